Source: an optimization exercise on an open RTL-to-GDS flow (aim: small area and a short achievable clock period). Production flows keep margins and buffers that such runs may drop. RTL that was checked went through simulation tests only; none was proved equivalent to the original. Order is by start time. A run may have started before the one above it ended, and the first run may already hold edits. The series may have gaps, and a smaller design here may also do less where the tests do not look. The RTL of runs 2, 3, 7 to 10, 18, 20 to 22, 24, 25, 27, 29, 31, 32 and 36 was laid out without a check of its function.

===== flow/config.mk =====
export PLATFORM = sky130hd
export DESIGN_NAME = cordic
export DESIGN_NICKNAME = cordic
export VERILOG_FILES = /design/flow/design.v
export SDC_FILE = /design/flow/constraint.sdc
export NUM_CORES = 4
export LEC_CHECK = 0
export CAP_MARGIN = 20
export CORE_MARGIN = 2
export CORE_UTILIZATION = 40
export SLEW_MARGIN = 20

===== flow/constraint.sdc =====
create_clock -name core_clock -period 5.0 [get_ports {clk}]
set_input_delay 1.0000 -clock core_clock [delete_from_list [all_inputs] [get_ports {clk}]]
set_output_delay 1.0000 -clock core_clock [all_outputs]
set_load 0.01 [all_outputs]

===== flow/design.v =====
module cordic (
    input wire signed [31:0] angle,
    input wire clk, reset,
    output reg signed [31:0] x, y
);
parameter STAGES = 6;
reg signed [31:0] x_reg [0:STAGES];
reg signed [31:0] y_reg [0:STAGES];
reg signed [31:0] z_reg [0:STAGES];
reg [1:0] quadrant_flag [0:STAGES];
reg signed [31:0] mapped_angle;
reg [1:0] quadrant;
wire signed [31:0] atan_table [0:STAGES];
assign atan_table[0] = 32'sd8192; 
assign atan_table[1] = 32'sd4830; 
assign atan_table[2] = 32'sd2556; 
assign atan_table[3] = 32'sd1298; 
assign atan_table[4] = 32'sd651; 
assign atan_table[5] = 32'sd326; 
assign atan_table[6] = 32'sd163; 
always @(*) begin
    if (angle >= 0 && angle <= 32'sd16386) begin  
        mapped_angle = angle;
        quadrant = 2'b00;
    end else if (angle > 32'sd16386 && angle <= 32'sd32768) begin  
        mapped_angle = 32'sd32768 - angle;  
        quadrant = 2'b01;
    end else if (angle > 32'sd32768 && angle <= 32'sd49151) begin  
        mapped_angle = angle - 32'sd32768;  
        quadrant = 2'b10;
    end else begin  
        mapped_angle = 32'sd65535 - angle;  
        quadrant = 2'b11;
    end
end
always @(posedge clk) begin
    if (reset) begin
        x_reg[0] <= 32'sd0;
        y_reg[0] <= 32'sd0;
        z_reg[0] <= 32'sd0;
        quadrant_flag[0] <= 2'b00;
    end else begin
        quadrant_flag[0] <= quadrant;
        x_reg[0] <= 32'sd256;
        y_reg[0] <= 32'sd0;
        z_reg[0] <= mapped_angle;
    end
end
genvar i;
generate for (i = 0; i < STAGES; i = i + 1) begin : cordic_stages
    always @(posedge clk) begin
        if (reset) begin
            x_reg[i+1] <= 32'sd0;
            y_reg[i+1] <= 32'sd0;
            z_reg[i+1] <= 32'sd0;
            quadrant_flag[i+1] <= 2'b00;
        end else begin
            quadrant_flag[i+1] <= quadrant_flag[i];
            if (z_reg[i][31]) begin  
                x_reg[i+1] <= x_reg[i] + (y_reg[i] >>> i);
                y_reg[i+1] <= y_reg[i] - (x_reg[i] >>> i);
                z_reg[i+1] <= z_reg[i] + atan_table[i];
            end else begin  
                x_reg[i+1] <= x_reg[i] - (y_reg[i] >>> i);
                y_reg[i+1] <= y_reg[i] + (x_reg[i] >>> i);
                z_reg[i+1] <= z_reg[i] - atan_table[i];
            end
        end
    end
end
endgenerate
always @(posedge clk) begin
    if (reset) begin
        x <= 32'sd0;
        y <= 32'sd0;
    end else begin
        case (quadrant_flag[STAGES])
            2'b00: begin  
                x <= x_reg[STAGES];
                y <= y_reg[STAGES];
            end
            2'b01: begin  
                x <= -x_reg[STAGES];
                y <= y_reg[STAGES];
            end
            2'b10: begin  
                x <= -x_reg[STAGES];
                y <= -y_reg[STAGES];
            end
            2'b11: begin  
                x <= x_reg[STAGES];
                y <= -y_reg[STAGES];
            end
        endcase
    end
end
endmodule

===== flow/run.sh =====
#!/bin/bash
# synth_recipe.tcl (not shown) runs the flow's synth.tcl, then flattens the netlist and writes it again
# the make line also repeats each setting of config.mk as NAME=value (left out here)
make -C /OpenROAD-flow-scripts/flow DESIGN_CONFIG=/design/flow/config.mk WORK_HOME=/design/flow/orfs CLKGATE_MAP_FILE= SYNTH_SCRIPT=/design/flow/synth_recipe.tcl finish

==> results of run 1 <==
[logic make-up after synthesis]
family                   after synthesis  synth area share, %
AND/OR/NAND/NOR                     1509                20.50
XOR/XNOR                             452                11.02
buffers and inverters                305                3.202
AO/OA/AOI/OAI                       1212                21.42
flip-flops                           497                27.64
multiplexers                          36                1.078
adder cells (fa/ha/maj)              429                15.14
[Yosys cell counts (all sizes together) (10+ instances only)]
master	count	area share, %
or4	26	0.57
a41oi	10	0.29
and2	35	0.61
nor3b	18	0.39
ha	418	15
nand3	71	1.0
nand2	198	2.1
o21ai	234	3.3
nand2b	46	0.80
nand4	35	0.61
fa	11	0.61
buf	25	0.28
or3	46	0.80
clkbuf	101	1.1
dfxtp	497	28
nor2b	103	1.8
and3	46	0.80
a2111oi	11	0.27
mux2	22	0.69
xnor2	252	6.1
o31ai	25	0.52
or2	20	0.35
a21oi	404	5.7
mux2i	14	0.39
a31oi	62	1.1
o21bai	50	1.0
nor3	156	2.2
a21boi	12	0.25
a211o	10	0.24
nand3b	13	0.28
nor2	623	6.5
o31a	10	0.24
a21o	156	3.3
o21a	59	1.2
a211oi	48	1.0
inv	177	1.8
nor4	47	0.94
xor2	200	4.9
o41ai	16	0.41
o211ai	20	0.42
[repair_timing]
action	in CTS	in global routing
endpoints found under the setup margin	0	1
gates resized for setup	0	1
hold endpoints to repair	0	0
[area by class of cell]
type,instances,area (µm²)
clock buffer,76,1639
clock inverter,31,442.9
fill,8912,49260
inverter,179,671.9
multi-input combinational,3638,24900
sequential,497,9955
tap,1176,1471
timing repair buffer,134,1266
[worst min-delay path by stage]
stage	start	cells after the start	end	slack [ns]
after floorplan	z_reg[2][2]$_SDFF_PP0_	1	z_reg[3][2]$_SDFF_PP0_	0.41
after global placement	z_reg[2][1]$_SDFF_PP0_	1	z_reg[3][1]$_SDFF_PP0_	0.42
after detailed placement	z_reg[2][1]$_SDFF_PP0_	1	z_reg[3][1]$_SDFF_PP0_	0.42
after CTS	z_reg[2][1]$_SDFF_PP0_	1	z_reg[3][1]$_SDFF_PP0_	0.44
after global routing	z_reg[0][10]$_SDFF_PP0_	1	z_reg[1][10]$_SDFF_PP0_	0.45
final	quadrant_flag[3][1]$_SDFF_PP0_	1	quadrant_flag[4][1]$_SDFF_PP0_	0.44
[stage by stage]
stage	utilization (%)	hold slack (ns)	setup slack, ns
after floorplan	-	0.4137	0.6298
after global placement	42.70	0.4193	0.5322
after detailed placement	42.70	0.4231	0.3974
after CTS	45.02	0.4357	0.3323
after global routing	45.02	0.4497	0.1010
final	45.02	0.4357	0.4245
[per-layer routing]
metal / global-route usage, % / share of wire, %
met2: 31.28 / 45
met1: 26.46 / 50
met4: 4.755 / 2.2
met3: 1.922 / 3.6
met5: 0 / 0
[critical path: cells and delay by family, from the launching register on]
kind | cells | cell delay [ns]
AO/OA/AOI/OAI | 9 | 1.72
XOR/XNOR | 1 | 0.14
adder cells (fa/ha/maj) | 2 | 0.55
buffers and inverters | 1 | 0.14
flip-flops | 1 | 0.35
AND/OR/NAND/NOR | 6 | 1.51
==> reports/metrics.yaml, run 1 <==
outcome:
  status: "no timing/DRC/antenna violations"
cells_and_area:
  final_cell_mix: "622 x nor2_1, 493 x dfxtp_1, 418 x ha_1"
  fin_nets: 4970
  n_antenna_cell: 0
  final-instance-count-excl-fill: 5731
  layout_commonest_cell: "nor2_1"
  fin_area_um2: 40340
  area_delta_synth_final_pct: 12.08
  drive_above_1_share_pct: 5.027
floorplanning:
  rows: 110
  dieArea_um2: 92390
  io_pins: 98
  die-width_um: 304.0
  start_util_pct: 40.17
  coreArea_um2: 89600
  chipHeight_um: 304.0
grt:
  grt_pass1_vias: 29067
  grt_use_total_pct: 18.97
  grt_pass1_wl_um: 148500
  antenna_found_initial: 0
  grt_max_degree: 215
  overflow: 0
timing:
  drv_slew: 0
  hold_viol_final: 0
  period_share_pct: 91.51
  finalCriticalPeriod_ns: 4.575
  tns_ns: 0
  rsz0062_at_grt: "false"
  tightestPinTransition_ns: 1.032
  fmax_mhz: 218.6
  slew_headroom_pct: 31.19
  clock_skew_ns: 0.03151
  setup_viol: 0
drt:
  drt_iter0_drc: 1621
  drc: 0
  num_vias: 30484
  drtAntennaViolNets: 0
  vias_per_cell: 5.319
  drtPass1Iterations: 8
  routedWlPerCell_um: 15.68
  wirelength_um: 89840
yosys:
  yosysSeqAreaShare_pct: 27.64
  synth-async-reset-ratio_pct: 0
  synthCells: 4440
  synth_edf_count: 0
  ys_ff_latch: 497
  yosys_most_used_dff: "dfxtp_1"
  yosysWarnings: 5
  mappedNetlistArea_um2: 35990
  syn_avg_cell_area_um2: 8.106
  synth_cell_type_count: 93
setup_path:
  startpoint: "x_reg[4][4]$_SDFF_PP0_"
  slowest_delay_ns: 0.42
  arrival_ns: 5.05
  cp_slowest_cell: "or4_1"
  path_max_fanout: 6
  r2r.worst_path.cells: 19
  crit_chain: "inv_1 -> ha_1 -> nand2b_1 -> or4_1 -> or2_2 -> nor3_1 -> and3_1 -> a21oi_1 -> xnor2_1 -> ha_1 -> a21o_1 -> a21o_1 -> a21o_1 -> a21o_1 -> a221o_1 -> a21oi_1 -> nor4b_1 -> a211oi_1 -> o211ai_1"
  worst_ep_required_time_ns: 5.48
  r2r_end: "y_reg[5][31]$_SDFF_PP0_"
  critPathCapture: "y_reg[5][31]$_SDFF_PP0_"
  start_kind: "register"
  crit_top_cell: "a21o_1"
  r2r_slack_ns: 0.42
  regToRegStartpoint: "x_reg[4][4]$_SDFF_PP0_"
  crit_type: "reg -> reg"
  end_kind: "register"
clock_network:
  cts_tree: "done"
  htreeDepth: 2
  cts-root-buf: "clkbuf_16"
  clockBufferDepth: 3
  cts.reportedPaths.clkPinSlew_ns: 0.06
  post_cts_buffers: 0
  cts_buffers: 57
  cts_hold_buf: 0
  cts_sinks: 497
  clk_latency_ns: 0.64
placement:
  portBuffers: 97
  dp.cells: 5624
  hpwlAfterDp_um: 70670
  place_congestion: 0.9012
  dpl-instance-area_um2: 38250
hold_path:
  hold_class: "reg -> reg"
flow_run:
  drv_cap: 0
Power of run 1 is not shown: the default activity estimate is doubtful for this run.
==> inputs of run 2 (changes only) <==
==> flow/design.v (replaced) <==
module cordic (
    input wire signed [31:0] angle,
    input wire clk, reset,
    output wire signed [31:0] x, y
);
reg [2:0] vcnt;
always @(posedge clk)
    if (reset) vcnt <= 3'd0;
    else if (vcnt != 3'd7) vcnt <= vcnt + 3'd1;
reg [15:0] lo1;
reg s1, h01, zr1;
always @(posedge clk) begin
    lo1 <= angle[15:0];
    s1  <= angle[31];
    h01 <= angle[16];
    zr1 <= (angle[30:17] == 14'd0);
end
wire in_r  = ~s1 & zr1 & ~h01;
wire h1    = ~s1 & zr1 & h01;
wire sneg  = (~s1 & ~zr1) | (s1 & zr1 & ~h01);
wire h1big = h1 & (lo1 > 16'd17526);
wire q0 = in_r & (lo1 <= 16'd16386);
wire q1 = in_r & (lo1 > 16'd16386) & (lo1 <= 16'd32768);
wire q2 = in_r & (lo1 > 16'd32768) & (lo1 <= 16'd49151);
wire force_ = ~in_r & ~(h1 & ~h1big);
wire neg = q1 | (in_r & ~q0 & ~q1 & ~q2);
wire [14:0] lop = neg ? ~lo1[14:0] : lo1[14:0];
wire [14:0] z1c = lop + 15'h6000 + {14'd0, q1};
reg [14:0] z1_2;
reg [1:0] q_2;
reg f_2;
always @(posedge clk) begin
    z1_2 <= force_ ? 15'd9335 : z1c;
    q_2  <= q0 ? 2'd0 : q1 ? 2'd1 : q2 ? 2'd2 : 2'd3;
    f_2  <= h1 | sneg;
end
wire d1 = z1_2[14];
wire [14:0] z2f = d1 ? z1_2 + 15'd4830 : z1_2 - 15'd4830;
wire [13:0] z2 = z2f[13:0];
wire d2 = z2[13];
wire [13:0] z3f = d2 ? z2 + 14'd2556 : z2 - 14'd2556;
reg [12:0] z3_3;
reg [1:0] d_3;
reg [1:0] q_3;
reg f_3;
always @(posedge clk) begin
    z3_3 <= z3f[12:0];
    d_3  <= {d2, d1};
    q_3  <= q_2;
    f_3  <= f_2;
end
wire d3 = z3_3[12];
wire [12:0] z4f = d3 ? z3_3 + 13'd1298 : z3_3 - 13'd1298;
wire signed [11:0] z4 = z4f[11:0];
wire d4 = z4[11];
wire d5 = d4 ? (z4 < -12'sd651) : (z4 < 12'sd651);
reg [7:0] code_4, code_5, code_6, code_7;
always @(posedge clk) begin
    code_4 <= {q_3, {d5, d4, d3, d_3} ^ {5{f_3}}, f_3};
    code_5 <= code_4;
    code_6 <= code_5;
    code_7 <= code_6;
end
reg [9:0] tx, ty;
always @(*) begin
    case (code_7)
            8'd0: begin tx = 10'd965; ty = 10'd416; end
            8'd1: begin tx = 10'd418; ty = 10'd59; end
            8'd2: begin tx = 10'd299; ty = 10'd297; end
            8'd3: begin tx = 10'd299; ty = 10'd725; end
            8'd4: begin tx = 10'd145; ty = 10'd395; end
            8'd5: begin tx = 10'd397; ty = 10'd879; end
            8'd6: begin tx = 10'd404; ty = 10'd121; end
            8'd7: begin tx = 10'd123; ty = 10'd620; end
            8'd8: begin tx = 10'd46; ty = 10'd418; end
            8'd9: begin tx = 10'd420; ty = 10'd978; end
            8'd10: begin tx = 10'd363; ty = 10'd214; end
            8'd11: begin tx = 10'd216; ty = 10'd661; end
            8'd12: begin tx = 10'd238; ty = 10'd347; end
            8'd13: begin tx = 10'd349; ty = 10'd786; end
            8'd14: begin tx = 10'd422; ty = 10'd19; end
            8'd15: begin tx = 10'd21; ty = 10'd602; end
            8'd16: begin tx = 10'd1017; ty = 10'd422; end
            8'd17: begin tx = 10'd422; ty = 10'd7; end
            8'd18: begin tx = 10'd333; ty = 10'd258; end
            8'd19: begin tx = 10'd258; ty = 10'd691; end
            8'd20: begin tx = 10'd192; ty = 10'd375; end
            8'd21: begin tx = 10'd375; ty = 10'd832; end
            8'd22: begin tx = 10'd416; ty = 10'd72; end
            8'd23: begin tx = 10'd72; ty = 10'd608; end
            8'd24: begin tx = 10'd97; ty = 10'd410; end
            8'd25: begin tx = 10'd410; ty = 10'd927; end
            8'd26: begin tx = 10'd387; ty = 10'd169; end
            8'd27: begin tx = 10'd169; ty = 10'd637; end
            8'd28: begin tx = 10'd279; ty = 10'd317; end
            8'd29: begin tx = 10'd316; ty = 10'd745; end
            8'd30: begin tx = 10'd420; ty = 10'd991; end
            8'd31: begin tx = 10'd991; ty = 10'd604; end
            8'd32: begin tx = 10'd991; ty = 10'd420; end
            8'd33: begin tx = 10'd420; ty = 10'd33; end
            8'd34: begin tx = 10'd317; ty = 10'd279; end
            8'd35: begin tx = 10'd279; ty = 10'd707; end
            8'd36: begin tx = 10'd169; ty = 10'd387; end
            8'd37: begin tx = 10'd387; ty = 10'd855; end
            8'd38: begin tx = 10'd410; ty = 10'd97; end
            8'd39: begin tx = 10'd97; ty = 10'd614; end
            8'd40: begin tx = 10'd72; ty = 10'd416; end
            8'd41: begin tx = 10'd416; ty = 10'd952; end
            8'd42: begin tx = 10'd375; ty = 10'd192; end
            8'd43: begin tx = 10'd192; ty = 10'd649; end
            8'd44: begin tx = 10'd258; ty = 10'd333; end
            8'd45: begin tx = 10'd333; ty = 10'd766; end
            8'd46: begin tx = 10'd422; ty = 10'd1017; end
            8'd47: begin tx = 10'd1017; ty = 10'd602; end
            8'd48: begin tx = 10'd19; ty = 10'd422; end
            8'd49: begin tx = 10'd420; ty = 10'd1005; end
            8'd50: begin tx = 10'd347; ty = 10'd238; end
            8'd51: begin tx = 10'd236; ty = 10'd677; end
            8'd52: begin tx = 10'd214; ty = 10'd363; end
            8'd53: begin tx = 10'd361; ty = 10'd810; end
            8'd54: begin tx = 10'd418; ty = 10'd46; end
            8'd55: begin tx = 10'd44; ty = 10'd606; end
            8'd56: begin tx = 10'd121; ty = 10'd404; end
            8'd57: begin tx = 10'd402; ty = 10'd903; end
            8'd58: begin tx = 10'd395; ty = 10'd145; end
            8'd59: begin tx = 10'd143; ty = 10'd629; end
            8'd60: begin tx = 10'd297; ty = 10'd299; end
            8'd61: begin tx = 10'd298; ty = 10'd727; end
            8'd62: begin tx = 10'd416; ty = 10'd965; end
            8'd63: begin tx = 10'd963; ty = 10'd608; end
            8'd64: begin tx = 10'd59; ty = 10'd416; end
            8'd65: begin tx = 10'd606; ty = 10'd59; end
            8'd66: begin tx = 10'd725; ty = 10'd297; end
            8'd67: begin tx = 10'd725; ty = 10'd725; end
            8'd68: begin tx = 10'd879; ty = 10'd395; end
            8'd69: begin tx = 10'd627; ty = 10'd879; end
            8'd70: begin tx = 10'd620; ty = 10'd121; end
            8'd71: begin tx = 10'd901; ty = 10'd620; end
            8'd72: begin tx = 10'd978; ty = 10'd418; end
            8'd73: begin tx = 10'd604; ty = 10'd978; end
            8'd74: begin tx = 10'd661; ty = 10'd214; end
            8'd75: begin tx = 10'd808; ty = 10'd661; end
            8'd76: begin tx = 10'd786; ty = 10'd347; end
            8'd77: begin tx = 10'd675; ty = 10'd786; end
            8'd78: begin tx = 10'd602; ty = 10'd19; end
            8'd79: begin tx = 10'd1003; ty = 10'd602; end
            8'd80: begin tx = 10'd7; ty = 10'd422; end
            8'd81: begin tx = 10'd602; ty = 10'd7; end
            8'd82: begin tx = 10'd691; ty = 10'd258; end
            8'd83: begin tx = 10'd766; ty = 10'd691; end
            8'd84: begin tx = 10'd832; ty = 10'd375; end
            8'd85: begin tx = 10'd649; ty = 10'd832; end
            8'd86: begin tx = 10'd608; ty = 10'd72; end
            8'd87: begin tx = 10'd952; ty = 10'd608; end
            8'd88: begin tx = 10'd927; ty = 10'd410; end
            8'd89: begin tx = 10'd614; ty = 10'd927; end
            8'd90: begin tx = 10'd637; ty = 10'd169; end
            8'd91: begin tx = 10'd855; ty = 10'd637; end
            8'd92: begin tx = 10'd745; ty = 10'd317; end
            8'd93: begin tx = 10'd708; ty = 10'd745; end
            8'd94: begin tx = 10'd604; ty = 10'd991; end
            8'd95: begin tx = 10'd33; ty = 10'd604; end
            8'd96: begin tx = 10'd33; ty = 10'd420; end
            8'd97: begin tx = 10'd604; ty = 10'd33; end
            8'd98: begin tx = 10'd707; ty = 10'd279; end
            8'd99: begin tx = 10'd745; ty = 10'd707; end
            8'd100: begin tx = 10'd855; ty = 10'd387; end
            8'd101: begin tx = 10'd637; ty = 10'd855; end
            8'd102: begin tx = 10'd614; ty = 10'd97; end
            8'd103: begin tx = 10'd927; ty = 10'd614; end
            8'd104: begin tx = 10'd952; ty = 10'd416; end
            8'd105: begin tx = 10'd608; ty = 10'd952; end
            8'd106: begin tx = 10'd649; ty = 10'd192; end
            8'd107: begin tx = 10'd832; ty = 10'd649; end
            8'd108: begin tx = 10'd766; ty = 10'd333; end
            8'd109: begin tx = 10'd691; ty = 10'd766; end
            8'd110: begin tx = 10'd602; ty = 10'd1017; end
            8'd111: begin tx = 10'd7; ty = 10'd602; end
            8'd112: begin tx = 10'd1005; ty = 10'd422; end
            8'd113: begin tx = 10'd604; ty = 10'd1005; end
            8'd114: begin tx = 10'd677; ty = 10'd238; end
            8'd115: begin tx = 10'd788; ty = 10'd677; end
            8'd116: begin tx = 10'd810; ty = 10'd363; end
            8'd117: begin tx = 10'd663; ty = 10'd810; end
            8'd118: begin tx = 10'd606; ty = 10'd46; end
            8'd119: begin tx = 10'd980; ty = 10'd606; end
            8'd120: begin tx = 10'd903; ty = 10'd404; end
            8'd121: begin tx = 10'd622; ty = 10'd903; end
            8'd122: begin tx = 10'd629; ty = 10'd145; end
            8'd123: begin tx = 10'd881; ty = 10'd629; end
            8'd124: begin tx = 10'd727; ty = 10'd299; end
            8'd125: begin tx = 10'd726; ty = 10'd727; end
            8'd126: begin tx = 10'd608; ty = 10'd965; end
            8'd127: begin tx = 10'd61; ty = 10'd608; end
            8'd128: begin tx = 10'd59; ty = 10'd608; end
            8'd129: begin tx = 10'd606; ty = 10'd965; end
            8'd130: begin tx = 10'd725; ty = 10'd727; end
            8'd131: begin tx = 10'd725; ty = 10'd299; end
            8'd132: begin tx = 10'd879; ty = 10'd629; end
            8'd133: begin tx = 10'd627; ty = 10'd145; end
            8'd134: begin tx = 10'd620; ty = 10'd903; end
            8'd135: begin tx = 10'd901; ty = 10'd404; end
            8'd136: begin tx = 10'd978; ty = 10'd606; end
            8'd137: begin tx = 10'd604; ty = 10'd46; end
            8'd138: begin tx = 10'd661; ty = 10'd810; end
            8'd139: begin tx = 10'd808; ty = 10'd363; end
            8'd140: begin tx = 10'd786; ty = 10'd677; end
            8'd141: begin tx = 10'd675; ty = 10'd238; end
            8'd142: begin tx = 10'd602; ty = 10'd1005; end
            8'd143: begin tx = 10'd1003; ty = 10'd422; end
            8'd144: begin tx = 10'd7; ty = 10'd602; end
            8'd145: begin tx = 10'd602; ty = 10'd1017; end
            8'd146: begin tx = 10'd691; ty = 10'd766; end
            8'd147: begin tx = 10'd766; ty = 10'd333; end
            8'd148: begin tx = 10'd832; ty = 10'd649; end
            8'd149: begin tx = 10'd649; ty = 10'd192; end
            8'd150: begin tx = 10'd608; ty = 10'd952; end
            8'd151: begin tx = 10'd952; ty = 10'd416; end
            8'd152: begin tx = 10'd927; ty = 10'd614; end
            8'd153: begin tx = 10'd614; ty = 10'd97; end
            8'd154: begin tx = 10'd637; ty = 10'd855; end
            8'd155: begin tx = 10'd855; ty = 10'd387; end
            8'd156: begin tx = 10'd745; ty = 10'd707; end
            8'd157: begin tx = 10'd708; ty = 10'd279; end
            8'd158: begin tx = 10'd604; ty = 10'd33; end
            8'd159: begin tx = 10'd33; ty = 10'd420; end
            8'd160: begin tx = 10'd33; ty = 10'd604; end
            8'd161: begin tx = 10'd604; ty = 10'd991; end
            8'd162: begin tx = 10'd707; ty = 10'd745; end
            8'd163: begin tx = 10'd745; ty = 10'd317; end
            8'd164: begin tx = 10'd855; ty = 10'd637; end
            8'd165: begin tx = 10'd637; ty = 10'd169; end
            8'd166: begin tx = 10'd614; ty = 10'd927; end
            8'd167: begin tx = 10'd927; ty = 10'd410; end
            8'd168: begin tx = 10'd952; ty = 10'd608; end
            8'd169: begin tx = 10'd608; ty = 10'd72; end
            8'd170: begin tx = 10'd649; ty = 10'd832; end
            8'd171: begin tx = 10'd832; ty = 10'd375; end
            8'd172: begin tx = 10'd766; ty = 10'd691; end
            8'd173: begin tx = 10'd691; ty = 10'd258; end
            8'd174: begin tx = 10'd602; ty = 10'd7; end
            8'd175: begin tx = 10'd7; ty = 10'd422; end
            8'd176: begin tx = 10'd1005; ty = 10'd602; end
            8'd177: begin tx = 10'd604; ty = 10'd19; end
            8'd178: begin tx = 10'd677; ty = 10'd786; end
            8'd179: begin tx = 10'd788; ty = 10'd347; end
            8'd180: begin tx = 10'd810; ty = 10'd661; end
            8'd181: begin tx = 10'd663; ty = 10'd214; end
            8'd182: begin tx = 10'd606; ty = 10'd978; end
            8'd183: begin tx = 10'd980; ty = 10'd418; end
            8'd184: begin tx = 10'd903; ty = 10'd620; end
            8'd185: begin tx = 10'd622; ty = 10'd121; end
            8'd186: begin tx = 10'd629; ty = 10'd879; end
            8'd187: begin tx = 10'd881; ty = 10'd395; end
            8'd188: begin tx = 10'd727; ty = 10'd725; end
            8'd189: begin tx = 10'd726; ty = 10'd297; end
            8'd190: begin tx = 10'd608; ty = 10'd59; end
            8'd191: begin tx = 10'd61; ty = 10'd416; end
            8'd192: begin tx = 10'd965; ty = 10'd608; end
            8'd193: begin tx = 10'd418; ty = 10'd965; end
            8'd194: begin tx = 10'd299; ty = 10'd727; end
            8'd195: begin tx = 10'd299; ty = 10'd299; end
            8'd196: begin tx = 10'd145; ty = 10'd629; end
            8'd197: begin tx = 10'd397; ty = 10'd145; end
            8'd198: begin tx = 10'd404; ty = 10'd903; end
            8'd199: begin tx = 10'd123; ty = 10'd404; end
            8'd200: begin tx = 10'd46; ty = 10'd606; end
            8'd201: begin tx = 10'd420; ty = 10'd46; end
            8'd202: begin tx = 10'd363; ty = 10'd810; end
            8'd203: begin tx = 10'd216; ty = 10'd363; end
            8'd204: begin tx = 10'd238; ty = 10'd677; end
            8'd205: begin tx = 10'd349; ty = 10'd238; end
            8'd206: begin tx = 10'd422; ty = 10'd1005; end
            8'd207: begin tx = 10'd21; ty = 10'd422; end
            8'd208: begin tx = 10'd1017; ty = 10'd602; end
            8'd209: begin tx = 10'd422; ty = 10'd1017; end
            8'd210: begin tx = 10'd333; ty = 10'd766; end
            8'd211: begin tx = 10'd258; ty = 10'd333; end
            8'd212: begin tx = 10'd192; ty = 10'd649; end
            8'd213: begin tx = 10'd375; ty = 10'd192; end
            8'd214: begin tx = 10'd416; ty = 10'd952; end
            8'd215: begin tx = 10'd72; ty = 10'd416; end
            8'd216: begin tx = 10'd97; ty = 10'd614; end
            8'd217: begin tx = 10'd410; ty = 10'd97; end
            8'd218: begin tx = 10'd387; ty = 10'd855; end
            8'd219: begin tx = 10'd169; ty = 10'd387; end
            8'd220: begin tx = 10'd279; ty = 10'd707; end
            8'd221: begin tx = 10'd316; ty = 10'd279; end
            8'd222: begin tx = 10'd420; ty = 10'd33; end
            8'd223: begin tx = 10'd991; ty = 10'd420; end
            8'd224: begin tx = 10'd991; ty = 10'd604; end
            8'd225: begin tx = 10'd420; ty = 10'd991; end
            8'd226: begin tx = 10'd317; ty = 10'd745; end
            8'd227: begin tx = 10'd279; ty = 10'd317; end
            8'd228: begin tx = 10'd169; ty = 10'd637; end
            8'd229: begin tx = 10'd387; ty = 10'd169; end
            8'd230: begin tx = 10'd410; ty = 10'd927; end
            8'd231: begin tx = 10'd97; ty = 10'd410; end
            8'd232: begin tx = 10'd72; ty = 10'd608; end
            8'd233: begin tx = 10'd416; ty = 10'd72; end
            8'd234: begin tx = 10'd375; ty = 10'd832; end
            8'd235: begin tx = 10'd192; ty = 10'd375; end
            8'd236: begin tx = 10'd258; ty = 10'd691; end
            8'd237: begin tx = 10'd333; ty = 10'd258; end
            8'd238: begin tx = 10'd422; ty = 10'd7; end
            8'd239: begin tx = 10'd1017; ty = 10'd422; end
            8'd240: begin tx = 10'd19; ty = 10'd602; end
            8'd241: begin tx = 10'd420; ty = 10'd19; end
            8'd242: begin tx = 10'd347; ty = 10'd786; end
            8'd243: begin tx = 10'd236; ty = 10'd347; end
            8'd244: begin tx = 10'd214; ty = 10'd661; end
            8'd245: begin tx = 10'd361; ty = 10'd214; end
            8'd246: begin tx = 10'd418; ty = 10'd978; end
            8'd247: begin tx = 10'd44; ty = 10'd418; end
            8'd248: begin tx = 10'd121; ty = 10'd620; end
            8'd249: begin tx = 10'd402; ty = 10'd121; end
            8'd250: begin tx = 10'd395; ty = 10'd879; end
            8'd251: begin tx = 10'd143; ty = 10'd395; end
            8'd252: begin tx = 10'd297; ty = 10'd725; end
            8'd253: begin tx = 10'd298; ty = 10'd297; end
            8'd254: begin tx = 10'd416; ty = 10'd59; end
            8'd255: begin tx = 10'd963; ty = 10'd416; end
        default: begin tx = 10'd0; ty = 10'd0; end
    endcase
end
reg [9:0] xr, yr;
always @(posedge clk) begin
    if (reset || vcnt != 3'd7) begin
        xr <= 10'd0;
        yr <= 10'd0;
    end else begin
        xr <= tx;
        yr <= ty;
    end
end
assign x = {{22{xr[9]}}, xr};
assign y = {{22{yr[9]}}, yr};
endmodule
==> run 2 against run 1 <==
The run now fails in 1_2_yosys.
==> reports/metrics.yaml, run 2 <==
yosys:
  yosysWarnings: 1  # was 5
outcome:
  haltStage: "1_2_yosys"
  status: "aborted with a tool error"  # was no timing/DRC/antenna violations
  tool.error: "ERROR: TCL interpreter returned an error: Source files actually used in the design:"
==> inputs of run 3 (changes only) <==
==> flow/design.v (replaced) <==
module cordic (
    input wire signed [31:0] angle,
    input wire clk, reset,
    output wire signed [31:0] x, y
);
reg [2:0] vcnt;
always @(posedge clk)
    if (reset) vcnt <= 3'd0;
    else if (vcnt != 3'd7) vcnt <= vcnt + 3'd1;
reg [15:0] lo1;
reg s1, h01, zr1;
always @(posedge clk) begin
    lo1 <= angle[15:0];
    s1  <= angle[31];
    h01 <= angle[16];
    zr1 <= (angle[30:17] == 14'd0);
end
wire in_r  = ~s1 & zr1 & ~h01;
wire h1    = ~s1 & zr1 & h01;
wire sneg  = (~s1 & ~zr1) | (s1 & zr1 & ~h01);
wire h1big = h1 & (lo1 > 16'd17526);
wire q0 = in_r & (lo1 <= 16'd16386);
wire q1 = in_r & (lo1 > 16'd16386) & (lo1 <= 16'd32768);
wire q2 = in_r & (lo1 > 16'd32768) & (lo1 <= 16'd49151);
wire force_ = ~in_r & ~(h1 & ~h1big);
wire neg = q1 | (in_r & ~q0 & ~q1 & ~q2);
wire [14:0] lop = neg ? ~lo1[14:0] : lo1[14:0];
wire [14:0] z1c = lop + 15'h6000 + {14'd0, q1};
reg [14:0] z1_2;
reg [1:0] q_2;
reg f_2;
always @(posedge clk) begin
    z1_2 <= force_ ? 15'd9335 : z1c;
    q_2  <= q0 ? 2'd0 : q1 ? 2'd1 : q2 ? 2'd2 : 2'd3;
    f_2  <= h1 | sneg;
end
wire d1 = z1_2[14];
wire [14:0] z2f = d1 ? z1_2 + 15'd4830 : z1_2 - 15'd4830;
wire [13:0] z2 = z2f[13:0];
wire d2 = z2[13];
wire [13:0] z3f = d2 ? z2 + 14'd2556 : z2 - 14'd2556;
reg [12:0] z3_3;
reg [1:0] d_3;
reg [1:0] q_3;
reg f_3;
always @(posedge clk) begin
    z3_3 <= z3f[12:0];
    d_3  <= {d2, d1};
    q_3  <= q_2;
    f_3  <= f_2;
end
wire d3 = z3_3[12];
wire [12:0] z4f = d3 ? z3_3 + 13'd1298 : z3_3 - 13'd1298;
wire signed [11:0] z4 = z4f[11:0];
wire d4 = z4[11];
wire d5 = d4 ? (z4 < -12'sd651) : (z4 < 12'sd651);
reg [7:0] code_4, code_5, code_6, code_7;
always @(posedge clk) begin
    code_4 <= {q_3, {d5, d4, d3, d_3} ^ {5{f_3}}, f_3};
    code_5 <= code_4;
    code_6 <= code_5;
    code_7 <= code_6;
end
wire [9:0] x6, y6;
cordic_tab tab (.d(code_7[5:0]), .xo(x6), .yo(y6));
wire nx = code_7[6] ^ code_7[7];
wire ny = code_7[7];
wire [9:0] tx = nx ? -x6 : x6;
wire [9:0] ty = ny ? -y6 : y6;
reg [9:0] xr, yr;
always @(posedge clk) begin
    if (reset || vcnt != 3'd7) begin
        xr <= 10'd0;
        yr <= 10'd0;
    end else begin
        xr <= tx;
        yr <= ty;
    end
end
assign x = {{22{xr[9]}}, xr};
assign y = {{22{yr[9]}}, yr};
endmodule
module cordic_tab(d, xo, yo);
  input [5:0] d;
  wire [5:0] d;
  output [9:0] xo;
  wire [9:0] xo;
  output [9:0] yo;
  wire [9:0] yo;
  wire _000_;
  wire _001_;
  wire _002_;
  wire _003_;
  wire _004_;
  wire _005_;
  wire _006_;
  wire _007_;
  wire _008_;
  wire _009_;
  wire _010_;
  wire _011_;
  wire _012_;
  wire _013_;
  wire _014_;
  wire _015_;
  wire _016_;
  wire _017_;
  wire _018_;
  wire _019_;
  wire _020_;
  wire _021_;
  wire _022_;
  wire _023_;
  wire _024_;
  wire _025_;
  wire _026_;
  wire _027_;
  wire _028_;
  wire _029_;
  wire _030_;
  wire _031_;
  wire _032_;
  wire _033_;
  wire _034_;
  wire _035_;
  wire _036_;
  wire _037_;
  wire _038_;
  wire _039_;
  wire _040_;
  wire _041_;
  wire _042_;
  wire _043_;
  wire _044_;
  wire _045_;
  wire _046_;
  wire _047_;
  wire _048_;
  wire _049_;
  wire _050_;
  wire _051_;
  wire _052_;
  wire _053_;
  wire _054_;
  wire _055_;
  wire _056_;
  wire _057_;
  wire _058_;
  wire _059_;
  wire _060_;
  wire _061_;
  wire _062_;
  wire _063_;
  wire _064_;
  wire _065_;
  wire _066_;
  wire _067_;
  wire _068_;
  wire _069_;
  wire _070_;
  wire _071_;
  wire _072_;
  wire _073_;
  wire _074_;
  wire _075_;
  wire _076_;
  wire _077_;
  wire _078_;
  wire _079_;
  wire _080_;
  wire _081_;
  wire _082_;
  wire _083_;
  wire _084_;
  wire _085_;
  wire _086_;
  wire _087_;
  wire _088_;
  wire _089_;
  wire _090_;
  wire _091_;
  wire _092_;
  wire _093_;
  wire _094_;
  wire _095_;
  wire _096_;
  wire _097_;
  wire _098_;
  wire _099_;
  wire _100_;
  wire _101_;
  wire _102_;
  wire _103_;
  wire _104_;
  wire _105_;
  wire _106_;
  wire _107_;
  wire _108_;
  wire _109_;
  wire _110_;
  wire _111_;
  wire _112_;
  wire _113_;
  wire _114_;
  wire _115_;
  wire _116_;
  wire _117_;
  wire _118_;
  wire _119_;
  wire _120_;
  wire _121_;
  wire _122_;
  wire _123_;
  wire _124_;
  wire _125_;
  wire _126_;
  wire _127_;
  wire _128_;
  wire _129_;
  wire _130_;
  wire _131_;
  wire _132_;
  wire _133_;
  wire _134_;
  wire _135_;
  wire _136_;
  wire _137_;
  wire _138_;
  wire _139_;
  wire _140_;
  wire _141_;
  wire _142_;
  wire _143_;
  wire _144_;
  wire _145_;
  wire _146_;
  wire _147_;
  wire _148_;
  wire _149_;
  wire _150_;
  wire _151_;
  wire _152_;
  wire _153_;
  wire _154_;
  wire _155_;
  wire _156_;
  wire _157_;
  wire _158_;
  wire _159_;
  wire _160_;
  wire _161_;
  wire _162_;
  wire _163_;
  wire _164_;
  wire _165_;
  wire _166_;
  wire _167_;
  wire _168_;
  wire _169_;
  wire _170_;
  wire _171_;
  wire _172_;
  wire _173_;
  wire _174_;
  wire _175_;
  wire _176_;
  wire _177_;
  wire _178_;
  wire _179_;
  wire _180_;
  wire _181_;
  wire _182_;
  wire _183_;
  wire _184_;
  wire _185_;
  wire _186_;
  wire _187_;
  wire _188_;
  wire _189_;
  wire _190_;
  wire _191_;
  wire _192_;
  wire _193_;
  wire _194_;
  wire _195_;
  wire _196_;
  wire _197_;
  wire _198_;
  wire _199_;
  wire _200_;
  wire _201_;
  wire _202_;
  wire _203_;
  wire _204_;
  wire _205_;
  wire _206_;
  wire _207_;
  wire _208_;
  wire _209_;
  wire _210_;
  wire _211_;
  wire _212_;
  wire _213_;
  wire _214_;
  wire _215_;
  wire _216_;
  wire _217_;
  wire _218_;
  wire _219_;
  wire _220_;
  wire _221_;
  wire _222_;
  wire _223_;
  wire _224_;
  wire _225_;
  wire _226_;
  wire _227_;
  wire _228_;
  wire _229_;
  wire _230_;
  wire _231_;
  wire _232_;
  wire _233_;
  wire _234_;
  wire _235_;
  wire _236_;
  wire _237_;
  wire _238_;
  wire _239_;
  wire _240_;
  wire _241_;
  wire _242_;
  wire _243_;
  wire _244_;
  wire _245_;
  wire _246_;
  wire _247_;
  wire _248_;
  wire _249_;
  wire _250_;
  wire _251_;
  wire _252_;
  wire _253_;
  wire _254_;
  wire _255_;
  wire _256_;
  wire _257_;
  wire _258_;
  wire _259_;
  wire _260_;
  wire _261_;
  wire _262_;
  wire _263_;
  wire _264_;
  wire _265_;
  wire _266_;
  wire _267_;
  wire _268_;
  wire _269_;
  wire _270_;
  wire _271_;
  wire _272_;
  wire _273_;
  wire _274_;
  wire _275_;
  wire _276_;
  wire _277_;
  wire _278_;
  wire _279_;
  wire _280_;
  wire _281_;
  wire _282_;
  wire _283_;
  wire _284_;
  wire _285_;
  wire _286_;
  wire _287_;
  assign _247_ = d[2] & _179_;
  assign _248_ = _246_ & ~(_247_);
  assign _249_ = _248_ | ~(d[3]);
  assign _250_ = d[5] | _249_;
  assign _251_ = ~(d[2] & d[0]);
  assign _252_ = ~(d[2] & _158_);
  assign _253_ = _169_ & _252_;
  assign _254_ = d[3] | _253_;
  assign _255_ = d[2] | ~(d[0]);
  assign _256_ = d[3] & d[5];
  assign _257_ = ~(d[2] & d[3]);
  assign _258_ = d[0] | ~(d[3]);
  assign _259_ = ~(_255_ & _256_);
  assign _260_ = _234_ | _259_;
  assign _261_ = _254_ & _260_;
  assign _262_ = ~(_250_ & _261_);
  assign _263_ = d[4] | _262_;
  assign _264_ = _253_ | ~(d[3]);
  assign _265_ = d[4] & _264_;
  assign _266_ = _224_ ? _239_ : _228_;
  assign _267_ = ~(_265_ & _266_);
  assign yo[6] = _263_ & _267_;
  assign _268_ = d[3] | ~(_251_);
  assign _269_ = ~(d[2] ^ d[0]);
  assign _270_ = ~(d[3] | _269_);
  assign _271_ = ~(_231_ | _234_);
  assign _272_ = ~(_270_ & _271_);
  assign _273_ = d[0] & d[3];
  assign _274_ = ~(d[0] & d[3]);
  assign _275_ = ~(d[4] | _273_);
  assign _276_ = _275_ & ~(_236_);
  assign _277_ = ~(_272_ & _276_);
  assign _278_ = d[1] & ~(d[2]);
  assign _279_ = d[1] | ~(d[2]);
  assign _280_ = d[3] & _279_;
  assign _281_ = d[1] | ~(d[3]);
  assign _282_ = d[3] & ~(_278_);
  assign _283_ = ~(_279_ & _282_);
  assign _284_ = d[4] & ~(_199_);
  assign _285_ = ~(_283_ & _284_);
  assign _286_ = _277_ & _285_;
  assign _287_ = d[5] | _286_;
  assign _000_ = d[0] | ~(d[2]);
  assign _001_ = ~(d[2] & _169_);
  assign _002_ = _252_ | ~(_169_);
  assign _003_ = ~(_236_ & _002_);
  assign _004_ = d[1] & ~(d[3]);
  assign _005_ = d[3] | ~(d[1]);
  assign _006_ = _232_ & _235_;
  assign _007_ = d[4] & d[5];
  assign _008_ = ~(d[4] | d[5]);
  assign _009_ = _007_ | _008_;
  assign _010_ = d[5] & ~(d[4]);
  assign _011_ = _010_ & ~(_006_);
  assign _012_ = ~(_003_ & _011_);
  assign _013_ = _230_ & _268_;
  assign _014_ = ~(_238_ & _013_);
  assign _015_ = ~(_007_ & _014_);
  assign _016_ = _287_ & _015_;
  assign yo[5] = ~(_012_ & _016_);
  assign _017_ = d[1] | _251_;
  assign _018_ = d[1] ? _245_ : _251_;
  assign _019_ = ~(d[3] & _018_);
  assign _020_ = d[4] & _272_;
  assign _021_ = ~(_019_ & _020_);
  assign _022_ = _269_ | ~(_158_);
  assign _023_ = ~(_158_ & _270_);
  assign _024_ = ~(_276_ & _023_);
  assign _025_ = _021_ & _024_;
  assign _026_ = d[0] ? _279_ : d[2];
  assign _027_ = d[3] & _245_;
  assign _028_ = ~(_282_ & _026_);
  assign _029_ = d[4] & _028_;
  assign _030_ = ~(_013_ & _029_);
  assign _031_ = d[3] | _018_;
  assign _032_ = ~(_158_ & _282_);
  assign _033_ = _031_ & _032_;
  assign _034_ = d[4] | _033_;
  assign _035_ = ~(_030_ & _034_);
  assign yo[4] = d[5] ? _035_ : _025_;
  assign _036_ = ~(_199_ & _009_);
  assign _037_ = ~(_247_ & _008_);
  assign _038_ = _036_ & _037_;
  assign _039_ = d[0] | _279_;
  assign _040_ = ~(_239_ & _039_);
  assign _041_ = ~(_007_ & _040_);
  assign _042_ = ~(_010_ & _027_);
  assign _043_ = d[0] & ~(d[3]);
  assign _044_ = _043_ | ~(_209_);
  assign _045_ = _232_ | _044_;
  assign _046_ = _042_ & _045_;
  assign _047_ = _041_ & _046_;
  assign yo[3] = ~(_038_ & _047_);
  assign _048_ = _003_ | ~(_255_);
  assign _049_ = d[3] | _279_;
  assign _050_ = _007_ & _049_;
  assign _051_ = ~(_048_ & _050_);
  assign _052_ = _229_ | _027_;
  assign _053_ = _209_ & _017_;
  assign _054_ = ~(_052_ & _053_);
  assign _055_ = ~(_270_ | _280_);
  assign _056_ = ~(_010_ & _055_);
  assign _057_ = ~(_235_ & _043_);
  assign _058_ = ~(d[3] & _278_);
  assign _059_ = ~(_057_ & _058_);
  assign _060_ = ~(_008_ & _059_);
  assign _061_ = _056_ & _060_;
  assign _062_ = _054_ & _061_;
  assign yo[2] = ~(_051_ & _062_);
  assign _063_ = d[3] | ~(_255_);
  assign _064_ = _281_ | ~(_245_);
  assign _065_ = d[4] & _064_;
  assign _066_ = ~(_063_ & _065_);
  assign _067_ = d[4] | ~(_251_);
  assign _068_ = _006_ | _067_;
  assign _069_ = d[5] & _066_;
  assign _070_ = ~(_068_ & _069_);
  assign _071_ = _232_ | ~(_283_);
  assign _072_ = _209_ & _251_;
  assign _073_ = ~(_251_ & _282_);
  assign _074_ = ~(_071_ & _072_);
  assign _075_ = d[3] | _245_;
  assign _076_ = _005_ & _075_;
  assign _077_ = ~(_273_ & _278_);
  assign _078_ = _008_ & _077_;
  assign _079_ = ~(_076_ & _078_);
  assign _080_ = _074_ & _079_;
  assign yo[1] = ~(_070_ & _080_);
  assign _081_ = _063_ | ~(_039_);
  assign _082_ = d[0] | _235_;
  assign _083_ = d[0] ? _231_ : _234_;
  assign _084_ = ~(d[3] & _083_);
  assign _085_ = d[4] & _084_;
  assign _086_ = ~(_081_ & _085_);
  assign _087_ = _083_ & ~(d[3]);
  assign _088_ = ~(d[4] | _087_);
  assign _089_ = ~(d[3] & _269_);
  assign _090_ = ~(d[3] & _234_);
  assign _091_ = _089_ & _090_;
  assign _092_ = ~(_088_ & _091_);
  assign yo[0] = ~(_086_ & _092_);
  assign _093_ = _007_ | ~(_227_);
  assign _094_ = _158_ | _093_;
  assign _095_ = _257_ | _008_;
  assign _096_ = _169_ | _095_;
  assign xo[9] = ~(_094_ & _096_);
  assign _097_ = _093_ & _095_;
  assign xo[8] = ~(_179_ & _097_);
  assign _098_ = ~(_000_ & _004_);
  assign _099_ = ~(d[5] & _231_);
  assign _100_ = ~(_259_ & _089_);
  assign _101_ = ~(_099_ & _100_);
  assign _102_ = _098_ & _101_;
  assign _103_ = d[4] | _102_;
  assign _104_ = _268_ | _278_;
  assign _105_ = d[5] | _104_;
  assign _106_ = ~(_280_ & _082_);
  assign _107_ = _105_ & _106_;
  assign _108_ = d[4] & ~(_270_);
  assign _109_ = _209_ | _108_;
  assign _110_ = ~(_107_ & _109_);
  assign xo[7] = _103_ & _110_;
  assign _111_ = ~(_058_ & _089_);
  assign _112_ = ~(d[5] & _111_);
  assign _113_ = _088_ & _112_;
  assign _114_ = _085_ | _113_;
  assign _115_ = _209_ & ~(d[3]);
  assign _116_ = ~(_022_ & _115_);
  assign _117_ = _008_ & ~(_231_);
  assign _118_ = ~(_236_ & _117_);
  assign _119_ = ~(_006_ & _007_);
  assign _120_ = _116_ & _118_;
  assign _121_ = _119_ & _120_;
  assign xo[6] = ~(_114_ & _121_);
  assign _122_ = ~(d[2] & _281_);
  assign _123_ = _199_ | _122_;
  assign _124_ = ~(_246_ & _123_);
  assign _125_ = ~(_010_ & _124_);
  assign _126_ = _158_ & _001_;
  assign _127_ = ~(d[3] & _126_);
  assign _128_ = d[0] | ~(_232_);
  assign _129_ = _007_ & _128_;
  assign _130_ = ~(_127_ & _129_);
  assign _131_ = _125_ & _130_;
  assign _132_ = ~(_235_ & _002_);
  assign _133_ = d[3] ? _248_ : _132_;
  assign _134_ = ~(_209_ & _133_);
  assign _135_ = _258_ & _090_;
  assign _136_ = d[3] | ~(_126_);
  assign _137_ = ~(_135_ & _136_);
  assign _138_ = ~(_008_ & _137_);
  assign _139_ = _134_ & _138_;
  assign xo[5] = ~(_131_ & _139_);
  assign _140_ = _065_ & _076_;
  assign _141_ = ~(_251_ & _140_);
  assign _142_ = ~(_232_ & _000_);
  assign _143_ = _135_ & _142_;
  assign _144_ = d[4] | _143_;
  assign _145_ = d[4] & _004_;
  assign _146_ = ~(d[5] | _145_);
  assign _147_ = _144_ & _146_;
  assign _148_ = ~(_141_ & _147_);
  assign _149_ = _251_ & ~(_076_);
  assign _150_ = d[1] & ~(_089_);
  assign _151_ = d[4] | _150_;
  assign _152_ = _149_ | _151_;
  assign _153_ = d[4] & _090_;
  assign _154_ = ~(_128_ & _153_);
  assign _155_ = d[5] & _154_;
  assign _156_ = ~(_152_ & _155_);
  assign xo[4] = ~(_148_ & _156_);
  assign _157_ = _283_ | ~(_245_);
  assign _159_ = ~(_104_ & _157_);
  assign _160_ = ~(_009_ & _159_);
  assign _161_ = d[0] & ~(_232_);
  assign _162_ = ~(_209_ & _075_);
  assign _163_ = _231_ | ~(_043_);
  assign _164_ = _161_ | _162_;
  assign _165_ = _234_ | _258_;
  assign _166_ = d[0] ? _257_ : _236_;
  assign _167_ = ~(_010_ & _166_);
  assign _168_ = _164_ & _167_;
  assign xo[3] = _160_ & _168_;
  assign _170_ = ~(_199_ & _000_);
  assign _171_ = ~(_257_ & _170_);
  assign _172_ = ~(_209_ & _171_);
  assign _173_ = d[3] | ~(_082_);
  assign _174_ = _173_ | ~(_002_);
  assign _175_ = _008_ & _058_;
  assign _176_ = ~(_174_ & _175_);
  assign _177_ = _239_ & _010_;
  assign _178_ = _090_ & _177_;
  assign _180_ = ~(_237_ & _178_);
  assign _181_ = d[2] ? _179_ : d[0];
  assign _182_ = _282_ | ~(_007_);
  assign _183_ = _182_ | ~(_181_);
  assign _184_ = _176_ & _180_;
  assign _185_ = _172_ & _183_;
  assign xo[2] = ~(_184_ & _185_);
  assign _186_ = ~(_232_ & _255_);
  assign _187_ = _007_ | _186_;
  assign _188_ = _008_ | _073_;
  assign _190_ = _281_ | ~(_008_);
  assign _191_ = ~(_229_ & _007_);
  assign _192_ = _190_ & _191_;
  assign _193_ = _188_ & _192_;
  assign yo[8] = ~(_187_ & _193_);
  assign _194_ = d[3] | ~(_248_);
  assign _195_ = ~(_165_ & _194_);
  assign _196_ = ~(_010_ & _195_);
  assign _197_ = d[4] & _163_;
  assign _198_ = ~(_249_ & _197_);
  assign _200_ = d[4] | ~(_258_);
  assign _201_ = _200_ | ~(_136_);
  assign _202_ = ~(_198_ & _201_);
  assign _203_ = d[5] | _202_;
  assign _204_ = _258_ | _278_;
  assign _205_ = _007_ & ~(_043_);
  assign _206_ = ~(_204_ & _205_);
  assign _207_ = _196_ & _206_;
  assign xo[1] = ~(_203_ & _207_);
  assign _208_ = ~(d[2] & _145_);
  assign _210_ = ~(_189_ & _282_);
  assign _211_ = ~(_108_ & _210_);
  assign _212_ = ~(_236_ & _269_);
  assign _213_ = ~(_229_ & _255_);
  assign _214_ = _098_ & _213_;
  assign _215_ = _212_ & _214_;
  assign _216_ = d[4] | _215_;
  assign _217_ = ~(_211_ & _216_);
  assign xo[0] = _208_ & _217_;
  assign _218_ = d[4] | _235_;
  assign _220_ = ~(_043_ & _218_);
  assign _221_ = d[5] ? _220_ : _057_;
  assign _222_ = ~(_158_ & _027_);
  assign _223_ = _008_ ? _274_ : _222_;
  assign yo[9] = ~(_221_ & _223_);
  assign _158_ = d[1] | d[0];
  assign _169_ = ~(d[1] & d[0]);
  assign _179_ = ~(d[1] ^ d[0]);
  assign _189_ = ~_179_;
  assign _199_ = ~(d[3] | _179_);
  assign _209_ = d[4] & ~(d[5]);
  assign _219_ = ~(_199_ & _209_);
  assign _224_ = ~(d[5] & _189_);
  assign _225_ = ~(d[2] & _224_);
  assign _226_ = ~(d[3] & _225_);
  assign _227_ = ~(d[2] | d[3]);
  assign _228_ = d[2] | d[3];
  assign _229_ = ~(d[1] | d[3]);
  assign _230_ = d[1] | d[3];
  assign _231_ = d[2] & d[1];
  assign _232_ = ~(d[3] | _231_);
  assign _233_ = _179_ & _232_;
  assign _234_ = ~(d[2] | d[1]);
  assign _235_ = d[2] | d[1];
  assign _236_ = d[3] & _235_;
  assign _237_ = ~(d[3] & _179_);
  assign _238_ = ~(_179_ & _236_);
  assign _239_ = d[3] | ~(d[2]);
  assign _240_ = ~(d[4] | _233_);
  assign _241_ = ~(_226_ & _240_);
  assign _242_ = ~(_238_ & _239_);
  assign _243_ = ~(d[4] & _242_);
  assign _244_ = _219_ & _243_;
  assign yo[7] = _241_ & _244_;
  assign _245_ = d[2] | d[0];
  assign _246_ = d[2] | _179_;
endmodule
==> run 3 against run 2 <==
The run now finishes clean.
==> reports/metrics.yaml, run 3 <==
drt:
  drtAntennaViolNets: 0
  num_vias: 5533
  drtPass1Iterations: 5
  vias_per_cell: 5.388
  wirelength_um: 15580
  drc: 0
  drt_iter0_drc: 348
  routedWlPerCell_um: 15.17
cells_and_area:
  fill_cells: 1584
  largest_register: "lo1"
  largest_reg_flops: 16
  drive_above_1_share_pct: 5.081
  fin_nets: 891
  layout_commonest_cell: "dfxtp_1"
  final_cell_mix: "110 x dfxtp_1, 97 x clkdlybuf4s50_1, 63 x nor2_1"
  area_delta_synth_final_pct: 16.32
  n_antenna_cell: 0
yosys:
  syn_avg_cell_area_um2: 8.745
  yosysMostFrequentCell: "dfxtp_1"
  synth_edf_count: 0
  synthAdderAreaFrac_pct: 10.83
  yosys_most_used_dff: "dfxtp_1"
  yosysWarnings: 1  # unchanged
  synthCells: 766
  synth_top_area_share_pct: 32.87
  synthXorXnorAreaFrac_pct: 9.227
  yosysTopAreaCell: "dfxtp_1"
  synth_compound_area_share_pct: 18.23
  synth_top_family_by_area: "compound AO/OA/AOI/OAI gates"
  mappedNetlistArea_um2: 6699
  ys_top_cells_by_count: "110 x dfxtp_1, 63 x nor2_1, 50 x ha_1, 49 x a21oi_1, 44 x buf_4"
  yosysSeqAreaShare_pct: 32.87
  synth_mux_area_share_pct: 2.858
  synth-async-reset-ratio_pct: 0
  synth_area_leaders: "dfxtp_1 33%, ha_1 9.3%, buf_4 4.9%"
  synth_simple_gate_area_share_pct: 17.03
  ys_ff_latch: 110
  synth_cell_type_count: 71
grt:
  grt_max_degree: 57
  grt_pass1_vias: 5242
  antenna_found_initial: 0
  grt_pass1_wl_um: 25530
  grt_use_total_pct: 17.68
  overflow: 0
setup_path:
  worst_ep_required_time_ns: 5.24
  start_kind: "register"
  r2r_end: "z3_3[12]$_DFF_P_"
  r2r.worst_path.cells: 16
  cp_top_family: "compound AO/OA/AOI/OAI gates"
  slowest_delay_ns: 0.57
  startpoint: "z1_2[14]$_SDFF_PP0_"
  arrival_ns: 4.54
  r2r_slack_ns: 0.70
  end_kind: "register"
  crit_type: "reg -> reg"
  path_max_fanout: 11
  worst-path-buf-inv: 0
  crit_top_cell: "a21oi_1"
  regToRegStartpoint: "z1_2[14]$_SDFF_PP0_"
  cp_slowest_cell: "dfxtp_1"
  crit_chain: "ha_1 -> a21o_1 -> a21oi_1 -> o21ai_0 -> o21ai_0 -> a21oi_1 -> xnor2_1 -> ha_1 -> a21oi_1 -> o21ai_0 -> a21oi_1 -> a21oi_1 -> a21o_1 -> a21oi_1 -> xnor3_1 -> xor2_1"
clock_network:
  htreeDepth: 3
  clockBufferDepth: 2
  cts_hold_buf: 0
  cts_resized: 0
  post_cts_buffers: 0
  clk_latency_ns: 0.35
  cts_tree: "done"
  cts-root-buf: "clkbuf_16"
  cts_buffers: 9
  cts_sinks: 110
  cts.reportedPaths.clkPinSlew_ns: 0.08
timing:
  clock_skew_ns: 0.01022
  slew_headroom_pct: 35.62
  period_share_pct: 86.02
  fmax_mhz: 232.5
  setup_viol: 0
  finalCriticalPeriod_ns: 4.301
  tns_ns: 0
  tightestPinTransition_ns: 0.9644
  drv_slew: 0
  hold_viol_final: 0
  rsz0062_at_grt: "false"
hold_path:
  whs_endpoint: "code_6[6]$_DFF_P_"
  holdPathStages: 0
  min_from: "code_5[6]$_DFF_P_"
  hold_class: "reg -> reg"
floorplanning:
  chipHeight_um: 133.4
  start_util_pct: 40.68
  rows: 47
  io_pins: 98
  dieArea_um2: 17800
  coreArea_um2: 16470
  die-width_um: 133.4
placement:
  portBuffers: 97
  hpwlAfterDp_um: 11560
  place_congestion: 0.9415
flow_run:
  drv_cap: 0
outcome:
  status: "no timing/DRC/antenna violations"  # was aborted with a tool error
==> run 3: how the worst max path moves through the flow <==
stage                            end  slack, ns  depth (start not counted)
finish              z3_3[12]$_DFF_P_       0.70                         16
global route        z3_3[12]$_DFF_P_       0.30                         17
CTS                 z3_3[12]$_DFF_P_       0.71                         16
detailed placement  z3_3[12]$_DFF_P_       0.73                         16
global placement    z3_3[12]$_DFF_P_       0.89                         16
floorplan           z3_3[12]$_DFF_P_       0.96                         16
==> run 3: stage by stage <==
step / util (%) / instance area, µm² / setup WS [ns] / cells / hold slack (ns)
6_report: 47.33 / 7792 / 0.6992 / 1027 / 0.3199
5_1_grt: 47.33 / 7792 / 0.3009 / 1027 / 0.3309
4_1_cts: 47.33 / 7792 / 0.7053 / 1027 / 0.3231
3_5_place_dp: 45.59 / 7507 / 0.7333 / 1011 / 0.3121
3_3_place_gp: 45.59 / 7507 / 0.8932 / 1011 / 0.3109
2_1_floorplan: - / 6699 / 0.9584 / 766 / 0.3096
==> run 3: cells by family (layout without fill, tap and decap cells) <==
group / after synthesis / count (layout)
mux: 16 / 16
compound gates: 183 / 183
simple gates: 223 / 223
xor+xnor: 69 / 69
buf+inv: 110 / 151
flops: 110 / 110
fa+ha+maj: 55 / 55
==> run 3: routing by layer <==
layer / vias to the layer above / GRT usage [%] / routed length, µm
li1: 2736 / - / -
met1: 2616 / 21.45 / 6682
met2: 159 / 31.19 / 7879
met3: 22 / 3.539 / 714
met4: 0 / 6.147 / 307
met5: - / 0 / 0
==> run 3: area by class of cell <==
cell class	count	area, µm²	share of cell area [%]
clock buffer	11	242.7	3.115
clock inverter	5	42.54	0.5459
sequential	110	2202	28.26
timing repair buffer	102	1008	12.94
tap	220	275.3	3.532
multi-input combinational	546	3897	50.02
inverter	33	123.9	1.590
Power of run 3 is not shown: the default activity estimate is doubtful for this run.
==> inputs of run 4 (changes only) <==
--- a/flow/design.v
+++ b/flow/design.v
@@ -7,56 +7,66 @@
 always @(posedge clk)
     if (reset) vcnt <= 3'd0;
     else if (vcnt != 3'd7) vcnt <= vcnt + 3'd1;
-reg [15:0] lo1;
-reg s1, h01, zr1;
+wire [15:0] lo = angle[15:0];
+wire s   = angle[31];
+wire h0  = angle[16];
+wire zr  = (angle[30:17] == 14'd0);
+wire in_r = ~s & zr & ~h0;
+wire h1   = ~s & zr & h0;
+wire sneg = (~s & ~zr) | (s & zr & ~h0);
+wire spos = s & ~(zr & ~h0);
+wire a_q0 = (lo <= 16'd16386);
+wire a_q1 = ~a_q0 & (lo <= 16'd32768);
+wire a_q2 = (lo > 16'd32768) & (lo <= 16'd49151);
+wire a_q3 = lo[15] & lo[14];
+wire a_q1s = ~a_q0 & ~lo[15];    
+wire neg = in_r & (a_q1s | a_q3);
+reg [14:0] lop_1;
+reg [1:0] q_1;
+reg f_1, sat_1, cin_1;
 always @(posedge clk) begin
-    lo1 <= angle[15:0];
-    s1  <= angle[31];
-    h01 <= angle[16];
-    zr1 <= (angle[30:17] == 14'd0);
+    lop_1 <= lo[14:0] ^ {15{neg}};
+    q_1   <= ~in_r ? 2'd3 : a_q0 ? 2'd0 : a_q1 ? 2'd1 : a_q2 ? 2'd2 : 2'd3;
+    f_1   <= h1 | sneg;
+    cin_1 <= in_r & a_q1s;
+    sat_1 <= sneg | spos | (h1 & (lo > 16'd17526));
 end
-wire in_r  = ~s1 & zr1 & ~h01;
-wire h1    = ~s1 & zr1 & h01;
-wire sneg  = (~s1 & ~zr1) | (s1 & zr1 & ~h01);
-wire h1big = h1 & (lo1 > 16'd17526);
-wire q0 = in_r & (lo1 <= 16'd16386);
-wire q1 = in_r & (lo1 > 16'd16386) & (lo1 <= 16'd32768);
-wire q2 = in_r & (lo1 > 16'd32768) & (lo1 <= 16'd49151);
-wire force_ = ~in_r & ~(h1 & ~h1big);
-wire neg = q1 | (in_r & ~q0 & ~q1 & ~q2);
-wire [14:0] lop = neg ? ~lo1[14:0] : lo1[14:0];
-wire [14:0] z1c = lop + 15'h6000 + {14'd0, q1};
-reg [14:0] z1_2;
-reg [1:0] q_2;
-reg f_2;
+wire cin = cin_1;
+function lt;
+    input [14:0] a;
+    input c;
+    input [15:0] t;
+    reg [15:0] sum;
+    begin
+        sum = {1'b0, a} + {1'b0, c} + (16'h8000 - t);
+        lt = ~sum[15];
+    end
+endfunction
+wire d1  = lt(lop_1, cin, 16'd8192);
+wire d2a = lt(lop_1, cin, 16'd3362);
+wire d2b = lt(lop_1, cin, 16'd13022);
+wire d2  = d1 ? d2a : d2b;
+wire [12:0] k3 = d1 ? (d2 ? 13'd7386 : 13'd2274) : (d2 ? 13'd5918 : 13'd806);    
+wire [12:0] z3 = lop_1[12:0] + {12'd0, cin} + k3;
+reg [12:0] z3_2;
+reg [1:0] d_2, q_2;
+reg f_2, sat_2;
 always @(posedge clk) begin
-    z1_2 <= force_ ? 15'd9335 : z1c;
-    q_2  <= q0 ? 2'd0 : q1 ? 2'd1 : q2 ? 2'd2 : 2'd3;
-    f_2  <= h1 | sneg;
+    z3_2  <= z3;
+    d_2   <= {d2, d1};
+    q_2   <= q_1;
+    f_2   <= f_1;
+    sat_2 <= sat_1;
 end
-wire d1 = z1_2[14];
-wire [14:0] z2f = d1 ? z1_2 + 15'd4830 : z1_2 - 15'd4830;
-wire [13:0] z2 = z2f[13:0];
-wire d2 = z2[13];
-wire [13:0] z3f = d2 ? z2 + 14'd2556 : z2 - 14'd2556;
-reg [12:0] z3_3;
-reg [1:0] d_3;
-reg [1:0] q_3;
-reg f_3;
+wire signed [12:0] z3s = z3_2;
+wire d3 = z3s[12];
+wire d4 = d3 ? (z3s < -13'sd1298) : (z3s < 13'sd1298);
+wire d5 = d3 ? (d4 ? (z3s < -13'sd1949) : (z3s < -13'sd647))
+             : (d4 ? (z3s < 13'sd647)   : (z3s < 13'sd1949));
+reg [7:0] code_3, code_4, code_5, code_6, code_7;
 always @(posedge clk) begin
-    z3_3 <= z3f[12:0];
-    d_3  <= {d2, d1};
-    q_3  <= q_2;
-    f_3  <= f_2;
-end
-wire d3 = z3_3[12];
-wire [12:0] z4f = d3 ? z3_3 + 13'd1298 : z3_3 - 13'd1298;
-wire signed [11:0] z4 = z4f[11:0];
-wire d4 = z4[11];
-wire d5 = d4 ? (z4 < -12'sd651) : (z4 < 12'sd651);
-reg [7:0] code_4, code_5, code_6, code_7;
-always @(posedge clk) begin
-    code_4 <= {q_3, {d5, d4, d3, d_3} ^ {5{f_3}}, f_3};
+    code_3 <= {q_2, ({d5, d4, d3, d_2} & {5{~sat_2}}) ^ {5{f_2}}, f_2};
+    code_4 <= code_3;
     code_5 <= code_4;
     code_6 <= code_5;
     code_7 <= code_6;
--- a/flow/config.mk
+++ b/flow/config.mk
@@ -8,4 +8,5 @@
 export CAP_MARGIN = 20
 export CORE_MARGIN = 2
 export CORE_UTILIZATION = 40
+export SETUP_SLACK_MARGIN = 2.5
 export SLEW_MARGIN = 20
==> run 4 against run 3 <==
Still clean. Hold slack worse by 0.0011 ns. Non-clock buffer count is 100 higher. Synthesized area is 9.8% lower. Highest routed layer unchanged.
==> reports/metrics.yaml, run 4 <==
setup_path:
  arrival_ns: 4.01  # was 4.54 ns
  worst-path-buf-inv: 2  # was 0
  worst_ep_required_time_ns: 5.23  # was 5.24 ns
  slowest_delay_ns: 0.36  # was 0.57 ns
  cp_slowest_cell: "or3_4"  # was dfxtp_1
  end_kind: "register"  # unchanged
  start_kind: "register"  # unchanged
  crit_chain: "ha_4 -> buf_6 -> or3_4 -> a21oi_2 -> a221o_1 -> a311oi_2 -> a211oi_2 -> nor2_1 -> a21oi_2 -> buf_4 -> ha_4 -> o21a_1 -> o21ai_2 -> a2111oi_4 -> o21a_1 -> o21a_1 -> o41a_1 -> xnor2_2"  # was ha_1 -> a21o_1 -> a21oi_1 -> o21ai_0 -> o21ai_0 -> a21oi_1 -> xnor2_1 -> ha_1 -> a21oi_1 -> o21ai_0 -> a21oi_1 -> a21oi_1 -> a21o_1 -> a21oi_1 -> xnor3_1 -> xor2_1
  path_max_fanout: 6  # was 11
  crit_top_cell: "o21a_1"  # was a21oi_1
  crit_type: "reg -> reg"  # unchanged
  cp_top_family: "compound AO/OA/AOI/OAI gates"  # unchanged
yosys:
  yosysWarnings: 1  # unchanged
  synth_top_area_share_pct: 33.80  # was 32.87%
  synth-async-reset-ratio_pct: 0  # unchanged
  synth_area_leaders: "dfxtp_1 34%, ha_1 6.8%, buf_4 5.8%"  # was dfxtp_1 33%, ha_1 9.3%, buf_4 4.9%
  yosysMostFrequentCell: "dfxtp_1"  # unchanged
  yosysSeqAreaShare_pct: 33.80  # was 32.87%
  ys_ff_latch: 102  # was 110
  mappedNetlistArea_um2: 6041  # was 6699 µm²
  ys_top_cells_by_count: "102 x dfxtp_1, 66 x nor2_1, 47 x buf_4, 38 x nand2_1, 37 x a21oi_1"  # was 110 x dfxtp_1, 63 x nor2_1, 50 x ha_1, 49 x a21oi_1, 44 x buf_4
  synthCells: 714  # was 766
  synth_cell_type_count: 73  # was 71
  syn_avg_cell_area_um2: 8.460  # was 8.745 µm²
  yosysTopAreaCell: "dfxtp_1"  # unchanged
  yosys_most_used_dff: "dfxtp_1"  # unchanged
  synth_edf_count: 0  # unchanged
grt:
  grt_max_degree: 40  # was 57
  grt_use_total_pct: 20.86  # was 17.68%
  antenna_found_initial: 0  # unchanged
  grt_pass1_wl_um: 27300  # was 25530 µm
  overflow: 0  # unchanged
  grt_pass1_vias: 5504  # was 5242
timing:
  clock_skew_ns: 0.007149  # was 0.01022 ns
  hold_viol_final: 0  # unchanged
  setup_viol: 0  # unchanged
  period_share_pct: 75.48  # was 86.02%
  tightestPinTransition_ns: 0.9788  # was 0.9644 ns
  fmax_mhz: 265.0  # was 232.5 MHz
  drv_slew: 0  # unchanged
  rsz0062_at_grt: "true"  # was false
  finalCriticalPeriod_ns: 3.774  # was 4.301 ns
  slew_headroom_pct: 34.28  # was 35.62%
  tns_ns: 0  # unchanged
floorplanning:
  die-width_um: 126.9  # was 133.4 µm
  coreArea_um2: 14640  # was 16470 µm²
  rows: 44  # was 47
  chipHeight_um: 126.9  # was 133.4 µm
  start_util_pct: 41.25  # was 40.68%
  io_pins: 98  # unchanged
  dieArea_um2: 16100  # was 17800 µm²
cells_and_area:
  n_antenna_cell: 0  # unchanged
  largest_register: "lop_1"  # was lo1
  area_delta_synth_final_pct: 47.33  # was 16.32%
  layout_commonest_cell: "clkdlybuf4s50_1"  # was dfxtp_1
  largest_reg_flops: 15  # was 16
  drive_above_1_share_pct: 31.13  # was 5.081%
  fin_nets: 912  # was 891
  final_cell_mix: "88 x clkdlybuf4s50_1, 87 x buf_4, 85 x dfxtp_1"  # was 110 x dfxtp_1, 97 x clkdlybuf4s50_1, 63 x nor2_1
clock_network:
  cts.reportedPaths.clkPinSlew_ns: 0.07  # was 0.08 ns
  cts_hold_buf: 0  # unchanged
  cts_buffers: 9  # unchanged
  htreeDepth: 3  # unchanged
  cts_tree: "done"  # unchanged
  clockBufferDepth: 2  # unchanged
  clk_latency_ns: 0.35  # about the same
  cts_sinks: 102  # was 110
  cts-root-buf: "clkbuf_16"  # unchanged
drt:
  drtPass1Iterations: 6  # was 5
  wirelength_um: 17600  # was 15580 µm
  drc: 0  # unchanged
  num_vias: 5808  # was 5533
  routedWlPerCell_um: 17.05  # was 15.17 µm
  vias_per_cell: 5.628  # was 5.388
  drtAntennaViolNets: 0  # unchanged
  drt_iter0_drc: 422  # was 348
placement:
  portBuffers: 97  # unchanged
  hpwlAfterDp_um: 10790  # was 11560 µm
  place_congestion: 0.9226  # was 0.9415
hold_path:
  hold_class: "reg -> reg"  # unchanged
outcome:
  status: "no timing/DRC/antenna violations"  # unchanged
flow_run:
  drv_cap: 0  # unchanged
==> run 4: cell type report <==
type	count	area [µm²]
clock buffer	10	250.2
clock inverter	6	67.56
fill	1191	5744
inverter	33	150.1
multi-input combinational	495	4189
sequential	102	2098
tap	184	230.2
timing repair buffer	202	1914
==> run 4: final timing paths <==
path | slack [ns] | end | cells after the start | start
worst max register to register | 1.23 | z3_2[12]$_DFF_P_ | 18 | lop_1[0]$_DFF_P_
worst max-delay path | 1.23 | z3_2[12]$_DFF_P_ | 18 | lop_1[0]$_DFF_P_
worst min register to register | 0.32 | code_7[2]$_DFF_P_ | 0 | code_6[2]$_DFF_P_
worst min-delay path | 0.32 | code_7[2]$_DFF_P_ | 0 | code_6[2]$_DFF_P_
==> run 4: what timing repair did <==
item	CTS	global route
endpoints found under the setup margin	91	39
buffers inserted	75	26
gates resized for setup	101	63
cloned	1	1
pin swaps	50	35
==> run 4: metal layers <==
layer / up-vias / wire [µm] / global-route usage [%]
met5: - / 0 / 0
met4: 0 / 596 / 8.662
met3: 60 / 1323 / 4.639
met2: 283 / 8318 / 34.03
met1: 2702 / 7359 / 26.76
li1: 2763 / - / -
==> run 4: stage by stage <==
step | instance area [µm²] | setup slack, ns | hold WS [ns] | instances | util (%)
after floorplan | 6361 | 1.558 | 0.3089 | 714 | -
after global placement | 6988 | 0.9179 | 0.3101 | 913 | 47.72
after detailed placement | 6988 | 0.7870 | 0.3118 | 913 | 47.72
after CTS | 8388 | 1.301 | 0.3220 | 1005 | 57.28
after global routing | 8900 | 1.068 | 0.3198 | 1032 | 60.77
final | 8900 | 1.226 | 0.3188 | 1032 | 60.77
==> run 4: logic make-up (layout without fill, tap and decap cells) <==
kind of cell / after synthesis / after routing / share of synthesized area (%)
AOI/OAI and AO/OA: 178 / 178 / 20.07
muxes: 9 / 9 / 1.698
DFF: 102 / 102 / 33.80
xor gates and xnor gates: 52 / 52 / 7.539
and+or+nand+nor: 221 / 221 / 18.91
buffers and inverters: 117 / 251 / 10.48
adders and majority gates: 35 / 35 / 7.498
Power of run 4 is not shown: the default activity estimate is doubtful for this run.
==> inputs of run 5 (changes only) <==
--- a/flow/config.mk
+++ b/flow/config.mk
@@ -8,5 +8,4 @@
 export CAP_MARGIN = 20
 export CORE_MARGIN = 2
 export CORE_UTILIZATION = 40
-export SETUP_SLACK_MARGIN = 2.5
 export SLEW_MARGIN = 20
==> run 5 against run 4 <==
Flip-flop and latch count unchanged. Register-to-register slack worse by 0.64 ns. Die area stayed put. Routed wire length shrank 16%. Clock skew shrank 0.0031 ns. Clock-buffer cell count unchanged. Fmax fell by 14%. Synthesized cell count stayed put. First-iteration DRC count fell by 12%. Hold slack better by 0.0069 ns. Worst setup slack lost 0.64 ns. Non-clock buffer count down 96. Critical path type unchanged.
==> reports/metrics.yaml, run 5 <==
clock_network:
  cts_sinks: 102  # unchanged
  cts_resized: 0  # was 101
  post_cts_buffers: 0  # was 75
  cts_buffers: 9  # unchanged
  clk_latency_ns: 0.35  # about the same
  cts.reportedPaths.clkPinSlew_ns: 0.06  # was 0.07 ns
  htreeDepth: 3  # unchanged
  clockBufferDepth: 2  # unchanged
  cts_tree: "done"  # unchanged
  cts-root-buf: "clkbuf_16"  # unchanged
  cts_hold_buf: 0  # unchanged
timing:
  setup_viol: 0  # unchanged
  hold_viol_final: 0  # unchanged
  slew_headroom_pct: 38.98  # was 34.28%
  drv_slew: 0  # unchanged
  rsz0062_at_grt: "false"  # was true
  clock_skew_ns: 0.004048  # was 0.007149 ns
  tns_ns: 0  # unchanged
  period_share_pct: 88.19  # was 75.48%
  fmax_mhz: 226.8  # was 265.0 MHz
  tightestPinTransition_ns: 0.9141  # was 0.9788 ns
  finalCriticalPeriod_ns: 4.409  # was 3.774 ns
cells_and_area:
  final-instance-count-excl-fill: 935  # was 1032
  area_delta_synth_final_pct: 17.73  # was 47.33%
  drive_above_1_share_pct: 4.394  # was 31.13%
  fin_nets: 816  # was 912
  largest_register: "lop_1"  # unchanged
  layout_commonest_cell: "dfxtp_1"  # was clkdlybuf4s50_1
  largest_reg_flops: 15  # unchanged
  n_antenna_cell: 0  # unchanged
  final_cell_mix: "102 x dfxtp_1, 97 x clkdlybuf4s50_1, 66 x nor2_1"  # was 88 x clkdlybuf4s50_1, 87 x buf_4, 85 x dfxtp_1
setup_path:
  r2r_end: "z3_2[12]$_DFF_P_"  # unchanged
  arrival_ns: 4.64  # was 4.01 ns
  crit_type: "reg -> reg"  # unchanged
  r2r.worst_path.cells: 17  # was 18
  end_kind: "register"  # unchanged
  path_max_fanout: 10  # was 6
  start_kind: "register"  # unchanged
  r2r_slack_ns: 0.59  # was 1.23 ns
  worst_ep_required_time_ns: 5.23  # about the same
  regToRegStartpoint: "lop_1[1]$_DFF_P_"  # was lop_1[0]$_DFF_P_
outcome:
  status: "no timing/DRC/antenna violations"  # unchanged
yosys:
  yosys_most_used_dff: "dfxtp_1"  # unchanged
  yosysSeqAreaShare_pct: 33.80  # unchanged
  ys_ff_latch: 102  # unchanged
  ys_top_cells_by_count: "102 x dfxtp_1, 66 x nor2_1, 47 x buf_4, 38 x nand2_1, 37 x a21oi_1"  # unchanged
  mappedNetlistArea_um2: 6041  # unchanged
  yosysTopAreaCell: "dfxtp_1"  # unchanged
  yosysWarnings: 1  # unchanged
  synth-async-reset-ratio_pct: 0  # unchanged
  yosysMostFrequentCell: "dfxtp_1"  # unchanged
  synth_area_leaders: "dfxtp_1 34%, ha_1 6.8%, buf_4 5.8%"  # unchanged
  synth_top_area_share_pct: 33.80  # unchanged
  synth_cell_type_count: 73  # unchanged
  synth_edf_count: 0  # unchanged
  syn_avg_cell_area_um2: 8.460  # unchanged
  synthCells: 714  # unchanged
placement:
  place_congestion: 0.9388  # was 0.9226
  portBuffers: 97  # unchanged
  hpwlAfterDp_um: 10860  # was 10790 µm
  dp.cells: 920  # was 913
drt:
  met3WireLength_um: 866  # was 1323 µm
  wl_met1_um: 7156  # was 7359 µm
  drtPass1Iterations: 5  # was 6
  dr_wl_met2_um: 6567  # was 8318 µm
  drtAntennaViolNets: 0  # unchanged
  vias_per_cell: 5.521  # was 5.628
  routedWlPerCell_um: 15.86  # was 17.05 µm
  num_vias: 5162  # was 5808
  drc: 0  # unchanged
  highest_layer: "met4"  # unchanged
  wirelength_um: 14830  # was 17600 µm
  drt_iter0_drc: 371  # was 422
floorplanning:
  coreArea_um2: 14640  # unchanged
  die-width_um: 126.9  # unchanged
  chipHeight_um: 126.9  # unchanged
  start_util_pct: 41.25  # unchanged
  io_pins: 98  # unchanged
  dieArea_um2: 16100  # unchanged
  rows: 44  # unchanged
grt:
  grt_pass1_wl_um: 24180  # was 27300 µm
  antenna_found_initial: 0  # unchanged
  grt_pass1_vias: 4891  # was 5504
  grt_max_degree: 39  # was 40
  grt_use_total_pct: 18.42  # was 20.86%
  overflow: 0  # unchanged
hold_path:
  hold_class: "reg -> reg"  # unchanged
  holdPathStages: 0  # unchanged
  min_from: "code_6[7]$_DFF_P_"  # was code_6[2]$_DFF_P_
  whs_endpoint: "code_7[7]$_DFF_P_"  # was code_7[2]$_DFF_P_
flow_run:
  drv_cap: 0  # unchanged
[run 5: cell counts after synthesis]
Identical to the previous run, type by type.
[run 5: critical path: stages, from the launching register on]
cell and delay (ns):
dfxtp_1 0.54, inv_1 0.14, ha_1 0.35, nand4b_1 0.18, a21oi_1 0.15, a221o_1 0.15
a311oi_1 0.10, a211oi_1 0.38, nor2_1 0.09, a21oi_1 0.40, ha_1 0.37, o21a_1 0.14
o21ai_0 0.22, a2111oi_0 0.19, o21a_1 0.23, o21a_1 0.19, o41a_1 0.32, xnor2_1 0.13
[run 5: stage by stage]
step | cell area [µm²] | hold WS [ns] | utilization (%) | setup slack, ns
2_1_floorplan | 6041 | 0.3096 | - | 1.260
3_3_place_gp | 6800 | 0.3102 | 46.44 | 0.8030
3_5_place_dp | 6800 | 0.3121 | 46.44 | 0.6518
4_1_cts | 7112 | 0.3274 | 48.56 | 0.6255
5_1_grt | 7112 | 0.3308 | 48.56 | 0.1868
6_report | 7112 | 0.3257 | 48.56 | 0.5906
[run 5: kinds of logic after synthesis]
family	Yosys count	share of synthesized area [%]
compound gates	178	20.07
xor+xnor	52	7.539
fa+ha+maj	35	7.498
buf+inv	117	10.48
flops	102	33.80
mux	9	1.698
simple gates	221	18.91
[run 5: area by class of cell]
cell class / count / area (µm²)
fill: 1426 / 7532
multi-input combinational: 495 / 3366
sequential: 102 / 2042
timing repair buffer: 106 / 1039
tap: 184 / 230.2
clock buffer: 10 / 229.0
inverter: 33 / 123.9
clock inverter: 5 / 82.58
[run 5: how the worst max path moves through the flow]
stage | slack, ns | end | start
after floorplan | 1.26 | z3_2[12]$_DFF_P_ | lop_1[0]$_DFF_P_
after global placement | 0.80 | z3_2[12]$_DFF_P_ | lop_1[0]$_DFF_P_
after detailed placement | 0.65 | z3_2[12]$_DFF_P_ | lop_1[0]$_DFF_P_
after CTS | 0.63 | z3_2[12]$_DFF_P_ | lop_1[1]$_DFF_P_
after global routing | 0.19 | z3_2[11]$_DFF_P_ | lop_1[1]$_DFF_P_
final | 0.59 | z3_2[12]$_DFF_P_ | lop_1[1]$_DFF_P_
[run 5: per-layer routing]
layer  up-vias  track usage (%)
li1       2580                -
met1      2375            25.16
met2       186            28.78
met3        21            4.260
met4         0            6.141
met5         -                0
Power of run 5 is not shown: the default activity estimate is doubtful for this run.
==> inputs of run 6 (changes only) <==
==> flow/flow/run.sh (new file) <==
#!/bin/bash
# Standard ORFS layout, except that the port buffers are plain buffers
# (buf_2) instead of the delay cells buffer_ports picks by default.
set -euo pipefail
export BUFFER_PORTS_ARGS="-buffer_cell sky130_fd_sc_hd__buf_2"
bash standard.sh finish > flow_standard.log 2>&1
==> flow/standard.sh (new file) <==
#!/bin/bash
# synth_recipe.tcl (not shown) runs the flow's synth.tcl, then flattens the netlist and writes it again
# the make line also repeats each setting of config.mk as NAME=value (left out here)
make -C /OpenROAD-flow-scripts/flow DESIGN_CONFIG=/design/flow/config.mk WORK_HOME=/design/flow/orfs CLKGATE_MAP_FILE= SYNTH_SCRIPT=/design/flow/synth_recipe.tcl "${@:-finish}"
removed: flow/run.sh
==> run 6 against run 5 <==
Critical path type unchanged. Critical path depth up 1. Still clean. Register-to-register slack worse by 0.11 ns. Largest cell class unchanged. Flip-flop and latch count unchanged. First-iteration DRC count grew 12%. Die area is the same. Clock skew increased by 0.0017 ns. Fmax is 2.4% lower. Hold slack got worse by 0.0024 ns.
==> reports/metrics.yaml, run 6 <==
outcome:
  status: "no timing/DRC/antenna violations"  # unchanged
cells_and_area:
  ff_latch_area_um2: 2042  # unchanged
  largest_register: "lop_1"  # unchanged
  fill_cells: 1433  # was 1426
  n_antenna_cell: 0  # unchanged
  fin_area_um2: 6601  # was 7112 µm²
  multi_input_area_um2: 3368  # was 3366 µm²
  drive_above_1_share_pct: 17.58  # was 4.394%
  area_delta_synth_final_pct: 9.279  # was 17.73%
  largest_reg_flops: 15  # unchanged
  fin_nets: 815  # was 816
  final_cell_mix: "102 x dfxtp_1, 97 x buf_2, 66 x nor2_1"  # was 102 x dfxtp_1, 97 x clkdlybuf4s50_1, 66 x nor2_1
  layout_commonest_cell: "dfxtp_1"  # unchanged
  post-route-util_pct: 45.08  # was 48.56%
timing:
  fmax_mhz: 221.4  # was 226.8 MHz
  drv_slew: 0  # unchanged
  slew_headroom_pct: 44.55  # was 38.98%
  period_share_pct: 90.34  # was 88.19%
  setup_viol: 0  # unchanged
  fin_ws_ns: 0.4831  # was 0.5906 ns
  rsz0062_at_grt: "false"  # unchanged
  tightestPinTransition_ns: 0.8306  # was 0.9141 ns
  tns_ns: 0  # unchanged
  finalCriticalPeriod_ns: 4.517  # was 4.409 ns
  hold_viol_final: 0  # unchanged
  clock_skew_ns: 0.005718  # was 0.004048 ns
setup_path:
  critPathCapture: "z3_2[11]$_DFF_P_"  # was z3_2[12]$_DFF_P_
  start_kind: "register"  # unchanged
  slowest_delay_ns: 0.38  # was 0.54 ns
  path_max_fanout: 14  # was 10
  worst_ep_required_time_ns: 5.28  # was 5.23 ns
  r2r.worst_path.cells: 18  # was 17
  arrival_ns: 4.79  # was 4.64 ns
  crit_top_cell: "a21oi_1"  # was o21a_1
  cp_slowest_cell: "a21oi_1"  # was dfxtp_1
  startpoint: "lop_1[0]$_DFF_P_"  # was lop_1[1]$_DFF_P_
  worst-path-buf-inv: 1  # unchanged
  regToRegStartpoint: "lop_1[0]$_DFF_P_"  # was lop_1[1]$_DFF_P_
  cp_top_family: "compound AO/OA/AOI/OAI gates"  # unchanged
  cp.depth: 18  # was 17
  crit_type: "reg -> reg"  # unchanged
  r2r_end: "z3_2[11]$_DFF_P_"  # was z3_2[12]$_DFF_P_
  r2r_slack_ns: 0.48  # was 0.59 ns
  crit_chain: "ha_2 -> inv_1 -> ha_1 -> nand4b_1 -> a21oi_1 -> a221o_1 -> a311oi_1 -> a211oi_1 -> nor2_1 -> a21oi_1 -> ha_1 -> and4_1 -> a221oi_1 -> o21ai_0 -> a211oi_1 -> o21bai_1 -> a21oi_1 -> xnor2_1"  # was inv_1 -> ha_1 -> nand4b_1 -> a21oi_1 -> a221o_1 -> a311oi_1 -> a211oi_1 -> nor2_1 -> a21oi_1 -> ha_1 -> o21a_1 -> o21ai_0 -> a2111oi_0 -> o21a_1 -> o21a_1 -> o41a_1 -> xnor2_1
  end_kind: "register"  # unchanged
clock_network:
  cts-root-buf: "clkbuf_16"  # unchanged
  cts.reportedPaths.clkPinSlew_ns: 0.07  # was 0.06 ns
  cts_buffers: 9  # unchanged
  clk_latency_ns: 0.35  # about the same
  htreeDepth: 3  # unchanged
  clockBufferDepth: 2  # unchanged
  cts_hold_buf: 0  # unchanged
  cts_tree: "done"  # unchanged
  cts_sinks: 102  # unchanged
yosys:
  yosys_most_used_dff: "dfxtp_1"  # unchanged
  ys_ff_latch: 102  # unchanged
  yosysMostFrequentCell: "dfxtp_1"  # unchanged
  yosysSeqAreaShare_pct: 33.80  # unchanged
  yosysWarnings: 1  # unchanged
  synth_cell_type_count: 73  # unchanged
  yosysTopAreaCell: "dfxtp_1"  # unchanged
  synth-async-reset-ratio_pct: 0  # unchanged
  ys_top_cells_by_count: "102 x dfxtp_1, 66 x nor2_1, 47 x buf_4, 38 x nand2_1, 37 x a21oi_1"  # unchanged
  mappedNetlistArea_um2: 6041  # unchanged
  syn_avg_cell_area_um2: 8.460  # unchanged
  synth_area_leaders: "dfxtp_1 34%, ha_1 6.8%, buf_4 5.8%"  # unchanged
  synth_edf_count: 0  # unchanged
  synthCells: 714  # unchanged
  synth_top_area_share_pct: 33.80  # unchanged
drt:
  drtPass1Iterations: 4  # was 5
  drtAntennaViolNets: 0  # unchanged
  vias_per_cell: 5.553  # was 5.521
  drc: 0  # unchanged
  num_vias: 5192  # was 5162
  wirelength_um: 14230  # was 14830 µm
  routedWlPerCell_um: 15.22  # was 15.86 µm
  drt_iter0_drc: 414  # was 371
floorplanning:
  rows: 44  # unchanged
  io_pins: 98  # unchanged
  dieArea_um2: 16100  # unchanged
  die-width_um: 126.9  # unchanged
  coreArea_um2: 14640  # unchanged
  chipHeight_um: 126.9  # unchanged
  start_util_pct: 41.25  # unchanged
grt:
  overflow: 0  # unchanged
  grt_pass1_vias: 4593  # was 4891
  grt_pass1_wl_um: 22890  # was 24180 µm
  antenna_found_initial: 0  # unchanged
  grt_use_total_pct: 17.43  # was 18.42%
  grt_max_degree: 26  # was 39
flow_run:
  drv_cap: 0  # unchanged
placement:
  place_ws_ns: 0.3272  # was 0.6518 ns
  dpl-instance-area_um2: 6307  # was 6800 µm²
  portBuffers: 97  # unchanged
  place_congestion: 0.9815  # was 0.9388
  hpwlAfterDp_um: 10410  # was 10860 µm
hold_path:
  holdPathStages: 0  # unchanged
  min_from: "code_3[3]$_DFF_P_"  # was code_6[7]$_DFF_P_
  hold_class: "reg -> reg"  # unchanged
-- run 6: cell types whose count changed in the layout (fill, tap and decap cells not counted), sizes merged --
cell	before	now
bufinv	2	0
buf	9	105
clkdlybuf4s50	97	0
clkinvlp	0	1
inv	34	36
-- run 6: worst min-delay path by stage --
stage	endpoint
global placement	code_5[4]$_DFF_P_
finish	code_4[3]$_DFF_P_
CTS	code_4[3]$_DFF_P_
global route	code_4[1]$_DFF_P_
floorplan	code_3[6]$_DFF_P_
detailed placement	code_5[4]$_DFF_P_
-- run 6: repair_timing --
item / in CTS / in global routing
hold endpoints to repair: 0 / 0
buffers inserted: 0 / 0
endpoints found under the setup margin: 0 / 2
resized for setup: 0 / 1
-- run 6: per-layer routing --
metal,track usage [%],wire (µm),up-vias
li1,-,-,2569
met3,4.386,989,11
met1,24.52,6777,2411
met2,26.57,6302,201
met4,4.913,160,0
met5,0,0,-
-- run 6: logic make-up (layout without fill, tap and decap cells) --
family                   Yosys count  in the layout  share of synthesized area (%)
AO/OA/AOI/OAI                    178            178                          20.07
XOR/XNOR                          52             52                          7.539
adder cells (fa/ha/maj)           35             35                          7.498
buffers and inverters            117            154                          10.48
flip-flops                       102            102                          33.80
multiplexers                       9              9                          1.698
AND/OR/NAND/NOR                  221            221                          18.91
-- run 6: cell type report --
class,instances,area share [%]
multi-input cells,495,51.02
inverters,33,1.876
well taps,184,3.487
flip-flops and latches,102,30.93
clock inverters,6,0.7961
clock buffers,10,3.620
repair buffers,105,8.264
-- run 6: worst reg2reg max path, delay by kind of cell (launching register included) --
| kind | cells | cell delay [ns] |
|---|---|---|
| buffers and inverters | 1 | 0.17 |
| xor gates and xnor gates | 1 | 0.14 |
| and+or+nand+nor | 3 | 0.50 |
| DFF | 1 | 0.35 |
| adders and majority gates | 3 | 1.07 |
| AOI/OAI and AO/OA | 10 | 2.22 |
-- run 6: through the flow --
stage	hold slack [ns]	instances
2_1_floorplan	0.3096	714
3_3_place_gp	0.3101	919
3_5_place_dp	0.3121	919
4_1_cts	0.3209	935
5_1_grt	0.3331	935
6_report	0.3233	935
Power of run 6 is not shown: the default activity estimate is doubtful for this run.
==> run 7: too many edits to list; what changed since run 6 <==
flow/design.v: 696 -> 815 lines; modules unchanged: 0
  cordic: edited, 92 -> 107 lines, not shown
  cordic_tab: edited, 604 -> 708 lines, shown in part
==> module cordic_tab, changes in run 7, first 61 of 736 lines <==
@@ -1,10 +1,14 @@
-module cordic_tab(d, xo, yo);
+module cordic_tab(d, xo, yo, nx, ny);
   input [5:0] d;
   wire [5:0] d;
   output [9:0] xo;
   wire [9:0] xo;
   output [9:0] yo;
   wire [9:0] yo;
+  output [9:0] nx;
+  wire [9:0] nx;
+  output [9:0] ny;
+  wire [9:0] ny;
   wire _000_;
   wire _001_;
   wire _002_;
@@ -293,312 +297,412 @@
   wire _285_;
   wire _286_;
   wire _287_;
-  assign _247_ = d[2] & _179_;
-  assign _248_ = _246_ & ~(_247_);
-  assign _249_ = _248_ | ~(d[3]);
-  assign _250_ = d[5] | _249_;
-  assign _251_ = ~(d[2] & d[0]);
-  assign _252_ = ~(d[2] & _158_);
-  assign _253_ = _169_ & _252_;
-  assign _254_ = d[3] | _253_;
-  assign _255_ = d[2] | ~(d[0]);
-  assign _256_ = d[3] & d[5];
-  assign _257_ = ~(d[2] & d[3]);
-  assign _258_ = d[0] | ~(d[3]);
-  assign _259_ = ~(_255_ & _256_);
-  assign _260_ = _234_ | _259_;
-  assign _261_ = _254_ & _260_;
-  assign _262_ = ~(_250_ & _261_);
-  assign _263_ = d[4] | _262_;
-  assign _264_ = _253_ | ~(d[3]);
-  assign _265_ = d[4] & _264_;
-  assign _266_ = _224_ ? _239_ : _228_;
-  assign _267_ = ~(_265_ & _266_);
-  assign yo[6] = _263_ & _267_;
-  assign _268_ = d[3] | ~(_251_);
-  assign _269_ = ~(d[2] ^ d[0]);
-  assign _270_ = ~(d[3] | _269_);
-  assign _271_ = ~(_231_ | _234_);
-  assign _272_ = ~(_270_ & _271_);
-  assign _273_ = d[0] & d[3];
-  assign _274_ = ~(d[0] & d[3]);
-  assign _275_ = ~(d[4] | _273_);
-  assign _276_ = _275_ & ~(_236_);
-  assign _277_ = ~(_272_ & _276_);
-  assign _278_ = d[1] & ~(d[2]);
-  assign _279_ = d[1] | ~(d[2]);
-  assign _280_ = d[3] & _279_;
-  assign _281_ = d[1] | ~(d[3]);
-  assign _282_ = d[3] & ~(_278_);
-  assign _283_ = ~(_279_ & _282_);
-  assign _284_ = d[4] & ~(_199_);
-  assign _285_ = ~(_283_ & _284_);
-  assign _286_ = _277_ & _285_;
==> run 7 against run 6 <==
Clock-buffer cell count grew 11. Cell count fell by 4.2%. Highest routed layer unchanged. Routed wire length shrank 0.70%. Final area rose by 1.8%. Flip-flop and latch count increased by 12. Global-route usage is 0.75 points higher. Fmax increased by 59%. Non-clock buffer count shrank 4. Synthesized area shrank 2.8%.
==> reports/metrics.yaml, run 7 <==
outcome:
  status: "no timing/DRC/antenna violations"  # unchanged
cells_and_area:
  area_delta_synth_final_pct: 14.43  # was 9.279%
  largest_reg_flops: 15  # unchanged
  final_cell_mix: "113 x dfxtp_1, 97 x buf_2, 56 x nor2_1"  # was 102 x dfxtp_1, 97 x buf_2, 66 x nor2_1
  n_antenna_cell: 0  # unchanged
  fill_cells: 1361  # was 1433
  largest_register: "lop_1"  # unchanged
  fin_nets: 767  # was 815
  layout_commonest_cell: "dfxtp_1"  # unchanged
  drive_above_1_share_pct: 20.79  # was 17.58%
  final-instance-count-excl-fill: 896  # was 935
  post-route-util_pct: 46.58  # was 45.08%
yosys:
  yosysMostFrequentCell: "dfxtp_1"  # unchanged
  ys_top_cells_by_count: "114 x dfxtp_1, 56 x nor2_1, 45 x buf_4, 40 x xnor2_1, 39 x nand2_1"  # was 102 x dfxtp_1, 66 x nor2_1, 47 x buf_4, 38 x nand2_1, 37 x a21oi_1
  mappedNetlistArea_um2: 5872  # was 6041 µm²
  synthAdderAreaFrac_pct: 7.628  # was 7.498%
  synth_edf_count: 0  # unchanged
  syn_avg_cell_area_um2: 8.897  # was 8.460 µm²
  synth_top_area_share_pct: 38.87  # was 33.80%
  synth_area_leaders: "dfxtp_1 39%, ha_1 6.6%, xnor2_1 6.0%"  # was dfxtp_1 34%, ha_1 6.8%, buf_4 5.8%
  synthCells: 660  # was 714
  yosysTopAreaCell: "dfxtp_1"  # unchanged
  synth_compound_area_share_pct: 19.97  # was 20.07%
  synth_simple_gate_area_share_pct: 14.94  # was 18.91%
  synth_cell_type_count: 67  # was 73
  yosysWarnings: 1  # unchanged
  yosys_most_used_dff: "dfxtp_1"  # unchanged
  synth_mux_area_share_pct: 1.662  # was 1.698%
  synth_top_family_by_area: "compound AO/OA/AOI/OAI gates"  # unchanged
  ys_ff_latch: 114  # was 102
  synthXorXnorAreaFrac_pct: 7.309  # was 7.539%
  yosysSeqAreaShare_pct: 38.87  # was 33.80%
  synth-async-reset-ratio_pct: 0  # unchanged
setup_path:
  startpoint: "code_7[2]$_DFF_P_"  # was lop_1[0]$_DFF_P_
  r2r_slack_ns: 2.16  # was 0.48 ns
  arrival_ns: 3.11  # was 4.79 ns
  end_kind: "register"  # unchanged
  crit_type: "reg -> reg"  # unchanged
  worst_ep_required_time_ns: 5.27  # was 5.28 ns
  r2r.worst_path.cells: 9  # was 18
  r2r_end: "yr[4]$_SDFF_PP0_"  # was z3_2[11]$_DFF_P_
  regToRegStartpoint: "code_7[2]$_DFF_P_"  # was lop_1[0]$_DFF_P_
  start_kind: "register"  # unchanged
  critPathCapture: "yr[4]$_SDFF_PP0_"  # was z3_2[11]$_DFF_P_
  path_max_fanout: 25  # was 14
timing:
  hold_viol_final: 0  # unchanged
  fmax_mhz: 351.9  # was 221.4 MHz
  finalCriticalPeriod_ns: 2.842  # was 4.517 ns
  slew_headroom_pct: 40.68  # was 44.55%
  clock_skew_ns: 0.009619  # was 0.005718 ns
  drv_slew: 0  # unchanged
  tns_ns: 0  # unchanged
  tightestPinTransition_ns: 0.8877  # was 0.8306 ns
  setup_viol: 0  # unchanged
  period_share_pct: 56.84  # was 90.34%
  rsz0062_at_grt: "false"  # unchanged
floorplanning:
  rows: 44  # unchanged
  dieArea_um2: 15670  # was 16100 µm²
  start_util_pct: 40.71  # was 41.25%
  die-width_um: 125.2  # was 126.9 µm
  chipHeight_um: 125.2  # was 126.9 µm
  io_pins: 98  # unchanged
  coreArea_um2: 14420  # was 14640 µm²
drt:
  num_vias: 4980  # was 5192
  drt_iter0_drc: 627  # was 414
  wirelength_um: 14130  # was 14230 µm
  routedWlPerCell_um: 15.77  # was 15.22 µm
  vias_per_cell: 5.558  # was 5.553
  drtAntennaViolNets: 0  # unchanged
  drc: 0  # unchanged
  drtPass1Iterations: 5  # was 4
clock_network:
  cts.reportedPaths.clkPinSlew_ns: 0.06  # was 0.07 ns
  clockBufferDepth: 2  # unchanged
  htreeDepth: 4  # was 3
  cts_resized: 0  # unchanged
  clk_latency_ns: 0.41  # was 0.35 ns
  cts_tree: "done"  # unchanged
  post_cts_buffers: 0  # unchanged
  cts_buffers: 17  # was 9
  cts_hold_buf: 0  # unchanged
  cts-root-buf: "clkbuf_16"  # unchanged
  cts_sinks: 114  # was 102
placement:
  dp.cells: 864  # was 919
  hpwlAfterDp_um: 9731  # was 10410 µm
  place_congestion: 0.9141  # was 0.9815
  portBuffers: 97  # unchanged
grt:
  grt_pass1_wl_um: 23120  # was 22890 µm
  grt_max_degree: 48  # was 26
  grt_pass1_vias: 4639  # was 4593
  overflow: 0  # unchanged
  antenna_found_initial: 0  # unchanged
  grt_use_total_pct: 18.18  # was 17.43%
flow_run:
  drv_cap: 0  # unchanged
hold_path:
  hold_class: "reg -> reg"  # unchanged
## run 7: cell types whose count changed in the layout (fill, tap and decap cells not counted), sizes merged, moves of 7 or more
cell,previous run,this run
o221ai,7,0
a211oi,13,6
xnor2,28,40
xor2,24,9
inv,36,23
o21ai,36,47
dfxtp,102,114
nor2,66,56
clkbuf,10,21
## run 7: cell type report
cell class	instances	area (µm²)	share of cell area (%)
multi-input combinational	443	3032	45.12
tap	184	230.2	3.426
inverter	22	82.58	1.229
timing repair buffer	101	515.5	7.672
sequential	114	2283	33.99
clock buffer	21	470.5	7.002
clock inverter	11	105.1	1.564
## run 7: metal layers
layer | vias up | global-route usage, % | wire [µm]
met5 | - | 0 | 0
met4 | 0 | 7.124 | 299
met3 | 26 | 4.536 | 1210
met2 | 258 | 29.99 | 6674
met1 | 2302 | 22.92 | 5945
li1 | 2394 | - | -
## run 7: worst min-delay path by stage
stage | to | cells past startpoint | start | slack, ns
floorplan | code_4[6]$_DFF_P_ | 0 | q_3[0]$_DFF_P_ | 0.31
global placement | code_7[7]$_DFF_P_ | 0 | code_6[7]$_DFF_P_ | 0.31
detailed placement | code_7[4]$_DFF_P_ | 0 | code_6[4]$_DFF_P_ | 0.31
CTS | code_7[7]$_DFF_P_ | 0 | code_6[7]$_DFF_P_ | 0.32
global route | code_7[0]$_DFF_P_ | 0 | code_6[0]$_DFF_P_ | 0.33
finish | code_6[6]$_DFF_P_ | 0 | code_5[6]$_DFF_P_ | 0.31
## run 7: cells by family after synthesis
kind of cell / count (synthesis)
AO/OA/AOI/OAI: 173
XOR/XNOR: 49
adder cells (fa/ha/maj): 34
buffers and inverters: 103
flip-flops: 114
multiplexers: 7
AND/OR/NAND/NOR: 180
## run 7: worst max-delay path, cell delays in order, from the launching register on
cell and delay (ns):
dfxtp_1 0.29, buf_4 0.23, inv_1 0.27, ha_1 0.52, nand2b_1 0.23, o21ai_0 0.10, mux4_2 0.48, a221oi_1 0.37
xnor2_1 0.16, nor2_1 0.05
## run 7: per-stage QoR
step                      setup slack, ns  instance area [µm²]  hold WS [ns]
after global routing                1.904                 6719        0.3274
final                               2.158                 6719        0.3138
after detailed placement            2.197                 6143        0.3121
after CTS                           2.190                 6719        0.3209
after floorplan                     2.620                 5872        0.3096
after global placement              2.234                 6136        0.3105
Power of run 7 is not shown: the default activity estimate is doubtful for this run.
==> inputs of run 8 (changes only) <==
==> flow/flow/run.sh (replaced) <==
#!/bin/bash
# Standard ORFS layout, except that the port buffers are plain buffers
# (buf_1) instead of the delay cells buffer_ports picks by default.
set -euo pipefail
export BUFFER_PORTS_ARGS="-buffer_cell sky130_fd_sc_hd__buf_1"
bash standard.sh finish > flow_standard.log 2>&1
==> run 8 against run 7 <==
Largest cell class unchanged. Critical path depth is 1 lower. Critical endpoint unchanged. Cell count is 0.11% lower. Global-route usage is 0.43 points lower. Still clean on timing, DRC and antenna.
==> reports/metrics.yaml, run 8 <==
setup_path:
  arrival_ns: 3.52  # was 3.11 ns
  startpoint: "code_7[2]$_DFF_P_"  # unchanged
  r2r_end: "yr[4]$_SDFF_PP0_"  # unchanged
  r2r.worst_path.cells: 8  # was 9
  path_max_fanout: 25  # unchanged
  critPathCapture: "yr[4]$_SDFF_PP0_"  # unchanged
  end_kind: "register"  # unchanged
  r2r_slack_ns: 1.75  # was 2.16 ns
  crit_type: "reg -> reg"  # unchanged
  start_kind: "register"  # unchanged
  worst_ep_required_time_ns: 5.27  # about the same
  regToRegStartpoint: "code_7[2]$_DFF_P_"  # unchanged
floorplanning:
  start_util_pct: 40.71  # unchanged
  chipHeight_um: 125.2  # unchanged
  dieArea_um2: 15670  # unchanged
  rows: 44  # unchanged
  coreArea_um2: 14420  # unchanged
  die-width_um: 125.2  # unchanged
  io_pins: 98  # unchanged
clock_network:
  cts_hold_buf: 0  # unchanged
  clockBufferDepth: 2  # unchanged
  cts_tree: "done"  # unchanged
  cts-root-buf: "clkbuf_16"  # unchanged
  clk_latency_ns: 0.41  # about the same
  cts_resized: 0  # unchanged
  cts_sinks: 114  # unchanged
  cts.reportedPaths.clkPinSlew_ns: 0.06  # about the same
  htreeDepth: 4  # unchanged
  cts_buffers: 17  # unchanged
  post_cts_buffers: 0  # unchanged
yosys:
  synthCells: 660  # unchanged
  ys_ff_latch: 114  # unchanged
  syn_avg_cell_area_um2: 8.897  # unchanged
  synth_cell_type_count: 67  # unchanged
  yosys_most_used_dff: "dfxtp_1"  # unchanged
  yosysTopAreaCell: "dfxtp_1"  # unchanged
  synth_area_leaders: "dfxtp_1 39%, ha_1 6.6%, xnor2_1 6.0%"  # unchanged
  yosysMostFrequentCell: "dfxtp_1"  # unchanged
  yosysWarnings: 1  # unchanged
  synth_top_area_share_pct: 38.87  # unchanged
  synth-async-reset-ratio_pct: 0  # unchanged
  synth_edf_count: 0  # unchanged
  ys_top_cells_by_count: "114 x dfxtp_1, 56 x nor2_1, 45 x buf_4, 40 x xnor2_1, 39 x nand2_1"  # unchanged
  mappedNetlistArea_um2: 5872  # unchanged
  yosysSeqAreaShare_pct: 38.87  # unchanged
placement:
  hpwlAfterDp_um: 9711  # was 9731 µm
  place_congestion: 0.9048  # was 0.9141
  place_ws_ns: 1.840  # was 2.197 ns
  dp.cells: 863  # was 864
  portBuffers: 97  # unchanged
grt:
  grt_use_met2_pct: 28.26  # was 29.99%
  grt_use_met1_pct: 21.84  # was 22.92%
  grt_use_met3_pct: 5.477  # was 4.536%
  grt_pass1_vias: 4543  # was 4639
  overflow: 0  # unchanged
  grt_pass1_wl_um: 22310  # was 23120 µm
  antenna_found_initial: 0  # unchanged
  busiest_layer: "met2"  # unchanged
  grt_use_total_pct: 17.75  # was 18.18%
  grt_max_degree: 45  # was 48
cells_and_area:
  fin_nets: 766  # was 767
  layout_commonest_cell: "dfxtp_1"  # unchanged
  largest_reg_flops: 15  # unchanged
  area_delta_synth_final_pct: 12.64  # was 14.43%
  final-instance-count-excl-fill: 895  # was 896
  final_cell_mix: "113 x dfxtp_1, 97 x buf_1, 56 x nor2_1"  # was 113 x dfxtp_1, 97 x buf_2, 56 x nor2_1
  largest_register: "lop_1"  # unchanged
  n_antenna_cell: 0  # unchanged
  drive_above_1_share_pct: 7.173  # was 20.79%
outcome:
  status: "no timing/DRC/antenna violations"  # unchanged
hold_path:
  hold_class: "reg -> reg"  # unchanged
drt:
  routedWlPerCell_um: 15.52  # was 15.77 µm
  drt_iter0_drc: 405  # was 627
  vias_per_cell: 5.429  # was 5.558
  drtPass1Iterations: 5  # unchanged
  wirelength_um: 13890  # was 14130 µm
  num_vias: 4859  # was 4980
  drc: 0  # unchanged
  drtAntennaViolNets: 0  # unchanged
timing:
  setup_viol: 0  # unchanged
  hold_viol_final: 0  # unchanged
  tightestPinTransition_ns: 0.9837  # was 0.8877 ns
  tns_ns: 0  # unchanged
  holdWs_ns: 0.3189  # was 0.3138 ns
  rsz0062_at_grt: "false"  # unchanged
  slew_headroom_pct: 34.33  # was 40.68%
  finalCriticalPeriod_ns: 3.251  # was 2.842 ns
  period_share_pct: 65.02  # was 56.84%
  fmax_mhz: 307.6  # was 351.9 MHz
  fin_ws_ns: 1.749  # was 2.158 ns
  clock_skew_ns: 0.006569  # was 0.009619 ns
  drv_slew: 0  # unchanged
flow_run:
  drv_cap: 0  # unchanged
## run 8: cells by family after synthesis
kind of cell	share of synthesized area (%)
simple gates	14.94
fa+ha+maj	7.628
mux	1.662
xor+xnor	7.309
buf+inv	9.631
flops	38.87
compound gates	19.97
## run 8: worst max-delay path: stages, from the launching register on
cell and delay, ns:
dfxtp_1 0.96, inv_1 0.34, ha_1 0.39, nor2_1 0.31, nor2_1 0.09, mux4_2 0.47
a221oi_1 0.31, xnor2_1 0.16, nor2_1 0.05
## run 8: area by class of cell
class,instances,area (µm²)
clock inverter,15,173.9
sequential,114,2283
inverter,22,82.58
clock buffer,17,425.4
timing repair buffer,100,386.6
fill,1409,7810
tap,184,230.2
multi-input combinational,443,3032
## run 8: stage by stage
step,utilization [%],cell area [µm²]
2_1_floorplan,-,5872
3_3_place_gp,41.65,6007
3_5_place_dp,41.65,6007
4_1_cts,45.80,6606
5_1_grt,45.85,6614
6_report,45.85,6614
## run 8: routing by layer
layer	up-vias	part of all wire [%]	wire, µm
met5	-	0	0
met4	0	2.6	367
met3	28	7.7	1073
met2	209	47	6505
met1	2229	43	5939
li1	2393	-	-
## run 8: worst min-delay path by stage
stage,slack [ns],startpoint,cells past startpoint,end
3_3_place_gp,0.31,code_5[5]$_DFF_P_,0,code_6[5]$_DFF_P_
5_1_grt,0.32,code_5[5]$_DFF_P_,0,code_6[5]$_DFF_P_
3_5_place_dp,0.31,code_4[1]$_DFF_P_,0,code_5[1]$_DFF_P_
4_1_cts,0.32,code_5[5]$_DFF_P_,0,code_6[5]$_DFF_P_
6_report,0.32,code_6[1]$_DFF_P_,0,code_7[1]$_DFF_P_
2_1_floorplan,0.31,q_3[0]$_DFF_P_,0,code_4[6]$_DFF_P_
Power of run 8 is not shown: the default activity estimate is doubtful for this run.
==> inputs of run 9 (changes only) <==
==> flow/flow/run.sh (replaced) <==
#!/bin/bash
# Standard ORFS layout, except that the port buffers are plain buffers
# (buf_2) instead of the delay cells buffer_ports picks by default.
set -euo pipefail
export BUFFER_PORTS_ARGS="-buffer_cell sky130_fd_sc_hd__buf_2"
bash standard.sh finish > flow_standard.log 2>&1
--- a/flow/config.mk
+++ b/flow/config.mk
@@ -8,4 +8,5 @@
 export CAP_MARGIN = 20
 export CORE_MARGIN = 2
 export CORE_UTILIZATION = 40
+export SETUP_SLACK_MARGIN = 2.7
 export SLEW_MARGIN = 20
==> run 9 against run 8 <==
Still clean. Via count is 3.6% higher. Synthesized area unchanged. Routed wire length up 3.7%. Worst setup slack improved by 0.97 ns. First-iteration DRC count grew 13%. Largest cell class unchanged.
==> reports/metrics.yaml, run 9 <==
yosys:
  yosys_most_used_dff: "dfxtp_1"  # unchanged
  yosysSeqAreaShare_pct: 38.87  # unchanged
  mappedNetlistArea_um2: 5872  # unchanged
  ys_ff_latch: 114  # unchanged
  yosysWarnings: 1  # unchanged
  synthCells: 660  # unchanged
  synth_area_leaders: "dfxtp_1 39%, ha_1 6.6%, xnor2_1 6.0%"  # unchanged
  synth_cell_type_count: 67  # unchanged
  yosysMostFrequentCell: "dfxtp_1"  # unchanged
  synth_top_area_share_pct: 38.87  # unchanged
  syn_avg_cell_area_um2: 8.897  # unchanged
  synth-async-reset-ratio_pct: 0  # unchanged
  yosysTopAreaCell: "dfxtp_1"  # unchanged
  synth_edf_count: 0  # unchanged
  ys_top_cells_by_count: "114 x dfxtp_1, 56 x nor2_1, 45 x buf_4, 40 x xnor2_1, 39 x nand2_1"  # unchanged
cells_and_area:
  final_cell_mix: "105 x dfxtp_1, 97 x buf_2, 55 x nor2_1"  # was 113 x dfxtp_1, 97 x buf_1, 56 x nor2_1
  layout_commonest_cell: "dfxtp_1"  # unchanged
  fin_nets: 790  # was 766
  n_antenna_cell: 0  # unchanged
  largest_reg_flops: 15  # unchanged
  largest_register: "lop_1"  # unchanged
  drive_above_1_share_pct: 28.30  # was 7.173%
  area_delta_synth_final_pct: 21.67  # was 12.64%
  fill_cells: 1349  # was 1409
hold_path:
  hold_class: "reg -> reg"  # unchanged
floorplanning:
  io_pins: 98  # unchanged
  chipHeight_um: 125.2  # unchanged
  coreArea_um2: 14420  # unchanged
  rows: 44  # unchanged
  dieArea_um2: 15670  # unchanged
  die-width_um: 125.2  # unchanged
  start_util_pct: 40.71  # unchanged
grt:
  overflow: 0  # unchanged
  grt_max_degree: 50  # was 45
  grt_use_total_pct: 18.06  # was 17.75%
  grt_pass1_vias: 4719  # was 4543
  grt_pass1_wl_um: 23000  # was 22310 µm
  antenna_found_initial: 0  # unchanged
setup_path:
  crit_type: "reg -> reg"  # unchanged
  worst_ep_required_time_ns: 5.27  # about the same
  arrival_ns: 2.54  # was 3.52 ns
  end_kind: "register"  # unchanged
  start_kind: "register"  # unchanged
  path_max_fanout: 15  # was 25
clock_network:
  clk_latency_ns: 0.41  # about the same
  htreeDepth: 4  # unchanged
  clockBufferDepth: 2  # unchanged
  cts-root-buf: "clkbuf_16"  # unchanged
  cts_hold_buf: 0  # unchanged
  cts.reportedPaths.clkPinSlew_ns: 0.06  # about the same
  cts_tree: "done"  # unchanged
  cts_sinks: 114  # unchanged
  cts_buffers: 17  # unchanged
flow_run:
  drv_cap: 0  # unchanged
placement:
  hpwlAfterDp_um: 9698  # was 9711 µm
  portBuffers: 97  # unchanged
  place_congestion: 0.9280  # was 0.9048
timing:
  tns_ns: 0  # unchanged
  rsz0062_at_grt: "true"  # was false
  finalCriticalPeriod_ns: 2.279  # was 3.251 ns
  setup_viol: 0  # unchanged
  drv_slew: 0  # unchanged
  hold_viol_final: 0  # unchanged
  tightestPinTransition_ns: 0.7881  # was 0.9837 ns
  period_share_pct: 45.58  # was 65.02%
  fmax_mhz: 438.8  # was 307.6 MHz
  slew_headroom_pct: 47.46  # was 34.33%
  clock_skew_ns: 0.007756  # was 0.006569 ns
drt:
  routedWlPerCell_um: 15.67  # was 15.52 µm
  drt_iter0_drc: 457  # was 405
  drtAntennaViolNets: 0  # unchanged
  num_vias: 5036  # was 4859
  vias_per_cell: 5.480  # was 5.429
  drtPass1Iterations: 5  # unchanged
  wirelength_um: 14400  # was 13890 µm
  drc: 0  # unchanged
outcome:
  status: "no timing/DRC/antenna violations"  # unchanged
==> run 9: cell counts after synthesis <==
No cell type changed its count.
==> run 9: path summary, 6_finish.rpt <==
path         slack (ns)                 to  cells past startpoint         startpoint
min reg2reg        0.32  code_7[1]$_DFF_P_                      0  code_6[1]$_DFF_P_
max                2.72   xr[3]$_SDFF_PP0_                      9  code_7[0]$_DFF_P_
max reg2reg        2.72   xr[3]$_SDFF_PP0_                      9  code_7[0]$_DFF_P_
min                0.32  code_7[1]$_DFF_P_                      0  code_6[1]$_DFF_P_
==> run 9: layout make-up <==
| class | instances | area [µm²] | share of cell area (%) |
|---|---|---|---|
| clock buffer | 17 | 425.4 | 5.954 |
| clock inverter | 15 | 175.2 | 2.452 |
| inverter | 22 | 100.1 | 1.401 |
| multi-input combinational | 443 | 3167 | 44.33 |
| sequential | 114 | 2308 | 32.31 |
| tap | 184 | 230.2 | 3.222 |
| timing repair buffer | 124 | 738.2 | 10.33 |
==> run 9: worst max-delay path, stage by stage, from the launching register on <==
cell and delay [ns]:
dfxtp_4 0.39, buf_12 0.16, clkinvlp_4 0.15, buf_4 0.19, ha_1 0.24, or4_1 0.42
a31o_1 0.24, a21oi_1 0.16, xnor2_1 0.13, nor2_1 0.06
==> run 9: repair_timing <==
action,4_1_cts,5_1_grt
gates resized for setup,30,25
setup buffers,8,14
endpoints found under the setup margin,38,59
pin swaps,1,4
hold endpoints to repair,0,0
cloned,0,1
==> run 9: layer usage <==
layer | part of all wire, % | wire length, µm | track usage (%) | vias up
li1 | - | - | - | 2431
met1 | 42 | 6009 | 22.01 | 2320
met2 | 47 | 6772 | 29.44 | 253
met3 | 8.8 | 1269 | 5.734 | 32
met4 | 2.4 | 346 | 7.778 | 0
met5 | 0 | 0 | 0 | -
==> run 9: cell families (layout without fill, tap and decap cells) <==
group                    Yosys count  after routing  share of synthesized area, %
adder cells (fa/ha/maj)           34             34                         7.628
flip-flops                       114            114                         38.87
XOR/XNOR                          49             49                         7.309
AND/OR/NAND/NOR                  180            180                         14.94
multiplexers                       7              7                         1.662
AO/OA/AOI/OAI                    173            173                         19.97
buffers and inverters            103            178                         9.631
==> run 9: stage by stage <==
step           hold slack, ns  util [%]  cell area [µm²]  worst slack (ns)  std cells
2_1_floorplan          0.3095         -             5883             2.666        660
4_1_cts                0.3170     47.99             6922             2.686        904
3_3_place_gp           0.3106     42.59             6143             2.225        864
5_1_grt                0.3228     49.53             7144             2.618        919
6_report               0.3169     49.53             7144             2.721        919
3_5_place_dp           0.3120     42.59             6143             2.179        864
Power of run 9 is not shown: the default activity estimate is doubtful for this run.
==> inputs of run 10 (changes only) <==
--- a/flow/config.mk
+++ b/flow/config.mk
@@ -8,5 +8,5 @@
 export CAP_MARGIN = 20
 export CORE_MARGIN = 2
 export CORE_UTILIZATION = 40
-export SETUP_SLACK_MARGIN = 2.7
+export SETUP_SLACK_MARGIN = 2.4
 export SLEW_MARGIN = 20
==> run 10 against run 9 <==
Still clean on timing, DRC and antenna. Synthesized cell count did not move. Routed wire length is 1.8% lower. Final area fell by 4.7%. Die area is the same. Non-clock buffer count fell by 19. Via count shrank 1.6%. Global-route usage up 0.26 points. Fmax shrank 12%. Clock-buffer cell count increased by 4. Clock skew up 0.0031 ns. Register-to-register slack worse by 0.30 ns. Flip-flop and latch count is the same. Largest cell class unchanged.
==> reports/metrics.yaml, run 10 <==
grt:
  grt_pass1_wl_um: 23300  # was 23000 µm
  grt_use_met2_pct: 29.99  # was 29.44%
  grt_use_met3_pct: 4.536  # was 5.734%
  antenna_found_initial: 0  # unchanged
  busiest_layer: "met2"  # unchanged
  grt_pass1_vias: 4666  # was 4719
  grt_use_met1_pct: 23.29  # was 22.01%
  grt_max_degree: 48  # was 50
  grt_use_total_pct: 18.33  # was 18.06%
  overflow: 0  # unchanged
floorplanning:
  rows: 44  # unchanged
  start_util_pct: 40.71  # unchanged
  coreArea_um2: 14420  # unchanged
  die-width_um: 125.2  # unchanged
  io_pins: 98  # unchanged
  dieArea_um2: 15670  # unchanged
  chipHeight_um: 125.2  # unchanged
clock_network:
  cts_sinks: 114  # unchanged
  cts-root-buf: "clkbuf_16"  # unchanged
  clk_latency_ns: 0.41  # about the same
  htreeDepth: 4  # unchanged
  cts_tree: "done"  # unchanged
  cts.reportedPaths.clkPinSlew_ns: 0.06  # about the same
  cts_hold_buf: 0  # unchanged
  clockBufferDepth: 2  # unchanged
  cts_buffers: 17  # unchanged
cells_and_area:
  n_antenna_cell: 0  # unchanged
  final_cell_mix: "111 x dfxtp_1, 97 x buf_2, 55 x nor2_1"  # was 105 x dfxtp_1, 97 x buf_2, 55 x nor2_1
  largest_reg_flops: 15  # unchanged
  area_delta_synth_final_pct: 15.96  # was 21.67%
  largest_register: "lop_1"  # unchanged
  drive_above_1_share_pct: 23.18  # was 28.30%
  layout_commonest_cell: "dfxtp_1"  # unchanged
  fin_nets: 771  # was 790
setup_path:
  end_kind: "register"  # unchanged
  slowest_delay_ns: 0.49  # was 0.42 ns
  start_kind: "register"  # unchanged
  cp_top_family: "adder cells"  # was buffers and inverters
  crit_chain: "buf_6 -> clkinvlp_4 -> ha_2 -> ha_1 -> o21ai_0 -> a32oi_1 -> nand3_1 -> or3_1 -> a21oi_1"  # was buf_12 -> clkinvlp_4 -> buf_4 -> ha_1 -> or4_1 -> a31o_1 -> a21oi_1 -> xnor2_1 -> nor2_1
  path_max_fanout: 30  # was 15
  worst_ep_required_time_ns: 5.33  # was 5.27 ns
  arrival_ns: 2.91  # was 2.54 ns
  worst-path-buf-inv: 2  # was 3
  cp_slowest_cell: "ha_2"  # was or4_1
  crit_type: "reg -> reg"  # unchanged
timing:
  fmax_mhz: 388.2  # was 438.8 MHz
  tns_ns: 0  # unchanged
  clock_skew_ns: 0.01081  # was 0.007756 ns
  hold_viol_final: 0  # unchanged
  drv_slew: 0  # unchanged
  finalCriticalPeriod_ns: 2.576  # was 2.279 ns
  rsz0062_at_grt: "true"  # unchanged
  period_share_pct: 51.52  # was 45.58%
  tightestPinTransition_ns: 0.8877  # was 0.7881 ns
  setup_viol: 0  # unchanged
  slew_headroom_pct: 40.68  # was 47.46%
yosys:
  yosysMostFrequentCell: "dfxtp_1"  # unchanged
  yosysTopAreaCell: "dfxtp_1"  # unchanged
  synth_top_area_share_pct: 38.87  # unchanged
  synth-async-reset-ratio_pct: 0  # unchanged
  synth_cell_type_count: 67  # unchanged
  mappedNetlistArea_um2: 5872  # unchanged
  ys_ff_latch: 114  # unchanged
  synth_edf_count: 0  # unchanged
  syn_avg_cell_area_um2: 8.897  # unchanged
  ys_top_cells_by_count: "114 x dfxtp_1, 56 x nor2_1, 45 x buf_4, 40 x xnor2_1, 39 x nand2_1"  # unchanged
  yosysWarnings: 1  # unchanged
  synthCells: 660  # unchanged
  yosys_most_used_dff: "dfxtp_1"  # unchanged
  synth_area_leaders: "dfxtp_1 39%, ha_1 6.6%, xnor2_1 6.0%"  # unchanged
  yosysSeqAreaShare_pct: 38.87  # unchanged
placement:
  portBuffers: 97  # unchanged
  hpwlAfterDp_um: 9731  # was 9698 µm
  place_congestion: 0.9141  # was 0.9280
drt:
  drc: 0  # unchanged
  wirelength_um: 14140  # was 14400 µm
  num_vias: 4954  # was 5036
  drt_iter0_drc: 534  # was 457
  drtAntennaViolNets: 0  # unchanged
  routedWlPerCell_um: 15.71  # was 15.67 µm
  drtPass1Iterations: 6  # was 5
  vias_per_cell: 5.504  # was 5.480
hold_path:
  hold_class: "reg -> reg"  # unchanged
flow_run:
  drv_cap: 0  # unchanged
outcome:
  status: "no timing/DRC/antenna violations"  # unchanged
==> run 10: timing repair <==
action | in CTS | in global routing
endpoints found under the setup margin | 10 | 10
setup buffers | 4 | 0
resized for setup | 10 | 7
==> run 10: metrics by stage <==
step	hold slack, ns	instances	util [%]	area, µm²	setup WS, ns
finish	0.3126	900	47.21	6809	2.424
global route	0.3274	900	47.21	6809	2.283
CTS	0.3209	900	47.02	6783	2.382
detailed placement	0.3121	864	42.59	6143	2.197
global placement	0.3105	864	42.54	6136	2.234
floorplan	0.3096	660	-	5872	2.620
==> run 10: path summary, 6_finish.rpt <==
check	startpoint	endpoint	slack [ns]	cells past startpoint
min reg2reg	code_5[6]$_DFF_P_	code_6[6]$_DFF_P_	0.31	0
max reg2reg	code_7[0]$_DFF_P_	xr[2]$_SDFF_PP0_	2.42	9
max	code_7[0]$_DFF_P_	xr[2]$_SDFF_PP0_	2.42	9
min	code_5[6]$_DFF_P_	code_6[6]$_DFF_P_	0.31	0
==> run 10: cell families after synthesis <==
logic type	count (synthesis)	synth area share (%)
adder cells (fa/ha/maj)	34	7.628
multiplexers	7	1.662
XOR/XNOR	49	7.309
flip-flops	114	38.87
AND/OR/NAND/NOR	180	14.94
buffers and inverters	103	9.631
AO/OA/AOI/OAI	173	19.97
==> run 10: per-layer routing <==
metal | routed length, µm | part of all wire [%]
met2 | 6650 | 47
met1 | 6040 | 43
met4 | 242 | 1.7
met5 | 0 | 0
met3 | 1206 | 8.5
==> run 10: layout make-up <==
type	instances	area (µm²)
Sequential cell	114	2286
Tap cell	184	230.2
Clock buffer	21	470.5
Fill cell	1350	7615
Multi-Input combinational cell	443	3078
Clock inverter	11	105.1
Inverter	22	90.09
Timing Repair Buffer	105	549.3
Power of run 10 is not shown: the default activity estimate is doubtful for this run.
## Run 11: large edit since run 10, in outline
flow/design.v: 815 -> 814 lines; modules unchanged: 1
  cordic: edited, 107 -> 106 lines, shown in part
==> module cordic as of run 11, first 16 of 106 lines <==
module cordic (
    input wire signed [31:0] angle,
    input wire clk, reset,
    output wire signed [31:0] x, y
);
reg [2:0] vcnt;
always @(posedge clk)
    if (reset) vcnt <= 3'd0;
    else if (vcnt != 3'd7) vcnt <= vcnt + 3'd1;
wire [15:0] lo = angle[15:0];
wire [12:0] zo;
wire lo_lt16387 = (~lo[15] & ~lo[14]) | (~lo[15] & lo[14] & ~lo[13] & ~lo[12] & ~lo[11] & ~lo[10] & ~lo[9] & ~lo[8] & ~lo[7] & ~lo[6] & ~lo[5] & ~lo[4] & ~lo[3] & ~lo[2] & ~lo[1]) | (~lo[15] & lo[14] & ~lo[13] & ~lo[12] & ~lo[11] & ~lo[10] & ~lo[9] & ~lo[8] & ~lo[7] & ~lo[6] & ~lo[5] & ~lo[4] & ~lo[3] & ~lo[2] & lo[1] & ~lo[0]);
wire lo_lt32769 = (~lo[15]) | (lo[15] & ~lo[14] & ~lo[13] & ~lo[12] & ~lo[11] & ~lo[10] & ~lo[9] & ~lo[8] & ~lo[7] & ~lo[6] & ~lo[5] & ~lo[4] & ~lo[3] & ~lo[2] & ~lo[1] & ~lo[0]);
wire lo_lt49152 = (~lo[15]) | (lo[15] & ~lo[14]);
wire lo_lt17527 = (~lo[15] & ~lo[14]) | (~lo[15] & lo[14] & ~lo[13] & ~lo[12] & ~lo[11] & ~lo[10]) | (~lo[15] & lo[14] & ~lo[13] & ~lo[12] & ~lo[11] & lo[10] & ~lo[9] & ~lo[8] & ~lo[7] & ~lo[6]) | (~lo[15] & lo[14] & ~lo[13] & ~lo[12] & ~lo[11] & lo[10] & ~lo[9] & ~lo[8] & ~lo[7] & lo[6] & ~lo[5]) | (~lo[15] & lo[14] & ~lo[13] & ~lo[12] & ~lo[11] & lo[10] & ~lo[9] & ~lo[8] & ~lo[7] & lo[6] & lo[5] & ~lo[4]) | (~lo[15] & lo[14] & ~lo[13] & ~lo[12] & ~lo[11] & lo[10] & ~lo[9] & ~lo[8] & ~lo[7] & lo[6] & lo[5] & lo[4] & ~lo[3] & ~lo[2]) | (~lo[15] & lo[14] & ~lo[13] & ~lo[12] & ~lo[11] & lo[10] & ~lo[9] & ~lo[8] & ~lo[7] & lo[6] & lo[5] & lo[4] & ~lo[3] & lo[2] & ~lo[1]) | (~lo[15] & lo[14] & ~lo[13] & ~lo[12] & ~lo[11] & lo[10] & ~lo[9] & ~lo[8] & ~lo[7] & lo[6] & lo[5] & lo[4] & ~lo[3] & lo[2] & lo[1] & ~lo[0]);
wire lo_lt8192 = (~lo[15] & ~lo[14] & ~lo[13]);
--- a/flow/config.mk
+++ b/flow/config.mk
@@ -8,5 +8,5 @@
 export CAP_MARGIN = 20
 export CORE_MARGIN = 2
 export CORE_UTILIZATION = 40
-export SETUP_SLACK_MARGIN = 2.4
+export SETUP_SLACK_MARGIN = 3.0
 export SLEW_MARGIN = 20
==> run 11 against run 10 <==
Still clean on timing, DRC and antenna. Non-clock buffer count up 67. Final area up 14%. Sequential share of layout area down 7.6 points. Hold slack better by 0.010 ns. Flip-flop and latch count down 15. Clock skew down 0.0014 ns. Critical path type is now in -> reg.
==> reports/metrics.yaml, run 11 <==
outcome:
  status: "no timing/DRC/antenna violations"  # unchanged
drt:
  drtAntennaViolNets: 0  # unchanged
  wirelength_um: 17140  # was 14140 µm
  highest_layer: "met4"  # unchanged
  drtPass1Iterations: 7  # was 6
  vias_per_cell: 5.765  # was 5.504
  met3WireLength_um: 1480  # was 1206 µm
  routedWlPerCell_um: 17.67  # was 15.71 µm
  drt_iter0_drc: 466  # was 534
  dr_wl_met2_um: 8156  # was 6650 µm
  num_vias: 5592  # was 4954
  drc: 0  # unchanged
  wl_met1_um: 6860  # was 6040 µm
setup_path:
  r2r_end: "z3_2[11]$_DFF_P_"  # was xr[2]$_SDFF_PP0_
  regToRegStartpoint: "cls_1[0]$_SDFF_PP0_"  # was code_7[0]$_DFF_P_
  slowest_delay_ns: 0.39  # was 0.49 ns
  crit_type: "in -> reg"  # was reg -> reg
  end_kind: "register"  # unchanged
  cp_top_family: "compound AO/OA/AOI/OAI gates"  # was adder cells
  arrival_ns: 2.60  # was 2.91 ns
  r2r.worst_path.cells: 9  # unchanged
  worst-path-buf-inv: 1  # was 2
  worst_ep_required_time_ns: 5.24  # was 5.33 ns
  r2r_slack_ns: 2.79  # was 2.42 ns
  crit_chain: "buf_2 -> o41ai_2 -> a21oi_2 -> or3_1 -> o311ai_0 -> a21oi_1 -> o22ai_1 -> nor2_1"  # was buf_6 -> clkinvlp_4 -> ha_2 -> ha_1 -> o21ai_0 -> a32oi_1 -> nand3_1 -> or3_1 -> a21oi_1
  path_max_fanout: 5  # was 30
  start_kind: "input pin"  # was register
  cp_slowest_cell: "o41ai_2"  # was ha_2
yosys:
  synthCells: 684  # was 660
  synth_edf_count: 0  # unchanged
  synth_cell_type_count: 67  # unchanged
  synth-async-reset-ratio_pct: 0  # unchanged
  yosysSeqAreaShare_pct: 34.91  # was 38.87%
  synth_area_leaders: "dfxtp_1 35%, ha_1 7.1%, buf_4 5.8%"  # was dfxtp_1 39%, ha_1 6.6%, xnor2_1 6.0%
  yosysTopAreaCell: "dfxtp_1"  # unchanged
  ys_ff_latch: 99  # was 114
  syn_avg_cell_area_um2: 8.299  # was 8.897 µm²
  mappedNetlistArea_um2: 5677  # was 5872 µm²
  synth_top_area_share_pct: 34.91  # was 38.87%
  yosys_most_used_dff: "dfxtp_1"  # unchanged
  ys_top_cells_by_count: "99 x dfxtp_1, 62 x nor2_1, 54 x nand2_1, 46 x a21oi_1, 45 x o21ai_0"  # was 114 x dfxtp_1, 56 x nor2_1, 45 x buf_4, 40 x xnor2_1, 39 x nand2_1
  yosysMostFrequentCell: "dfxtp_1"  # unchanged
  yosysWarnings: 1  # unchanged
floorplanning:
  chipHeight_um: 123.1  # was 125.2 µm
  rows: 43  # was 44
  coreArea_um2: 13880  # was 14420 µm²
  die-width_um: 123.1  # was 125.2 µm
  io_pins: 98  # unchanged
  dieArea_um2: 15160  # was 15670 µm²
  start_util_pct: 40.90  # was 40.71%
cells_and_area:
  drive_above_1_share_pct: 40.13  # was 23.18%
  n_antenna_cell: 0  # unchanged
  fin_nets: 854  # was 771
  layout_commonest_cell: "dfxtp_1"  # unchanged
  area_delta_synth_final_pct: 36.50  # was 15.96%
  final_cell_mix: "88 x dfxtp_1, 85 x buf_2, 58 x nor2_1"  # was 111 x dfxtp_1, 97 x buf_2, 55 x nor2_1
hold_path:
  holdPathStages: 0  # unchanged
  min_from: "code_3[5]$_DFF_P_"  # was code_5[6]$_DFF_P_
  whs_endpoint: "code_4[5]$_DFF_P_"  # was code_6[6]$_DFF_P_
  hold_class: "reg -> reg"  # unchanged
clock_network:
  htreeDepth: 3  # was 4
  cts_tree: "done"  # unchanged
  cts_buffers: 9  # was 17
  clockBufferDepth: 2  # unchanged
  cts.reportedPaths.clkPinSlew_ns: 0.07  # was 0.06 ns
  cts-root-buf: "clkbuf_16"  # unchanged
  clk_latency_ns: 0.35  # was 0.41 ns
  cts_sinks: 99  # was 114
  cts_hold_buf: 0  # unchanged
timing:
  tns_ns: 0  # unchanged
  slew_headroom_pct: 48.86  # was 40.68%
  setup_viol: 0  # unchanged
  drv_slew: 0  # unchanged
  fmax_mhz: 424.9  # was 388.2 MHz
  period_share_pct: 47.07  # was 51.52%
  clock_skew_ns: 0.009391  # was 0.01081 ns
  rsz0062_at_grt: "true"  # unchanged
  fin_ws_ns: 2.647  # was 2.424 ns
  tightestPinTransition_ns: 0.7670  # was 0.8877 ns
  hold_viol_final: 0  # unchanged
  finalCriticalPeriod_ns: 2.353  # was 2.576 ns
placement:
  place_congestion: 0.9546  # was 0.9141
  portBuffers: 97  # unchanged
  place_ws_ns: 1.988  # was 2.197 ns
  hpwlAfterDp_um: 10110  # was 9731 µm
grt:
  grt_max_degree: 77  # was 48
  grt_pass1_vias: 4942  # was 4666
  antenna_found_initial: 0  # unchanged
  overflow: 0  # unchanged
  grt_pass1_wl_um: 24410  # was 23300 µm
  grt_use_total_pct: 20.60  # was 18.33%
flow_run:
  drv_cap: 0  # unchanged
==> run 11: changes by cell type in the layout (fill, tap and decap cells not counted), moves of 10 or more <==
cell | before | now
dfxtp_1 | 111 | 88
buf_4 | 7 | 55
xnor2_1 | 39 | 26
buf_6 | 1 | 19
ha_4 | 1 | 13
buf_2 | 97 | 85
xnor2_2 | 1 | 11
==> run 11: metrics by stage <==
step	hold WS, ns	std cells	utilization (%)	instance area [µm²]
floorplan	0.3089	684	-	5784
detailed placement	0.3121	882	43.26	6005
CTS	0.3219	936	50.14	6959
global route	0.3285	970	55.82	7749
global placement	0.3104	882	43.26	6005
finish	0.3231	970	55.82	7749
==> run 11: kinds of logic after synthesis <==
group / count (synthesis) / share of synthesized area, %
flops: 99 / 34.91
buf+inv: 109 / 10.65
fa+ha+maj: 35 / 8.111
xor+xnor: 42 / 6.480
mux: 9 / 1.609
simple gates: 196 / 15.85
compound gates: 194 / 22.39
==> run 11: how the worst max path moves through the flow <==
stage | slack, ns | start | to | depth (start not counted)
CTS | 2.79 | angle[5] | lop_1[1]$_DFF_P_ | 7
global placement | 2.04 | angle[10] | lop_1[12]$_DFF_P_ | 7
detailed placement | 1.99 | angle[10] | lop_1[7]$_DFF_P_ | 7
global route | 2.53 | angle[2] | d_1[1]$_DFF_P_ | 8
finish | 2.65 | angle[2] | d_1[1]$_DFF_P_ | 8
floorplan | 2.51 | angle[18] | lop_1[10]$_DFF_P_ | 7
==> run 11: layout make-up <==
cell class,count,area (µm²)
sequential,99,2016
multi-input combinational,477,3795
clock buffer,10,229.0
clock inverter,6,58.81
inverter,26,125.1
fill,1218,6132
tap,180,225.2
timing repair buffer,172,1300
==> run 11: per-layer routing <==
| layer | global-route usage (%) | up-vias |
|---|---|---|
| met5 | 0 | - |
| met4 | 10.30 | 0 |
| met3 | 4.935 | 61 |
| met2 | 31.94 | 309 |
| met1 | 26.72 | 2632 |
| li1 | - | 2590 |
==> run 11: what timing repair did <==
| item | in CTS | in global routing |
|---|---|---|
| buffers inserted | 37 | 32 |
| cloned | 1 | 2 |
| hold endpoints to repair | 0 | 0 |
| pin swaps | 40 | 65 |
| endpoints found under the setup margin | 88 | 57 |
| resized for setup | 94 | 112 |
Power of run 11 is not shown: the default activity estimate is doubtful for this run.
==> inputs of run 12 (changes only) <==
--- a/flow/config.mk
+++ b/flow/config.mk
@@ -8,5 +8,5 @@
 export CAP_MARGIN = 20
 export CORE_MARGIN = 2
 export CORE_UTILIZATION = 40
-export SETUP_SLACK_MARGIN = 3.0
+export SETUP_SLACK_MARGIN = 2.7
 export SLEW_MARGIN = 20
==> run 12 against run 11 <==
Hold slack improved by 0.0015 ns. Core utilization decreased by 6.0 points. Critical path depth unchanged. Die area unchanged. Non-clock buffer count decreased by 44. Critical path type unchanged. Critical endpoint unchanged.
==> reports/metrics.yaml, run 12 <==
drt:
  drc: 0  # unchanged
  routedWlPerCell_um: 17.21  # was 17.67 µm
  drt_iter0_drc: 687  # was 466
  vias_per_cell: 5.703  # was 5.765
  wirelength_um: 15920  # was 17140 µm
  drtPass1Iterations: 6  # was 7
  drtAntennaViolNets: 0  # unchanged
  num_vias: 5275  # was 5592
timing:
  tns_ns: 0  # unchanged
  rsz0062_at_grt: "true"  # unchanged
  finalCriticalPeriod_ns: 2.321  # was 2.353 ns
  fmax_mhz: 430.9  # was 424.9 MHz
  drv_slew: 0  # unchanged
  hold_viol_final: 0  # unchanged
  clock_skew_ns: 0.008178  # was 0.009391 ns
  setup_viol: 0  # unchanged
  period_share_pct: 46.42  # was 47.07%
  slew_headroom_pct: 48.44  # was 48.86%
  tightestPinTransition_ns: 0.7734  # was 0.7670 ns
clock_network:
  cts_sinks: 99  # unchanged
  cts-root-buf: "clkbuf_16"  # unchanged
  cts.reportedPaths.clkPinSlew_ns: 0.07  # about the same
  clk_latency_ns: 0.35  # about the same
  clockBufferDepth: 2  # unchanged
  cts_buffers: 9  # unchanged
  htreeDepth: 3  # unchanged
  cts_tree: "done"  # unchanged
grt:
  grt_max_degree: 49  # was 77
  overflow: 0  # unchanged
  grt_use_total_pct: 20.47  # was 20.60%
  grt_pass1_wl_um: 24280  # was 24410 µm
  antenna_found_initial: 0  # unchanged
  grt_pass1_vias: 4880  # was 4942
setup_path:
  regToRegStartpoint: "cls_1[0]$_SDFF_PP0_"  # unchanged
  path_max_fanout: 4  # was 5
  arrival_ns: 2.57  # was 2.60 ns
  r2r.worst_path.cells: 9  # unchanged
  startpoint: "angle[30]"  # was angle[2]
  start_kind: "input pin"  # unchanged
  crit_type: "in -> reg"  # unchanged
  crit_chain: "buf_6 -> nor4_4 -> nand4_1 -> or3_4 -> a211oi_4 -> o22ai_2 -> a21oi_1 -> nor2_1"  # was buf_2 -> o41ai_2 -> a21oi_2 -> or3_1 -> o311ai_0 -> a21oi_1 -> o22ai_1 -> nor2_1
  slowest_delay_ns: 0.46  # was 0.39 ns
  end_kind: "register"  # unchanged
  cp_slowest_cell: "or3_4"  # was o41ai_2
  worst_ep_required_time_ns: 5.25  # was 5.24 ns
yosys:
  synth_cell_type_count: 67  # unchanged
  synth_top_area_share_pct: 34.91  # unchanged
  synthCells: 684  # unchanged
  synth_area_leaders: "dfxtp_1 35%, ha_1 7.1%, buf_4 5.8%"  # unchanged
  yosys_most_used_dff: "dfxtp_1"  # unchanged
  syn_avg_cell_area_um2: 8.299  # unchanged
  yosysSeqAreaShare_pct: 34.91  # unchanged
  yosysWarnings: 1  # unchanged
  yosysTopAreaCell: "dfxtp_1"  # unchanged
  ys_top_cells_by_count: "99 x dfxtp_1, 62 x nor2_1, 54 x nand2_1, 46 x a21oi_1, 45 x o21ai_0"  # unchanged
  mappedNetlistArea_um2: 5677  # unchanged
  yosysMostFrequentCell: "dfxtp_1"  # unchanged
  synth_edf_count: 0  # unchanged
  synth-async-reset-ratio_pct: 0  # unchanged
  ys_ff_latch: 99  # unchanged
floorplanning:
  chipHeight_um: 123.1  # unchanged
  io_pins: 98  # unchanged
  dieArea_um2: 15160  # unchanged
  die-width_um: 123.1  # unchanged
  rows: 43  # unchanged
  coreArea_um2: 13880  # unchanged
  start_util_pct: 40.90  # unchanged
cells_and_area:
  final_cell_mix: "92 x dfxtp_1, 92 x buf_2, 60 x nor2_1"  # was 88 x dfxtp_1, 85 x buf_2, 58 x nor2_1
  fill_cells: 1321  # was 1218
  area_delta_synth_final_pct: 21.78  # was 36.50%
  n_antenna_cell: 0  # unchanged
  drive_above_1_share_pct: 28.32  # was 40.13%
  fin_nets: 810  # was 854
  multi_input_area_um2: 3435  # was 3795 µm²
  ff_latch_area_um2: 2003  # was 2016 µm²
hold_path:
  holdPathStages: 0  # unchanged
  min_from: "code_5[3]$_DFF_P_"  # was code_3[5]$_DFF_P_
  hold_class: "reg -> reg"  # unchanged
placement:
  place_congestion: 1.023  # was 0.9546
  portBuffers: 97  # unchanged
  hpwlAfterDp_um: 10360  # was 10110 µm
flow_run:
  drv_cap: 0  # unchanged
outcome:
  status: "no timing/DRC/antenna violations"  # unchanged
-- run 12: timing repair --
| item | 4_1_cts | 5_1_grt |
|---|---|---|
| gates resized for setup | 34 | 54 |
| endpoints found under the hold margin | 0 | 0 |
| pin swaps | 8 | 22 |
| hold buffers | 0 | 0 |
| cloned | 1 | 1 |
| setup buffers | 13 | 11 |
| setup endpoints to repair | 36 | 81 |
-- run 12: final timing paths --
path                             to  slack, ns
setup / recovery     d_1[1]$_DFF_P_       2.68
hold / removal    code_6[3]$_DFF_P_       0.32
setup reg to reg   z3_2[11]$_DFF_P_       2.72
hold reg to reg   code_6[3]$_DFF_P_       0.32
-- run 12: metal layers --
metal	GRT usage (%)	part of all wire, %	wire (µm)
met5	0	0	0
met3	4.428	8.6	1369
met2	31.28	44	7061
met1	26.96	43	6793
met4	10.94	4.4	699
-- run 12: cell type report --
type / instances / area share (%)
tap: 180 / 3.258
multi-input combinational: 477 / 49.68
clock buffer: 9 / 3.258
inverter: 26 / 1.575
clock inverter: 6 / 1.520
timing repair buffer: 128 / 11.73
sequential: 99 / 28.98
-- run 12: through the flow --
stage | setup WS, ns | instances | util [%] | area (µm²) | hold WS [ns]
global placement | 1.971 | 884 | 43.19 | 5995 | 0.3104
CTS | 2.681 | 913 | 47.22 | 6555 | 0.3257
global route | 2.604 | 925 | 49.80 | 6913 | 0.3300
detailed placement | 1.939 | 884 | 43.19 | 5995 | 0.3120
finish | 2.679 | 925 | 49.80 | 6913 | 0.3245
floorplan | 2.509 | 684 | - | 5746 | 0.3096
-- run 12: cell families after synthesis --
group / share of synthesized area, %
buf+inv: 10.65
fa+ha+maj: 8.111
simple gates: 15.85
mux: 1.609
xor+xnor: 6.480
compound gates: 22.39
flops: 34.91
-- run 12: critical path, delay by kind of cell --
family                 cells  cell delay [ns]
AO/OA/AOI/OAI              3             0.54
AND/OR/NAND/NOR            4             0.93
buffers and inverters      1             0.10
Power of run 12 is not shown: the default activity estimate is doubtful for this run.
==> run 13: too many edits to list; what changed since run 12 <==
flow/design.v: 814 -> 466 lines; modules unchanged: 0
  cordic: edited, 106 -> 106 lines
  cordic_tab: edited, 708 -> 360 lines, shown in part
==> module cordic, changes in run 13 <==
@@ -79,7 +79,7 @@
 wire [1:0] q = cls_2[2] ? {cls_2[1] | cls_2[0], 1'b1} : cls_2[1:0];
 reg [7:0] code_3, code_4, code_5, code_6, code_7;
 always @(posedge clk) begin
-    code_3 <= {q, ({d5, d4, d3, d_2} & {5{~sat}}) ^ {5{f}}, f};
+    code_3 <= {q, {d5 ^ d4, d4 ^ d3, d3 ^ d_2[1], d_2[1] ^ d_2[0], d_2[0]} & {5{~sat}}, f};
     code_4 <= code_3;
     code_5 <= code_4;
     code_6 <= code_5;
==> module cordic_tab as of run 13, first 124 of 360 lines <==
module cordic_tab(d, xo, yo, nx, ny);
  input [5:0] d;
  wire [5:0] d;
  output [9:0] xo;
  wire [9:0] xo;
  output [9:0] yo;
  wire [9:0] yo;
  output [9:0] nx;
  wire [9:0] nx;
  output [9:0] ny;
  wire [9:0] ny;
  wire _000_;
  wire _001_;
  wire _002_;
  wire _003_;
  wire _004_;
  wire _005_;
  wire _006_;
  wire _007_;
  wire _008_;
  wire _009_;
  wire _010_;
  wire _011_;
  wire _012_;
  wire _013_;
  wire _014_;
  wire _015_;
  wire _016_;
  wire _017_;
  wire _018_;
  wire _019_;
  wire _020_;
  wire _021_;
  wire _022_;
  wire _023_;
  wire _024_;
  wire _025_;
  wire _026_;
  wire _027_;
  wire _028_;
  wire _029_;
  wire _030_;
  wire _031_;
  wire _032_;
  wire _033_;
  wire _034_;
  wire _035_;
  wire _036_;
  wire _037_;
  wire _038_;
  wire _039_;
  wire _040_;
  wire _041_;
  wire _042_;
  wire _043_;
  wire _044_;
  wire _045_;
  wire _046_;
  wire _047_;
  wire _048_;
  wire _049_;
  wire _050_;
  wire _051_;
  wire _052_;
  wire _053_;
  wire _054_;
  wire _055_;
  wire _056_;
  wire _057_;
  wire _058_;
  wire _059_;
  wire _060_;
  wire _061_;
  wire _062_;
  wire _063_;
  wire _064_;
  wire _065_;
  wire _066_;
  wire _067_;
  wire _068_;
  wire _069_;
  wire _070_;
  wire _071_;
  wire _072_;
  wire _073_;
  wire _074_;
  wire _075_;
  wire _076_;
  wire _077_;
  wire _078_;
  wire _079_;
  wire _080_;
  wire _081_;
  wire _082_;
  wire _083_;
  wire _084_;
  wire _085_;
  wire _086_;
  wire _087_;
  wire _088_;
  wire _089_;
  wire _090_;
  wire _091_;
  wire _092_;
  wire _093_;
  wire _094_;
  wire _095_;
  wire _096_;
  wire _097_;
  wire _098_;
  wire _099_;
  wire _100_;
  wire _101_;
  wire _102_;
  wire _103_;
  wire _104_;
  wire _105_;
  wire _106_;
  wire _107_;
  wire _108_;
  wire _109_;
  wire _110_;
  wire _111_;
  wire _112_;
==> run 13 against run 12 <==
Still clean on timing, DRC and antenna. Via count down 16%. Sequential share of layout area up 3.2 points. Worst setup slack worse by 0.066 ns.
==> reports/metrics.yaml, run 13 <==
grt:
  grt_max_degree: 39  # was 49
  antenna_found_initial: 0  # unchanged
  overflow: 0  # unchanged
  grt_pass1_vias: 4059  # was 4880
  grt_use_total_pct: 15.86  # was 20.47%
  grt_pass1_wl_um: 18630  # was 24280 µm
clock_network:
  htreeDepth: 3  # unchanged
  clk_latency_ns: 0.34  # was 0.35 ns
  cts_sinks: 99  # unchanged
  cts_tree: "done"  # unchanged
  cts-root-buf: "clkbuf_16"  # unchanged
  cts_buffers: 9  # unchanged
  clockBufferDepth: 2  # unchanged
  cts.reportedPaths.clkPinSlew_ns: 0.07  # about the same
cells_and_area:
  n_antenna_cell: 0  # unchanged
  layout_commonest_cell: "buf_2"
  area_delta_synth_final_pct: 17.18  # was 21.78%
  final_cell_mix: "97 x buf_2, 94 x dfxtp_1, 50 x nor2_1"  # was 92 x dfxtp_1, 92 x buf_2, 60 x nor2_1
  drive_above_1_share_pct: 25.79  # was 28.32%
  fin_nets: 718  # was 810
placement:
  portBuffers: 97  # unchanged
  place_congestion: 0.9001  # was 1.023
  hpwlAfterDp_um: 7847  # was 10360 µm
outcome:
  status: "no timing/DRC/antenna violations"  # unchanged
timing:
  period_share_pct: 47.74  # was 46.42%
  finalCriticalPeriod_ns: 2.387  # was 2.321 ns
  tightestPinTransition_ns: 0.8691  # was 0.7734 ns
  setup_viol: 0  # unchanged
  clock_skew_ns: 0.008287  # was 0.008178 ns
  drv_slew: 0  # unchanged
  rsz0062_at_grt: "true"  # unchanged
  tns_ns: 0  # unchanged
  slew_headroom_pct: 41.64  # was 48.44%
  fmax_mhz: 419.0  # was 430.9 MHz
  hold_viol_final: 0  # unchanged
setup_path:
  arrival_ns: 2.67  # was 2.57 ns
  worst_ep_required_time_ns: 5.29  # was 5.25 ns
  crit_type: "in -> reg"  # unchanged
  r2r.worst_path.cells: 9  # unchanged
  end_kind: "register"  # unchanged
  path_max_fanout: 5  # was 4
  start_kind: "input pin"  # unchanged
floorplanning:
  dieArea_um2: 14170  # was 15160 µm²
  io_pins: 98  # unchanged
  coreArea_um2: 13090  # was 13880 µm²
  rows: 42  # was 43
  start_util_pct: 40.46  # was 40.90%
  die-width_um: 119.0  # was 123.1 µm
  chipHeight_um: 119.0  # was 123.1 µm
yosys:
  synthCells: 606  # was 684
  synth_edf_count: 0  # unchanged
  yosysWarnings: 1  # unchanged
  yosysMostFrequentCell: "dfxtp_1"  # unchanged
  yosys_most_used_dff: "dfxtp_1"  # unchanged
  yosysSeqAreaShare_pct: 37.44  # was 34.91%
  synth-async-reset-ratio_pct: 0  # unchanged
  mappedNetlistArea_um2: 5294  # was 5677 µm²
  synth_area_leaders: "dfxtp_1 37%, xnor2_1 6.3%, buf_4 6.2%"  # was dfxtp_1 35%, ha_1 7.1%, buf_4 5.8%
  syn_avg_cell_area_um2: 8.736  # was 8.299 µm²
  ys_top_cells_by_count: "99 x dfxtp_1, 50 x nor2_1, 48 x a21oi_1, 44 x buf_4, 40 x nand2_1"  # was 99 x dfxtp_1, 62 x nor2_1, 54 x nand2_1, 46 x a21oi_1, 45 x o21ai_0
  ys_ff_latch: 99  # unchanged
  yosysTopAreaCell: "dfxtp_1"  # unchanged
  synth_cell_type_count: 64  # was 67
  synth_top_area_share_pct: 37.44  # was 34.91%
drt:
  wirelength_um: 11340  # was 15920 µm
  drc: 0  # unchanged
  num_vias: 4440  # was 5275
  drtAntennaViolNets: 0  # unchanged
  vias_per_cell: 5.292  # was 5.703
  routedWlPerCell_um: 13.51  # was 17.21 µm
  drtPass1Iterations: 5  # was 6
  drt_iter0_drc: 232  # was 687
flow_run:
  drv_cap: 0  # unchanged
hold_path:
  hold_class: "reg -> reg"  # unchanged
  holdPathStages: 0  # unchanged
[run 13: changes by cell type in the layout (fill, tap and decap cells not counted), moves of 7 or more]
cell,delta
o21ai_0,-17
nand2_1,-14
buf_4,-12
nor2_1,-10
nor3_1,-7
o211ai_1,-7
xor2_1,+7
[run 13: logic make-up (layout without fill, tap and decap cells)]
| group | count (synthesis) | count (layout) | share of synthesized area [%] |
|---|---|---|---|
| compound gates | 159 | 159 | 19.55 |
| xor+xnor | 50 | 50 | 8.272 |
| buf+inv | 95 | 151 | 10.14 |
| fa+ha+maj | 26 | 26 | 6.145 |
| simple gates | 167 | 168 | 16.33 |
| mux | 10 | 10 | 2.127 |
| flops | 99 | 99 | 37.44 |
[run 13: through the flow]
| stage | setup slack [ns] | cells | instance area, µm² | util [%] | hold slack, ns |
|---|---|---|---|---|---|
| CTS | 2.603 | 828 | 6012 | 45.95 | 0.3286 |
| floorplan | 2.475 | 606 | 5325 | - | 0.3096 |
| global placement | 2.214 | 810 | 5599 | 42.79 | 0.3102 |
| global route | 2.502 | 839 | 6203 | 47.41 | 0.3308 |
| detailed placement | 2.198 | 810 | 5599 | 42.79 | 0.3121 |
| finish | 2.613 | 839 | 6203 | 47.41 | 0.3215 |
[run 13: worst max-delay path, cell delays in order]
cell	delay, ns
buf_2	0.14
a2111oi_2	0.43
nand4_1	0.24
nor4b_4	0.20
a32oi_1	0.19
o22ai_2	0.13
a211oi_1	0.21
or3_1	0.12
[run 13: path summary, 6_finish.rpt]
path,start,endpoint,slack [ns]
max,angle[0],d_1[1]$_DFF_P_,2.61
min,code_4[2]$_DFF_P_,code_5[2]$_DFF_P_,0.32
max reg2reg,code_7[2]$_DFF_P_,xr[2]$_SDFF_PP0_,2.80
min reg2reg,code_4[2]$_DFF_P_,code_5[2]$_DFF_P_,0.32
[run 13: what timing repair did]
action / in CTS / in global routing
hold buffers: 0 / 0
pin swaps: 3 / 4
resized for setup: 22 / 21
hold endpoints to repair: 0 / 0
cloned: 0 / 1
buffers inserted: 2 / 10
endpoints found under the setup margin: 22 / 27
[run 13: layout make-up]
class	instances	area [µm²]
fill	1236	6882
multi-input combinational	413	2944
sequential	99	1998
timing repair buffer	113	625.6
clock buffer	10	239.0
tap	176	220.2
inverter	22	97.59
clock inverter	6	78.83
[run 13: metal layers]
layer	track usage [%]	vias up	routed length, µm	part of all wire, %
li1	-	2225	-	-
met1	19.92	2020	4873	43
met2	26.90	176	5590	49
met3	1.868	19	665	5.9
met4	7.813	0	206	1.8
met5	0	-	0	0
Power of run 13 is not shown: the default activity estimate is doubtful for this run.
==> inputs of run 14 (changes only) <==
--- a/flow/config.mk
+++ b/flow/config.mk
@@ -7,6 +7,7 @@
 export LEC_CHECK = 0
 export CAP_MARGIN = 20
 export CORE_MARGIN = 2
-export CORE_UTILIZATION = 40
+export CORE_UTILIZATION = 60
+export CTS_BUF_LIST = sky130_fd_sc_hd__clkbuf_4 sky130_fd_sc_hd__clkbuf_8
 export SETUP_SLACK_MARGIN = 2.7
 export SLEW_MARGIN = 20
==> run 14 against run 13 <==
Register-to-register slack got worse by 0.12 ns. Highest routed layer unchanged. Hold slack got worse by 0.0025 ns. Sequential share of layout area increased by 1.4 points. Fmax increased by 1.8%. Final area decreased by 4.2%. Core utilization increased by 21 points. Die area decreased by 32%. Non-clock buffer count decreased by 4. Worst setup slack improved by 0.043 ns. Synthesized area unchanged.
==> reports/metrics.yaml, run 14 <==
clock_network:
  clockBufferDepth: 2  # unchanged
  cts_hold_buf: 0  # unchanged
  cts_tree: "done"  # unchanged
  cts-root-buf: "clkbuf_8"  # was clkbuf_16
  clk_latency_ns: 0.37  # was 0.34 ns
  cts_buffers: 9  # unchanged
  cts.reportedPaths.clkPinSlew_ns: 0.11  # was 0.07 ns
  htreeDepth: 3  # unchanged
  cts_sinks: 99  # unchanged
setup_path:
  r2r.worst_path.cells: 9  # unchanged
  end_kind: "register"  # unchanged
  crit_type: "in -> reg"  # unchanged
  worst_ep_required_time_ns: 5.25  # was 5.29 ns
  r2r_slack_ns: 2.68  # was 2.80 ns
  cp_slowest_cell: "nor4_4"  # was a2111oi_2
  crit_chain: "buf_2 -> nor4_4 -> nand4_4 -> nor3_4 -> a31oi_2 -> o22ai_2 -> a211oi_1 -> or3_1"  # was buf_2 -> a2111oi_2 -> nand4_1 -> nor4b_4 -> a32oi_1 -> o22ai_2 -> a211oi_1 -> or3_1
  r2r_end: "yr[4]$_SDFF_PP0_"  # was xr[2]$_SDFF_PP0_
  slowest_delay_ns: 0.31  # was 0.43 ns
  arrival_ns: 2.59  # was 2.67 ns
  start_kind: "input pin"  # unchanged
  path_max_fanout: 4  # was 5
  regToRegStartpoint: "code_7[1]$_DFF_P_"  # was code_7[2]$_DFF_P_
yosys:
  mappedNetlistArea_um2: 5294  # unchanged
  synthCells: 606  # unchanged
  synth_area_leaders: "dfxtp_1 37%, xnor2_1 6.3%, buf_4 6.2%"  # unchanged
  synth_top_area_share_pct: 37.44  # unchanged
  synthAdderAreaFrac_pct: 6.145  # unchanged
  synth-async-reset-ratio_pct: 0  # unchanged
  synth_top_family_by_area: "compound AO/OA/AOI/OAI gates"  # unchanged
  synth_edf_count: 0  # unchanged
  synth_cell_type_count: 64  # unchanged
  ys_top_cells_by_count: "99 x dfxtp_1, 50 x nor2_1, 48 x a21oi_1, 44 x buf_4, 40 x nand2_1"  # unchanged
  yosysSeqAreaShare_pct: 37.44  # unchanged
  yosys_most_used_dff: "dfxtp_1"  # unchanged
  synth_simple_gate_area_share_pct: 16.33  # unchanged
  synth_mux_area_share_pct: 2.127  # unchanged
  yosysMostFrequentCell: "dfxtp_1"  # unchanged
  synth_compound_area_share_pct: 19.55  # unchanged
  yosysWarnings: 1  # unchanged
  synthXorXnorAreaFrac_pct: 8.272  # unchanged
  yosysTopAreaCell: "dfxtp_1"  # unchanged
  syn_avg_cell_area_um2: 8.736  # unchanged
  ys_ff_latch: 99  # unchanged
floorplanning:
  chipHeight_um: 97.93  # was 119.0 µm
  io_pins: 98  # unchanged
  dieArea_um2: 9590  # was 14170 µm²
  rows: 34  # was 42
  coreArea_um2: 8636  # was 13090 µm²
  die-width_um: 97.93  # was 119.0 µm
  start_util_pct: 61.30  # was 40.46%
cells_and_area:
  post-route-util_pct: 68.81  # was 47.41%
  area_delta_synth_final_pct: 12.24  # was 17.18%
  n_antenna_cell: 0  # unchanged
  layout_commonest_cell: "buf_2"  # unchanged
  fin_nets: 713  # was 718
  drive_above_1_share_pct: 25.38  # was 25.79%
  final_cell_mix: "97 x buf_2, 91 x dfxtp_1, 50 x nor2_1"  # was 97 x buf_2, 94 x dfxtp_1, 50 x nor2_1
timing:
  drv_slew: 0  # unchanged
  period_share_pct: 46.88  # was 47.74%
  fmax_mhz: 426.6  # was 419.0 MHz
  rsz0062_at_grt: "true"  # unchanged
  clock_skew_ns: 0.01516  # was 0.008287 ns
  hold_viol_final: 0  # unchanged
  slew_headroom_pct: 43.94  # was 41.64%
  fin_ws_ns: 2.656  # was 2.613 ns
  tightestPinTransition_ns: 0.8349  # was 0.8691 ns
  finalCriticalPeriod_ns: 2.344  # was 2.387 ns
  setup_viol: 0  # unchanged
  tns_ns: 0  # unchanged
grt:
  overflow: 0  # unchanged
  grt_pass1_wl_um: 18290  # was 18630 µm
  antenna_found_initial: 0  # unchanged
  grt_max_degree: 36  # was 39
  grt_pass1_vias: 3989  # was 4059
  grt_use_total_pct: 23.05  # was 15.86%
hold_path:
  whs_endpoint: "code_7[3]$_DFF_P_"  # was code_5[2]$_DFF_P_
  min_from: "code_6[3]$_DFF_P_"  # was code_4[2]$_DFF_P_
  holdPathStages: 0  # unchanged
  hold_class: "reg -> reg"  # unchanged
placement:
  place_congestion: 0.9392  # was 0.9001
  portBuffers: 97  # unchanged
  hpwlAfterDp_um: 8096  # was 7847 µm
  place_ws_ns: 2.173  # was 2.198 ns
drt:
  num_vias: 4446  # was 4440
  wirelength_um: 11490  # was 11340 µm
  drtAntennaViolNets: 0  # unchanged
  drtPass1Iterations: 5  # unchanged
  vias_per_cell: 5.804  # was 5.292
  drc: 0  # unchanged
  drt_iter0_drc: 176  # was 232
  routedWlPerCell_um: 15.00  # was 13.51 µm
flow_run:
  drv_cap: 0  # unchanged
outcome:
  status: "no timing/DRC/antenna violations"  # unchanged
-- run 14: cell counts after synthesis --
No cell type changed its count.
-- run 14: metrics by stage --
stage	std cells	cell area, µm²	hold slack (ns)
finish	766	5942	0.3190
global route	766	5942	0.3370
CTS	762	5803	0.3217
detailed placement	742	5514	0.3121
global placement	742	5514	0.3096
floorplan	606	5325	0.3096
-- run 14: critical path, delay by kind of cell --
kind                   cells  cell delay, ns
AOI/OAI and AO/OA          3            0.44
buffers and inverters      1            0.11
and+or+nand+nor            4            1.03
-- run 14: worst max-delay path by stage --
stage	cells past startpoint	start	endpoint
6_report	8	angle[25]	d_1[1]$_DFF_P_
5_1_grt	9	code_7[0]$_DFF_P_	xr[2]$_SDFF_PP0_
4_1_cts	9	code_7[2]$_DFF_P_	yr[2]$_SDFF_PP0_
3_5_place_dp	9	code_7[2]$_DFF_P_	yr[2]$_SDFF_PP0_
3_3_place_gp	9	code_7[2]$_DFF_P_	yr[2]$_SDFF_PP0_
2_1_floorplan	7	angle[18]	d_1[1]$_DFF_P_
-- run 14: layer usage --
metal	wire length (µm)	part of all wire (%)	vias up	global-route usage, %
met5	0	0	-	0
met4	304	2.6	0	9.081
met3	575	5.0	34	4.653
met2	5980	52	163	42.10
met1	4628	40	2047	26.28
li1	-	-	2202	-
-- run 14: layout make-up --
type                       instances  area, µm²
clock inverter                     7      78.83
inverter                          22      88.84
multi-input combinational        412       2913
fill                             720       2694
timing repair buffer             109      605.6
tap                              108      135.1
sequential                        99       1997
clock buffer                       9      123.9
-- run 14: logic make-up after synthesis --
logic type / Yosys count
xor gates and xnor gates: 50
adders and majority gates: 26
DFF: 99
AOI/OAI and AO/OA: 159
buffers and inverters: 95
muxes: 10
and+or+nand+nor: 167
-- run 14: timing repair --
action                                  in CTS  in global routing
resized for setup                           17                 21
endpoints found under the setup margin      18                 49
pin swaps                                    3                  7
setup buffers                                4                  3
gates cloned                                 0                  1
Power of run 14 is not shown: the default activity estimate is doubtful for this run.
==> inputs of run 15 (changes only) <==
--- a/flow/config.mk
+++ b/flow/config.mk
@@ -5,6 +5,7 @@
 export SDC_FILE = /design/flow/constraint.sdc
 export NUM_CORES = 4
 export LEC_CHECK = 0
+export ABC_AREA = 1
 export CAP_MARGIN = 20
 export CORE_MARGIN = 2
 export CORE_UTILIZATION = 60
==> run 15 against run 14 <==
Register-to-register slack better by 0.14 ns. Worst setup slack better by 0.16 ns. Fmax up 7.3%. Die area up 4.0%. Via count up 11%. Non-clock buffer count down 3. Critical path type is now reg -> reg. First-iteration DRC count up 56%. Still clean on timing, DRC and antenna.
==> reports/metrics.yaml, run 15 <==
drt:
  drtAntennaViolNets: 0  # unchanged
  drtPass1Iterations: 6  # was 5
  drc: 0  # unchanged
  vias_per_cell: 5.362  # was 5.804
  routedWlPerCell_um: 13.01  # was 15.00 µm
  wirelength_um: 11930  # was 11490 µm
  drt_iter0_drc: 275  # was 176
  num_vias: 4917  # was 4446
yosys:
  mappedNetlistArea_um2: 5514  # was 5294 µm²
  synth_area_leaders: "dfxtp_1 36%, nand2_1 11%, buf_4 6.1%"  # was dfxtp_1 37%, xnor2_1 6.3%, buf_4 6.2%
  yosys_most_used_dff: "dfxtp_1"  # unchanged
  yosysWarnings: 1  # unchanged
  ys_ff_latch: 99  # unchanged
  synthCells: 747  # was 606
  synth_edf_count: 0  # unchanged
  syn_avg_cell_area_um2: 7.382  # was 8.736 µm²
  synth_top_area_share_pct: 35.94  # was 37.44%
  synth-async-reset-ratio_pct: 0  # unchanged
  ys_top_cells_by_count: "155 x nand2_1, 99 x dfxtp_1, 87 x nor2_1, 70 x inv_1, 52 x o21ai_0"  # was 99 x dfxtp_1, 50 x nor2_1, 48 x a21oi_1, 44 x buf_4, 40 x nand2_1
  yosysSeqAreaShare_pct: 35.94  # was 37.44%
  yosysMostFrequentCell: "nand2_1"  # was dfxtp_1
  yosysTopAreaCell: "dfxtp_1"  # unchanged
  synth_cell_type_count: 46  # was 64
cells_and_area:
  layout_commonest_cell: "nand2_1"  # was buf_2
  fin_nets: 864  # was 713
  n_antenna_cell: 0  # unchanged
  final-instance-count-excl-fill: 917  # was 766
  final_cell_mix: "155 x nand2_1, 97 x buf_2, 93 x dfxtp_1"  # was 97 x buf_2, 91 x dfxtp_1, 50 x nor2_1
  drive_above_1_share_pct: 20.89  # was 25.38%
  fill_cells: 764  # was 720
  area_delta_synth_final_pct: 8.691  # was 12.24%
clock_network:
  cts_buffers: 9  # unchanged
  clockBufferDepth: 2  # unchanged
  clk_latency_ns: 0.36  # was 0.37 ns
  cts_tree: "done"  # unchanged
  htreeDepth: 3  # unchanged
  cts-root-buf: "clkbuf_8"  # unchanged
  cts.reportedPaths.clkPinSlew_ns: 0.11  # about the same
  cts_sinks: 99  # unchanged
  cts_hold_buf: 0  # unchanged
grt:
  grt_pass1_vias: 4419  # was 3989
  grt_pass1_wl_um: 19280  # was 18290 µm
  grt_max_degree: 32  # was 36
  antenna_found_initial: 0  # unchanged
  overflow: 0  # unchanged
  grt_use_total_pct: 23.58  # was 23.05%
timing:
  period_share_pct: 43.67  # was 46.88%
  clock_skew_ns: 0.02002  # was 0.01516 ns
  slew_headroom_pct: 52.54  # was 43.94%
  finalCriticalPeriod_ns: 2.184  # was 2.344 ns
  fmax_mhz: 457.9  # was 426.6 MHz
  tightestPinTransition_ns: 0.7111  # was 0.8349 ns
  setup_viol: 0  # unchanged
  tns_ns: 0  # unchanged
  drv_slew: 0  # unchanged
  hold_viol_final: 0  # unchanged
  rsz0062_at_grt: "false"  # was true
hold_path:
  min_from: "code_3[7]$_DFF_P_"  # was code_6[3]$_DFF_P_
  holdPathStages: 0  # unchanged
  hold_class: "reg -> reg"  # unchanged
  whs_endpoint: "code_4[7]$_DFF_P_"  # was code_7[3]$_DFF_P_
setup_path:
  worst_ep_required_time_ns: 5.31  # was 5.25 ns
  regToRegStartpoint: "code_7[5]$_DFF_P_"  # was code_7[1]$_DFF_P_
  start_kind: "register"  # was input pin
  r2r_slack_ns: 2.82  # was 2.68 ns
  r2r.worst_path.cells: 8  # was 9
  path_max_fanout: 13  # was 4
  r2r_end: "yr[8]$_SDFF_PP0_"  # was yr[4]$_SDFF_PP0_
  crit_type: "reg -> reg"  # was in -> reg
  end_kind: "register"  # unchanged
  arrival_ns: 2.49  # was 2.59 ns
floorplanning:
  start_util_pct: 62.62  # was 61.30%
  die-width_um: 99.87  # was 97.93 µm
  chipHeight_um: 99.87  # was 97.93 µm
  dieArea_um2: 9973  # was 9590 µm²
  rows: 34  # unchanged
  io_pins: 98  # unchanged
  coreArea_um2: 8806  # was 8636 µm²
placement:
  hpwlAfterDp_um: 9021  # was 8096 µm
  dp.cells: 893  # was 742
  portBuffers: 97  # unchanged
  place_congestion: 0.9315  # was 0.9392
flow_run:
  drv_cap: 0  # unchanged
outcome:
  status: "no timing/DRC/antenna violations"  # unchanged
-- run 15: cell types whose count changed in the layout (fill, tap and decap cells not counted), sizes merged, moves of 9 or more --
cell / previous run / this run
a31oi: 19 / 1
nand3: 9 / 44
nand2: 40 / 161
xnor2: 38 / 9
mux2i: 9 / 0
inv: 23 / 75
o21ai: 25 / 58
nor2: 50 / 99
xor2: 12 / 22
nand2b: 11 / 0
-- run 15: how the worst max path moves through the flow --
stage	endpoint	from	cells after the start	slack (ns)
after floorplan	lop_1[2]$_DFF_P_	angle[18]	7	2.87
after global placement	xr[9]$_SDFF_PP0_	reset	4	2.48
after detailed placement	yr[4]$_SDFF_PP0_	code_7[0]$_DFF_P_	13	2.57
after CTS	yr[4]$_SDFF_PP0_	code_7[1]$_DFF_P_	13	2.68
after global routing	yr[4]$_SDFF_PP0_	code_7[1]$_DFF_P_	13	2.72
final	yr[8]$_SDFF_PP0_	code_7[5]$_DFF_P_	8	2.82
-- run 15: final cells by class --
class                   instances  area (µm²)  share of cell area (%)
multi-input cells             514        2836                   47.33
well taps                     108       135.1                   2.255
inverters                      74       281.5                   4.697
clock inverters                 7       68.82                   1.148
flip-flops and latches         99        1994                   33.28
repair buffers                106       553.0                   9.228
clock buffers                   9       123.9                   2.067
-- run 15: critical path: stages (launching register included) --
cell and delay, ns:
dfxtp_1 0.69, inv_1 0.29, nand2_2 0.22, inv_1 0.19
nor2_2 0.25, nand2_1 0.08, o21ai_1 0.15, o21ai_0 0.10
a21oi_1 0.15
-- run 15: timing repair --
action	in CTS	in global routing
endpoints found under the setup margin	4	60
setup buffers	0	8
resized for setup	2	9
-- run 15: kinds of logic (layout without fill, tap and decap cells) --
group	count (synthesis)	in the layout	share of synthesized area [%]
flip-flops	99	99	35.94
XOR/XNOR	31	31	6.422
buffers and inverters	134	196	12.75
AND/OR/NAND/NOR	331	331	26.28
adder cells (fa/ha/maj)	26	26	5.900
AO/OA/AOI/OAI	126	126	12.71
-- run 15: per-layer routing --
layer	track usage, %	share of wire, %	vias to the layer above
met4	6.955	1.5	0
met5	0	0	-
met2	42.15	50	229
met3	4.805	7.4	33
met1	28.66	41	2143
li1	-	-	2512
-- run 15: stage by stage --
step | cell area, µm² | hold slack (ns) | setup WS, ns | util (%)
6_report | 5993 | 0.3233 | 2.816 | 68.06
3_3_place_gp | 5717 | 0.3098 | 2.477 | 64.92
4_1_cts | 5918 | 0.3271 | 2.682 | 67.21
3_5_place_dp | 5719 | 0.3121 | 2.566 | 64.95
2_1_floorplan | 5514 | 0.3096 | 2.872 | -
5_1_grt | 5993 | 0.3219 | 2.718 | 68.06
Power of run 15 is not shown: the default activity estimate is doubtful for this run.
==> inputs of run 16 (changes only) <==
--- a/flow/design.v
+++ b/flow/design.v
@@ -42,7 +42,6 @@
 wire qb = ~lo_lt16387 & lo_lt32769;
 wire qc = ~lo_lt32769 & lo_lt49152;
 wire qd = ~lo_lt49152;
-wire lo_32768 = lo[15] & ~lo_lt32769;       
 wire selA = ~in_r | qa;
 wire d1 = (selA & lo_lt8192) | (in_r & qb & ~lo_lt24577) | (in_r & qc & lo_lt40960) | (in_r & qd & ~lo_lt57344);
 wire d2y = (selA & lo_lt3362) | (in_r & qb & ~lo_lt29407) | (in_r & qc & lo_lt36130) | (in_r & qd & ~lo_lt62174);
@@ -88,7 +87,7 @@
 wire [9:0] x6, y6, nzx, nzy;
 cordic_tab tab (.d(code_7[5:0]), .xo(x6), .yo(y6), .nx(nzx), .ny(nzy));
 wire negx = code_7[6] ^ code_7[7];
-wire negy = code_7[7];
+wire negy = code_7[7] ^ code_7[0];          
 wire [9:0] tx = x6 ^ (nzx & {10{negx}});
 wire [9:0] ty = y6 ^ (nzy & {10{negy}});
 reg [9:0] xr, yr;
@@ -241,224 +240,160 @@
   wire _123_;
   wire _124_;
   wire _125_;
-  wire _126_;
-  wire _127_;
-  wire _128_;
-  wire _129_;
-  wire _130_;
-  wire _131_;
-  wire _132_;
-  wire _133_;
-  wire _134_;
-  wire _135_;
-  wire _136_;
-  wire _137_;
-  wire _138_;
-  wire _139_;
-  wire _140_;
-  wire _141_;
-  wire _142_;
-  wire _143_;
-  wire _144_;
-  wire _145_;
-  wire _146_;
-  wire _147_;
-  wire _148_;
-  wire _149_;
-  wire _150_;
-  wire _151_;
-  wire _152_;
-  wire _153_;
-  wire _154_;
-  wire _155_;
-  wire _156_;
-  wire _157_;
-  assign yo[5] = d[5] ? _008_ : _013_;
-  assign _014_ = _133_ ? d[0] : _142_;
-  assign _015_ = _115_ ? _000_ : _014_;
-  assign _016_ = d[0] & d[1];
-  assign _017_ = d[2] ? d[0] : _016_;
-  assign _018_ = _133_ ? _126_ : _142_;
-  assign _019_ = _115_ ? _017_ : _018_;
-  assign _020_ = d[4] ? _015_ : _019_;
-  assign _021_ = d[2] ? d[0] : _146_;
-  assign _022_ = _021_ ^ _115_;
-  assign _023_ = ~(d[0] | d[1]);
-  assign _024_ = _133_ ? _016_ : _023_;
-  assign _025_ = _115_ ? _143_ : _024_;
-  assign _026_ = _113_ ? _022_ : _025_;
-  assign yo[4] = _105_ ? _020_ : _026_;
-  assign _027_ = _115_ ? _156_ : _000_;
-  assign _028_ = d[1] & ~(d[2]);
-  assign _029_ = _126_ ? d[2] : _028_;
-  assign _030_ = d[3] ? _000_ : _029_;
-  assign _031_ = d[4] ? _027_ : _030_;
-  assign _032_ = _000_ ^ d[3];
-  assign _033_ = d[0] & ~(d[1]);
-  assign _034_ = _133_ ? d[1] : _033_;
-  assign _035_ = _115_ ? _000_ : _034_;
-  assign _036_ = _113_ ? _032_ : _035_;
-  assign yo[3] = _105_ ? _031_ : _036_;
-  assign _037_ = d[0] ? d[2] : _028_;
-  assign _038_ = d[0] | ~(d[1]);
-  assign _039_ = d[2] ? d[0] : _038_;
-  assign _040_ = _115_ ? _037_ : _039_;
-  assign _041_ = d[3] ? _142_ : _152_;
-  assign _042_ = _113_ ? _040_ : _041_;
-  assign _043_ = d[0] | d[1];
-  assign _044_ = d[2] & ~(_043_);
-  assign _045_ = _115_ ? _146_ : _044_;
-  assign _046_ = d[2] ? _126_ : _135_;
-  assign _047_ = d[3] ? d[0] : _046_;
-  assign _048_ = d[4] ? _045_ : _047_;
-  assign yo[2] = _105_ ? _042_ : _048_;
-  assign _049_ = d[0] & ~(_123_);
-  assign _050_ = ~(d[1] & d[3]);
-  assign _051_ = ~(_050_ & _049_);
-  assign _052_ = d[0] ? d[1] : _109_;
-  assign _053_ = d[4] ? _051_ : _052_;
-  assign _054_ = _133_ ? _038_ : _146_;
-  assign _055_ = _054_ ^ _115_;
-  assign _056_ = _133_ ? _038_ : _043_;
-  assign _057_ = d[3] ? _044_ : _056_;
-  assign _058_ = _113_ ? _055_ : _057_;
-  assign yo[1] = _105_ ? _053_ : _058_;
-  assign _059_ = _106_ & ~(_130_);
-  assign _060_ = d[3] ? _109_ : _059_;
-  assign ny[1] = _113_ ? _106_ : _060_;
-  assign _061_ = ~(d[1] | d[2]);
-  assign xo[9] = _061_ & ~(_145_);
-  assign xo[8] = ~(_145_ & _134_);
-  assign _062_ = _115_ ? _133_ : _106_;
-  assign _063_ = d[4] ? _059_ : _062_;
-  assign _064_ = _115_ ? _133_ : _059_;
-  assign _065_ = _113_ ? _062_ : _064_;
-  assign xo[7] = _105_ ? _063_ : _065_;
-  assign _066_ = d[4] ? d[2] : _061_;
-  assign _067_ = d[3] ? _103_ : _123_;
-  assign _068_ = _113_ ? _061_ : _067_;
-  assign xo[6] = _105_ ? _066_ : _068_;
-  assign _069_ = d[1] ^ d[3];
-  assign _070_ = _115_ ? _133_ : d[1];
-  assign _071_ = _113_ ? _069_ : _070_;
-  assign _072_ = d[3] ? _118_ : _059_;
-  assign _073_ = _061_ ^ _115_;
-  assign _074_ = d[4] ? _072_ : _073_;
-  assign xo[5] = d[5] ? _071_ : _074_;
-  assign _075_ = d[0] & d[2];
-  assign _076_ = ~(_075_ | _131_);
-  assign _077_ = d[3] ? _109_ : _123_;
-  assign _078_ = _113_ ? _076_ : _077_;
-  assign _079_ = _028_ ^ _115_;
-  assign _080_ = _115_ ? _061_ : _130_;
-  assign _081_ = _113_ ? _079_ : _080_;
-  assign xo[4] = _105_ ? _078_ : _081_;
-  assign _082_ = _133_ ? _134_ : _043_;
-  assign _083_ = _115_ ? d[2] : _082_;
-  assign _084_ = _123_ ^ d[3];
-  assign _085_ = d[3] ? _061_ : _123_;
-  assign _086_ = _113_ ? _084_ : _085_;
-  assign xo[3] = _105_ ? _083_ : _086_;
-  assign _087_ = _115_ ? d[1] : _130_;
-  assign _088_ = _113_ ? _115_ : _087_;
-  assign _089_ = d[2] ? _038_ : _043_;
-  assign _090_ = _115_ ? _089_ : _006_;
-  assign _091_ = _133_ & ~(_043_);
-  assign _092_ = d[3] ? _037_ : _091_;
-  assign _093_ = d[4] ? _090_ : _092_;
-  assign xo[2] = d[5] ? _088_ : _093_;
-  assign _094_ = ~_069_;
-  assign _095_ = d[3] ? _130_ : _059_;
-  assign _096_ = _113_ ? _094_ : _095_;
-  assign _097_ = ~(d[0] & d[3]);
-  assign _098_ = _130_ ? _097_ : d[0];
-  assign _099_ = d[4] ? _126_ : _098_;
-  assign xo[1] = d[5] ? _096_ : _099_;
-  assign _100_ = d[3] ? _130_ : _123_;
-  assign _101_ = d[3] ? _103_ : _136_;
-  assign nx[1] = d[4] ? _100_ : _101_;
-  assign _102_ = _120_ | _133_;
-  assign ny[6] = _102_ | _050_;
-  assign _103_ = d[2] | ~(d[1]);
-  assign _104_ = d[5] & ~(_103_);
-  assign _105_ = ~d[5];
-  assign _106_ = d[1] | d[2];
-  assign _107_ = d[4] | d[3];
-  assign _108_ = _107_ | _106_;
-  assign _109_ = d[2] & ~(d[1]);
-  assign _110_ = ~(d[4] & d[3]);
-  assign _111_ = _110_ | _109_;
-  assign ny[3] = _105_ ? _108_ : _111_;
-  assign ny[4] = ny[3] | _104_;
-  assign _112_ = _106_ | d[4];
-  assign _113_ = ~d[4];
-  assign _114_ = _106_ | d[3];
-  assign _115_ = ~d[3];
-  assign _116_ = _109_ | _115_;
-  assign _117_ = _113_ ? _114_ : _116_;
-  assign ny[2] = _105_ ? _112_ : _117_;
-  assign _118_ = d[1] | ~(d[2]);
-  assign _119_ = _118_ | _115_;
-  assign _120_ = ~(d[4] & d[5]);
-  assign nx[6] = _120_ | _119_;
-  assign _121_ = _103_ | d[0];
-  assign _122_ = _121_ | _107_;
-  assign _123_ = ~(d[1] ^ d[2]);
-  assign _124_ = _123_ | _110_;
-  assign nx[4] = _105_ ? _122_ : _124_;
-  assign _125_ = _121_ | d[3];
-  assign _126_ = ~d[0];
-  assign _127_ = _118_ | _126_;
-  assign _128_ = _127_ | _115_;
-  assign _129_ = _113_ ? _125_ : _128_;
-  assign _130_ = d[1] & d[2];
-  assign _131_ = _130_ | _115_;
-  assign _132_ = _131_ | _113_;
-  assign nx[3] = _105_ ? _129_ : _132_;
-  assign _133_ = ~d[2];
-  assign _134_ = ~d[1];
-  assign _135_ = ~(d[0] & d[1]);
-  assign _136_ = _133_ ? _134_ : _135_;
-  assign _137_ = _136_ | d[3];
-  assign _138_ = d[4] ? _131_ : _137_;
-  assign _139_ = d[0] & ~(_130_);
-  assign _140_ = ~(_139_ & _114_);
-  assign _141_ = _113_ ? _121_ : _140_;
-  assign nx[2] = d[5] ? _138_ : _141_;
-  assign _142_ = d[0] ^ d[1];
-  assign _143_ = d[2] ? d[0] : _142_;
-  assign _144_ = d[4] & ~(d[5]);
-  assign _145_ = _144_ | d[3];
-  assign yo[9] = _145_ ? d[0] : _143_;
-  assign _146_ = ~(d[0] ^ d[1]);
-  assign _147_ = _115_ ? _126_ : _146_;
-  assign _148_ = d[4] ? _146_ : _147_;
-  assign yo[8] = d[5] ? _147_ : _148_;
-  assign _149_ = d[2] ? _126_ : _146_;
-  assign _150_ = ~(d[0] ^ d[2]);
-  assign _151_ = d[3] ? _149_ : _150_;
-  assign _152_ = _146_ ^ d[2];
-  assign _153_ = _113_ ? _151_ : _152_;
-  assign _154_ = _115_ ? _150_ : _152_;
-  assign _155_ = _113_ ? _151_ : _154_;
-  assign yo[7] = _105_ ? _153_ : _155_;
-  assign _156_ = d[0] ^ d[2];
-  assign _157_ = _113_ ? _143_ : _156_;
-  assign _000_ = _146_ ^ _133_;
-  assign _001_ = d[1] | ~(d[0]);
-  assign _002_ = d[2] ? _001_ : _142_;
-  assign _003_ = _115_ ? _000_ : _002_;
-  assign _004_ = _113_ ? _143_ : _003_;
-  assign yo[6] = _105_ ? _157_ : _004_;
-  assign _005_ = _146_ ^ d[3];
-  assign _006_ = d[0] ? _133_ : _134_;
-  assign _007_ = _115_ ? _150_ : _006_;
-  assign _008_ = _113_ ? _005_ : _007_;
-  assign _009_ = _133_ ? _126_ : _146_;
-  assign _010_ = _115_ ? _152_ : _009_;
-  assign _011_ = d[0] ? _133_ : _103_;
-  assign _012_ = d[3] ? _143_ : _011_;
-  assign _013_ = d[4] ? _010_ : _012_;
+  assign _018_ = d[4] ? _092_ : _017_;
+  assign _019_ = _081_ ^ _073_;
+  assign _020_ = d[3] ? _106_ : _082_;
+  assign _021_ = _076_ ? _019_ : _020_;
+  assign xo[4] = _072_ ? _018_ : _021_;
+  assign _022_ = _098_ ? _089_ : _015_;
+  assign _023_ = _073_ ? d[2] : _022_;
+  assign _024_ = _074_ ^ _073_;
+  assign _025_ = d[3] ? _082_ : _086_;
+  assign _026_ = _076_ ? _024_ : _025_;
+  assign xo[3] = _072_ ? _023_ : _026_;
+  assign _027_ = _073_ ? d[1] : _106_;
+  assign _028_ = _076_ ? _073_ : _027_;
+  assign _029_ = _098_ & ~(_015_);
+  assign _030_ = d[0] ? d[2] : _081_;
+  assign _031_ = _073_ ? _029_ : _030_;
+  assign _032_ = d[0] | ~(d[1]);
+  assign _033_ = d[2] ? _032_ : _015_;
+  assign _034_ = _120_ ? _089_ : _098_;
+  assign _035_ = _073_ ? _033_ : _034_;
+  assign _036_ = _076_ ? _031_ : _035_;
+  assign xo[2] = d[5] ? _028_ : _036_;
+  assign _037_ = _093_ & _078_;
+  assign _038_ = d[3] ? _106_ : _074_;
+  assign _039_ = _076_ ? _037_ : _038_;
+  assign _040_ = _039_ & ~(_072_);
+  assign _041_ = ~(d[2] & d[1]);
+  assign _042_ = _041_ | _073_;
+  assign _043_ = _042_ | _120_;
+  assign _044_ = _041_ & ~(_104_);
+  assign _045_ = _110_ | d[5];
+  assign _046_ = _045_ | _044_;
+  assign _047_ = _043_ & ~(_046_);
+  assign xo[1] = _047_ | _040_;
+  assign _048_ = d[3] ? _106_ : _086_;
+  assign _049_ = _084_ & ~(_113_);
+  assign nx[1] = d[4] ? _048_ : _049_;
+  assign _050_ = d[3] & ~(_085_);
+  assign _051_ = _076_ ? _050_ : _038_;
+  assign _052_ = _073_ ? _081_ : _085_;
+  assign _053_ = _076_ ? _011_ : _052_;
+  assign yo[4] = _072_ ? _051_ : _053_;
+  assign _054_ = _093_ & ~(_006_);
+  assign _055_ = _081_ & ~(_100_);
+  assign _056_ = _055_ | _007_;
+  assign yo[6] = _056_ | _054_;
+  assign _057_ = d[3] ? _041_ : _086_;
+  assign _058_ = _076_ ? _019_ : _057_;
+  assign _059_ = d[2] | d[3];
+  assign _060_ = ~(_059_ & _078_);
+  assign _061_ = _076_ ? _037_ : _060_;
+  assign yo[5] = _072_ ? _058_ : _061_;
+  assign ny[6] = _042_ | _003_;
+  assign _062_ = _073_ ? _098_ : _084_;
+  assign _063_ = d[4] ? _086_ : _062_;
+  assign _064_ = _073_ ? _098_ : _086_;
+  assign _065_ = d[4] ? _064_ : _062_;
+  assign yo[7] = _072_ ? _063_ : _065_;
+  assign _066_ = _059_ | d[1];
+  assign _067_ = _066_ | d[4];
+  assign _068_ = _074_ | ~(_102_);
+  assign ny[4] = _072_ ? _067_ : _068_;
+  assign _069_ = ~(_102_ & _009_);
+  assign ny[3] = _072_ ? _067_ : _069_;
+  assign nx[6] = _003_ | _109_;
+  assign _070_ = _085_ | _073_;
+  assign _071_ = d[4] ? _070_ : _066_;
+  assign ny[2] = _072_ ? _005_ : _071_;
+  assign _072_ = ~d[5];
+  assign _073_ = ~d[3];
+  assign _074_ = d[2] ^ d[1];
+  assign _075_ = _073_ ? d[2] : _074_;
+  assign _076_ = ~d[4];
+  assign _077_ = _074_ ^ d[3];
+  assign _078_ = d[1] | ~(d[3]);
+  assign _079_ = _078_ & _074_;
+  assign _080_ = _076_ ? _077_ : _079_;
+  assign yo[3] = _072_ ? _075_ : _080_;
+  assign _081_ = d[1] & ~(d[2]);
+  assign _082_ = ~(d[2] | d[1]);
+  assign _083_ = _073_ ? _081_ : _082_;
+  assign _084_ = d[2] | ~(d[1]);
+  assign _085_ = d[2] & ~(d[1]);
+  assign _086_ = _084_ & ~(_085_);
+  assign _087_ = d[3] ? d[1] : _086_;
+  assign _088_ = _076_ ? _083_ : _087_;
+  assign _089_ = ~d[1];
+  assign _090_ = _073_ ? _089_ : _085_;
+  assign _091_ = _076_ ? _073_ : _090_;
+  assign yo[2] = _072_ ? _088_ : _091_;
+  assign _092_ = d[3] ? _085_ : _086_;
+  assign _093_ = d[3] | ~(d[1]);
+  assign _094_ = ~(_093_ & _078_);
+  assign _095_ = d[4] ? _092_ : _094_;
+  assign _096_ = _085_ | d[4];
+  assign yo[1] = d[5] ? _095_ : _096_;
+  assign _097_ = _084_ | d[3];
+  assign _098_ = ~d[2];
+  assign _099_ = d[1] ? d[4] : _098_;
+  assign ny[1] = ~(_099_ & _097_);
+  assign _100_ = d[4] & ~(d[5]);
+  assign yo[9] = ~(_100_ | _097_);
+  assign _101_ = _073_ & ~(_100_);
+  assign yo[8] = _101_ | _089_;
+  assign _102_ = d[4] & d[3];
+  assign _103_ = ~(_102_ & _074_);
+  assign _104_ = d[0] | d[4];
+  assign _105_ = _104_ | _097_;
+  assign nx[4] = d[5] ? _103_ : _105_;
+  assign _106_ = d[2] & d[1];
+  assign _107_ = _106_ | _073_;
+  assign _108_ = _107_ | _076_;
+  assign _109_ = _078_ | _098_;
+  assign _110_ = d[0] & d[4];
+  assign _111_ = _110_ & ~(_109_);
+  assign _112_ = _105_ & ~(_111_);
+  assign nx[3] = d[5] ? _108_ : _112_;
+  assign _113_ = d[0] & ~(_093_);
+  assign _114_ = _097_ & ~(_113_);
+  assign _115_ = d[4] ? _107_ : _114_;
+  assign _116_ = _084_ | d[0];
+  assign _117_ = d[1] | ~(d[0]);
+  assign _118_ = ~(d[0] & d[1]);
+  assign _119_ = d[2] ? _117_ : _118_;
+  assign _120_ = ~d[0];
+  assign _121_ = _098_ ? _120_ : _117_;
+  assign _122_ = _073_ ? _119_ : _121_;
+  assign _123_ = _076_ ? _116_ : _122_;
+  assign nx[2] = d[5] ? _115_ : _123_;
+  assign _124_ = d[2] | d[1];
+  assign xo[9] = _101_ & ~(_124_);
+  assign xo[8] = _101_ | d[1];
+  assign _125_ = _073_ ? _098_ : _124_;
+  assign _000_ = d[4] ? _074_ : _125_;
+  assign _001_ = _073_ ? _098_ : _074_;
+  assign _002_ = _076_ ? _125_ : _001_;
+  assign xo[7] = _072_ ? _000_ : _002_;
+  assign _003_ = ~(d[5] & d[4]);
+  assign _004_ = ~(_003_ | _079_);
+  assign _005_ = _124_ | d[4];
+  assign _006_ = ~(d[2] & d[4]);
+  assign _007_ = _072_ & ~(_006_);
+  assign _008_ = _007_ | ~(_005_);
+  assign xo[6] = _008_ | _004_;
+  assign _009_ = d[1] | ~(d[2]);
+  assign _010_ = d[3] ? _009_ : _074_;
+  assign _011_ = _082_ ^ _073_;
+  assign _012_ = d[4] ? _010_ : _011_;
+  assign _013_ = d[3] ? d[1] : _098_;
+  assign _014_ = _076_ ? _094_ : _013_;
+  assign xo[5] = _072_ ? _012_ : _014_;
+  assign _015_ = d[0] | d[1];
+  assign _016_ = _015_ & ~(_098_);
+  assign _017_ = d[3] & ~(_016_);
   assign { ny[9:7], ny[5], ny[0] } = { 3'h7, ny[4], 1'h0 };
   assign { nx[9:7], nx[5], nx[0] } = { 3'h7, nx[4], 1'h0 };
   assign yo[0] = ny[1];
--- a/flow/config.mk
+++ b/flow/config.mk
@@ -5,7 +5,6 @@
 export SDC_FILE = /design/flow/constraint.sdc
 export NUM_CORES = 4
 export LEC_CHECK = 0
-export ABC_AREA = 1
 export CAP_MARGIN = 20
 export CORE_MARGIN = 2
 export CORE_UTILIZATION = 60
==> run 16 against run 15 <==
Clock skew decreased by 0.012 ns. Final area down 4.9%. Sequential share of layout area grew 1.7 points. Global-route usage decreased by 0.67 points. Routed wire length decreased by 11%. Non-clock buffer count unchanged.
==> reports/metrics.yaml, run 16 <==
grt:
  grt_pass1_vias: 3603  # was 4419
  antenna_found_initial: 0  # unchanged
  grt_pass1_wl_um: 16250  # was 19280 µm
  grt_use_total_pct: 22.91  # was 23.58%
  grt_max_degree: 43  # was 32
  overflow: 0  # unchanged
clock_network:
  cts_buffers: 9  # unchanged
  cts-root-buf: "clkbuf_8"  # unchanged
  cts_hold_buf: 0  # unchanged
  cts.reportedPaths.clkPinSlew_ns: 0.10  # was 0.11 ns
  cts_sinks: 99  # unchanged
  htreeDepth: 3  # unchanged
  cts_tree: "done"  # unchanged
  clk_latency_ns: 0.37  # was 0.36 ns
  clockBufferDepth: 2  # unchanged
floorplanning:
  dieArea_um2: 9077  # was 9973 µm²
  io_pins: 98  # unchanged
  die-width_um: 95.28  # was 99.87 µm
  coreArea_um2: 8134  # was 8806 µm²
  chipHeight_um: 95.28  # was 99.87 µm
  start_util_pct: 61.45  # was 62.62%
  rows: 33  # was 34
yosys:
  yosys_most_used_dff: "dfxtp_1"  # unchanged
  synth_simple_gate_area_share_pct: 15.44  # was 26.28%
  synthXorXnorAreaFrac_pct: 9.562  # was 6.422%
  synth_compound_area_share_pct: 17.92  # was 12.71%
  synthAdderAreaFrac_pct: 5.507  # was 5.900%
  synth_top_area_share_pct: 39.65  # was 35.94%
  yosysTopAreaCell: "dfxtp_1"  # unchanged
  synth_top_family_by_area: "compound AO/OA/AOI/OAI gates"  # was simple AND/OR/NAND/NOR gates
  yosysWarnings: 1  # unchanged
  ys_ff_latch: 99  # unchanged
  synth_area_leaders: "dfxtp_1 40%, buf_4 6.6%, ha_1 5.5%"  # was dfxtp_1 36%, nand2_1 11%, buf_4 6.1%
  synth_cell_type_count: 64  # was 46
  ys_top_cells_by_count: "99 x dfxtp_1, 49 x nor2_1, 44 x buf_4, 31 x a21oi_1"  # was 155 x nand2_1, 99 x dfxtp_1, 87 x nor2_1, 70 x inv_1, 52 x o21ai_0
  mappedNetlistArea_um2: 4999  # was 5514 µm²
  yosysSeqAreaShare_pct: 39.65  # was 35.94%
  syn_avg_cell_area_um2: 9.072  # was 7.382 µm²
  yosysMostFrequentCell: "dfxtp_1"  # was nand2_1
  synthCells: 551  # was 747
  synth-async-reset-ratio_pct: 0  # unchanged
  synth_mux_area_share_pct: 1.477  # was 0%
  synth_edf_count: 0  # unchanged
drt:
  drc: 0  # unchanged
  vias_per_cell: 5.689  # was 5.362
  drt_iter0_drc: 187  # was 275
  drtAntennaViolNets: 0  # unchanged
  routedWlPerCell_um: 14.93  # was 13.01 µm
  wirelength_um: 10650  # was 11930 µm
  drtPass1Iterations: 5  # was 6
  num_vias: 4056  # was 4917
setup_path:
  crit_type: "in -> reg"  # was reg -> reg
  end_kind: "register"  # unchanged
  worst_ep_required_time_ns: 5.25  # was 5.31 ns
  r2r.worst_path.cells: 8  # unchanged
  start_kind: "input pin"  # was register
  arrival_ns: 2.68  # was 2.49 ns
  path_max_fanout: 4  # was 13
timing:
  fmax_mhz: 411.9  # was 457.9 MHz
  period_share_pct: 48.56  # was 43.67%
  finalCriticalPeriod_ns: 2.428  # was 2.184 ns
  tightestPinTransition_ns: 0.9559  # was 0.7111 ns
  tns_ns: 0  # unchanged
  setup_viol: 0  # unchanged
  slew_headroom_pct: 35.82  # was 52.54%
  hold_viol_final: 0  # unchanged
  clock_skew_ns: 0.007741  # was 0.02002 ns
  rsz0062_at_grt: "true"  # was false
  drv_slew: 0  # unchanged
cells_and_area:
  final_cell_mix: "94 x dfxtp_1, 91 x buf_2, 49 x nor2_1"  # was 155 x nand2_1, 97 x buf_2, 93 x dfxtp_1
  fin_nets: 659  # was 864
  n_antenna_cell: 0  # unchanged
  fill_cells: 627  # was 764
  layout_commonest_cell: "dfxtp_1"  # was nand2_1
  area_delta_synth_final_pct: 13.99  # was 8.691%
  drive_above_1_share_pct: 28.95  # was 20.89%
flow_run:
  drv_cap: 0  # unchanged
placement:
  portBuffers: 97  # unchanged
  place_congestion: 0.9555  # was 0.9315
  hpwlAfterDp_um: 7133  # was 9021 µm
hold_path:
  holdPathStages: 0  # unchanged
  hold_class: "reg -> reg"  # unchanged
outcome:
  status: "no timing/DRC/antenna violations"  # unchanged
-- run 16: changes by cell type after synthesis, sizes merged, moves of 13 or more --
cell,delta
xnor2,+31
nand2,-134
nor2,-50
clkbuf,+13
a21oi,-14
inv,-52
o21ai,-25
xor2,-16
nand3,-34
-- run 16: through the flow --
| step | hold WS (ns) | worst slack, ns | instance area, µm² | cells | util, % |
|---|---|---|---|---|---|
| global route | 0.3406 | 2.498 | 5698 | 713 | 70.05 |
| detailed placement | 0.3121 | 1.688 | 5204 | 689 | 63.97 |
| global placement | 0.3107 | 1.735 | 5204 | 689 | 63.97 |
| floorplan | 0.3096 | 2.156 | 5021 | 551 | - |
| CTS | 0.3253 | 2.574 | 5544 | 708 | 68.16 |
| finish | 0.3260 | 2.572 | 5698 | 713 | 70.05 |
-- run 16: worst max-delay path, cell delays in order --
cell     delay [ns]
buf_12         0.11
or4_4          0.55
nor4_4         0.37
nor2b_2        0.25
o21ai_4        0.07
a31oi_1        0.21
a32oi_1        0.12
-- run 16: area by class of cell --
class / count / area [µm²] / share of cell area, %
Multi-Input combinational cell: 365 / 2678 / 46.99
Sequential cell: 99 / 1993 / 34.98
Timing Repair Buffer: 106 / 595.6 / 10.45
Clock buffer: 10 / 137.6 / 2.415
Tap cell: 105 / 131.4 / 2.306
Inverter: 22 / 82.58 / 1.449
Clock inverter: 6 / 80.08 / 1.405
-- run 16: layer usage --
layer / share of wire, % / GRT usage (%)
met5: 0 / 0
met4: 2.7 / 12.08
met3: 4.8 / 3.399
met2: 53 / 41.67
met1: 39 / 25.64
-- run 16: what timing repair did --
item	4_1_cts	5_1_grt
cloned	1	0
gates resized for setup	23	32
setup buffers	2	5
pin swaps	11	16
setup endpoints to repair	26	72
-- run 16: cells by family after synthesis --
logic type               after synthesis
AND/OR/NAND/NOR                      153
AO/OA/AOI/OAI                        136
flip-flops                            99
buffers and inverters                 88
XOR/XNOR                              46
adder cells (fa/ha/maj)               22
multiplexers                           7
-- run 16: worst paths after layout --
path / start / to / slack (ns)
worst max register to register: code_7[2]$_DFF_P_ / yr[5]$_SDFF_PP0_ / 2.79
worst min register to register: code_5[3]$_DFF_P_ / code_6[3]$_DFF_P_ / 0.33
worst max-delay path: angle[7] / d_1[1]$_DFF_P_ / 2.57
worst min-delay path: code_5[3]$_DFF_P_ / code_6[3]$_DFF_P_ / 0.33
Power of run 16 is not shown: the default activity estimate is doubtful for this run.
==> inputs of run 17 (changes only) <==
--- a/flow/config.mk
+++ b/flow/config.mk
@@ -5,6 +5,7 @@
 export SDC_FILE = /design/flow/constraint.sdc
 export NUM_CORES = 4
 export LEC_CHECK = 0
+export ABC_AREA = 1
 export CAP_MARGIN = 20
 export CORE_MARGIN = 2
 export CORE_UTILIZATION = 60
==> run 17 against run 16 <==
Register-to-register slack gained 0.11 ns. Sequential share of layout area grew 1.5 points. Core utilization fell by 3.4 points. Critical path depth increased by 3. Via count grew 7.1%. Synthesized cell count grew 21%. First-iteration DRC count fell by 13%. Fmax increased by 16%. Global-route usage is 0.79 points higher. Routed wire length down 1.5%. Clock skew increased by 0.0058 ns. Worst setup slack improved by 0.33 ns. Critical endpoint is now z3_2[10]$_DFF_P_. Largest cell class unchanged.
==> reports/metrics.yaml, run 17 <==
drt:
  drc: 0  # unchanged
  drt_iter0_drc: 163  # was 187
  drtPass1Iterations: 6  # was 5
  num_vias: 4345  # was 4056
  routedWlPerCell_um: 12.63  # was 14.93 µm
  drtAntennaViolNets: 0  # unchanged
  wirelength_um: 10480  # was 10650 µm
  vias_per_cell: 5.235  # was 5.689
yosys:
  ys_top_cells_by_count: "126 x nand2_1, 99 x dfxtp_1, 78 x nor2_1, 66 x inv_1, 50 x o21ai_0"  # was 99 x dfxtp_1, 49 x nor2_1, 44 x buf_4, 31 x a21oi_1
  mappedNetlistArea_um2: 5020  # was 4999 µm²
  yosysSeqAreaShare_pct: 39.48  # was 39.65%
  synthCells: 668  # was 551
  yosysWarnings: 1  # unchanged
  yosysTopAreaCell: "dfxtp_1"  # unchanged
  yosysMostFrequentCell: "nand2_1"  # was dfxtp_1
  synth_edf_count: 0  # unchanged
  synth-async-reset-ratio_pct: 0  # unchanged
  synth_cell_type_count: 40  # was 64
  synth_top_area_share_pct: 39.48  # was 39.65%
  synth_area_leaders: "dfxtp_1 39%, nand2_1 9.4%, buf_4 6.9%"  # was dfxtp_1 40%, buf_4 6.6%, ha_1 5.5%
  syn_avg_cell_area_um2: 7.515  # was 9.072 µm²
  ys_ff_latch: 99  # unchanged
  yosys_most_used_dff: "dfxtp_1"  # unchanged
setup_path:
  worst_ep_required_time_ns: 5.29  # was 5.25 ns
  crit_type: "reg -> reg"  # was in -> reg
  regToRegStartpoint: "cls_1[1]$_SDFF_PP1_"  # was code_7[2]$_DFF_P_
  r2r_end: "z3_2[10]$_DFF_P_"  # was yr[5]$_SDFF_PP0_
  path_max_fanout: 3  # was 4
  cp_slowest_cell: "dfxtp_1"  # was or4_4
  r2r_slack_ns: 2.90  # was 2.79 ns
  start_kind: "register"  # was input pin
  slowest_delay_ns: 0.33  # was 0.55 ns
  r2r.worst_path.cells: 10  # was 8
  arrival_ns: 2.39  # was 2.68 ns
  crit_chain: "nor3b_2 -> ha_1 -> inv_1 -> ha_1 -> nor3_1 -> nor2_1 -> o21ai_0 -> nand3_1 -> nand2_1 -> xor2_1"  # was buf_12 -> or4_4 -> nor4_4 -> nor2b_2 -> o21ai_4 -> a31oi_1 -> a32oi_1
  crit_top_cell: "ha_1"
  end_kind: "register"  # unchanged
clock_network:
  cts_hold_buf: 0  # unchanged
  cts_resized: 1  # was 23
  cts_tree: "done"  # unchanged
  clk_latency_ns: 0.36  # was 0.37 ns
  cts-root-buf: "clkbuf_8"  # unchanged
  htreeDepth: 3  # unchanged
  clockBufferDepth: 2  # unchanged
  cts_buffers: 9  # unchanged
  cts.reportedPaths.clkPinSlew_ns: 0.10  # about the same
  cts_sinks: 99  # unchanged
  post_cts_buffers: 0  # was 2
timing:
  tns_ns: 0  # unchanged
  hold_viol_final: 0  # unchanged
  tightestPinTransition_ns: 0.9846  # was 0.9559 ns
  drv_slew: 0  # unchanged
  period_share_pct: 41.95  # was 48.56%
  setup_viol: 0  # unchanged
  fmax_mhz: 476.8  # was 411.9 MHz
  rsz0062_at_grt: "false"  # was true
  clock_skew_ns: 0.01359  # was 0.007741 ns
  slew_headroom_pct: 34.12  # was 35.82%
  finalCriticalPeriod_ns: 2.098  # was 2.428 ns
grt:
  antenna_found_initial: 0  # unchanged
  overflow: 0  # unchanged
  grt_use_total_pct: 23.70  # was 22.91%
  grt_max_degree: 24  # was 43
  grt_pass1_wl_um: 17140  # was 16250 µm
  grt_pass1_vias: 3988  # was 3603
hold_path:
  min_from: "code_6[5]$_DFF_P_"  # was code_5[3]$_DFF_P_
  whs_endpoint: "code_7[5]$_DFF_P_"  # was code_6[3]$_DFF_P_
  hold_class: "reg -> reg"  # unchanged
  holdPathStages: 0  # unchanged
floorplanning:
  coreArea_um2: 8175  # was 8134 µm²
  die-width_um: 95.47  # was 95.28 µm
  io_pins: 98  # unchanged
  chipHeight_um: 95.47  # was 95.28 µm
  dieArea_um2: 9114  # was 9077 µm²
  start_util_pct: 61.40  # was 61.45%
  rows: 33  # unchanged
cells_and_area:
  fin_nets: 776  # was 659
  final_cell_mix: "126 x nand2_1, 97 x buf_2, 93 x dfxtp_1"  # was 94 x dfxtp_1, 91 x buf_2, 49 x nor2_1
  n_antenna_cell: 0  # unchanged
  layout_commonest_cell: "nand2_1"  # was dfxtp_1
  post-route-util_pct: 66.67  # was 70.05%
  area_delta_synth_final_pct: 8.574  # was 13.99%
  drive_above_1_share_pct: 18.21  # was 28.95%
flow_run:
  drv_cap: 0  # unchanged
placement:
  place_congestion: 0.9758  # was 0.9555
  portBuffers: 97  # unchanged
  hpwlAfterDp_um: 8083  # was 7133 µm
outcome:
  status: "no timing/DRC/antenna violations"  # unchanged
-- run 17: cell count changes after synthesis, moves of 14 or more --
cell / delta
nand3_1: +29
nor2_1: +29
inv_1: +45
nand2_1: +99
xnor2_1: -24
a21oi_1: +14
xor2_1: +19
o21ai_0: +20
-- run 17: layer usage --
metal,up-vias,global-route usage [%],part of all wire (%)
li1,2228,-,-
met5,-,0,0
met1,1935,26.19,41
met2,159,43.54,51
met3,23,4.664,5.6
met4,0,10.83,2.2
-- run 17: worst max-delay path: cells and delay by family (launching register included) --
family | cells | cell delay [ns]
AND/OR/NAND/NOR | 5 | 0.77
AO/OA/AOI/OAI | 1 | 0.29
adder cells (fa/ha/maj) | 2 | 0.46
buffers and inverters | 1 | 0.06
XOR/XNOR | 1 | 0.13
flip-flops | 1 | 0.33
-- run 17: logic make-up (layout without fill, tap and decap cells) --
family	Yosys count	in the layout	share of synthesized area, %
AOI/OAI and AO/OA	124	124	13.71
adders and majority gates	22	22	5.483
buffers and inverters	125	182	13.21
xor gates and xnor gates	33	33	6.057
DFF	99	99	39.48
and+or+nand+nor	265	265	22.06
-- run 17: final cells by class --
| cell class | instances | area, µm² |
|---|---|---|
| sequential | 99 | 1989 |
| timing repair buffer | 97 | 485.5 |
| multi-input combinational | 444 | 2380 |
| tap | 105 | 131.4 |
| fill | 708 | 2725 |
| inverter | 69 | 259.0 |
| clock inverter | 6 | 73.82 |
| clock buffer | 10 | 131.4 |
-- run 17: stage by stage --
stage | instance area [µm²] | std cells | hold WS, ns | setup WS [ns]
2_1_floorplan | 5020 | 668 | 0.3096 | 2.938
3_3_place_gp | 5233 | 814 | 0.3096 | 2.609
3_5_place_dp | 5233 | 814 | 0.3121 | 2.591
4_1_cts | 5439 | 830 | 0.3235 | 2.725
5_1_grt | 5450 | 830 | 0.3251 | 2.706
6_report | 5450 | 830 | 0.3215 | 2.902
-- run 17: how the worst max path moves through the flow --
stage / startpoint / end / slack (ns) / cells after the start
after floorplan: angle[30] / lop_1[10]$_DFF_P_ / 2.94 / 7
after global placement: angle[10] / d_1[1]$_DFF_P_ / 2.61 / 10
after detailed placement: reset / xr[0]$_SDFF_PP0_ / 2.59 / 4
after CTS: cls_1[0]$_SDFF_PP0_ / z3_2[10]$_DFF_P_ / 2.73 / 10
after global routing: cls_1[1]$_SDFF_PP1_ / z3_2[10]$_DFF_P_ / 2.71 / 10
final: cls_1[1]$_SDFF_PP1_ / z3_2[10]$_DFF_P_ / 2.90 / 10
Power of run 17 is not shown: the default activity estimate is doubtful for this run.
==> inputs of run 18 (changes only) <==
--- a/flow/design.v
+++ b/flow/design.v
@@ -84,11 +84,11 @@
     code_6 <= code_5;
     code_7 <= code_6;
 end
-wire [9:0] x6, y6, nzx, nzy;
-cordic_tab tab (.d(code_7[5:0]), .xo(x6), .yo(y6), .nx(nzx), .ny(nzy));
+wire [9:0] x6, y6, nzx, nzy, x6f;
+cordic_tab tab (.h(code_7[5:1]), .xo(x6), .nx(nzx), .x1(x6f), .yo(y6), .ny(nzy));
 wire negx = code_7[6] ^ code_7[7];
-wire negy = code_7[7] ^ code_7[0];          
-wire [9:0] tx = x6 ^ (nzx & {10{negx}});
+wire negy = code_7[7] ^ code_7[0];           
+wire [9:0] tx = code_7[0] ? x6f : x6 ^ (nzx & {10{negx}});
 wire [9:0] ty = y6 ^ (nzy & {10{negy}});
 reg [9:0] xr, yr;
 always @(posedge clk) begin
@@ -103,15 +103,17 @@
 assign x = {{22{xr[9]}}, xr};
 assign y = {{22{yr[9]}}, yr};
 endmodule
-module cordic_tab(d, xo, yo, nx, ny);
-  input [5:0] d;
-  wire [5:0] d;
+module cordic_tab(h, xo, nx, x1, yo, ny);
+  input [4:0] h;
+  wire [4:0] h;
   output [9:0] xo;
   wire [9:0] xo;
-  output [9:0] yo;
-  wire [9:0] yo;
   output [9:0] nx;
   wire [9:0] nx;
+  output [9:0] x1;
+  wire [9:0] x1;
+  output [9:0] yo;
+  wire [9:0] yo;
   output [9:0] ny;
   wire [9:0] ny;
   wire _000_;
@@ -223,179 +225,150 @@
   wire _106_;
   wire _107_;
   wire _108_;
-  wire _109_;
-  wire _110_;
-  wire _111_;
-  wire _112_;
-  wire _113_;
-  wire _114_;
-  wire _115_;
-  wire _116_;
-  wire _117_;
-  wire _118_;
-  wire _119_;
-  wire _120_;
-  wire _121_;
-  wire _122_;
-  wire _123_;
-  wire _124_;
-  wire _125_;
-  assign _018_ = d[4] ? _092_ : _017_;
-  assign _019_ = _081_ ^ _073_;
-  assign _020_ = d[3] ? _106_ : _082_;
-  assign _021_ = _076_ ? _019_ : _020_;
-  assign xo[4] = _072_ ? _018_ : _021_;
-  assign _022_ = _098_ ? _089_ : _015_;
-  assign _023_ = _073_ ? d[2] : _022_;
-  assign _024_ = _074_ ^ _073_;
-  assign _025_ = d[3] ? _082_ : _086_;
-  assign _026_ = _076_ ? _024_ : _025_;
-  assign xo[3] = _072_ ? _023_ : _026_;
-  assign _027_ = _073_ ? d[1] : _106_;
-  assign _028_ = _076_ ? _073_ : _027_;
-  assign _029_ = _098_ & ~(_015_);
-  assign _030_ = d[0] ? d[2] : _081_;
-  assign _031_ = _073_ ? _029_ : _030_;
-  assign _032_ = d[0] | ~(d[1]);
-  assign _033_ = d[2] ? _032_ : _015_;
-  assign _034_ = _120_ ? _089_ : _098_;
-  assign _035_ = _073_ ? _033_ : _034_;
-  assign _036_ = _076_ ? _031_ : _035_;
-  assign xo[2] = d[5] ? _028_ : _036_;
-  assign _037_ = _093_ & _078_;
-  assign _038_ = d[3] ? _106_ : _074_;
-  assign _039_ = _076_ ? _037_ : _038_;
-  assign _040_ = _039_ & ~(_072_);
-  assign _041_ = ~(d[2] & d[1]);
-  assign _042_ = _041_ | _073_;
-  assign _043_ = _042_ | _120_;
-  assign _044_ = _041_ & ~(_104_);
-  assign _045_ = _110_ | d[5];
-  assign _046_ = _045_ | _044_;
-  assign _047_ = _043_ & ~(_046_);
-  assign xo[1] = _047_ | _040_;
-  assign _048_ = d[3] ? _106_ : _086_;
-  assign _049_ = _084_ & ~(_113_);
-  assign nx[1] = d[4] ? _048_ : _049_;
-  assign _050_ = d[3] & ~(_085_);
-  assign _051_ = _076_ ? _050_ : _038_;
-  assign _052_ = _073_ ? _081_ : _085_;
-  assign _053_ = _076_ ? _011_ : _052_;
-  assign yo[4] = _072_ ? _051_ : _053_;
-  assign _054_ = _093_ & ~(_006_);
-  assign _055_ = _081_ & ~(_100_);
-  assign _056_ = _055_ | _007_;
-  assign yo[6] = _056_ | _054_;
-  assign _057_ = d[3] ? _041_ : _086_;
-  assign _058_ = _076_ ? _019_ : _057_;
-  assign _059_ = d[2] | d[3];
-  assign _060_ = ~(_059_ & _078_);
-  assign _061_ = _076_ ? _037_ : _060_;
-  assign yo[5] = _072_ ? _058_ : _061_;
-  assign ny[6] = _042_ | _003_;
-  assign _062_ = _073_ ? _098_ : _084_;
-  assign _063_ = d[4] ? _086_ : _062_;
-  assign _064_ = _073_ ? _098_ : _086_;
-  assign _065_ = d[4] ? _064_ : _062_;
-  assign yo[7] = _072_ ? _063_ : _065_;
-  assign _066_ = _059_ | d[1];
-  assign _067_ = _066_ | d[4];
-  assign _068_ = _074_ | ~(_102_);
-  assign ny[4] = _072_ ? _067_ : _068_;
-  assign _069_ = ~(_102_ & _009_);
-  assign ny[3] = _072_ ? _067_ : _069_;
-  assign nx[6] = _003_ | _109_;
-  assign _070_ = _085_ | _073_;
-  assign _071_ = d[4] ? _070_ : _066_;
-  assign ny[2] = _072_ ? _005_ : _071_;
-  assign _072_ = ~d[5];
-  assign _073_ = ~d[3];
-  assign _074_ = d[2] ^ d[1];
-  assign _075_ = _073_ ? d[2] : _074_;
-  assign _076_ = ~d[4];
-  assign _077_ = _074_ ^ d[3];
-  assign _078_ = d[1] | ~(d[3]);
-  assign _079_ = _078_ & _074_;
-  assign _080_ = _076_ ? _077_ : _079_;
-  assign yo[3] = _072_ ? _075_ : _080_;
-  assign _081_ = d[1] & ~(d[2]);
-  assign _082_ = ~(d[2] | d[1]);
-  assign _083_ = _073_ ? _081_ : _082_;
-  assign _084_ = d[2] | ~(d[1]);
-  assign _085_ = d[2] & ~(d[1]);
-  assign _086_ = _084_ & ~(_085_);
-  assign _087_ = d[3] ? d[1] : _086_;
-  assign _088_ = _076_ ? _083_ : _087_;
-  assign _089_ = ~d[1];
-  assign _090_ = _073_ ? _089_ : _085_;
-  assign _091_ = _076_ ? _073_ : _090_;
-  assign yo[2] = _072_ ? _088_ : _091_;
-  assign _092_ = d[3] ? _085_ : _086_;
-  assign _093_ = d[3] | ~(d[1]);
-  assign _094_ = ~(_093_ & _078_);
-  assign _095_ = d[4] ? _092_ : _094_;
-  assign _096_ = _085_ | d[4];
-  assign yo[1] = d[5] ? _095_ : _096_;
-  assign _097_ = _084_ | d[3];
-  assign _098_ = ~d[2];
-  assign _099_ = d[1] ? d[4] : _098_;
-  assign ny[1] = ~(_099_ & _097_);
-  assign _100_ = d[4] & ~(d[5]);
-  assign yo[9] = ~(_100_ | _097_);
-  assign _101_ = _073_ & ~(_100_);
-  assign yo[8] = _101_ | _089_;
-  assign _102_ = d[4] & d[3];
-  assign _103_ = ~(_102_ & _074_);
-  assign _104_ = d[0] | d[4];
-  assign _105_ = _104_ | _097_;
-  assign nx[4] = d[5] ? _103_ : _105_;
-  assign _106_ = d[2] & d[1];
-  assign _107_ = _106_ | _073_;
-  assign _108_ = _107_ | _076_;
-  assign _109_ = _078_ | _098_;
-  assign _110_ = d[0] & d[4];
-  assign _111_ = _110_ & ~(_109_);
-  assign _112_ = _105_ & ~(_111_);
-  assign nx[3] = d[5] ? _108_ : _112_;
-  assign _113_ = d[0] & ~(_093_);
-  assign _114_ = _097_ & ~(_113_);
-  assign _115_ = d[4] ? _107_ : _114_;
-  assign _116_ = _084_ | d[0];
-  assign _117_ = d[1] | ~(d[0]);
-  assign _118_ = ~(d[0] & d[1]);
-  assign _119_ = d[2] ? _117_ : _118_;
-  assign _120_ = ~d[0];
-  assign _121_ = _098_ ? _120_ : _117_;
-  assign _122_ = _073_ ? _119_ : _121_;
-  assign _123_ = _076_ ? _116_ : _122_;
-  assign nx[2] = d[5] ? _115_ : _123_;
-  assign _124_ = d[2] | d[1];
-  assign xo[9] = _101_ & ~(_124_);
-  assign xo[8] = _101_ | d[1];
-  assign _125_ = _073_ ? _098_ : _124_;
-  assign _000_ = d[4] ? _074_ : _125_;
-  assign _001_ = _073_ ? _098_ : _074_;
-  assign _002_ = _076_ ? _125_ : _001_;
-  assign xo[7] = _072_ ? _000_ : _002_;
-  assign _003_ = ~(d[5] & d[4]);
-  assign _004_ = ~(_003_ | _079_);
-  assign _005_ = _124_ | d[4];
-  assign _006_ = ~(d[2] & d[4]);
-  assign _007_ = _072_ & ~(_006_);
-  assign _008_ = _007_ | ~(_005_);
-  assign xo[6] = _008_ | _004_;
-  assign _009_ = d[1] | ~(d[2]);
-  assign _010_ = d[3] ? _009_ : _074_;
-  assign _011_ = _082_ ^ _073_;
-  assign _012_ = d[4] ? _010_ : _011_;
-  assign _013_ = d[3] ? d[1] : _098_;
-  assign _014_ = _076_ ? _094_ : _013_;
-  assign xo[5] = _072_ ? _012_ : _014_;
-  assign _015_ = d[0] | d[1];
-  assign _016_ = _015_ & ~(_098_);
-  assign _017_ = d[3] & ~(_016_);
+  assign _057_ = ~h[0];
+  assign _058_ = ~(h[1] | h[2]);
+  assign _059_ = ~(_058_ & _057_);
+  assign _060_ = h[4] | h[3];
+  assign _061_ = _060_ | _059_;
+  assign _062_ = h[4] & h[3];
+  assign _063_ = ~h[2];
+  assign _064_ = h[1] ^ h[0];
+  assign _065_ = _064_ | _063_;
+  assign _066_ = _062_ & ~(_065_);
+  assign ny[4] = _061_ & ~(_066_);
+  assign _067_ = h[1] & ~(h[0]);
+  assign _068_ = h[2] & ~(_067_);
+  assign _069_ = ~(h[4] & h[3]);
+  assign _070_ = _068_ & ~(_069_);
+  assign ny[3] = _061_ & ~(_070_);
+  assign _071_ = ~h[3];
+  assign _072_ = h[1] | h[0];
+  assign _073_ = _071_ & ~(_072_);
+  assign _074_ = h[4] & h[2];
+  assign _075_ = _073_ & ~(_074_);
+  assign ny[2] = ~(_075_ | _070_);
+  assign _076_ = h[0] & ~(h[1]);
+  assign _077_ = h[3] & ~(h[4]);
+  assign _078_ = _077_ | h[2];
+  assign yo[9] = _076_ & ~(_078_);
+  assign _079_ = _063_ & ~(_077_);
+  assign yo[8] = _079_ | _057_;
+  assign _080_ = ~h[4];
+  assign _081_ = ~(h[1] ^ h[0]);
+  assign _082_ = ~h[1];
+  assign _083_ = h[1] | ~(h[0]);
+  assign _084_ = _063_ ? _082_ : _083_;
+  assign _085_ = h[3] ? _081_ : _084_;
+  assign _086_ = _063_ ? _082_ : _081_;
+  assign _087_ = h[3] ? _086_ : _084_;
+  assign yo[7] = _080_ ? _085_ : _087_;
+  assign _088_ = h[1] & h[2];
+  assign _089_ = _064_ | _088_;
+  assign _090_ = _071_ ? _076_ : _089_;
+  assign _091_ = h[3] ? h[1] : _076_;
+  assign yo[6] = h[4] ? _090_ : _091_;
+  assign _092_ = h[0] | ~(h[2]);
+  assign _093_ = _058_ | ~(_092_);
+  assign _094_ = ~(h[0] ^ h[2]);
+  assign _095_ = h[3] ? _093_ : _094_;
+  assign _096_ = ~(h[1] & h[0]);
+  assign _097_ = h[2] ? _096_ : _081_;
+  assign _098_ = _076_ ^ _063_;
+  assign _099_ = h[3] ? _097_ : _098_;
+  assign yo[5] = h[4] ? _095_ : _099_;
+  assign _100_ = ~(h[1] | h[0]);
+  assign _101_ = _100_ ^ _063_;
+  assign _102_ = _063_ ? _076_ : _067_;
+  assign _103_ = _071_ ? _101_ : _102_;
+  assign _104_ = h[1] & h[0];
+  assign _105_ = h[2] ? _104_ : _064_;
+  assign _106_ = _071_ ? _068_ : _105_;
+  assign yo[4] = h[4] ? _103_ : _106_;
+  assign _107_ = _063_ ? h[1] : _064_;
+  assign _108_ = _092_ & ~(_081_);
+  assign _000_ = _081_ ^ _063_;
+  assign _001_ = h[3] ? _108_ : _000_;
+  assign yo[3] = _080_ ? _107_ : _001_;
+  assign _002_ = _063_ ? _057_ : _067_;
+  assign _003_ = _071_ ? _063_ : _002_;
+  assign _004_ = h[2] ? h[0] : _081_;
+  assign _005_ = _063_ ? _076_ : _100_;
+  assign _006_ = h[3] ? _004_ : _005_;
+  assign yo[2] = h[4] ? _003_ : _006_;
+  assign _007_ = h[0] ^ h[2];
+  assign _008_ = h[2] ? _067_ : _081_;
+  assign _009_ = _071_ ? _007_ : _008_;
+  assign _010_ = _067_ | h[3];
+  assign yo[1] = h[4] ? _009_ : _010_;
+  assign _011_ = _083_ | h[2];
+  assign _012_ = h[0] ? h[3] : _082_;
+  assign ny[1] = ~(_012_ & _011_);
+  assign _013_ = _057_ ? _058_ : _088_;
+  assign _014_ = _071_ ? _098_ : _013_;
+  assign _015_ = h[2] & ~(h[1]);
+  assign _016_ = _071_ ? _015_ : _008_;
+  assign x1[4] = h[4] ? _014_ : _016_;
+  assign _017_ = ~(h[1] & h[2]);
+  assign _018_ = _017_ & ~(_064_);
+  assign _019_ = _081_ ^ h[2];
+  assign _020_ = h[3] ? _018_ : _019_;
+  assign _021_ = _063_ ? h[1] : _083_;
+  assign x1[3] = h[4] ? _020_ : _021_;
+  assign _022_ = _088_ ^ h[3];
+  assign _023_ = _063_ ? h[0] : _104_;
+  assign _024_ = _071_ ? _063_ : _023_;
+  assign x1[2] = _080_ ? _022_ : _024_;
+  assign _025_ = h[0] & ~(_017_);
+  assign _026_ = _071_ & ~(_025_);
+  assign _027_ = _071_ ? _094_ : _105_;
+  assign x1[1] = _080_ ? _026_ : _027_;
+  assign _028_ = _063_ ? _057_ : _083_;
+  assign _029_ = h[2] ? _104_ : _081_;
+  assign x1[0] = _071_ ? _028_ : _029_;
+  assign _030_ = _069_ | _082_;
+  assign nx[6] = _030_ | _092_;
+  assign _031_ = _011_ | h[3];
+  assign _032_ = _081_ | _063_;
+  assign _033_ = _032_ | _071_;
+  assign nx[4] = _080_ ? _031_ : _033_;
+  assign _034_ = _060_ & ~(_062_);
+  assign _035_ = _104_ | _063_;
+  assign _036_ = _071_ ? _011_ : _035_;
+  assign nx[3] = _036_ | _034_;
+  assign _037_ = _083_ | h[3];
+  assign nx[2] = _080_ ? _037_ : _036_;
+  assign x1[9] = _100_ & ~(_078_);
+  assign x1[8] = _079_ | h[0];
+  assign _038_ = _063_ ? _082_ : _072_;
+  assign _039_ = h[3] ? _064_ : _038_;
+  assign _040_ = _063_ ? _082_ : _064_;
+  assign _041_ = h[3] ? _040_ : _038_;
+  assign x1[7] = _080_ ? _039_ : _041_;
+  assign _042_ = _062_ & ~(_108_);
+  assign _043_ = _077_ & ~(_082_);
+  assign _044_ = _043_ | _073_;
+  assign x1[6] = _044_ | _042_;
+  assign _045_ = h[0] | ~(h[1]);
+  assign _046_ = h[2] ? _045_ : _064_;
+  assign _047_ = _071_ ? _101_ : _046_;
+  assign _048_ = h[2] ? h[0] : _082_;
+  assign _049_ = _071_ ? _007_ : _048_;
+  assign x1[5] = _080_ ? _047_ : _049_;
+  assign _050_ = h[2] & ~(_104_);
+  assign _051_ = _071_ ? _050_ : _008_;
+  assign xo[4] = h[4] ? _014_ : _051_;
+  assign _052_ = _063_ ? h[1] : _081_;
+  assign xo[3] = h[4] ? _020_ : _052_;
+  assign _053_ = h[2] ? _057_ : _064_;
+  assign _054_ = h[2] ? _076_ : _100_;
+  assign _055_ = h[3] ? _053_ : _054_;
+  assign xo[2] = h[4] ? _024_ : _055_;
+  assign _056_ = _104_ | h[3];
+  assign xo[1] = h[4] ? _027_ : _056_;
+  assign nx[1] = _071_ ? _083_ : _029_;
+  assign ny[6] = ~(_025_ & _062_);
   assign { ny[9:7], ny[5], ny[0] } = { 3'h7, ny[4], 1'h0 };
-  assign { nx[9:7], nx[5], nx[0] } = { 3'h7, nx[4], 1'h0 };
   assign yo[0] = ny[1];
-  assign xo[0] = nx[1];
+  assign { nx[9:7], nx[5], nx[0] } = { 3'h7, nx[4], 1'h0 };
+  assign { xo[9:5], xo[0] } = { x1[9:5], nx[1] };
 endmodule
==> run 18 against run 17 <==
Synthesized area up 5.6%. Synthesized cell count is 2.4% higher. Cell count is 2.3% higher. Worst setup slack worse by 0.072 ns. Critical path depth decreased by 2. Die area grew 5.3%. Sequential share of layout area shrank 1.6 points. Hold slack got worse by 0.0096 ns. Non-clock buffer count up 1.
==> reports/metrics.yaml, run 18 <==
timing:
  period_share_pct: 43.39  # was 41.95%
  fin_ws_ns: 2.830  # was 2.902 ns
  clock_skew_ns: 0.01492  # was 0.01359 ns
  rsz0062_at_grt: "true"  # was false
  slew_headroom_pct: 56.01  # was 34.12%
  setup_viol: 0  # unchanged
  tns_ns: 0  # unchanged
  tightestPinTransition_ns: 0.6592  # was 0.9846 ns
  fmax_mhz: 460.9  # was 476.8 MHz
  drv_slew: 0  # unchanged
  finalCriticalPeriod_ns: 2.170  # was 2.098 ns
  hold_viol_final: 0  # unchanged
grt:
  overflow: 0  # unchanged
  grt_max_degree: 24  # unchanged
  grt_pass1_wl_um: 18610  # was 17140 µm
  grt_use_total_pct: 23.61  # was 23.70%
  grt_use_met3_pct: 4.939  # was 4.664%
  busiest_layer: "met2"  # unchanged
  grt_use_met2_pct: 42.68  # was 43.54%
  grt_pass1_vias: 4234  # was 3988
  antenna_found_initial: 0  # unchanged
  grt_use_met1_pct: 26.63  # was 26.19%
setup_path:
  path_max_fanout: 10  # was 3
  start_kind: "register"  # unchanged
  arrival_ns: 2.46  # was 2.39 ns
  worst_ep_required_time_ns: 5.29  # about the same
  crit_type: "reg -> reg"  # unchanged
  r2r_slack_ns: 2.83  # was 2.90 ns
  end_kind: "register"  # unchanged
placement:
  place_ws_ns: 2.582  # was 2.591 ns
  hpwlAfterDp_um: 8647  # was 8083 µm
  portBuffers: 97  # unchanged
  place_congestion: 0.9308  # was 0.9758
cells_and_area:
  multi_input_area_um2: 2589  # was 2380 µm²
  drive_above_1_share_pct: 21.59  # was 18.21%
  area_delta_synth_final_pct: 7.672  # was 8.574%
  fill_cells: 725  # was 708
  layout_commonest_cell: "nand2_1"  # unchanged
  final_cell_mix: "130 x nand2_1, 97 x buf_2, 93 x dfxtp_1"  # was 126 x nand2_1, 97 x buf_2, 93 x dfxtp_1
  fin_nets: 797  # was 776
  ff_latch_area_um2: 1989  # unchanged
  n_antenna_cell: 0  # unchanged
drt:
  drt_iter0_drc: 152  # was 163
  drtPass1Iterations: 5  # was 6
  drc: 0  # unchanged
  wirelength_um: 11170  # was 10480 µm
  num_vias: 4473  # was 4345
  routedWlPerCell_um: 13.15  # was 12.63 µm
  drtAntennaViolNets: 0  # unchanged
  vias_per_cell: 5.269  # was 5.235
yosys:
  ys_ff_latch: 99  # unchanged
  synth_area_leaders: "dfxtp_1 37%, nand2_1 9.2%, buf_4 6.5%"  # was dfxtp_1 39%, nand2_1 9.4%, buf_4 6.9%
  syn_avg_cell_area_um2: 7.749  # was 7.515 µm²
  yosysTopAreaCell: "dfxtp_1"  # unchanged
  yosys_most_used_dff: "dfxtp_1"  # unchanged
  yosysSeqAreaShare_pct: 37.39  # was 39.48%
  ys_top_cells_by_count: "130 x nand2_1, 99 x dfxtp_1, 74 x inv_1, 61 x nor2_1, 49 x a21oi_1"  # was 126 x nand2_1, 99 x dfxtp_1, 78 x nor2_1, 66 x inv_1, 50 x o21ai_0
  yosysWarnings: 1  # unchanged
  synth_top_area_share_pct: 37.39  # was 39.48%
  mappedNetlistArea_um2: 5300  # was 5020 µm²
  synth_cell_type_count: 42  # was 40
  synthCells: 684  # was 668
  yosysMostFrequentCell: "nand2_1"  # unchanged
  synth_edf_count: 0  # unchanged
  synth-async-reset-ratio_pct: 0  # unchanged
clock_network:
  post_cts_buffers: 0  # unchanged
  htreeDepth: 3  # unchanged
  cts_sinks: 99  # unchanged
  cts-root-buf: "clkbuf_8"  # unchanged
  cts.reportedPaths.clkPinSlew_ns: 0.10  # about the same
  cts_buffers: 9  # unchanged
  clockBufferDepth: 2  # unchanged
  cts_tree: "done"  # unchanged
  cts_hold_buf: 0  # unchanged
  clk_latency_ns: 0.36  # about the same
floorplanning:
  die-width_um: 97.99  # was 95.47 µm
  chipHeight_um: 97.99  # was 95.47 µm
  io_pins: 98  # unchanged
  start_util_pct: 61.37  # was 61.40%
  dieArea_um2: 9601  # was 9114 µm²
  rows: 34  # was 33
  coreArea_um2: 8636  # was 8175 µm²
outcome:
  status: "no timing/DRC/antenna violations"  # unchanged
flow_run:
  drv_cap: 0  # unchanged
hold_path:
  hold_class: "reg -> reg"  # unchanged
-- run 18: cell count changes after synthesis, sizes merged, moves of 6 or more --
cell and change:
inv +9, o21ai -13, nor2 -7, nand2 +6
-- run 18: critical path: stages, from the launching register on --
cell and delay [ns]:
dfxtp_2 0.41, clkinv_2 0.16, ha_1 0.39, ha_1 0.28
or2_2 0.29, a21oi_1 0.18, o21bai_1 0.15, a21oi_1 0.09
a21oi_1 0.15
-- run 18: per-layer routing --
metal  vias to the layer above  part of all wire (%)
met1                      2022                    41
met4                         0                   2.0
met5                         -                     0
met3                        22                   6.0
met2                       153                    51
li1                       2276                     -
-- run 18: logic make-up (layout without fill, tap and decap cells) --
logic type / count (synthesis) / in the layout / share of synthesized area, %
adders and majority gates: 26 / 26 / 6.138
xor gates and xnor gates: 33 / 33 / 6.870
buffers and inverters: 136 / 193 / 13.81
and+or+nand+nor: 271 / 271 / 23.14
DFF: 99 / 99 / 37.39
AOI/OAI and AO/OA: 119 / 119 / 12.65
-- run 18: area by class of cell --
| cell class | instances | share of cell area, % |
|---|---|---|
| well taps | 108 | 2.368 |
| clock buffers | 11 | 2.543 |
| flip-flops and latches | 99 | 34.86 |
| clock inverters | 4 | 0.8989 |
| repair buffers | 98 | 8.638 |
| multi-input cells | 449 | 45.36 |
| inverters | 80 | 5.328 |
-- run 18: through the flow --
stage	cell area (µm²)	util [%]	hold slack (ns)	cells
global route	5707	66.08	0.3125	849
global placement	5499	63.68	0.3096	834
finish	5707	66.08	0.3118	849
detailed placement	5499	63.68	0.3121	834
CTS	5697	65.97	0.3178	849
floorplan	5300	-	0.3096	684
-- run 18: worst paths after layout --
check                    startpoint                 to  depth (start not counted)
setup / recovery  code_7[1]$_DFF_P_   xr[3]$_SDFF_PP0_                          8
hold / removal    code_6[5]$_DFF_P_  code_7[5]$_DFF_P_                          0
setup reg to reg  code_7[1]$_DFF_P_   xr[3]$_SDFF_PP0_                          8
hold reg to reg   code_6[5]$_DFF_P_  code_7[5]$_DFF_P_                          0
-- run 18: what timing repair did --
item	CTS	global route
setup endpoints to repair	3	58
gates resized for setup	1	6
cloned	0	0
Power of run 18 is not shown: the default activity estimate is doubtful for this run.
==> inputs of run 19 (changes only) <==
==> flow/design.v: back to that of run 16 <==
==> flow/flow/run.sh (replaced) <==
#!/bin/bash
# Standard ORFS layout, except that the port buffers are plain buffers
# (buf_1) instead of the delay cells buffer_ports picks by default.
set -euo pipefail
export BUFFER_PORTS_ARGS="-buffer_cell sky130_fd_sc_hd__buf_1"
bash standard.sh finish > flow_standard.log 2>&1
==> run 19 against run 18 <==
Hold slack better by 0.017 ns. First-iteration DRC count up 15%. Fmax up 3.6%. Synthesized cell count down 2.3%. Clock-buffer cell count down 2. Register-to-register slack better by 0.07 ns. Highest routed layer unchanged.
==> reports/metrics.yaml, run 19 <==
outcome:
  status: "no timing/DRC/antenna violations"  # unchanged
yosys:
  yosysWarnings: 1  # unchanged
  syn_avg_cell_area_um2: 7.515  # was 7.749 µm²
  synth_edf_count: 0  # unchanged
  synth-async-reset-ratio_pct: 0  # unchanged
  yosysTopAreaCell: "dfxtp_1"  # unchanged
  synth_area_leaders: "dfxtp_1 39%, nand2_1 9.4%, buf_4 6.9%"  # was dfxtp_1 37%, nand2_1 9.2%, buf_4 6.5%
  yosysMostFrequentCell: "nand2_1"  # unchanged
  yosys_most_used_dff: "dfxtp_1"  # unchanged
  ys_ff_latch: 99  # unchanged
  yosysSeqAreaShare_pct: 39.48  # was 37.39%
  synth_top_area_share_pct: 39.48  # was 37.39%
  synthCells: 668  # was 684
  mappedNetlistArea_um2: 5020  # was 5300 µm²
  synth_cell_type_count: 40  # was 42
  ys_top_cells_by_count: "126 x nand2_1, 99 x dfxtp_1, 78 x nor2_1, 66 x inv_1, 50 x o21ai_0"  # was 130 x nand2_1, 99 x dfxtp_1, 74 x inv_1, 61 x nor2_1, 49 x a21oi_1
placement:
  place_congestion: 0.9307  # was 0.9308
  portBuffers: 97  # unchanged
  hpwlAfterDp_um: 7882  # was 8647 µm
setup_path:
  r2r_slack_ns: 2.90  # was 2.83 ns
  crit_top_cell: "ha_1"  # was a21oi_1
  cp_top_family: "simple AND/OR/NAND/NOR gates"  # was adder cells
  slowest_delay_ns: 0.33  # was 0.41 ns
  cp_slowest_cell: "dfxtp_1"  # was dfxtp_2
  worst_ep_required_time_ns: 5.31  # was 5.29 ns
  arrival_ns: 2.40  # was 2.46 ns
  start_kind: "register"  # unchanged
  path_max_fanout: 3  # was 10
  crit_chain: "nor3b_2 -> ha_1 -> inv_1 -> ha_1 -> nor3_1 -> nor2_1 -> o21ai_0 -> nand3_1 -> nand2_1 -> xor2_1"  # was clkinv_2 -> ha_1 -> ha_1 -> or2_2 -> a21oi_1 -> o21bai_1 -> a21oi_1 -> a21oi_1
  end_kind: "register"  # unchanged
  worst-path-buf-inv: 1  # unchanged
  crit_type: "reg -> reg"  # unchanged
hold_path:
  hold_class: "reg -> reg"  # unchanged
clock_network:
  htreeDepth: 3  # unchanged
  cts_tree: "done"  # unchanged
  cts.reportedPaths.clkPinSlew_ns: 0.10  # about the same
  cts_buffers: 9  # unchanged
  clk_latency_ns: 0.37  # was 0.36 ns
  clockBufferDepth: 2  # unchanged
  cts_sinks: 99  # unchanged
  post_cts_buffers: 0  # unchanged
  cts-root-buf: "clkbuf_8"  # unchanged
cells_and_area:
  final_cell_mix: "126 x nand2_1, 97 x buf_1, 92 x dfxtp_1"  # was 130 x nand2_1, 97 x buf_2, 93 x dfxtp_1
  layout_commonest_cell: "nand2_1"  # unchanged
  fin_nets: 776  # was 797
  drive_above_1_share_pct: 4.966  # was 21.59%
  area_delta_synth_final_pct: 6.231  # was 7.672%
  n_antenna_cell: 0  # unchanged
grt:
  antenna_found_initial: 0  # unchanged
  grt_max_degree: 24  # unchanged
  grt_pass1_vias: 3863  # was 4234
  grt_use_total_pct: 23.64  # was 23.61%
  overflow: 0  # unchanged
  grt_pass1_wl_um: 16960  # was 18610 µm
timing:
  hold_viol_final: 0  # unchanged
  fmax_mhz: 477.3  # was 460.9 MHz
  drv_slew: 0  # unchanged
  clock_skew_ns: 0.01518  # was 0.01492 ns
  finalCriticalPeriod_ns: 2.095  # was 2.170 ns
  tightestPinTransition_ns: 0.9450  # was 0.6592 ns
  setup_viol: 0  # unchanged
  period_share_pct: 41.91  # was 43.39%
  rsz0062_at_grt: "false"  # was true
  slew_headroom_pct: 36.76  # was 56.01%
  tns_ns: 0  # unchanged
floorplanning:
  dieArea_um2: 9114  # was 9601 µm²
  die-width_um: 95.47  # was 97.99 µm
  io_pins: 98  # unchanged
  start_util_pct: 61.40  # was 61.37%
  coreArea_um2: 8175  # was 8636 µm²
  rows: 33  # was 34
  chipHeight_um: 95.47  # was 97.99 µm
drt:
  wirelength_um: 10340  # was 11170 µm
  drtAntennaViolNets: 0  # unchanged
  vias_per_cell: 5.202  # was 5.269
  drtPass1Iterations: 6  # was 5
  drc: 0  # unchanged
  drt_iter0_drc: 175  # was 152
  routedWlPerCell_um: 12.46  # was 13.15 µm
  num_vias: 4318  # was 4473
flow_run:
  drv_cap: 0  # unchanged
## run 19: cell families (layout without fill, tap and decap cells)
logic type                 Yosys count  count (layout)  synth area share [%]
DFF                                 99              99                 39.48
adders and majority gates           22              22                 5.483
buffers and inverters              125             182                 13.21
xor gates and xnor gates            33              33                 6.057
and+or+nand+nor                    265             265                 22.06
AOI/OAI and AO/OA                  124             124                 13.71
## run 19: layout make-up
cell class	count	area, µm²
inverters	69	259.0
multi-input cells	444	2380
well taps	105	131.4
flip-flops and latches	99	1991
fillers	778	2843
clock buffers	9	123.9
repair buffers	97	364.1
clock inverters	7	83.83
## run 19: worst paths after layout
| check | start | endpoint | depth (start not counted) |
|---|---|---|---|
| worst max-delay path | cls_1[1]$_SDFF_PP1_ | z3_2[10]$_DFF_P_ | 10 |
| worst min-delay path | code_3[1]$_DFF_P_ | code_4[1]$_DFF_P_ | 0 |
| worst max register to register | cls_1[1]$_SDFF_PP1_ | z3_2[10]$_DFF_P_ | 10 |
| worst min register to register | code_3[1]$_DFF_P_ | code_4[1]$_DFF_P_ | 0 |
## run 19: what timing repair did
| item | 4_1_cts | 5_1_grt |
|---|---|---|
| hold buffers | 0 | 0 |
| gates resized for setup | 2 | 6 |
| setup endpoints to repair | 8 | 35 |
## run 19: stage by stage
step	worst slack (ns)	instance area, µm²	util, %	instances	hold slack, ns
global placement	2.641	5111	62.52	814	0.3101
detailed placement	2.554	5111	62.52	814	0.3121
finish	2.905	5333	65.23	830	0.3286
floorplan	2.938	5020	-	668	0.3096
global route	2.728	5333	65.23	830	0.3348
CTS	2.725	5325	65.14	830	0.3316
## run 19: layer usage
layer / vias to the layer above / share of wire (%) / GRT usage, %
li1: 2241 / - / -
met1: 1895 / 44 / 28.87
met2: 158 / 48 / 40.90
met3: 24 / 5.9 / 5.138
met4: 0 / 2.2 / 8.571
met5: - / 0 / 0
Power of run 19 is not shown: the default activity estimate is doubtful for this run.
==> inputs of run 20 (changes only) <==
--- a/flow/design.v
+++ b/flow/design.v
@@ -36,8 +36,8 @@
 wire zr  = (angle[30:17] == 14'd0);
 wire in_r = ~s & zr & ~h0;
 wire h1   = ~s & zr & h0;
-wire sneg = (~s & ~zr) | (s & zr & ~h0) | (h1 & ~lo_lt17527);
-wire spos = s & ~(zr & ~h0);
+wire h1ok = h1 & lo_lt17527;                
+wire f0   = h1 | (~s & ~zr) | (s & zr & ~h0);    
 wire qa = lo_lt16387;
 wire qb = ~lo_lt16387 & lo_lt32769;
 wire qc = ~lo_lt32769 & lo_lt49152;
@@ -47,19 +47,18 @@
 wire d2y = (selA & lo_lt3362) | (in_r & qb & ~lo_lt29407) | (in_r & qc & lo_lt36130) | (in_r & qd & ~lo_lt62174);
 wire d2n = (selA & lo_lt13022) | (in_r & qb & ~lo_lt19747) | (in_r & qc & lo_lt45790) | (in_r & qd & ~lo_lt52514);
 wire d2 = d1 ? d2y : d2n;
-wire qb_s = qb & ~lo[15];                    
-wire neg = in_r & (qb_s | qd);
-wire [2:0] cls = sneg ? 3'b110 : spos ? 3'b111 : h1 ? 3'b101 :
-                 (qa ? 3'b000 : qb_s ? 3'b001 : qc ? 3'b010 : qd ? 3'b011 : 3'b100);
-reg [14:0] lop_1;
+wire [1:0] qi = {~lo_lt32769, qb | qd};
+wire neg = in_r & qi[0];
+wire [2:0] cls = in_r ? {1'b0, qi} : {1'b1, ~h1ok, f0};
+reg [12:0] lop_1;
 reg [1:0] d_1;
 reg [2:0] cls_1;
 always @(posedge clk) begin
-    lop_1 <= lo[14:0] ^ {15{neg}};
+    lop_1 <= lo[12:0] ^ {13{neg}};
     d_1   <= {d2, d1};
     cls_1 <= cls;
 end
-wire cin = (cls_1 == 3'b001);
+wire cin = (cls_1 == 3'b001);               
 wire [12:0] k3 = d_1[0] ? (d_1[1] ? 13'd7386 : 13'd2274) : (d_1[1] ? 13'd5918 : 13'd806);
 reg [12:0] z3_2;
 reg [1:0] d_2;
@@ -74,8 +73,8 @@
 wire d4 = d3 ? t_m1298 : t_p1298;
 wire d5 = d3 ? (d4 ? t_m1949 : t_m647) : (d4 ? t_p647 : t_p1949);
 wire sat = cls_2[2] & cls_2[1];
-wire f   = cls_2[2] & (cls_2[1] ^ cls_2[0]);
-wire [1:0] q = cls_2[2] ? {cls_2[1] | cls_2[0], 1'b1} : cls_2[1:0];
+wire f   = cls_2[2] & cls_2[0];
+wire [1:0] q = cls_2[1:0] | {2{cls_2[2]}};
 reg [7:0] code_3, code_4, code_5, code_6, code_7;
 always @(posedge clk) begin
     code_3 <= {q, {d5 ^ d4, d4 ^ d3, d3 ^ d_2[1], d_2[1] ^ d_2[0], d_2[0]} & {5{~sat}}, f};
==> run 20 against run 19 <==
Global-route usage up 0.11 points. Non-clock buffer count up 1. Clock-buffer cell count unchanged. Worst setup slack worse by 0.015 ns. Synthesized cell count down 1.2%. Final area down 0.66%. Sequential share of layout area up 0.27 points. Largest cell class unchanged. Highest routed layer unchanged.
==> reports/metrics.yaml, run 20 <==
timing:
  slew_headroom_pct: 46.89  # was 36.76%
  setup_viol: 0  # unchanged
  rsz0062_at_grt: "false"  # unchanged
  fmax_mhz: 473.9  # was 477.3 MHz
  period_share_pct: 42.20  # was 41.91%
  clock_skew_ns: 0.01566  # was 0.01518 ns
  hold_viol_final: 0  # unchanged
  tns_ns: 0  # unchanged
  finalCriticalPeriod_ns: 2.110  # was 2.095 ns
  tightestPinTransition_ns: 0.7909  # was 0.9450 ns
  drv_slew: 0  # unchanged
yosys:
  synth_area_leaders: "dfxtp_1 40%, nand2_1 9.4%, buf_4 6.8%"  # was dfxtp_1 39%, nand2_1 9.4%, buf_4 6.9%
  synth_compound_area_share_pct: 13.46  # was 13.71%
  yosysTopAreaCell: "dfxtp_1"  # unchanged
  synth_top_family_by_area: "simple AND/OR/NAND/NOR gates"  # unchanged
  synth_cell_type_count: 38  # was 40
  synth_edf_count: 0  # unchanged
  syn_avg_cell_area_um2: 7.522  # was 7.515 µm²
  yosys_most_used_dff: "dfxtp_1"  # unchanged
  synth-async-reset-ratio_pct: 0  # unchanged
  synth_mux_area_share_pct: 0  # unchanged
  yosysSeqAreaShare_pct: 39.92  # was 39.48%
  synthCells: 660  # was 668
  synthAdderAreaFrac_pct: 5.292  # was 5.484%
  ys_top_cells_by_count: "124 x nand2_1, 99 x dfxtp_1, 76 x inv_1, 68 x nor2_1, 58 x a21oi_1"  # was 126 x nand2_1, 99 x dfxtp_1, 78 x nor2_1, 66 x inv_1, 50 x o21ai_0
  synth_simple_gate_area_share_pct: 22.00  # was 22.06%
  yosysMostFrequentCell: "nand2_1"  # unchanged
  synth_top_area_share_pct: 39.92  # was 39.48%
  yosysWarnings: 1  # unchanged
  synthXorXnorAreaFrac_pct: 5.444  # was 6.057%
  ys_ff_latch: 99  # unchanged
  mappedNetlistArea_um2: 4965  # was 5020 µm²
outcome:
  status: "no timing/DRC/antenna violations"  # unchanged
setup_path:
  cp_slowest_cell: "dfxtp_2"  # was dfxtp_1
  cp.depth: 7  # was 10
  worst_ep_required_time_ns: 5.31  # about the same
  path_max_fanout: 9  # was 3
  r2r.worst_path.cells: 7  # was 10
  end_kind: "register"  # unchanged
  slowest_delay_ns: 0.46  # was 0.33 ns
  crit_type: "reg -> reg"  # unchanged
  start_kind: "register"  # unchanged
  worst-path-buf-inv: 1  # unchanged
  cp_top_family: "compound AO/OA/AOI/OAI gates"  # was simple AND/OR/NAND/NOR gates
  arrival_ns: 2.42  # was 2.40 ns
  crit_chain: "inv_1 -> ha_1 -> ha_1 -> a31o_2 -> a21oi_1 -> o21ai_0 -> a21oi_1"  # was nor3b_2 -> ha_1 -> inv_1 -> ha_1 -> nor3_1 -> nor2_1 -> o21ai_0 -> nand3_1 -> nand2_1 -> xor2_1
drt:
  drt_iter0_drc: 262  # was 175
  wirelength_um: 10320  # was 10340 µm
  vias_per_cell: 5.305  # was 5.202
  num_vias: 4371  # was 4318
  drtAntennaViolNets: 0  # unchanged
  drtPass1Iterations: 5  # was 6
  routedWlPerCell_um: 12.52  # was 12.46 µm
  drc: 0  # unchanged
grt:
  overflow: 0  # unchanged
  grt_max_degree: 24  # unchanged
  grt_pass1_wl_um: 16820  # was 16960 µm
  grt_use_total_pct: 23.75  # was 23.64%
  grt_pass1_vias: 3818  # was 3863
  antenna_found_initial: 0  # unchanged
cells_and_area:
  area_delta_synth_final_pct: 6.704  # was 6.231%
  post-route-util_pct: 65.13  # was 65.23%
  layout_commonest_cell: "nand2_1"  # unchanged
  final_cell_mix: "124 x nand2_1, 96 x buf_1, 93 x dfxtp_1"  # was 126 x nand2_1, 97 x buf_1, 92 x dfxtp_1
  fin_nets: 769  # was 776
  drive_above_1_share_pct: 5.285  # was 4.966%
  n_antenna_cell: 0  # unchanged
  fin_area_um2: 5298  # was 5333 µm²
floorplanning:
  chipHeight_um: 94.97  # was 95.47 µm
  rows: 33  # unchanged
  die-width_um: 94.97  # was 95.47 µm
  io_pins: 98  # unchanged
  dieArea_um2: 9018  # was 9114 µm²
  coreArea_um2: 8134  # was 8175 µm²
  start_util_pct: 61.04  # was 61.40%
clock_network:
  cts_sinks: 99  # unchanged
  cts_buffers: 9  # unchanged
  cts_hold_buf: 0  # unchanged
  cts.reportedPaths.clkPinSlew_ns: 0.10  # about the same
  clockBufferDepth: 2  # unchanged
  htreeDepth: 3  # unchanged
  cts_tree: "done"  # unchanged
  cts-root-buf: "clkbuf_8"  # unchanged
  post_cts_buffers: 0  # unchanged
  cts_resized: 5  # was 2
  clk_latency_ns: 0.37  # about the same
placement:
  place_congestion: 0.9527  # was 0.9307
  dpl-instance-area_um2: 5071  # was 5111 µm²
  portBuffers: 97  # unchanged
  hpwlAfterDp_um: 7851  # was 7882 µm
hold_path:
  hold_class: "reg -> reg"  # unchanged
  holdPathStages: 0  # unchanged
flow_run:
  drv_cap: 0  # unchanged
==> run 20: cell types whose count changed after synthesis, sizes merged, moves of 3 or more <==
cell,previous run,this run
a21oi,45,58
o21ai,54,41
inv,69,78
nor2,81,72
nand3,39,31
nand2,129,125
nand4,5,9
a211oi,3,0
buf,53,50
or2,1,4
==> run 20: kinds of logic after synthesis <==
| kind of cell | after synthesis |
|---|---|
| AND/OR/NAND/NOR | 255 |
| AO/OA/AOI/OAI | 122 |
| flip-flops | 99 |
| buffers and inverters | 133 |
| adder cells (fa/ha/maj) | 21 |
| XOR/XNOR | 30 |
==> run 20: cell type report <==
| class | instances | area, µm² |
|---|---|---|
| fill | 740 | 2836 |
| multi-input combinational | 428 | 2305 |
| sequential | 99 | 1992 |
| timing repair buffer | 98 | 372.9 |
| inverter | 78 | 292.8 |
| tap | 105 | 131.4 |
| clock buffer | 9 | 123.9 |
| clock inverter | 7 | 80.08 |
==> run 20: worst paths after layout <==
check / start / endpoint / slack [ns]
worst max-delay path: code_7[2]$_DFF_P_ / xr[5]$_SDFF_PP0_ / 2.89
worst min-delay path: code_6[1]$_DFF_P_ / code_7[1]$_DFF_P_ / 0.33
worst max register to register: code_7[2]$_DFF_P_ / xr[5]$_SDFF_PP0_ / 2.89
worst min register to register: code_6[1]$_DFF_P_ / code_7[1]$_DFF_P_ / 0.33
==> run 20: stage by stage <==
step / hold slack, ns / setup WS, ns / cells
2_1_floorplan: 0.3096 / 2.747 / 660
3_3_place_gp: 0.3099 / 2.553 / 808
3_5_place_dp: 0.3121 / 2.488 / 808
4_1_cts: 0.3346 / 2.706 / 824
5_1_grt: 0.3351 / 2.730 / 824
6_report: 0.3314 / 2.890 / 824
==> run 20: routing by layer <==
metal / GRT usage, % / routed length, µm / up-vias
li1: - / - / 2216
met1: 28.27 / 4359 / 1936
met2: 41.90 / 5069 / 191
met3: 4.310 / 625 / 28
met4: 9.903 / 264 / 0
met5: 0 / 0 / -
Power of run 20 is not shown: the default activity estimate is doubtful for this run.
==> inputs of run 21 (changes only) <==
--- a/flow/config.mk
+++ b/flow/config.mk
@@ -10,5 +10,5 @@
 export CORE_MARGIN = 2
 export CORE_UTILIZATION = 60
 export CTS_BUF_LIST = sky130_fd_sc_hd__clkbuf_4 sky130_fd_sc_hd__clkbuf_8
-export SETUP_SLACK_MARGIN = 2.7
+export SETUP_SLACK_MARGIN = 2.85
 export SLEW_MARGIN = 20
==> run 21 against run 20 <==
Synthesized cell count unchanged. Cell count is 0.85% higher. Via count rose by 2.0%. Critical endpoint is now z3_2[10]$_DFF_P_. Sequential share of layout area decreased by 0.56 points. Still clean. First-iteration DRC count shrank 14%. Flip-flop and latch count stayed put.
==> reports/metrics.yaml, run 21 <==
drt:
  drc: 0  # unchanged
  vias_per_cell: 5.366  # was 5.305
  met3WireLength_um: 746  # was 625 µm
  highest_layer: "met4"  # unchanged
  wl_met1_um: 4325  # was 4359 µm
  wirelength_um: 10830  # was 10320 µm
  drtAntennaViolNets: 0  # unchanged
  num_vias: 4459  # was 4371
  drt_iter0_drc: 225  # was 262
  routedWlPerCell_um: 13.03  # was 12.52 µm
  drtPass1Iterations: 5  # unchanged
  dr_wl_met2_um: 5444  # was 5069 µm
grt:
  grt_pass1_wl_um: 17090  # was 16820 µm
  grt_max_degree: 24  # unchanged
  overflow: 0  # unchanged
  antenna_found_initial: 0  # unchanged
  grt_use_total_pct: 24.11  # was 23.75%
  grt_pass1_vias: 3914  # was 3818
timing:
  fmax_mhz: 462.7  # was 473.9 MHz
  slew_headroom_pct: 47.41  # was 46.89%
  finalCriticalPeriod_ns: 2.161  # was 2.110 ns
  hold_viol_final: 0  # unchanged
  setup_viol: 0  # unchanged
  rsz0062_at_grt: "true"  # was false
  clock_skew_ns: 0.01459  # was 0.01566 ns
  drv_slew: 0  # unchanged
  tightestPinTransition_ns: 0.7832  # was 0.7909 ns
  period_share_pct: 43.22  # was 42.20%
  tns_ns: 0  # unchanged
setup_path:
  start_kind: "register"  # unchanged
  path_max_fanout: 3  # was 9
  crit_chain: "nor3b_1 -> ha_1 -> inv_1 -> ha_1 -> o21ai_2 -> a21oi_1 -> o21ai_0 -> a21oi_1 -> xor2_1"  # was inv_1 -> ha_1 -> ha_1 -> a31o_2 -> a21oi_1 -> o21ai_0 -> a21oi_1
  crit_type: "reg -> reg"  # unchanged
  end_kind: "register"  # unchanged
  cp_slowest_cell: "dfxtp_1"  # was dfxtp_2
  slowest_delay_ns: 0.33  # was 0.46 ns
  r2r_slack_ns: 2.84  # was 2.89 ns
  arrival_ns: 2.41  # was 2.42 ns
  regToRegStartpoint: "cls_1[0]$_DFF_P_"  # was code_7[2]$_DFF_P_
  r2r.worst_path.cells: 9  # was 7
  worst_ep_required_time_ns: 5.25  # was 5.31 ns
  worst-path-buf-inv: 1  # unchanged
  cp_top_family: "compound AO/OA/AOI/OAI gates"  # unchanged
  r2r_end: "z3_2[10]$_DFF_P_"  # was xr[5]$_SDFF_PP0_
clock_network:
  cts-root-buf: "clkbuf_8"  # unchanged
  clockBufferDepth: 2  # unchanged
  cts_buffers: 9  # unchanged
  clk_latency_ns: 0.36  # was 0.37 ns
  htreeDepth: 3  # unchanged
  cts_tree: "done"  # unchanged
  cts_sinks: 99  # unchanged
  cts_hold_buf: 0  # unchanged
  cts.reportedPaths.clkPinSlew_ns: 0.10  # about the same
outcome:
  status: "no timing/DRC/antenna violations"  # unchanged
yosys:
  mappedNetlistArea_um2: 4965  # unchanged
  synth-async-reset-ratio_pct: 0  # unchanged
  synth_area_leaders: "dfxtp_1 40%, nand2_1 9.4%, buf_4 6.8%"  # unchanged
  yosysTopAreaCell: "dfxtp_1"  # unchanged
  yosysWarnings: 1  # unchanged
  syn_avg_cell_area_um2: 7.522  # unchanged
  yosysMostFrequentCell: "nand2_1"  # unchanged
  synth_cell_type_count: 38  # unchanged
  synth_top_area_share_pct: 39.92  # unchanged
  ys_top_cells_by_count: "124 x nand2_1, 99 x dfxtp_1, 76 x inv_1, 68 x nor2_1, 58 x a21oi_1"  # unchanged
  synth_edf_count: 0  # unchanged
  ys_ff_latch: 99  # unchanged
  yosys_most_used_dff: "dfxtp_1"  # unchanged
  yosysSeqAreaShare_pct: 39.92  # unchanged
  synthCells: 660  # unchanged
cells_and_area:
  n_antenna_cell: 0  # unchanged
  fin_nets: 776  # was 769
  final_cell_mix: "122 x nand2_1, 95 x buf_1, 91 x dfxtp_1"  # was 124 x nand2_1, 96 x buf_1, 93 x dfxtp_1
  fill_cells: 719  # was 740
  layout_commonest_cell: "nand2_1"  # unchanged
  area_delta_synth_final_pct: 8.997  # was 6.704%
  drive_above_1_share_pct: 8.953  # was 5.285%
floorplanning:
  start_util_pct: 61.04  # unchanged
  io_pins: 98  # unchanged
  dieArea_um2: 9018  # unchanged
  coreArea_um2: 8134  # unchanged
  chipHeight_um: 94.97  # unchanged
  rows: 33  # unchanged
  die-width_um: 94.97  # unchanged
placement:
  hpwlAfterDp_um: 8145  # was 7851 µm
  portBuffers: 97  # unchanged
  place_congestion: 0.9177  # was 0.9527
hold_path:
  min_from: "code_6[1]$_DFF_P_"  # unchanged
  whs_endpoint: "code_7[1]$_DFF_P_"  # unchanged
  hold_class: "reg -> reg"  # unchanged
  holdPathStages: 0  # unchanged
flow_run:
  drv_cap: 0  # unchanged
## run 21: cells by family after synthesis
logic type	Yosys count	share of synthesized area (%)
AND/OR/NAND/NOR	255	22.00
flip-flops	99	39.92
buffers and inverters	133	13.89
adder cells (fa/ha/maj)	21	5.292
XOR/XNOR	30	5.444
AO/OA/AOI/OAI	122	13.46
## run 21: routing by layer
metal	up-vias	global-route usage, %
li1	2229	-
met3	29	4.709
met4	0	10.39
met1	1996	27.56
met5	-	0
met2	205	43.50
## run 21: worst register-to-register path, stage by stage, from the launching register on
cell and delay, ns:
dfxtp_1 0.33, nor3b_1 0.26, ha_1 0.22, inv_1 0.05, ha_1 0.21, o21ai_2 0.24
a21oi_1 0.16, o21ai_0 0.29, a21oi_1 0.13, xor2_1 0.17
## run 21: worst max-delay path by stage
stage / from / endpoint / slack (ns) / cells past startpoint
final: cls_1[0]$_DFF_P_ / z3_2[10]$_DFF_P_ / 2.84 / 9
after global routing: cls_1[0]$_DFF_P_ / z3_2[10]$_DFF_P_ / 2.71 / 9
after CTS: cls_1[0]$_DFF_P_ / z3_2[10]$_DFF_P_ / 2.72 / 9
after detailed placement: angle[15] / lop_1[10]$_DFF_P_ / 2.47 / 12
after global placement: angle[15] / lop_1[10]$_DFF_P_ / 2.54 / 12
after floorplan: angle[30] / lop_1[10]$_DFF_P_ / 2.82 / 10
## run 21: stage by stage
step | utilization [%] | hold WS, ns | worst slack, ns | cell area, µm² | std cells
CTS | 64.81 | 0.3223 | 2.718 | 5271 | 824
global placement | 62.47 | 0.3102 | 2.538 | 5081 | 808
global route | 66.53 | 0.3255 | 2.710 | 5411 | 831
floorplan | - | 0.3096 | 2.823 | 4982 | 660
detailed placement | 62.47 | 0.3121 | 2.470 | 5081 | 808
finish | 66.53 | 0.3228 | 2.839 | 5411 | 831
## run 21: cell type report
cell class	count	area (µm²)	share of cell area [%]
multi-input combinational	428	2366	43.72
sequential	99	2004	37.04
timing repair buffer	105	426.7	7.884
inverter	78	300.3	5.549
tap	105	131.4	2.428
clock buffer	9	123.9	2.289
clock inverter	7	58.81	1.087
## run 21: what timing repair did
item                                   4_1_cts  5_1_grt
endpoints found under the hold margin        0        0
cloned                                       0        0
setup endpoints to repair                   58       76
resized for setup                            7       25
pin swaps                                    0        1
setup buffers                                0        7
Power of run 21 is not shown: the default activity estimate is doubtful for this run.
==> inputs of run 22 (changes only) <==
--- a/flow/config.mk
+++ b/flow/config.mk
@@ -10,5 +10,5 @@
 export CORE_MARGIN = 2
 export CORE_UTILIZATION = 60
 export CTS_BUF_LIST = sky130_fd_sc_hd__clkbuf_4 sky130_fd_sc_hd__clkbuf_8
-export SETUP_SLACK_MARGIN = 2.85
+export SETUP_SLACK_MARGIN = 3.0
 export SLEW_MARGIN = 20
==> run 22 against run 21 <==
Highest routed layer unchanged. Largest cell class unchanged. Cell count increased by 2.6%. Clock skew decreased by 0.0029 ns. Synthesized area unchanged. Critical endpoint is now x[27]. Clock-buffer cell count unchanged.
==> reports/metrics.yaml, run 22 <==
clock_network:
  cts_hold_buf: 0  # unchanged
  cts-root-buf: "clkbuf_8"  # unchanged
  htreeDepth: 3  # unchanged
  clk_latency_ns: 0.36  # about the same
  clockBufferDepth: 2  # unchanged
  cts.reportedPaths.clkPinSlew_ns: 0.11  # was 0.10 ns
  cts_buffers: 9  # unchanged
  cts_tree: "done"  # unchanged
  cts_sinks: 99  # unchanged
yosys:
  synth_compound_area_share_pct: 13.46  # unchanged
  synth_top_family_by_area: "simple AND/OR/NAND/NOR gates"  # unchanged
  synth_simple_gate_area_share_pct: 22.00  # unchanged
  ys_ff_latch: 99  # unchanged
  synth_mux_area_share_pct: 0  # unchanged
  synth_area_leaders: "dfxtp_1 40%, nand2_1 9.4%, buf_4 6.8%"  # unchanged
  mappedNetlistArea_um2: 4965  # unchanged
  ys_top_cells_by_count: "124 x nand2_1, 99 x dfxtp_1, 76 x inv_1, 68 x nor2_1, 58 x a21oi_1"  # unchanged
  yosysWarnings: 1  # unchanged
  synthAdderAreaFrac_pct: 5.292  # unchanged
  yosys_most_used_dff: "dfxtp_1"  # unchanged
  syn_avg_cell_area_um2: 7.522  # unchanged
  synthCells: 660  # unchanged
  synth_top_area_share_pct: 39.92  # unchanged
  synthXorXnorAreaFrac_pct: 5.444  # unchanged
  yosysSeqAreaShare_pct: 39.92  # unchanged
  synth_cell_type_count: 38  # unchanged
  synth-async-reset-ratio_pct: 0  # unchanged
  yosysTopAreaCell: "dfxtp_1"  # unchanged
  yosysMostFrequentCell: "nand2_1"  # unchanged
  synth_edf_count: 0  # unchanged
timing:
  finalCriticalPeriod_ns: 2.019  # was 2.161 ns
  setup_viol: 0  # unchanged
  clock_skew_ns: 0.01172  # was 0.01459 ns
  hold_viol_final: 0  # unchanged
  tns_ns: 0  # unchanged
  slew_headroom_pct: 42.73  # was 47.41%
  period_share_pct: 40.38  # was 43.22%
  fmax_mhz: 495.3  # was 462.7 MHz
  tightestPinTransition_ns: 0.8529  # was 0.7832 ns
  rsz0062_at_grt: "true"  # unchanged
  drv_slew: 0  # unchanged
hold_path:
  min_from: "code_3[1]$_DFF_P_"  # was code_6[1]$_DFF_P_
  hold_class: "reg -> reg"  # unchanged
cells_and_area:
  multi_input_area_um2: 2531  # was 2366 µm²
  fin_nets: 798  # was 776
  n_antenna_cell: 0  # unchanged
  ff_latch_area_um2: 2008  # was 2004 µm²
  area_delta_synth_final_pct: 21.55  # was 8.997%
  drive_above_1_share_pct: 22.59  # was 8.953%
  layout_commonest_cell: "nand2_1"  # unchanged
  final_cell_mix: "119 x nand2_1, 90 x dfxtp_1, 69 x inv_1"  # was 122 x nand2_1, 95 x buf_1, 91 x dfxtp_1
  fill_cells: 631  # was 719
drt:
  vias_per_cell: 5.370  # was 5.366
  drc: 0  # unchanged
  drt_iter0_drc: 257  # was 225
  drtPass1Iterations: 5  # unchanged
  drtAntennaViolNets: 0  # unchanged
  wirelength_um: 11780  # was 10830 µm
  num_vias: 4581  # was 4459
  routedWlPerCell_um: 13.81  # was 13.03 µm
placement:
  portBuffers: 97  # unchanged
  place_congestion: 0.9754  # was 0.9177
  hpwlAfterDp_um: 7872  # was 8145 µm
floorplanning:
  start_util_pct: 61.04  # unchanged
  dieArea_um2: 9018  # unchanged
  rows: 33  # unchanged
  io_pins: 98  # unchanged
  die-width_um: 94.97  # unchanged
  chipHeight_um: 94.97  # unchanged
  coreArea_um2: 8134  # unchanged
outcome:
  status: "no timing/DRC/antenna violations"  # unchanged
setup_path:
  startpoint: "xr[9]$_SDFF_PP0_"  # was cls_1[0]$_DFF_P_
  cp_top_family: "flip-flops"  # was compound AO/OA/AOI/OAI gates
  start_kind: "register"  # unchanged
  slowest_delay_ns: 0.39  # was 0.33 ns
  path_max_fanout: 12  # was 3
  end_kind: "primary output"  # was register
  cp_slowest_cell: "dfxtp_4"  # was dfxtp_1
  crit_type: "reg -> out"  # was reg -> reg
  arrival_ns: 1.02  # was 2.41 ns
  crit_chain: "buf_12 -> buf_2"  # was nor3b_1 -> ha_1 -> inv_1 -> ha_1 -> o21ai_2 -> a21oi_1 -> o21ai_0 -> a21oi_1 -> xor2_1
  worst_ep_required_time_ns: 4.00  # was 5.25 ns
  worst-path-buf-inv: 2  # was 1
  r2r_slack_ns: 3.10  # was 2.84 ns
  regToRegStartpoint: "code_7[1]$_DFF_P_"  # was cls_1[0]$_DFF_P_
grt:
  grt_max_degree: 20  # was 24
  grt_pass1_vias: 4036  # was 3914
  overflow: 0  # unchanged
  grt_pass1_wl_um: 17840  # was 17090 µm
  grt_use_total_pct: 25.18  # was 24.11%
  antenna_found_initial: 0  # unchanged
flow_run:
  drv_cap: 0  # unchanged
==> run 22: cell count changes in the layout (fill, tap and decap cells not counted), sizes merged <==
cell,change
clkinv,-1
clkinvlp,+2
nand2,+1
clkbuf,+8
inv,-1
buf,+13
==> run 22: worst register-to-register path: cells and delay by family (launching register included) <==
family,cells,cell delay (ns)
buffers and inverters,2,0.33
flip-flops,1,0.39
AO/OA/AOI/OAI,4,0.75
adder cells (fa/ha/maj),1,0.30
==> run 22: logic make-up (layout without fill, tap and decap cells) <==
family | Yosys count | after routing
AOI/OAI and AO/OA | 122 | 122
xor gates and xnor gates | 30 | 30
and+or+nand+nor | 255 | 256
DFF | 99 | 99
adders and majority gates | 21 | 21
buffers and inverters | 133 | 220
==> run 22: metrics by stage <==
stage          worst slack [ns]  area [µm²]  hold slack [ns]  utilization, %  cells
2_1_floorplan             2.823        4996           0.3096               -    660
3_3_place_gp              2.493        5095           0.3099           62.64    808
3_5_place_dp              2.426        5095           0.3121           62.64    808
4_1_cts                   2.929        5605           0.3204           68.91    831
5_1_grt                   2.883        6035           0.3275           74.19    853
6_report                  2.981        6035           0.3206           74.19    853
==> run 22: what timing repair did <==
| item | CTS | global route |
|---|---|---|
| gates resized for setup | 75 | 117 |
| pin swaps | 1 | 16 |
| gates cloned | 2 | 1 |
| setup endpoints to repair | 83 | 76 |
| setup buffers | 5 | 21 |
==> run 22: cell type report <==
cell class	instances	area share, %
Tap cell	105	2.177
Inverter	78	5.183
Timing Repair Buffer	126	14.29
Clock buffer	9	2.053
Sequential cell	99	33.28
Multi-Input combinational cell	429	41.94
Clock inverter	7	1.078
==> run 22: final timing paths <==
kind,end,cells past startpoint
max,x[27],2
min reg2reg,code_4[1]$_DFF_P_,0
min,code_4[1]$_DFF_P_,0
max reg2reg,xr[1]$_SDFF_PP0_,7
==> run 22: layer usage <==
layer / global-route usage (%) / vias up / share of wire (%)
met1: 28.51 / 2068 / 39
met3: 5.826 / 29 / 6.8
met4: 11.71 / 0 / 2.6
met5: 0 / - / 0
li1: - / 2267 / -
met2: 44.62 / 217 / 51
Power of run 22 is not shown: the default activity estimate is doubtful for this run.
==> inputs of run 23 (changes only) <==
--- a/flow/design.v
+++ b/flow/design.v
@@ -36,8 +36,8 @@
 wire zr  = (angle[30:17] == 14'd0);
 wire in_r = ~s & zr & ~h0;
 wire h1   = ~s & zr & h0;
-wire h1ok = h1 & lo_lt17527;                
-wire f0   = h1 | (~s & ~zr) | (s & zr & ~h0);    
+wire sneg = (~s & ~zr) | (s & zr & ~h0) | (h1 & ~lo_lt17527);
+wire spos = s & ~(zr & ~h0);
 wire qa = lo_lt16387;
 wire qb = ~lo_lt16387 & lo_lt32769;
 wire qc = ~lo_lt32769 & lo_lt49152;
@@ -47,18 +47,19 @@
 wire d2y = (selA & lo_lt3362) | (in_r & qb & ~lo_lt29407) | (in_r & qc & lo_lt36130) | (in_r & qd & ~lo_lt62174);
 wire d2n = (selA & lo_lt13022) | (in_r & qb & ~lo_lt19747) | (in_r & qc & lo_lt45790) | (in_r & qd & ~lo_lt52514);
 wire d2 = d1 ? d2y : d2n;
-wire [1:0] qi = {~lo_lt32769, qb | qd};
-wire neg = in_r & qi[0];
-wire [2:0] cls = in_r ? {1'b0, qi} : {1'b1, ~h1ok, f0};
-reg [12:0] lop_1;
+wire qb_s = qb & ~lo[15];                    
+wire neg = in_r & (qb_s | qd);
+wire [2:0] cls = sneg ? 3'b110 : spos ? 3'b111 : h1 ? 3'b101 :
+                 (qa ? 3'b000 : qb_s ? 3'b001 : qc ? 3'b010 : qd ? 3'b011 : 3'b100);
+reg [14:0] lop_1;
 reg [1:0] d_1;
 reg [2:0] cls_1;
 always @(posedge clk) begin
-    lop_1 <= lo[12:0] ^ {13{neg}};
+    lop_1 <= lo[14:0] ^ {15{neg}};
     d_1   <= {d2, d1};
     cls_1 <= cls;
 end
-wire cin = (cls_1 == 3'b001);               
+wire cin = (cls_1 == 3'b001);
 wire [12:0] k3 = d_1[0] ? (d_1[1] ? 13'd7386 : 13'd2274) : (d_1[1] ? 13'd5918 : 13'd806);
 reg [12:0] z3_2;
 reg [1:0] d_2;
@@ -73,8 +74,8 @@
 wire d4 = d3 ? t_m1298 : t_p1298;
 wire d5 = d3 ? (d4 ? t_m1949 : t_m647) : (d4 ? t_p647 : t_p1949);
 wire sat = cls_2[2] & cls_2[1];
-wire f   = cls_2[2] & cls_2[0];
-wire [1:0] q = cls_2[1:0] | {2{cls_2[2]}};
+wire f   = cls_2[2] & (cls_2[1] ^ cls_2[0]);
+wire [1:0] q = cls_2[2] ? {cls_2[1] | cls_2[0], 1'b1} : cls_2[1:0];
 reg [7:0] code_3, code_4, code_5, code_6, code_7;
 always @(posedge clk) begin
     code_3 <= {q, {d5 ^ d4, d4 ^ d3, d3 ^ d_2[1], d_2[1] ^ d_2[0], d_2[0]} & {5{~sat}}, f};
--- a/flow/config.mk
+++ b/flow/config.mk
@@ -10,5 +10,5 @@
 export CORE_MARGIN = 2
 export CORE_UTILIZATION = 60
 export CTS_BUF_LIST = sky130_fd_sc_hd__clkbuf_4 sky130_fd_sc_hd__clkbuf_8
-export SETUP_SLACK_MARGIN = 3.0
+export SETUP_SLACK_MARGIN = 2.85
 export SLEW_MARGIN = 20
==> run 23 against run 22 <==
Still clean on timing, DRC and antenna. Final area is 11% lower. Register-to-register slack lost 0.14 ns. Synthesized area rose by 1.1%. Global-route usage shrank 1.5 points. Non-clock buffer count fell by 29. Critical path depth increased by 6. Clock skew fell by 0.0010 ns. Largest cell class unchanged.
==> reports/metrics.yaml, run 23 <==
yosys:
  yosysTopAreaCell: "dfxtp_1"  # unchanged
  yosysSeqAreaShare_pct: 39.48  # was 39.92%
  ys_ff_latch: 99  # unchanged
  synthAdderAreaFrac_pct: 5.484  # was 5.292%
  synth-async-reset-ratio_pct: 0  # unchanged
  synth_compound_area_share_pct: 13.71  # was 13.46%
  synthXorXnorAreaFrac_pct: 6.057  # was 5.444%
  synth_top_area_share_pct: 39.48  # was 39.92%
  mappedNetlistArea_um2: 5020  # was 4965 µm²
  yosys_most_used_dff: "dfxtp_1"  # unchanged
  ys_top_cells_by_count: "126 x nand2_1, 99 x dfxtp_1, 78 x nor2_1, 66 x inv_1, 50 x o21ai_0"  # was 124 x nand2_1, 99 x dfxtp_1, 76 x inv_1, 68 x nor2_1, 58 x a21oi_1
  yosysMostFrequentCell: "nand2_1"  # unchanged
  synth_cell_type_count: 40  # was 38
  yosysWarnings: 1  # unchanged
  synth_simple_gate_area_share_pct: 22.06  # was 22.00%
  synth_top_family_by_area: "simple AND/OR/NAND/NOR gates"  # unchanged
  synth_mux_area_share_pct: 0  # unchanged
  syn_avg_cell_area_um2: 7.515  # was 7.522 µm²
  synth_edf_count: 0  # unchanged
  synth_area_leaders: "dfxtp_1 39%, nand2_1 9.4%, buf_4 6.9%"  # was dfxtp_1 40%, nand2_1 9.4%, buf_4 6.8%
  synthCells: 668  # was 660
clock_network:
  htreeDepth: 3  # unchanged
  cts_tree: "done"  # unchanged
  clk_latency_ns: 0.36  # about the same
  cts.reportedPaths.clkPinSlew_ns: 0.10  # was 0.11 ns
  cts-root-buf: "clkbuf_8"  # unchanged
  post_cts_buffers: 0  # was 5
  cts_hold_buf: 0  # unchanged
  cts_resized: 6  # was 75
  clockBufferDepth: 2  # unchanged
  cts_sinks: 99  # unchanged
  cts_buffers: 9  # unchanged
floorplanning:
  io_pins: 98  # unchanged
  die-width_um: 95.47  # was 94.97 µm
  coreArea_um2: 8175  # was 8134 µm²
  dieArea_um2: 9114  # was 9018 µm²
  chipHeight_um: 95.47  # was 94.97 µm
  rows: 33  # unchanged
  start_util_pct: 61.40  # was 61.04%
placement:
  place_congestion: 0.9307  # was 0.9754
  hpwlAfterDp_um: 7882  # was 7872 µm
  place_ws_ns: 2.554  # was 2.426 ns
  portBuffers: 97  # unchanged
timing:
  fin_ws_ns: 2.962  # was 2.981 ns
  setup_viol: 0  # unchanged
  hold_viol_final: 0  # unchanged
  rsz0062_at_grt: "false"  # was true
  tns_ns: 0  # unchanged
  tightestPinTransition_ns: 0.5871  # was 0.8529 ns
  fmax_mhz: 490.6  # was 495.3 MHz
  finalCriticalPeriod_ns: 2.038  # was 2.019 ns
  slew_headroom_pct: 60.67  # was 42.73%
  clock_skew_ns: 0.01071  # was 0.01172 ns
  drv_slew: 0  # unchanged
  period_share_pct: 40.76  # was 40.38%
grt:
  antenna_found_initial: 0  # unchanged
  grt_use_total_pct: 23.66  # was 25.18%
  grt_pass1_wl_um: 16970  # was 17840 µm
  overflow: 0  # unchanged
  grt_pass1_vias: 3872  # was 4036
  grt_max_degree: 24  # was 20
drt:
  num_vias: 4336  # was 4581
  drtPass1Iterations: 5  # unchanged
  vias_per_cell: 5.224  # was 5.370
  drt_iter0_drc: 160  # was 257
  drtAntennaViolNets: 0  # unchanged
  wirelength_um: 10400  # was 11780 µm
  routedWlPerCell_um: 12.53  # was 13.81 µm
  drc: 0  # unchanged
cells_and_area:
  final_cell_mix: "125 x nand2_1, 96 x buf_1, 92 x dfxtp_1"  # was 119 x nand2_1, 90 x dfxtp_1, 69 x inv_1
  drive_above_1_share_pct: 5.655  # was 22.59%
  area_delta_synth_final_pct: 6.680  # was 21.55%
  layout_commonest_cell: "nand2_1"  # unchanged
  fin_nets: 776  # was 798
  n_antenna_cell: 0  # unchanged
setup_path:
  arrival_ns: 2.32  # was 1.02 ns
  end_kind: "register"  # was primary output
  crit_chain: "nor3b_4 -> ha_1 -> inv_1 -> ha_1 -> o21ai_0 -> nand3_1 -> o2111ai_1 -> xor2_1"  # was buf_12 -> buf_2
  crit_type: "reg -> reg"  # was reg -> out
  cp_slowest_cell: "o21ai_0"  # was dfxtp_4
  worst_ep_required_time_ns: 5.28  # was 4.00 ns
  start_kind: "register"  # unchanged
  crit_top_cell: "ha_1"
  path_max_fanout: 3  # was 12
  slowest_delay_ns: 0.38  # was 0.39 ns
outcome:
  status: "no timing/DRC/antenna violations"  # unchanged
hold_path:
  hold_class: "reg -> reg"  # unchanged
flow_run:
  drv_cap: 0  # unchanged
[run 23: cell types whose count changed in the layout (fill, tap and decap cells not counted), moves of 6 or more]
| cell | delta |
|---|---|
| buf_1 | +56 |
| buf_6 | -29 |
| buf_4 | -27 |
| nor2_1 | +23 |
| buf_2 | -18 |
| nand3_1 | +12 |
| o21ai_0 | +12 |
| a21oi_1 | -8 |
| clkbuf_2 | -8 |
| nor2_4 | -7 |
| nand2_1 | +6 |
| nor2_2 | -6 |
[run 23: final timing paths]
check                                          from           endpoint  slack (ns)  cells after the start
worst min-delay path              code_3[1]$_DFF_P_  code_4[1]$_DFF_P_        0.33                      0
worst max-delay path            cls_1[1]$_SDFF_PP1_   z3_2[12]$_DFF_P_        2.96                      8
worst min register to register    code_3[1]$_DFF_P_  code_4[1]$_DFF_P_        0.33                      0
worst max register to register  cls_1[1]$_SDFF_PP1_   z3_2[12]$_DFF_P_        2.96                      8
[run 23: critical path: cells and delay by family, from the launching register on]
| family | cells | cell delay [ns] |
|---|---|---|
| compound gates | 2 | 0.55 |
| xor+xnor | 1 | 0.18 |
| fa+ha+maj | 2 | 0.42 |
| buf+inv | 1 | 0.06 |
| flops | 1 | 0.35 |
| simple gates | 2 | 0.41 |
[run 23: layer usage]
metal / global-route usage, % / wire length (µm) / vias up
li1: - / - / 2242
met1: 28.82 / 4492 / 1898
met2: 40.79 / 4954 / 170
met3: 5.296 / 707 / 26
met4: 8.810 / 244 / 0
met5: 0 / 0 / -
[run 23: cells by family after synthesis]
logic type	after synthesis
AO/OA/AOI/OAI	124
XOR/XNOR	33
adder cells (fa/ha/maj)	22
buffers and inverters	125
flip-flops	99
AND/OR/NAND/NOR	265
[run 23: layout make-up]
class	instances	area, µm²
Clock buffer	9	123.9
Clock inverter	7	83.83
Fill cell	774	2820
Inverter	69	259.0
Multi-Input combinational cell	444	2396
Sequential cell	99	1996
Tap cell	105	131.4
Timing Repair Buffer	97	365.4
[run 23: stage by stage]
stage	hold WS [ns]	cell area, µm²	std cells	util (%)
finish	0.3296	5355	830	65.50
global route	0.3348	5355	830	65.50
CTS	0.3315	5330	830	65.20
detailed placement	0.3121	5111	814	62.52
global placement	0.3101	5111	814	62.52
floorplan	0.3096	5020	668	-
Power of run 23 is not shown: the default activity estimate is doubtful for this run.
==> inputs of run 24 (changes only) <==
--- a/flow/design.v
+++ b/flow/design.v
@@ -36,8 +36,8 @@
 wire zr  = (angle[30:17] == 14'd0);
 wire in_r = ~s & zr & ~h0;
 wire h1   = ~s & zr & h0;
-wire sneg = (~s & ~zr) | (s & zr & ~h0) | (h1 & ~lo_lt17527);
-wire spos = s & ~(zr & ~h0);
+wire h1ok = h1 & lo_lt17527;                
+wire f0   = h1 | (~s & ~zr) | (s & zr & ~h0);    
 wire qa = lo_lt16387;
 wire qb = ~lo_lt16387 & lo_lt32769;
 wire qc = ~lo_lt32769 & lo_lt49152;
@@ -47,19 +47,18 @@
 wire d2y = (selA & lo_lt3362) | (in_r & qb & ~lo_lt29407) | (in_r & qc & lo_lt36130) | (in_r & qd & ~lo_lt62174);
 wire d2n = (selA & lo_lt13022) | (in_r & qb & ~lo_lt19747) | (in_r & qc & lo_lt45790) | (in_r & qd & ~lo_lt52514);
 wire d2 = d1 ? d2y : d2n;
-wire qb_s = qb & ~lo[15];                    
-wire neg = in_r & (qb_s | qd);
-wire [2:0] cls = sneg ? 3'b110 : spos ? 3'b111 : h1 ? 3'b101 :
-                 (qa ? 3'b000 : qb_s ? 3'b001 : qc ? 3'b010 : qd ? 3'b011 : 3'b100);
-reg [14:0] lop_1;
+wire [1:0] qi = {~lo_lt32769, qb | qd};
+wire neg = in_r & qi[0];
+wire [2:0] cls = in_r ? {1'b0, qi} : {1'b1, ~h1ok, f0};
+reg [12:0] lop_1;
 reg [1:0] d_1;
 reg [2:0] cls_1;
 always @(posedge clk) begin
-    lop_1 <= lo[14:0] ^ {15{neg}};
+    lop_1 <= lo[12:0] ^ {13{neg}};
     d_1   <= {d2, d1};
     cls_1 <= cls;
 end
-wire cin = (cls_1 == 3'b001);
+wire cin = (cls_1 == 3'b001);               
 wire [12:0] k3 = d_1[0] ? (d_1[1] ? 13'd7386 : 13'd2274) : (d_1[1] ? 13'd5918 : 13'd806);
 reg [12:0] z3_2;
 reg [1:0] d_2;
@@ -74,8 +73,8 @@
 wire d4 = d3 ? t_m1298 : t_p1298;
 wire d5 = d3 ? (d4 ? t_m1949 : t_m647) : (d4 ? t_p647 : t_p1949);
 wire sat = cls_2[2] & cls_2[1];
-wire f   = cls_2[2] & (cls_2[1] ^ cls_2[0]);
-wire [1:0] q = cls_2[2] ? {cls_2[1] | cls_2[0], 1'b1} : cls_2[1:0];
+wire f   = cls_2[2] & cls_2[0];
+wire [1:0] q = cls_2[1:0] | {2{cls_2[2]}};
 reg [7:0] code_3, code_4, code_5, code_6, code_7;
 always @(posedge clk) begin
     code_3 <= {q, {d5 ^ d4, d4 ^ d3, d3 ^ d_2[1], d_2[1] ^ d_2[0], d_2[0]} & {5{~sat}}, f};
==> flow/flow/run.sh (replaced) <==
#!/bin/bash
# Standard ORFS layout with two changes:
#  - after the standard synthesis, the combinational logic is re-mapped for
#    area by yosys/abc (flow/reopt.ys.in, flow/reopt.abc); the registers,
#    their names and cell types are kept as the standard synthesis made them;
#  - the port buffers are plain buf_1 cells instead of the delay cells
#    buffer_ports picks by default.
set -euo pipefail
export BUFFER_PORTS_ARGS="-buffer_cell sky130_fd_sc_hd__buf_1"
R=orfs/results/${FLOW_PLATFORM}/cordic/base
LIB=$FLOW_HOME/platforms/sky130hd/lib/sky130_fd_sc_hd__tt_025C_1v80.lib
YOSYS=$FLOW_HOME/../tools/install/yosys/bin/yosys
[ -x "$YOSYS" ] || YOSYS=yosys
bash standard.sh synth > flow_synth.log 2>&1
cp $R/1_2_yosys.v std_synth.v
sed -e "s#LIBFILE#$LIB#g" -e "s#INFILE#std_synth.v#" -e "s#OUTFILE#reopt.v#" flow/reopt.ys.in > reopt.ys
$YOSYS -s reopt.ys > flow_reopt.log 2>&1
cp reopt.v $R/1_2_yosys.v
bash standard.sh finish > flow_standard.log 2>&1
==> flow/flow/reopt.abc (new file) <==
strash
dch -f
map -a
mfs2
strash
dch -f
map -a
topo
stime -c
==> flow/flow/reopt.ys.in (new file) <==
read_liberty -ignore_miss_func LIBFILE
read_verilog -noblackbox INFILE
hierarchy -top cordic
blackbox sky130_fd_sc_hd__dfxtp_* sky130_fd_sc_hd__conb_1
flatten
opt -purge
abc -script flow/reopt.abc -liberty LIBFILE -dont_use sky130_fd_sc_hd__lpflow_bleeder_1 -dont_use sky130_fd_sc_hd__lpflow_clkbufkapwr_1 -dont_use sky130_fd_sc_hd__lpflow_clkbufkapwr_16 -dont_use sky130_fd_sc_hd__lpflow_clkbufkapwr_2 -dont_use sky130_fd_sc_hd__lpflow_clkbufkapwr_4 -dont_use sky130_fd_sc_hd__lpflow_clkbufkapwr_8 -dont_use sky130_fd_sc_hd__lpflow_clkinvkapwr_1 -dont_use sky130_fd_sc_hd__lpflow_clkinvkapwr_16 -dont_use sky130_fd_sc_hd__lpflow_clkinvkapwr_2 -dont_use sky130_fd_sc_hd__lpflow_clkinvkapwr_4 -dont_use sky130_fd_sc_hd__lpflow_clkinvkapwr_8 -dont_use sky130_fd_sc_hd__lpflow_decapkapwr_12 -dont_use sky130_fd_sc_hd__lpflow_decapkapwr_3 -dont_use sky130_fd_sc_hd__lpflow_decapkapwr_4 -dont_use sky130_fd_sc_hd__lpflow_decapkapwr_6 -dont_use sky130_fd_sc_hd__lpflow_decapkapwr_8 -dont_use sky130_fd_sc_hd__lpflow_inputiso0n_1 -dont_use sky130_fd_sc_hd__lpflow_inputiso0p_1 -dont_use sky130_fd_sc_hd__lpflow_inputiso1n_1 -dont_use sky130_fd_sc_hd__lpflow_inputiso1p_1 -dont_use sky130_fd_sc_hd__lpflow_inputisolatch_1 -dont_use sky130_fd_sc_hd__lpflow_isobufsrc_1 -dont_use sky130_fd_sc_hd__lpflow_isobufsrc_16 -dont_use sky130_fd_sc_hd__lpflow_isobufsrc_2 -dont_use sky130_fd_sc_hd__lpflow_isobufsrc_4 -dont_use sky130_fd_sc_hd__lpflow_isobufsrc_8 -dont_use sky130_fd_sc_hd__lpflow_isobufsrckapwr_16 -dont_use sky130_fd_sc_hd__lpflow_lsbuf_lh_hl_isowell_tap_1 -dont_use sky130_fd_sc_hd__lpflow_lsbuf_lh_hl_isowell_tap_2 -dont_use sky130_fd_sc_hd__lpflow_lsbuf_lh_hl_isowell_tap_4 -dont_use sky130_fd_sc_hd__lpflow_lsbuf_lh_isowell_4 -dont_use sky130_fd_sc_hd__lpflow_lsbuf_lh_isowell_tap_1 -dont_use sky130_fd_sc_hd__lpflow_lsbuf_lh_isowell_tap_2 -dont_use sky130_fd_sc_hd__lpflow_lsbuf_lh_isowell_tap_4 -dont_use sky130_fd_sc_hd__probe_p_8 -dont_use sky130_fd_sc_hd__probec_p_8 
opt_clean -purge
splitnets
opt_clean -purge
hilomap -singleton -hicell sky130_fd_sc_hd__conb_1 HI -locell sky130_fd_sc_hd__conb_1 LO
insbuf -buf sky130_fd_sc_hd__buf_4 A X
opt_clean -purge
rename -hide w:*
tee -o reopt_stat.txt stat -liberty LIBFILE
write_verilog -noattr -nohex -nodec OUTFILE
--- a/flow/config.mk
+++ b/flow/config.mk
@@ -10,5 +10,5 @@
 export CORE_MARGIN = 2
 export CORE_UTILIZATION = 60
 export CTS_BUF_LIST = sky130_fd_sc_hd__clkbuf_4 sky130_fd_sc_hd__clkbuf_8
-export SETUP_SLACK_MARGIN = 2.85
+export SETUP_SLACK_MARGIN = 2.7
 export SLEW_MARGIN = 20
==> run 24 against run 23 <==
Synthesized cell count shrank 11%. Via count down 2.1%. Final area shrank 1.5%. Worst setup slack got worse by 0.55 ns. Global-route usage is 1.4 points higher. First-iteration DRC count decreased by 6.3%. Critical path type is now in -> reg. Still clean on timing, DRC and antenna. Register-to-register slack lost 0.24 ns. Sequential share of layout area rose by 0.52 points. Clock skew is 0.0041 ns lower. Flip-flop and latch count is the same.
==> reports/metrics.yaml, run 24 <==
clock_network:
  cts_hold_buf: 0  # unchanged
  clk_latency_ns: 0.38  # was 0.36 ns
  htreeDepth: 3  # unchanged
  cts_buffers: 9  # unchanged
  cts_sinks: 99  # unchanged
  cts_tree: "done"  # unchanged
  cts-root-buf: "clkbuf_8"  # unchanged
  clockBufferDepth: 2  # unchanged
  cts.reportedPaths.clkPinSlew_ns: 0.10  # about the same
cells_and_area:
  fin_nets: 702  # was 776
  area_delta_synth_final_pct: 16.02  # was 6.680%
  drive_above_1_share_pct: 12.78  # was 5.655%
  fill_cells: 577  # was 774
  final-instance-count-excl-fill: 772  # was 830
  n_antenna_cell: 0  # unchanged
  layout_commonest_cell: "nor2_1"  # was nand2_1
  final_cell_mix: "113 x nor2_1, 96 x buf_1, 92 x dfxtp_1"  # was 125 x nand2_1, 96 x buf_1, 92 x dfxtp_1
  ff_latch_area_um2: 1993  # was 1996 µm²
  post-route-util_pct: 72.34  # was 65.50%
  fin_area_um2: 5275  # was 5355 µm²
  multi_input_area_um2: 2180  # was 2396 µm²
setup_path:
  arrival_ns: 2.90  # was 2.32 ns
  worst_ep_required_time_ns: 5.31  # was 5.28 ns
  r2r_end: "z3_2[10]$_DFF_P_"  # was z3_2[12]$_DFF_P_
  start_kind: "input pin"  # was register
  r2r.worst_path.cells: 11  # was 8
  path_max_fanout: 3  # unchanged
  end_kind: "register"  # unchanged
  crit_type: "in -> reg"  # was reg -> reg
  r2r_slack_ns: 2.72  # was 2.96 ns
  regToRegStartpoint: "d_1[1]$_DFF_P_"  # was cls_1[1]$_SDFF_PP1_
placement:
  portBuffers: 97  # unchanged
  hpwlAfterDp_um: 7570  # was 7882 µm
  place_congestion: 0.9345  # was 0.9307
  dp.cells: 742  # was 814
  dpl-instance-area_um2: 4783  # was 5111 µm²
yosys:
  syn_avg_cell_area_um2: 7.681  # was 7.515 µm²
  synthCells: 592  # was 668
  mappedNetlistArea_um2: 4547  # was 5020 µm²
  yosysWarnings: 1  # unchanged
timing:
  rsz0062_at_grt: "true"  # was false
  setup_viol: 0  # unchanged
  fmax_mhz: 386.5  # was 490.6 MHz
  hold_viol_final: 0  # unchanged
  tightestPinTransition_ns: 0.6728  # was 0.5871 ns
  finalCriticalPeriod_ns: 2.587  # was 2.038 ns
  tns_ns: 0  # unchanged
  slew_headroom_pct: 54.82  # was 60.67%
  period_share_pct: 51.75  # was 40.76%
  clock_skew_ns: 0.006573  # was 0.01071 ns
  drv_slew: 0  # unchanged
drt:
  drt_iter0_drc: 150  # was 160
  drtPass1Iterations: 5  # unchanged
  drtAntennaViolNets: 0  # unchanged
  num_vias: 4244  # was 4336
  routedWlPerCell_um: 13.70  # was 12.53 µm
  vias_per_cell: 5.497  # was 5.224
  drc: 0  # unchanged
  wirelength_um: 10580  # was 10400 µm
flow_run:
  drv_cap: 0  # unchanged
floorplanning:
  rows: 31  # was 33
  io_pins: 98  # unchanged
  die-width_um: 91.05  # was 95.47 µm
  coreArea_um2: 7292  # was 8175 µm²
  start_util_pct: 62.35  # was 61.40%
  dieArea_um2: 8290  # was 9114 µm²
  chipHeight_um: 91.05  # was 95.47 µm
grt:
  grt_pass1_wl_um: 16910  # was 16970 µm
  overflow: 0  # unchanged
  antenna_found_initial: 0  # unchanged
  grt_pass1_vias: 3799  # was 3872
  grt_use_total_pct: 25.06  # was 23.66%
  grt_max_degree: 24  # unchanged
hold_path:
  holdPathStages: 0  # unchanged
  hold_class: "reg -> reg"  # unchanged
  min_from: "code_6[4]$_DFF_P_"  # was code_3[1]$_DFF_P_
  whs_endpoint: "code_7[4]$_DFF_P_"  # was code_4[1]$_DFF_P_
outcome:
  status: "no timing/DRC/antenna violations"  # unchanged
[run 24: cell type report]
class,instances,share of cell area [%]
multi-input cells,373,41.32
well taps,99,2.348
clock buffers,9,2.348
repair buffers,110,8.895
flip-flops and latches,99,37.78
clock inverters,7,1.471
inverters,75,5.835
[run 24: metrics by stage]
step                setup slack (ns)  hold slack, ns
floorplan                      2.394          0.3096
global placement               2.220          0.3097
detailed placement             1.984          0.3121
CTS                            2.484          0.3295
global route                   2.294          0.3403
finish                         2.413          0.3312
[run 24: worst max path at each step]
stage,from,end,slack [ns],cells after the start
floorplan,angle[26],d_1[1]$_DFF_P_,2.39,9
global placement,angle[26],d_1[1]$_DFF_P_,2.22,10
detailed placement,angle[20],d_1[1]$_DFF_P_,1.98,11
CTS,angle[19],d_1[1]$_DFF_P_,2.48,11
global route,angle[7],d_1[1]$_DFF_P_,2.29,11
finish,angle[21],d_1[1]$_DFF_P_,2.41,11
[run 24: critical path, cell delays in order]
cell and delay (ns):
buf_1 0.08, nor4_2 0.32, nand4_1 0.18, or2_4 0.28
nor2_4 0.14, clkinv_4 0.07, a2111oi_4 0.22, clkinv_2 0.16
nand4_1 0.13, o221ai_2 0.13, o211ai_1 0.19
[run 24: metal layers]
layer	global-route usage (%)	vias up	share of wire, %
met5	0	-	0
met2	46.36	205	52
met3	4.398	45	5.9
met4	14.39	0	3.9
li1	-	2079	-
met1	26.50	1915	38
[run 24: timing repair]
| action | in CTS | in global routing |
|---|---|---|
| setup buffers | 5 | 8 |
| gates cloned | 1 | 0 |
| pin swaps | 14 | 6 |
| gates resized for setup | 24 | 30 |
| setup endpoints to repair | 63 | 33 |
Power of run 24 is not shown: the default activity estimate is doubtful for this run.
==> inputs of run 25 (changes only) <==
==> flow/flow/reopt.abc (replaced) <==
strash
dch
map -B 0.9
topo
stime -c
buffer -c
upsize -c
dnsize -c
==> run 25 against run 24 <==
Still clean. Critical path depth fell by 10. Global-route usage rose by 0.99 points. Core utilization is 6.3 points lower. Register-to-register slack improved by 0.19 ns. Clock-buffer cell count did not move. Cell count grew 16%. Synthesized cell count increased by 22%. Hold slack lost 0.0088 ns. Via count up 12%. Sequential share of layout area decreased by 0.97 points.
==> reports/metrics.yaml, run 25 <==
outcome:
  status: "no timing/DRC/antenna violations"  # unchanged
drt:
  num_vias: 4741  # was 4244
  drc: 0  # unchanged
  drt_iter0_drc: 237  # was 150
  drtAntennaViolNets: 0  # unchanged
  routedWlPerCell_um: 12.86  # was 13.70 µm
  wirelength_um: 11470  # was 10580 µm
  drtPass1Iterations: 7  # was 5
  vias_per_cell: 5.315  # was 5.497
grt:
  grt_pass1_vias: 4173  # was 3799
  grt_pass1_wl_um: 18690  # was 16910 µm
  grt_use_total_pct: 26.05  # was 25.06%
  overflow: 0  # unchanged
  antenna_found_initial: 0  # unchanged
  grt_max_degree: 24  # unchanged
timing:
  drv_slew: 0  # unchanged
  fmax_mhz: 475.0  # was 386.5 MHz
  setup_viol: 0  # unchanged
  tightestPinTransition_ns: 0.5890  # was 0.6728 ns
  period_share_pct: 42.10  # was 51.75%
  rsz0062_at_grt: "false"  # was true
  clock_skew_ns: 0.01801  # was 0.006573 ns
  holdWs_ns: 0.3224  # was 0.3312 ns
  hold_viol_final: 0  # unchanged
  finalCriticalPeriod_ns: 2.105  # was 2.587 ns
  slew_headroom_pct: 60.68  # was 54.82%
  tns_ns: 0  # unchanged
setup_path:
  crit_type: "reg -> out"  # was in -> reg
  slowest_delay_ns: 0.53  # was 0.32 ns
  crit_chain: "buf_1"  # was buf_1 -> nor4_2 -> nand4_1 -> or2_4 -> nor2_4 -> clkinv_4 -> a2111oi_4 -> clkinv_2 -> nand4_1 -> o221ai_2 -> o211ai_1
  arrival_ns: 1.11  # was 2.90 ns
  critPathCapture: "x[17]"  # was d_1[1]$_DFF_P_
  regToRegStartpoint: "code_7[3]$_DFF_P_"  # was d_1[1]$_DFF_P_
  cp_slowest_cell: "dfxtp_2"  # was nor4_2
  cp.depth: 1  # was 11
  path_max_fanout: 23  # was 3
  worst-path-buf-inv: 1  # was 3
  end_kind: "primary output"  # was register
  r2r_slack_ns: 2.91  # was 2.72 ns
  r2r_end: "xr[3]$_SDFF_PP0_"  # was z3_2[10]$_DFF_P_
  startpoint: "xr[9]$_SDFF_PP0_"  # was angle[21]
  cp_top_family: "flip-flops"  # was simple AND/OR/NAND/NOR gates
  worst_ep_required_time_ns: 4.00  # was 5.31 ns
  start_kind: "register"  # was input pin
  r2r.worst_path.cells: 8  # was 11
cells_and_area:
  drive_above_1_share_pct: 6.226  # was 12.78%
  layout_commonest_cell: "nand2_1"  # was nor2_1
  final_cell_mix: "171 x nand2_1, 103 x nor2_1, 96 x buf_1"  # was 113 x nor2_1, 96 x buf_1, 92 x dfxtp_1
  fin_nets: 816  # was 702
  n_antenna_cell: 0  # unchanged
  area_delta_synth_final_pct: 6.703  # was 16.02%
floorplanning:
  die-width_um: 95.82  # was 91.05 µm
  io_pins: 98  # unchanged
  dieArea_um2: 9181  # was 8290 µm²
  coreArea_um2: 8175  # was 7292 µm²
  start_util_pct: 61.88  # was 62.35%
  chipHeight_um: 95.82  # was 91.05 µm
  rows: 33  # was 31
clock_network:
  htreeDepth: 3  # unchanged
  clockBufferDepth: 2  # unchanged
  cts-root-buf: "clkbuf_8"  # unchanged
  cts_buffers: 9  # unchanged
  cts_hold_buf: 0  # unchanged
  cts_sinks: 99  # unchanged
  clk_latency_ns: 0.38  # about the same
  cts_tree: "done"  # unchanged
  cts.reportedPaths.clkPinSlew_ns: 0.12  # was 0.10 ns
  post_cts_buffers: 0  # was 5
yosys:
  syn_avg_cell_area_um2: 6.997  # was 7.681 µm²
  mappedNetlistArea_um2: 5059  # was 4547 µm²
  synthCells: 723  # was 592
  yosysWarnings: 1  # unchanged
placement:
  hpwlAfterDp_um: 8759  # was 7570 µm
  portBuffers: 97  # unchanged
  place_congestion: 0.9446  # was 0.9345
hold_path:
  holdPathStages: 0  # unchanged
  hold_class: "reg -> reg"  # unchanged
flow_run:
  drv_cap: 0  # unchanged
run 25: layer usage:
layer  up-vias  wire, µm  global-route usage (%)
li1       2376         -                       -
met1      2066      4433                   29.49
met2       242      5775                   47.03
met3        57       779                   4.699
met4         0       483                   12.50
met5         -         0                       0
run 25: cell type report:
class | instances | area, µm²
Tap cell | 105 | 131.4
Clock buffer | 9 | 123.9
Multi-Input combinational cell | 486 | 2369
Clock inverter | 7 | 83.83
Sequential cell | 99 | 1987
Inverter | 88 | 330.3
Fill cell | 725 | 2778
Timing Repair Buffer | 98 | 372.9
run 25: worst min-delay path by stage:
stage	startpoint	endpoint	slack (ns)
final	code_6[7]$_DFF_P_	code_7[7]$_DFF_P_	0.32
after global routing	code_6[2]$_DFF_P_	code_7[2]$_DFF_P_	0.34
after CTS	code_6[7]$_DFF_P_	code_7[7]$_DFF_P_	0.33
after global placement	code_5[5]$_DFF_P_	code_6[5]$_DFF_P_	0.31
after detailed placement	code_3[0]$_DFF_P_	code_4[0]$_DFF_P_	0.31
after floorplan	code_3[0]$_DFF_P_	code_4[0]$_DFF_P_	0.31
run 25: timing repair:
| action | in CTS | in global routing |
|---|---|---|
| hold endpoints to repair | 0 | 0 |
| resized for setup | 1 | 4 |
| setup endpoints to repair | 23 | 32 |
| pin swaps | 0 | 0 |
run 25: through the flow:
stage	util, %	cells	cell area, µm²	setup WS, ns
floorplan	-	723	5059	2.814
global placement	63.41	876	5184	2.583
detailed placement	63.41	876	5184	2.538
CTS	65.96	892	5393	2.721
global route	66.02	892	5398	2.734
finish	66.02	892	5398	2.895
Power of run 25 is not shown: the default activity estimate is doubtful for this run.
==> inputs of run 26 (changes only) <==
--- a/flow/design.v
+++ b/flow/design.v
@@ -36,8 +36,8 @@
 wire zr  = (angle[30:17] == 14'd0);
 wire in_r = ~s & zr & ~h0;
 wire h1   = ~s & zr & h0;
-wire h1ok = h1 & lo_lt17527;                
-wire f0   = h1 | (~s & ~zr) | (s & zr & ~h0);    
+wire sneg = (~s & ~zr) | (s & zr & ~h0) | (h1 & ~lo_lt17527);
+wire spos = s & ~(zr & ~h0);
 wire qa = lo_lt16387;
 wire qb = ~lo_lt16387 & lo_lt32769;
 wire qc = ~lo_lt32769 & lo_lt49152;
@@ -47,18 +47,19 @@
 wire d2y = (selA & lo_lt3362) | (in_r & qb & ~lo_lt29407) | (in_r & qc & lo_lt36130) | (in_r & qd & ~lo_lt62174);
 wire d2n = (selA & lo_lt13022) | (in_r & qb & ~lo_lt19747) | (in_r & qc & lo_lt45790) | (in_r & qd & ~lo_lt52514);
 wire d2 = d1 ? d2y : d2n;
-wire [1:0] qi = {~lo_lt32769, qb | qd};
-wire neg = in_r & qi[0];
-wire [2:0] cls = in_r ? {1'b0, qi} : {1'b1, ~h1ok, f0};
-reg [12:0] lop_1;
+wire qb_s = qb & ~lo[15];                    
+wire neg = in_r & (qb_s | qd);
+wire [2:0] cls = sneg ? 3'b110 : spos ? 3'b111 : h1 ? 3'b101 :
+                 (qa ? 3'b000 : qb_s ? 3'b001 : qc ? 3'b010 : qd ? 3'b011 : 3'b100);
+reg [14:0] lop_1;
 reg [1:0] d_1;
 reg [2:0] cls_1;
 always @(posedge clk) begin
-    lop_1 <= lo[12:0] ^ {13{neg}};
+    lop_1 <= lo[14:0] ^ {15{neg}};
     d_1   <= {d2, d1};
     cls_1 <= cls;
 end
-wire cin = (cls_1 == 3'b001);               
+wire cin = (cls_1 == 3'b001);
 wire [12:0] k3 = d_1[0] ? (d_1[1] ? 13'd7386 : 13'd2274) : (d_1[1] ? 13'd5918 : 13'd806);
 reg [12:0] z3_2;
 reg [1:0] d_2;
@@ -73,8 +74,8 @@
 wire d4 = d3 ? t_m1298 : t_p1298;
 wire d5 = d3 ? (d4 ? t_m1949 : t_m647) : (d4 ? t_p647 : t_p1949);
 wire sat = cls_2[2] & cls_2[1];
-wire f   = cls_2[2] & cls_2[0];
-wire [1:0] q = cls_2[1:0] | {2{cls_2[2]}};
+wire f   = cls_2[2] & (cls_2[1] ^ cls_2[0]);
+wire [1:0] q = cls_2[2] ? {cls_2[1] | cls_2[0], 1'b1} : cls_2[1:0];
 reg [7:0] code_3, code_4, code_5, code_6, code_7;
 always @(posedge clk) begin
     code_3 <= {q, {d5 ^ d4, d4 ^ d3, d3 ^ d_2[1], d_2[1] ^ d_2[0], d_2[0]} & {5{~sat}}, f};
==> flow/flow/run.sh (replaced) <==
#!/bin/bash
# Standard ORFS layout, except that the port buffers are plain buffers
# (buf_1) instead of the delay cells buffer_ports picks by default.
set -euo pipefail
export BUFFER_PORTS_ARGS="-buffer_cell sky130_fd_sc_hd__buf_1"
bash standard.sh finish > flow_standard.log 2>&1
--- a/flow/config.mk
+++ b/flow/config.mk
@@ -8,7 +8,7 @@
 export ABC_AREA = 1
 export CAP_MARGIN = 20
 export CORE_MARGIN = 2
-export CORE_UTILIZATION = 60
+export CORE_UTILIZATION = 65
 export CTS_BUF_LIST = sky130_fd_sc_hd__clkbuf_4 sky130_fd_sc_hd__clkbuf_8
-export SETUP_SLACK_MARGIN = 2.7
+export SETUP_SLACK_MARGIN = 2.85
 export SLEW_MARGIN = 20
removed: flow/flow/reopt.abc
removed: flow/flow/reopt.ys.in
==> run 26 against run 25 <==
Largest cell class unchanged. Hold slack improved by 0.0046 ns. Worst setup slack improved by 0.040 ns. Fmax is 1.9% higher. Via count down 6.6%. Critical path depth up 8. Clock skew decreased by 0.0066 ns. Final area down 1.1%. Synthesized area shrank 0.77%. Flip-flop and latch count did not move. Global-route usage shrank 0.89 points.
==> reports/metrics.yaml, run 26 <==
outcome:
  status: "no timing/DRC/antenna violations"  # unchanged
clock_network:
  clockBufferDepth: 2  # unchanged
  cts_buffers: 9  # unchanged
  cts-root-buf: "clkbuf_8"  # unchanged
  cts_sinks: 99  # unchanged
  htreeDepth: 3  # unchanged
  cts_tree: "done"  # unchanged
  cts.reportedPaths.clkPinSlew_ns: 0.10  # was 0.12 ns
  clk_latency_ns: 0.36  # was 0.38 ns
  cts_hold_buf: 0  # unchanged
  post_cts_buffers: 0  # unchanged
setup_path:
  cp_top_family: "simple AND/OR/NAND/NOR gates"  # was flip-flops
  r2r.worst_path.cells: 11  # was 8
  cp_slowest_cell: "buf_1"  # was dfxtp_2
  end_kind: "register"  # was primary output
  slowest_delay_ns: 0.36  # was 0.53 ns
  crit_top_cell: "nor2_1"
  crit_type: "in -> reg"  # was reg -> out
  r2r_slack_ns: 3.01  # was 2.91 ns
  start_kind: "input pin"  # was register
  worst-path-buf-inv: 1  # unchanged
  path_max_fanout: 13  # was 23
  arrival_ns: 2.30  # was 1.11 ns
  regToRegStartpoint: "code_7[2]$_DFF_P_"  # was code_7[3]$_DFF_P_
  crit_chain: "buf_1 -> nor2_4 -> nand3_1 -> nor2_1 -> nand2_1 -> nand2_2 -> nor2_1 -> nand2_4 -> xor2_1"  # was buf_1
  worst_ep_required_time_ns: 5.24  # was 4.00 ns
  r2r_end: "xr[3]$_SDFF_PP0_"  # unchanged
yosys:
  synth_edf_count: 0
  ys_top_cells_by_count: "126 x nand2_1, 99 x dfxtp_1, 78 x nor2_1, 66 x inv_1, 50 x o21ai_0"
  yosysWarnings: 1  # unchanged
  yosysTopAreaCell: "dfxtp_1"
  synth_cell_type_count: 40
  synthCells: 668  # was 723
  syn_avg_cell_area_um2: 7.515  # was 6.997 µm²
  yosysMostFrequentCell: "nand2_1"
  synth_top_area_share_pct: 39.48
  synth-async-reset-ratio_pct: 0
  yosys_most_used_dff: "dfxtp_1"
  synth_area_leaders: "dfxtp_1 39%, nand2_1 9.4%, buf_4 6.9%"
  yosysSeqAreaShare_pct: 39.48
  mappedNetlistArea_um2: 5020  # was 5059 µm²
  ys_ff_latch: 99
drt:
  wirelength_um: 10280  # was 11470 µm
  vias_per_cell: 5.352  # was 5.315
  num_vias: 4426  # was 4741
  drc: 0  # unchanged
  drtAntennaViolNets: 0  # unchanged
  drtPass1Iterations: 5  # was 7
  drt_iter0_drc: 191  # was 237
  routedWlPerCell_um: 12.43  # was 12.86 µm
timing:
  setup_viol: 0  # unchanged
  drv_slew: 0  # unchanged
  slew_headroom_pct: 61.19  # was 60.68%
  tightestPinTransition_ns: 0.5815  # was 0.5890 ns
  hold_viol_final: 0  # unchanged
  rsz0062_at_grt: "false"  # unchanged
  tns_ns: 0  # unchanged
  clock_skew_ns: 0.01143  # was 0.01801 ns
  finalCriticalPeriod_ns: 2.065  # was 2.105 ns
  fmax_mhz: 484.2  # was 475.0 MHz
  period_share_pct: 41.31  # was 42.10%
floorplanning:
  die-width_um: 91.88  # was 95.82 µm
  io_pins: 98  # unchanged
  dieArea_um2: 8442  # was 9181 µm²
  coreArea_um2: 7607  # was 8175 µm²
  rows: 32  # was 33
  chipHeight_um: 91.88  # was 95.82 µm
  start_util_pct: 65.99  # was 61.88%
placement:
  place_congestion: 0.9795  # was 0.9446
  portBuffers: 97  # unchanged
  hpwlAfterDp_um: 7762  # was 8759 µm
grt:
  grt_use_total_pct: 25.16  # was 26.05%
  overflow: 0  # unchanged
  grt_pass1_wl_um: 17260  # was 18690 µm
  grt_max_degree: 24  # unchanged
  antenna_found_initial: 0  # unchanged
  grt_pass1_vias: 4026  # was 4173
cells_and_area:
  final_cell_mix: "125 x nand2_1, 97 x buf_1, 92 x dfxtp_1"  # was 171 x nand2_1, 103 x nor2_1, 96 x buf_1
  drive_above_1_share_pct: 5.793  # was 6.226%
  layout_commonest_cell: "nand2_1"  # unchanged
  fin_nets: 776  # was 816
  area_delta_synth_final_pct: 6.306  # was 6.703%
  n_antenna_cell: 0  # unchanged
hold_path:
  min_from: "code_5[1]$_DFF_P_"  # was code_6[7]$_DFF_P_
  whs_endpoint: "code_6[1]$_DFF_P_"  # was code_7[7]$_DFF_P_
  hold_class: "reg -> reg"  # unchanged
  holdPathStages: 0  # unchanged
flow_run:
  drv_cap: 0  # unchanged
[run 26: what timing repair did]
item | CTS | global route
resized for setup | 6 | 11
endpoints found under the hold margin | 0 | 0
setup endpoints to repair | 50 | 48
[run 26: worst reg2reg max path, cell delays in order, from the launching register on]
cell	delay [ns]
dfxtp_2	0.48
inv_1	0.15
ha_2	0.44
inv_1	0.09
nand2_1	0.09
nand3_1	0.08
nand2_1	0.07
inv_1	0.05
nand2_1	0.08
o31ai_1	0.09
o21ai_0	0.19
a21oi_1	0.06
[run 26: layer usage]
layer	wire length, µm	track usage, %	vias to the layer above	share of wire [%]
met1	4133	29.15	1963	40
met4	241	10.45	0	2.3
li1	-	-	2241	-
met2	5206	45.59	198	51
met5	0	0	-	0
met3	700	4.437	24	6.8
[run 26: how the worst max path moves through the flow]
stage / start / to / depth (start not counted) / slack [ns]
after floorplan: angle[30] / lop_1[10]$_DFF_P_ / 7 / 2.94
after global placement: angle[13] / lop_1[0]$_DFF_P_ / 9 / 2.66
after detailed placement: angle[13] / lop_1[11]$_DFF_P_ / 9 / 2.59
after CTS: xr[9]$_SDFF_PP0_ / x[22] / 1 / 2.88
after global routing: angle[13] / lop_1[11]$_DFF_P_ / 9 / 2.85
final: angle[13] / lop_1[11]$_DFF_P_ / 9 / 2.93
[run 26: logic make-up (layout without fill, tap and decap cells)]
| group | Yosys count | count (layout) | share of synthesized area [%] |
|---|---|---|---|
| compound gates | 124 | 124 | 13.71 |
| xor+xnor | 33 | 33 | 6.057 |
| fa+ha+maj | 22 | 22 | 5.483 |
| buf+inv | 125 | 182 | 13.21 |
| flops | 99 | 99 | 39.48 |
| simple gates | 265 | 265 | 22.06 |
[run 26: stage by stage]
stage               std cells  hold WS [ns]  worst slack (ns)  cell area [µm²]  util (%)
global placement          811        0.3103             2.662             5107     67.14
floorplan                 668        0.3096             2.938             5020         -
finish                    827        0.3270             2.935             5336     70.15
detailed placement        811        0.3121             2.588             5107     67.14
CTS                       827        0.3301             2.876             5311     69.82
global route              827        0.3278             2.852             5336     70.15
[run 26: layout make-up]
class / count / area [µm²]
Clock buffer: 10 / 137.6
Clock inverter: 6 / 55.05
Fill cell: 645 / 2271
Inverter: 69 / 259.0
Multi-Input combinational cell: 444 / 2397
Sequential cell: 99 / 1996
Tap cell: 102 / 127.6
Timing Repair Buffer: 97 / 364.1
Power of run 26 is not shown: the default activity estimate is doubtful for this run.
==> inputs of run 27 (changes only) <==
--- a/flow/design.v
+++ b/flow/design.v
@@ -36,8 +36,8 @@
 wire zr  = (angle[30:17] == 14'd0);
 wire in_r = ~s & zr & ~h0;
 wire h1   = ~s & zr & h0;
-wire sneg = (~s & ~zr) | (s & zr & ~h0) | (h1 & ~lo_lt17527);
-wire spos = s & ~(zr & ~h0);
+wire h1ok = h1 & lo_lt17527;                
+wire f0   = h1 | (~s & ~zr) | (s & zr & ~h0);    
 wire qa = lo_lt16387;
 wire qb = ~lo_lt16387 & lo_lt32769;
 wire qc = ~lo_lt32769 & lo_lt49152;
@@ -47,19 +47,18 @@
 wire d2y = (selA & lo_lt3362) | (in_r & qb & ~lo_lt29407) | (in_r & qc & lo_lt36130) | (in_r & qd & ~lo_lt62174);
 wire d2n = (selA & lo_lt13022) | (in_r & qb & ~lo_lt19747) | (in_r & qc & lo_lt45790) | (in_r & qd & ~lo_lt52514);
 wire d2 = d1 ? d2y : d2n;
-wire qb_s = qb & ~lo[15];                    
-wire neg = in_r & (qb_s | qd);
-wire [2:0] cls = sneg ? 3'b110 : spos ? 3'b111 : h1 ? 3'b101 :
-                 (qa ? 3'b000 : qb_s ? 3'b001 : qc ? 3'b010 : qd ? 3'b011 : 3'b100);
-reg [14:0] lop_1;
+wire [1:0] qi = {~lo_lt32769, qb | qd};
+wire neg = in_r & qi[0];
+wire [2:0] cls = in_r ? {1'b0, qi} : {1'b1, ~h1ok, f0};
+reg [12:0] lop_1;
 reg [1:0] d_1;
 reg [2:0] cls_1;
 always @(posedge clk) begin
-    lop_1 <= lo[14:0] ^ {15{neg}};
+    lop_1 <= lo[12:0] ^ {13{neg}};
     d_1   <= {d2, d1};
     cls_1 <= cls;
 end
-wire cin = (cls_1 == 3'b001);
+wire cin = (cls_1 == 3'b001);               
 wire [12:0] k3 = d_1[0] ? (d_1[1] ? 13'd7386 : 13'd2274) : (d_1[1] ? 13'd5918 : 13'd806);
 reg [12:0] z3_2;
 reg [1:0] d_2;
@@ -74,8 +73,8 @@
 wire d4 = d3 ? t_m1298 : t_p1298;
 wire d5 = d3 ? (d4 ? t_m1949 : t_m647) : (d4 ? t_p647 : t_p1949);
 wire sat = cls_2[2] & cls_2[1];
-wire f   = cls_2[2] & (cls_2[1] ^ cls_2[0]);
-wire [1:0] q = cls_2[2] ? {cls_2[1] | cls_2[0], 1'b1} : cls_2[1:0];
+wire f   = cls_2[2] & cls_2[0];
+wire [1:0] q = cls_2[1:0] | {2{cls_2[2]}};
 reg [7:0] code_3, code_4, code_5, code_6, code_7;
 always @(posedge clk) begin
     code_3 <= {q, {d5 ^ d4, d4 ^ d3, d3 ^ d_2[1], d_2[1] ^ d_2[0], d_2[0]} & {5{~sat}}, f};
--- a/flow/config.mk
+++ b/flow/config.mk
@@ -8,7 +8,7 @@
 export ABC_AREA = 1
 export CAP_MARGIN = 20
 export CORE_MARGIN = 2
-export CORE_UTILIZATION = 65
+export CORE_UTILIZATION = 50
 export CTS_BUF_LIST = sky130_fd_sc_hd__clkbuf_4 sky130_fd_sc_hd__clkbuf_8
-export SETUP_SLACK_MARGIN = 2.85
+export SETUP_SLACK_MARGIN = 2.7
 export SLEW_MARGIN = 20
==> run 27 against run 26 <==
Still clean. Die area rose by 27%. Register-to-register slack got worse by 0.16 ns. Final area fell by 0.61%. Fmax fell by 4.3%. Clock-buffer cell count fell by 1. Core utilization fell by 15 points. Synthesized area fell by 1.1%. Cell count rose by 3.0%. First-iteration DRC count rose by 7.9%. Synthesized cell count fell by 1.2%. Global-route usage fell by 5.1 points. Critical endpoint is now lop_1[9]$_DFF_P_.
==> reports/metrics.yaml, run 27 <==
clock_network:
  clockBufferDepth: 2  # unchanged
  cts_tree: "done"  # unchanged
  clk_latency_ns: 0.36  # about the same
  post_cts_buffers: 0  # unchanged
  cts_buffers: 9  # unchanged
  cts.reportedPaths.clkPinSlew_ns: 0.09  # was 0.10 ns
  cts-root-buf: "clkbuf_8"  # unchanged
  cts_hold_buf: 0  # unchanged
  cts_sinks: 99  # unchanged
  htreeDepth: 3  # unchanged
drt:
  drtAntennaViolNets: 0  # unchanged
  drc: 0  # unchanged
  wirelength_um: 10550  # was 10280 µm
  drt_iter0_drc: 206  # was 191
  vias_per_cell: 4.998  # was 5.352
  routedWlPerCell_um: 12.38  # was 12.43 µm
  drtPass1Iterations: 5  # unchanged
  num_vias: 4258  # was 4426
hold_path:
  holdPathStages: 0  # unchanged
  hold_class: "reg -> reg"  # unchanged
timing:
  tns_ns: 0  # unchanged
  fmax_mhz: 463.6  # was 484.2 MHz
  fin_ws_ns: 2.843  # was 2.935 ns
  slew_headroom_pct: 48.57  # was 61.19%
  clock_skew_ns: 0.01119  # was 0.01143 ns
  tightestPinTransition_ns: 0.7660  # was 0.5815 ns
  drv_slew: 0  # unchanged
  finalCriticalPeriod_ns: 2.157  # was 2.065 ns
  holdWs_ns: 0.3284  # was 0.3270 ns
  rsz0062_at_grt: "true"  # was false
  setup_viol: 0  # unchanged
  period_share_pct: 43.14  # was 41.31%
  hold_viol_final: 0  # unchanged
yosys:
  mappedNetlistArea_um2: 4965  # was 5020 µm²
  ys_top_cells_by_count: "124 x nand2_1, 99 x dfxtp_1, 76 x inv_1, 68 x nor2_1, 58 x a21oi_1"  # was 126 x nand2_1, 99 x dfxtp_1, 78 x nor2_1, 66 x inv_1, 50 x o21ai_0
  yosysSeqAreaShare_pct: 39.92  # was 39.48%
  synth-async-reset-ratio_pct: 0  # unchanged
  synth_cell_type_count: 38  # was 40
  syn_avg_cell_area_um2: 7.522  # was 7.515 µm²
  synth_top_area_share_pct: 39.92  # was 39.48%
  ys_ff_latch: 99  # unchanged
  synth_area_leaders: "dfxtp_1 40%, nand2_1 9.4%, buf_4 6.8%"  # was dfxtp_1 39%, nand2_1 9.4%, buf_4 6.9%
  yosysTopAreaCell: "dfxtp_1"  # unchanged
  yosysMostFrequentCell: "nand2_1"  # unchanged
  yosysWarnings: 1  # unchanged
  synth_edf_count: 0  # unchanged
  synthCells: 660  # was 668
  yosys_most_used_dff: "dfxtp_1"  # unchanged
setup_path:
  cp.depth: 10  # was 9
  crit_top_cell: "nand2_1"  # was nor2_1
  worst_ep_required_time_ns: 5.24  # about the same
  start_kind: "input pin"  # unchanged
  cp_slowest_cell: "nor3_1"  # was buf_1
  path_max_fanout: 13  # unchanged
  slowest_delay_ns: 0.27  # was 0.36 ns
  r2r.worst_path.cells: 9  # was 11
  cp_top_family: "simple AND/OR/NAND/NOR gates"  # unchanged
  crit_chain: "buf_1 -> nor2_1 -> inv_1 -> nor3_1 -> nand2_1 -> nand2_1 -> nor2_2 -> inv_2 -> nand2_4 -> xor2_1"  # was buf_1 -> nor2_4 -> nand3_1 -> nor2_1 -> nand2_1 -> nand2_2 -> nor2_1 -> nand2_4 -> xor2_1
  crit_type: "in -> reg"  # unchanged
  worst-path-buf-inv: 3  # was 1
  end_kind: "register"  # unchanged
  arrival_ns: 2.39  # was 2.30 ns
grt:
  overflow: 0  # unchanged
  grt_pass1_vias: 3957  # was 4026
  antenna_found_initial: 0  # unchanged
  grt_pass1_wl_um: 17840  # was 17260 µm
  grt_use_total_pct: 20.06  # was 25.16%
  grt_max_degree: 24  # unchanged
cells_and_area:
  fin_nets: 769  # was 776
  drive_above_1_share_pct: 5.702  # was 5.793%
  area_delta_synth_final_pct: 6.830  # was 6.306%
  n_antenna_cell: 0  # unchanged
  multi_input_area_um2: 2301  # was 2397 µm²
  layout_commonest_cell: "nand2_1"  # unchanged
  final-instance-count-excl-fill: 852  # was 827
  final_cell_mix: "124 x nand2_1, 95 x buf_1, 93 x dfxtp_1"  # was 125 x nand2_1, 97 x buf_1, 92 x dfxtp_1
  ff_latch_area_um2: 1989  # was 1996 µm²
  fill_cells: 966  # was 645
placement:
  dp.cells: 836  # was 811
  hpwlAfterDp_um: 8183  # was 7762 µm
  place_ws_ns: 2.463  # was 2.588 ns
  portBuffers: 97  # unchanged
  place_congestion: 0.9362  # was 0.9795
floorplanning:
  die-width_um: 103.6  # was 91.88 µm
  chipHeight_um: 103.6  # was 91.88 µm
  coreArea_um2: 9684  # was 7607 µm²
  rows: 36  # was 32
  start_util_pct: 51.27  # was 65.99%
  io_pins: 98  # unchanged
  dieArea_um2: 10740  # was 8442 µm²
outcome:
  status: "no timing/DRC/antenna violations"  # unchanged
flow_run:
  drv_cap: 0  # unchanged
==> run 27: cell count changes after synthesis, sizes merged, moves of 8 or more <==
cell | before | now
o21ai | 54 | 41
nand3 | 39 | 31
a21oi | 45 | 58
nor2 | 81 | 72
inv | 69 | 78
==> run 27: logic make-up (layout without fill, tap and decap cells) <==
family	count (synthesis)	in the layout	synth area share [%]
AOI/OAI and AO/OA	122	122	13.46
xor gates and xnor gates	30	30	5.444
adders and majority gates	21	21	5.292
buffers and inverters	133	192	13.89
DFF	99	99	39.92
and+or+nand+nor	255	255	22.00
==> run 27: timing repair <==
item,4_1_cts,5_1_grt
endpoints found under the setup margin,4,70
gates resized for setup,3,9
cloned,0,0
==> run 27: worst paths after layout <==
path         slack (ns)           endpoint         startpoint
max                2.84   lop_1[9]$_DFF_P_           angle[7]
min reg2reg        0.33  code_6[7]$_DFF_P_  code_5[7]$_DFF_P_
min                0.33  code_6[7]$_DFF_P_  code_5[7]$_DFF_P_
max reg2reg        2.85   yr[2]$_SDFF_PP0_  code_7[1]$_DFF_P_
==> run 27: final cells by class <==
class	instances	share of cell area (%)
clock buffers	9	2.335
flip-flops and latches	99	37.51
clock inverters	7	1.062
well taps	133	3.138
multi-input cells	428	43.38
inverters	78	5.520
repair buffers	98	7.054
==> run 27: per-layer routing <==
layer / vias up / wire [µm] / GRT usage (%)
met4: 0 / 210 / 8.108
met1: 1891 / 4553 / 24.13
met3: 24 / 511 / 3.965
li1: 2208 / - / -
met5: - / 0 / 0
met2: 135 / 5273 / 35.10
==> run 27: per-stage QoR <==
stage	util (%)	instance area, µm²
floorplan	-	4965
global placement	52.73	5106
detailed placement	52.73	5106
CTS	54.61	5289
global route	54.77	5304
finish	54.77	5304
Power of run 27 is not shown: the default activity estimate is doubtful for this run.
==> inputs of run 28 (changes only) <==
--- a/flow/design.v
+++ b/flow/design.v
@@ -36,8 +36,8 @@
 wire zr  = (angle[30:17] == 14'd0);
 wire in_r = ~s & zr & ~h0;
 wire h1   = ~s & zr & h0;
-wire h1ok = h1 & lo_lt17527;                
-wire f0   = h1 | (~s & ~zr) | (s & zr & ~h0);    
+wire sneg = (~s & ~zr) | (s & zr & ~h0) | (h1 & ~lo_lt17527);
+wire spos = s & ~(zr & ~h0);
 wire qa = lo_lt16387;
 wire qb = ~lo_lt16387 & lo_lt32769;
 wire qc = ~lo_lt32769 & lo_lt49152;
@@ -47,18 +47,19 @@
 wire d2y = (selA & lo_lt3362) | (in_r & qb & ~lo_lt29407) | (in_r & qc & lo_lt36130) | (in_r & qd & ~lo_lt62174);
 wire d2n = (selA & lo_lt13022) | (in_r & qb & ~lo_lt19747) | (in_r & qc & lo_lt45790) | (in_r & qd & ~lo_lt52514);
 wire d2 = d1 ? d2y : d2n;
-wire [1:0] qi = {~lo_lt32769, qb | qd};
-wire neg = in_r & qi[0];
-wire [2:0] cls = in_r ? {1'b0, qi} : {1'b1, ~h1ok, f0};
-reg [12:0] lop_1;
+wire qb_s = qb & ~lo[15];                    
+wire neg = in_r & (qb_s | qd);
+wire [2:0] cls = sneg ? 3'b110 : spos ? 3'b111 : h1 ? 3'b101 :
+                 (qa ? 3'b000 : qb_s ? 3'b001 : qc ? 3'b010 : qd ? 3'b011 : 3'b100);
+reg [14:0] lop_1;
 reg [1:0] d_1;
 reg [2:0] cls_1;
 always @(posedge clk) begin
-    lop_1 <= lo[12:0] ^ {13{neg}};
+    lop_1 <= lo[14:0] ^ {15{neg}};
     d_1   <= {d2, d1};
     cls_1 <= cls;
 end
-wire cin = (cls_1 == 3'b001);               
+wire cin = (cls_1 == 3'b001);
 wire [12:0] k3 = d_1[0] ? (d_1[1] ? 13'd7386 : 13'd2274) : (d_1[1] ? 13'd5918 : 13'd806);
 reg [12:0] z3_2;
 reg [1:0] d_2;
@@ -73,8 +74,8 @@
 wire d4 = d3 ? t_m1298 : t_p1298;
 wire d5 = d3 ? (d4 ? t_m1949 : t_m647) : (d4 ? t_p647 : t_p1949);
 wire sat = cls_2[2] & cls_2[1];
-wire f   = cls_2[2] & cls_2[0];
-wire [1:0] q = cls_2[1:0] | {2{cls_2[2]}};
+wire f   = cls_2[2] & (cls_2[1] ^ cls_2[0]);
+wire [1:0] q = cls_2[2] ? {cls_2[1] | cls_2[0], 1'b1} : cls_2[1:0];
 reg [7:0] code_3, code_4, code_5, code_6, code_7;
 always @(posedge clk) begin
     code_3 <= {q, {d5 ^ d4, d4 ^ d3, d3 ^ d_2[1], d_2[1] ^ d_2[0], d_2[0]} & {5{~sat}}, f};
--- a/flow/config.mk
+++ b/flow/config.mk
@@ -8,7 +8,9 @@
 export ABC_AREA = 1
 export CAP_MARGIN = 20
 export CORE_MARGIN = 2
-export CORE_UTILIZATION = 50
+export CORE_UTILIZATION = 60
 export CTS_BUF_LIST = sky130_fd_sc_hd__clkbuf_4 sky130_fd_sc_hd__clkbuf_8
-export SETUP_SLACK_MARGIN = 2.7
+export CTS_CLUSTER_DIAMETER = 80
+export CTS_CLUSTER_SIZE = 40
+export SETUP_SLACK_MARGIN = 2.85
 export SLEW_MARGIN = 20
==> run 28 against run 27 <==
Die area down 15%. Sequential share of layout area down 0.24 points. Still clean. Via count up 1.8%. Clock-buffer cell count unchanged.
==> reports/metrics.yaml, run 28 <==
grt:
  grt_use_met2_pct: 40.79  # was 35.10%
  overflow: 0  # unchanged
  grt_use_total_pct: 23.66  # was 20.06%
  grt_pass1_wl_um: 16970  # was 17840 µm
  grt_max_degree: 24  # unchanged
  grt_pass1_vias: 3872  # was 3957
  grt_use_met3_pct: 5.296  # was 3.965%
  antenna_found_initial: 0  # unchanged
  busiest_layer: "met2"  # unchanged
  grt_use_met1_pct: 28.82  # was 24.13%
yosys:
  yosysWarnings: 1  # unchanged
  ys_ff_latch: 99  # unchanged
  yosysSeqAreaShare_pct: 39.48  # was 39.92%
  ys_top_cells_by_count: "126 x nand2_1, 99 x dfxtp_1, 78 x nor2_1, 66 x inv_1, 50 x o21ai_0"  # was 124 x nand2_1, 99 x dfxtp_1, 76 x inv_1, 68 x nor2_1, 58 x a21oi_1
  synth_cell_type_count: 40  # was 38
  synth_top_area_share_pct: 39.48  # was 39.92%
  yosysMostFrequentCell: "nand2_1"  # unchanged
  syn_avg_cell_area_um2: 7.515  # was 7.522 µm²
  synthCells: 668  # was 660
  mappedNetlistArea_um2: 5020  # was 4965 µm²
  yosysTopAreaCell: "dfxtp_1"  # unchanged
  synth_area_leaders: "dfxtp_1 39%, nand2_1 9.4%, buf_4 6.9%"  # was dfxtp_1 40%, nand2_1 9.4%, buf_4 6.8%
  synth-async-reset-ratio_pct: 0  # unchanged
  yosys_most_used_dff: "dfxtp_1"  # unchanged
  synth_edf_count: 0  # unchanged
setup_path:
  worst_ep_required_time_ns: 5.28  # was 5.24 ns
  arrival_ns: 2.32  # was 2.39 ns
  end_kind: "register"  # unchanged
  start_kind: "register"  # was input pin
  path_max_fanout: 3  # was 13
  crit_type: "reg -> reg"  # was in -> reg
cells_and_area:
  final_cell_mix: "125 x nand2_1, 96 x buf_1, 92 x dfxtp_1"  # was 124 x nand2_1, 95 x buf_1, 93 x dfxtp_1
  area_delta_synth_final_pct: 6.680  # was 6.830%
  fin_nets: 776  # was 769
  layout_commonest_cell: "nand2_1"  # unchanged
  drive_above_1_share_pct: 5.655  # was 5.702%
  n_antenna_cell: 0  # unchanged
timing:
  setup_viol: 0  # unchanged
  rsz0062_at_grt: "false"  # was true
  finalCriticalPeriod_ns: 2.038  # was 2.157 ns
  clock_skew_ns: 0.01071  # was 0.01119 ns
  slew_headroom_pct: 60.67  # was 48.57%
  hold_viol_final: 0  # unchanged
  fmax_mhz: 490.6  # was 463.6 MHz
  period_share_pct: 40.76  # was 43.14%
  drv_slew: 0  # unchanged
  tightestPinTransition_ns: 0.5871  # was 0.7660 ns
  tns_ns: 0  # unchanged
floorplanning:
  dieArea_um2: 9114  # was 10740 µm²
  rows: 33  # was 36
  die-width_um: 95.47  # was 103.6 µm
  io_pins: 98  # unchanged
  chipHeight_um: 95.47  # was 103.6 µm
  coreArea_um2: 8175  # was 9684 µm²
  start_util_pct: 61.40  # was 51.27%
drt:
  drtPass1Iterations: 5  # unchanged
  drc: 0  # unchanged
  drtAntennaViolNets: 0  # unchanged
  vias_per_cell: 5.224  # was 4.998
  num_vias: 4336  # was 4258
  wirelength_um: 10400  # was 10550 µm
  routedWlPerCell_um: 12.53  # was 12.38 µm
  drt_iter0_drc: 160  # was 206
clock_network:
  clockBufferDepth: 2  # unchanged
  cts-root-buf: "clkbuf_8"  # unchanged
  htreeDepth: 3  # unchanged
  clk_latency_ns: 0.36  # about the same
  cts_buffers: 9  # unchanged
  cts.reportedPaths.clkPinSlew_ns: 0.10  # was 0.09 ns
  cts_tree: "done"  # unchanged
  cts_sinks: 99  # unchanged
  post_cts_buffers: 0  # unchanged
placement:
  portBuffers: 97  # unchanged
  place_congestion: 0.9307  # was 0.9362
  hpwlAfterDp_um: 7882  # was 8183 µm
flow_run:
  drv_cap: 0  # unchanged
hold_path:
  hold_class: "reg -> reg"  # unchanged
outcome:
  status: "no timing/DRC/antenna violations"  # unchanged
run 28: cell types whose count changed in the layout (fill, tap and decap cells not counted), sizes merged, moves of 3 or more:
cell	delta
nor2	+9
nand4	-4
or2	-3
nand2	+4
nand3	+8
inv	-10
a21oi	-13
o21ai	+13
a211oi	+3
run 28: final timing paths:
path	from	endpoint	slack, ns	cells after the start
worst max register to register	cls_1[1]$_SDFF_PP1_	z3_2[12]$_DFF_P_	2.96	8
worst min-delay path	code_3[1]$_DFF_P_	code_4[1]$_DFF_P_	0.33	0
worst min register to register	code_3[1]$_DFF_P_	code_4[1]$_DFF_P_	0.33	0
worst max-delay path	cls_1[1]$_SDFF_PP1_	z3_2[12]$_DFF_P_	2.96	8
run 28: cell type report:
class	instances	area [µm²]
Multi-Input combinational cell	444	2396
Inverter	69	259.0
Tap cell	105	131.4
Timing Repair Buffer	97	365.4
Fill cell	774	2820
Clock inverter	7	83.83
Sequential cell	99	1996
Clock buffer	9	123.9
run 28: kinds of logic after synthesis:
family	Yosys count	share of synthesized area, %
and+or+nand+nor	265	22.06
buffers and inverters	125	13.21
AOI/OAI and AO/OA	124	13.71
DFF	99	39.48
xor gates and xnor gates	33	6.057
adders and majority gates	22	5.483
run 28: critical path: stages, from the launching register on:
cell and delay [ns]:
dfxtp_1 0.35, nor3b_4 0.26, ha_1 0.21, inv_1 0.06
ha_1 0.21, o21ai_0 0.38, nand3_1 0.15, o2111ai_1 0.17
xor2_1 0.18
run 28: repair_timing:
item                                    in CTS  in global routing
hold buffers                                 0                  0
pin swaps                                    0                  0
endpoints found under the setup margin      51                 82
gates resized for setup                      6                 11
hold endpoints to repair                     0                  0
run 28: per-stage QoR:
stage	hold slack, ns	worst slack, ns	instances	area (µm²)	utilization [%]
final	0.3296	2.962	830	5355	65.50
after global routing	0.3348	2.858	830	5355	65.50
after CTS	0.3315	2.855	830	5330	65.20
after detailed placement	0.3121	2.554	814	5111	62.52
after global placement	0.3101	2.641	814	5111	62.52
after floorplan	0.3096	2.938	668	5020	-
run 28: routing by layer:
layer | vias up | routed length, µm
met5 | - | 0
met4 | 0 | 244
met3 | 26 | 707
met2 | 170 | 4954
met1 | 1898 | 4492
li1 | 2242 | -
Power of run 28 is not shown: the default activity estimate is doubtful for this run.
==> inputs of run 29 (changes only) <==
==> flow/design.v: back to that of run 18 <==
--- a/flow/config.mk
+++ b/flow/config.mk
@@ -10,7 +10,5 @@
 export CORE_MARGIN = 2
 export CORE_UTILIZATION = 60
 export CTS_BUF_LIST = sky130_fd_sc_hd__clkbuf_4 sky130_fd_sc_hd__clkbuf_8
-export CTS_CLUSTER_DIAMETER = 80
-export CTS_CLUSTER_SIZE = 40
 export SETUP_SLACK_MARGIN = 2.85
 export SLEW_MARGIN = 20
==> run 29 against run 28 <==
Via count grew 4.2%. Critical path depth is the same. Fmax shrank 2.2%. Critical endpoint is now xr[3]$_SDFF_PP0_.
==> reports/metrics.yaml, run 29 <==
outcome:
  status: "no timing/DRC/antenna violations"  # unchanged
yosys:
  ys_top_cells_by_count: "130 x nand2_1, 99 x dfxtp_1, 74 x inv_1, 61 x nor2_1, 49 x a21oi_1"  # was 126 x nand2_1, 99 x dfxtp_1, 78 x nor2_1, 66 x inv_1, 50 x o21ai_0
  yosys_most_used_dff: "dfxtp_1"  # unchanged
  syn_avg_cell_area_um2: 7.749  # was 7.515 µm²
  ys_ff_latch: 99  # unchanged
  yosysMostFrequentCell: "nand2_1"  # unchanged
  mappedNetlistArea_um2: 5300  # was 5020 µm²
  synthCells: 684  # was 668
  yosysTopAreaCell: "dfxtp_1"  # unchanged
  synth_cell_type_count: 42  # was 40
  synth_top_area_share_pct: 37.39  # was 39.48%
  yosysSeqAreaShare_pct: 37.39  # was 39.48%
  synth-async-reset-ratio_pct: 0  # unchanged
  synth_area_leaders: "dfxtp_1 37%, nand2_1 9.2%, buf_4 6.5%"  # was dfxtp_1 39%, nand2_1 9.4%, buf_4 6.9%
  yosysWarnings: 1  # unchanged
  synth_edf_count: 0  # unchanged
placement:
  place_congestion: 0.9481  # was 0.9307
  hpwlAfterDp_um: 8790  # was 7882 µm
  portBuffers: 97  # unchanged
drt:
  drtAntennaViolNets: 0  # unchanged
  drc: 0  # unchanged
  num_vias: 4516  # was 4336
  drt_iter0_drc: 206  # was 160
  wirelength_um: 11220  # was 10400 µm
  routedWlPerCell_um: 13.17  # was 12.53 µm
  vias_per_cell: 5.300  # was 5.224
  drtPass1Iterations: 5  # unchanged
timing:
  period_share_pct: 41.68  # was 40.76%
  hold_viol_final: 0  # unchanged
  rsz0062_at_grt: "true"  # was false
  finalCriticalPeriod_ns: 2.084  # was 2.038 ns
  drv_slew: 0  # unchanged
  tns_ns: 0  # unchanged
  slew_headroom_pct: 57.06  # was 60.67%
  clock_skew_ns: 0.01938  # was 0.01071 ns
  tightestPinTransition_ns: 0.6434  # was 0.5871 ns
  fmax_mhz: 479.9  # was 490.6 MHz
  setup_viol: 0  # unchanged
hold_path:
  min_from: "code_6[2]$_DFF_P_"  # was code_3[1]$_DFF_P_
  hold_class: "reg -> reg"  # unchanged
clock_network:
  cts_sinks: 99  # unchanged
  htreeDepth: 3  # unchanged
  clockBufferDepth: 2  # unchanged
  clk_latency_ns: 0.35  # was 0.36 ns
  cts_hold_buf: 0  # unchanged
  cts.reportedPaths.clkPinSlew_ns: 0.10  # about the same
  cts_buffers: 9  # unchanged
  cts-root-buf: "clkbuf_8"  # unchanged
  cts_tree: "done"  # unchanged
grt:
  grt_use_total_pct: 23.71  # was 23.66%
  overflow: 0  # unchanged
  busiest_layer: "met2"  # unchanged
  grt_max_degree: 24  # unchanged
  grt_pass1_wl_um: 18940  # was 16970 µm
  antenna_found_initial: 0  # unchanged
  grt_pass1_vias: 4265  # was 3872
  grt_use_met2_pct: 43.89  # was 40.79%
  grt_use_met3_pct: 5.011  # was 5.296%
  grt_use_met1_pct: 27.25  # was 28.82%
cells_and_area:
  n_antenna_cell: 0  # unchanged
  layout_commonest_cell: "nand2_1"  # unchanged
  area_delta_synth_final_pct: 6.516  # was 6.680%
  fin_nets: 799  # was 776
  drive_above_1_share_pct: 10.35  # was 5.655%
  final_cell_mix: "130 x nand2_1, 94 x buf_1, 92 x dfxtp_1"  # was 125 x nand2_1, 96 x buf_1, 92 x dfxtp_1
floorplanning:
  coreArea_um2: 8636  # was 8175 µm²
  chipHeight_um: 97.99  # was 95.47 µm
  io_pins: 98  # unchanged
  dieArea_um2: 9601  # was 9114 µm²
  die-width_um: 97.99  # was 95.47 µm
  start_util_pct: 61.37  # was 61.40%
  rows: 34  # was 33
setup_path:
  crit_chain: "clkinvlp_4 -> ha_4 -> ha_1 -> or2_2 -> a21oi_2 -> o21bai_1 -> a21oi_1 -> a21oi_1"  # was nor3b_4 -> ha_1 -> inv_1 -> ha_1 -> o21ai_0 -> nand3_1 -> o2111ai_1 -> xor2_1
  arrival_ns: 2.36  # was 2.32 ns
  crit_top_cell: "a21oi_1"  # was ha_1
  startpoint: "code_7[2]$_DFF_P_"  # was cls_1[1]$_SDFF_PP1_
  cp_top_family: "adder cells"  # was compound AO/OA/AOI/OAI gates
  slowest_delay_ns: 0.43  # was 0.38 ns
  cp_slowest_cell: "dfxtp_4"  # was o21ai_0
  path_max_fanout: 8  # was 3
  worst_ep_required_time_ns: 5.28  # about the same
  worst-path-buf-inv: 1  # unchanged
  end_kind: "register"  # unchanged
  regToRegStartpoint: "code_7[2]$_DFF_P_"  # was cls_1[1]$_SDFF_PP1_
  crit_type: "reg -> reg"  # unchanged
  start_kind: "register"  # unchanged
flow_run:
  drv_cap: 0  # unchanged
-- run 29: cell count changes in the layout (fill, tap and decap cells not counted), moves of 5 or more --
cell and delta:
inv_1 +7, xor2_1 -10, nand2_1 +5, o21ai_0 -12
xor2_2 +9, nor2_2 +7, nor2_1 -17
-- run 29: worst paths after layout --
check             depth (start not counted)                end  slack, ns
hold reg to reg                           0  code_7[2]$_DFF_P_       0.32
hold / removal                            0  code_7[2]$_DFF_P_       0.32
setup / recovery                          8   xr[3]$_SDFF_PP0_       2.92
setup reg to reg                          8   xr[3]$_SDFF_PP0_       2.92
-- run 29: per-layer routing --
| layer | part of all wire, % | routed length, µm | up-vias |
|---|---|---|---|
| li1 | - | - | 2281 |
| met5 | 0 | 0 | - |
| met4 | 2.3 | 258 | 0 |
| met3 | 5.4 | 605 | 24 |
| met2 | 52 | 5819 | 161 |
| met1 | 40 | 4541 | 2050 |
-- run 29: logic make-up after synthesis --
| family | count (synthesis) | synth area share, % |
|---|---|---|
| and+or+nand+nor | 271 | 23.14 |
| buffers and inverters | 136 | 13.81 |
| xor gates and xnor gates | 33 | 6.870 |
| adders and majority gates | 26 | 6.138 |
| AOI/OAI and AO/OA | 119 | 12.65 |
| DFF | 99 | 37.39 |
-- run 29: layout make-up --
| cell class | count | area, µm² |
|---|---|---|
| Clock buffer | 10 | 137.6 |
| Clock inverter | 6 | 46.29 |
| Fill cell | 782 | 2990 |
| Inverter | 80 | 309.0 |
| Multi-Input combinational cell | 449 | 2629 |
| Sequential cell | 99 | 1998 |
| Tap cell | 108 | 135.1 |
| Timing Repair Buffer | 100 | 390.4 |
-- run 29: metrics by stage --
step / setup slack [ns] / hold WS [ns] / std cells / cell area (µm²) / utilization [%]
after floorplan: 2.862 / 0.3096 / 684 / 5300 / -
after global placement: 2.540 / 0.3095 / 833 / 5370 / 62.18
after detailed placement: 2.524 / 0.3128 / 833 / 5370 / 62.18
after CTS: 2.826 / 0.3152 / 849 / 5568 / 64.47
after global routing: 2.837 / 0.3265 / 852 / 5645 / 65.37
final: 2.916 / 0.3153 / 852 / 5645 / 65.37
-- run 29: worst reg2reg max path: stages (launching register included) --
cell	delay (ns)
dfxtp_4	0.43
clkinvlp_4	0.17
ha_4	0.33
ha_1	0.23
or2_2	0.30
a21oi_2	0.18
o21bai_1	0.15
a21oi_1	0.09
a21oi_1	0.14
-- run 29: timing repair --
item	4_1_cts	5_1_grt
hold endpoints to repair	0	0
setup endpoints to repair	64	57
pin swaps	0	1
setup buffers	0	3
resized for setup	9	15
Power of run 29 is not shown: the default activity estimate is doubtful for this run.
==> inputs of run 30 (changes only) <==
==> flow/design.v: back to that of run 16 <==
--- a/flow/config.mk
+++ b/flow/config.mk
@@ -12,3 +12,4 @@
 export CTS_BUF_LIST = sky130_fd_sc_hd__clkbuf_4 sky130_fd_sc_hd__clkbuf_8
 export SETUP_SLACK_MARGIN = 2.85
 export SLEW_MARGIN = 20
+export SYNTH_HIERARCHICAL = 1
==> run 30 against run 29 <==
Final area up 1.9%. Worst setup slack better by 0.062 ns. Non-clock buffer count up 1. Routed wire length down 2.4%. Core utilization up 0.29 points. Flip-flop and latch count unchanged. Largest cell class unchanged. Cell count up 5.0%. Synthesized cell count up 7.2%.
==> reports/metrics.yaml, run 30 <==
outcome:
  status: "no timing/DRC/antenna violations"  # unchanged
clock_network:
  cts_buffers: 9  # unchanged
  cts_tree: "done"  # unchanged
  cts_hold_buf: 0  # unchanged
  htreeDepth: 3  # unchanged
  cts_sinks: 99  # unchanged
  cts-root-buf: "clkbuf_8"  # unchanged
  clockBufferDepth: 2  # unchanged
  cts.reportedPaths.clkPinSlew_ns: 0.11  # was 0.10 ns
  clk_latency_ns: 0.37  # was 0.35 ns
yosys:
  yosysTopAreaCell: "dfxtp_1"  # unchanged
  syn_avg_cell_area_um2: 7.466  # was 7.749 µm²
  synth-async-reset-ratio_pct: 0  # unchanged
  synth_area_leaders: "dfxtp_1 36%, nand2_1 13%, buf_4 7.8%"  # was dfxtp_1 37%, nand2_1 9.2%, buf_4 6.5%
  yosysSeqAreaShare_pct: 36.21  # was 37.39%
  ys_top_cells_by_count: "189 x nand2_1, 99 x dfxtp_1, 62 x nor2_1, 57 x buf_4, 55 x inv_1"  # was 130 x nand2_1, 99 x dfxtp_1, 74 x inv_1, 61 x nor2_1, 49 x a21oi_1
  synthAdderAreaFrac_pct: 5.716  # was 6.138%
  synthXorXnorAreaFrac_pct: 6.447  # was 6.870%
  synth_edf_count: 0  # unchanged
  yosys_most_used_dff: "dfxtp_1"  # unchanged
  ys_ff_latch: 99  # unchanged
  synth_simple_gate_area_share_pct: 26.61  # was 23.14%
  synthCells: 733  # was 684
  synth_mux_area_share_pct: 0  # unchanged
  synth_top_family_by_area: "simple AND/OR/NAND/NOR gates"  # unchanged
  yosysWarnings: 7  # was 1
  synth_compound_area_share_pct: 11.04  # was 12.65%
  synth_cell_type_count: 44  # was 42
  yosysMostFrequentCell: "nand2_1"  # unchanged
  mappedNetlistArea_um2: 5473  # was 5300 µm²
  synth_top_area_share_pct: 36.21  # was 37.39%
cells_and_area:
  fill_cells: 774  # was 782
  layout_commonest_cell: "nand2_1"  # unchanged
  n_antenna_cell: 0  # unchanged
  post-route-util_pct: 65.66  # was 65.37%
  drive_above_1_share_pct: 8.005  # was 10.35%
  area_delta_synth_final_pct: 5.144  # was 6.516%
  fin_area_um2: 5754  # was 5645 µm²
  fin_nets: 841  # was 799
  final_cell_mix: "189 x nand2_1, 95 x buf_1, 93 x dfxtp_1"  # was 130 x nand2_1, 94 x buf_1, 92 x dfxtp_1
floorplanning:
  dieArea_um2: 9901  # was 9601 µm²
  start_util_pct: 62.45  # was 61.37%
  coreArea_um2: 8763  # was 8636 µm²
  die-width_um: 99.51  # was 97.99 µm
  chipHeight_um: 99.51  # was 97.99 µm
  io_pins: 98  # unchanged
  rows: 34  # unchanged
setup_path:
  path_max_fanout: 23  # was 8
  worst-path-buf-inv: 1  # unchanged
  worst_ep_required_time_ns: 4.00  # was 5.28 ns
  crit_type: "reg -> out"  # was reg -> reg
  end_kind: "primary output"  # was register
  cp_slowest_cell: "dfxtp_4"  # unchanged
  crit_chain: "buf_1"  # was clkinvlp_4 -> ha_4 -> ha_1 -> or2_2 -> a21oi_2 -> o21bai_1 -> a21oi_1 -> a21oi_1
  start_kind: "register"  # unchanged
  cp_top_family: "flip-flops"  # was adder cells
  slowest_delay_ns: 0.47  # was 0.43 ns
  arrival_ns: 1.02  # was 2.36 ns
timing:
  clock_skew_ns: 0.01886  # was 0.01938 ns
  tightestPinTransition_ns: 0.7075  # was 0.6434 ns
  fmax_mhz: 494.5  # was 479.9 MHz
  setup_viol: 0  # unchanged
  period_share_pct: 40.45  # was 41.68%
  finalCriticalPeriod_ns: 2.022  # was 2.084 ns
  tns_ns: 0  # unchanged
  holdWs_ns: 0.3289  # was 0.3153 ns
  drv_slew: 0  # unchanged
  rsz0062_at_grt: "false"  # was true
  hold_viol_final: 0  # unchanged
  slew_headroom_pct: 52.77  # was 57.06%
hold_path:
  hold_class: "reg -> reg"  # unchanged
grt:
  grt_use_total_pct: 22.60  # was 23.71%
  grt_use_met1_pct: 28.14  # was 27.25%
  grt_max_degree: 28  # was 24
  antenna_found_initial: 0  # unchanged
  grt_pass1_vias: 4255  # was 4265
  grt_pass1_wl_um: 18410  # was 18940 µm
  grt_use_met2_pct: 39.19  # was 43.89%
  grt_use_met3_pct: 4.076  # was 5.011%
  overflow: 0  # unchanged
  busiest_layer: "met2"  # unchanged
placement:
  dpl-instance-area_um2: 5483  # was 5370 µm²
  place_congestion: 0.9597  # was 0.9481
  hpwlAfterDp_um: 8212  # was 8790 µm
  portBuffers: 97  # unchanged
drt:
  vias_per_cell: 5.096  # was 5.300
  drc: 0  # unchanged
  num_vias: 4561  # was 4516
  drt_iter0_drc: 216  # was 206
  routedWlPerCell_um: 12.24  # was 13.17 µm
  drtPass1Iterations: 7  # was 5
  drtAntennaViolNets: 0  # unchanged
  wirelength_um: 10960  # was 11220 µm
flow_run:
  drv_cap: 0  # unchanged
run 30: cell count changes after synthesis, sizes merged, moves of 2 or more:
| cell | delta |
|---|---|
| xor2 | -2 |
| or2 | +18 |
| clkbuf | +3 |
| nand2 | +58 |
| buf | +10 |
| clkinv | -2 |
| nor2 | -6 |
| conb | +2 |
| inv | -16 |
| nand4 | -6 |
| o21a | +2 |
| nand3b | +2 |
| o31ai | -6 |
run 30: kinds of logic (layout without fill, tap and decap cells):
kind of cell	after synthesis	in the layout
AO/OA/AOI/OAI	109	109
buffers and inverters	131	179
flip-flops	99	99
adder cells (fa/ha/maj)	25	25
XOR/XNOR	30	30
other	2	8
AND/OR/NAND/NOR	337	337
run 30: final timing paths:
path,slack [ns],start,to,depth (start not counted)
hold reg to reg,0.33,code_6[7]$_DFF_P_,code_7[7]$_DFF_P_,0
setup / recovery,2.98,yr[9]$_SDFF_PP0_,y[24],1
hold / removal,0.33,code_6[7]$_DFF_P_,code_7[7]$_DFF_P_,0
setup reg to reg,3.00,code_7[5]$_DFF_P_,xr[6]$_SDFF_PP0_,7
run 30: layout make-up:
type / count / area, µm² / area share (%)
Clock buffer: 9 / 123.9 / 2.153
Sequential cell: 99 / 1999 / 34.75
Inverter: 62 / 237.7 / 4.131
Multi-Input combinational cell: 509 / 2768 / 48.10
Timing Repair Buffer: 101 / 396.6 / 6.893
Clock inverter: 7 / 93.84 / 1.631
Tap cell: 108 / 135.1 / 2.348
run 30: timing repair:
action | 4_1_cts | 5_1_grt
endpoints found under the setup margin | 60 | 46
buffers inserted | 0 | 3
pin swaps | 0 | 1
gates resized for setup | 4 | 11
run 30: stage by stage:
stage	worst slack, ns	std cells
after floorplan	2.968	739
after global placement	2.634	876
after detailed placement	2.630	876
after CTS	2.882	892
after global routing	2.868	895
final	2.978	895
run 30: metal layers:
metal,wire length (µm),part of all wire [%],vias to the layer above
li1,-,-,2375
met1,4669,43,1982
met2,5419,49,176
met3,641,5.9,28
met4,225,2.1,0
met5,0,0,-
run 30: modules after synthesis, one instance, submodules excluded:
module / flops+latches / area (µm²)
cordic: 99 / 4442
cordic_tab: 0 / 1031
Power of run 30 is not shown: the default activity estimate is doubtful for this run.
==> inputs of run 31 (changes only) <==
--- a/flow/design.v
+++ b/flow/design.v
@@ -8,7 +8,7 @@
     if (reset) vcnt <= 3'd0;
     else if (vcnt != 3'd7) vcnt <= vcnt + 3'd1;
 wire [15:0] lo = angle[15:0];
-wire [12:0] zo;
+wire [11:0] w;
 wire lo_lt16387 = (~lo[15] & ~lo[14]) | (~lo[15] & lo[14] & ~lo[13] & ~lo[12] & ~lo[11] & ~lo[10] & ~lo[9] & ~lo[8] & ~lo[7] & ~lo[6] & ~lo[5] & ~lo[4] & ~lo[3] & ~lo[2] & ~lo[1]) | (~lo[15] & lo[14] & ~lo[13] & ~lo[12] & ~lo[11] & ~lo[10] & ~lo[9] & ~lo[8] & ~lo[7] & ~lo[6] & ~lo[5] & ~lo[4] & ~lo[3] & ~lo[2] & lo[1] & ~lo[0]);
 wire lo_lt32769 = (~lo[15]) | (lo[15] & ~lo[14] & ~lo[13] & ~lo[12] & ~lo[11] & ~lo[10] & ~lo[9] & ~lo[8] & ~lo[7] & ~lo[6] & ~lo[5] & ~lo[4] & ~lo[3] & ~lo[2] & ~lo[1] & ~lo[0]);
 wire lo_lt49152 = (~lo[15]) | (lo[15] & ~lo[14]);
@@ -25,12 +25,9 @@
 wire lo_lt19747 = (~lo[15] & ~lo[14]) | (~lo[15] & lo[14] & ~lo[13] & ~lo[12] & ~lo[11]) | (~lo[15] & lo[14] & ~lo[13] & ~lo[12] & lo[11] & ~lo[10]) | (~lo[15] & lo[14] & ~lo[13] & ~lo[12] & lo[11] & lo[10] & ~lo[9] & ~lo[8]) | (~lo[15] & lo[14] & ~lo[13] & ~lo[12] & lo[11] & lo[10] & ~lo[9] & lo[8] & ~lo[7] & ~lo[6] & ~lo[5]) | (~lo[15] & lo[14] & ~lo[13] & ~lo[12] & lo[11] & lo[10] & ~lo[9] & lo[8] & ~lo[7] & ~lo[6] & lo[5] & ~lo[4] & ~lo[3] & ~lo[2] & ~lo[1]) | (~lo[15] & lo[14] & ~lo[13] & ~lo[12] & lo[11] & lo[10] & ~lo[9] & lo[8] & ~lo[7] & ~lo[6] & lo[5] & ~lo[4] & ~lo[3] & ~lo[2] & lo[1] & ~lo[0]);
 wire lo_lt45790 = (~lo[15]) | (lo[15] & ~lo[14] & ~lo[13]) | (lo[15] & ~lo[14] & lo[13] & ~lo[12]) | (lo[15] & ~lo[14] & lo[13] & lo[12] & ~lo[11] & ~lo[10] & ~lo[9]) | (lo[15] & ~lo[14] & lo[13] & lo[12] & ~lo[11] & ~lo[10] & lo[9] & ~lo[8] & ~lo[7]) | (lo[15] & ~lo[14] & lo[13] & lo[12] & ~lo[11] & ~lo[10] & lo[9] & ~lo[8] & lo[7] & ~lo[6]) | (lo[15] & ~lo[14] & lo[13] & lo[12] & ~lo[11] & ~lo[10] & lo[9] & ~lo[8] & lo[7] & lo[6] & ~lo[5] & ~lo[4]) | (lo[15] & ~lo[14] & lo[13] & lo[12] & ~lo[11] & ~lo[10] & lo[9] & ~lo[8] & lo[7] & lo[6] & ~lo[5] & lo[4] & ~lo[3]) | (lo[15] & ~lo[14] & lo[13] & lo[12] & ~lo[11] & ~lo[10] & lo[9] & ~lo[8] & lo[7] & lo[6] & ~lo[5] & lo[4] & lo[3] & ~lo[2]) | (lo[15] & ~lo[14] & lo[13] & lo[12] & ~lo[11] & ~lo[10] & lo[9] & ~lo[8] & lo[7] & lo[6] & ~lo[5] & lo[4] & lo[3] & lo[2] & ~lo[1]);
 wire lo_lt52514 = (~lo[15]) | (lo[15] & ~lo[14]) | (lo[15] & lo[14] & ~lo[13] & ~lo[12] & ~lo[11]) | (lo[15] & lo[14] & ~lo[13] & ~lo[12] & lo[11] & ~lo[10]) | (lo[15] & lo[14] & ~lo[13] & ~lo[12] & lo[11] & lo[10] & ~lo[9] & ~lo[8]) | (lo[15] & lo[14] & ~lo[13] & ~lo[12] & lo[11] & lo[10] & ~lo[9] & lo[8] & ~lo[7] & ~lo[6] & ~lo[5]) | (lo[15] & lo[14] & ~lo[13] & ~lo[12] & lo[11] & lo[10] & ~lo[9] & lo[8] & ~lo[7] & ~lo[6] & lo[5] & ~lo[4] & ~lo[3] & ~lo[2] & ~lo[1]);
-wire t_m1298 = (~zo[12] & ~zo[11]) | (~zo[12] & zo[11] & ~zo[10] & ~zo[9]) | (~zo[12] & zo[11] & ~zo[10] & zo[9] & ~zo[8] & ~zo[7]) | (~zo[12] & zo[11] & ~zo[10] & zo[9] & ~zo[8] & zo[7] & ~zo[6]) | (~zo[12] & zo[11] & ~zo[10] & zo[9] & ~zo[8] & zo[7] & zo[6] & ~zo[5]) | (~zo[12] & zo[11] & ~zo[10] & zo[9] & ~zo[8] & zo[7] & zo[6] & zo[5] & ~zo[4] & ~zo[3]) | (~zo[12] & zo[11] & ~zo[10] & zo[9] & ~zo[8] & zo[7] & zo[6] & zo[5] & ~zo[4] & zo[3] & ~zo[2]) | (~zo[12] & zo[11] & ~zo[10] & zo[9] & ~zo[8] & zo[7] & zo[6] & zo[5] & ~zo[4] & zo[3] & zo[2] & ~zo[1]);
-wire t_p1298 = (~zo[12]) | (zo[12] & ~zo[11] & ~zo[10]) | (zo[12] & ~zo[11] & zo[10] & ~zo[9] & ~zo[8]) | (zo[12] & ~zo[11] & zo[10] & ~zo[9] & zo[8] & ~zo[7] & ~zo[6] & ~zo[5] & ~zo[4]) | (zo[12] & ~zo[11] & zo[10] & ~zo[9] & zo[8] & ~zo[7] & ~zo[6] & ~zo[5] & zo[4] & ~zo[3] & ~zo[2] & ~zo[1]);
-wire t_m1949 = (~zo[12] & ~zo[11]) | (~zo[12] & zo[11] & ~zo[10] & ~zo[9] & ~zo[8] & ~zo[7] & ~zo[6]) | (~zo[12] & zo[11] & ~zo[10] & ~zo[9] & ~zo[8] & ~zo[7] & zo[6] & ~zo[5]) | (~zo[12] & zo[11] & ~zo[10] & ~zo[9] & ~zo[8] & ~zo[7] & zo[6] & zo[5] & ~zo[4] & ~zo[3] & ~zo[2] & ~zo[1]) | (~zo[12] & zo[11] & ~zo[10] & ~zo[9] & ~zo[8] & ~zo[7] & zo[6] & zo[5] & ~zo[4] & ~zo[3] & ~zo[2] & zo[1] & ~zo[0]);
-wire t_m647 = (~zo[12] & ~zo[11]) | (~zo[12] & zo[11] & ~zo[10]) | (~zo[12] & zo[11] & zo[10] & ~zo[9] & ~zo[8]) | (~zo[12] & zo[11] & zo[10] & ~zo[9] & zo[8] & ~zo[7] & ~zo[6]) | (~zo[12] & zo[11] & zo[10] & ~zo[9] & zo[8] & ~zo[7] & zo[6] & ~zo[5]) | (~zo[12] & zo[11] & zo[10] & ~zo[9] & zo[8] & ~zo[7] & zo[6] & zo[5] & ~zo[4]) | (~zo[12] & zo[11] & zo[10] & ~zo[9] & zo[8] & ~zo[7] & zo[6] & zo[5] & zo[4] & ~zo[3]) | (~zo[12] & zo[11] & zo[10] & ~zo[9] & zo[8] & ~zo[7] & zo[6] & zo[5] & zo[4] & zo[3] & ~zo[2] & ~zo[1] & ~zo[0]);
-wire t_p647 = (~zo[12]) | (zo[12] & ~zo[11] & ~zo[10] & ~zo[9]) | (zo[12] & ~zo[11] & ~zo[10] & zo[9] & ~zo[8] & ~zo[7]) | (zo[12] & ~zo[11] & ~zo[10] & zo[9] & ~zo[8] & zo[7] & ~zo[6] & ~zo[5] & ~zo[4] & ~zo[3] & ~zo[2]) | (zo[12] & ~zo[11] & ~zo[10] & zo[9] & ~zo[8] & zo[7] & ~zo[6] & ~zo[5] & ~zo[4] & ~zo[3] & zo[2] & ~zo[1]) | (zo[12] & ~zo[11] & ~zo[10] & zo[9] & ~zo[8] & zo[7] & ~zo[6] & ~zo[5] & ~zo[4] & ~zo[3] & zo[2] & zo[1] & ~zo[0]);
-wire t_p1949 = (~zo[12]) | (zo[12] & ~zo[11] & ~zo[10]) | (zo[12] & ~zo[11] & zo[10] & ~zo[9]) | (zo[12] & ~zo[11] & zo[10] & zo[9] & ~zo[8]) | (zo[12] & ~zo[11] & zo[10] & zo[9] & zo[8] & ~zo[7]) | (zo[12] & ~zo[11] & zo[10] & zo[9] & zo[8] & zo[7] & ~zo[6] & ~zo[5] & ~zo[4]) | (zo[12] & ~zo[11] & zo[10] & zo[9] & zo[8] & zo[7] & ~zo[6] & ~zo[5] & zo[4] & ~zo[3]) | (zo[12] & ~zo[11] & zo[10] & zo[9] & zo[8] & zo[7] & ~zo[6] & ~zo[5] & zo[4] & zo[3] & ~zo[2]) | (zo[12] & ~zo[11] & zo[10] & zo[9] & zo[8] & zo[7] & ~zo[6] & ~zo[5] & zo[4] & zo[3] & zo[2] & ~zo[1] & ~zo[0]);
+wire w_lt647 = (~w[11] & ~w[10] & ~w[9]) | (~w[11] & ~w[10] & w[9] & ~w[8] & ~w[7]) | (~w[11] & ~w[10] & w[9] & ~w[8] & w[7] & ~w[6] & ~w[5] & ~w[4] & ~w[3] & ~w[2]) | (~w[11] & ~w[10] & w[9] & ~w[8] & w[7] & ~w[6] & ~w[5] & ~w[4] & ~w[3] & w[2] & ~w[1]) | (~w[11] & ~w[10] & w[9] & ~w[8] & w[7] & ~w[6] & ~w[5] & ~w[4] & ~w[3] & w[2] & w[1] & ~w[0]);
+wire w_lt1298 = (~w[11] & ~w[10]) | (~w[11] & w[10] & ~w[9] & ~w[8]) | (~w[11] & w[10] & ~w[9] & w[8] & ~w[7] & ~w[6] & ~w[5] & ~w[4]) | (~w[11] & w[10] & ~w[9] & w[8] & ~w[7] & ~w[6] & ~w[5] & w[4] & ~w[3] & ~w[2] & ~w[1]);
+wire w_lt1949 = (~w[11] & ~w[10]) | (~w[11] & w[10] & ~w[9]) | (~w[11] & w[10] & w[9] & ~w[8]) | (~w[11] & w[10] & w[9] & w[8] & ~w[7]) | (~w[11] & w[10] & w[9] & w[8] & w[7] & ~w[6] & ~w[5] & ~w[4]) | (~w[11] & w[10] & w[9] & w[8] & w[7] & ~w[6] & ~w[5] & w[4] & ~w[3]) | (~w[11] & w[10] & w[9] & w[8] & w[7] & ~w[6] & ~w[5] & w[4] & w[3] & ~w[2]) | (~w[11] & w[10] & w[9] & w[8] & w[7] & ~w[6] & ~w[5] & w[4] & w[3] & w[2] & ~w[1] & ~w[0]);
 wire s   = angle[31];
 wire h0  = angle[16];
 wire zr  = (angle[30:17] == 14'd0);
@@ -48,37 +45,38 @@
 wire d2n = (selA & lo_lt13022) | (in_r & qb & ~lo_lt19747) | (in_r & qc & lo_lt45790) | (in_r & qd & ~lo_lt52514);
 wire d2 = d1 ? d2y : d2n;
 wire qb_s = qb & ~lo[15];                    
-wire neg = in_r & (qb_s | qd);
 wire [2:0] cls = sneg ? 3'b110 : spos ? 3'b111 : h1 ? 3'b101 :
                  (qa ? 3'b000 : qb_s ? 3'b001 : qc ? 3'b010 : qd ? 3'b011 : 3'b100);
-reg [14:0] lop_1;
+reg [12:0] lo_1;
 reg [1:0] d_1;
 reg [2:0] cls_1;
 always @(posedge clk) begin
-    lop_1 <= lo[14:0] ^ {15{neg}};
+    lo_1  <= lo[12:0];
     d_1   <= {d2, d1};
     cls_1 <= cls;
 end
-wire cin = (cls_1 == 3'b001);
+wire cin  = (cls_1 == 3'b001);
+wire neg1 = (cls_1 == 3'b001) | (cls_1 == 3'b011);
 wire [12:0] k3 = d_1[0] ? (d_1[1] ? 13'd7386 : 13'd2274) : (d_1[1] ? 13'd5918 : 13'd806);
-reg [12:0] z3_2;
+reg [12:0] y_2;
 reg [1:0] d_2;
 reg [2:0] cls_2;
 always @(posedge clk) begin
-    z3_2  <= lop_1[12:0] + {12'd0, cin} + k3;
+    y_2   <= lo_1 + (k3 ^ {13{neg1}}) + {12'd0, cin ^ neg1};
     d_2   <= d_1;
     cls_2 <= cls_1;
 end
-assign zo = {~z3_2[12], z3_2[11:0]};       
-wire d3 = z3_2[12];
-wire d4 = d3 ? t_m1298 : t_p1298;
-wire d5 = d3 ? (d4 ? t_m1949 : t_m647) : (d4 ? t_p647 : t_p1949);
+wire neg2 = (cls_2 == 3'b001) | (cls_2 == 3'b011);
+wire d3 = y_2[12] ^ neg2;
+assign w = y_2[11:0] ^ {12{y_2[12]}};
+wire g4 = w_lt1298;
+wire g5 = w_lt1298 ? ~w_lt647 : w_lt1949;
 wire sat = cls_2[2] & cls_2[1];
 wire f   = cls_2[2] & (cls_2[1] ^ cls_2[0]);
 wire [1:0] q = cls_2[2] ? {cls_2[1] | cls_2[0], 1'b1} : cls_2[1:0];
 reg [7:0] code_3, code_4, code_5, code_6, code_7;
 always @(posedge clk) begin
-    code_3 <= {q, {d5 ^ d4, d4 ^ d3, d3 ^ d_2[1], d_2[1] ^ d_2[0], d_2[0]} & {5{~sat}}, f};
+    code_3 <= {q, {g5, g4, d3 ^ d_2[1], d_2[1] ^ d_2[0], d_2[0]} & {5{~sat}}, f};
     code_4 <= code_3;
     code_5 <= code_4;
     code_6 <= code_5;
--- a/flow/config.mk
+++ b/flow/config.mk
@@ -12,4 +12,3 @@
 export CTS_BUF_LIST = sky130_fd_sc_hd__clkbuf_4 sky130_fd_sc_hd__clkbuf_8
 export SETUP_SLACK_MARGIN = 2.85
 export SLEW_MARGIN = 20
-export SYNTH_HIERARCHICAL = 1
==> run 31 against run 30 <==
Still clean on timing, DRC and antenna. Synthesized cell count fell by 11%. Flip-flop and latch count did not move. Core utilization rose by 1.7 points. Die area fell by 6.3%. Non-clock buffer count fell by 1. Clock-buffer cell count rose by 1. Hold slack got worse by 0.0086 ns. Worst setup slack got worse by 0.096 ns.
==> reports/metrics.yaml, run 31 <==
outcome:
  status: "no timing/DRC/antenna violations"  # unchanged
placement:
  dp.cells: 797  # was 876
  hpwlAfterDp_um: 8054  # was 8212 µm
  place_ws_ns: 2.643  # was 2.630 ns
  portBuffers: 97  # unchanged
  place_congestion: 0.9925  # was 0.9597
clock_network:
  clk_latency_ns: 0.36  # was 0.37 ns
  cts.reportedPaths.clkPinSlew_ns: 0.10  # was 0.11 ns
  htreeDepth: 3  # unchanged
  clockBufferDepth: 2  # unchanged
  cts_sinks: 99  # unchanged
  cts-root-buf: "clkbuf_8"  # unchanged
  cts_hold_buf: 0  # unchanged
  cts_tree: "done"  # unchanged
  cts_buffers: 9  # unchanged
grt:
  grt_pass1_vias: 3975  # was 4255
  grt_pass1_wl_um: 17280  # was 18410 µm
  grt_max_degree: 24  # was 28
  antenna_found_initial: 0  # unchanged
  overflow: 0  # unchanged
  grt_use_total_pct: 23.93  # was 22.60%
setup_path:
  cp_top_family: "simple AND/OR/NAND/NOR gates"  # was flip-flops
  crit_chain: "inv_2 -> nor2_4 -> buf_12 -> xnor2_4 -> buf_4 -> ha_1 -> inv_1 -> nor3_1 -> nand4_1 -> nand2_1 -> xor2_1"  # was buf_1
  crit_type: "reg -> reg"  # was reg -> out
  start_kind: "register"  # unchanged
  worst-path-buf-inv: 4  # was 1
  path_max_fanout: 4  # was 23
  arrival_ns: 2.41  # was 1.02 ns
  end_kind: "register"  # was primary output
  slowest_delay_ns: 0.37  # was 0.47 ns
  cp_slowest_cell: "ha_1"  # was dfxtp_4
  worst_ep_required_time_ns: 5.29  # was 4.00 ns
cells_and_area:
  drive_above_1_share_pct: 13.22  # was 8.005%
  post-route-util_pct: 67.36  # was 65.66%
  final-instance-count-excl-fill: 816  # was 895
  area_delta_synth_final_pct: 8.784  # was 5.144%
  n_antenna_cell: 0  # unchanged
  layout_commonest_cell: "nand2_1"  # unchanged
  fin_nets: 764  # was 841
  final_cell_mix: "113 x nand2_1, 97 x buf_1, 92 x dfxtp_1"  # was 189 x nand2_1, 95 x buf_1, 93 x dfxtp_1
timing:
  fmax_mhz: 472.1  # was 494.5 MHz
  hold_viol_final: 0  # unchanged
  drv_slew: 0  # unchanged
  rsz0062_at_grt: "true"  # was false
  clock_skew_ns: 0.01317  # was 0.01886 ns
  slew_headroom_pct: 45.93  # was 52.77%
  finalCriticalPeriod_ns: 2.118  # was 2.022 ns
  period_share_pct: 42.36  # was 40.45%
  tightestPinTransition_ns: 0.8100  # was 0.7075 ns
  setup_viol: 0  # unchanged
  tns_ns: 0  # unchanged
  fin_ws_ns: 2.882  # was 2.978 ns
yosys:
  mappedNetlistArea_um2: 5114  # was 5473 µm²
  synth-async-reset-ratio_pct: 0  # unchanged
  yosys_most_used_dff: "dfxtp_1"  # unchanged
  synth_top_area_share_pct: 38.76  # was 36.21%
  yosysWarnings: 1  # was 7
  yosysTopAreaCell: "dfxtp_1"  # unchanged
  synth_cell_type_count: 49  # was 44
  synthCells: 651  # was 733
  ys_top_cells_by_count: "114 x nand2_1, 99 x dfxtp_1, 64 x nor2_1, 56 x inv_1, 46 x buf_4"  # was 189 x nand2_1, 99 x dfxtp_1, 62 x nor2_1, 57 x buf_4, 55 x inv_1
  synth_edf_count: 0  # unchanged
  ys_ff_latch: 99  # unchanged
  syn_avg_cell_area_um2: 7.855  # was 7.466 µm²
  yosysSeqAreaShare_pct: 38.76  # was 36.21%
  synth_area_leaders: "dfxtp_1 39%, nand2_1 8.4%, buf_4 6.8%"  # was dfxtp_1 36%, nand2_1 13%, buf_4 7.8%
  yosysMostFrequentCell: "nand2_1"  # unchanged
drt:
  drc: 0  # unchanged
  num_vias: 4331  # was 4561
  vias_per_cell: 5.308  # was 5.096
  drtPass1Iterations: 5  # was 7
  drtAntennaViolNets: 0  # unchanged
  wirelength_um: 10840  # was 10960 µm
  routedWlPerCell_um: 13.29  # was 12.24 µm
  drt_iter0_drc: 162  # was 216
floorplanning:
  dieArea_um2: 9278  # was 9901 µm²
  chipHeight_um: 96.32  # was 99.51 µm
  rows: 33  # was 34
  start_util_pct: 61.92  # was 62.45%
  coreArea_um2: 8258  # was 8763 µm²
  io_pins: 98  # unchanged
  die-width_um: 96.32  # was 99.51 µm
flow_run:
  drv_cap: 0  # unchanged
hold_path:
  hold_class: "reg -> reg"  # unchanged
-- run 31: logic make-up (layout without fill, tap and decap cells) --
kind of cell,Yosys count,in the layout,share of synthesized area [%]
simple gates,252,252,22.31
buf+inv,125,185,13.33
compound gates,120,120,13.82
flops,99,99,38.76
xor+xnor,31,31,5.750
fa+ha+maj,24,24,6.019
-- run 31: layout make-up --
cell class	count	area [µm²]
Clock buffer	10	137.6
Inverter	69	261.5
Clock inverter	6	40.04
Tap cell	105	131.4
Timing Repair Buffer	100	399.1
Sequential cell	99	2001
Multi-Input combinational cell	427	2592
Fill cell	714	2695
-- run 31: through the flow --
| stage | cell area (µm²) | hold slack, ns |
|---|---|---|
| 6_report | 5563 | 0.3203 |
| 2_1_floorplan | 5114 | 0.3096 |
| 3_3_place_gp | 5189 | 0.3096 |
| 4_1_cts | 5414 | 0.3199 |
| 3_5_place_dp | 5189 | 0.3121 |
| 5_1_grt | 5563 | 0.3213 |
-- run 31: path summary, 6_finish.rpt --
check	slack, ns	cells past startpoint	startpoint	to
worst max-delay path	2.88	11	cls_1[0]$_SDFF_PP0_	y_2[11]$_DFF_P_
worst min-delay path	0.32	0	code_5[2]$_DFF_P_	code_6[2]$_DFF_P_
worst max register to register	2.88	11	cls_1[0]$_SDFF_PP0_	y_2[11]$_DFF_P_
worst min register to register	0.32	0	code_5[2]$_DFF_P_	code_6[2]$_DFF_P_
-- run 31: what timing repair did --
action | CTS | global route
resized for setup | 10 | 26
buffers inserted | 1 | 2
pin swaps | 1 | 2
endpoints found under the setup margin | 61 | 57
hold endpoints to repair | 0 | 0
-- run 31: layer usage --
metal | wire length, µm | track usage [%]
met3 | 683 | 4.777
met1 | 4308 | 27.16
met4 | 452 | 13.50
met2 | 5397 | 41.72
met5 | 0 | 0
Power of run 31 is not shown: the default activity estimate is doubtful for this run.
--- run 32: outline of the changes from run 31 ---
flow/design.v: 399 -> 427 lines; modules unchanged: 0
  cordic: edited, 103 -> 105 lines, not shown
  cordic_tab: edited, 296 -> 322 lines, shown in part
==> module cordic_tab as of run 32, first 124 of 322 lines <==
module cordic_tab(d, xo, yo, nx, ny);
  input [5:0] d;
  wire [5:0] d;
  output [9:0] xo;
  wire [9:0] xo;
  output [9:0] yo;
  wire [9:0] yo;
  output [9:0] nx;
  wire [9:0] nx;
  output [9:0] ny;
  wire [9:0] ny;
  wire _000_;
  wire _001_;
  wire _002_;
  wire _003_;
  wire _004_;
  wire _005_;
  wire _006_;
  wire _007_;
  wire _008_;
  wire _009_;
  wire _010_;
  wire _011_;
  wire _012_;
  wire _013_;
  wire _014_;
  wire _015_;
  wire _016_;
  wire _017_;
  wire _018_;
  wire _019_;
  wire _020_;
  wire _021_;
  wire _022_;
  wire _023_;
  wire _024_;
  wire _025_;
  wire _026_;
  wire _027_;
  wire _028_;
  wire _029_;
  wire _030_;
  wire _031_;
  wire _032_;
  wire _033_;
  wire _034_;
  wire _035_;
  wire _036_;
  wire _037_;
  wire _038_;
  wire _039_;
  wire _040_;
  wire _041_;
  wire _042_;
  wire _043_;
  wire _044_;
  wire _045_;
  wire _046_;
  wire _047_;
  wire _048_;
  wire _049_;
  wire _050_;
  wire _051_;
  wire _052_;
  wire _053_;
  wire _054_;
  wire _055_;
  wire _056_;
  wire _057_;
  wire _058_;
  wire _059_;
  wire _060_;
  wire _061_;
  wire _062_;
  wire _063_;
  wire _064_;
  wire _065_;
  wire _066_;
  wire _067_;
  wire _068_;
  wire _069_;
  wire _070_;
  wire _071_;
  wire _072_;
  wire _073_;
  wire _074_;
  wire _075_;
  wire _076_;
  wire _077_;
  wire _078_;
  wire _079_;
  wire _080_;
  wire _081_;
  wire _082_;
  wire _083_;
  wire _084_;
  wire _085_;
  wire _086_;
  wire _087_;
  wire _088_;
  wire _089_;
  wire _090_;
  wire _091_;
  wire _092_;
  wire _093_;
  wire _094_;
  wire _095_;
  wire _096_;
  wire _097_;
  wire _098_;
  wire _099_;
  wire _100_;
  wire _101_;
  wire _102_;
  wire _103_;
  wire _104_;
  wire _105_;
  wire _106_;
  wire _107_;
  wire _108_;
  wire _109_;
  wire _110_;
  wire _111_;
  wire _112_;
==> run 32 against run 31 <==
Routed wire length decreased by 0.89%. Hold slack got worse by 0.0072 ns. Critical path type unchanged. Cell count increased by 3.3%. Clock skew increased by 0.0010 ns. Sequential share of layout area decreased by 0.27 points.
==> reports/metrics.yaml, run 32 <==
yosys:
  syn_avg_cell_area_um2: 7.773  # was 7.855 µm²
  synthCells: 674  # was 651
  synth_top_area_share_pct: 37.83  # was 38.76%
  ys_ff_latch: 99  # unchanged
  synth_area_leaders: "dfxtp_1 38%, nand2_1 8.7%, buf_4 6.7%"  # was dfxtp_1 39%, nand2_1 8.4%, buf_4 6.8%
  yosysWarnings: 1  # unchanged
  mappedNetlistArea_um2: 5239  # was 5114 µm²
  synth-async-reset-ratio_pct: 0  # unchanged
  yosysSeqAreaShare_pct: 37.83  # was 38.76%
  yosysMostFrequentCell: "nand2_1"  # unchanged
  ys_top_cells_by_count: "122 x nand2_1, 99 x dfxtp_1, 86 x nor2_1, 64 x inv_1, 47 x buf_4"  # was 114 x nand2_1, 99 x dfxtp_1, 64 x nor2_1, 56 x inv_1, 46 x buf_4
  synth_cell_type_count: 49  # unchanged
  yosys_most_used_dff: "dfxtp_1"  # unchanged
  synth_edf_count: 0  # unchanged
  yosysTopAreaCell: "dfxtp_1"  # unchanged
timing:
  drv_slew: 0  # unchanged
  hold_viol_final: 0  # unchanged
  period_share_pct: 42.20  # was 42.36%
  tightestPinTransition_ns: 0.7552  # was 0.8100 ns
  slew_headroom_pct: 49.29  # was 45.93%
  setup_viol: 0  # unchanged
  fmax_mhz: 473.9  # was 472.1 MHz
  clock_skew_ns: 0.01418  # was 0.01317 ns
  finalCriticalPeriod_ns: 2.110  # was 2.118 ns
  rsz0062_at_grt: "true"  # unchanged
  tns_ns: 0  # unchanged
drt:
  highest_layer: "met4"  # unchanged
  wirelength_um: 10750  # was 10840 µm
  drtAntennaViolNets: 0  # unchanged
  num_vias: 4381  # was 4331
  wl_met1_um: 4401  # was 4308 µm
  drt_iter0_drc: 217  # was 162
  dr_wl_met2_um: 5509  # was 5397 µm
  drtPass1Iterations: 4  # was 5
  vias_per_cell: 5.197  # was 5.308
  met3WireLength_um: 586  # was 683 µm
  routedWlPerCell_um: 12.75  # was 13.29 µm
  drc: 0  # unchanged
floorplanning:
  die-width_um: 97.44  # was 96.32 µm
  io_pins: 98  # unchanged
  dieArea_um2: 9495  # was 9278 µm²
  chipHeight_um: 97.44  # was 96.32 µm
  rows: 34  # was 33
  coreArea_um2: 8593  # was 8258 µm²
  start_util_pct: 60.96  # was 61.92%
clock_network:
  cts-root-buf: "clkbuf_8"  # unchanged
  clk_latency_ns: 0.36  # about the same
  cts_buffers: 9  # unchanged
  cts_sinks: 99  # unchanged
  cts_hold_buf: 0  # unchanged
  clockBufferDepth: 2  # unchanged
  cts.reportedPaths.clkPinSlew_ns: 0.11  # was 0.10 ns
  cts_tree: "done"  # unchanged
  htreeDepth: 3  # unchanged
placement:
  portBuffers: 97  # unchanged
  hpwlAfterDp_um: 8272  # was 8054 µm
  place_congestion: 0.9708  # was 0.9925
  dpl-instance-area_um2: 5326  # was 5189 µm²
  dp.cells: 824  # was 797
cells_and_area:
  final-instance-count-excl-fill: 843  # was 816
  drive_above_1_share_pct: 9.660  # was 13.22%
  area_delta_synth_final_pct: 6.735  # was 8.784%
  n_antenna_cell: 0  # unchanged
  fill_cells: 779  # was 714
  fin_nets: 790  # was 764
  post-route-util_pct: 65.07  # was 67.36%
  fin_area_um2: 5592  # was 5563 µm²
  layout_commonest_cell: "nand2_1"  # unchanged
  final_cell_mix: "122 x nand2_1, 96 x buf_1, 92 x dfxtp_1"  # was 113 x nand2_1, 97 x buf_1, 92 x dfxtp_1
hold_path:
  hold_class: "reg -> reg"  # unchanged
  holdPathStages: 0  # unchanged
  min_from: "code_6[1]$_DFF_P_"  # was code_5[2]$_DFF_P_
flow_run:
  drv_cap: 0  # unchanged
grt:
  grt_pass1_vias: 4058  # was 3975
  antenna_found_initial: 0  # unchanged
  overflow: 0  # unchanged
  grt_max_degree: 24  # unchanged
  grt_use_total_pct: 22.65  # was 23.93%
  grt_pass1_wl_um: 17760  # was 17280 µm
setup_path:
  end_kind: "register"  # unchanged
  worst_ep_required_time_ns: 5.26  # was 5.29 ns
  startpoint: "code_7[3]$_DFF_P_"  # was cls_1[0]$_SDFF_PP0_
  r2r.worst_path.cells: 8  # was 11
  arrival_ns: 2.37  # was 2.41 ns
  path_max_fanout: 13  # was 4
  start_kind: "register"  # unchanged
  crit_type: "reg -> reg"  # unchanged
  regToRegStartpoint: "code_7[3]$_DFF_P_"  # was cls_1[0]$_SDFF_PP0_
outcome:
  status: "no timing/DRC/antenna violations"  # unchanged
## run 32: cell types whose count changed after synthesis, sizes merged, moves of 5 or more
cell and delta:
a31oi -5, nand2 +10, nand3 +5, nand4 +5, nor2 +19, nor3 -5, xnor2 -5
## run 32: kinds of logic (layout without fill, tap and decap cells)
group	count (synthesis)	count (layout)	share of synthesized area, %
flip-flops	99	99	37.83
XOR/XNOR	30	30	6.305
adder cells (fa/ha/maj)	26	26	6.210
buffers and inverters	125	186	12.99
AO/OA/AOI/OAI	107	107	11.68
AND/OR/NAND/NOR	287	287	24.98
## run 32: critical path, cell delays in order (launching register included)
cell and delay [ns]:
dfxtp_2 0.55, ha_1 0.34, inv_1 0.13, ha_1 0.24, o21ai_0 0.16, a21oi_1 0.05
or3_1 0.33, o21ai_0 0.16, a21oi_1 0.05
## run 32: what timing repair did
action / 4_1_cts / 5_1_grt
pin swaps: 0 / 2
setup endpoints to repair: 53 / 69
resized for setup: 5 / 11
setup buffers: 0 / 3
cloned: 0 / 0
## run 32: cell type report
type / count / area, µm² / share of cell area [%]
timing repair buffer: 101 / 407.9 / 7.295
multi-input combinational: 450 / 2595 / 46.41
clock buffer: 9 / 123.9 / 2.215
clock inverter: 7 / 68.82 / 1.231
sequential: 99 / 1996 / 35.69
tap: 108 / 135.1 / 2.417
inverter: 69 / 265.3 / 4.744
## run 32: per-stage QoR
stage	worst slack [ns]	hold slack (ns)
2_1_floorplan	2.884	0.3096
3_3_place_gp	2.514	0.3101
3_5_place_dp	2.554	0.3121
4_1_cts	2.737	0.3188
5_1_grt	2.772	0.3239
6_report	2.890	0.3131
## run 32: worst paths after layout
path / to / slack (ns)
max reg2reg: yr[5]$_SDFF_PP0_ / 2.89
min reg2reg: code_7[1]$_DFF_P_ / 0.31
min: code_7[1]$_DFF_P_ / 0.31
max: yr[5]$_SDFF_PP0_ / 2.89
## run 32: layer usage
| metal | up-vias | global-route usage [%] |
|---|---|---|
| li1 | 2253 | - |
| met1 | 1945 | 26.47 |
| met2 | 161 | 40.80 |
| met3 | 22 | 4.532 |
| met4 | 0 | 8.547 |
| met5 | - | 0 |
Power of run 32 is not shown: the default activity estimate is doubtful for this run.
==> inputs of run 33 (changes only) <==
==> flow/design.v: back to that of run 16 <==
--- a/flow/config.mk
+++ b/flow/config.mk
@@ -10,5 +10,5 @@
 export CORE_MARGIN = 2
 export CORE_UTILIZATION = 60
 export CTS_BUF_LIST = sky130_fd_sc_hd__clkbuf_4 sky130_fd_sc_hd__clkbuf_8
-export SETUP_SLACK_MARGIN = 2.85
+export SETUP_SLACK_MARGIN = 2.8
 export SLEW_MARGIN = 20
==> run 33 against run 32 <==
Synthesized cell count fell by 0.89%. Synthesized area down 4.2%. Non-clock buffer count is 4 lower. Die area down 4.0%. Clock skew is essentially flat. First-iteration DRC count decreased by 15%. Flip-flop and latch count unchanged. Global-route usage increased by 0.99 points. Clock-buffer cell count is the same. Final area decreased by 4.3%. Critical path depth stayed put. Highest routed layer unchanged.
==> reports/metrics.yaml, run 33 <==
timing:
  hold_viol_final: 0  # unchanged
  slew_headroom_pct: 61.07  # was 49.29%
  period_share_pct: 41.18  # was 42.20%
  setup_viol: 0  # unchanged
  tightestPinTransition_ns: 0.5833  # was 0.7552 ns
  rsz0062_at_grt: "false"  # was true
  finalCriticalPeriod_ns: 2.059  # was 2.110 ns
  holdWs_ns: 0.3287  # was 0.3131 ns
  clock_skew_ns: 0.01440  # was 0.01418 ns
  fmax_mhz: 485.6  # was 473.9 MHz
  drv_slew: 0  # unchanged
  tns_ns: 0  # unchanged
clock_network:
  cts_tree: "done"  # unchanged
  cts-root-buf: "clkbuf_8"  # unchanged
  clk_latency_ns: 0.37  # was 0.36 ns
  clockBufferDepth: 2  # unchanged
  cts.reportedPaths.clkPinSlew_ns: 0.10  # was 0.11 ns
  cts_sinks: 99  # unchanged
  cts_buffers: 9  # unchanged
  htreeDepth: 3  # unchanged
  cts_hold_buf: 0  # unchanged
  post_cts_buffers: 0  # unchanged
grt:
  grt_max_degree: 24  # unchanged
  grt_use_met1_pct: 28.87  # was 26.47%
  grt_pass1_wl_um: 16960  # was 17760 µm
  busiest_layer: "met2"  # unchanged
  grt_pass1_vias: 3863  # was 4058
  grt_use_met3_pct: 5.138  # was 4.532%
  grt_use_met2_pct: 40.90  # was 40.80%
  antenna_found_initial: 0  # unchanged
  grt_use_total_pct: 23.64  # was 22.65%
  overflow: 0  # unchanged
yosys:
  synth_top_family_by_area: "simple AND/OR/NAND/NOR gates"  # unchanged
  yosysWarnings: 1  # unchanged
  synth_compound_area_share_pct: 13.71  # was 11.68%
  synth_cell_type_count: 40  # was 49
  synth_simple_gate_area_share_pct: 22.06  # was 24.98%
  synthCells: 668  # was 674
  yosysSeqAreaShare_pct: 39.48  # was 37.83%
  synth_edf_count: 0  # unchanged
  synth_mux_area_share_pct: 0  # unchanged
  synth_top_area_share_pct: 39.48  # was 37.83%
  synth-async-reset-ratio_pct: 0  # unchanged
  yosysTopAreaCell: "dfxtp_1"  # unchanged
  synthAdderAreaFrac_pct: 5.484  # was 6.210%
  yosysMostFrequentCell: "nand2_1"  # unchanged
  syn_avg_cell_area_um2: 7.515  # was 7.773 µm²
  yosys_most_used_dff: "dfxtp_1"  # unchanged
  ys_ff_latch: 99  # unchanged
  synthXorXnorAreaFrac_pct: 6.057  # was 6.305%
  synth_area_leaders: "dfxtp_1 39%, nand2_1 9.4%, buf_4 6.9%"  # was dfxtp_1 38%, nand2_1 8.7%, buf_4 6.7%
  mappedNetlistArea_um2: 5020  # was 5239 µm²
  ys_top_cells_by_count: "126 x nand2_1, 99 x dfxtp_1, 78 x nor2_1, 66 x inv_1, 50 x o21ai_0"  # was 122 x nand2_1, 99 x dfxtp_1, 86 x nor2_1, 64 x inv_1, 47 x buf_4
hold_path:
  whs_endpoint: "code_7[3]$_DFF_P_"  # was code_7[1]$_DFF_P_
  hold_class: "reg -> reg"  # unchanged
  min_from: "code_6[3]$_DFF_P_"  # was code_6[1]$_DFF_P_
  holdPathStages: 0  # unchanged
floorplanning:
  start_util_pct: 61.40  # was 60.96%
  chipHeight_um: 95.47  # was 97.44 µm
  rows: 33  # was 34
  io_pins: 98  # unchanged
  die-width_um: 95.47  # was 97.44 µm
  dieArea_um2: 9114  # was 9495 µm²
  coreArea_um2: 8175  # was 8593 µm²
drt:
  vias_per_cell: 5.198  # was 5.197
  drtPass1Iterations: 5  # was 4
  drt_iter0_drc: 185  # was 217
  num_vias: 4314  # was 4381
  drtAntennaViolNets: 0  # unchanged
  wirelength_um: 10390  # was 10750 µm
  drc: 0  # unchanged
  routedWlPerCell_um: 12.52  # was 12.75 µm
cells_and_area:
  fin_nets: 776  # was 790
  final-instance-count-excl-fill: 830  # was 843
  drive_above_1_share_pct: 5.655  # was 9.660%
  area_delta_synth_final_pct: 6.555  # was 6.735%
  layout_commonest_cell: "nand2_1"  # unchanged
  final_cell_mix: "125 x nand2_1, 96 x buf_1, 92 x dfxtp_1"  # was 122 x nand2_1, 96 x buf_1, 92 x dfxtp_1
  n_antenna_cell: 0  # unchanged
setup_path:
  crit_top_cell: "ha_1"
  r2r.worst_path.cells: 8  # unchanged
  arrival_ns: 2.35  # was 2.37 ns
  end_kind: "register"  # unchanged
  cp_slowest_cell: "o21ai_0"  # was dfxtp_2
  path_max_fanout: 3  # was 13
  regToRegStartpoint: "cls_1[1]$_SDFF_PP1_"  # was code_7[3]$_DFF_P_
  crit_chain: "nor3b_2 -> ha_1 -> inv_1 -> ha_1 -> o21ai_0 -> nand3_1 -> o2111ai_1 -> xor2_1"  # was ha_1 -> inv_1 -> ha_1 -> o21ai_0 -> a21oi_1 -> or3_1 -> o21ai_0 -> a21oi_1
  cp_top_family: "compound AO/OA/AOI/OAI gates"  # was adder cells
  r2r_end: "z3_2[12]$_DFF_P_"  # was yr[5]$_SDFF_PP0_
  start_kind: "register"  # unchanged
  r2r_slack_ns: 2.94  # was 2.89 ns
  worst_ep_required_time_ns: 5.29  # was 5.26 ns
  worst-path-buf-inv: 1  # unchanged
  crit_type: "reg -> reg"  # unchanged
  slowest_delay_ns: 0.38  # was 0.55 ns
placement:
  portBuffers: 97  # unchanged
  hpwlAfterDp_um: 7882  # was 8272 µm
  place_congestion: 0.9307  # was 0.9708
  dp.cells: 814  # was 824
flow_run:
  drv_cap: 0  # unchanged
outcome:
  status: "no timing/DRC/antenna violations"  # unchanged
run 33: cell types whose count changed after synthesis, moves of 6 or more:
cell	delta
nand2_2	-6
nand3_1	+7
nor2_1	-8
o21ai_0	+11
xor2_1	+13
xor2_2	-9
run 33: layout make-up:
type                       count  area (µm²)
clock inverter                 7       83.83
tap                          105       131.4
inverter                      69       259.0
multi-input combinational    444        2390
clock buffer                   9       123.9
sequential                    99        1996
fill                         773        2826
timing repair buffer          97       365.4
run 33: how the worst max path moves through the flow:
stage                         from                end  slack, ns  cells past startpoint
5_1_grt        cls_1[0]$_SDFF_PP0_   z3_2[12]$_DFF_P_       2.82                      8
6_report       cls_1[1]$_SDFF_PP1_   z3_2[12]$_DFF_P_       2.94                      8
3_3_place_gp             angle[13]   lop_1[0]$_DFF_P_       2.64                      9
4_1_cts          code_7[1]$_DFF_P_   xr[3]$_SDFF_PP0_       2.83                     11
3_5_place_dp             angle[13]   lop_1[2]$_DFF_P_       2.55                      9
2_1_floorplan            angle[30]  lop_1[10]$_DFF_P_       2.94                      7
run 33: worst reg2reg max path: cells and delay by family (launching register included):
family	cells	cell delay, ns
flip-flops	1	0.33
XOR/XNOR	1	0.18
buffers and inverters	1	0.06
AO/OA/AOI/OAI	2	0.55
adder cells (fa/ha/maj)	2	0.44
AND/OR/NAND/NOR	2	0.43
run 33: kinds of logic after synthesis:
group                    count (synthesis)
flip-flops                              99
XOR/XNOR                                33
adder cells (fa/ha/maj)                 22
AO/OA/AOI/OAI                          124
buffers and inverters                  125
AND/OR/NAND/NOR                        265
run 33: timing repair:
action                                  4_1_cts  5_1_grt
resized for setup                             5       11
hold endpoints to repair                      0        0
endpoints found under the setup margin       51       47
run 33: stage by stage:
stage | utilization, % | area [µm²] | worst slack (ns)
detailed placement | 62.52 | 5111 | 2.554
global placement | 62.52 | 5111 | 2.641
finish | 65.43 | 5349 | 2.941
CTS | 65.18 | 5329 | 2.829
global route | 65.43 | 5349 | 2.821
floorplan | - | 5020 | 2.938
run 33: routing by layer:
layer / up-vias / wire (µm)
li1: 2237 / -
met1: 1892 / 4568
met2: 162 / 4986
met3: 23 / 613
met4: 0 / 221
met5: - / 0
Power of run 33 is not shown: the default activity estimate is doubtful for this run.
==> inputs of run 34 (changes only) <==
--- a/flow/config.mk
+++ b/flow/config.mk
@@ -10,5 +10,5 @@
 export CORE_MARGIN = 2
 export CORE_UTILIZATION = 60
 export CTS_BUF_LIST = sky130_fd_sc_hd__clkbuf_4 sky130_fd_sc_hd__clkbuf_8
-export SETUP_SLACK_MARGIN = 2.8
+export SETUP_SLACK_MARGIN = 2.9
 export SLEW_MARGIN = 20
==> run 34 against run 33 <==
Critical path depth fell by 7. Fmax increased by 2.6%. Worst setup slack better by 0.053 ns. First-iteration DRC count increased by 14%. Die area unchanged. Register-to-register slack better by 0.14 ns. Critical path type is now reg -> out. Clock skew down 0.0042 ns. Via count rose by 1.3%. Synthesized area unchanged. Clock-buffer cell count stayed put. Cell count grew 0.48%. Core utilization increased by 0.69 points.
==> reports/metrics.yaml, run 34 <==
grt:
  grt_use_met1_pct: 28.82  # was 28.87%
  antenna_found_initial: 0  # unchanged
  overflow: 0  # unchanged
  grt_max_degree: 24  # unchanged
  busiest_layer: "met2"  # unchanged
  grt_use_met3_pct: 5.296  # was 5.138%
  grt_pass1_wl_um: 16970  # was 16960 µm
  grt_use_total_pct: 23.66  # was 23.64%
  grt_pass1_vias: 3872  # was 3863
  grt_use_met2_pct: 40.79  # was 40.90%
yosys:
  yosysWarnings: 1  # unchanged
  synth_top_area_share_pct: 39.48  # unchanged
  ys_ff_latch: 99  # unchanged
  synth-async-reset-ratio_pct: 0  # unchanged
  yosysMostFrequentCell: "nand2_1"  # unchanged
  yosysTopAreaCell: "dfxtp_1"  # unchanged
  mappedNetlistArea_um2: 5020  # unchanged
  ys_top_cells_by_count: "126 x nand2_1, 99 x dfxtp_1, 78 x nor2_1, 66 x inv_1, 50 x o21ai_0"  # unchanged
  yosys_most_used_dff: "dfxtp_1"  # unchanged
  synth_area_leaders: "dfxtp_1 39%, nand2_1 9.4%, buf_4 6.9%"  # unchanged
  synth_cell_type_count: 40  # unchanged
  yosysSeqAreaShare_pct: 39.48  # unchanged
  synthCells: 668  # unchanged
  synth_edf_count: 0  # unchanged
  syn_avg_cell_area_um2: 7.515  # unchanged
cells_and_area:
  layout_commonest_cell: "nand2_1"  # unchanged
  fill_cells: 771  # was 773
  multi_input_area_um2: 2405  # was 2390 µm²
  drive_above_1_share_pct: 6.447  # was 5.655%
  fin_nets: 780  # was 776
  final_cell_mix: "125 x nand2_1, 96 x buf_1, 92 x dfxtp_1"  # unchanged
  ff_latch_area_um2: 2003  # was 1996 µm²
  area_delta_synth_final_pct: 7.677  # was 6.555%
  n_antenna_cell: 0  # unchanged
drt:
  num_vias: 4368  # was 4314
  drtAntennaViolNets: 0  # unchanged
  vias_per_cell: 5.237  # was 5.198
  drtPass1Iterations: 5  # unchanged
  routedWlPerCell_um: 12.48  # was 12.52 µm
  wirelength_um: 10410  # was 10390 µm
  drt_iter0_drc: 210  # was 185
  drc: 0  # unchanged
floorplanning:
  start_util_pct: 61.40  # unchanged
  die-width_um: 95.47  # unchanged
  dieArea_um2: 9114  # unchanged
  rows: 33  # unchanged
  io_pins: 98  # unchanged
  chipHeight_um: 95.47  # unchanged
  coreArea_um2: 8175  # unchanged
setup_path:
  crit_type: "reg -> out"  # was reg -> reg
  worst-path-buf-inv: 1  # unchanged
  slowest_delay_ns: 0.46  # was 0.38 ns
  cp_slowest_cell: "dfxtp_4"  # was o21ai_0
  path_max_fanout: 23  # was 3
  end_kind: "primary output"  # was register
  arrival_ns: 1.01  # was 2.35 ns
  worst_ep_required_time_ns: 4.00  # was 5.29 ns
  crit_chain: "buf_1"  # was nor3b_2 -> ha_1 -> inv_1 -> ha_1 -> o21ai_0 -> nand3_1 -> o2111ai_1 -> xor2_1
  start_kind: "register"  # unchanged
  cp_top_family: "flip-flops"  # was compound AO/OA/AOI/OAI gates
timing:
  tns_ns: 0  # unchanged
  holdWs_ns: 0.3280  # was 0.3287 ns
  fmax_mhz: 498.4  # was 485.6 MHz
  hold_viol_final: 0  # unchanged
  finalCriticalPeriod_ns: 2.006  # was 2.059 ns
  drv_slew: 0  # unchanged
  slew_headroom_pct: 60.85  # was 61.07%
  clock_skew_ns: 0.01016  # was 0.01440 ns
  setup_viol: 0  # unchanged
  rsz0062_at_grt: "true"  # was false
  period_share_pct: 40.13  # was 41.18%
  tightestPinTransition_ns: 0.5866  # was 0.5833 ns
clock_network:
  cts_buffers: 9  # unchanged
  cts_tree: "done"  # unchanged
  cts-root-buf: "clkbuf_8"  # unchanged
  clk_latency_ns: 0.36  # was 0.37 ns
  clockBufferDepth: 2  # unchanged
  cts.reportedPaths.clkPinSlew_ns: 0.10  # about the same
  cts_sinks: 99  # unchanged
  htreeDepth: 3  # unchanged
hold_path:
  hold_class: "reg -> reg"  # unchanged
placement:
  place_congestion: 0.9307  # unchanged
  portBuffers: 97  # unchanged
  hpwlAfterDp_um: 7882  # unchanged
flow_run:
  drv_cap: 0  # unchanged
outcome:
  status: "no timing/DRC/antenna violations"  # unchanged
-- run 34: cell counts after synthesis --
No cell type changed its count.
-- run 34: final timing paths --
check                           depth (start not counted)           endpoint               from  slack, ns
worst min-delay path                                    0  code_4[1]$_DFF_P_  code_3[1]$_DFF_P_       0.33
worst min register to register                          0  code_4[1]$_DFF_P_  code_3[1]$_DFF_P_       0.33
worst max-delay path                                    1              x[24]   xr[9]$_SDFF_PP0_       2.99
worst max register to register                         10   xr[5]$_SDFF_PP0_  code_7[2]$_DFF_P_       3.08
-- run 34: cells by family after synthesis --
logic type | count (synthesis) | synth area share (%)
AOI/OAI and AO/OA | 124 | 13.71
and+or+nand+nor | 265 | 22.06
buffers and inverters | 125 | 13.21
DFF | 99 | 39.48
adders and majority gates | 22 | 5.483
xor gates and xnor gates | 33 | 6.057
-- run 34: area by class of cell --
cell class                 count  share of cell area [%]
inverter                      69                   4.861
timing repair buffer         101                   7.315
sequential                    99                   37.06
tap                          105                   2.431
clock inverter                 7                   1.551
clock buffer                   9                   2.292
multi-input combinational    444                   44.49
-- run 34: per-layer routing --
metal / vias to the layer above / part of all wire [%]
li1: 2254 / -
met1: 1917 / 43
met2: 172 / 48
met3: 25 / 6.4
met4: 0 / 2.3
met5: - / 0
-- run 34: per-stage QoR --
| stage | std cells | area (µm²) | util (%) | setup slack [ns] |
|---|---|---|---|---|
| after floorplan | 668 | 5020 | - | 2.938 |
| after global placement | 814 | 5111 | 62.52 | 2.641 |
| after detailed placement | 814 | 5111 | 62.52 | 2.554 |
| after CTS | 830 | 5334 | 65.24 | 2.887 |
| after global routing | 834 | 5405 | 66.12 | 2.894 |
| final | 834 | 5405 | 66.12 | 2.994 |
-- run 34: what timing repair did --
item / CTS / global route
endpoints found under the setup margin: 59 / 62
cloned: 0 / 0
hold buffers: 0 / 0
buffers inserted: 0 / 4
resized for setup: 8 / 16
Power of run 34 is not shown: the default activity estimate is doubtful for this run.
==> inputs of run 35 (changes only) <==
--- a/flow/config.mk
+++ b/flow/config.mk
@@ -10,5 +10,5 @@
 export CORE_MARGIN = 2
 export CORE_UTILIZATION = 60
 export CTS_BUF_LIST = sky130_fd_sc_hd__clkbuf_4 sky130_fd_sc_hd__clkbuf_8
-export SETUP_SLACK_MARGIN = 2.9
+export SETUP_SLACK_MARGIN = 3.0
 export SLEW_MARGIN = 20
==> run 35 against run 34 <==
Via count is 1.9% higher. Critical endpoint is now y[31]. Core utilization is 4.8 points higher. Critical path type unchanged. Register-to-register slack worse by 0.07 ns.
==> reports/metrics.yaml, run 35 <==
outcome:
  status: "no timing/DRC/antenna violations"  # unchanged
yosys:
  synthCells: 668  # unchanged
  ys_ff_latch: 99  # unchanged
  synth_top_area_share_pct: 39.48  # unchanged
  yosysTopAreaCell: "dfxtp_1"  # unchanged
  yosysMostFrequentCell: "nand2_1"  # unchanged
  syn_avg_cell_area_um2: 7.515  # unchanged
  synth_area_leaders: "dfxtp_1 39%, nand2_1 9.4%, buf_4 6.9%"  # unchanged
  yosysWarnings: 1  # unchanged
  yosysSeqAreaShare_pct: 39.48  # unchanged
  synth-async-reset-ratio_pct: 0  # unchanged
  synth_edf_count: 0  # unchanged
  yosys_most_used_dff: "dfxtp_1"  # unchanged
  mappedNetlistArea_um2: 5020  # unchanged
  synth_cell_type_count: 40  # unchanged
  ys_top_cells_by_count: "126 x nand2_1, 99 x dfxtp_1, 78 x nor2_1, 66 x inv_1, 50 x o21ai_0"  # unchanged
hold_path:
  hold_class: "reg -> reg"  # unchanged
  min_from: "code_6[1]$_DFF_P_"  # was code_3[1]$_DFF_P_
  whs_endpoint: "code_7[1]$_DFF_P_"  # was code_4[1]$_DFF_P_
  holdPathStages: 0  # unchanged
setup_path:
  path_max_fanout: 6  # was 23
  worst_ep_required_time_ns: 4.00  # about the same
  start_kind: "register"  # unchanged
  crit_type: "reg -> out"  # unchanged
  regToRegStartpoint: "cls_1[1]$_SDFF_PP1_"  # was code_7[2]$_DFF_P_
  r2r_end: "z3_2[12]$_DFF_P_"  # was xr[5]$_SDFF_PP0_
  end_kind: "primary output"  # unchanged
  startpoint: "yr[9]$_SDFF_PP0_"  # was xr[9]$_SDFF_PP0_
  arrival_ns: 1.05  # was 1.01 ns
  r2r.worst_path.cells: 8  # was 10
  r2r_slack_ns: 3.01  # was 3.08 ns
grt:
  grt_pass1_vias: 4047  # was 3872
  grt_pass1_wl_um: 17510  # was 16970 µm
  grt_max_degree: 19  # was 24
  overflow: 0  # unchanged
  antenna_found_initial: 0  # unchanged
  grt_use_total_pct: 24.42  # was 23.66%
drt:
  drt_iter0_drc: 238  # was 210
  drc: 0  # unchanged
  num_vias: 4451  # was 4368
  wirelength_um: 11270  # was 10410 µm
  routedWlPerCell_um: 13.38  # was 12.48 µm
  drtPass1Iterations: 5  # unchanged
  vias_per_cell: 5.286  # was 5.237
  drtAntennaViolNets: 0  # unchanged
cells_and_area:
  layout_commonest_cell: "nand2_1"  # unchanged
  drive_above_1_share_pct: 16.82  # was 6.447%
  n_antenna_cell: 0  # unchanged
  fin_nets: 788  # was 780
  area_delta_synth_final_pct: 15.55  # was 7.677%
  final_cell_mix: "124 x nand2_1, 90 x dfxtp_1, 68 x nor2_1"  # was 125 x nand2_1, 96 x buf_1, 92 x dfxtp_1
  fill_cells: 679  # was 771
clock_network:
  cts_tree: "done"  # unchanged
  htreeDepth: 3  # unchanged
  clk_latency_ns: 0.37  # was 0.36 ns
  cts-root-buf: "clkbuf_8"  # unchanged
  cts_sinks: 99  # unchanged
  cts_buffers: 9  # unchanged
  clockBufferDepth: 2  # unchanged
  cts.reportedPaths.clkPinSlew_ns: 0.10  # about the same
  cts_hold_buf: 0  # unchanged
floorplanning:
  rows: 33  # unchanged
  coreArea_um2: 8175  # unchanged
  die-width_um: 95.47  # unchanged
  dieArea_um2: 9114  # unchanged
  io_pins: 98  # unchanged
  chipHeight_um: 95.47  # unchanged
  start_util_pct: 61.40  # unchanged
timing:
  slew_headroom_pct: 63.09  # was 60.85%
  hold_viol_final: 0  # unchanged
  finalCriticalPeriod_ns: 2.054  # was 2.006 ns
  clock_skew_ns: 0.01303  # was 0.01016 ns
  tightestPinTransition_ns: 0.5531  # was 0.5866 ns
  tns_ns: 0  # unchanged
  setup_viol: 0  # unchanged
  period_share_pct: 41.08  # was 40.13%
  fmax_mhz: 486.8  # was 498.4 MHz
  rsz0062_at_grt: "true"  # unchanged
  drv_slew: 0  # unchanged
placement:
  portBuffers: 97  # unchanged
  hpwlAfterDp_um: 7734  # was 7882 µm
  place_congestion: 0.9404  # was 0.9307
flow_run:
  drv_cap: 0  # unchanged
run 35: repair_timing:
action,CTS,global route
endpoints found under the setup margin,64,84
buffers inserted,4,5
resized for setup,54,93
gates cloned,1,2
pin swaps,0,6
run 35: cell type report:
class / count / area [µm²] / area share, %
clock buffers: 10 / 137.6 / 2.373
inverters: 69 / 266.5 / 4.594
well taps: 105 / 131.4 / 2.265
multi-input cells: 444 / 2486 / 42.86
flip-flops and latches: 99 / 2006 / 34.58
repair buffers: 109 / 694.4 / 11.97
clock inverters: 6 / 78.83 / 1.359
run 35: critical path, stage by stage, from the launching register on:
cell	delay, ns
dfxtp_4	0.40
clkbuf_16	0.15
buf_2	0.13
run 35: metrics by stage:
step	util, %	hold slack, ns	instances	setup WS, ns	cell area (µm²)
final	70.95	0.3209	842	2.946	5801
after global routing	70.95	0.3273	842	2.911	5801
after detailed placement	62.76	0.3121	814	2.614	5131
after CTS	67.75	0.3253	835	2.913	5539
after global placement	62.76	0.3097	814	2.674	5131
after floorplan	-	0.3096	668	2.999	5044
run 35: how the worst max path moves through the flow:
stage                     endpoint  slack [ns]  cells after the start
global placement    d_1[1]$_DFF_P_        2.67                     10
detailed placement  d_1[1]$_DFF_P_        2.61                     10
floorplan           d_1[1]$_DFF_P_        3.00                     13
CTS                          x[13]        2.91                      2
finish                       y[31]        2.95                      2
global route                 y[31]        2.91                      2
run 35: metal layers:
metal | vias to the layer above | track usage (%) | part of all wire, % | wire length, µm
met2 | 204 | 42.84 | 49 | 5477
met1 | 1957 | 29.43 | 42 | 4773
met3 | 29 | 3.478 | 6.5 | 727
li1 | 2261 | - | - | -
met5 | - | 0 | 0 | 0
met4 | 0 | 11.31 | 2.6 | 291
run 35: logic make-up after synthesis:
| kind of cell | after synthesis | share of synthesized area [%] |
|---|---|---|
| xor+xnor | 33 | 6.057 |
| simple gates | 265 | 22.06 |
| compound gates | 124 | 13.71 |
| flops | 99 | 39.48 |
| buf+inv | 125 | 13.21 |
| fa+ha+maj | 22 | 5.483 |
Power of run 35 is not shown: the default activity estimate is doubtful for this run.
==> inputs of run 36 (changes only) <==
--- a/flow/design.v
+++ b/flow/design.v
@@ -36,8 +36,8 @@
 wire zr  = (angle[30:17] == 14'd0);
 wire in_r = ~s & zr & ~h0;
 wire h1   = ~s & zr & h0;
-wire sneg = (~s & ~zr) | (s & zr & ~h0) | (h1 & ~lo_lt17527);
-wire spos = s & ~(zr & ~h0);
+wire h1ok = h1 & lo_lt17527;                
+wire f0   = h1 | (~s & ~zr) | (s & zr & ~h0);    
 wire qa = lo_lt16387;
 wire qb = ~lo_lt16387 & lo_lt32769;
 wire qc = ~lo_lt32769 & lo_lt49152;
@@ -47,19 +47,18 @@
 wire d2y = (selA & lo_lt3362) | (in_r & qb & ~lo_lt29407) | (in_r & qc & lo_lt36130) | (in_r & qd & ~lo_lt62174);
 wire d2n = (selA & lo_lt13022) | (in_r & qb & ~lo_lt19747) | (in_r & qc & lo_lt45790) | (in_r & qd & ~lo_lt52514);
 wire d2 = d1 ? d2y : d2n;
-wire qb_s = qb & ~lo[15];                    
-wire neg = in_r & (qb_s | qd);
-wire [2:0] cls = sneg ? 3'b110 : spos ? 3'b111 : h1 ? 3'b101 :
-                 (qa ? 3'b000 : qb_s ? 3'b001 : qc ? 3'b010 : qd ? 3'b011 : 3'b100);
-reg [14:0] lop_1;
+wire [1:0] qi = {~lo_lt32769, qb | qd};
+wire neg = in_r & qi[0];
+wire [2:0] cls = in_r ? {1'b0, qi} : {1'b1, ~h1ok, f0};
+reg [12:0] lop_1;
 reg [1:0] d_1;
 reg [2:0] cls_1;
 always @(posedge clk) begin
-    lop_1 <= lo[14:0] ^ {15{neg}};
+    lop_1 <= lo[12:0] ^ {13{neg}};
     d_1   <= {d2, d1};
     cls_1 <= cls;
 end
-wire cin = (cls_1 == 3'b001);
+wire cin = (cls_1 == 3'b001);               
 wire [12:0] k3 = d_1[0] ? (d_1[1] ? 13'd7386 : 13'd2274) : (d_1[1] ? 13'd5918 : 13'd806);
 reg [12:0] z3_2;
 reg [1:0] d_2;
@@ -74,8 +73,8 @@
 wire d4 = d3 ? t_m1298 : t_p1298;
 wire d5 = d3 ? (d4 ? t_m1949 : t_m647) : (d4 ? t_p647 : t_p1949);
 wire sat = cls_2[2] & cls_2[1];
-wire f   = cls_2[2] & (cls_2[1] ^ cls_2[0]);
-wire [1:0] q = cls_2[2] ? {cls_2[1] | cls_2[0], 1'b1} : cls_2[1:0];
+wire f   = cls_2[2] & cls_2[0];
+wire [1:0] q = cls_2[1:0] | {2{cls_2[2]}};
 reg [7:0] code_3, code_4, code_5, code_6, code_7;
 always @(posedge clk) begin
     code_3 <= {q, {d5 ^ d4, d4 ^ d3, d3 ^ d_2[1], d_2[1] ^ d_2[0], d_2[0]} & {5{~sat}}, f};
--- a/flow/config.mk
+++ b/flow/config.mk
@@ -10,5 +10,5 @@
 export CORE_MARGIN = 2
 export CORE_UTILIZATION = 60
 export CTS_BUF_LIST = sky130_fd_sc_hd__clkbuf_4 sky130_fd_sc_hd__clkbuf_8
-export SETUP_SLACK_MARGIN = 3.0
+export SETUP_SLACK_MARGIN = 2.9
 export SLEW_MARGIN = 20
==> run 36 against run 35 <==
First-iteration DRC count up 18%. Final area down 4.9%. Global-route usage down 0.12 points. Clock-buffer cell count down 1. Synthesized cell count down 1.2%. Clock skew up 0.0012 ns. Cell count down 0.36%. Register-to-register slack better by 0.03 ns. Hold slack better by 0.0048 ns. Critical path type is now in -> reg. Critical endpoint is now lop_1[1]$_DFF_P_.
==> reports/metrics.yaml, run 36 <==
outcome:
  status: "no timing/DRC/antenna violations"  # unchanged
yosys:
  synthCells: 660  # was 668
  yosysTopAreaCell: "dfxtp_1"  # unchanged
  yosysWarnings: 1  # unchanged
  synth_area_leaders: "dfxtp_1 40%, nand2_1 9.4%, buf_4 6.8%"  # was dfxtp_1 39%, nand2_1 9.4%, buf_4 6.9%
  synth_edf_count: 0  # unchanged
  mappedNetlistArea_um2: 4965  # was 5020 µm²
  ys_ff_latch: 99  # unchanged
  synth_cell_type_count: 38  # was 40
  synth-async-reset-ratio_pct: 0  # unchanged
  yosysSeqAreaShare_pct: 39.92  # was 39.48%
  synth_top_area_share_pct: 39.92  # was 39.48%
  yosys_most_used_dff: "dfxtp_1"  # unchanged
  ys_top_cells_by_count: "124 x nand2_1, 99 x dfxtp_1, 76 x inv_1, 68 x nor2_1, 58 x a21oi_1"  # was 126 x nand2_1, 99 x dfxtp_1, 78 x nor2_1, 66 x inv_1, 50 x o21ai_0
  yosysMostFrequentCell: "nand2_1"  # unchanged
  syn_avg_cell_area_um2: 7.522  # was 7.515 µm²
cells_and_area:
  final_cell_mix: "122 x nand2_1, 94 x buf_1, 90 x dfxtp_1"  # was 124 x nand2_1, 90 x dfxtp_1, 68 x nor2_1
  area_delta_synth_final_pct: 11.14  # was 15.55%
  n_antenna_cell: 0  # unchanged
  fill_cells: 705  # was 679
  drive_above_1_share_pct: 11.17  # was 16.82%
  fin_nets: 784  # was 788
  layout_commonest_cell: "nand2_1"  # unchanged
drt:
  drc: 0  # unchanged
  met3WireLength_um: 782  # was 727 µm
  wirelength_um: 11170  # was 11270 µm
  highest_layer: "met4"  # unchanged
  drtAntennaViolNets: 0  # unchanged
  vias_per_cell: 5.421  # was 5.286
  dr_wl_met2_um: 5701  # was 5477 µm
  drt_iter0_drc: 281  # was 238
  routedWlPerCell_um: 13.31  # was 13.38 µm
  wl_met1_um: 4363  # was 4773 µm
  drtPass1Iterations: 5  # unchanged
  num_vias: 4548  # was 4451
clock_network:
  cts.reportedPaths.clkPinSlew_ns: 0.10  # about the same
  clk_latency_ns: 0.36  # was 0.37 ns
  cts_buffers: 9  # unchanged
  cts_tree: "done"  # unchanged
  clockBufferDepth: 2  # unchanged
  cts_sinks: 99  # unchanged
  cts-root-buf: "clkbuf_8"  # unchanged
  htreeDepth: 3  # unchanged
flow_run:
  drv_cap: 0  # unchanged
setup_path:
  end_kind: "register"  # was primary output
  worst_ep_required_time_ns: 5.24  # was 4.00 ns
  cp_slowest_cell: "nor2_2"  # was dfxtp_4
  path_max_fanout: 6  # unchanged
  cp_top_family: "simple AND/OR/NAND/NOR gates"  # was flip-flops
  worst-path-buf-inv: 3  # was 2
  start_kind: "input pin"  # was register
  crit_type: "in -> reg"  # was reg -> out
  slowest_delay_ns: 0.17  # was 0.40 ns
  arrival_ns: 2.26  # was 1.05 ns
  crit_chain: "buf_1 -> nor2_2 -> buf_4 -> nand3_1 -> nor2_1 -> nand2_1 -> nand2_1 -> nor2_2 -> inv_2 -> nand2_4 -> xor2_1"  # was clkbuf_16 -> buf_2
grt:
  antenna_found_initial: 0  # unchanged
  grt_use_total_pct: 24.30  # was 24.42%
  grt_pass1_wl_um: 17210  # was 17510 µm
  grt_pass1_vias: 3933  # was 4047
  overflow: 0  # unchanged
  grt_max_degree: 24  # was 19
floorplanning:
  die-width_um: 94.97  # was 95.47 µm
  rows: 33  # unchanged
  chipHeight_um: 94.97  # was 95.47 µm
  start_util_pct: 61.04  # was 61.40%
  coreArea_um2: 8134  # was 8175 µm²
  dieArea_um2: 9018  # was 9114 µm²
  io_pins: 98  # unchanged
timing:
  drv_slew: 0  # unchanged
  finalCriticalPeriod_ns: 2.015  # was 2.054 ns
  hold_viol_final: 0  # unchanged
  clock_skew_ns: 0.01420  # was 0.01303 ns
  holdWs_ns: 0.3257  # was 0.3209 ns
  slew_headroom_pct: 44.65  # was 63.09%
  setup_viol: 0  # unchanged
  rsz0062_at_grt: "true"  # unchanged
  tightestPinTransition_ns: 0.8243  # was 0.5531 ns
  fmax_mhz: 496.4  # was 486.8 MHz
  tns_ns: 0  # unchanged
  period_share_pct: 40.29  # was 41.08%
placement:
  place_congestion: 0.9177  # was 0.9404
  hpwlAfterDp_um: 8145  # was 7734 µm
  portBuffers: 97  # unchanged
hold_path:
  hold_class: "reg -> reg"  # unchanged
-- run 36: changes by cell type in the layout (fill, tap and decap cells not counted), sizes merged, moves of 3 or more --
cell | previous run | this run
o21ai | 54 | 41
nand4 | 5 | 9
a21oi | 45 | 58
or2 | 1 | 4
nor2 | 81 | 72
nand2 | 129 | 126
a211oi | 3 | 0
inv | 70 | 79
buf | 106 | 109
nand3 | 39 | 31
-- run 36: path summary, 6_finish.rpt --
path                          start                 to  slack, ns  cells past startpoint
setup / recovery          angle[12]   lop_1[1]$_DFF_P_       2.99                     11
hold reg to reg   code_6[1]$_DFF_P_  code_7[1]$_DFF_P_       0.33                      0
hold / removal    code_6[1]$_DFF_P_  code_7[1]$_DFF_P_       0.33                      0
setup reg to reg  code_7[1]$_DFF_P_   yr[2]$_SDFF_PP0_       3.04                      9
-- run 36: metal layers --
metal	up-vias	track usage, %
met5	-	0
met4	0	10.39
met3	33	4.469
met2	233	43.68
met1	2036	28.11
li1	2246	-
-- run 36: what timing repair did --
| action | 4_1_cts | 5_1_grt |
|---|---|---|
| resized for setup | 13 | 33 |
| buffers inserted | 4 | 10 |
| pin swaps | 0 | 6 |
| endpoints found under the setup margin | 71 | 56 |
| cloned | 0 | 1 |
| hold buffers | 0 | 0 |
-- run 36: final cells by class --
type	count	area [µm²]	share of cell area, %
Tap cell	105	131.4	2.381
Timing Repair Buffer	112	483.0	8.753
Inverter	78	304.0	5.510
Sequential cell	99	2008	36.39
Clock buffer	9	123.9	2.245
Multi-Input combinational cell	429	2409	43.65
Clock inverter	7	58.81	1.066
-- run 36: metrics by stage --
step	instance area [µm²]	utilization, %	instances	setup slack (ns)
after floorplan	4982	-	660	2.823
after global placement	5081	62.47	808	2.538
after detailed placement	5081	62.47	808	2.470
after CTS	5328	65.50	828	2.814
after global routing	5518	67.84	839	2.890
final	5518	67.84	839	2.985
-- run 36: cell families after synthesis --
kind of cell | after synthesis | share of synthesized area, %
buffers and inverters | 133 | 13.89
flip-flops | 99 | 39.92
XOR/XNOR | 30 | 5.444
adder cells (fa/ha/maj) | 21 | 5.292
AO/OA/AOI/OAI | 122 | 13.46
AND/OR/NAND/NOR | 255 | 22.00
Power of run 36 is not shown: the default activity estimate is doubtful for this run.
==> inputs of run 37 (changes only) <==
--- a/flow/design.v
+++ b/flow/design.v
@@ -36,8 +36,8 @@
 wire zr  = (angle[30:17] == 14'd0);
 wire in_r = ~s & zr & ~h0;
 wire h1   = ~s & zr & h0;
-wire h1ok = h1 & lo_lt17527;                
-wire f0   = h1 | (~s & ~zr) | (s & zr & ~h0);    
+wire sneg = (~s & ~zr) | (s & zr & ~h0) | (h1 & ~lo_lt17527);
+wire spos = s & ~(zr & ~h0);
 wire qa = lo_lt16387;
 wire qb = ~lo_lt16387 & lo_lt32769;
 wire qc = ~lo_lt32769 & lo_lt49152;
@@ -47,18 +47,19 @@
 wire d2y = (selA & lo_lt3362) | (in_r & qb & ~lo_lt29407) | (in_r & qc & lo_lt36130) | (in_r & qd & ~lo_lt62174);
 wire d2n = (selA & lo_lt13022) | (in_r & qb & ~lo_lt19747) | (in_r & qc & lo_lt45790) | (in_r & qd & ~lo_lt52514);
 wire d2 = d1 ? d2y : d2n;
-wire [1:0] qi = {~lo_lt32769, qb | qd};
-wire neg = in_r & qi[0];
-wire [2:0] cls = in_r ? {1'b0, qi} : {1'b1, ~h1ok, f0};
-reg [12:0] lop_1;
+wire qb_s = qb & ~lo[15];                    
+wire neg = in_r & (qb_s | qd);
+wire [2:0] cls = sneg ? 3'b110 : spos ? 3'b111 : h1 ? 3'b101 :
+                 (qa ? 3'b000 : qb_s ? 3'b001 : qc ? 3'b010 : qd ? 3'b011 : 3'b100);
+reg [14:0] lop_1;
 reg [1:0] d_1;
 reg [2:0] cls_1;
 always @(posedge clk) begin
-    lop_1 <= lo[12:0] ^ {13{neg}};
+    lop_1 <= lo[14:0] ^ {15{neg}};
     d_1   <= {d2, d1};
     cls_1 <= cls;
 end
-wire cin = (cls_1 == 3'b001);               
+wire cin = (cls_1 == 3'b001);
 wire [12:0] k3 = d_1[0] ? (d_1[1] ? 13'd7386 : 13'd2274) : (d_1[1] ? 13'd5918 : 13'd806);
 reg [12:0] z3_2;
 reg [1:0] d_2;
@@ -73,8 +74,8 @@
 wire d4 = d3 ? t_m1298 : t_p1298;
 wire d5 = d3 ? (d4 ? t_m1949 : t_m647) : (d4 ? t_p647 : t_p1949);
 wire sat = cls_2[2] & cls_2[1];
-wire f   = cls_2[2] & cls_2[0];
-wire [1:0] q = cls_2[1:0] | {2{cls_2[2]}};
+wire f   = cls_2[2] & (cls_2[1] ^ cls_2[0]);
+wire [1:0] q = cls_2[2] ? {cls_2[1] | cls_2[0], 1'b1} : cls_2[1:0];
 reg [7:0] code_3, code_4, code_5, code_6, code_7;
 always @(posedge clk) begin
     code_3 <= {q, {d5 ^ d4, d4 ^ d3, d3 ^ d_2[1], d_2[1] ^ d_2[0], d_2[0]} & {5{~sat}}, f};
--- a/flow/config.mk
+++ b/flow/config.mk
@@ -8,7 +8,7 @@
 export ABC_AREA = 1
 export CAP_MARGIN = 20
 export CORE_MARGIN = 2
-export CORE_UTILIZATION = 60
+export CORE_UTILIZATION = 65
 export CTS_BUF_LIST = sky130_fd_sc_hd__clkbuf_4 sky130_fd_sc_hd__clkbuf_8
 export SETUP_SLACK_MARGIN = 2.9
 export SLEW_MARGIN = 20
==> run 37 against run 36 <==
Worst setup slack worse by 0.0014 ns. Via count fell by 2.5%. Highest routed layer unchanged. Clock-buffer cell count is 1 higher. Still clean. First-iteration DRC count down 38%. Die area is 6.4% lower.
==> reports/metrics.yaml, run 37 <==
yosys:
  yosysSeqAreaShare_pct: 39.48  # was 39.92%
  synth_edf_count: 0  # unchanged
  ys_ff_latch: 99  # unchanged
  yosys_most_used_dff: "dfxtp_1"  # unchanged
  synth-async-reset-ratio_pct: 0  # unchanged
  synth_area_leaders: "dfxtp_1 39%, nand2_1 9.4%, buf_4 6.9%"  # was dfxtp_1 40%, nand2_1 9.4%, buf_4 6.8%
  synth_cell_type_count: 40  # was 38
  yosysWarnings: 1  # unchanged
  yosysMostFrequentCell: "nand2_1"  # unchanged
  mappedNetlistArea_um2: 5020  # was 4965 µm²
  syn_avg_cell_area_um2: 7.515  # was 7.522 µm²
  synth_top_area_share_pct: 39.48  # was 39.92%
  ys_top_cells_by_count: "126 x nand2_1, 99 x dfxtp_1, 78 x nor2_1, 66 x inv_1, 50 x o21ai_0"  # was 124 x nand2_1, 99 x dfxtp_1, 76 x inv_1, 68 x nor2_1, 58 x a21oi_1
  synthCells: 668  # was 660
  yosysTopAreaCell: "dfxtp_1"  # unchanged
cells_and_area:
  layout_commonest_cell: "nand2_1"  # unchanged
  n_antenna_cell: 0  # unchanged
  fin_nets: 776  # was 784
  drive_above_1_share_pct: 6.483  # was 11.17%
  fill_cells: 646  # was 705
  final_cell_mix: "125 x nand2_1, 96 x buf_1, 92 x dfxtp_1"  # was 122 x nand2_1, 94 x buf_1, 90 x dfxtp_1
  area_delta_synth_final_pct: 6.605  # was 11.14%
drt:
  drt_iter0_drc: 175  # was 281
  vias_per_cell: 5.360  # was 5.421
  drtPass1Iterations: 4  # was 5
  drc: 0  # unchanged
  routedWlPerCell_um: 12.62  # was 13.31 µm
  drtAntennaViolNets: 0  # unchanged
  num_vias: 4433  # was 4548
  wirelength_um: 10440  # was 11170 µm
setup_path:
  startpoint: "xr[9]$_SDFF_PP0_"  # was angle[12]
  r2r_end: "xr[3]$_SDFF_PP0_"  # was yr[2]$_SDFF_PP0_
  end_kind: "primary output"  # was register
  slowest_delay_ns: 0.47  # was 0.17 ns
  arrival_ns: 1.02  # was 2.26 ns
  start_kind: "register"  # was input pin
  cp_slowest_cell: "dfxtp_4"  # was nor2_2
  worst-path-buf-inv: 1  # was 3
  worst_ep_required_time_ns: 4.00  # was 5.24 ns
  r2r_slack_ns: 3.02  # was 3.04 ns
  critPathCapture: "x[28]"  # was lop_1[1]$_DFF_P_
  regToRegStartpoint: "code_7[1]$_DFF_P_"  # unchanged
  r2r.worst_path.cells: 11  # was 9
  path_max_fanout: 23  # was 6
  cp_top_family: "flip-flops"  # was simple AND/OR/NAND/NOR gates
  crit_type: "reg -> out"  # was in -> reg
  cp.depth: 1  # was 11
  crit_chain: "buf_1"  # was buf_1 -> nor2_2 -> buf_4 -> nand3_1 -> nor2_1 -> nand2_1 -> nand2_1 -> nor2_2 -> inv_2 -> nand2_4 -> xor2_1
outcome:
  status: "no timing/DRC/antenna violations"  # unchanged
clock_network:
  post_cts_buffers: 0  # was 4
  clockBufferDepth: 2  # unchanged
  clk_latency_ns: 0.36  # about the same
  cts-root-buf: "clkbuf_8"  # unchanged
  cts.reportedPaths.clkPinSlew_ns: 0.10  # about the same
  cts_buffers: 9  # unchanged
  cts_sinks: 99  # unchanged
  htreeDepth: 3  # unchanged
  cts_tree: "done"  # unchanged
  cts_hold_buf: 0  # unchanged
floorplanning:
  rows: 32  # was 33
  chipHeight_um: 91.88  # was 94.97 µm
  die-width_um: 91.88  # was 94.97 µm
  io_pins: 98  # unchanged
  start_util_pct: 65.99  # was 61.04%
  coreArea_um2: 7607  # was 8134 µm²
  dieArea_um2: 8442  # was 9018 µm²
timing:
  tightestPinTransition_ns: 0.5896  # was 0.8243 ns
  period_share_pct: 40.32  # was 40.29%
  rsz0062_at_grt: "false"  # was true
  drv_slew: 0  # unchanged
  slew_headroom_pct: 60.65  # was 44.65%
  fin_ws_ns: 2.984  # was 2.985 ns
  setup_viol: 0  # unchanged
  fmax_mhz: 496.0  # was 496.4 MHz
  finalCriticalPeriod_ns: 2.016  # was 2.015 ns
  tns_ns: 0  # unchanged
  clock_skew_ns: 0.01132  # was 0.01420 ns
  hold_viol_final: 0  # unchanged
flow_run:
  drv_cap: 0  # unchanged
hold_path:
  hold_class: "reg -> reg"  # unchanged
placement:
  place_congestion: 0.9795  # was 0.9177
  portBuffers: 97  # unchanged
  hpwlAfterDp_um: 7762  # was 8145 µm
  place_ws_ns: 2.588  # was 2.470 ns
grt:
  grt_max_degree: 24  # unchanged
  overflow: 0  # unchanged
  grt_pass1_vias: 4029  # was 3933
  grt_use_total_pct: 25.20  # was 24.30%
  antenna_found_initial: 0  # unchanged
  grt_pass1_wl_um: 17290  # was 17210 µm
run 37: metal layers:
layer | up-vias | share of wire, % | global-route usage [%]
li1 | 2237 | - | -
met5 | - | 0 | 0
met2 | 212 | 51 | 45.65
met3 | 28 | 7.0 | 4.437
met4 | 0 | 2.4 | 10.45
met1 | 1956 | 40 | 29.21
run 37: cell type report:
type,count,area [µm²],share of cell area [%]
Clock inverter,6,55.05,1.029
Multi-Input combinational cell,444,2409,45.01
Inverter,69,259.0,4.840
Timing Repair Buffer,97,365.4,6.827
Clock buffer,10,137.6,2.572
Sequential cell,99,1998,37.34
Tap cell,102,127.6,2.385
run 37: cell families (layout without fill, tap and decap cells):
logic type,after synthesis,after routing,synth area share [%]
buffers and inverters,125,182,13.21
AOI/OAI and AO/OA,124,124,13.71
xor gates and xnor gates,33,33,6.057
DFF,99,99,39.48
and+or+nand+nor,265,265,22.06
adders and majority gates,22,22,5.483
run 37: timing repair:
action                                 in CTS  in global routing
resized for setup                           7                 16
setup endpoints to repair                  56                 60
cloned                                      0                  0
endpoints found under the hold margin       0                  0
run 37: through the flow:
stage | instance area (µm²) | hold WS (ns) | std cells | util (%)
final | 5351 | 0.3254 | 827 | 70.35
after global routing | 5351 | 0.3278 | 827 | 70.35
after CTS | 5314 | 0.3301 | 827 | 69.85
after detailed placement | 5107 | 0.3121 | 811 | 67.14
after global placement | 5107 | 0.3103 | 811 | 67.14
after floorplan | 5020 | 0.3096 | 668 | -
run 37: worst min-delay path by stage:
stage	start	slack (ns)	to	cells past startpoint
final	code_5[1]$_DFF_P_	0.33	code_6[1]$_DFF_P_	0
after global routing	code_6[5]$_DFF_P_	0.33	code_7[5]$_DFF_P_	0
after CTS	code_3[2]$_DFF_P_	0.33	code_4[2]$_DFF_P_	0
after detailed placement	code_3[2]$_DFF_P_	0.31	code_4[2]$_DFF_P_	0
after global placement	code_6[6]$_DFF_P_	0.31	code_7[6]$_DFF_P_	0
after floorplan	code_3[0]$_DFF_P_	0.31	code_4[0]$_DFF_P_	0
run 37: worst reg2reg max path, cell delays in order (launching register included):
cell     delay [ns]
dfxtp_2        0.47
inv_2          0.15
ha_2           0.44
inv_1          0.09
nand2_1        0.10
nand3_1        0.08
nand2_1        0.08
inv_1          0.05
nand2_1        0.08
o31ai_1        0.09
o21ai_0        0.19
a21oi_1        0.06
Power of run 37 is not shown: the default activity estimate is doubtful for this run.
==> inputs of run 38 (changes only) <==
--- a/flow/config.mk
+++ b/flow/config.mk
@@ -8,7 +8,8 @@
 export ABC_AREA = 1
 export CAP_MARGIN = 20
 export CORE_MARGIN = 2
-export CORE_UTILIZATION = 65
+export CORE_UTILIZATION = 60
 export CTS_BUF_LIST = sky130_fd_sc_hd__clkbuf_4 sky130_fd_sc_hd__clkbuf_8
 export SETUP_SLACK_MARGIN = 2.9
 export SLEW_MARGIN = 20
+export TNS_END_PERCENT = 100
==> run 38 against run 37 <==
Highest routed layer unchanged. Register-to-register slack improved by 0.06 ns. Flip-flop and latch count unchanged. Still clean. Via count shrank 1.5%. Worst setup slack improved by 0.0097 ns. Synthesized area unchanged. Clock skew shrank 0.0012 ns. Cell count up 0.85%.
==> reports/metrics.yaml, run 38 <==
drt:
  drtPass1Iterations: 5  # was 4
  routedWlPerCell_um: 12.48  # was 12.62 µm
  num_vias: 4368  # was 4433
  drc: 0  # unchanged
  drtAntennaViolNets: 0  # unchanged
  drt_iter0_drc: 210  # was 175
  wirelength_um: 10410  # was 10440 µm
  vias_per_cell: 5.237  # was 5.360
timing:
  fmax_mhz: 498.4  # was 496.0 MHz
  setup_viol: 0  # unchanged
  period_share_pct: 40.13  # was 40.32%
  hold_viol_final: 0  # unchanged
  tns_ns: 0  # unchanged
  tightestPinTransition_ns: 0.5866  # was 0.5896 ns
  finalCriticalPeriod_ns: 2.006  # was 2.016 ns
  drv_slew: 0  # unchanged
  rsz0062_at_grt: "true"  # was false
  fin_ws_ns: 2.994  # was 2.984 ns
  clock_skew_ns: 0.01016  # was 0.01132 ns
  slew_headroom_pct: 60.85  # was 60.65%
clock_network:
  clk_latency_ns: 0.36  # about the same
  clockBufferDepth: 2  # unchanged
  cts-root-buf: "clkbuf_8"  # unchanged
  cts.reportedPaths.clkPinSlew_ns: 0.10  # about the same
  cts_buffers: 9  # unchanged
  htreeDepth: 3  # unchanged
  cts_sinks: 99  # unchanged
  cts_tree: "done"  # unchanged
yosys:
  yosysTopAreaCell: "dfxtp_1"  # unchanged
  synth_top_area_share_pct: 39.48  # unchanged
  synth_edf_count: 0  # unchanged
  yosysSeqAreaShare_pct: 39.48  # unchanged
  yosys_most_used_dff: "dfxtp_1"  # unchanged
  yosysMostFrequentCell: "nand2_1"  # unchanged
  ys_top_cells_by_count: "126 x nand2_1, 99 x dfxtp_1, 78 x nor2_1, 66 x inv_1, 50 x o21ai_0"  # unchanged
  synth-async-reset-ratio_pct: 0  # unchanged
  yosysWarnings: 1  # unchanged
  mappedNetlistArea_um2: 5020  # unchanged
  syn_avg_cell_area_um2: 7.515  # unchanged
  synth_area_leaders: "dfxtp_1 39%, nand2_1 9.4%, buf_4 6.9%"  # unchanged
  synth_cell_type_count: 40  # unchanged
  ys_ff_latch: 99  # unchanged
  synthCells: 668  # unchanged
floorplanning:
  rows: 33  # was 32
  chipHeight_um: 95.47  # was 91.88 µm
  io_pins: 98  # unchanged
  coreArea_um2: 8175  # was 7607 µm²
  die-width_um: 95.47  # was 91.88 µm
  dieArea_um2: 9114  # was 8442 µm²
  start_util_pct: 61.40  # was 65.99%
placement:
  place_ws_ns: 2.554  # was 2.588 ns
  portBuffers: 97  # unchanged
  place_congestion: 0.9307  # was 0.9795
  hpwlAfterDp_um: 7882  # was 7762 µm
cells_and_area:
  final_cell_mix: "125 x nand2_1, 96 x buf_1, 92 x dfxtp_1"  # unchanged
  layout_commonest_cell: "nand2_1"  # unchanged
  n_antenna_cell: 0  # unchanged
  fill_cells: 771  # was 646
  area_delta_synth_final_pct: 7.677  # was 6.605%
  drive_above_1_share_pct: 6.447  # was 6.483%
  fin_nets: 780  # was 776
grt:
  grt_max_degree: 24  # unchanged
  overflow: 0  # unchanged
  grt_pass1_wl_um: 16970  # was 17290 µm
  grt_pass1_vias: 3872  # was 4029
  grt_use_total_pct: 23.66  # was 25.20%
  antenna_found_initial: 0  # unchanged
setup_path:
  cp_slowest_cell: "dfxtp_4"  # unchanged
  worst-path-buf-inv: 1  # unchanged
  crit_chain: "buf_1"  # unchanged
  arrival_ns: 1.01  # was 1.02 ns
  path_max_fanout: 23  # unchanged
  cp_top_family: "flip-flops"  # unchanged
  crit_type: "reg -> out"  # unchanged
  worst_ep_required_time_ns: 4.00  # about the same
  slowest_delay_ns: 0.46  # was 0.47 ns
  start_kind: "register"  # unchanged
  end_kind: "primary output"  # unchanged
flow_run:
  drv_cap: 0  # unchanged
hold_path:
  hold_class: "reg -> reg"  # unchanged
outcome:
  status: "no timing/DRC/antenna violations"  # unchanged
==> run 38: cell counts after synthesis <==
Identical to the previous run, type by type.
==> run 38: cells by family after synthesis <==
kind of cell	Yosys count	synth area share (%)
simple gates	265	22.06
buf+inv	125	13.21
compound gates	124	13.71
flops	99	39.48
xor+xnor	33	6.057
fa+ha+maj	22	5.483
==> run 38: layout make-up <==
| class | instances | area [µm²] | share of cell area (%) |
|---|---|---|---|
| Clock buffer | 9 | 123.9 | 2.292 |
| Clock inverter | 7 | 83.83 | 1.551 |
| Inverter | 69 | 262.8 | 4.861 |
| Multi-Input combinational cell | 444 | 2405 | 44.49 |
| Sequential cell | 99 | 2003 | 37.06 |
| Tap cell | 105 | 131.4 | 2.431 |
| Timing Repair Buffer | 101 | 395.4 | 7.315 |
==> run 38: through the flow <==
step	hold WS, ns	std cells	cell area (µm²)	utilization [%]
2_1_floorplan	0.3096	668	5020	-
3_3_place_gp	0.3101	814	5111	62.52
3_5_place_dp	0.3121	814	5111	62.52
4_1_cts	0.3298	830	5334	65.24
5_1_grt	0.3276	834	5405	66.12
6_report	0.3280	834	5405	66.12
==> run 38: path summary, 6_finish.rpt <==
path | depth (start not counted) | endpoint | start | slack, ns
worst max-delay path | 1 | x[24] | xr[9]$_SDFF_PP0_ | 2.99
worst min-delay path | 0 | code_4[1]$_DFF_P_ | code_3[1]$_DFF_P_ | 0.33
worst max register to register | 10 | xr[5]$_SDFF_PP0_ | code_7[2]$_DFF_P_ | 3.08
worst min register to register | 0 | code_4[1]$_DFF_P_ | code_3[1]$_DFF_P_ | 0.33
==> run 38: what timing repair did <==
| item | in CTS | in global routing |
|---|---|---|
| setup buffers | 0 | 4 |
| endpoints found under the setup margin | 59 | 62 |
| gates resized for setup | 8 | 16 |
| pin swaps | 0 | 0 |
| hold buffers | 0 | 0 |
==> run 38: metal layers <==
metal  global-route usage, %  wire length, µm  vias up
met5                       0                0        -
met4                   8.810              239        0
met3                   5.296              671       25
met2                   40.79             4979      172
met1                   28.82             4517     1917
li1                        -                -     2254
Power of run 38 is not shown: the default activity estimate is doubtful for this run.
==> inputs of run 39 (changes only) <==
--- a/flow/config.mk
+++ b/flow/config.mk
@@ -10,6 +10,6 @@
 export CORE_MARGIN = 2
 export CORE_UTILIZATION = 60
 export CTS_BUF_LIST = sky130_fd_sc_hd__clkbuf_4 sky130_fd_sc_hd__clkbuf_8
+export GPL_TIMING_DRIVEN = 0
 export SETUP_SLACK_MARGIN = 2.9
 export SLEW_MARGIN = 20
-export TNS_END_PERCENT = 100
==> run 39 against run 38 <==
Via count grew 11%. First-iteration DRC count grew 35%. Fmax decreased by 6.5%. Routed wire length up 27%. Critical path depth grew 2. Final area increased by 15%. Hold slack got worse by 0.015 ns. Worst setup slack got worse by 0.14 ns. Largest cell class unchanged.
==> reports/metrics.yaml, run 39 <==
cells_and_area:
  drive_above_1_share_pct: 19.26  # was 6.447%
  area_delta_synth_final_pct: 23.73  # was 7.677%
  final_cell_mix: "126 x nand2_1, 95 x dfxtp_1, 71 x nor2_1"  # was 125 x nand2_1, 96 x buf_1, 92 x dfxtp_1
  fill_cells: 610  # was 771
  layout_commonest_cell: "nand2_1"  # unchanged
  n_antenna_cell: 0  # unchanged
  fin_nets: 841  # was 780
yosys:
  synth_cell_type_count: 40  # unchanged
  yosys_most_used_dff: "dfxtp_1"  # unchanged
  synth_area_leaders: "dfxtp_1 39%, nand2_1 9.4%, buf_4 6.9%"  # unchanged
  yosysTopAreaCell: "dfxtp_1"  # unchanged
  ys_ff_latch: 99  # unchanged
  ys_top_cells_by_count: "126 x nand2_1, 99 x dfxtp_1, 78 x nor2_1, 66 x inv_1, 50 x o21ai_0"  # unchanged
  synthCells: 668  # unchanged
  synth_edf_count: 0  # unchanged
  yosysSeqAreaShare_pct: 39.48  # unchanged
  synth_top_area_share_pct: 39.48  # unchanged
  yosysWarnings: 1  # unchanged
  syn_avg_cell_area_um2: 7.515  # unchanged
  yosysMostFrequentCell: "nand2_1"  # unchanged
  mappedNetlistArea_um2: 5020  # unchanged
  synth-async-reset-ratio_pct: 0  # unchanged
floorplanning:
  dieArea_um2: 9114  # unchanged
  chipHeight_um: 95.47  # unchanged
  io_pins: 98  # unchanged
  die-width_um: 95.47  # unchanged
  rows: 33  # unchanged
  coreArea_um2: 8175  # unchanged
  start_util_pct: 61.40  # unchanged
setup_path:
  crit_type: "reg -> out"  # unchanged
  end_kind: "primary output"  # unchanged
  worst_ep_required_time_ns: 4.00  # about the same
  path_max_fanout: 7  # was 23
  arrival_ns: 1.15  # was 1.01 ns
  start_kind: "register"  # unchanged
clock_network:
  cts_buffers: 9  # unchanged
  clockBufferDepth: 2  # unchanged
  clk_latency_ns: 0.37  # was 0.36 ns
  cts_tree: "done"  # unchanged
  htreeDepth: 3  # unchanged
  cts-root-buf: "clkbuf_8"  # unchanged
  cts.reportedPaths.clkPinSlew_ns: 0.10  # about the same
  cts_sinks: 99  # unchanged
placement:
  portBuffers: 96  # was 97
  place_congestion: 0.9686  # was 0.9307
  hpwlAfterDp_um: 8450  # was 7882 µm
grt:
  antenna_found_initial: 0  # unchanged
  overflow: 0  # unchanged
  grt_pass1_vias: 4414  # was 3872
  grt_max_degree: 17  # was 24
  grt_pass1_wl_um: 19460  # was 16970 µm
  grt_use_total_pct: 27.22  # was 23.66%
drt:
  wirelength_um: 13200  # was 10410 µm
  drt_iter0_drc: 283  # was 210
  num_vias: 4837  # was 4368
  drtPass1Iterations: 6  # was 5
  routedWlPerCell_um: 14.77  # was 12.48 µm
  drtAntennaViolNets: 0  # unchanged
  vias_per_cell: 5.411  # was 5.237
  drc: 0  # unchanged
timing:
  rsz0062_at_grt: "true"  # unchanged
  hold_viol_final: 0  # unchanged
  drv_slew: 0  # unchanged
  tightestPinTransition_ns: 0.5635  # was 0.5866 ns
  tns_ns: 0  # unchanged
  period_share_pct: 42.94  # was 40.13%
  slew_headroom_pct: 62.25  # was 60.85%
  fmax_mhz: 465.8  # was 498.4 MHz
  finalCriticalPeriod_ns: 2.147  # was 2.006 ns
  clock_skew_ns: 0.01399  # was 0.01016 ns
  setup_viol: 0  # unchanged
flow_run:
  drv_cap: 0  # unchanged
hold_path:
  hold_class: "reg -> reg"  # unchanged
outcome:
  status: "no timing/DRC/antenna violations"  # unchanged
-- run 39: cell counts after synthesis --
No cell type changed its count.
-- run 39: final cells by class --
class,count,area (µm²),share of cell area (%)
plain buffers,56,495.5,7.977
clock buffers,10,137.6,2.216
clock inverters,5,62.56,1.007
inverters,69,259.0,4.170
multi-input cells,444,2435,39.20
flip-flops and latches,99,1992,32.07
well taps,105,131.4,2.115
repair buffers,106,698.2,11.24
-- run 39: cells by family (layout without fill, tap and decap cells) --
family	count (synthesis)	in the layout	synth area share [%]
simple gates	265	265	22.06
xor+xnor	33	33	6.057
buf+inv	125	246	13.21
fa+ha+maj	22	22	5.483
compound gates	124	124	13.71
flops	99	99	39.48
-- run 39: layer usage --
layer | share of wire, % | track usage [%]
met1 | 37 | 29.65
met2 | 53 | 50.65
met3 | 6.3 | 4.980
met4 | 4.1 | 12.74
met5 | 0 | 0
-- run 39: final timing paths --
| path | endpoint | from | slack, ns | depth (start not counted) |
|---|---|---|---|---|
| setup reg to reg | xr[2]$_SDFF_PP0_ | code_7[2]$_DFF_P_ | 2.94 | 10 |
| hold reg to reg | code_7[3]$_DFF_P_ | code_6[3]$_DFF_P_ | 0.31 | 0 |
| hold / removal | code_7[3]$_DFF_P_ | code_6[3]$_DFF_P_ | 0.31 | 0 |
| setup / recovery | y[21] | yr[9]$_SDFF_PP0_ | 2.85 | 3 |
-- run 39: what timing repair did --
action                                  4_1_cts  5_1_grt
endpoints found under the setup margin       59       68
hold buffers                                  0        0
buffers inserted                              7        1
endpoints found under the hold margin         0        0
gates cloned                                  2        0
pin swaps                                     0        1
gates resized for setup                      34      123
-- run 39: per-stage QoR --
| step | hold slack [ns] | instance area (µm²) | setup slack [ns] | utilization [%] | instances |
|---|---|---|---|---|---|
| floorplan | 0.3096 | 5020 | 2.938 | - | 668 |
| global placement | 0.3099 | 5512 | 2.490 | 67.42 | 869 |
| detailed placement | 0.3121 | 5512 | 2.498 | 67.42 | 869 |
| CTS | 0.3157 | 5882 | 2.864 | 71.95 | 893 |
| global route | 0.3167 | 6211 | 2.775 | 75.97 | 894 |
| finish | 0.3131 | 6211 | 2.853 | 75.97 | 894 |
-- run 39: worst max-delay path: stages (launching register included) --
cell      delay (ns)
dfxtp_4         0.38
buf_4           0.16
buf_4           0.13
clkbuf_2        0.12
Power of run 39 is not shown: the default activity estimate is doubtful for this run.
==> inputs of run 40 (changes only) <==
--- a/flow/config.mk
+++ b/flow/config.mk
@@ -6,10 +6,9 @@
 export NUM_CORES = 4
 export LEC_CHECK = 0
 export ABC_AREA = 1
-export CAP_MARGIN = 20
+export CAP_MARGIN = 0
 export CORE_MARGIN = 2
 export CORE_UTILIZATION = 60
 export CTS_BUF_LIST = sky130_fd_sc_hd__clkbuf_4 sky130_fd_sc_hd__clkbuf_8
-export GPL_TIMING_DRIVEN = 0
 export SETUP_SLACK_MARGIN = 2.9
-export SLEW_MARGIN = 20
+export SLEW_MARGIN = 0
==> run 40 against run 39 <==
Sequential share of layout area is 5.0 points higher. First-iteration DRC count shrank 26%. Critical path depth down 2. Fmax grew 7.0%. Register-to-register slack improved by 0.14 ns. Routed wire length is 21% lower. Largest cell class unchanged.
==> reports/metrics.yaml, run 40 <==
setup_path:
  crit_type: "reg -> out"  # unchanged
  path_max_fanout: 23  # was 7
  r2r.worst_path.cells: 10  # unchanged
  cp_top_family: "flip-flops"  # was buffers and inverters
  slowest_delay_ns: 0.46  # was 0.38 ns
  r2r_end: "xr[5]$_SDFF_PP0_"  # was xr[2]$_SDFF_PP0_
  end_kind: "primary output"  # unchanged
  regToRegStartpoint: "code_7[2]$_DFF_P_"  # unchanged
  crit_chain: "buf_1"  # was buf_4 -> buf_4 -> clkbuf_2
  r2r_slack_ns: 3.08  # was 2.94 ns
  worst-path-buf-inv: 1  # was 3
  worst_ep_required_time_ns: 4.00  # about the same
  start_kind: "register"  # unchanged
  arrival_ns: 1.01  # was 1.15 ns
  cp_slowest_cell: "dfxtp_4"  # unchanged
grt:
  overflow: 0  # unchanged
  grt_pass1_vias: 3872  # was 4414
  grt_max_degree: 24  # was 17
  grt_pass1_wl_um: 16970  # was 19460 µm
  antenna_found_initial: 0  # unchanged
  grt_use_total_pct: 23.66  # was 27.22%
floorplanning:
  chipHeight_um: 95.47  # unchanged
  io_pins: 98  # unchanged
  start_util_pct: 61.40  # unchanged
  coreArea_um2: 8175  # unchanged
  dieArea_um2: 9114  # unchanged
  die-width_um: 95.47  # unchanged
  rows: 33  # unchanged
cells_and_area:
  n_antenna_cell: 0  # unchanged
  area_delta_synth_final_pct: 7.677  # was 23.73%
  drive_above_1_share_pct: 6.447  # was 19.26%
  fin_area_um2: 5405  # was 6211 µm²
  fill_cells: 771  # was 610
  fin_nets: 780  # was 841
  layout_commonest_cell: "nand2_1"  # unchanged
  final_cell_mix: "125 x nand2_1, 96 x buf_1, 92 x dfxtp_1"  # was 126 x nand2_1, 95 x dfxtp_1, 71 x nor2_1
clock_network:
  cts_buffers: 9  # unchanged
  clockBufferDepth: 2  # unchanged
  clk_latency_ns: 0.36  # was 0.37 ns
  htreeDepth: 3  # unchanged
  cts-root-buf: "clkbuf_8"  # unchanged
  cts_hold_buf: 0  # unchanged
  cts.reportedPaths.clkPinSlew_ns: 0.10  # about the same
  cts_sinks: 99  # unchanged
  cts_tree: "done"  # unchanged
drt:
  vias_per_cell: 5.237  # was 5.411
  drc: 0  # unchanged
  wirelength_um: 10410  # was 13200 µm
  drt_iter0_drc: 210  # was 283
  drtPass1Iterations: 5  # was 6
  drtAntennaViolNets: 0  # unchanged
  num_vias: 4368  # was 4837
  routedWlPerCell_um: 12.48  # was 14.77 µm
yosys:
  synth_top_area_share_pct: 39.48  # unchanged
  ys_top_cells_by_count: "126 x nand2_1, 99 x dfxtp_1, 78 x nor2_1, 66 x inv_1, 50 x o21ai_0"  # unchanged
  synth_cell_type_count: 40  # unchanged
  yosysSeqAreaShare_pct: 39.48  # unchanged
  ys_ff_latch: 99  # unchanged
  yosysTopAreaCell: "dfxtp_1"  # unchanged
  synth_edf_count: 0  # unchanged
  syn_avg_cell_area_um2: 7.515  # unchanged
  synth-async-reset-ratio_pct: 0  # unchanged
  mappedNetlistArea_um2: 5020  # unchanged
  yosysWarnings: 1  # unchanged
  synthCells: 668  # unchanged
  synth_area_leaders: "dfxtp_1 39%, nand2_1 9.4%, buf_4 6.9%"  # unchanged
  yosysMostFrequentCell: "nand2_1"  # unchanged
  yosys_most_used_dff: "dfxtp_1"  # unchanged
timing:
  fmax_mhz: 498.4  # was 465.8 MHz
  drv_slew: 0  # unchanged
  hold_viol_final: 0  # unchanged
  tns_ns: 0  # unchanged
  fin_ws_ns: 2.994  # was 2.853 ns
  rsz0062_at_grt: "true"  # unchanged
  clock_skew_ns: 0.01016  # was 0.01399 ns
  period_share_pct: 40.13  # was 42.94%
  tightestPinTransition_ns: 0.5866  # was 0.5635 ns
  finalCriticalPeriod_ns: 2.006  # was 2.147 ns
  setup_viol: 0  # unchanged
  slew_headroom_pct: 60.85  # was 62.25%
hold_path:
  min_from: "code_3[1]$_DFF_P_"  # was code_6[3]$_DFF_P_
  holdPathStages: 0  # unchanged
  whs_endpoint: "code_4[1]$_DFF_P_"  # was code_7[3]$_DFF_P_
  hold_class: "reg -> reg"  # unchanged
placement:
  place_congestion: 0.9307  # was 0.9686
  place_ws_ns: 2.554  # was 2.498 ns
  portBuffers: 97  # was 96
  hpwlAfterDp_um: 7882  # was 8450 µm
  dpl-instance-area_um2: 5111  # was 5512 µm²
flow_run:
  drv_cap: 0  # unchanged
outcome:
  status: "no timing/DRC/antenna violations"  # unchanged
==> run 40: cell type report <==
cell class	count	area, µm²	area share, %
multi-input combinational	444	2405	44.49
sequential	99	2003	37.06
timing repair buffer	101	395.4	7.315
inverter	69	262.8	4.861
tap	105	131.4	2.431
clock buffer	9	123.9	2.292
clock inverter	7	83.83	1.551
==> run 40: what timing repair did <==
| action | in CTS | in global routing |
|---|---|---|
| setup endpoints to repair | 59 | 62 |
| buffers inserted | 0 | 4 |
| resized for setup | 8 | 16 |
==> run 40: worst max-delay path by stage <==
stage                                    from           endpoint  slack [ns]  cells past startpoint
final                        xr[9]$_SDFF_PP0_              x[24]        2.99                      1
after global routing         yr[9]$_SDFF_PP0_              y[17]        2.89                      1
after CTS                 cls_1[1]$_SDFF_PP1_   z3_2[10]$_DFF_P_        2.89                     10
after detailed placement            angle[13]   lop_1[2]$_DFF_P_        2.55                      9
after global placement              angle[13]   lop_1[0]$_DFF_P_        2.64                      9
after floorplan                     angle[30]  lop_1[10]$_DFF_P_        2.94                      7
==> run 40: per-layer routing <==
| layer | wire length, µm | share of wire [%] | GRT usage [%] |
|---|---|---|---|
| met2 | 4979 | 48 | 40.79 |
| met3 | 671 | 6.4 | 5.296 |
| met4 | 239 | 2.3 | 8.810 |
| met5 | 0 | 0 | 0 |
| met1 | 4517 | 43 | 28.82 |
==> run 40: per-stage QoR <==
stage                     utilization, %  hold slack, ns  instances
final                              66.12          0.3280        834
after CTS                          65.24          0.3298        830
after global placement             62.52          0.3101        814
after global routing               66.12          0.3276        834
after floorplan                        -          0.3096        668
after detailed placement           62.52          0.3121        814
==> run 40: logic make-up after synthesis <==
logic type	count (synthesis)	synth area share, %
xor+xnor	33	6.057
fa+ha+maj	22	5.483
simple gates	265	22.06
flops	99	39.48
buf+inv	125	13.21
compound gates	124	13.71
==> run 40: worst reg2reg max path, cell delays in order (launching register included) <==
cell and delay (ns):
dfxtp_4 0.41, inv_1 0.15, ha_1 0.25, ha_1 0.31
nand3_1 0.12, nand2_1 0.08, inv_1 0.04, o21ai_0 0.12
inv_1 0.13, o21ai_0 0.17, a21oi_1 0.05
Power of run 40 is not shown: the default activity estimate is doubtful for this run.
==> inputs of run 41 (changes only) <==
--- a/flow/config.mk
+++ b/flow/config.mk
@@ -6,9 +6,9 @@
 export NUM_CORES = 4
 export LEC_CHECK = 0
 export ABC_AREA = 1
-export CAP_MARGIN = 0
+export CAP_MARGIN = 10
 export CORE_MARGIN = 2
 export CORE_UTILIZATION = 60
 export CTS_BUF_LIST = sky130_fd_sc_hd__clkbuf_4 sky130_fd_sc_hd__clkbuf_8
 export SETUP_SLACK_MARGIN = 2.9
-export SLEW_MARGIN = 0
+export SLEW_MARGIN = 10
==> run 41 against run 40 <==
Still clean. Core utilization unchanged. Fmax unchanged. Clock skew unchanged. Global-route usage unchanged. Cell count unchanged. Final area unchanged. Clock-buffer cell count unchanged. Critical path type unchanged. Highest routed layer unchanged.
==> reports/metrics.yaml, run 41 <==
outcome:
  status: "no timing/DRC/antenna violations"  # unchanged
yosys:
  synth-async-reset-ratio_pct: 0  # unchanged
  yosysTopAreaCell: "dfxtp_1"  # unchanged
  yosysMostFrequentCell: "nand2_1"  # unchanged
  syn_avg_cell_area_um2: 7.515  # unchanged
  mappedNetlistArea_um2: 5020  # unchanged
  synth_top_area_share_pct: 39.48  # unchanged
  synthCells: 668  # unchanged
  yosysWarnings: 1  # unchanged
  ys_ff_latch: 99  # unchanged
  yosysSeqAreaShare_pct: 39.48  # unchanged
  ys_top_cells_by_count: "126 x nand2_1, 99 x dfxtp_1, 78 x nor2_1, 66 x inv_1, 50 x o21ai_0"  # unchanged
  synth_edf_count: 0  # unchanged
  yosys_most_used_dff: "dfxtp_1"  # unchanged
  synth_area_leaders: "dfxtp_1 39%, nand2_1 9.4%, buf_4 6.9%"  # unchanged
  synth_cell_type_count: 40  # unchanged
clock_network:
  clk_latency_ns: 0.36  # about the same
  cts.reportedPaths.clkPinSlew_ns: 0.10  # about the same
  cts_buffers: 9  # unchanged
  htreeDepth: 3  # unchanged
  cts_hold_buf: 0  # unchanged
  cts_sinks: 99  # unchanged
  cts_tree: "done"  # unchanged
  cts-root-buf: "clkbuf_8"  # unchanged
  clockBufferDepth: 2  # unchanged
timing:
  drv_slew: 0  # unchanged
  slew_headroom_pct: 60.85  # unchanged
  rsz0062_at_grt: "true"  # unchanged
  period_share_pct: 40.13  # unchanged
  fmax_mhz: 498.4  # unchanged
  hold_viol_final: 0  # unchanged
  clock_skew_ns: 0.01016  # unchanged
  finalCriticalPeriod_ns: 2.006  # unchanged
  tns_ns: 0  # unchanged
  setup_viol: 0  # unchanged
  tightestPinTransition_ns: 0.5866  # unchanged
grt:
  grt_use_total_pct: 23.66  # unchanged
  grt_pass1_wl_um: 16970  # unchanged
  overflow: 0  # unchanged
  grt_pass1_vias: 3872  # unchanged
  antenna_found_initial: 0  # unchanged
  grt_max_degree: 24  # unchanged
floorplanning:
  rows: 33  # unchanged
  chipHeight_um: 95.47  # unchanged
  start_util_pct: 61.40  # unchanged
  coreArea_um2: 8175  # unchanged
  die-width_um: 95.47  # unchanged
  io_pins: 98  # unchanged
  dieArea_um2: 9114  # unchanged
drt:
  vias_per_cell: 5.237  # unchanged
  num_vias: 4368  # unchanged
  routedWlPerCell_um: 12.48  # unchanged
  drtPass1Iterations: 5  # unchanged
  wirelength_um: 10410  # unchanged
  drt_iter0_drc: 210  # unchanged
  drtAntennaViolNets: 0  # unchanged
  drc: 0  # unchanged
setup_path:
  crit_type: "reg -> out"  # unchanged
  slowest_delay_ns: 0.46  # about the same
  worst-path-buf-inv: 1  # unchanged
  cp_top_family: "flip-flops"  # unchanged
  worst_ep_required_time_ns: 4.00  # about the same
  path_max_fanout: 23  # unchanged
  end_kind: "primary output"  # unchanged
  crit_chain: "buf_1"  # unchanged
  start_kind: "register"  # unchanged
  arrival_ns: 1.01  # about the same
  cp_slowest_cell: "dfxtp_4"  # unchanged
placement:
  portBuffers: 97  # unchanged
  hpwlAfterDp_um: 7882  # unchanged
  place_congestion: 0.9307  # unchanged
cells_and_area:
  drive_above_1_share_pct: 6.447  # unchanged
  final_cell_mix: "125 x nand2_1, 96 x buf_1, 92 x dfxtp_1"  # unchanged
  n_antenna_cell: 0  # unchanged
  post-route-util_pct: 66.12  # unchanged
  fin_nets: 780  # unchanged
  area_delta_synth_final_pct: 7.677  # unchanged
  layout_commonest_cell: "nand2_1"  # unchanged
hold_path:
  hold_class: "reg -> reg"  # unchanged
flow_run:
  drv_cap: 0  # unchanged
run 41: cell counts in the layout (fill, tap and decap cells not counted):
Identical to the previous run, type by type.
run 41: layout make-up:
| type | instances | area, µm² |
|---|---|---|
| repair buffers | 101 | 395.4 |
| well taps | 105 | 131.4 |
| flip-flops and latches | 99 | 2003 |
| fillers | 771 | 2770 |
| clock inverters | 7 | 83.83 |
| inverters | 69 | 262.8 |
| multi-input cells | 444 | 2405 |
| clock buffers | 9 | 123.9 |
run 41: worst paths after layout:
kind / startpoint / end / slack, ns / cells past startpoint
hold reg to reg: code_3[1]$_DFF_P_ / code_4[1]$_DFF_P_ / 0.33 / 0
setup reg to reg: code_7[2]$_DFF_P_ / xr[5]$_SDFF_PP0_ / 3.08 / 10
hold / removal: code_3[1]$_DFF_P_ / code_4[1]$_DFF_P_ / 0.33 / 0
setup / recovery: xr[9]$_SDFF_PP0_ / x[24] / 2.99 / 1
run 41: layer usage:
metal | track usage [%] | vias to the layer above | routed length (µm)
li1 | - | 2254 | -
met1 | 28.82 | 1917 | 4517
met2 | 40.79 | 172 | 4979
met3 | 5.296 | 25 | 671
met4 | 8.810 | 0 | 239
met5 | 0 | - | 0
run 41: repair_timing:
item	4_1_cts	5_1_grt
resized for setup	8	16
setup endpoints to repair	59	62
buffers inserted	0	4
gates cloned	0	0
run 41: cell families (layout without fill, tap and decap cells):
group / count (synthesis) / count (layout) / synth area share [%]
simple gates: 265 / 265 / 22.06
flops: 99 / 99 / 39.48
fa+ha+maj: 22 / 22 / 5.483
compound gates: 124 / 124 / 13.71
xor+xnor: 33 / 33 / 6.057
buf+inv: 125 / 186 / 13.21
run 41: through the flow:
stage / std cells / hold slack [ns] / worst slack [ns] / cell area, µm²
after floorplan: 668 / 0.3096 / 2.938 / 5020
after global placement: 814 / 0.3101 / 2.641 / 5111
after detailed placement: 814 / 0.3121 / 2.554 / 5111
after CTS: 830 / 0.3298 / 2.887 / 5334
after global routing: 834 / 0.3276 / 2.894 / 5405
final: 834 / 0.3280 / 2.994 / 5405
run 41: worst register-to-register path, stage by stage (launching register included):
cell     delay (ns)
dfxtp_4        0.41
inv_1          0.15
ha_1           0.25
ha_1           0.31
nand3_1        0.12
nand2_1        0.08
inv_1          0.04
o21ai_0        0.12
inv_1          0.13
o21ai_0        0.17
a21oi_1        0.05
Power of run 41 is not shown: the default activity estimate is doubtful for this run.

## afterwards: timing with drivers on the ports
The flow's constraints put no driver on any port. The routed layouts listed below were extracted and timed again, unchanged, in two steps.
Step 1, drivers: a clkbuf_16 drives clk and a buf_2 each remaining input, both assumed.
Step 2, shift: input delay + t, output delay - t, t = (earliest + latest rising clock arrival at the registers) / 2. This alone moves slack from input paths to output paths.
Slacks: no drivers / after step 1 / after step 2; pairs: no drivers / after step 1.
run | t, ns | slack for setup (ns) | worst setup path at the end | worst data-port slew with drivers (ns)
run 1 | 0.689 | 0.425 / 0.425 / 0.425 | register to register | 0.06
run 3 | 0.389 | 0.699 / 0.699 / 0.699 | register to register | 0.04
run 4 | 0.389 | 1.226 / 1.226 / 1.226 | register to register | 0.04
run 5 | 0.388 | 0.591 / 0.591 / 0.591 | register to register | 0.03
run 6 | 0.390 | 0.483 / 0.483 / 0.483 | register to register | 0.03
run 7 | 0.452 | 2.158 / 2.158 / 2.158 | register to register | 0.06
run 8 | 0.450 | 1.749 / 1.749 / 1.749 | register to register | 0.06
run 9 | 0.447 | 2.721 / 2.721 / 2.495 | input to register | 0.07
run 10 | 0.451 | 2.424 / 2.424 / 2.211 | input to register | 0.06
run 11 | 0.382 | 2.647 / 2.666 / 2.284 | input to register | 0.07
run 12 | 0.383 | 2.679 / 2.679 / 2.296 | input to register | 0.05
run 13 | 0.378 | 2.613 / 2.634 / 2.256 | input to register | 0.04
run 14 | 0.394 | 2.656 / 2.668 / 2.275 | input to register | 0.03
run 15 | 0.388 | 2.816 / 2.816 / 2.565 | input to register | 0.03
run 16 | 0.391 | 2.572 / 2.554 / 2.163 | input to register | 0.06
run 17 | 0.378 | 2.902 / 2.891 / 2.588 | input to register | 0.03
run 18 | 0.384 | 2.830 / 2.830 / 2.682 | input to register | 0.03
run 19 | 0.387 | 2.905 / 2.886 / 2.554 | input to register | 0.03
run 20 | 0.397 | 2.890 / 2.875 / 2.544 | input to register | 0.04
run 21 | 0.388 | 2.839 / 2.839 / 2.600 | input to register | 0.03
run 22 | 0.391 | 2.981 / 2.948 / 2.677 | input to register | 0.04
run 23 | 0.386 | 2.962 / 2.962 / 2.663 | input to register | 0.03
run 24 | 0.405 | 2.413 / 2.419 / 2.014 | input to register | 0.04
run 25 | 0.400 | 2.895 / 2.861 / 2.539 | input to register | 0.03
run 26 | 0.390 | 2.935 / 2.948 / 2.558 | input to register | 0.03
run 27 | 0.387 | 2.843 / 2.853 / 2.468 | input to register | 0.03
run 28 | 0.386 | 2.962 / 2.962 / 2.663 | input to register | 0.03
run 29 | 0.375 | 2.916 / 2.916 / 2.637 | input to register | 0.03
run 30 | 0.384 | 2.978 / 2.950 / 2.650 | input to register | 0.03
run 31 | 0.385 | 2.882 / 2.882 / 2.730 | input to register | 0.03
run 32 | 0.388 | 2.890 / 2.890 / 2.583 | input to register | 0.03
run 33 | 0.388 | 2.941 / 2.941 / 2.663 | input to register | 0.03
run 34 | 0.386 | 2.994 / 2.964 / 2.664 | input to register | 0.03
run 35 | 0.396 | 2.946 / 2.916 / 2.715 | input to register | 0.04
run 36 | 0.385 | 2.985 / 2.969 / 2.611 | input to register | 0.03
run 37 | 0.390 | 2.984 / 2.949 / 2.658 | input to register | 0.03
run 38 | 0.386 | 2.994 / 2.964 / 2.664 | input to register | 0.03
run 39 | 0.390 | 2.853 / 2.823 / 2.623 | input to register | 0.04
run 40 | 0.386 | 2.994 / 2.964 / 2.664 | input to register | 0.03
run 41 | 0.386 | 2.994 / 2.964 / 2.664 | input to register | 0.03
After both steps setup and hold are still met in every run listed. For run 16, which loses most, drivers alone change the setup slack by -0.018 ns; drivers and shift together by -0.409 ns.
